From an optimization exercise on the open Yosys and OpenROAD flow, aimed at small area, a short achievable clock period and few clock cycles per item; shortcuts taken in it are not production practice. At most, simulation tests tie the RTL to the original design; equivalence was not proved. Order is by start time. A run may have started before the one above it ended, and the first run may already hold edits. Not every run is shown, and edits may drop behaviour that the tests do not exercise. The RTL of runs 3 to 10, 17, 22, 23, 27, 28 and 31 to 33 was laid out without a check of its function.

==> design.v <==
module add2N #(
    parameter N = 32
)(
    input  wire [2*N-1:0] a,
    input  wire [2*N-1:0] b,
    output wire [2*N-1:0] y
);
    assign y = a + b;
endmodule
module down_counter #(
    parameter W = 6  
)(
    input  wire clk,
    input  wire rst,
    input  wire load,
    input  wire dec,
    input  wire [W-1:0] init_val,
    output wire is_zero,
    output reg  [W-1:0] value
);
    assign is_zero = (value == 0);
    always @(posedge clk) begin
        if (rst) begin
            value <= 0;
        end else if (load) begin
            value <= init_val;
        end else if (dec) begin
            value <= value - 1;
        end
    end
endmodule
module mul_control (
    input  wire clk,
    input  wire rst,
    input  wire start,
    input  wire cnt_zero,
    input  wire lsb_is_one,
    output reg  ld_operands,
    output reg  clr_product,
    output reg  add_enable,
    output reg  shift_enable,
    output reg  cnt_load,
    output reg  cnt_dec,
    output reg  sel_add_src,  
    output reg  busy,
    output reg  done
);
    localparam [1:0] 
        IDLE = 2'b00,
        LOAD = 2'b01,
        RUN  = 2'b10,
        DONE = 2'b11;
    reg [1:0] state, next_state;
    always @(posedge clk) begin
        if (rst) 
            state <= IDLE;
        else 
            state <= next_state;
    end
    always @* begin
        next_state = state;
        case (state)
            IDLE: begin
                if (start && !busy) next_state = LOAD;
                else        next_state = IDLE;
            end
            LOAD: begin
                next_state = RUN;
            end
            RUN: begin
                if (cnt_zero) next_state = DONE;
                else          next_state = RUN;
            end
            DONE: begin
                next_state = IDLE;
            end
            default: next_state = IDLE;
        endcase
    end
    always @* begin
        ld_operands  = 0;
        clr_product  = 0;
        add_enable   = 0;
        shift_enable = 0;
        cnt_load     = 0;
        cnt_dec      = 0;
        sel_add_src  = 0;  
        done         = 0;
        busy         = 1;  
        case (state)
            IDLE: begin
                busy = 0;  
            end
            LOAD: begin
                ld_operands = 1;
                clr_product = 1;
                cnt_load    = 1;
            end
            RUN: begin
                if (lsb_is_one) begin
                    add_enable = 1;
                end
                shift_enable = 1;
                cnt_dec      = 1;
            end
            DONE: begin
                done = 1;
                busy = 0;
            end
        endcase
    end
endmodule
module mul_datapath #(
    parameter N = 32
)(
    input  wire clk,
    input  wire rst,
    input  wire ld_operands,
    input  wire clr_product,
    input  wire add_enable,
    input  wire shift_enable,
    input  wire cnt_load,
    input  wire cnt_dec,
    input  wire sel_add_src,  
    output wire cnt_zero,
    output wire lsb_is_one,
    input  wire [N-1:0] multiplicand_in,
    input  wire [N-1:0] multiplier_in,
    output wire [2*N-1:0] product_out
);
    reg [2*N-1:0] mcand_reg;  
    reg [N-1:0]   mplier_reg;  
    reg [2*N-1:0] prod_reg;    
    wire [2*N-1:0] sum_result;
    wire [5:0]     cnt_value;  
    assign product_out = prod_reg;
    assign lsb_is_one  = mplier_reg[0];
    add2N #(.N(N)) adder_inst (
        .a(prod_reg),
        .b(mcand_reg),
        .y(sum_result)
    );
    down_counter #(.W(6)) counter_inst (
        .clk(clk),
        .rst(rst),
        .load(cnt_load),
        .dec(cnt_dec),
        .init_val(6'd32),  
        .is_zero(cnt_zero),
        .value(cnt_value)
    );
    always @(posedge clk) begin
        if (rst) begin
            mcand_reg  <= 0;
            mplier_reg <= 0;
            prod_reg   <= 0;
        end else begin
            if (ld_operands) begin
                mcand_reg  <= { {N{1'b0}}, multiplicand_in };  
                mplier_reg <= multiplier_in;
            end
            if (clr_product) begin
                prod_reg <= 0;
            end
            if (add_enable) begin
                prod_reg <= sum_result; 
            end
            if (shift_enable) begin
                mcand_reg  <= mcand_reg << 1;
                mplier_reg <= mplier_reg >> 1;
            end
        end
    end
endmodule
module seq_multiplier #(
    parameter N = 32
)(
    input  wire clk,
    input  wire rst,
    input  wire start,
    input  wire [N-1:0] multiplicand,
    input  wire [N-1:0] multiplier,
    output wire [2*N-1:0] product,
    output wire busy,
    output wire done
);
    wire ld_operands;
    wire clr_product;
    wire add_enable;
    wire shift_enable;
    wire cnt_load;
    wire cnt_dec;
    wire sel_add_src;  
    wire cnt_zero;
    wire lsb_is_one;
    mul_control ctrl_inst (
        .clk(clk),
        .rst(rst),
        .start(start),
        .cnt_zero(cnt_zero),
        .lsb_is_one(lsb_is_one),
        .ld_operands(ld_operands),
        .clr_product(clr_product),
        .add_enable(add_enable),
        .shift_enable(shift_enable),
        .cnt_load(cnt_load),
        .cnt_dec(cnt_dec),
        .sel_add_src(sel_add_src),
        .busy(busy),
        .done(done)
    );
    mul_datapath #(.N(N)) dp_inst (
        .clk(clk),
        .rst(rst),
        .ld_operands(ld_operands),
        .clr_product(clr_product),
        .add_enable(add_enable),
        .shift_enable(shift_enable),
        .cnt_load(cnt_load),
        .cnt_dec(cnt_dec),
        .sel_add_src(sel_add_src),
        .cnt_zero(cnt_zero),
        .lsb_is_one(lsb_is_one),
        .multiplicand_in(multiplicand),
        .multiplier_in(multiplier),
        .product_out(product)
    );
endmodule
==> run.sh <==
#!/bin/bash
# synth_recipe.tcl (not shown) runs the flow's synth.tcl, then flattens the netlist and writes it again
# the make line also repeats each setting of config.mk as NAME=value (left out here)
make -C /OpenROAD-flow-scripts/flow DESIGN_CONFIG=/design/flow/config.mk WORK_HOME=/design/flow/orfs CLKGATE_MAP_FILE= SYNTH_SCRIPT=/design/flow/synth_recipe.tcl finish
==> config.mk <==
export PLATFORM = sky130hd
export DESIGN_NAME = seq_multiplier
export DESIGN_NICKNAME = seq_multiplier
export VERILOG_FILES = /design/flow/design.v
export SDC_FILE = /design/flow/constraint.sdc
export NUM_CORES = 4
export LEC_CHECK = 0
export CAP_MARGIN = 20
export CORE_MARGIN = 2
export CORE_UTILIZATION = 40
export SLEW_MARGIN = 20
==> constraint.sdc <==
create_clock -name core_clock -period 4.5 [get_ports {clk}]
set_input_delay 0.9000 -clock core_clock [delete_from_list [all_inputs] [get_ports {clk}]]
set_output_delay 0.9000 -clock core_clock [all_outputs]
set_load 0.01 [all_outputs]
==> notes.md, run 1 <==
- The flow ran to the end and the layout has no timing, DRC or antenna violations.
- Buf+Inv Stages, Crit Path: 1
- The first routing iteration left 492 violations.
- CTS-repair resized insts: 0
- The worst path uses 79.40% of the clock period.
* Detail-routed via count per cell: 5.610
- Count of cell types in the netlist: 69
* Rel. slew slack: 47.99%
- Counting flops with a built-in enable in the synthesized netlist gives 0.
- Entering global routing, the biggest net connects a little over 70 pins.
- The synthesized netlist occupies a cell area of 9784 um2.
* Sum Neg Setup Slack: 0 ns
- The Yosys step of the flow raised 3 warnings.
- The routed layout has roughly 9000 vias.
* Clock Sinks: ~170
* Portion of the post-synthesis area used by sequential elements: 34.37%
- Kind of critical path: reg2reg
- Unrepaired setup endpoints after global routing: false
- FF+latch count, synth: 168
- At the worst endpoint, the required time is 4.83 ns.
* Standard cell with the maximum stage delay on the critical path: sky130_fd_sc_hd__a2111o_1
- Global route total overflow: 0
- Number of max-slew violations in the final report: 0
- Global-route wire length before repair: approximately 45000 um
- Based on the critical path, the design can be clocked at up to 279.9 MHz.
* Synth Area per Inst: about 8.3 um2
- Post-CTS setup buffer count: 0
- Row Count: 57
- Number of nets produced by synthesis: 1315
* # fillers: around 2400
- In this run the worst path has a maximum fanout of 4.
- Clock skew: 0.01502 ns
* Fraction of final layout cells with drive strength greater than 1: under 10%
- In this run the remaining antenna-violating nets after routing total 0.
- The floorplan step set the die height to 160.4 um.
* Transition time of the tightest slew-check pin: 0.7783 ns
- Drt pass-1 iters: 5
- Final-report hold violation count: 0
- Largest buffer count on any clock path: 2
* Multi-input gate area: roughly 6000 um2
* Worst path cell trace: ha_1 -> inv_1 -> fa_1 -> and2b_1 -> o2111ai_2 -> a211oi_1 -> o21bai_1 -> a2111o_1 -> a21oi_1 -> and2_1 -> a41oi_1 -> xnor2_1 -> a22o_1
- Async set or reset register ratio after synthesis: 0%
- Initial core utilization: 40.47%
* Area growth syn-to-layout: 21.39%
- The die is 160.4 um wide.
- Global routing consumed, over all layers together, 21.00% of the routing resources.
* Minimum period implied by the final worst setup slack: 3.573 ns
- The library cell used most frequently in the layout, excluding fill and tap cells, is sky130_fd_sc_hd__dfxtp_1.
- Antenna cells: 0
* Arrival time of the worst setup path: 3.90 ns
- In the layout the commonest cells are 168 x sky130_fd_sc_hd__dfxtp_1, 131 x sky130_fd_sc_hd__clkdlybuf4s50_1, 106 x sky130_fd_sc_hd__nand2_1, 102 x sky130_fd_sc_hd__nor2_1, 97 x sky130_fd_sc_hd__a21oi_1.
- Synth top area share: 34.37%
- Post-detail-place hpwl: 18940 um
- Clock H-tree levels: 4
- Placer Congestion: roughly 0.86
- For the worst-skew pair, the clock arrives at the later sink with an insertion delay of between 0.4 and 0.5 ns.
* Instance count of the mapped netlist: 1179
- Number of global-route vias before repair: between 8000 and 9000
- The worst setup path is launched from a flip-flop.
- Post-DR wirelength/cell: 16.76 um
* Crit-path max cell delay: 0.48 ns
* Total wirelength of the detailed-routed design: 26710 um
- Element type at the critical path end: flip-flop
* Biggest area contributors in the synthesized netlist: sky130_fd_sc_hd__dfxtp_1 34%, sky130_fd_sc_hd__ha_1 8.7%, sky130_fd_sc_hd__a21oi_1 5.0%
- Endpoints failing setup: 0
- Fin nets: 1392
* Main synth FF type: sky130_fd_sc_hd__dfxtp_1
* Clock slew seen by the registers of the worst setup and hold paths: 0.07 ns
* Number of primary I/O pins: approximately 130
* Standard cell core area: about 24000 um2
- Cell taking the most area after synthesis: sky130_fd_sc_hd__dfxtp_1
* Initial antenna violation count: 0
- Post-route DRC: 0
- Die Area: 25730 um2
- TritonCTS built the clock tree.
- Count of maximum capacitance violations: 0
- Input and output buffers added on the ports amount to 132.
* FF/Latch Area: 3363 um2
* Clock buffers created by TritonCTS: 17
* Hold buffer count at CTS: 0
- Among cell families on the critical path, the largest total delay comes from compound AO/OA/AOI/OAI gates.
* Clk root buf: sky130_fd_sc_hd__clkbuf_16
- Worst hold path type: reg2reg
## Yosys cell counts, types with 4 or more instances
| cell type | n |
|---|---|
| sky130_fd_sc_hd__ha_1 | 68 |
| sky130_fd_sc_hd__and3_1 | 6 |
| sky130_fd_sc_hd__o21ai_0 | 68 |
| sky130_fd_sc_hd__o21bai_1 | 13 |
| sky130_fd_sc_hd__buf_1 | 8 |
| sky130_fd_sc_hd__nand2_1 | 106 |
| sky130_fd_sc_hd__a22o_1 | 33 |
| sky130_fd_sc_hd__nand3_1 | 34 |
| sky130_fd_sc_hd__or3_1 | 5 |
| sky130_fd_sc_hd__a211oi_1 | 38 |
| sky130_fd_sc_hd__a21o_1 | 33 |
| sky130_fd_sc_hd__a22oi_1 | 63 |
| sky130_fd_sc_hd__o31ai_1 | 4 |
| sky130_fd_sc_hd__xnor2_1 | 37 |
| sky130_fd_sc_hd__a21oi_1 | 97 |
| sky130_fd_sc_hd__buf_2 | 5 |
| sky130_fd_sc_hd__xor2_1 | 23 |
| sky130_fd_sc_hd__o221ai_1 | 4 |
| sky130_fd_sc_hd__and2_1 | 5 |
| sky130_fd_sc_hd__clkbuf_1 | 71 |
| sky130_fd_sc_hd__nor4_1 | 5 |
| sky130_fd_sc_hd__nor2_1 | 105 |
| sky130_fd_sc_hd__o21a_1 | 10 |
| sky130_fd_sc_hd__nor2b_1 | 7 |
| sky130_fd_sc_hd__a31oi_1 | 11 |
| sky130_fd_sc_hd__mux2i_1 | 33 |
| sky130_fd_sc_hd__inv_1 | 32 |
| sky130_fd_sc_hd__nor3_1 | 6 |
| sky130_fd_sc_hd__nand4_1 | 23 |
| sky130_fd_sc_hd__dfxtp_1 | 168 |
## worst reg2reg max path, stage by stage (launching register included)
cell and delay (ns):
sky130_fd_sc_hd__dfxtp_1 0.36, sky130_fd_sc_hd__ha_1 0.18, sky130_fd_sc_hd__inv_1 0.05, sky130_fd_sc_hd__fa_1 0.37
sky130_fd_sc_hd__and2b_1 0.27, sky130_fd_sc_hd__o2111ai_2 0.15, sky130_fd_sc_hd__a211oi_1 0.47, sky130_fd_sc_hd__o21bai_1 0.17
sky130_fd_sc_hd__a2111o_1 0.48, sky130_fd_sc_hd__a21oi_1 0.22, sky130_fd_sc_hd__and2_1 0.26, sky130_fd_sc_hd__a41oi_1 0.16
sky130_fd_sc_hd__xnor2_1 0.15, sky130_fd_sc_hd__a22o_1 0.19
## per-layer routing
metal  vias to the layer above  share of wire [%]  wire length, um  global-route usage (%)
met5                         -                  0                0                       0
met4                         0                1.3              343                   4.382
met3                        24                5.0             1325                   4.623
met2                       216                 46            12380                   35.42
met1                      4207                 47            12660                   27.65
li1                       4489                  -                -                       -
## cell type report
type / count / area share [%]
sequential: 168 / 28.32
clock inverter: 15 / 1.390
clock buffer: 17 / 3.582
timing repair buffer: 142 / 11.74
inverter: 32 / 1.011
tap: 324 / 3.413
multi-input combinational: 895 / 50.55
## cells by family after synthesis
kind of cell    synth area share [%]
xor+xnor                       5.371
simple gates                   14.74
mux                            3.376
compound gates                 28.72
buf+inv                        4.514
flops                          34.37
fa+ha+maj                      8.900
## per-stage QoR
step                      utilization (%)  area, um2  hold slack [ns]  setup WS [ns]  instances
after CTS                           49.13      11880           0.4829         0.9540       1593
after detailed placement            46.69      11290           0.4729         0.9721       1561
final                               49.13      11880           0.4778         0.9270       1593
after global placement              46.68      11290           0.4606          1.081       1561
after floorplan                         -       9784           0.4494          1.341       1179
after global routing                49.13      11880           0.4997         0.6966       1593
## worst paths after layout
path	startpoint	endpoint	slack [ns]	cells after the start
hold reg to reg	dp_inst.counter_inst.value[5]$_SDFFE_PP0P_	dp_inst.counter_inst.value[5]$_SDFFE_PP0P_	0.48	2
setup / recovery	dp_inst.prod_reg[0]$_SDFFE_PP0P_	dp_inst.prod_reg[56]$_SDFFE_PP0P_	0.93	13
hold / removal	dp_inst.counter_inst.value[5]$_SDFFE_PP0P_	dp_inst.counter_inst.value[5]$_SDFFE_PP0P_	0.48	2
setup reg to reg	dp_inst.prod_reg[0]$_SDFFE_PP0P_	dp_inst.prod_reg[56]$_SDFFE_PP0P_	0.93	13
Testbench counts, summed over its fixed seeds: cycles 57,600, items 1,600.
Power of run 1 is not shown: the default activity estimate is doubtful for this run.
==> run 2, diff against run 1 <==
==> design.v (replaced) <==
module seq_multiplier #(
    parameter N = 32
)(
    input  wire clk,
    input  wire rst,
    input  wire start,
    input  wire [N-1:0] multiplicand,
    input  wire [N-1:0] multiplier,
    output wire [2*N-1:0] product,
    output wire busy,
    output wire done
);
  reg busy_r, done_r, cpa_r, first_r;
  reg [3:0] cnt;
  reg [31:0] mc;            
  reg [31:0] plo;           
  reg [34:0] s, c;          
  reg [3:0] px, py;         
  reg cf;                   
  reg na, oa, ta, nb, ob, tb;   
  assign busy = busy_r;
  assign done = done_r;
  assign product = {s[31:0], plo};
  always @(posedge clk) begin
    if (rst) begin
      busy_r <= 1'b0;
      done_r <= 1'b0;
      cpa_r  <= 1'b0;
    end else begin
      if (!busy_r) busy_r <= start;
      else if (cpa_r) busy_r <= 1'b0;
      done_r <= busy_r & cpa_r;
      cpa_r  <= busy_r & (cnt == 4'd8);
    end
    cnt <= busy_r ? cnt + 4'd1 : 4'd1;
    first_r <= ~busy_r;
  end
  wire m7 = (cnt == 4'd7);                   
  wire [2:0] tra = busy_r ? plo[6:4] : {multiplier[2:1], 1'b0};
  wire [2:0] trb = busy_r ? {plo[8] & ~m7, plo[7:6]} : multiplier[4:2];
  always @(posedge clk) begin
    na <= tra[2];
    oa <= tra[1] ^ tra[0];
    ta <= (tra[2] & ~tra[1] & ~tra[0]) | (~tra[2] & tra[1] & tra[0]);
    nb <= trb[2];
    ob <= trb[1] ^ trb[0];
    tb <= (trb[2] & ~trb[1] & ~trb[0]) | (~trb[2] & trb[1] & trb[0]);
  end
  wire [33:0] mcx = {1'b0, mc, 1'b0};
  wire [32:0] ppa, ppb;
  genvar k;
  generate
    for (k = 0; k < 33; k = k + 1) begin : g_pp
      assign ppa[k] = ((oa & mcx[k+1]) | (ta & mcx[k])) ^ na;
      assign ppb[k] = ((ob & mcx[k+1]) | (tb & mcx[k])) ^ nb;
    end
  endgenerate
  wire ta34 = first_r ? na : ~na;
  wire ta35 = first_r ? na : 1'b1;
  wire ta36 = first_r & ~na;
  wire [34:0] se = s & {35{~first_r | plo[0]}};
  wire fs1 = c[1] ^ na ^ se[1];
  wire fc2 = (c[1] & na) | (c[1] & se[1]) | (na & se[1]);
  wire fs3 = c[2] ^ se[2] ^ ppa[1];
  wire fc4 = (c[2] & se[2]) | (c[2] & ppa[1]) | (se[2] & ppa[1]);
  wire fs5 = c[3] ^ nb ^ se[3];
  wire fc6 = (c[3] & nb) | (c[3] & se[3]) | (nb & se[3]);
  wire fs7 = ppb[0] ^ ppa[2] ^ fs5;
  wire fc8 = (ppb[0] & ppa[2]) | (ppb[0] & fs5) | (ppa[2] & fs5);
  wire fs9 = c[4] ^ se[4] ^ ppb[1];
  wire fc10 = (c[4] & se[4]) | (c[4] & ppb[1]) | (se[4] & ppb[1]);
  wire fs11 = ppa[3] ^ fc6 ^ fc8;
  wire fc12 = (ppa[3] & fc6) | (ppa[3] & fc8) | (fc6 & fc8);
  wire fs13 = c[5] ^ se[5] ^ ppb[2];
  wire fc14 = (c[5] & se[5]) | (c[5] & ppb[2]) | (se[5] & ppb[2]);
  wire fs15 = ppa[4] ^ fc10 ^ fs13;
  wire fc16 = (ppa[4] & fc10) | (ppa[4] & fs13) | (fc10 & fs13);
  wire fs17 = c[6] ^ se[6] ^ ppb[3];
  wire fc18 = (c[6] & se[6]) | (c[6] & ppb[3]) | (se[6] & ppb[3]);
  wire fs19 = ppa[5] ^ fc14 ^ fs17;
  wire fc20 = (ppa[5] & fc14) | (ppa[5] & fs17) | (fc14 & fs17);
  wire fs21 = c[7] ^ se[7] ^ ppb[4];
  wire fc22 = (c[7] & se[7]) | (c[7] & ppb[4]) | (se[7] & ppb[4]);
  wire fs23 = ppa[6] ^ fc18 ^ fs21;
  wire fc24 = (ppa[6] & fc18) | (ppa[6] & fs21) | (fc18 & fs21);
  wire fs25 = c[8] ^ se[8] ^ ppb[5];
  wire fc26 = (c[8] & se[8]) | (c[8] & ppb[5]) | (se[8] & ppb[5]);
  wire fs27 = ppa[7] ^ fc22 ^ fs25;
  wire fc28 = (ppa[7] & fc22) | (ppa[7] & fs25) | (fc22 & fs25);
  wire fs29 = c[9] ^ se[9] ^ ppb[6];
  wire fc30 = (c[9] & se[9]) | (c[9] & ppb[6]) | (se[9] & ppb[6]);
  wire fs31 = ppa[8] ^ fc26 ^ fs29;
  wire fc32 = (ppa[8] & fc26) | (ppa[8] & fs29) | (fc26 & fs29);
  wire fs33 = c[10] ^ se[10] ^ ppb[7];
  wire fc34 = (c[10] & se[10]) | (c[10] & ppb[7]) | (se[10] & ppb[7]);
  wire fs35 = ppa[9] ^ fc30 ^ fs33;
  wire fc36 = (ppa[9] & fc30) | (ppa[9] & fs33) | (fc30 & fs33);
  wire fs37 = c[11] ^ se[11] ^ ppb[8];
  wire fc38 = (c[11] & se[11]) | (c[11] & ppb[8]) | (se[11] & ppb[8]);
  wire fs39 = ppa[10] ^ fc34 ^ fs37;
  wire fc40 = (ppa[10] & fc34) | (ppa[10] & fs37) | (fc34 & fs37);
  wire fs41 = c[12] ^ se[12] ^ ppb[9];
  wire fc42 = (c[12] & se[12]) | (c[12] & ppb[9]) | (se[12] & ppb[9]);
  wire fs43 = ppa[11] ^ fc38 ^ fs41;
  wire fc44 = (ppa[11] & fc38) | (ppa[11] & fs41) | (fc38 & fs41);
  wire fs45 = c[13] ^ se[13] ^ ppb[10];
  wire fc46 = (c[13] & se[13]) | (c[13] & ppb[10]) | (se[13] & ppb[10]);
  wire fs47 = ppa[12] ^ fc42 ^ fs45;
  wire fc48 = (ppa[12] & fc42) | (ppa[12] & fs45) | (fc42 & fs45);
  wire fs49 = c[14] ^ se[14] ^ ppb[11];
  wire fc50 = (c[14] & se[14]) | (c[14] & ppb[11]) | (se[14] & ppb[11]);
  wire fs51 = ppa[13] ^ fc46 ^ fs49;
  wire fc52 = (ppa[13] & fc46) | (ppa[13] & fs49) | (fc46 & fs49);
  wire fs53 = c[15] ^ se[15] ^ ppb[12];
  wire fc54 = (c[15] & se[15]) | (c[15] & ppb[12]) | (se[15] & ppb[12]);
  wire fs55 = ppa[14] ^ fc50 ^ fs53;
  wire fc56 = (ppa[14] & fc50) | (ppa[14] & fs53) | (fc50 & fs53);
  wire fs57 = c[16] ^ se[16] ^ ppb[13];
  wire fc58 = (c[16] & se[16]) | (c[16] & ppb[13]) | (se[16] & ppb[13]);
  wire fs59 = ppa[15] ^ fc54 ^ fs57;
  wire fc60 = (ppa[15] & fc54) | (ppa[15] & fs57) | (fc54 & fs57);
  wire fs61 = c[17] ^ se[17] ^ ppb[14];
  wire fc62 = (c[17] & se[17]) | (c[17] & ppb[14]) | (se[17] & ppb[14]);
  wire fs63 = ppa[16] ^ fc58 ^ fs61;
  wire fc64 = (ppa[16] & fc58) | (ppa[16] & fs61) | (fc58 & fs61);
  wire fs65 = c[18] ^ se[18] ^ ppb[15];
  wire fc66 = (c[18] & se[18]) | (c[18] & ppb[15]) | (se[18] & ppb[15]);
  wire fs67 = ppa[17] ^ fc62 ^ fs65;
  wire fc68 = (ppa[17] & fc62) | (ppa[17] & fs65) | (fc62 & fs65);
  wire fs69 = c[19] ^ se[19] ^ ppb[16];
  wire fc70 = (c[19] & se[19]) | (c[19] & ppb[16]) | (se[19] & ppb[16]);
  wire fs71 = ppa[18] ^ fc66 ^ fs69;
  wire fc72 = (ppa[18] & fc66) | (ppa[18] & fs69) | (fc66 & fs69);
  wire fs73 = c[20] ^ se[20] ^ ppb[17];
  wire fc74 = (c[20] & se[20]) | (c[20] & ppb[17]) | (se[20] & ppb[17]);
  wire fs75 = ppa[19] ^ fc70 ^ fs73;
  wire fc76 = (ppa[19] & fc70) | (ppa[19] & fs73) | (fc70 & fs73);
  wire fs77 = c[21] ^ se[21] ^ ppb[18];
  wire fc78 = (c[21] & se[21]) | (c[21] & ppb[18]) | (se[21] & ppb[18]);
  wire fs79 = ppa[20] ^ fc74 ^ fs77;
  wire fc80 = (ppa[20] & fc74) | (ppa[20] & fs77) | (fc74 & fs77);
  wire fs81 = c[22] ^ se[22] ^ ppb[19];
  wire fc82 = (c[22] & se[22]) | (c[22] & ppb[19]) | (se[22] & ppb[19]);
  wire fs83 = ppa[21] ^ fc78 ^ fs81;
  wire fc84 = (ppa[21] & fc78) | (ppa[21] & fs81) | (fc78 & fs81);
  wire fs85 = c[23] ^ se[23] ^ ppb[20];
  wire fc86 = (c[23] & se[23]) | (c[23] & ppb[20]) | (se[23] & ppb[20]);
  wire fs87 = ppa[22] ^ fc82 ^ fs85;
  wire fc88 = (ppa[22] & fc82) | (ppa[22] & fs85) | (fc82 & fs85);
  wire fs89 = c[24] ^ se[24] ^ ppb[21];
  wire fc90 = (c[24] & se[24]) | (c[24] & ppb[21]) | (se[24] & ppb[21]);
  wire fs91 = ppa[23] ^ fc86 ^ fs89;
  wire fc92 = (ppa[23] & fc86) | (ppa[23] & fs89) | (fc86 & fs89);
  wire fs93 = c[25] ^ se[25] ^ ppb[22];
  wire fc94 = (c[25] & se[25]) | (c[25] & ppb[22]) | (se[25] & ppb[22]);
  wire fs95 = ppa[24] ^ fc90 ^ fs93;
  wire fc96 = (ppa[24] & fc90) | (ppa[24] & fs93) | (fc90 & fs93);
  wire fs97 = c[26] ^ se[26] ^ ppb[23];
  wire fc98 = (c[26] & se[26]) | (c[26] & ppb[23]) | (se[26] & ppb[23]);
  wire fs99 = ppa[25] ^ fc94 ^ fs97;
  wire fc100 = (ppa[25] & fc94) | (ppa[25] & fs97) | (fc94 & fs97);
  wire fs101 = c[27] ^ se[27] ^ ppb[24];
  wire fc102 = (c[27] & se[27]) | (c[27] & ppb[24]) | (se[27] & ppb[24]);
  wire fs103 = ppa[26] ^ fc98 ^ fs101;
  wire fc104 = (ppa[26] & fc98) | (ppa[26] & fs101) | (fc98 & fs101);
  wire fs105 = c[28] ^ se[28] ^ ppb[25];
  wire fc106 = (c[28] & se[28]) | (c[28] & ppb[25]) | (se[28] & ppb[25]);
  wire fs107 = ppa[27] ^ fc102 ^ fs105;
  wire fc108 = (ppa[27] & fc102) | (ppa[27] & fs105) | (fc102 & fs105);
  wire fs109 = c[29] ^ se[29] ^ ppb[26];
  wire fc110 = (c[29] & se[29]) | (c[29] & ppb[26]) | (se[29] & ppb[26]);
  wire fs111 = ppa[28] ^ fc106 ^ fs109;
  wire fc112 = (ppa[28] & fc106) | (ppa[28] & fs109) | (fc106 & fs109);
  wire fs113 = c[30] ^ se[30] ^ ppb[27];
  wire fc114 = (c[30] & se[30]) | (c[30] & ppb[27]) | (se[30] & ppb[27]);
  wire fs115 = ppa[29] ^ fc110 ^ fs113;
  wire fc116 = (ppa[29] & fc110) | (ppa[29] & fs113) | (fc110 & fs113);
  wire fs117 = c[31] ^ se[31] ^ ppb[28];
  wire fc118 = (c[31] & se[31]) | (c[31] & ppb[28]) | (se[31] & ppb[28]);
  wire fs119 = ppa[30] ^ fc114 ^ fs117;
  wire fc120 = (ppa[30] & fc114) | (ppa[30] & fs117) | (fc114 & fs117);
  wire fs121 = c[32] ^ se[32] ^ ppb[29];
  wire fc122 = (c[32] & se[32]) | (c[32] & ppb[29]) | (se[32] & ppb[29]);
  wire fs123 = ppa[31] ^ fc118 ^ fs121;
  wire fc124 = (ppa[31] & fc118) | (ppa[31] & fs121) | (fc118 & fs121);
  wire fs125 = c[33] ^ se[33] ^ ppb[30];
  wire fc126 = (c[33] & se[33]) | (c[33] & ppb[30]) | (se[33] & ppb[30]);
  wire fs127 = ppa[32] ^ fc122 ^ fs125;
  wire fc128 = (ppa[32] & fc122) | (ppa[32] & fs125) | (fc122 & fs125);
  wire fs129 = c[34] ^ ta34 ^ se[34];
  wire fc130 = (c[34] & ta34) | (c[34] & se[34]) | (ta34 & se[34]);
  wire fs131 = ppb[31] ^ fs129 ^ fc126;
  wire fc132 = (ppb[31] & fs129) | (ppb[31] & fc126) | (fs129 & fc126);
  wire fs133 = ta35 ^ ppb[32] ^ fc130;
  wire fc134 = (ta35 & ppb[32]) | (ta35 & fc130) | (ppb[32] & fc130);
  wire fs135 = ta36 ^ ~nb ^ fc134;
  wire fc136 = (ta36 & ~nb) | (ta36 & fc134) | (~nb & fc134);
  wire [38:0] x = {1'b0, 1'b1, fs135, fs133, fc128, fc124, fc120, fc116, fc112, fc108, fc104, fc100, fc96, fc92, fc88, fc84, fc80, fc76, fc72, fc68, fc64, fc60, fc56, fc52, fc48, fc44, fc40, fc36, fc32, fc28, fc24, fc20, fc16, fc12, fs9, fc4, fc2, ppa[0], c[0]};
  wire [38:0] y = {1'b0, fc136, 1'b0, fc132, fs131, fs127, fs123, fs119, fs115, fs111, fs107, fs103, fs99, fs95, fs91, fs87, fs83, fs79, fs75, fs71, fs67, fs63, fs59, fs55, fs51, fs47, fs43, fs39, fs35, fs31, fs27, fs23, fs19, fs15, fs11, fs7, fs3, fs1, se[0]};
  wire [4:0] chunk = {1'b0, px} + {1'b0, py} + {4'd0, cf};
  wire [31:0] hi = s[31:0] + c[31:0] + {31'd0, chunk[4]};
  always @(posedge clk) begin
    mc <= multiplicand;
    if (!busy_r) begin
      plo <= multiplier;
      s   <= {3'b000, multiplicand};
      c   <= 35'd0;
      px  <= 4'd0;
      py  <= 4'd0;
      cf  <= 1'b0;
    end else begin
      plo <= {chunk[3:0], plo[31:4]};
      s   <= cpa_r ? {x[38:36], hi} : x[38:4];
      c   <= y[38:4];
      px  <= x[3:0];
      py  <= y[3:0];
      cf  <= chunk[4];
    end
  end
endmodule
==> run 2 against run 1 <==
Still clean. Synthesized cell count is 14% lower. Global-route usage is 0.94 points lower. Die area is 1.9% lower. Via count is 20% lower. First-iteration DRC count is 11% lower. Hold slack worse by 0.039 ns. Sequential cell count is 15 lower. Utilization hardly changed. Critical path type unchanged. Largest cell class unchanged.
==> notes.md, run 2 <==
* Multi-input gate area: approximately 5700 um2
- Die Y-Extent: between 150 and 200 um
- Of the cells placed in the final design, the portion with a size suffix greater than 1 is roughly 7.8%.
- The net count of the finished layout is 1261.
- Clock slew seen by the registers of the worst setup and hold paths: 0.08 ns
- Element type at the critical path end: flip-flop
- Global route total overflow: 0
- The critical path goes through inv_1 -> fa_1 -> inv_1 -> fa_1 -> a21o_1 -> a21o_1 -> fa_1 -> inv_1 -> fa_1 -> nor2b_1 -> o2111a_1 -> o21ai_1 -> a21oi_1 -> a21oi_1 -> o21ai_1 -> a221oi_2 -> xor2_1 -> o21ai_0.
- Post-Syn Area: 9598 um2
- For this run, design rule violations remaining after detail routing come to 0.
* Required time worst endpoint: 4.80 ns
- Most used standard cells in the synthesized netlist: 153 x sky130_fd_sc_hd__dfxtp_1, 107 x sky130_fd_sc_hd__inv_1, 86 x sky130_fd_sc_hd__xnor2_1
- After layout, the worst setup slack is 0.5921 ns.
- Row Count: 56
- Counting both buffers and inverters, the worst setup path holds a total of 3.
* Register with the most flip-flops: c
- Count of maximum capacitance violations: 0
* Outcome: finished clean
- Once the floorplan was initialized, standard cells occupied 40.77% of the core.
- The die covers 25250 um2.
* Startpoint of the worst hold path: cnt[0]$_SDFF_PN1_
- From left edge to right edge, the die measures around 160 um.
* Number of max-slew violations in the final report: 0
* Minimum period implied by the final worst setup slack: 3.908 ns
* FF+latch count, synth: 153
* Worst hold path type: reg2reg
- In this design, the stage delay of the slowest critical-path cell is 0.41 ns.
- Area growth syn-to-layout: 20.54%
* Flip-flop count of the largest register, all copies and words added: 33
* Cell count after placement: 1387
- Library cell with the highest instance count after synthesis: sky130_fd_sc_hd__dfxtp_1
- STA classifies the critical path startpoint as a flip-flop.
- Final-report hold violation count: 0
* Antenna cells: 0
- Highest attainable clock frequency: 255.9 MHz
* Clk root buf: sky130_fd_sc_hd__clkbuf_16
- Counting flops with an async set or reset pin after synthesis yields a share of 0%.
- Routability-driven placement finished with a final weighted congestion of about 0.84.
* Number of global-route vias before repair: between 7000 and 8000
* Synth top area share: 31.91%
- The biggest area contributor in the post-synthesis netlist is sky130_fd_sc_hd__dfxtp_1.
* Main synth FF type: sky130_fd_sc_hd__dfxtp_1
- Post-DR wirelength/cell: 17.62 um
- Clock tree from TritonCTS: built
- Total wirelength of the detailed-routed design: roughly 25000 um
* Post-detail-place hpwl: 18490 um
* Biggest area contributors in the synthesized netlist: sky130_fd_sc_hd__dfxtp_1 32%, sky130_fd_sc_hd__fa_1 14%, sky130_fd_sc_hd__xnor2_1 7.8%
- During placement, the flow inserted port buffers numbering 132.
- The worst register-to-register path ends at product[60]$_DFF_P_.
* Hold slack final: around 0.44 ns
- Hold path endpoint: cnt[0]$_SDFF_PN1_
- Largest buffer count on any clock path: 2
* Post-CTS setup buffer count: 0
- Transition time of the tightest slew-check pin: 1.074 ns
- Standard cell with the maximum stage delay on the critical path: sky130_fd_sc_hd__fa_1
- The detail route stage leaves a number of antenna-violating nets equal to 0.
- Leading cell type in the layout, fill and taps excluded: sky130_fd_sc_hd__dfxtp_1
- The layout has 2300 filler cells.
- CP top delay family: compound AO/OA/AOI/OAI gates
- Routed via count: between 7000 and 8000
- For the worst-skew pair, the clock arrives at the later sink with an insertion delay of 0.44 ns.
- FF/Latch Area: ~3000 um2
- Most Frequent Cell on Critical Path: sky130_fd_sc_hd__fa_1
- Highest-count cells in the layout ignoring fill and taps: 151 x sky130_fd_sc_hd__dfxtp_1, 132 x sky130_fd_sc_hd__clkdlybuf4s50_1, 107 x sky130_fd_sc_hd__inv_1, 86 x sky130_fd_sc_hd__xnor2_1, 69 x sky130_fd_sc_hd__fa_1
- In this run the mean area of a mapped cell was 9.512 um2.
- Yosys mapped a number of flops with a built-in enable equal to 0.
* Setup slack of the most critical reg-to-reg path: 0.59 ns
* Yosys warning total: 1
* Instance count of the mapped netlist: 1009
* Drt pass-1 iters: 7
- Number of nets produced by synthesis: around 1200
* Kind of critical path: reg2reg
- Startpoint of the lowest-slack register-to-register path: py[0]$_SDFF_PN0_
* Sum Neg Setup Slack: 0 ns
- Setup WS pre-CTS: 0.6345 ns
- The clock arrives with 0.01340 ns of skew.
* Portion of the post-synthesis area used by sequential elements: 31.91%
- The worst pin sits at a relative slew slack of 28.31%.
- Gates resized during post-CTS repair numbered 0.
* Initial antenna violation count: 0
- Pin count of the biggest net entering global routing: 90
* Crit Path Max Fanout: 3
- Global-route wire length before repair: between 40000 and 50000 um
* Hold buffer count at CTS: 0
- Post-layout instance count excluding filler cells: 1419
- The number of clock buffers added by TritonCTS is 17.
* Arrival time of the worst setup path: approximately 4.2 ns
- For this run, the total global-route usage over all layers was measured as about 20%.
- Setup violations remaining at the end of the flow were counted as 0.
- Along the worst hold path, the cell count comes to 1.
- The detailed router finished its first iteration with 438 violations.
* Number of primary I/O pins: 133
- Clock Sinks: 153
- Yosys mapped the design onto 62 distinct sky130hd cell types.
* Detail-routed via count per cell: 5.049
* Final Cycle Share: 86.84%
* Standard cell core area: roughly 24000 um2
- Unrepaired setup endpoints after global routing: false
- Clock H-tree levels: 4
- Cell depth of the worst flop-to-flop path: 18
run 2: cell type report:
cell class / count / share of cell area, %
clock buffer: 17 / 3.677
inverter: 107 / 3.471
timing repair buffer: 142 / 12.07
clock inverter: 15 / 1.709
tap: 319 / 3.450
sequential: 153 / 26.52
multi-input combinational: 666 / 49.11
run 2: kinds of logic (layout without fill, tap and decap cells):
family / Yosys count / after routing / synth area share (%)
xor gates and xnor gates: 101 / 101 / 9.217
buffers and inverters: 190 / 281 / 8.891
AOI/OAI and AO/OA: 211 / 211 / 15.27
DFF: 153 / 153 / 31.91
adders and majority gates: 107 / 107 / 19.35
muxes: 50 / 50 / 5.579
and+or+nand+nor: 197 / 197 / 9.790
run 2: how the worst max path moves through the flow:
stage,startpoint,to,slack [ns],cells after the start
finish,py[0]$_SDFF_PN0_,product[60]$_DFF_P_,0.59,18
global route,px[0]$_SDFF_PN0_,product[62]$_DFF_P_,0.37,18
CTS,py[0]$_SDFF_PN0_,product[60]$_DFF_P_,0.61,18
detailed placement,py[0]$_SDFF_PN0_,product[60]$_DFF_P_,0.63,18
global placement,px[0]$_SDFF_PN0_,product[60]$_DFF_P_,0.77,18
floorplan,px[0]$_SDFF_PN0_,product[60]$_DFF_P_,1.13,18
run 2: worst reg2reg max path, cell delays in order (launching register included):
cell                       delay [ns]
sky130_fd_sc_hd__dfxtp_1         0.30
sky130_fd_sc_hd__inv_1           0.07
sky130_fd_sc_hd__fa_1            0.17
sky130_fd_sc_hd__inv_1           0.06
sky130_fd_sc_hd__fa_1            0.40
sky130_fd_sc_hd__a21o_1          0.17
sky130_fd_sc_hd__a21o_1          0.19
sky130_fd_sc_hd__fa_1            0.41
sky130_fd_sc_hd__inv_1           0.10
sky130_fd_sc_hd__fa_1            0.21
sky130_fd_sc_hd__nor2b_1         0.07
sky130_fd_sc_hd__o2111a_1        0.28
sky130_fd_sc_hd__o21ai_1         0.20
sky130_fd_sc_hd__a21oi_1         0.10
sky130_fd_sc_hd__a21oi_1         0.31
sky130_fd_sc_hd__o21ai_1         0.19
sky130_fd_sc_hd__a221oi_2        0.31
sky130_fd_sc_hd__xor2_1          0.16
sky130_fd_sc_hd__o21ai_0         0.08
run 2: through the flow:
stage          util, %  area [um2]
6_report         49.14       11570
5_1_grt          49.14       11570
4_1_cts          49.14       11570
3_5_place_dp     46.50       10950
3_3_place_gp     46.50       10950
2_1_floorplan        -        9598
run 2: layer usage:
layer / vias to the layer above / track usage (%) / routed length (um)
met1: 3476 / 26.89 / 11520
met3: 22 / 4.467 / 1285
met2: 191 / 33.51 / 11990
met5: - / 0 / 0
met4: 0 / 3.967 / 209
li1: 3475 / - / -
Testbench counts for the RTL of run 2, summed over its fixed seeds: cycles 17,600, items 1,600.
Power of run 2 is not shown: the default activity estimate is doubtful for this run.
==> run 3, diff against run 2 <==
==> design.v (replaced) <==
module seq_multiplier #(
    parameter N = 32
)(
    input  wire clk,
    input  wire rst,
    input  wire start,
    input  wire [N-1:0] multiplicand,
    input  wire [N-1:0] multiplier,
    output wire [2*N-1:0] product,
    output wire busy,
    output wire done
);
  reg busy_q, idle_r, done_r, cpa_r, first_r;
  reg [3:0] cnt;
  reg [31:0] mc;            
  reg [31:0] plo;           
  reg [31:0] phi;           
  reg [34:0] s, c;          
  reg [3:0] px, py;         
  reg cf;                   
  reg na, oa, ta, nb, ob, tb;   
  assign busy = busy_q;
  assign done = done_r;
  assign product = {phi, plo};
  wire busy_n = ~rst & (idle_r ? start : ~cpa_r);
  always @(posedge clk) begin
    busy_q  <= busy_n;           
    idle_r  <= ~busy_n;          
    done_r  <= ~rst & ~idle_r & cpa_r;
    cpa_r   <= ~rst & ~idle_r & (cnt == 4'd8);
    cnt     <= idle_r ? 4'd1 : cnt + 4'd1;
    first_r <= idle_r;
  end
  wire m7 = (cnt == 4'd7);                   
  wire [2:0] tra = idle_r ? {multiplier[2:1], 1'b0} : plo[6:4];
  wire [2:0] trb = idle_r ? multiplier[4:2] : {plo[8] & ~m7, plo[7:6]};
  always @(posedge clk) begin
    na <= tra[2];
    oa <= tra[1] ^ tra[0];
    ta <= (tra[2] & ~tra[1] & ~tra[0]) | (~tra[2] & tra[1] & tra[0]);
    nb <= trb[2];
    ob <= trb[1] ^ trb[0];
    tb <= (trb[2] & ~trb[1] & ~trb[0]) | (~trb[2] & trb[1] & trb[0]);
  end
  wire [33:0] mcx = {1'b0, mc, 1'b0};
  wire [32:0] sa, sb;
  genvar k;
  generate
    for (k = 0; k < 33; k = k + 1) begin : g_pp
      assign sa[k] = (oa & mcx[k+1]) | (ta & mcx[k]);
      assign sb[k] = (ob & mcx[k+1]) | (tb & mcx[k]);
    end
  endgenerate
  wire ta34 = first_r ? na : ~na;
  wire ta35 = first_r ? na : 1'b1;
  wire ta36 = first_r & ~na;
  wire [34:0] se = first_r ? ({3'b000, mc} & {35{plo[0]}}) : s;
  wire [34:0] ce = c & {35{~first_r}};
  wire fs1 = ce[1] ^ na ^ se[1];
  wire fc2 = (ce[1] & na) | (ce[1] & se[1]) | (na & se[1]);
  wire pp3 = sa[0] ^ na;
  wire fx6 = ce[2] ^ se[2] ^ na;
  wire fg7 = na ? (ce[2] & se[2]) : (ce[2] | se[2]);
  wire fp8 = na ? (ce[2] | se[2]) : (ce[2] & se[2]);
  wire fs4 = fx6 ^ sa[1];
  wire fc5 = sa[1] ? fg7 : fp8;
  wire fs9 = ce[3] ^ nb ^ se[3];
  wire fc10 = (ce[3] & nb) | (ce[3] & se[3]) | (nb & se[3]);
  wire pp13 = sb[0] ^ nb;
  wire pp14 = sa[2] ^ na;
  wire fs11 = pp13 ^ pp14 ^ fs9;
  wire fc12 = (pp13 & pp14) | (pp13 & fs9) | (pp14 & fs9);
  wire fx17 = ce[4] ^ se[4] ^ nb;
  wire fg18 = nb ? (ce[4] & se[4]) : (ce[4] | se[4]);
  wire fp19 = nb ? (ce[4] | se[4]) : (ce[4] & se[4]);
  wire fs15 = fx17 ^ sb[1];
  wire fc16 = sb[1] ? fg18 : fp19;
  wire pp22 = sa[3] ^ na;
  wire fs20 = pp22 ^ fc10 ^ fs15;
  wire fc21 = (pp22 & fc10) | (pp22 & fs15) | (fc10 & fs15);
  wire fx25 = ce[5] ^ se[5] ^ nb;
  wire fg26 = nb ? (ce[5] & se[5]) : (ce[5] | se[5]);
  wire fp27 = nb ? (ce[5] | se[5]) : (ce[5] & se[5]);
  wire fs23 = fx25 ^ sb[2];
  wire fc24 = sb[2] ? fg26 : fp27;
  wire pp30 = sa[4] ^ na;
  wire fs28 = pp30 ^ fc16 ^ fs23;
  wire fc29 = (pp30 & fc16) | (pp30 & fs23) | (fc16 & fs23);
  wire fx33 = ce[6] ^ se[6] ^ nb;
  wire fg34 = nb ? (ce[6] & se[6]) : (ce[6] | se[6]);
  wire fp35 = nb ? (ce[6] | se[6]) : (ce[6] & se[6]);
  wire fs31 = fx33 ^ sb[3];
  wire fc32 = sb[3] ? fg34 : fp35;
  wire pp38 = sa[5] ^ na;
  wire fs36 = pp38 ^ fc24 ^ fs31;
  wire fc37 = (pp38 & fc24) | (pp38 & fs31) | (fc24 & fs31);
  wire fx41 = ce[7] ^ se[7] ^ nb;
  wire fg42 = nb ? (ce[7] & se[7]) : (ce[7] | se[7]);
  wire fp43 = nb ? (ce[7] | se[7]) : (ce[7] & se[7]);
  wire fs39 = fx41 ^ sb[4];
  wire fc40 = sb[4] ? fg42 : fp43;
  wire pp46 = sa[6] ^ na;
  wire fs44 = pp46 ^ fc32 ^ fs39;
  wire fc45 = (pp46 & fc32) | (pp46 & fs39) | (fc32 & fs39);
  wire fx49 = ce[8] ^ se[8] ^ nb;
  wire fg50 = nb ? (ce[8] & se[8]) : (ce[8] | se[8]);
  wire fp51 = nb ? (ce[8] | se[8]) : (ce[8] & se[8]);
  wire fs47 = fx49 ^ sb[5];
  wire fc48 = sb[5] ? fg50 : fp51;
  wire pp54 = sa[7] ^ na;
  wire fs52 = pp54 ^ fc40 ^ fs47;
  wire fc53 = (pp54 & fc40) | (pp54 & fs47) | (fc40 & fs47);
  wire fx57 = ce[9] ^ se[9] ^ nb;
  wire fg58 = nb ? (ce[9] & se[9]) : (ce[9] | se[9]);
  wire fp59 = nb ? (ce[9] | se[9]) : (ce[9] & se[9]);
  wire fs55 = fx57 ^ sb[6];
  wire fc56 = sb[6] ? fg58 : fp59;
  wire pp62 = sa[8] ^ na;
  wire fs60 = pp62 ^ fc48 ^ fs55;
  wire fc61 = (pp62 & fc48) | (pp62 & fs55) | (fc48 & fs55);
  wire fx65 = ce[10] ^ se[10] ^ nb;
  wire fg66 = nb ? (ce[10] & se[10]) : (ce[10] | se[10]);
  wire fp67 = nb ? (ce[10] | se[10]) : (ce[10] & se[10]);
  wire fs63 = fx65 ^ sb[7];
  wire fc64 = sb[7] ? fg66 : fp67;
  wire pp70 = sa[9] ^ na;
  wire fs68 = pp70 ^ fc56 ^ fs63;
  wire fc69 = (pp70 & fc56) | (pp70 & fs63) | (fc56 & fs63);
  wire fx73 = ce[11] ^ se[11] ^ nb;
  wire fg74 = nb ? (ce[11] & se[11]) : (ce[11] | se[11]);
  wire fp75 = nb ? (ce[11] | se[11]) : (ce[11] & se[11]);
  wire fs71 = fx73 ^ sb[8];
  wire fc72 = sb[8] ? fg74 : fp75;
  wire pp78 = sa[10] ^ na;
  wire fs76 = pp78 ^ fc64 ^ fs71;
  wire fc77 = (pp78 & fc64) | (pp78 & fs71) | (fc64 & fs71);
  wire fx81 = ce[12] ^ se[12] ^ nb;
  wire fg82 = nb ? (ce[12] & se[12]) : (ce[12] | se[12]);
  wire fp83 = nb ? (ce[12] | se[12]) : (ce[12] & se[12]);
  wire fs79 = fx81 ^ sb[9];
  wire fc80 = sb[9] ? fg82 : fp83;
  wire pp86 = sa[11] ^ na;
  wire fs84 = pp86 ^ fc72 ^ fs79;
  wire fc85 = (pp86 & fc72) | (pp86 & fs79) | (fc72 & fs79);
  wire fx89 = ce[13] ^ se[13] ^ nb;
  wire fg90 = nb ? (ce[13] & se[13]) : (ce[13] | se[13]);
  wire fp91 = nb ? (ce[13] | se[13]) : (ce[13] & se[13]);
  wire fs87 = fx89 ^ sb[10];
  wire fc88 = sb[10] ? fg90 : fp91;
  wire pp94 = sa[12] ^ na;
  wire fs92 = pp94 ^ fc80 ^ fs87;
  wire fc93 = (pp94 & fc80) | (pp94 & fs87) | (fc80 & fs87);
  wire fx97 = ce[14] ^ se[14] ^ nb;
  wire fg98 = nb ? (ce[14] & se[14]) : (ce[14] | se[14]);
  wire fp99 = nb ? (ce[14] | se[14]) : (ce[14] & se[14]);
  wire fs95 = fx97 ^ sb[11];
  wire fc96 = sb[11] ? fg98 : fp99;
  wire pp102 = sa[13] ^ na;
  wire fs100 = pp102 ^ fc88 ^ fs95;
  wire fc101 = (pp102 & fc88) | (pp102 & fs95) | (fc88 & fs95);
  wire fx105 = ce[15] ^ se[15] ^ nb;
  wire fg106 = nb ? (ce[15] & se[15]) : (ce[15] | se[15]);
  wire fp107 = nb ? (ce[15] | se[15]) : (ce[15] & se[15]);
  wire fs103 = fx105 ^ sb[12];
  wire fc104 = sb[12] ? fg106 : fp107;
  wire pp110 = sa[14] ^ na;
  wire fs108 = pp110 ^ fc96 ^ fs103;
  wire fc109 = (pp110 & fc96) | (pp110 & fs103) | (fc96 & fs103);
  wire fx113 = ce[16] ^ se[16] ^ nb;
  wire fg114 = nb ? (ce[16] & se[16]) : (ce[16] | se[16]);
  wire fp115 = nb ? (ce[16] | se[16]) : (ce[16] & se[16]);
  wire fs111 = fx113 ^ sb[13];
  wire fc112 = sb[13] ? fg114 : fp115;
  wire pp118 = sa[15] ^ na;
  wire fs116 = pp118 ^ fc104 ^ fs111;
  wire fc117 = (pp118 & fc104) | (pp118 & fs111) | (fc104 & fs111);
  wire fx121 = ce[17] ^ se[17] ^ nb;
  wire fg122 = nb ? (ce[17] & se[17]) : (ce[17] | se[17]);
  wire fp123 = nb ? (ce[17] | se[17]) : (ce[17] & se[17]);
  wire fs119 = fx121 ^ sb[14];
  wire fc120 = sb[14] ? fg122 : fp123;
  wire pp126 = sa[16] ^ na;
  wire fs124 = pp126 ^ fc112 ^ fs119;
  wire fc125 = (pp126 & fc112) | (pp126 & fs119) | (fc112 & fs119);
  wire fx129 = ce[18] ^ se[18] ^ nb;
  wire fg130 = nb ? (ce[18] & se[18]) : (ce[18] | se[18]);
  wire fp131 = nb ? (ce[18] | se[18]) : (ce[18] & se[18]);
  wire fs127 = fx129 ^ sb[15];
  wire fc128 = sb[15] ? fg130 : fp131;
  wire pp134 = sa[17] ^ na;
  wire fs132 = pp134 ^ fc120 ^ fs127;
  wire fc133 = (pp134 & fc120) | (pp134 & fs127) | (fc120 & fs127);
  wire fx137 = ce[19] ^ se[19] ^ nb;
  wire fg138 = nb ? (ce[19] & se[19]) : (ce[19] | se[19]);
  wire fp139 = nb ? (ce[19] | se[19]) : (ce[19] & se[19]);
  wire fs135 = fx137 ^ sb[16];
  wire fc136 = sb[16] ? fg138 : fp139;
  wire pp142 = sa[18] ^ na;
  wire fs140 = pp142 ^ fc128 ^ fs135;
  wire fc141 = (pp142 & fc128) | (pp142 & fs135) | (fc128 & fs135);
  wire fx145 = ce[20] ^ se[20] ^ nb;
  wire fg146 = nb ? (ce[20] & se[20]) : (ce[20] | se[20]);
  wire fp147 = nb ? (ce[20] | se[20]) : (ce[20] & se[20]);
  wire fs143 = fx145 ^ sb[17];
  wire fc144 = sb[17] ? fg146 : fp147;
  wire pp150 = sa[19] ^ na;
  wire fs148 = pp150 ^ fc136 ^ fs143;
  wire fc149 = (pp150 & fc136) | (pp150 & fs143) | (fc136 & fs143);
  wire fx153 = ce[21] ^ se[21] ^ nb;
  wire fg154 = nb ? (ce[21] & se[21]) : (ce[21] | se[21]);
  wire fp155 = nb ? (ce[21] | se[21]) : (ce[21] & se[21]);
  wire fs151 = fx153 ^ sb[18];
  wire fc152 = sb[18] ? fg154 : fp155;
  wire pp158 = sa[20] ^ na;
  wire fs156 = pp158 ^ fc144 ^ fs151;
  wire fc157 = (pp158 & fc144) | (pp158 & fs151) | (fc144 & fs151);
  wire fx161 = ce[22] ^ se[22] ^ nb;
  wire fg162 = nb ? (ce[22] & se[22]) : (ce[22] | se[22]);
  wire fp163 = nb ? (ce[22] | se[22]) : (ce[22] & se[22]);
  wire fs159 = fx161 ^ sb[19];
  wire fc160 = sb[19] ? fg162 : fp163;
  wire pp166 = sa[21] ^ na;
  wire fs164 = pp166 ^ fc152 ^ fs159;
  wire fc165 = (pp166 & fc152) | (pp166 & fs159) | (fc152 & fs159);
  wire fx169 = ce[23] ^ se[23] ^ nb;
  wire fg170 = nb ? (ce[23] & se[23]) : (ce[23] | se[23]);
  wire fp171 = nb ? (ce[23] | se[23]) : (ce[23] & se[23]);
  wire fs167 = fx169 ^ sb[20];
  wire fc168 = sb[20] ? fg170 : fp171;
  wire pp174 = sa[22] ^ na;
  wire fs172 = pp174 ^ fc160 ^ fs167;
  wire fc173 = (pp174 & fc160) | (pp174 & fs167) | (fc160 & fs167);
  wire fx177 = ce[24] ^ se[24] ^ nb;
  wire fg178 = nb ? (ce[24] & se[24]) : (ce[24] | se[24]);
  wire fp179 = nb ? (ce[24] | se[24]) : (ce[24] & se[24]);
  wire fs175 = fx177 ^ sb[21];
  wire fc176 = sb[21] ? fg178 : fp179;
  wire pp182 = sa[23] ^ na;
  wire fs180 = pp182 ^ fc168 ^ fs175;
  wire fc181 = (pp182 & fc168) | (pp182 & fs175) | (fc168 & fs175);
  wire fx185 = ce[25] ^ se[25] ^ nb;
  wire fg186 = nb ? (ce[25] & se[25]) : (ce[25] | se[25]);
  wire fp187 = nb ? (ce[25] | se[25]) : (ce[25] & se[25]);
  wire fs183 = fx185 ^ sb[22];
  wire fc184 = sb[22] ? fg186 : fp187;
  wire pp190 = sa[24] ^ na;
  wire fs188 = pp190 ^ fc176 ^ fs183;
  wire fc189 = (pp190 & fc176) | (pp190 & fs183) | (fc176 & fs183);
  wire fx193 = ce[26] ^ se[26] ^ nb;
  wire fg194 = nb ? (ce[26] & se[26]) : (ce[26] | se[26]);
  wire fp195 = nb ? (ce[26] | se[26]) : (ce[26] & se[26]);
  wire fs191 = fx193 ^ sb[23];
  wire fc192 = sb[23] ? fg194 : fp195;
  wire pp198 = sa[25] ^ na;
  wire fs196 = pp198 ^ fc184 ^ fs191;
  wire fc197 = (pp198 & fc184) | (pp198 & fs191) | (fc184 & fs191);
  wire fx201 = ce[27] ^ se[27] ^ nb;
  wire fg202 = nb ? (ce[27] & se[27]) : (ce[27] | se[27]);
  wire fp203 = nb ? (ce[27] | se[27]) : (ce[27] & se[27]);
  wire fs199 = fx201 ^ sb[24];
  wire fc200 = sb[24] ? fg202 : fp203;
  wire pp206 = sa[26] ^ na;
  wire fs204 = pp206 ^ fc192 ^ fs199;
  wire fc205 = (pp206 & fc192) | (pp206 & fs199) | (fc192 & fs199);
  wire fx209 = ce[28] ^ se[28] ^ nb;
  wire fg210 = nb ? (ce[28] & se[28]) : (ce[28] | se[28]);
  wire fp211 = nb ? (ce[28] | se[28]) : (ce[28] & se[28]);
  wire fs207 = fx209 ^ sb[25];
  wire fc208 = sb[25] ? fg210 : fp211;
  wire pp214 = sa[27] ^ na;
  wire fs212 = pp214 ^ fc200 ^ fs207;
  wire fc213 = (pp214 & fc200) | (pp214 & fs207) | (fc200 & fs207);
  wire fx217 = ce[29] ^ se[29] ^ nb;
  wire fg218 = nb ? (ce[29] & se[29]) : (ce[29] | se[29]);
  wire fp219 = nb ? (ce[29] | se[29]) : (ce[29] & se[29]);
  wire fs215 = fx217 ^ sb[26];
  wire fc216 = sb[26] ? fg218 : fp219;
  wire pp222 = sa[28] ^ na;
  wire fs220 = pp222 ^ fc208 ^ fs215;
  wire fc221 = (pp222 & fc208) | (pp222 & fs215) | (fc208 & fs215);
  wire fx225 = ce[30] ^ se[30] ^ nb;
  wire fg226 = nb ? (ce[30] & se[30]) : (ce[30] | se[30]);
  wire fp227 = nb ? (ce[30] | se[30]) : (ce[30] & se[30]);
  wire fs223 = fx225 ^ sb[27];
  wire fc224 = sb[27] ? fg226 : fp227;
  wire pp230 = sa[29] ^ na;
  wire fs228 = pp230 ^ fc216 ^ fs223;
  wire fc229 = (pp230 & fc216) | (pp230 & fs223) | (fc216 & fs223);
  wire fx233 = ce[31] ^ se[31] ^ nb;
  wire fg234 = nb ? (ce[31] & se[31]) : (ce[31] | se[31]);
  wire fp235 = nb ? (ce[31] | se[31]) : (ce[31] & se[31]);
  wire fs231 = fx233 ^ sb[28];
  wire fc232 = sb[28] ? fg234 : fp235;
  wire pp238 = sa[30] ^ na;
  wire fs236 = pp238 ^ fc224 ^ fs231;
  wire fc237 = (pp238 & fc224) | (pp238 & fs231) | (fc224 & fs231);
  wire fx241 = ce[32] ^ se[32] ^ nb;
  wire fg242 = nb ? (ce[32] & se[32]) : (ce[32] | se[32]);
  wire fp243 = nb ? (ce[32] | se[32]) : (ce[32] & se[32]);
  wire fs239 = fx241 ^ sb[29];
  wire fc240 = sb[29] ? fg242 : fp243;
  wire pp246 = sa[31] ^ na;
  wire fs244 = pp246 ^ fc232 ^ fs239;
  wire fc245 = (pp246 & fc232) | (pp246 & fs239) | (fc232 & fs239);
  wire fx249 = ce[33] ^ se[33] ^ nb;
  wire fg250 = nb ? (ce[33] & se[33]) : (ce[33] | se[33]);
  wire fp251 = nb ? (ce[33] | se[33]) : (ce[33] & se[33]);
  wire fs247 = fx249 ^ sb[30];
  wire fc248 = sb[30] ? fg250 : fp251;
  wire pp254 = sa[32] ^ na;
  wire fs252 = pp254 ^ fc240 ^ fs247;
  wire fc253 = (pp254 & fc240) | (pp254 & fs247) | (fc240 & fs247);
  wire fs255 = ce[34] ^ ta34 ^ se[34];
  wire fc256 = (ce[34] & ta34) | (ce[34] & se[34]) | (ta34 & se[34]);
  wire pp259 = sb[31] ^ nb;
  wire fs257 = pp259 ^ fs255 ^ fc248;
  wire fc258 = (pp259 & fs255) | (pp259 & fc248) | (fs255 & fc248);
  wire pp262 = sb[32] ^ nb;
  wire fs260 = ta35 ^ pp262 ^ fc256;
  wire fc261 = (ta35 & pp262) | (ta35 & fc256) | (pp262 & fc256);
  wire fs263 = ta36 ^ ~nb ^ fc261;
  wire fc264 = (ta36 & ~nb) | (ta36 & fc261) | (~nb & fc261);
  wire [38:0] x = {1'b0, 1'b1, fs263, fs260, fc253, fc245, fc237, fc229, fc221, fc213, fc205, fc197, fc189, fc181, fc173, fc165, fc157, fc149, fc141, fc133, fc125, fc117, fc109, fc101, fc93, fc85, fc77, fc69, fc61, fc53, fc45, fc37, fc29, fc21, fc12, fc5, fc2, pp3, ce[0]};
  wire [38:0] y = {1'b0, fc264, 1'b0, fc258, fs257, fs252, fs244, fs236, fs228, fs220, fs212, fs204, fs196, fs188, fs180, fs172, fs164, fs156, fs148, fs140, fs132, fs124, fs116, fs108, fs100, fs92, fs84, fs76, fs68, fs60, fs52, fs44, fs36, fs28, fs20, fs11, fs4, fs1, se[0]};
  wire [4:0] chunk = {1'b0, px} + {1'b0, py} + {4'd0, cf};
  wire [36:0] full = {s[31:0], px, 1'b1} + {c[31:0], py, cf};
  always @(posedge clk) begin
    mc  <= multiplicand;
    plo <= idle_r ? multiplier : {chunk[3:0], plo[31:4]};
    phi <= full[36:5];
    s   <= x[38:4];
    c   <= y[38:4];
    px  <= idle_r ? 4'd0 : x[3:0];
    py  <= idle_r ? 4'd0 : y[3:0];
    cf  <= ~idle_r & chunk[4];
  end
endmodule
==> run 3 against run 2 <==
Via count increased by 12%. Clock skew increased by 0.0020 ns. First-iteration DRC count decreased by 0.23%. Non-clock buffer count decreased by 2. Critical endpoint is now phi[31]$_DFF_P_. Clock-buffer cell count unchanged. Design area increased by 9.8%.
==> notes.md, run 3 <==
- Outcome: finished clean
- The final critical path takes up approximately 64% of the cycle.
- The total area inside the core boundary comes to 25840 um2.
- Synth Area per Inst: 9.428 um2
- Clock-pin slew was measured on the worst setup and hold paths at 0.08 ns.
* Detail-routed via count per cell: 5.129
* Main synth FF type: sky130_fd_sc_hd__dfxtp_1
- Standard cell with the maximum stage delay on the critical path: sky130_fd_sc_hd__a21oi_1
* Clock H-tree levels: 4
* Post-Syn Area: between 10000 and 15000 um2
- Cells fill 49.18% of the core in the end.
- The routed design has 26250 um of wire.
- In this run the deepest clock path goes through 2 buffers.
- For the final routed database, the setup TNS stands at 0 ns.
- sky130_fd_sc_hd__dfxtp_1 takes more of the synthesized area than any other cell.
* Number of nets produced by synthesis: 1311
- Of all flip-flops after synthesis, the portion carrying an async set or reset was 0%.
* Synth top area share: 35.45%
- The die covers 27430 um2.
- The final hold violation count was 0.
- Counting the buffers created by CTS gives 17.
- Pin count of the biggest net entering global routing: 70
- Counting both buffers and inverters, the worst setup path holds a total of 0.
- Number of cells traversed by the worst hold path: 1
- Cell depth of the worst flop-to-flop path: 9
- Global route total overflow: 0
- STA classifies the critical path startpoint as a flip-flop.
- In this run the horizontal extent of the chip is approximately 170 um.
- For this run, the register share of the synthesized area comes to 35.45%.
- Number of global-route vias before repair: 8168
* Initial detailed-routing violation count: between 400 and 500
- Instance count of the mapped netlist: 1108
* Transition time of the tightest slew-check pin: between 1 and 1.5 ns
- Initial antenna violation count: 0
- 0 antenna diodes ended up in the layout.
* Initial core utilization: 40.43%
- Hold slack final: 0.4401 ns
- Biggest area contributors in the synthesized netlist: sky130_fd_sc_hd__dfxtp_1 35%, sky130_fd_sc_hd__ha_1 12%, sky130_fd_sc_hd__fa_1 7.1%
- Post-CTS setup buffer count: 0
* Post-DR wirelength/cell: 16.78 um
- Data arrives at the worst endpoint at around 3.2 ns.
- Placer Congestion: between 0.8 and 0.9
- The clock net in this run drives a total of 185 sinks.
* Number of max-slew violations in the final report: 0
* Most Frequent Cell on Critical Path: sky130_fd_sc_hd__a21oi_1
- Required time worst endpoint: 4.83 ns
- Across every metal layer, demand over resource in global routing totals 19.23%.
* Yosys warning total: 1
* Worst hold path type: reg2reg
* Crit Path Max Fanout: 3
- Between clock sinks in the finished design, the worst skew comes to about 0.015 ns.
* Count of cell types in the netlist: between 50 and 60
- In this run the remaining antenna-violating nets after routing total 0.
- After clock tree synthesis, the repair step resized 0 gates.
- Number of enable flip-flop cells after synthesis: 0
- Of the cells placed in the final design, the portion with a size suffix greater than 1 is 6.265%.
* FF+latch count, synth: 185
- The setup check on the worst reg-to-reg path leaves a slack of 1.60 ns.
- Among all cell types in the netlist, the one instantiated most often is sky130_fd_sc_hd__dfxtp_1.
- Counting buffers and inverters, the worst setup path is 9 cells deep.
* Number of primary I/O pins: about 130
- Crit-path max cell delay: around 0.52 ns
* Clock Latency Late Sink: roughly 0.45 ns
- Leading cell type in the layout, fill and taps excluded: sky130_fd_sc_hd__dfxtp_1
* CP top delay family: compound AO/OA/AOI/OAI gates
* Kind of critical path: reg2reg
- Buffers inserted to repair hold after CTS numbered 0.
- For this run, the detailed router's first-pass iteration total came to 5.
- Routed via count: 8021
* Die Y-Extent: between 150 and 200 um
- Unrepaired setup endpoints after global routing: false
* Element type at the critical path end: flip-flop
- TritonCTS built the clock tree.
- In the routed design, unresolved DRC markers number 0.
- Fin nets: 1419
- Rel. slew slack: about a fifth
- Endpoints failing setup: 0
- The area growth from synthesis to layout is 21.64%.
- After floorplanning, the core was divided into 59 placement rows.
* Highest attainable clock frequency: roughly 350 MHz
- Worst path cell trace: fa_1 -> a211oi_1 -> o21ai_2 -> o2111ai_2 -> o311ai_1 -> a21oi_1 -> a21oi_2 -> a21oi_1 -> xnor2_1
- In the synthesized netlist, the cells that appear most often are 185 x sky130_fd_sc_hd__dfxtp_1, 112 x sky130_fd_sc_hd__inv_1, 99 x sky130_fd_sc_hd__ha_1.
* Clk root buf: sky130_fd_sc_hd__clkbuf_16
- Highest-count cells in the layout ignoring fill and taps: 181 x sky130_fd_sc_hd__dfxtp_1, 132 x sky130_fd_sc_hd__clkdlybuf4s50_1, 112 x sky130_fd_sc_hd__inv_1, 99 x sky130_fd_sc_hd__ha_1, 84 x sky130_fd_sc_hd__xnor2_1
* Count of maximum capacitance violations: 0
* Minimum period implied by the final worst setup slack: between 2 and 3 ns
* Post-detail-place hpwl: 19240 um
- Port buffering added around 130 buffers.
- Global-route wire length before repair: 42660 um
## run 3: path summary, 6_finish.rpt
kind,end,startpoint
setup / recovery,phi[31]$_DFF_P_,px[0]$_SDFF_PP0_
hold / removal,cnt[0]$_SDFF_PP1_,cnt[0]$_SDFF_PP1_
setup reg to reg,phi[31]$_DFF_P_,px[0]$_SDFF_PP0_
hold reg to reg,cnt[0]$_SDFF_PP1_,cnt[0]$_SDFF_PP1_
## run 3: area by class of cell
cell class,count,area [um2]
Multi-Input combinational cell,760,6122
Clock inverter,15,227.7
Inverter,112,420.4
Tap cell,335,419.2
Clock buffer,17,425.4
Fill cell,2443,13130
Timing Repair Buffer,140,1381
Sequential cell,185,3711
## run 3: per-layer routing
layer | GRT usage, % | routed length, um | vias up | part of all wire (%)
li1 | - | - | 3908 | -
met1 | 24.95 | 11570 | 3809 | 44
met2 | 31.90 | 12290 | 277 | 47
met3 | 4.994 | 1977 | 27 | 7.5
met4 | 4.991 | 416 | 0 | 1.6
met5 | 0 | 0 | - | 0
## run 3: stage by stage
stage               cells  area [um2]  setup WS, ns
finish               1564       12710         1.602
global route         1564       12710         1.351
detailed placement   1532       12050         1.681
floorplan            1108       10450         2.051
CTS                  1564       12700         1.645
global placement     1532       12050         1.701
## run 3: cells by family after synthesis
kind of cell    share of synthesized area (%)
compound gates                          15.85
simple gates                            9.474
flops                                   35.45
buf+inv                                 5.941
fa+ha+maj                               18.95
xor+xnor                                11.15
mux                                     3.186
## run 3: worst reg2reg max path: stages (launching register included)
cell and delay [ns]:
sky130_fd_sc_hd__dfxtp_1 0.34, sky130_fd_sc_hd__fa_1 0.47, sky130_fd_sc_hd__a211oi_1 0.31, sky130_fd_sc_hd__o21ai_2 0.14
sky130_fd_sc_hd__o2111ai_2 0.23, sky130_fd_sc_hd__o311ai_1 0.19, sky130_fd_sc_hd__a21oi_1 0.53, sky130_fd_sc_hd__a21oi_2 0.21
sky130_fd_sc_hd__a21oi_1 0.27, sky130_fd_sc_hd__xnor2_1 0.10
Power of run 3 is not shown: the default activity estimate is doubtful for this run.
==> run 4, diff against run 3 <==
--- a/config.mk
+++ b/config.mk
@@ -9,3 +9,4 @@
 export CORE_MARGIN = 2
 export CORE_UTILIZATION = 40
+export SETUP_SLACK_MARGIN = 2.6
 export SLEW_MARGIN = 20
==> run 4 against run 3 <==
Die area stayed put. Global-route usage is 1.2 points higher. Synthesized cell count stayed put. Largest cell class unchanged. Design area is 15% higher. Routed wire length is 11% higher. Utilization is 7.4 points higher. Hold slack better by 0.0042 ns. Final cell count is 3.7% higher. Critical path type unchanged. Still clean. Critical path depth stayed put.
==> notes.md, run 4 <==
* Outcome: finished clean
* Pin count of the biggest net entering global routing: 57
- Initial core utilization: between 40% and 50%
* Main synth FF type: sky130_fd_sc_hd__dfxtp_1
- Final Cycle Share: 53.21%
- From bottom edge to top edge, the die measures 165.6 um.
- Between clock sinks in the finished design, the worst skew comes to 0.01648 ns.
* Required time worst endpoint: 4.83 ns
- Biggest area contributors in the synthesized netlist: sky130_fd_sc_hd__dfxtp_1 35%, sky130_fd_sc_hd__ha_1 12%, sky130_fd_sc_hd__fa_1 7.1%
- Global routing used 20.40% of the available tracks.
- By count the netlist is led by 185 x sky130_fd_sc_hd__dfxtp_1, 112 x sky130_fd_sc_hd__inv_1, 99 x sky130_fd_sc_hd__ha_1.
- The number of placed instances, taps included, is 1532.
- In the synthesized netlist the async set-or-reset flop fraction comes to 0%.
- The worst setup path is captured at a flip-flop.
* Post-layout instance count excluding filler cells: 1622
- Cell taking the most area after synthesis: sky130_fd_sc_hd__dfxtp_1
- The setup path with the least slack is of type reg2reg.
- Highest-count cells in the layout ignoring fill and taps: 142 x sky130_fd_sc_hd__dfxtp_1, 107 x sky130_fd_sc_hd__inv_1, 80 x sky130_fd_sc_hd__xnor2_1, 66 x sky130_fd_sc_hd__clkdlybuf4s50_1, 62 x sky130_fd_sc_hd__a22oi_1
- The final hold violation count is 0.
* Count of maximum capacitance violations: 0
* Number of primary I/O pins: 133
- The via count of the first global-routing pass is 8536.
* Post-DR wirelength/cell: between 15 and 20 um
* Drt pass-1 iters: 5
- Using the TritonRoute via totals, the vias-per-cell ratio works out to 5.203.
- Post-detail-place hpwl: approximately 19000 um
* Sum Neg Setup Slack: 0 ns
- Standard cell core area: 25840 um2
- Number of max-slew violations in the final report: 0
- Synthesis produced a netlist whose cell count is 1108.
* Crit. Startpoint: px[0]$_SDFF_PP0_
* Minimum period implied by the final worst setup slack: around 2.4 ns
- Clock buffers created by TritonCTS: 17
- FF/Latch Area: 3775 um2
- The count of nets left with antenna violations once routing finished came out at 0.
- Area growth syn-to-layout: 39.87%
- Setup violations remaining at the end of the flow were counted as 0.
- Clock-pin slew was measured on the worst setup and hold paths at roughly 0.080 ns.
- Initial detailed-routing violation count: 563
* Clock Sinks: 185
- For this run, the number of Yosys warnings is 1.
* Transition time of the tightest slew-check pin: 0.6414 ns
- Measured along the x axis, the die boundary spans 165.6 um.
- For this run, design rule violations remaining after detail routing come to 0.
- The worst setup path is launched from a flip-flop.
* Clk root buf: sky130_fd_sc_hd__clkbuf_16
- After synthesis, flip-flops and latches occupy a little over a third of the total area.
- Row Count: 59
- In this run the number of H-tree levels came out at 4.
- Global route total overflow: 0
- In this run, distinct cell masters in the synthesized netlist total 53.
- Leading cell type in the layout, fill and taps excluded: sky130_fd_sc_hd__dfxtp_1
- Multi-input gate area: approximately 7600 um2
- # fillers: 2218
* Total wirelength of the detailed-routed design: approximately 29000 um
- Library cell with the highest instance count after synthesis: sky130_fd_sc_hd__dfxtp_1
- The number of antenna violations at the first check in global routing was 1.
- For this block, the via count after detailed routing is 8439.
* Arrival time of the worst setup path: around 2.7 ns
- The worst hold path begins at cnt[0]$_SDFF_PP1_.
- Synth top area share: 35.45%
* Post-Syn Area: 10450 um2
* Number of enable flip-flop cells after synthesis: 0
- The congestion estimate from routability-driven global placement came to 0.8563.
- The number of nets handed over by synthesis was about 1300.
- Of the cells placed in the final design, the portion with a size suffix greater than 1 is a little under two fifths.
* Crit Path Max Fanout: 3
- Worst hold path type: reg2reg
* Clock Latency Late Sink: 0.45 ns
* FF+latch count, synth: approximately 190
- The repair_antennas step left the layout with diodes totalling 0.
* Highest attainable clock frequency: 417.7 MHz
* Largest buffer count on any clock path: 2
- Fin nets: 1477
* Unrepaired setup endpoints after global routing: true
- In this run the critical register-to-register path is launched from px[0]$_SDFF_PP0_.
* Global-route wire length before repair: 45150 um
- Clock tree from TritonCTS: built
- Count of input and output buffers: 132
- Each instance of the synthesized netlist takes up on average between 9 and 10 um2.
- The worst pin sits at a relative slew slack of 57.24%.
* Die Area: 27430 um2
run 4: changes by cell type in the layout (fill, tap and decap cells not counted), moves of 33 or more:
| cell | delta |
|---|---|
| sky130_fd_sc_hd__dfxtp_2 | +33 |
| sky130_fd_sc_hd__ha_4 | +38 |
| sky130_fd_sc_hd__clkdlybuf4s50_1 | -66 |
| sky130_fd_sc_hd__dfxtp_1 | -39 |
| sky130_fd_sc_hd__a21oi_1 | -38 |
| sky130_fd_sc_hd__buf_2 | +49 |
| sky130_fd_sc_hd__ha_1 | -61 |
run 4: final timing paths:
kind                                     endpoint  slack, ns  cells past startpoint
worst max-delay path              phi[23]$_DFF_P_       2.11                      9
worst min-delay path            cnt[0]$_SDFF_PP1_       0.44                      1
worst max register to register    phi[23]$_DFF_P_       2.11                      9
worst min register to register  cnt[0]$_SDFF_PP1_       0.44                      1
run 4: kinds of logic (layout without fill, tap and decap cells):
logic type      Yosys count  in the layout  synth area share (%)
compound gates          252            252                 15.85
simple gates            209            209                 9.474
flops                   185            185                 35.45
buf+inv                 163            342                 5.941
fa+ha+maj               136            136                 18.95
xor+xnor                133            133                 11.15
mux                      30             30                 3.186
run 4: per-stage QoR:
step,hold slack [ns],util [%],area (um2),worst slack (ns)
2_1_floorplan,0.3289,-,10650,2.462
3_3_place_gp,0.4185,47.20,12200,1.868
3_5_place_dp,0.4271,47.21,12200,1.953
4_1_cts,0.4491,53.87,13920,2.128
5_1_grt,0.4726,56.55,14610,2.003
6_report,0.4443,56.55,14610,2.106
run 4: what timing repair did:
action,CTS,global route
pin swaps,54,62
buffers inserted,41,15
cloned,2,0
hold buffers,0,0
gates resized for setup,434,157
endpoints found under the setup margin,161,124
run 4: area by class of cell:
type	count	share of cell area, %
Inverter	112	2.903
Sequential cell	185	25.83
Tap cell	335	2.869
Timing Repair Buffer	198	11.71
Clock buffer	17	2.911
Multi-Input combinational cell	760	52.26
Clock inverter	15	1.507
run 4: layer usage:
metal	global-route usage (%)	part of all wire [%]	vias up
met5	0	0.045	-
met4	6.389	2.1	2
met3	4.707	6.8	34
met2	33.10	47	304
met1	27.02	44	4081
li1	-	-	4018
run 4: critical path: stages (launching register included):
cell and delay (ns):
sky130_fd_sc_hd__dfxtp_2 0.34, sky130_fd_sc_hd__fa_2 0.40, sky130_fd_sc_hd__a211oi_2 0.22, sky130_fd_sc_hd__o21ai_2 0.12
sky130_fd_sc_hd__o2111ai_4 0.31, sky130_fd_sc_hd__o311ai_4 0.15, sky130_fd_sc_hd__a21oi_4 0.33, sky130_fd_sc_hd__a21oi_4 0.13
sky130_fd_sc_hd__buf_4 0.15, sky130_fd_sc_hd__xor2_1 0.13
Power of run 4 is not shown: the default activity estimate is doubtful for this run.
==> run 5, diff against run 4 <==
--- a/design.v
+++ b/design.v
@@ -13,5 +13,4 @@
   reg busy_q, idle_r, done_r, cpa_r, first_r;
   reg [3:0] cnt;
-  reg [31:0] mc;            
   reg [31:0] plo;           
   reg [31:0] phi;           
@@ -43,5 +42,5 @@
     tb <= (trb[2] & ~trb[1] & ~trb[0]) | (~trb[2] & trb[1] & trb[0]);
   end
-  wire [33:0] mcx = {1'b0, mc, 1'b0};
+  wire [33:0] mcx = {1'b0, multiplicand, 1'b0};
   wire [32:0] sa, sb;
   genvar k;
@@ -55,5 +54,5 @@
   wire ta35 = first_r ? na : 1'b1;
   wire ta36 = first_r & ~na;
-  wire [34:0] se = first_r ? ({3'b000, mc} & {35{plo[0]}}) : s;
+  wire [34:0] se = first_r ? ({3'b000, multiplicand} & {35{plo[0]}}) : s;
   wire [34:0] ce = c & {35{~first_r}};
   wire fs1 = ce[1] ^ na ^ se[1];
@@ -326,5 +325,4 @@
   wire [36:0] full = {s[31:0], px, 1'b1} + {c[31:0], py, cf};
   always @(posedge clk) begin
-    mc  <= multiplicand;
     plo <= idle_r ? multiplier : {chunk[3:0], plo[31:4]};
     phi <= full[36:5];
==> flow/run.sh (new file) <==
#!/bin/bash
# Layout flow: the standard ORFS flow (standard.sh, unchanged synthesis), with the port
# buffers made of sky130_fd_sc_hd__buf_2 instead of the default delay-cell buffers.
# make's full output goes to make_finish.log in the work folder; ORFS keeps each step's log
# under orfs/logs/.
set -euo pipefail
bash standard.sh "BUFFER_PORTS_ARGS=-buffer_cell sky130_fd_sc_hd__buf_2" finish > make_finish.log 2>&1
test -f out/final.def
==> standard.sh (new file) <==
#!/bin/bash
# synth_recipe.tcl (not shown) runs the flow's synth.tcl, then flattens the netlist and writes it again
# the make line also repeats each setting of config.mk as NAME=value (left out here)
make -C /OpenROAD-flow-scripts/flow DESIGN_CONFIG=/design/flow/config.mk WORK_HOME=/design/flow/orfs CLKGATE_MAP_FILE= SYNTH_SCRIPT=/design/flow/synth_recipe.tcl "${@:-finish}"
--- a/config.mk
+++ b/config.mk
@@ -9,4 +9,6 @@
 export CORE_MARGIN = 2
 export CORE_UTILIZATION = 40
-export SETUP_SLACK_MARGIN = 2.6
+export CTS_BUF_LIST = sky130_fd_sc_hd__clkbuf_8
+export CTS_CLUSTER_SIZE = 40
+export SETUP_SLACK_MARGIN = 2.7
 export SLEW_MARGIN = 20
removed: run.sh
==> run 5 against run 4 <==
Synthesized cell count is 2.9% lower. Critical path depth is 2 higher. First-iteration DRC count is 23% lower. Critical path type unchanged. Design area is 2.9% lower. Register-to-register slack better by 0.09 ns. Area after synthesis is 6.0% lower. Hold slack better by 0.0026 ns. Setup slack better by 0.090 ns. Global-route usage is 1.0 points higher. Clock-buffer cell count stayed put. Still clean.
==> notes.md, run 5 <==
* # fillers: 1969
- Tracing the worst setup path back leads to its startpoint at px[2]$_SDFF_PP0_.
* Clock skew: between 0.02 and 0.025 ns
* Placer Congestion: between 0.8 and 0.9
* Startpoint of the lowest-slack register-to-register path: px[2]$_SDFF_PP0_
- Total wirelength of the detailed-routed design: 28810 um
- The synthesized design contains 153 register bits.
* Clk root buf: sky130_fd_sc_hd__clkbuf_8
* Area growth syn-to-layout: 44.56%
* Final-report hold violation count: 0
* Startpoint types: flip-flop
- Of the available clock period, the critical path in the final layout requires 51.20%.
* Sum Neg Setup Slack: 0 ns
- In this run the worst hold path is classified as reg2reg.
- The share of the Yosys chip area taken by registers is 31.21%.
* Cell taking the most area after synthesis: sky130_fd_sc_hd__dfxtp_1
* Clock slew seen by the registers of the worst setup and hold paths: 0.11 ns
- Count of cell types in the netlist: 53
* Synth Area per Inst: 9.121 um2
- Largest buffer count on any clock path: 2
* Pin count of the biggest net entering global routing: 57
* Post-Syn Area: just under 10000 um2
* Clock Latency Late Sink: 0.48 ns
* GRT Resource Usage Total: 21.44%
- The via count of the first global-routing pass was 8400.
- Clock buffers created by TritonCTS: 17
- Clock H-tree levels: 4
* Number of primary I/O pins: between 100 and 150
- Standard cell core area: 24180 um2
- Counting every instance in the synthesized netlist gives 1076.
- Die Y-Extent: 160.6 um
- The final-report max-slew violation count was 0.
- Floorplan die width: 160.6 um
- Detail-routed via count per cell: 5.246
- STA puts the critical path data required time at 4.90 ns.
- Counting flops with a built-in enable in the synthesized netlist gives 0.
- After floorplanning, the core was divided into 57 placement rows.
* Number of nets with antenna violations after routing: 0
- The worst setup path is of the reg2reg kind.
- In this run, post-CTS hold repair placed 0 buffers.
- STA classifies the critical path endpoint as a flip-flop.
- Initial core utilization: 40.59%
- Fraction of final layout cells with drive strength greater than 1: 48.37%
* Biggest area contributors in the synthesized netlist: sky130_fd_sc_hd__dfxtp_1 31%, sky130_fd_sc_hd__ha_1 13%, sky130_fd_sc_hd__fa_1 7.5%
- Main synth FF type: sky130_fd_sc_hd__dfxtp_1
* Minimum period implied by the final worst setup slack: 2.304 ns
* Global route total overflow: 0
- Count of maximum capacitance violations: 0
- Startpoint of the worst hold path: cnt[0]$_SDFF_PP1_
- Transition time of the tightest slew-check pin: between 0.6 and 0.7 ns
- Routed via count: 8305
* Fin nets: 1449
- The number of antenna violations at the first check in global routing was 0.
- In the synthesized netlist the async set-or-reset flop fraction comes to 0%.
* Yosys warning total: 1
- Measured against its own limit, the worst slew margin works out to 58.45%.
* Post-DR wirelength/cell: about 18 um
- Based on the critical path, the design can be clocked at up to 434.0 MHz.
- Detailed placement finished with a half-perimeter wire length of 18850 um.
- Die Area: 25810 um2
* Outcome: finished clean
* Drt pass-1 iters: 5
- Count of input and output buffers: between 100 and 150
- Global-route wire length before repair: 43630 um
- Initial detailed-routing violation count: 433
- Clock Sinks: 153
- Setup repair after global routing could not meet its margin everywhere.
* Post-route DRC: 0
- The number of antenna diodes in the final layout is 0.
* Most used standard cells in the synthesized netlist: 153 x sky130_fd_sc_hd__dfxtp_1, 112 x sky130_fd_sc_hd__inv_1, 99 x sky130_fd_sc_hd__ha_1
- TritonCTS built the clock tree.
- Leading cell type in the layout, fill and taps excluded: sky130_fd_sc_hd__inv_1
- Setup violations remaining at the end of the flow were counted as 0.
* Number of nets produced by synthesis: 1279
- At the worst endpoint, the arrival time is 2.71 ns.
- Among all cell types in the netlist, the one instantiated most often is sky130_fd_sc_hd__dfxtp_1.
- The top cell type by area accounts for 31.21% of the synthesized area.
- Of all nets on the critical path, the largest fanout is 4.
* Highest-count cells in the layout ignoring fill and taps: 102 x sky130_fd_sc_hd__inv_1, 92 x sky130_fd_sc_hd__buf_2, 91 x sky130_fd_sc_hd__dfxtp_1, 68 x sky130_fd_sc_hd__xnor2_1, 65 x sky130_fd_sc_hd__buf_6
## run 5: cell count changes after synthesis, sizes merged
cell | before | now
buf | 11 | 15
dfxtp | 185 | 153
clkbuf | 40 | 36
## run 5: cell families (layout without fill, tap and decap cells)
| logic type | Yosys count | in the layout | share of synthesized area [%] |
|---|---|---|---|
| and+or+nand+nor | 209 | 211 | 10.08 |
| adders and majority gates | 136 | 136 | 20.17 |
| AOI/OAI and AO/OA | 252 | 252 | 16.87 |
| muxes | 30 | 30 | 3.391 |
| DFF | 153 | 153 | 31.21 |
| buffers and inverters | 163 | 344 | 6.413 |
| xor gates and xnor gates | 133 | 133 | 11.87 |
## run 5: final cells by class
class                   count  area (um2)  area share, %
multi-input cells         762        8019          56.52
flip-flops and latches    153        3166          22.31
repair buffers            200        1725          12.16
inverters                 112       429.2          3.025
well taps                 324       405.4          2.857
clock buffers              17       234.0          1.649
clock inverters            15       209.0          1.473
## run 5: worst max-delay path: stages (launching register included)
cell	delay [ns]
sky130_fd_sc_hd__dfxtp_2	0.34
sky130_fd_sc_hd__ha_4	0.25
sky130_fd_sc_hd__buf_6	0.12
sky130_fd_sc_hd__a21oi_4	0.14
sky130_fd_sc_hd__nor2b_4	0.07
sky130_fd_sc_hd__o31ai_4	0.29
sky130_fd_sc_hd__a211oi_2	0.10
sky130_fd_sc_hd__buf_4	0.17
sky130_fd_sc_hd__a211oi_4	0.34
sky130_fd_sc_hd__o21bai_2	0.12
sky130_fd_sc_hd__a21oi_2	0.14
sky130_fd_sc_hd__xnor2_1	0.13
## run 5: stage by stage
stage / cells / instance area, um2 / worst slack [ns] / hold WS, ns / utilization [%]
2_1_floorplan: 1076 / 10350 / 2.365 / 0.3290 / -
3_3_place_gp: 1489 / 11210 / 1.847 / 0.4222 / 46.35
3_5_place_dp: 1489 / 11210 / 1.799 / 0.4216 / 46.35
4_1_cts: 1561 / 13020 / 2.209 / 0.4504 / 53.84
5_1_grt: 1583 / 14190 / 2.062 / 0.4742 / 58.68
6_report: 1583 / 14190 / 2.196 / 0.4469 / 58.68
## run 5: per-layer routing
| layer | global-route usage [%] | routed length, um | share of wire [%] | vias to the layer above |
|---|---|---|---|---|
| met1 | 27.80 | 12720 | 44 | 4098 |
| li1 | - | - | - | 3918 |
| met5 | 0 | 0 | 0 | - |
| met4 | 6.429 | 507 | 1.8 | 0 |
| met3 | 4.649 | 1641 | 5.7 | 37 |
| met2 | 35.87 | 13940 | 48 | 252 |
## run 5: final timing paths
kind / endpoint / slack [ns] / depth (start not counted)
setup / recovery: phi[24]$_DFF_P_ / 2.20 / 11
hold reg to reg: cnt[0]$_SDFF_PP1_ / 0.45 / 1
setup reg to reg: phi[24]$_DFF_P_ / 2.20 / 11
hold / removal: cnt[0]$_SDFF_PP1_ / 0.45 / 1
## run 5: timing repair
item / 4_1_cts / 5_1_grt
pin swaps: 42 / 77
cloned: 5 / 2
resized for setup: 226 / 171
buffers inserted: 35 / 20
endpoints found under the setup margin: 165 / 157
Power of run 5 is not shown: the default activity estimate is doubtful for this run.
==> run 6, diff against run 5 <==
--- a/config.mk
+++ b/config.mk
@@ -9,6 +9,4 @@
 export CORE_MARGIN = 2
 export CORE_UTILIZATION = 40
-export CTS_BUF_LIST = sky130_fd_sc_hd__clkbuf_8
-export CTS_CLUSTER_SIZE = 40
 export SETUP_SLACK_MARGIN = 2.7
 export SLEW_MARGIN = 20
==> run 6 against run 5 <==
Critical path type unchanged. First-iteration DRC count increased by 20%. Still clean on timing, DRC and antenna. Highest routed layer unchanged. Global-route usage is 0.15 points higher. Register-to-register slack about the same.
==> notes.md, run 6 <==
- The routed design has 29400 um of wire.
- For this run, design rule violations remaining after detail routing come to 0.
- In the synthesized netlist, the cells that appear most often are 153 x sky130_fd_sc_hd__dfxtp_1, 112 x sky130_fd_sc_hd__inv_1, 99 x sky130_fd_sc_hd__ha_1.
* Leading cell type in the layout, fill and taps excluded: sky130_fd_sc_hd__inv_1
- Endpoints failing setup: 0
- Startpoint of the lowest-slack register-to-register path: s[6]$_DFF_P_
- Post-layout instance count excluding filler cells: about 1600
- The final-report max-slew violation count came to 0.
- From synthesis to final layout, the design area changed by 49.11%.
- Post-DR wirelength/cell: roughly 18 um
- Count of maximum capacitance violations: 0
- Fin nets: 1460
* Number of primary I/O pins: approximately 130
- Standard cell core area: 24180 um2
- Counting tap cells, the placed design contains a total of 1489 instances.
- Met1 GRT Util: 28.20%
- Biggest area contributors in the synthesized netlist: sky130_fd_sc_hd__dfxtp_1 31%, sky130_fd_sc_hd__ha_1 13%, sky130_fd_sc_hd__fa_1 7.5%
- The floorplan step defined a die boundary enclosing 25810 um2.
- Main synth FF type: sky130_fd_sc_hd__dfxtp_1
- Initial antenna violation count: 0
- Number of enable flip-flop cells after synthesis: 0
* Number of nets with antenna violations after routing: 0
- FF+latch count, synth: 153
- The tree built by TritonCTS fans out to 153 sinks.
* Startpoint types: flip-flop
- The clock reaches the later pin of the worst-skew pair after 0.44 ns.
- Count of input and output buffers: 132
* Count of cell types in the netlist: 53
* Global-route wire length before repair: 44100 um
- The H-tree was split into 4 levels.
- Cells with a size suffix above 1 make up 50.47% of the layout.
- Clk root buf: sky130_fd_sc_hd__clkbuf_16
- Timing would allow up to 433.4 MHz.
- The via count of the first global-routing pass is 8429.
* Global routing's busiest layer: met2
* Async set or reset register ratio after synthesis: 0%
* Row Count: 57
- Clock-pin slew was measured on the worst setup and hold paths at 0.07 ns.
* Outcome: finished clean
* Pin count of the biggest net entering global routing: between 50 and 60
- Detailed routing inserted a total of approximately 8400 vias.
- Antenna cells: 0
* Highest-count cells in the layout ignoring fill and taps: 107 x sky130_fd_sc_hd__inv_1, 92 x sky130_fd_sc_hd__buf_2, 89 x sky130_fd_sc_hd__dfxtp_1, 67 x sky130_fd_sc_hd__xnor2_1, 62 x sky130_fd_sc_hd__buf_6
- Counting every instance in the synthesized netlist gives approximately 1100.
* Required time worst endpoint: 4.87 ns
- Once the floorplan was initialized, standard cells occupied 40.59% of the core.
- Adding up every negative setup slack in the final design gives 0 ns.
- Sequential cells were found to cover 31.21% of the synthesized design area.
* Synth Area per Inst: 9.121 um2
* Library cell with the highest instance count after synthesis: sky130_fd_sc_hd__dfxtp_1
- At the end of routability-driven placement, the weighted congestion stood at between 0.8 and 0.9.
* Capture point of the worst reg-to-reg path: phi[29]$_DFF_P_
- Detailed placement finished with a half-perimeter wire length of 18850 um.
- Die Y-Extent: approximately 160 um
- Cell depth of the worst flop-to-flop path: 8
* Transition time of the tightest slew-check pin: 0.6103 ns
- Global routing consumed, on the met3 layer, 3.977% of the routing resources.
- Yosys warning total: 1
- Element type at the critical path end: flip-flop
* Crit Path Max Fanout: 7
- Unrepaired setup endpoints after global routing: true
- Setup ws final: around 2.2 ns
- From left edge to right edge, the die measures between 150 and 200 um.
- The critical path ends at phi[29]$_DFF_P_.
- When the netlist entered floorplanning its net count stood at 1279.
- The detailed router finished its first iteration with 518 violations.
* Worst hold path type: reg2reg
- Minimum period implied by the final worst setup slack: about 2.3 ns
- By startpoint and endpoint, the worst setup path is classified as reg2reg.
- The final hold violation count is 0.
- Using the TritonRoute via totals, the vias-per-cell ratio works out to 5.246.
- Post-Syn Area: slightly below 10000 um2
- Cell taking the most area after synthesis: sky130_fd_sc_hd__dfxtp_1
- The first TritonRoute pass finished after 5 iterations.
* Global route total overflow: 0
- Synth top area share: 31.21%
- Global routing consumed, over all layers together, 21.59% of the routing resources.
- After filler insertion, the fill cell instance count of the layout stands at 1916.
- Setup WS pre-CTS: 1.799 ns
- Crit. Startpoint: s[6]$_DFF_P_
- Arrival time of the worst setup path: between 2 and 3 ns
- Clock skew: 0.01704 ns
- Setup slack of the most critical reg-to-reg path: between 2 and 2.5 ns
- TritonCTS built the clock tree.
* Clock buffers created by TritonCTS: 17
- Final Cycle Share: 51.28%
- Met2 GRT Util: between 30% and 40%
- The clock passes through at most 2 buffers.
- The worst pin sits at a relative slew slack of between 50% and 60%.
-- run 6: repair_timing --
action,in CTS,in global routing
hold buffers,0,0
setup buffers,45,20
pin swaps,66,95
gates resized for setup,238,169
endpoints found under the setup margin,129,138
gates cloned,5,3
-- run 6: how the worst min path moves through the flow --
stage                      start                end  cells after the start
2_1_floorplan     idle_r$_DFF_P_    first_r$_DFF_P_                      0
3_3_place_gp   cnt[0]$_SDFF_PP1_  cnt[0]$_SDFF_PP1_                      1
3_5_place_dp   cnt[0]$_SDFF_PP1_  cnt[0]$_SDFF_PP1_                      1
4_1_cts        cnt[0]$_SDFF_PP1_  cnt[0]$_SDFF_PP1_                      1
5_1_grt        cnt[0]$_SDFF_PP1_  cnt[0]$_SDFF_PP1_                      1
6_report       cnt[0]$_SDFF_PP1_  cnt[0]$_SDFF_PP1_                      1
-- run 6: layout make-up --
type                            instances  area (um2)  area share (%)
Clock buffer                           17       425.4           2.907
Clock inverter                         15       209.0           1.428
Inverter                              112       426.7           2.916
Multi-Input combinational cell        761        8135           55.59
Sequential cell                       153        3166           21.63
Tap cell                              324       405.4           2.770
Timing Repair Buffer                  212        1867           12.76
-- run 6: logic make-up (layout without fill, tap and decap cells) --
family / count (synthesis) / count (layout) / synth area share (%)
xor+xnor: 133 / 133 / 11.87
mux: 30 / 30 / 3.391
simple gates: 209 / 210 / 10.08
buf+inv: 163 / 356 / 6.413
compound gates: 252 / 252 / 16.87
flops: 153 / 153 / 31.21
fa+ha+maj: 136 / 136 / 20.17
-- run 6: per-stage QoR --
step                      hold slack [ns]  utilization (%)  area [um2]
after floorplan                    0.3290                -       10350
after global placement             0.4222            46.35       11210
after detailed placement           0.4216            46.35       11210
after CTS                          0.4425            55.32       13370
after global routing               0.4650            60.53       14630
final                              0.4389            60.53       14630
-- run 6: worst max-delay path: stages (launching register included) --
cell and delay (ns):
sky130_fd_sc_hd__dfxtp_1 0.35, sky130_fd_sc_hd__ha_2 0.46, sky130_fd_sc_hd__o21ai_0 0.15, sky130_fd_sc_hd__a21oi_1 0.23
sky130_fd_sc_hd__o21ai_1 0.14, sky130_fd_sc_hd__o2bb2ai_4 0.16, sky130_fd_sc_hd__o32a_4 0.36, sky130_fd_sc_hd__o41ai_4 0.24
sky130_fd_sc_hd__xor2_1 0.16
-- run 6: per-layer routing --
metal	routed length [um]	share of wire, %
met5	0	0
met4	604	2.1
met3	1719	5.8
met2	14210	48
met1	12860	44
Power of run 6 is not shown: the default activity estimate is doubtful for this run.
==> run 7, diff against run 6 <==
--- a/design.v
+++ b/design.v
@@ -322,14 +322,302 @@
   wire [38:0] x = {1'b0, 1'b1, fs263, fs260, fc253, fc245, fc237, fc229, fc221, fc213, fc205, fc197, fc189, fc181, fc173, fc165, fc157, fc149, fc141, fc133, fc125, fc117, fc109, fc101, fc93, fc85, fc77, fc69, fc61, fc53, fc45, fc37, fc29, fc21, fc12, fc5, fc2, pp3, ce[0]};
   wire [38:0] y = {1'b0, fc264, 1'b0, fc258, fs257, fs252, fs244, fs236, fs228, fs220, fs212, fs204, fs196, fs188, fs180, fs172, fs164, fs156, fs148, fs140, fs132, fs124, fs116, fs108, fs100, fs92, fs84, fs76, fs68, fs60, fs52, fs44, fs36, fs28, fs20, fs11, fs4, fs1, se[0]};
-  wire [4:0] chunk = {1'b0, px} + {1'b0, py} + {4'd0, cf};
-  wire [36:0] full = {s[31:0], px, 1'b1} + {c[31:0], py, cf};
+  wire [35:0] ap, ag;
+  assign ap[0] = px[0] ^ py[0];
+  assign ag[0] = px[0] & py[0];
+  assign ap[1] = px[1] ^ py[1];
+  assign ag[1] = px[1] & py[1];
+  assign ap[2] = px[2] ^ py[2];
+  assign ag[2] = px[2] & py[2];
+  assign ap[3] = px[3] ^ py[3];
+  assign ag[3] = px[3] & py[3];
+  assign ap[4] = s[0] ^ c[0];
+  assign ag[4] = s[0] & c[0];
+  assign ap[5] = s[1] ^ c[1];
+  assign ag[5] = s[1] & c[1];
+  assign ap[6] = s[2] ^ c[2];
+  assign ag[6] = s[2] & c[2];
+  assign ap[7] = s[3] ^ c[3];
+  assign ag[7] = s[3] & c[3];
+  assign ap[8] = s[4] ^ c[4];
+  assign ag[8] = s[4] & c[4];
+  assign ap[9] = s[5] ^ c[5];
+  assign ag[9] = s[5] & c[5];
+  assign ap[10] = s[6] ^ c[6];
+  assign ag[10] = s[6] & c[6];
+  assign ap[11] = s[7] ^ c[7];
+  assign ag[11] = s[7] & c[7];
+  assign ap[12] = s[8] ^ c[8];
+  assign ag[12] = s[8] & c[8];
+  assign ap[13] = s[9] ^ c[9];
+  assign ag[13] = s[9] & c[9];
+  assign ap[14] = s[10] ^ c[10];
+  assign ag[14] = s[10] & c[10];
+  assign ap[15] = s[11] ^ c[11];
+  assign ag[15] = s[11] & c[11];
+  assign ap[16] = s[12] ^ c[12];
+  assign ag[16] = s[12] & c[12];
+  assign ap[17] = s[13] ^ c[13];
+  assign ag[17] = s[13] & c[13];
+  assign ap[18] = s[14] ^ c[14];
+  assign ag[18] = s[14] & c[14];
+  assign ap[19] = s[15] ^ c[15];
+  assign ag[19] = s[15] & c[15];
+  assign ap[20] = s[16] ^ c[16];
+  assign ag[20] = s[16] & c[16];
+  assign ap[21] = s[17] ^ c[17];
+  assign ag[21] = s[17] & c[17];
+  assign ap[22] = s[18] ^ c[18];
+  assign ag[22] = s[18] & c[18];
+  assign ap[23] = s[19] ^ c[19];
+  assign ag[23] = s[19] & c[19];
+  assign ap[24] = s[20] ^ c[20];
+  assign ag[24] = s[20] & c[20];
+  assign ap[25] = s[21] ^ c[21];
+  assign ag[25] = s[21] & c[21];
+  assign ap[26] = s[22] ^ c[22];
+  assign ag[26] = s[22] & c[22];
+  assign ap[27] = s[23] ^ c[23];
+  assign ag[27] = s[23] & c[23];
+  assign ap[28] = s[24] ^ c[24];
+  assign ag[28] = s[24] & c[24];
+  assign ap[29] = s[25] ^ c[25];
+  assign ag[29] = s[25] & c[25];
+  assign ap[30] = s[26] ^ c[26];
+  assign ag[30] = s[26] & c[26];
+  assign ap[31] = s[27] ^ c[27];
+  assign ag[31] = s[27] & c[27];
+  assign ap[32] = s[28] ^ c[28];
+  assign ag[32] = s[28] & c[28];
+  assign ap[33] = s[29] ^ c[29];
+  assign ag[33] = s[29] & c[29];
+  assign ap[34] = s[30] ^ c[30];
+  assign ag[34] = s[30] & c[30];
+  assign ap[35] = s[31] ^ c[31];
+  assign ag[35] = s[31] & c[31];
+  wire kg0_1 = ag[0] | (ap[0] & cf);
+  wire kg0_3 = ag[2] | (ap[2] & ag[1]);
+  wire kp0_3 = ap[2] & ap[1];
+  wire kg0_5 = ag[4] | (ap[4] & ag[3]);
+  wire kp0_5 = ap[4] & ap[3];
+  wire kg0_7 = ag[6] | (ap[6] & ag[5]);
+  wire kp0_7 = ap[6] & ap[5];
+  wire kg0_9 = ag[8] | (ap[8] & ag[7]);
+  wire kp0_9 = ap[8] & ap[7];
+  wire kg0_11 = ag[10] | (ap[10] & ag[9]);
+  wire kp0_11 = ap[10] & ap[9];
+  wire kg0_13 = ag[12] | (ap[12] & ag[11]);
+  wire kp0_13 = ap[12] & ap[11];
+  wire kg0_15 = ag[14] | (ap[14] & ag[13]);
+  wire kp0_15 = ap[14] & ap[13];
+  wire kg0_17 = ag[16] | (ap[16] & ag[15]);
+  wire kp0_17 = ap[16] & ap[15];
+  wire kg0_19 = ag[18] | (ap[18] & ag[17]);
+  wire kp0_19 = ap[18] & ap[17];
+  wire kg0_21 = ag[20] | (ap[20] & ag[19]);
+  wire kp0_21 = ap[20] & ap[19];
+  wire kg0_23 = ag[22] | (ap[22] & ag[21]);
+  wire kp0_23 = ap[22] & ap[21];
+  wire kg0_25 = ag[24] | (ap[24] & ag[23]);
+  wire kp0_25 = ap[24] & ap[23];
+  wire kg0_27 = ag[26] | (ap[26] & ag[25]);
+  wire kp0_27 = ap[26] & ap[25];
+  wire kg0_29 = ag[28] | (ap[28] & ag[27]);
+  wire kp0_29 = ap[28] & ap[27];
+  wire kg0_31 = ag[30] | (ap[30] & ag[29]);
+  wire kp0_31 = ap[30] & ap[29];
+  wire kg0_33 = ag[32] | (ap[32] & ag[31]);
+  wire kp0_33 = ap[32] & ap[31];
+  wire kg0_35 = ag[34] | (ap[34] & ag[33]);
+  wire kp0_35 = ap[34] & ap[33];
+  wire kg1_2 = ag[1] | (ap[1] & kg0_1);
+  wire kp1_2 = ap[1] & 1'b0;
+  wire kg1_3 = kg0_3 | (kp0_3 & kg0_1);
+  wire kp1_3 = kp0_3 & 1'b0;
+  wire kg1_6 = ag[5] | (ap[5] & kg0_5);
+  wire kp1_6 = ap[5] & kp0_5;
+  wire kg1_7 = kg0_7 | (kp0_7 & kg0_5);
+  wire kp1_7 = kp0_7 & kp0_5;
+  wire kg1_10 = ag[9] | (ap[9] & kg0_9);
+  wire kp1_10 = ap[9] & kp0_9;
+  wire kg1_11 = kg0_11 | (kp0_11 & kg0_9);
+  wire kp1_11 = kp0_11 & kp0_9;
+  wire kg1_14 = ag[13] | (ap[13] & kg0_13);
+  wire kp1_14 = ap[13] & kp0_13;
+  wire kg1_15 = kg0_15 | (kp0_15 & kg0_13);
+  wire kp1_15 = kp0_15 & kp0_13;
+  wire kg1_18 = ag[17] | (ap[17] & kg0_17);
+  wire kp1_18 = ap[17] & kp0_17;
+  wire kg1_19 = kg0_19 | (kp0_19 & kg0_17);
+  wire kp1_19 = kp0_19 & kp0_17;
+  wire kg1_22 = ag[21] | (ap[21] & kg0_21);
+  wire kp1_22 = ap[21] & kp0_21;
+  wire kg1_23 = kg0_23 | (kp0_23 & kg0_21);
+  wire kp1_23 = kp0_23 & kp0_21;
+  wire kg1_26 = ag[25] | (ap[25] & kg0_25);
+  wire kp1_26 = ap[25] & kp0_25;
+  wire kg1_27 = kg0_27 | (kp0_27 & kg0_25);
+  wire kp1_27 = kp0_27 & kp0_25;
+  wire kg1_30 = ag[29] | (ap[29] & kg0_29);
+  wire kp1_30 = ap[29] & kp0_29;
+  wire kg1_31 = kg0_31 | (kp0_31 & kg0_29);
+  wire kp1_31 = kp0_31 & kp0_29;
+  wire kg1_34 = ag[33] | (ap[33] & kg0_33);
+  wire kp1_34 = ap[33] & kp0_33;
+  wire kg1_35 = kg0_35 | (kp0_35 & kg0_33);
+  wire kp1_35 = kp0_35 & kp0_33;
+  wire kg2_4 = ag[3] | (ap[3] & kg1_3);
+  wire kp2_4 = ap[3] & kp1_3;
+  wire kg2_5 = kg0_5 | (kp0_5 & kg1_3);
+  wire kp2_5 = kp0_5 & kp1_3;
+  wire kg2_6 = kg1_6 | (kp1_6 & kg1_3);
+  wire kp2_6 = kp1_6 & kp1_3;
+  wire kg2_7 = kg1_7 | (kp1_7 & kg1_3);
+  wire kp2_7 = kp1_7 & kp1_3;
+  wire kg2_12 = ag[11] | (ap[11] & kg1_11);
+  wire kp2_12 = ap[11] & kp1_11;
+  wire kg2_13 = kg0_13 | (kp0_13 & kg1_11);
+  wire kp2_13 = kp0_13 & kp1_11;
+  wire kg2_14 = kg1_14 | (kp1_14 & kg1_11);
+  wire kp2_14 = kp1_14 & kp1_11;
+  wire kg2_15 = kg1_15 | (kp1_15 & kg1_11);
+  wire kp2_15 = kp1_15 & kp1_11;
+  wire kg2_20 = ag[19] | (ap[19] & kg1_19);
+  wire kp2_20 = ap[19] & kp1_19;
+  wire kg2_21 = kg0_21 | (kp0_21 & kg1_19);
+  wire kp2_21 = kp0_21 & kp1_19;
+  wire kg2_22 = kg1_22 | (kp1_22 & kg1_19);
+  wire kp2_22 = kp1_22 & kp1_19;
+  wire kg2_23 = kg1_23 | (kp1_23 & kg1_19);
+  wire kp2_23 = kp1_23 & kp1_19;
+  wire kg2_28 = ag[27] | (ap[27] & kg1_27);
+  wire kp2_28 = ap[27] & kp1_27;
+  wire kg2_29 = kg0_29 | (kp0_29 & kg1_27);
+  wire kp2_29 = kp0_29 & kp1_27;
+  wire kg2_30 = kg1_30 | (kp1_30 & kg1_27);
+  wire kp2_30 = kp1_30 & kp1_27;
+  wire kg2_31 = kg1_31 | (kp1_31 & kg1_27);
+  wire kp2_31 = kp1_31 & kp1_27;
+  wire kg2_36 = ag[35] | (ap[35] & kg1_35);
+  wire kp2_36 = ap[35] & kp1_35;
+  wire kg3_8 = ag[7] | (ap[7] & kg2_7);
+  wire kp3_8 = ap[7] & kp2_7;
+  wire kg3_9 = kg0_9 | (kp0_9 & kg2_7);
+  wire kp3_9 = kp0_9 & kp2_7;
+  wire kg3_10 = kg1_10 | (kp1_10 & kg2_7);
+  wire kp3_10 = kp1_10 & kp2_7;
+  wire kg3_11 = kg1_11 | (kp1_11 & kg2_7);
+  wire kp3_11 = kp1_11 & kp2_7;
+  wire kg3_12 = kg2_12 | (kp2_12 & kg2_7);
+  wire kp3_12 = kp2_12 & kp2_7;
+  wire kg3_13 = kg2_13 | (kp2_13 & kg2_7);
+  wire kp3_13 = kp2_13 & kp2_7;
+  wire kg3_14 = kg2_14 | (kp2_14 & kg2_7);
+  wire kp3_14 = kp2_14 & kp2_7;
+  wire kg3_15 = kg2_15 | (kp2_15 & kg2_7);
+  wire kp3_15 = kp2_15 & kp2_7;
+  wire kg3_24 = ag[23] | (ap[23] & kg2_23);
+  wire kp3_24 = ap[23] & kp2_23;
+  wire kg3_25 = kg0_25 | (kp0_25 & kg2_23);
+  wire kp3_25 = kp0_25 & kp2_23;
+  wire kg3_26 = kg1_26 | (kp1_26 & kg2_23);
+  wire kp3_26 = kp1_26 & kp2_23;
+  wire kg3_27 = kg1_27 | (kp1_27 & kg2_23);
+  wire kp3_27 = kp1_27 & kp2_23;
+  wire kg3_28 = kg2_28 | (kp2_28 & kg2_23);
+  wire kp3_28 = kp2_28 & kp2_23;
+  wire kg3_29 = kg2_29 | (kp2_29 & kg2_23);
+  wire kp3_29 = kp2_29 & kp2_23;
+  wire kg3_30 = kg2_30 | (kp2_30 & kg2_23);
+  wire kp3_30 = kp2_30 & kp2_23;
+  wire kg3_31 = kg2_31 | (kp2_31 & kg2_23);
+  wire kp3_31 = kp2_31 & kp2_23;
+  wire kg4_16 = ag[15] | (ap[15] & kg3_15);
+  wire kp4_16 = ap[15] & kp3_15;
+  wire kg4_17 = kg0_17 | (kp0_17 & kg3_15);
+  wire kp4_17 = kp0_17 & kp3_15;
+  wire kg4_18 = kg1_18 | (kp1_18 & kg3_15);
+  wire kp4_18 = kp1_18 & kp3_15;
+  wire kg4_19 = kg1_19 | (kp1_19 & kg3_15);
+  wire kp4_19 = kp1_19 & kp3_15;
+  wire kg4_20 = kg2_20 | (kp2_20 & kg3_15);
+  wire kp4_20 = kp2_20 & kp3_15;
+  wire kg4_21 = kg2_21 | (kp2_21 & kg3_15);
+  wire kp4_21 = kp2_21 & kp3_15;
+  wire kg4_22 = kg2_22 | (kp2_22 & kg3_15);
+  wire kp4_22 = kp2_22 & kp3_15;
+  wire kg4_23 = kg2_23 | (kp2_23 & kg3_15);
+  wire kp4_23 = kp2_23 & kp3_15;
+  wire kg4_24 = kg3_24 | (kp3_24 & kg3_15);
+  wire kp4_24 = kp3_24 & kp3_15;
+  wire kg4_25 = kg3_25 | (kp3_25 & kg3_15);
+  wire kp4_25 = kp3_25 & kp3_15;
+  wire kg4_26 = kg3_26 | (kp3_26 & kg3_15);
+  wire kp4_26 = kp3_26 & kp3_15;
+  wire kg4_27 = kg3_27 | (kp3_27 & kg3_15);
+  wire kp4_27 = kp3_27 & kp3_15;
+  wire kg4_28 = kg3_28 | (kp3_28 & kg3_15);
+  wire kp4_28 = kp3_28 & kp3_15;
+  wire kg4_29 = kg3_29 | (kp3_29 & kg3_15);
+  wire kp4_29 = kp3_29 & kp3_15;
+  wire kg4_30 = kg3_30 | (kp3_30 & kg3_15);
+  wire kp4_30 = kp3_30 & kp3_15;
+  wire kg4_31 = kg3_31 | (kp3_31 & kg3_15);
+  wire kp4_31 = kp3_31 & kp3_15;
+  wire kg5_32 = ag[31] | (ap[31] & kg4_31);
+  wire kp5_32 = ap[31] & kp4_31;
+  wire kg5_33 = kg0_33 | (kp0_33 & kg4_31);
+  wire kp5_33 = kp0_33 & kp4_31;
+  wire kg5_34 = kg1_34 | (kp1_34 & kg4_31);
+  wire kp5_34 = kp1_34 & kp4_31;
+  wire kg5_35 = kg1_35 | (kp1_35 & kg4_31);
+  wire kp5_35 = kp1_35 & kp4_31;
+  wire kg5_36 = kg2_36 | (kp2_36 & kg4_31);
+  wire kp5_36 = kp2_36 & kp4_31;
+  wire [35:0] sum;
+  assign sum[0] = ap[0] ^ cf;
+  assign sum[1] = ap[1] ^ kg0_1;
+  assign sum[2] = ap[2] ^ kg1_2;
+  assign sum[3] = ap[3] ^ kg1_3;
+  assign sum[4] = ap[4] ^ kg2_4;
+  assign sum[5] = ap[5] ^ kg2_5;
+  assign sum[6] = ap[6] ^ kg2_6;
+  assign sum[7] = ap[7] ^ kg2_7;
+  assign sum[8] = ap[8] ^ kg3_8;
+  assign sum[9] = ap[9] ^ kg3_9;
+  assign sum[10] = ap[10] ^ kg3_10;
+  assign sum[11] = ap[11] ^ kg3_11;
+  assign sum[12] = ap[12] ^ kg3_12;
+  assign sum[13] = ap[13] ^ kg3_13;
+  assign sum[14] = ap[14] ^ kg3_14;
+  assign sum[15] = ap[15] ^ kg3_15;
+  assign sum[16] = ap[16] ^ kg4_16;
+  assign sum[17] = ap[17] ^ kg4_17;
+  assign sum[18] = ap[18] ^ kg4_18;
+  assign sum[19] = ap[19] ^ kg4_19;
+  assign sum[20] = ap[20] ^ kg4_20;
+  assign sum[21] = ap[21] ^ kg4_21;
+  assign sum[22] = ap[22] ^ kg4_22;
+  assign sum[23] = ap[23] ^ kg4_23;
+  assign sum[24] = ap[24] ^ kg4_24;
+  assign sum[25] = ap[25] ^ kg4_25;
+  assign sum[26] = ap[26] ^ kg4_26;
+  assign sum[27] = ap[27] ^ kg4_27;
+  assign sum[28] = ap[28] ^ kg4_28;
+  assign sum[29] = ap[29] ^ kg4_29;
+  assign sum[30] = ap[30] ^ kg4_30;
+  assign sum[31] = ap[31] ^ kg4_31;
+  assign sum[32] = ap[32] ^ kg5_32;
+  assign sum[33] = ap[33] ^ kg5_33;
+  assign sum[34] = ap[34] ^ kg5_34;
+  assign sum[35] = ap[35] ^ kg5_35;
+  wire cy4 = kg2_4;
   always @(posedge clk) begin
-    plo <= idle_r ? multiplier : {chunk[3:0], plo[31:4]};
-    phi <= full[36:5];
+    plo <= idle_r ? multiplier : {sum[3:0], plo[31:4]};
+    phi <= sum[35:4];
     s   <= x[38:4];
     c   <= y[38:4];
     px  <= idle_r ? 4'd0 : x[3:0];
     py  <= idle_r ? 4'd0 : y[3:0];
-    cf  <= ~idle_r & chunk[4];
+    cf  <= ~idle_r & cy4;
   end
 endmodule
--- a/config.mk
+++ b/config.mk
@@ -9,4 +9,3 @@
 export CORE_MARGIN = 2
 export CORE_UTILIZATION = 40
-export SETUP_SLACK_MARGIN = 2.7
 export SLEW_MARGIN = 20
==> run 7 against run 6 <==
Setup slack lost 0.35 ns. Via count shrank 17%. Sequential cell count is the same. First-iteration DRC count shrank 47%. Critical path depth grew 1. Clock skew shrank 0.0090 ns. Non-clock buffer count shrank 74. Sequential share of layout area grew 6.5 points. Largest cell class unchanged. Critical endpoint is now phi[25]$_DFF_P_. Critical path type unchanged. Synthesized cell count shrank 8.6%. Routed wire length shrank 28%.
==> notes.md, run 7 <==
* Most Frequent Cell on Critical Path: sky130_fd_sc_hd__o21ai_2
- Highest-count cells in the layout ignoring fill and taps: 147 x sky130_fd_sc_hd__dfxtp_1, 132 x sky130_fd_sc_hd__buf_2, 123 x sky130_fd_sc_hd__inv_1, 98 x sky130_fd_sc_hd__ha_1, 87 x sky130_fd_sc_hd__xnor2_1
- Fraction of final layout cells with drive strength greater than 1: 19.19%
- Counting the fill cells in the layout gives 2199.
- Clock-pin slew was measured on the worst setup and hold paths at roughly 0.08 ns.
- Post-CTS setup buffer count: 0
- Leading cell type in the layout, fill and taps excluded: sky130_fd_sc_hd__dfxtp_1
- Clock Latency Late Sink: 0.43 ns
* Final-report hold violation count: 0
* Count of maximum capacitance violations: 0
* Rel. slew slack: roughly 51%
- Startpoint of the worst hold path: cnt[0]$_SDFF_PP1_
- Pin count of the biggest net entering global routing: between 70 and 80
- Placer Congestion: roughly 0.8
- FF+latch count, synth: 153
* Placed cell areas: 10280 um2
- Number of nets produced by synthesis: 1189
- By count the netlist is led by 153 x sky130_fd_sc_hd__dfxtp_1, 123 x sky130_fd_sc_hd__inv_1, 98 x sky130_fd_sc_hd__ha_1.
- Number of enable flip-flop cells after synthesis: 0
- Sequential cells were found to cover about a third of the synthesized design area.
- Dividing the synthesized area by the synthesized cell count gives 9.488 um2.
* Yosys warning total: 1
* Count of cell types in the netlist: 49
- Instance count of the mapped netlist: 983
* Detail-routed via count per cell: 4.851
* Total wirelength of the detailed-routed design: 21190 um
- Global routing finished with a remaining overflow of 0.
- After synthesis, the largest area contributor takes up 32.84% of total cell area.
- Static timing analysis puts the maximum clock frequency at 376.9 MHz.
* End-of-flow core utilization: between 40 and 50%
- Global routing used 17.91% of the available tracks.
- Transition time of the tightest slew-check pin: 0.7280 ns
- Number of max-slew violations in the final report: 0
- Biggest area contributors in the synthesized netlist: sky130_fd_sc_hd__dfxtp_1 33%, sky130_fd_sc_hd__ha_1 13%, sky130_fd_sc_hd__fa_1 8.8%
- Clock H-tree levels: 4
* Standard cell with the maximum stage delay on the critical path: sky130_fd_sc_hd__fa_1
* Post-Syn Area: 9326 um2
- Hold buffer count at CTS: 0
- Main synth FF type: sky130_fd_sc_hd__dfxtp_1
- Post-detail-place hpwl: about 16000 um
- For this run, design rule violations remaining after detail routing come to 0.
- Summing all non-filler instances in the final layout gives an area of between 10000 and 15000 um2.
- Kind of critical path: reg2reg
- Adding up every negative setup slack in the final design gives 0 ns.
* Global-route wire length before repair: 34240 um
- After the first detailed-routing iteration, the DRC count stood at 276.
- CP top delay family: compound AO/OA/AOI/OAI gates
* Clock Sinks: 153
* Floorplan die width: between 150 and 200 um
- Count of input and output buffers: about 130
- The flow ran to the end and the layout has no timing, DRC or antenna violations.
- Crit Path Max Fanout: 5
- Number of nets with antenna violations after routing: 0
- TritonCTS built the clock tree.
- Dividing the final minimum period by the clock period gives between 50% and 60%.
- Startpoint of the lowest-slack register-to-register path: px[0]$_SDFF_PP0_
- Fin nets: approximately 1300
- Die Y-Extent: between 150 and 200 um
* Initial antenna violation count: 3
- Crit. Startpoint: px[0]$_SDFF_PP0_
- Drt pass-1 iters: 5
- Yosys instantiated no cell more often than sky130_fd_sc_hd__dfxtp_1.
- Number of global-route vias before repair: 6743
- Clk root buf: sky130_fd_sc_hd__clkbuf_16
- Worst hold path type: reg2reg
- The biggest area contributor in the post-synthesis netlist is sky130_fd_sc_hd__dfxtp_1.
* Die Area: 24550 um2
* Initial core utilization: between 40 and 50%
* Clock buffers created by TritonCTS: 17
- Worst path cell trace: fa_1 -> a211oi_1 -> nor3_1 -> o21ai_2 -> nand2_1 -> a31oi_4 -> o21ai_2 -> a31oi_1 -> xnor2_1
* Number of primary I/O pins: 133
- STA puts the critical path data arrival time at 3.02 ns.
- Endpoints failing setup: 0
- Async set or reset register ratio after synthesis: 0%
- Post-DR wirelength/cell: 14.81 um
* Routed via count: 6942
- CTS-repair resized insts: 0
- Minimum period implied by the final worst setup slack: 2.653 ns
- Row Count: 55
- STA classifies the critical path startpoint as a flip-flop.
- Element type at the critical path end: flip-flop
- Clock skew on the completed layout was measured at 0.008079 ns.
* Standard cell core area: about 23000 um2
- Setup repair after global routing left no endpoint under its margin.
- Relative to the synthesized area, the layout overhead comes to 17.23%.
- Buf+Inv Stages, Crit Path: 0
- For this run, the slowest stage of the critical path takes approximately 0.47 ns.
- For the worst setup path, the data required time is 4.86 ns.
- Largest buffer count on any clock path: 2
## run 7: cell types whose count changed after synthesis, moves of 5 or more
cell,before,now
sky130_fd_sc_hd__a21o_1,13,4
sky130_fd_sc_hd__a21oi_1,80,51
sky130_fd_sc_hd__inv_1,112,123
sky130_fd_sc_hd__nand2_1,71,56
sky130_fd_sc_hd__nand4_1,9,4
sky130_fd_sc_hd__o21ai_0,30,15
sky130_fd_sc_hd__xor2_1,49,39
## run 7: layout make-up
| type | count | area (um2) | share of cell area (%) |
|---|---|---|---|
| diodes | 3 | 7.507 | 0.06867 |
| clock buffers | 17 | 425.4 | 3.891 |
| clock inverters | 15 | 214.0 | 1.957 |
| inverters | 123 | 461.7 | 4.223 |
| multi-input cells | 669 | 5657 | 51.74 |
| flip-flops and latches | 153 | 3070 | 28.08 |
| well taps | 313 | 391.6 | 3.582 |
| repair buffers | 138 | 705.7 | 6.455 |
## run 7: worst paths after layout
check	to	slack, ns	depth (start not counted)
setup / recovery	phi[25]$_DFF_P_	1.85	9
setup reg to reg	phi[25]$_DFF_P_	1.85	9
hold / removal	cnt[0]$_SDFF_PP1_	0.44	1
hold reg to reg	cnt[0]$_SDFF_PP1_	0.44	1
## run 7: cells by family after synthesis
| group | share of synthesized area, % |
|---|---|
| AOI/OAI and AO/OA | 13.91 |
| xor gates and xnor gates | 11.83 |
| adders and majority gates | 21.95 |
| buffers and inverters | 6.520 |
| DFF | 32.84 |
| muxes | 3.582 |
| and+or+nand+nor | 9.364 |
## run 7: routing by layer
metal | routed length [um] | part of all wire [%] | vias up | GRT usage, %
met3 | 938 | 4.4 | 16 | 3.766
met5 | 0 | 0 | - | 0
met1 | 9681 | 46 | 3316 | 23.11
met2 | 10340 | 49 | 143 | 30.50
li1 | - | - | 3467 | -
met4 | 229 | 1.1 | 0 | 4.587
## run 7: stage by stage
| step | hold slack, ns | worst slack [ns] | instances |
|---|---|---|---|
| final | 0.4361 | 1.847 | 1431 |
| after global routing | 0.4736 | 1.577 | 1429 |
| after CTS | 0.4399 | 1.799 | 1428 |
| after detailed placement | 0.4223 | 1.827 | 1396 |
| after global placement | 0.4206 | 1.625 | 1396 |
| after floorplan | 0.3412 | 2.051 | 983 |
Power of run 7 is not shown: the default activity estimate is doubtful for this run.
==> run 8, diff against run 7 <==
--- a/config.mk
+++ b/config.mk
@@ -9,3 +9,5 @@
 export CORE_MARGIN = 2
 export CORE_UTILIZATION = 40
+export SETUP_SLACK_MARGIN = 2.6
 export SLEW_MARGIN = 20
+export TNS_END_PERCENT = 10
==> run 8 against run 7 <==
Synthesized cell count unchanged. Non-clock buffer count grew 21. Clock-buffer cell count unchanged. Sequential cell count stayed put. Sequential share of layout area decreased by 1.4 points. Largest cell class unchanged. Critical path type unchanged. Clock skew rose by 0.0064 ns. Still clean on timing, DRC and antenna.
==> notes.md, run 8 <==
- The clock period could shrink to ~2.4 ns.
* Placer Congestion: 0.7970
- At the worst endpoint, the required time is slightly below 5 ns.
* Post-Syn Area: ~9300 um2
* Most used standard cells in the synthesized netlist: 153 x sky130_fd_sc_hd__dfxtp_1, 123 x sky130_fd_sc_hd__inv_1, 98 x sky130_fd_sc_hd__ha_1
- The flow ran to the end and the layout has no timing, DRC or antenna violations.
- Hold buffer count at CTS: 0
* Initial core utilization: 40.94%
* Fin nets: 1329
- For the worst setup path, the data arrival time is about 2.8 ns.
- Setup repair after global routing could not meet its margin everywhere.
- Dividing the detail-routed via count by the number of cells gives 4.862.
- Synthesis handed over a netlist of 983 instances.
- Number of max-slew violations in the final report: 0
- End-of-flow core utilization: roughly half
* Portion of the post-synthesis area used by sequential elements: 32.84%
- Routed via count: 7059
- Post-detail-place hpwl: 15740 um
* Area growth syn-to-layout: 23.97%
- Async set or reset register ratio after synthesis: 0%
* Clock Sinks: around 150
- Sorting the synthesized cells by area gives the leading types as sky130_fd_sc_hd__dfxtp_1 33%, sky130_fd_sc_hd__ha_1 13%, sky130_fd_sc_hd__fa_1 8.8%.
- Main synth FF type: sky130_fd_sc_hd__dfxtp_1
* Drt pass-1 iters: 5
- Entering global routing, the biggest net connects 71 pins.
- Of all nets on the critical path, the largest fanout is 3.
- Kind of critical path: reg2reg
* Element type at the critical path end: flip-flop
- Clock Latency Late Sink: 0.44 ns
* Highest attainable clock frequency: 413.4 MHz
* Row Count: 55
* Die Y-Extent: 156.7 um
- Clock tree from TritonCTS: built
* Clock buffers created by TritonCTS: 17
* Number of nets with antenna violations after routing: 0
- The highest metal layer carrying signal wires in the routed design is met4.
- Post-DR wirelength/cell: between 15 and 20 um
* FF+latch count, synth: 153
* Initial detailed-routing violation count: approximately 320
* Met2 Wirelength: 10880 um
- Final-report hold violation count: 0
- The largest total area in the synthesized netlist belongs to sky130_fd_sc_hd__dfxtp_1.
- Synthesis produced a netlist with a net count of 1189.
- The via count of the first global-routing pass is a little over 7000.
- Library cell with the highest instance count after synthesis: sky130_fd_sc_hd__dfxtp_1
- For the pin with the worst max-slew slack, the measured transition is 0.6342 ns.
- Clock slew seen by the registers of the worst setup and hold paths: 0.08 ns
- Yosys warning total: 1
- Met3 routed wirelength: 927 um
- Count of cell types in the netlist: 49
- The library cells used most frequently in the layout, excluding fill and tap cells, are 138 x sky130_fd_sc_hd__dfxtp_1, 132 x sky130_fd_sc_hd__buf_2, 122 x sky130_fd_sc_hd__inv_1, 85 x sky130_fd_sc_hd__xnor2_1, 85 x sky130_fd_sc_hd__ha_1.
- Counting flops with a built-in enable in the synthesized netlist gives 0.
- On the final layout, the worst clock skew is 0.01447 ns.
- Global route total overflow: 0
- The die covers 24550 um2.
- Endpoints failing setup: 0
- Standard cell core area: 22780 um2
- The tightest hold path in the finished design has a slack of 0.4394 ns.
- The first global-routing pass estimated 35780 um of wire.
- Rel. slew slack: 57.72%
- For this block, wires on met1 add up to 10030 um.
- The library cell used most frequently in the layout, excluding fill and tap cells, is sky130_fd_sc_hd__dfxtp_1.
- Across the run, the number of max-cap violations was 0.
* Worst hold path type: reg2reg
- In this run the mean area of a mapped cell was 9.488 um2.
- In the final layout, the share of cells above drive strength 1 is about a quarter.
- GRT Resource Usage Total: between 10% and 20%
- Clock H-tree levels: 4
* Number of primary I/O pins: 133
* Total wirelength of the detailed-routed design: 22190 um
* Final Cycle Share: about 54%
- Startpoint types: flip-flop
* Largest buffer count on any clock path: 2
- Post-route DRC: 0
- In the final timing run, aggregate negative setup slack is 0 ns.
- Synth top area share: 32.84%
- Port buffering added between 100 and 150 buffers.
- CTS placed an instance of sky130_fd_sc_hd__clkbuf_16 at the clock tree root.
- Initial antenna violation count: 2
- The die is 156.7 um wide.
## run 8: cells by family after synthesis
group | synth area share [%]
AOI/OAI and AO/OA | 13.91
and+or+nand+nor | 9.364
buffers and inverters | 6.520
DFF | 32.84
adders and majority gates | 21.95
xor gates and xnor gates | 11.83
muxes | 3.582
## run 8: timing repair
| item | in CTS | in global routing |
|---|---|---|
| pin swaps | 23 | 19 |
| gates resized for setup | 52 | 26 |
| gates cloned | 3 | 0 |
| endpoints found under the setup margin | 97 | 104 |
| buffers inserted | 6 | 10 |
## run 8: cell type report
cell class                      count  area [um2]
Antenna cell                        3       7.507
Fill cell                        2132       11220
Timing Repair Buffer              159       980.9
Clock buffer                       17       425.4
Sequential cell                   153        3089
Inverter                          123       461.7
Tap cell                          313       391.6
Clock inverter                     15       206.4
Multi-Input combinational cell    669        6000
## run 8: final timing paths
kind                       end  slack [ns]  cells after the start              start
max            phi[27]$_DFF_P_        2.08                      8       s[1]$_DFF_P_
min          cnt[0]$_SDFF_PP1_        0.44                      1  cnt[0]$_SDFF_PP1_
max reg2reg    phi[27]$_DFF_P_        2.08                      8       s[1]$_DFF_P_
min reg2reg  cnt[0]$_SDFF_PP1_        0.44                      1  cnt[0]$_SDFF_PP1_
## run 8: layer usage
metal | global-route usage, % | vias to the layer above
met3 | 3.572 | 24
met5 | 0 | -
li1 | - | 3517
met2 | 31.72 | 149
met4 | 6.073 | 0
met1 | 23.91 | 3369
## run 8: critical path: stages (launching register included)
cell                        delay [ns]
sky130_fd_sc_hd__dfxtp_2          0.36
sky130_fd_sc_hd__ha_4             0.28
sky130_fd_sc_hd__nand4_1          0.18
sky130_fd_sc_hd__nor3_4           0.29
sky130_fd_sc_hd__o21ai_4          0.13
sky130_fd_sc_hd__a2111oi_4        0.43
sky130_fd_sc_hd__nor2_2           0.10
sky130_fd_sc_hd__fa_2             0.54
sky130_fd_sc_hd__inv_2            0.03
## run 8: through the flow
step | instances | instance area, um2 | setup WS [ns]
after floorplan | 983 | 9398 | 2.351
after global placement | 1398 | 10350 | 1.966
after detailed placement | 1398 | 10350 | 1.950
after CTS | 1439 | 11350 | 2.077
after global routing | 1450 | 11560 | 1.998
final | 1452 | 11560 | 2.081
Power of run 8 is not shown: the default activity estimate is doubtful for this run.
==> run 9, diff against run 8 <==
--- a/design.v
+++ b/design.v
@@ -18,5 +18,6 @@
   reg [3:0] px, py;         
   reg cf;                   
-  reg na, oa, ta, nb, ob, tb;   
+  reg nan, oa, ta, nb, ob, tb;   
+  wire na = ~nan;              
   assign busy = busy_q;
   assign done = done_r;
@@ -35,5 +36,5 @@
   wire [2:0] trb = idle_r ? multiplier[4:2] : {plo[8] & ~m7, plo[7:6]};
   always @(posedge clk) begin
-    na <= tra[2];
+    nan <= ~tra[2];
     oa <= tra[1] ^ tra[0];
     ta <= (tra[2] & ~tra[1] & ~tra[0]) | (~tra[2] & tra[1] & tra[0]);
==> flow/run.sh (replaced) <==
#!/bin/bash
# Layout flow: the standard ORFS flow (standard.sh, unchanged synthesis), with
#  - port buffers made of sky130_fd_sc_hd__buf_2 instead of the default delay-cell buffers;
#  - clock tree synthesis without dummy load cells, with larger sink clusters.
# make's full output goes to make_finish.log in the work folder; ORFS keeps each step's log
# under orfs/logs/.
set -euo pipefail
CTS="-sink_clustering_enable -repair_clock_nets -dont_use_dummy_load -sink_clustering_size 30 -buf_list sky130_fd_sc_hd__clkbuf_16"
bash standard.sh "BUFFER_PORTS_ARGS=-buffer_cell sky130_fd_sc_hd__buf_2" "CTS_ARGS=$CTS" finish > make_finish.log 2>&1
test -f out/final.def
==> run 9 against run 8 <==
Synthesized cell count decreased by 0.41%. Register-to-register slack got worse by 0.07 ns. Non-clock buffer count increased by 7. Hold slack got worse by 0.0082 ns. Die area increased by 0.65%. Routed wire length increased by 1.8%. Clock-buffer cell count unchanged. Via count increased by 0.25%. Design area unchanged. Fmax decreased by 2.8%. Sequential share of layout area increased by 0.32 points. Critical path type unchanged. Highest routed layer unchanged.
==> notes.md, run 9 <==
- On the critical path, the stage with the largest delay is an instance of sky130_fd_sc_hd__or4b_4.
* Total wirelength of the detailed-routed design: 22580 um
- Highest attainable clock frequency: 401.6 MHz
- Cell depth of the worst flop-to-flop path: 9
- The critical path starts at s[12]$_DFF_P_.
* Startpoint types: flip-flop
- In the synthesized netlist the async set-or-reset flop fraction comes to 0%.
* Initial detailed-routing violation count: 363
- Arrival time of the worst setup path: 2.80 ns
- Entering global routing, the biggest net connects 70 pins.
- Post-DR wirelength/cell: 15.61 um
- Startpoint of the lowest-slack register-to-register path: s[12]$_DFF_P_
* Cell taking the most area after synthesis: sky130_fd_sc_hd__dfxtp_1
* Number of global-route vias before repair: slightly above 7000
- Yosys warning total: 1
- Fin nets: 1334
* Clock Sinks: 154
* Leading cell type in the layout, fill and taps excluded: sky130_fd_sc_hd__buf_2
* Clock skew: 0.03632 ns
- Minimum period implied by the final worst setup slack: about 2.5 ns
- After technology mapping, the gate count stands at 979.
* Main synth FF type: sky130_fd_sc_hd__dfxtp_1
- Placer Congestion: 0.7773
- Post-route DRC: 0
- Final-report hold violation count: 0
- The top cell type by area accounts for 32.84% of the synthesized area.
- After synthesis the cells add up to 9389 um2.
* # fillers: 2190
* Element type at the critical path end: flip-flop
- Portion of the post-synthesis area used by sequential elements: around a third
* Capture point of the worst reg-to-reg path: phi[28]$_DFF_P_
* Detail-routed via count per cell: 4.891
- Number of enable flip-flop cells after synthesis: 0
- Setup slack of the most critical reg-to-reg path: 2.01 ns
- In the finished design, the share of the clock period the worst path needs comes to 55.33%.
* Clock Latency Late Sink: 0.44 ns
- The floorplan step set the die width to approximately 160 um.
- The top cell types in the final layout, fill and taps aside, are 132 x sky130_fd_sc_hd__buf_2, 125 x sky130_fd_sc_hd__dfxtp_1, 118 x sky130_fd_sc_hd__inv_1, 84 x sky130_fd_sc_hd__xnor2_1, 78 x sky130_fd_sc_hd__ha_1.
* Worst path cell trace: ha_4 -> nand4_1 -> nor2_2 -> or4b_4 -> a21oi_4 -> or2_4 -> nor2_2 -> fa_1 -> xnor2_1
- Transition time of the tightest slew-check pin: 0.5947 ns
- Number of nets with antenna violations after routing: 0
- The first global-routing pass estimated 36290 um of wire.
- Number of stages on the worst setup path: 9
* Fraction of final layout cells with drive strength greater than 1: 27.00%
* Kind of critical path: reg2reg
- GRT Resource Usage Total: between 10% and 20%
* Clk root buf: sky130_fd_sc_hd__clkbuf_16
* Synth Area per Inst: 9.590 um2
- Number of primary I/O pins: 133
* Routed via count: a little over 7000
* Standard cell core area: ~23000 um2
- The die is 157.2 um tall.
- The number of antenna violations at the first check in global routing was 2.
* Clock H-tree levels: 4
* Biggest area contributors in the synthesized netlist: sky130_fd_sc_hd__dfxtp_1 33%, sky130_fd_sc_hd__ha_1 13%, sky130_fd_sc_hd__fa_1 8.7%
* Crit Path Max Fanout: 6
- Required time worst endpoint: 4.81 ns
- Clock-pin slew was measured on the worst setup and hold paths at 0.06 ns.
- Most used standard cells in the synthesized netlist: 154 x sky130_fd_sc_hd__dfxtp_1, 119 x sky130_fd_sc_hd__inv_1, 98 x sky130_fd_sc_hd__ha_1
- Crit-path max cell delay: 0.55 ns
* Most Frequent Cell on Critical Path: sky130_fd_sc_hd__nor2_2
- Initial core utilization: 40.36%
- The floorplan step defined a die boundary enclosing between 20000 and 25000 um2.
* Number of max-slew violations in the final report: 0
- Unrepaired setup endpoints after global routing: true
- Yosys instantiated no cell more often than sky130_fd_sc_hd__dfxtp_1.
- Rel. slew slack: 60.35%
- The synthesized netlist contains 53 unique library cells.
- Area growth syn-to-layout: 23.15%
- Row generation in the floorplan step produced 56 rows.
- After routing, the total negative slack on setup checks comes to 0 ns.
- FF+latch count, synth: between 150 and 200
* Endpoints failing setup: 0
- Largest buffer count on any clock path: 2
- Across the run, the number of max-cap violations was 0.
- Post-detail-place hpwl: 16050 um
- Global route total overflow: 0
- Startpoint of the worst hold path: cnt[0]$_SDFF_PP1_
- Following the worst setup path forward leads to its endpoint at phi[28]$_DFF_P_.
* Clock buffers created by TritonCTS: 17
- The pre-antenna-repair detailed-routing pass consisted of 4 iterations.
- CP top delay family: simple AND/OR/NAND/NOR gates
- The run finished with no timing, DRC or antenna violations.
* Count of input and output buffers: around 130
* Number of nets produced by synthesis: 1185
- TritonCTS built the clock tree.
- The critical path contains buffers and inverters numbering 0 combined.
* Worst hold path type: reg2reg
## run 9: cell count changes after synthesis, moves of 3 or more
cell,before,now
sky130_fd_sc_hd__a221o_1,0,3
sky130_fd_sc_hd__o21a_1,33,30
sky130_fd_sc_hd__a21oi_1,51,44
sky130_fd_sc_hd__o21ai_1,0,3
sky130_fd_sc_hd__inv_1,123,119
sky130_fd_sc_hd__nor2b_1,5,11
sky130_fd_sc_hd__nand2_1,56,47
sky130_fd_sc_hd__clkbuf_1,33,30
## run 9: how the worst min path moves through the flow
| stage | slack (ns) | cells past startpoint | end |
|---|---|---|---|
| global placement | 0.42 | 1 | cnt[0]$_SDFF_PP1_ |
| CTS | 0.44 | 1 | cnt[0]$_SDFF_PP1_ |
| finish | 0.43 | 1 | cnt[0]$_SDFF_PP1_ |
| detailed placement | 0.42 | 1 | cnt[0]$_SDFF_PP1_ |
| global route | 0.46 | 1 | cnt[0]$_SDFF_PP1_ |
| floorplan | 0.34 | 0 | first_r$_DFF_P_ |
## run 9: layout make-up
class / instances / area (um2) / area share, %
Timing Repair Buffer: 166 / 1016 / 8.787
Clock buffer: 17 / 425.4 / 3.679
Multi-Input combinational cell: 669 / 6137 / 53.08
Inverter: 120 / 452.9 / 3.917
Sequential cell: 154 / 3127 / 27.04
Antenna cell: 2 / 5.005 / 0.04329
Tap cell: 319 / 399.1 / 3.452
## run 9: cell families after synthesis
family | synth area share (%)
AND/OR/NAND/NOR | 9.915
multiplexers | 3.425
AO/OA/AOI/OAI | 13.94
XOR/XNOR | 11.85
adder cells (fa/ha/maj) | 21.80
buffers and inverters | 6.237
flip-flops | 32.84
## run 9: repair_timing
item                                    in CTS  in global routing
hold buffers                                 0                  0
resized for setup                           53                 23
cloned                                       1                  0
setup buffers                               17                  8
pin swaps                                   30                  9
endpoints found under the setup margin      98                 90
## run 9: through the flow
stage / instances / worst slack, ns / instance area, um2 / hold WS [ns] / util (%)
floorplan: 979 / 2.141 / 9612 / 0.3412 / -
global placement: 1402 / 1.834 / 10590 / 0.4218 / 45.50
detailed placement: 1402 / 1.815 / 10590 / 0.4214 / 45.50
CTS: 1437 / 1.999 / 11390 / 0.4368 / 48.98
global route: 1445 / 1.929 / 11560 / 0.4610 / 49.68
finish: 1447 / 2.010 / 11560 / 0.4313 / 49.70
## run 9: per-layer routing
layer  global-route usage (%)  vias up  wire, um
met5                        0        -         0
met3                    5.149       30      1336
met4                    5.974        0       491
met2                    30.21      178     10310
met1                    24.53     3353     10450
li1                         -     3516         -
Power of run 9 is not shown: the default activity estimate is doubtful for this run.
## Run 10: large edit since run 9, in outline
design.v: 624 -> 355 lines; modules unchanged: 0
  seq_multiplier: edited, 624 -> 355 lines, shown in part
==> module seq_multiplier, changes in run 10, first 44 of 364 lines <==
@@ -11,5 +11,6 @@
     output wire done
 );
-  reg busy_q, idle_r, done_r, cpa_r, first_r;
+  reg busy_q, idle_r, done_r, cpa2_r, first_r;
+  reg gm, gs, gcn;          
   reg [3:0] cnt;
   reg [31:0] plo;           
@@ -18,4 +19,6 @@
   reg [3:0] px, py;         
   reg cf;                   
+  reg [3:0] lo;             
+  reg [2:0] bg, bp;         
   reg nan, oa, ta, nb, ob, tb;   
   wire na = ~nan;              
@@ -23,12 +26,15 @@
   assign done = done_r;
   assign product = {phi, plo};
-  wire busy_n = ~rst & (idle_r ? start : ~cpa_r);
+  wire busy_n = ~rst & (idle_r ? start : ~cpa2_r);
   always @(posedge clk) begin
     busy_q  <= busy_n;           
     idle_r  <= ~busy_n;          
-    done_r  <= ~rst & ~idle_r & cpa_r;
-    cpa_r   <= ~rst & ~idle_r & (cnt == 4'd8);
+    done_r  <= ~rst & ~idle_r & cpa2_r;
+    cpa2_r  <= ~rst & ~idle_r & (cnt == 4'd9);
     cnt     <= idle_r ? 4'd1 : cnt + 4'd1;
     first_r <= idle_r;
+    gm      <= idle_r & multiplier[0];   
+    gs      <= ~idle_r;                  
+    gcn     <= idle_r;                   
   end
   wire m7 = (cnt == 4'd7);                   
@@ -55,6 +61,6 @@
   wire ta35 = first_r ? na : 1'b1;
   wire ta36 = first_r & ~na;
-  wire [34:0] se = first_r ? ({3'b000, multiplicand} & {35{plo[0]}}) : s;
-  wire [34:0] ce = c & {35{~first_r}};
+  wire [34:0] se = ({3'b000, multiplicand} & {35{gm}}) | (s & {35{gs}});
+  wire [34:0] ce = c & ~{35{gcn}};
   wire fs1 = ce[1] ^ na ^ se[1];
   wire fc2 = (ce[1] & na) | (ce[1] & se[1]) | (na & se[1]);
@@ -323,302 +329,27 @@
==> run 10 against run 9 <==
Still clean. Die area grew 8.2%. Setup slack improved by 0.52 ns. Clock skew down 0.015 ns. Final cell count rose by 4.0%. Synthesized cell count increased by 5.8%. Largest cell class unchanged.
==> notes.md, run 10 <==
- Outcome: finished clean
- In this run the tool buffered the top-level ports with between 100 and 150 buffer cells.
- The detail route stage leaves a number of antenna-violating nets equal to 0.
* Cell count after placement: 1468
- In this run, synthesis inferred 0 flip-flops with an integrated enable.
- Setup total negative slack on the finished layout was measured at 0 ns.
- The clock net in this run drives a total of 166 sinks.
- The root buffer cell chosen for the clock tree is sky130_fd_sc_hd__clkbuf_16.
* Yosys warning total: 1
- Between clock sinks in the finished design, the worst skew comes to 0.02096 ns.
- Initial core utilization: 40.55%
- Yosys instantiated no cell more often than sky130_fd_sc_hd__dfxtp_1.
* Element type at the critical path end: flip-flop
- Transition time of the tightest slew-check pin: 0.6141 ns
- After layout, the minimum clock period comes to 1.970 ns.
- FF+latch count, synth: around 170
- Summing every instance area after synthesis gives 10180 um2.
- The total area inside the core boundary comes to 25110 um2.
- Crit Path Max Fanout: 5
* Pin count of the biggest net entering global routing: 44
* Die Y-Extent: 163.6 um
* Clock Latency Late Sink: 0.42 ns
- Total wirelength of the detailed-routed design: 24040 um
- The first detailed-routing pass took 5 iterations.
- Routed via count: 7542
* Fin nets: 1392
- The worst hold path belongs to the class reg2reg.
* Final-report hold violation count: 0
* Unrepaired setup endpoints after global routing: true
- Post-route DRC: 0
- After synthesis, the most frequently instantiated cells are 166 x sky130_fd_sc_hd__dfxtp_1, 111 x sky130_fd_sc_hd__inv_1, 108 x sky130_fd_sc_hd__ha_1.
* Detail-routed via count per cell: 5.011
- Die Area: 26750 um2
- Synthesis instantiated 43 different standard cells from the library.
- Synth top area share: between 30% and 40%
- The via count of the first global-routing pass came to 7705.
- For the worst setup path, the data required time is 4.77 ns.
- Hold slack final: about 0.42 ns
* Post-detail-place hpwl: 17570 um
- Number of primary I/O pins: 133
- The critical path is of the in2reg type.
* Final Cycle Share: 43.79%
- The clock passes through at most 2 buffers.
- In the final layout, the share of cells above drive strength 1 is 24.79%.
- The worst setup path is launched from an input port.
* Floorplan die width: 163.6 um
- Highest attainable clock frequency: 507.5 MHz
- Leading cell type in the layout, fill and taps excluded: sky130_fd_sc_hd__dfxtp_1
- In this run the core area contains just under 60 standard-cell rows.
* Arrival time of the worst setup path: 2.25 ns
- Number of nets produced by synthesis: 1252
* Global-route wire length before repair: 39040 um
- Dividing the synthesized area by the synthesized cell count gives ~9.8 um2.
* Main synth FF type: sky130_fd_sc_hd__dfxtp_1
- TritonCTS built the clock tree.
- Across the run, the number of max-cap violations was 0.
* Clock H-tree levels: 4
* Highest-count cells in the layout ignoring fill and taps: 151 x sky130_fd_sc_hd__dfxtp_1, 127 x sky130_fd_sc_hd__buf_2, 108 x sky130_fd_sc_hd__inv_1, 100 x sky130_fd_sc_hd__ha_1, 78 x sky130_fd_sc_hd__xnor2_1
- Instance count of the mapped netlist: 1036
- The final-report max-slew violation count came to 0.
* Area growth syn-to-layout: 20.07%
- Post-DR wirelength/cell: between 15 and 20 um
* GRT Resource Usage Total: ~18%
* Endpoints failing setup: 0
* Rel. slew slack: 59.06%
* Global route total overflow: 0
- Leaving out filler cells and counting taps, the final layout contains 1505.
- TritonCTS created 17 clock buffers.
- Hold buffer count at CTS: 0
- Biggest area contributors in the synthesized netlist: sky130_fd_sc_hd__dfxtp_1 33%, sky130_fd_sc_hd__ha_1 13%, sky130_fd_sc_hd__fa_1 8.1%
* Portion of the post-synthesis area used by sequential elements: between 30% and 40%
* Async set or reset register ratio after synthesis: 0%
- The number of antenna violations at the first check in global routing came to 1.
- Initial detailed-routing violation count: roughly 440
- Routability-driven placement finished with a final weighted congestion of 0.7983.
- Clock-pin slew was measured on the worst setup and hold paths at around 0.060 ns.
- Cell taking the most area after synthesis: sky130_fd_sc_hd__dfxtp_1
==> run 10: cell count changes in the layout (fill, tap and decap cells not counted), sizes merged, moves of 8 or more <==
| cell | before | now |
|---|---|---|
| o21ai | 16 | 38 |
| ha | 98 | 108 |
| mux2 | 25 | 36 |
| mux2i | 4 | 21 |
| o21a | 30 | 2 |
| nand3 | 9 | 22 |
| inv | 120 | 112 |
| xor2 | 41 | 53 |
| nor2 | 61 | 34 |
| dfxtp | 154 | 166 |
| and3 | 0 | 8 |
| a22o | 0 | 26 |
| a21oi | 47 | 29 |
==> run 10: cell families after synthesis <==
kind of cell,after synthesis,synth area share (%)
buffers and inverters,152,5.788
AOI/OAI and AO/OA,189,12.72
muxes,57,6.046
DFF,166,32.64
and+or+nand+nor,178,9.007
adders and majority gates,149,21.33
xor gates and xnor gates,145,12.47
==> run 10: timing repair <==
item                                    CTS  global route
endpoints found under the setup margin   81            70
gates resized for setup                  60            46
setup buffers                            12             7
pin swaps                                22            24
==> run 10: final timing paths <==
kind | start | endpoint | slack [ns] | cells past startpoint
worst max register to register | nb$_DFF_P_ | c[18]$_DFF_P_ | 2.59 | 4
worst max-delay path | multiplicand[27] | c[23]$_DFF_P_ | 2.53 | 6
worst min register to register | cnt[0]$_SDFF_PP1_ | cnt[0]$_SDFF_PP1_ | 0.42 | 1
worst min-delay path | cnt[0]$_SDFF_PP1_ | cnt[0]$_SDFF_PP1_ | 0.42 | 1
==> run 10: layer usage <==
metal	track usage, %	share of wire [%]	vias to the layer above	wire length [um]
li1	-	-	3746	-
met1	24.65	47	3636	11380
met2	30.90	48	140	11490
met3	3.580	3.8	18	925
met4	4.226	0.94	2	227
met5	0	0.046	-	11
==> run 10: cell type report <==
type	count	area (um2)
clock buffers	17	425.4
multi-input cells	718	6611
flip-flops and latches	166	3357
diodes	1	2.502
repair buffers	161	993.5
fillers	2453	12880
well taps	330	412.9
inverters	112	422.9
==> run 10: worst max-delay path, stage by stage <==
cell	delay [ns]
sky130_fd_sc_hd__buf_2	0.14
sky130_fd_sc_hd__a22o_1	0.26
sky130_fd_sc_hd__inv_1	0.10
sky130_fd_sc_hd__ha_4	0.21
sky130_fd_sc_hd__xor2_2	0.17
sky130_fd_sc_hd__fa_1	0.45
==> run 10: stage by stage <==
| stage | utilization, % | worst slack [ns] | instance area (um2) |
|---|---|---|---|
| global route | 48.68 | 2.449 | 12220 |
| finish | 48.69 | 2.530 | 12230 |
| global placement | 44.49 | 2.073 | 11170 |
| detailed placement | 44.49 | 2.012 | 11170 |
| CTS | 47.55 | 2.539 | 11940 |
| floorplan | - | 2.308 | 10190 |
Power of run 10 is not shown: the default activity estimate is doubtful for this run.
==> run 11, diff against run 10 <==
--- a/design.v
+++ b/design.v
@@ -12,5 +12,4 @@
 );
   reg busy_q, idle_r, done_r, cpa2_r, first_r;
-  reg gm, gs, gcn;          
   reg [3:0] cnt;
   reg [31:0] plo;           
@@ -34,7 +33,4 @@
     cnt     <= idle_r ? 4'd1 : cnt + 4'd1;
     first_r <= idle_r;
-    gm      <= idle_r & multiplier[0];   
-    gs      <= ~idle_r;                  
-    gcn     <= idle_r;                   
   end
   wire m7 = (cnt == 4'd7);                   
@@ -61,6 +57,6 @@
   wire ta35 = first_r ? na : 1'b1;
   wire ta36 = first_r & ~na;
-  wire [34:0] se = ({3'b000, multiplicand} & {35{gm}}) | (s & {35{gs}});
-  wire [34:0] ce = c & ~{35{gcn}};
+  wire [34:0] se = first_r ? ({3'b000, multiplicand} & {35{plo[0]}}) : s;
+  wire [34:0] ce = c & {35{~first_r}};
   wire fs1 = ce[1] ^ na ^ se[1];
   wire fc2 = (ce[1] & na) | (ce[1] & se[1]) | (na & se[1]);
==> run 11 against run 10 <==
Sequential cell count down 2. Sequential share of layout area about the same. Clock skew up 0.0024 ns. Utilization down 1.0 points. Critical path type is now reg2reg. Synthesized cell count up 4.6%. Setup slack worse by 0.078 ns. Die area up 1.3%. Critical path depth up 1. Area after synthesis up 1.3%.
==> notes.md, run 11 <==
* Startpoint types: flip-flop
- The path with the worst hold slack has its endpoint at cnt[0]$_SDFF_PP1_.
- In the final timing run, aggregate negative setup slack is 0 ns.
- At the pin with the least slew margin, the transition time is 0.6136 ns.
* Number of nets produced by synthesis: ~1300
- FF+latch count, synth: 164
- Highest-count cells in the layout ignoring fill and taps: 151 x sky130_fd_sc_hd__dfxtp_1, 136 x sky130_fd_sc_hd__inv_1, 132 x sky130_fd_sc_hd__buf_2, 103 x sky130_fd_sc_hd__ha_1, 89 x sky130_fd_sc_hd__xnor2_1
- The core region is 25250 um2.
- Counting every sink on the clock net gives 164.
- The flow ran to the end and the layout has no timing, DRC or antenna violations.
* Largest buffer count on any clock path: 2
- Post-route DRC: 0
* Standard cell with the maximum stage delay on the critical path: sky130_fd_sc_hd__fa_1
- The worst hold path begins at cnt[0]$_SDFF_PP1_.
- The synthesized netlist devotes ~10% of its cell area to simple gates.
- Instance count of the mapped netlist: 1084
* Count of input and output buffers: approximately 130
* Pin count of the biggest net entering global routing: 56
* Biggest area contributors in the synthesized netlist: sky130_fd_sc_hd__dfxtp_1 32%, sky130_fd_sc_hd__ha_1 13%, sky130_fd_sc_hd__fa_1 8.0%
- The startpoint identified for the worst register-to-register timing path is first_r$_DFF_P_.
- Count of maximum capacitance violations: 0
- In this run the mean area of a mapped cell was 9.514 um2.
* Clock buffers created by TritonCTS: 17
- The first global-routing pass estimated between 30000 and 40000 um of wire.
- Unrepaired setup endpoints after global routing: true
* Number of primary I/O pins: 133
- Clock tree from TritonCTS: built
- Clock latency on the worst-skew pair, taken at its later pin, is around 0.43 ns.
* Cell depth of the worst flop-to-flop path: 7
- At the end of routability-driven placement, the weighted congestion stood at ~0.80.
* Placed cell areas: 11280 um2
- Antenna cells: 0
* Post-Syn Area: 10310 um2
- Total wirelength of the detailed-routed design: 23190 um
- In the final layout, the share of cells above drive strength 1 is a little over 20%.
- For this block, the initial DRC count from the detailed router was 370.
- Routed via count: 7548
- Final-report hold violation count: 0
- After filler insertion, the fill cell instance count of the layout stands at about 2500.
* CP top delay family: adder cells
* Number of global-route vias before repair: roughly 7400
* Hold buffer count at CTS: 0
* Yosys warning total: 1
- Clock H-tree levels: 4
- The critical path in this run is classified as reg2reg.
* Clk root buf: sky130_fd_sc_hd__clkbuf_16
- Final Cycle Share: a little under half
- Based on the critical path, the design can be clocked at up to 488.2 MHz.
* Element type at the critical path end: flip-flop
* Area growth syn-to-layout: 16.69%
* Synth top area share: 31.83%
* Most used standard cells in the synthesized netlist: 164 x sky130_fd_sc_hd__dfxtp_1, 136 x sky130_fd_sc_hd__inv_1, 106 x sky130_fd_sc_hd__ha_1
- Main synth FF type: sky130_fd_sc_hd__dfxtp_1
- Counting flops with a built-in enable in the synthesized netlist gives 0.
- GRT Resource Usage Total: 17.55%
- Setup ws final: 2.451 ns
- Worst hold path type: reg2reg
- Library cell with the highest instance count after synthesis: sky130_fd_sc_hd__dfxtp_1
* Setup WS pre-CTS: about 1.8 ns
* Cell count after placement: roughly 1500
- After routing the design area is 12040 um2.
* Row Count: between 50 and 60
* Buf+Inv Stages, Crit Path: 1
- The worst register-to-register path ends at c[25]$_DFF_P_.
- Die Area: 27080 um2
* Leading cell type in the layout, fill and taps excluded: sky130_fd_sc_hd__dfxtp_1
- Die Y-Extent: 164.6 um
* Rel. slew slack: 59.09%
- In this run the horizontal extent of the chip is roughly 160 um.
- Fin nets: 1424
- After detailed routing, the average wire length per cell comes to between 15 and 20 um.
- Counting flops with an async set or reset pin after synthesis yields a share of 0%.
- Xor and xnor area share after synthesis: between 10% and 20%
- Count of cell types in the netlist: 41
* Crit-path max cell delay: 0.47 ns
- Clock slew seen by the registers of the worst setup and hold paths: approximately 0.06 ns
* Setup slack of the most critical reg-to-reg path: 2.45 ns
- In this run the remaining antenna-violating nets after routing total 0.
- Initial core utilization: 40.84%
* Clock skew: between 0.02 and 0.025 ns
* Arrival time of the worst setup path: 2.34 ns
- Post-layout instance count excluding filler cells: around 1500
- Combinational family with the most area after synthesis: adder cells
- Initial antenna violation count: 0
- Endpoints failing setup: 0
- Fraction of synthesized area in multiplexers: ~6.3%
- Along the worst hold path, the cell count comes to 1.
- The largest total area in the synthesized netlist belongs to sky130_fd_sc_hd__dfxtp_1.
* Portion of the post-synthesis area used by sequential elements: 31.83%
* Worst path cell trace: and2_4 -> buf_12 -> nand2_1 -> o21a_1 -> ha_1 -> xor2_2 -> fa_1
- In the routed layout, each cell is associated on average with a via count of between 4 and 5.
- STA puts the critical path data required time at ~4.8 ns.
- Subtracting the final worst setup slack from the clock period gives 2.049 ns.
* Global route total overflow: 0
- Drt pass-1 iters: 5
- Area share of fa/ha/maj cells after synthesis: 20.82%
- Post-detail-place hpwl: 17020 um
- The synthesized netlist devotes 12.05% of its cell area to compound gates.
- Of all nets on the critical path, the largest fanout is 10.
* Number of max-slew violations in the final report: 0
==> run 11: worst max-delay path by stage <==
stage | slack (ns) | cells past startpoint | from | to
final | 2.45 | 7 | first_r$_DFF_P_ | c[25]$_DFF_P_
after global routing | 2.38 | 5 | ob$_DFF_P_ | c[26]$_DFF_P_
after CTS | 2.46 | 7 | first_r$_DFF_P_ | c[25]$_DFF_P_
after detailed placement | 1.76 | 4 | tb$_DFF_P_ | c[25]$_DFF_P_
after global placement | 1.89 | 4 | tb$_DFF_P_ | c[25]$_DFF_P_
after floorplan | 2.37 | 5 | multiplicand[3] | py[3]$_SDFF_PP0_
==> run 11: layout make-up <==
class	count	area, um2	share of cell area, %
clock buffer	17	425.4	3.535
inverter	137	516.7	4.294
multi-input combinational	741	6466	53.73
sequential	164	3309	27.50
tap	330	412.9	3.431
timing repair buffer	149	904.6	7.516
==> run 11: routing by layer <==
metal	track usage [%]	part of all wire, %	vias to the layer above
met4	4.348	1.2	0
met1	22.67	47	3599
met3	2.687	3.5	19
met2	30.73	48	124
met5	0	0	-
li1	-	-	3806
==> run 11: stage by stage <==
step | utilization (%) | hold slack (ns)
after global placement | 44.67 | 0.4225
after detailed placement | 44.67 | 0.4275
after floorplan | - | 0.3258
after CTS | 47.12 | 0.4437
final | 47.66 | 0.4426
after global routing | 47.66 | 0.4611
==> run 11: cells by family (layout without fill, tap and decap cells) <==
kind of cell,count (synthesis),in the layout
compound gates,185,185
simple gates,204,204
buf+inv,179,303
mux,60,60
fa+ha+maj,147,147
flops,164,164
xor+xnor,145,145
==> run 11: what timing repair did <==
item,CTS,global route
cloned,2,1
pin swaps,4,12
buffers inserted,4,2
hold endpoints to repair,0,0
gates resized for setup,28,21
setup endpoints to repair,82,94
Testbench counts for the RTL of run 11, summed over its fixed seeds: cycles 19,200, items 1,600.
Power of run 11 is not shown: the default activity estimate is doubtful for this run.
==> run 12, diff against run 11 <==
==> design.v (replaced) <==
module seq_multiplier #(
    parameter N = 32
)(
    input  wire clk,
    input  wire rst,
    input  wire start,
    input  wire [N-1:0] multiplicand,
    input  wire [N-1:0] multiplier,
    output wire [2*N-1:0] product,
    output wire busy,
    output wire done
);
  reg busy_q, idle_r, done_r, cpa2_r, first_r;
  reg gm, gs, gcn;          
  reg [3:0] cnt;
  reg [31:0] plo;           
  reg [31:0] phi;           
  reg [34:0] s, c;          
  reg [3:0] px, py;         
  reg cf;                   
  reg [3:0] lo;             
  reg [2:0] bg, bp;         
  reg nan, oa, ta, nb, ob, tb;   
  wire na = ~nan;              
  assign busy = busy_q;
  assign done = done_r;
  assign product = {phi, plo};
  wire busy_n = ~rst & (idle_r ? start : ~cpa2_r);
  always @(posedge clk) begin
    busy_q  <= busy_n;           
    idle_r  <= ~busy_n;          
    done_r  <= ~rst & ~idle_r & cpa2_r;
    cpa2_r  <= ~rst & ~idle_r & (cnt == 4'd9);
    cnt     <= idle_r ? 4'd1 : cnt + 4'd1;
    first_r <= idle_r;
    gm      <= idle_r & multiplier[0];   
    gs      <= ~idle_r;                  
    gcn     <= idle_r;                   
  end
  wire m7 = (cnt == 4'd7);                   
  wire [2:0] tra = idle_r ? {multiplier[2:1], 1'b0} : plo[6:4];
  wire [2:0] trb = idle_r ? multiplier[4:2] : {plo[8] & ~m7, plo[7:6]};
  always @(posedge clk) begin
    nan <= ~tra[2];
    oa <= tra[1] ^ tra[0];
    ta <= (tra[2] & ~tra[1] & ~tra[0]) | (~tra[2] & tra[1] & tra[0]);
    nb <= trb[2];
    ob <= trb[1] ^ trb[0];
    tb <= (trb[2] & ~trb[1] & ~trb[0]) | (~trb[2] & trb[1] & trb[0]);
  end
  wire [33:0] mcx = {1'b0, multiplicand, 1'b0};
  wire [32:0] sa, sb;
  genvar k;
  generate
    for (k = 0; k < 33; k = k + 1) begin : g_pp
      assign sa[k] = (oa & mcx[k+1]) | (ta & mcx[k]);
      assign sb[k] = (ob & mcx[k+1]) | (tb & mcx[k]);
    end
  endgenerate
  wire ta34 = first_r ? na : ~na;
  wire ta35 = first_r ? na : 1'b1;
  wire ta36 = first_r & ~na;
  wire [34:0] se = ({3'b000, multiplicand} & {35{gm}}) | (s & {35{gs}});
  wire [34:0] ce = c & ~{35{gcn}};
  wire fs1 = ce[1] ^ na ^ se[1];
  wire fc2 = (ce[1] & na) | (ce[1] & se[1]) | (na & se[1]);
  wire pp3 = sa[0] ^ na;
  wire pp6 = sa[1] ^ na;
  wire fs4 = ce[2] ^ se[2] ^ pp6;
  wire fc5 = (ce[2] & se[2]) | (ce[2] & pp6) | (se[2] & pp6);
  wire fs7 = ce[3] ^ nb ^ se[3];
  wire fc8 = (ce[3] & nb) | (ce[3] & se[3]) | (nb & se[3]);
  wire pp11 = sb[0] ^ nb;
  wire pp12 = sa[2] ^ na;
  wire fs9 = pp11 ^ pp12 ^ fs7;
  wire fc10 = (pp11 & pp12) | (pp11 & fs7) | (pp12 & fs7);
  wire pp15 = sb[1] ^ nb;
  wire fs13 = ce[4] ^ se[4] ^ pp15;
  wire fc14 = (ce[4] & se[4]) | (ce[4] & pp15) | (se[4] & pp15);
  wire pp18 = sa[3] ^ na;
  wire fs16 = pp18 ^ fc8 ^ fs13;
  wire fc17 = (pp18 & fc8) | (pp18 & fs13) | (fc8 & fs13);
  wire pp21 = sb[2] ^ nb;
  wire fs19 = ce[5] ^ se[5] ^ pp21;
  wire fc20 = (ce[5] & se[5]) | (ce[5] & pp21) | (se[5] & pp21);
  wire pp24 = sa[4] ^ na;
  wire fs22 = pp24 ^ fc14 ^ fs19;
  wire fc23 = (pp24 & fc14) | (pp24 & fs19) | (fc14 & fs19);
  wire pp27 = sb[3] ^ nb;
  wire fs25 = ce[6] ^ se[6] ^ pp27;
  wire fc26 = (ce[6] & se[6]) | (ce[6] & pp27) | (se[6] & pp27);
  wire pp30 = sa[5] ^ na;
  wire fs28 = pp30 ^ fc20 ^ fs25;
  wire fc29 = (pp30 & fc20) | (pp30 & fs25) | (fc20 & fs25);
  wire pp33 = sb[4] ^ nb;
  wire fs31 = ce[7] ^ se[7] ^ pp33;
  wire fc32 = (ce[7] & se[7]) | (ce[7] & pp33) | (se[7] & pp33);
  wire pp36 = sa[6] ^ na;
  wire fs34 = pp36 ^ fc26 ^ fs31;
  wire fc35 = (pp36 & fc26) | (pp36 & fs31) | (fc26 & fs31);
  wire pp39 = sb[5] ^ nb;
  wire fs37 = ce[8] ^ se[8] ^ pp39;
  wire fc38 = (ce[8] & se[8]) | (ce[8] & pp39) | (se[8] & pp39);
  wire pp42 = sa[7] ^ na;
  wire fs40 = pp42 ^ fc32 ^ fs37;
  wire fc41 = (pp42 & fc32) | (pp42 & fs37) | (fc32 & fs37);
  wire pp45 = sb[6] ^ nb;
  wire fs43 = ce[9] ^ se[9] ^ pp45;
  wire fc44 = (ce[9] & se[9]) | (ce[9] & pp45) | (se[9] & pp45);
  wire pp48 = sa[8] ^ na;
  wire fs46 = pp48 ^ fc38 ^ fs43;
  wire fc47 = (pp48 & fc38) | (pp48 & fs43) | (fc38 & fs43);
  wire pp51 = sb[7] ^ nb;
  wire fs49 = ce[10] ^ se[10] ^ pp51;
  wire fc50 = (ce[10] & se[10]) | (ce[10] & pp51) | (se[10] & pp51);
  wire pp54 = sa[9] ^ na;
  wire fs52 = pp54 ^ fc44 ^ fs49;
  wire fc53 = (pp54 & fc44) | (pp54 & fs49) | (fc44 & fs49);
  wire pp57 = sb[8] ^ nb;
  wire fs55 = ce[11] ^ se[11] ^ pp57;
  wire fc56 = (ce[11] & se[11]) | (ce[11] & pp57) | (se[11] & pp57);
  wire pp60 = sa[10] ^ na;
  wire fs58 = pp60 ^ fc50 ^ fs55;
  wire fc59 = (pp60 & fc50) | (pp60 & fs55) | (fc50 & fs55);
  wire pp63 = sb[9] ^ nb;
  wire fs61 = ce[12] ^ se[12] ^ pp63;
  wire fc62 = (ce[12] & se[12]) | (ce[12] & pp63) | (se[12] & pp63);
  wire pp66 = sa[11] ^ na;
  wire fs64 = pp66 ^ fc56 ^ fs61;
  wire fc65 = (pp66 & fc56) | (pp66 & fs61) | (fc56 & fs61);
  wire pp69 = sb[10] ^ nb;
  wire fs67 = ce[13] ^ se[13] ^ pp69;
  wire fc68 = (ce[13] & se[13]) | (ce[13] & pp69) | (se[13] & pp69);
  wire pp72 = sa[12] ^ na;
  wire fs70 = pp72 ^ fc62 ^ fs67;
  wire fc71 = (pp72 & fc62) | (pp72 & fs67) | (fc62 & fs67);
  wire pp75 = sb[11] ^ nb;
  wire fs73 = ce[14] ^ se[14] ^ pp75;
  wire fc74 = (ce[14] & se[14]) | (ce[14] & pp75) | (se[14] & pp75);
  wire pp78 = sa[13] ^ na;
  wire fs76 = pp78 ^ fc68 ^ fs73;
  wire fc77 = (pp78 & fc68) | (pp78 & fs73) | (fc68 & fs73);
  wire pp81 = sb[12] ^ nb;
  wire fs79 = ce[15] ^ se[15] ^ pp81;
  wire fc80 = (ce[15] & se[15]) | (ce[15] & pp81) | (se[15] & pp81);
  wire pp84 = sa[14] ^ na;
  wire fs82 = pp84 ^ fc74 ^ fs79;
  wire fc83 = (pp84 & fc74) | (pp84 & fs79) | (fc74 & fs79);
  wire pp87 = sb[13] ^ nb;
  wire fs85 = ce[16] ^ se[16] ^ pp87;
  wire fc86 = (ce[16] & se[16]) | (ce[16] & pp87) | (se[16] & pp87);
  wire pp90 = sa[15] ^ na;
  wire fs88 = pp90 ^ fc80 ^ fs85;
  wire fc89 = (pp90 & fc80) | (pp90 & fs85) | (fc80 & fs85);
  wire pp93 = sb[14] ^ nb;
  wire fs91 = ce[17] ^ se[17] ^ pp93;
  wire fc92 = (ce[17] & se[17]) | (ce[17] & pp93) | (se[17] & pp93);
  wire pp96 = sa[16] ^ na;
  wire fs94 = pp96 ^ fc86 ^ fs91;
  wire fc95 = (pp96 & fc86) | (pp96 & fs91) | (fc86 & fs91);
  wire pp99 = sb[15] ^ nb;
  wire fs97 = ce[18] ^ se[18] ^ pp99;
  wire fc98 = (ce[18] & se[18]) | (ce[18] & pp99) | (se[18] & pp99);
  wire pp102 = sa[17] ^ na;
  wire fs100 = pp102 ^ fc92 ^ fs97;
  wire fc101 = (pp102 & fc92) | (pp102 & fs97) | (fc92 & fs97);
  wire pp105 = sb[16] ^ nb;
  wire fs103 = ce[19] ^ se[19] ^ pp105;
  wire fc104 = (ce[19] & se[19]) | (ce[19] & pp105) | (se[19] & pp105);
  wire pp108 = sa[18] ^ na;
  wire fs106 = pp108 ^ fc98 ^ fs103;
  wire fc107 = (pp108 & fc98) | (pp108 & fs103) | (fc98 & fs103);
  wire pp111 = sb[17] ^ nb;
  wire fs109 = ce[20] ^ se[20] ^ pp111;
  wire fc110 = (ce[20] & se[20]) | (ce[20] & pp111) | (se[20] & pp111);
  wire pp114 = sa[19] ^ na;
  wire fs112 = pp114 ^ fc104 ^ fs109;
  wire fc113 = (pp114 & fc104) | (pp114 & fs109) | (fc104 & fs109);
  wire pp117 = sb[18] ^ nb;
  wire fs115 = ce[21] ^ se[21] ^ pp117;
  wire fc116 = (ce[21] & se[21]) | (ce[21] & pp117) | (se[21] & pp117);
  wire pp120 = sa[20] ^ na;
  wire fs118 = pp120 ^ fc110 ^ fs115;
  wire fc119 = (pp120 & fc110) | (pp120 & fs115) | (fc110 & fs115);
  wire pp123 = sb[19] ^ nb;
  wire fs121 = ce[22] ^ se[22] ^ pp123;
  wire fc122 = (ce[22] & se[22]) | (ce[22] & pp123) | (se[22] & pp123);
  wire pp126 = sa[21] ^ na;
  wire fs124 = pp126 ^ fc116 ^ fs121;
  wire fc125 = (pp126 & fc116) | (pp126 & fs121) | (fc116 & fs121);
  wire pp129 = sb[20] ^ nb;
  wire fs127 = ce[23] ^ se[23] ^ pp129;
  wire fc128 = (ce[23] & se[23]) | (ce[23] & pp129) | (se[23] & pp129);
  wire pp132 = sa[22] ^ na;
  wire fs130 = pp132 ^ fc122 ^ fs127;
  wire fc131 = (pp132 & fc122) | (pp132 & fs127) | (fc122 & fs127);
  wire pp135 = sb[21] ^ nb;
  wire fs133 = ce[24] ^ se[24] ^ pp135;
  wire fc134 = (ce[24] & se[24]) | (ce[24] & pp135) | (se[24] & pp135);
  wire pp138 = sa[23] ^ na;
  wire fs136 = pp138 ^ fc128 ^ fs133;
  wire fc137 = (pp138 & fc128) | (pp138 & fs133) | (fc128 & fs133);
  wire pp141 = sb[22] ^ nb;
  wire fs139 = ce[25] ^ se[25] ^ pp141;
  wire fc140 = (ce[25] & se[25]) | (ce[25] & pp141) | (se[25] & pp141);
  wire pp144 = sa[24] ^ na;
  wire fs142 = pp144 ^ fc134 ^ fs139;
  wire fc143 = (pp144 & fc134) | (pp144 & fs139) | (fc134 & fs139);
  wire pp147 = sb[23] ^ nb;
  wire fs145 = ce[26] ^ se[26] ^ pp147;
  wire fc146 = (ce[26] & se[26]) | (ce[26] & pp147) | (se[26] & pp147);
  wire pp150 = sa[25] ^ na;
  wire fs148 = pp150 ^ fc140 ^ fs145;
  wire fc149 = (pp150 & fc140) | (pp150 & fs145) | (fc140 & fs145);
  wire pp153 = sb[24] ^ nb;
  wire fs151 = ce[27] ^ se[27] ^ pp153;
  wire fc152 = (ce[27] & se[27]) | (ce[27] & pp153) | (se[27] & pp153);
  wire pp156 = sa[26] ^ na;
  wire fs154 = pp156 ^ fc146 ^ fs151;
  wire fc155 = (pp156 & fc146) | (pp156 & fs151) | (fc146 & fs151);
  wire pp159 = sb[25] ^ nb;
  wire fs157 = ce[28] ^ se[28] ^ pp159;
  wire fc158 = (ce[28] & se[28]) | (ce[28] & pp159) | (se[28] & pp159);
  wire pp162 = sa[27] ^ na;
  wire fs160 = pp162 ^ fc152 ^ fs157;
  wire fc161 = (pp162 & fc152) | (pp162 & fs157) | (fc152 & fs157);
  wire pp165 = sb[26] ^ nb;
  wire fs163 = ce[29] ^ se[29] ^ pp165;
  wire fc164 = (ce[29] & se[29]) | (ce[29] & pp165) | (se[29] & pp165);
  wire pp168 = sa[28] ^ na;
  wire fs166 = pp168 ^ fc158 ^ fs163;
  wire fc167 = (pp168 & fc158) | (pp168 & fs163) | (fc158 & fs163);
  wire pp171 = sb[27] ^ nb;
  wire fs169 = ce[30] ^ se[30] ^ pp171;
  wire fc170 = (ce[30] & se[30]) | (ce[30] & pp171) | (se[30] & pp171);
  wire pp174 = sa[29] ^ na;
  wire fs172 = pp174 ^ fc164 ^ fs169;
  wire fc173 = (pp174 & fc164) | (pp174 & fs169) | (fc164 & fs169);
  wire pp177 = sb[28] ^ nb;
  wire fs175 = ce[31] ^ se[31] ^ pp177;
  wire fc176 = (ce[31] & se[31]) | (ce[31] & pp177) | (se[31] & pp177);
  wire pp180 = sa[30] ^ na;
  wire fs178 = pp180 ^ fc170 ^ fs175;
  wire fc179 = (pp180 & fc170) | (pp180 & fs175) | (fc170 & fs175);
  wire pp183 = sb[29] ^ nb;
  wire fs181 = ce[32] ^ se[32] ^ pp183;
  wire fc182 = (ce[32] & se[32]) | (ce[32] & pp183) | (se[32] & pp183);
  wire pp186 = sa[31] ^ na;
  wire fs184 = pp186 ^ fc176 ^ fs181;
  wire fc185 = (pp186 & fc176) | (pp186 & fs181) | (fc176 & fs181);
  wire pp189 = sb[30] ^ nb;
  wire fs187 = ce[33] ^ se[33] ^ pp189;
  wire fc188 = (ce[33] & se[33]) | (ce[33] & pp189) | (se[33] & pp189);
  wire pp192 = sa[32] ^ na;
  wire fs190 = pp192 ^ fc182 ^ fs187;
  wire fc191 = (pp192 & fc182) | (pp192 & fs187) | (fc182 & fs187);
  wire fs193 = ce[34] ^ ta34 ^ se[34];
  wire fc194 = (ce[34] & ta34) | (ce[34] & se[34]) | (ta34 & se[34]);
  wire pp197 = sb[31] ^ nb;
  wire fs195 = pp197 ^ fs193 ^ fc188;
  wire fc196 = (pp197 & fs193) | (pp197 & fc188) | (fs193 & fc188);
  wire pp200 = sb[32] ^ nb;
  wire fs198 = ta35 ^ pp200 ^ fc194;
  wire fc199 = (ta35 & pp200) | (ta35 & fc194) | (pp200 & fc194);
  wire fs201 = ta36 ^ ~nb ^ fc199;
  wire fc202 = (ta36 & ~nb) | (ta36 & fc199) | (~nb & fc199);
  wire [38:0] x = {1'b0, 1'b1, fs201, fs198, fc191, fc185, fc179, fc173, fc167, fc161, fc155, fc149, fc143, fc137, fc131, fc125, fc119, fc113, fc107, fc101, fc95, fc89, fc83, fc77, fc71, fc65, fc59, fc53, fc47, fc41, fc35, fc29, fc23, fc17, fc10, fc5, fc2, pp3, ce[0]};
  wire [38:0] y = {1'b0, fc202, 1'b0, fc196, fs195, fs190, fs184, fs178, fs172, fs166, fs160, fs154, fs148, fs142, fs136, fs130, fs124, fs118, fs112, fs106, fs100, fs94, fs88, fs82, fs76, fs70, fs64, fs58, fs52, fs46, fs40, fs34, fs28, fs22, fs16, fs9, fs4, fs1, se[0]};
  wire [4:0] lo5 = {1'b0, px} + {1'b0, py} + {4'd0, cf};
  wire [8:0] a0 = {1'b0, s[7:0]}   + {1'b0, c[7:0]};
  wire [8:0] a1 = {1'b0, s[15:8]}  + {1'b0, c[15:8]};
  wire [8:0] a2 = {1'b0, s[23:16]} + {1'b0, c[23:16]};
  wire [7:0] a3 = s[31:24] + c[31:24];
  wire k1 = bg[0] | (bp[0] & cf);
  wire k2 = bg[1] | (bp[1] & bg[0]) | (bp[1] & bp[0] & cf);
  wire k3 = bg[2] | (bp[2] & bg[1]) | (bp[2] & bp[1] & bg[0]) | (bp[2] & bp[1] & bp[0] & cf);
  wire [7:0] i0 = phi[7:0]   + {7'd0, cf};
  wire [7:0] i1 = phi[15:8]  + {7'd0, k1};
  wire [7:0] i2 = phi[23:16] + {7'd0, k2};
  wire [7:0] i3 = phi[31:24] + {7'd0, k3};
  always @(posedge clk) begin
    plo <= idle_r ? multiplier : {lo, plo[31:4]};
    lo  <= lo5[3:0];
    phi <= cpa2_r ? {i3, i2, i1, i0} : {a3, a2[7:0], a1[7:0], a0[7:0]};
    bg  <= {a2[8], a1[8], a0[8]};
    bp  <= {&a2[7:0], &a1[7:0], &a0[7:0]};
    s   <= x[38:4];
    c   <= y[38:4];
    px  <= idle_r ? 4'd0 : x[3:0];
    py  <= idle_r ? 4'd0 : y[3:0];
    cf  <= ~idle_r & lo5[4];
  end
endmodule
==> run 12 against run 11 <==
Still clean. Utilization rose by 1.8 points. Critical path depth fell by 2. Via count fell by 11%. Non-clock buffer count rose by 15. Final cell count fell by 16%. Area after synthesis fell by 10%. Synthesized cell count fell by 20%. Register-to-register slack barely moved.
==> notes.md, run 12 <==
- Main synth FF type: sky130_fd_sc_hd__dfxtp_1
- Final Cycle Share: 46.43%
* Instance count of the mapped netlist: 868
- The tool flagged a number of max-cap violations equal to 0.
- In this run, synthesis inferred 0 flip-flops with an integrated enable.
* Crit Path Max Fanout: 5
- Headroom to the max-slew limit came out at 60.15%.
- Summing the areas of all and, or, nand and nor instances in the mapped netlist gives a little under a tenth of the synthesized area.
- Fraction of synthesized area in multiplexers: 4.545%
- In this run, distinct cell masters in the synthesized netlist total 49.
* Count of input and output buffers: 132
- Entering global routing, the biggest net connects 58 pins.
* Async set or reset register ratio after synthesis: 0%
- Transition time of the tightest slew-check pin: about 0.60 ns
* Highest attainable clock frequency: 478.6 MHz
* Area growth syn-to-layout: 21.11%
- STA classifies the critical path endpoint as a flip-flop.
- Setup violations remaining at the end of the flow were counted as 0.
- After the first detailed-routing iteration, the DRC count stood at 405.
- In the final routed layout, each cell accounts on average for 17.30 um.
* Unrepaired setup endpoints after global routing: true
- CP top delay family: adder cells
- The flow ran to the end and the layout has no timing, DRC or antenna violations.
* Global-route wire length before repair: 35870 um
- Required time worst endpoint: 4.77 ns
- Leading cell type in the layout, fill and taps excluded: sky130_fd_sc_hd__dfxtp_1
* Post-route DRC: 0
- Standard cell with the maximum stage delay on the critical path: sky130_fd_sc_hd__fa_1
* Startpoint types: input port
* Clk root buf: sky130_fd_sc_hd__clkbuf_16
- For the worst-skew pair, the clock arrives at the later sink with an insertion delay of between 0.4 and 0.5 ns.
- Summed over all layers, the global routing overflow is 0.
- No sink is reached through more buffers than the 2 on the longest clock path.
- For this run, the register share of the synthesized area comes to 35.93%.
- The worst path needs ~2.1 ns of the cycle, external delays included.
- Number of global-route vias before repair: 6664
- Initial core utilization: about 40%
* Synth Area per Inst: roughly 11 um2
- For this run, the slowest stage of the critical path takes 0.47 ns.
- In this run the biggest area consumer among cell types represents 35.93% of the synthesized area.
- By instance count, the leading cell after synthesis is sky130_fd_sc_hd__dfxtp_1.
- Before antenna repair, the detailed router went through 5 iterations.
- Summing the areas of all fa, ha and maj instances in the mapped netlist gives roughly 22% of the synthesized area.
- By area the synthesized netlist is led by sky130_fd_sc_hd__dfxtp_1 36%, sky130_fd_sc_hd__fa_1 15%, sky130_fd_sc_hd__xnor2_1 8.6%.
* Fraction of final layout cells with drive strength greater than 1: 26.26%
- Clock H-tree levels: 4
* Cell taking the most area after synthesis: sky130_fd_sc_hd__dfxtp_1
- Clock skew: about 0.033 ns
- Yosys warning total: 1
- The tightest min-delay check is of the reg2reg type.
- Buf+Inv Stages, Crit Path: 1
- Counting flops and latches in the post-synthesis netlist gives 166.
- Xor and xnor area share after synthesis: 10.89%
* Floorplan die width: 156.1 um
- Die Y-Extent: 156.1 um
- Summing the areas of all compound-gate instances in the mapped netlist gives 14.35% of the synthesized area.
- Worst path cell trace: buf_2 -> a22oi_2 -> xnor2_2 -> fa_1 -> fa_1
- Total wirelength of the detailed-routed design: 22400 um
- Sum Neg Setup Slack: 0 ns
- The number of nets in the synthesized netlist is 1053.
- The final-report max-slew violation count was 0.
- Fin nets: 1196
* Clock buffers created by TritonCTS: 17
* Final-report hold violation count: 0
* Die Area: 24360 um2
* Clock slew seen by the registers of the worst setup and hold paths: 0.06 ns
* Clock tree from TritonCTS: built
- Most Frequent Cell on Critical Path: sky130_fd_sc_hd__fa_1
* Placer Congestion: roughly 0.83
- By startpoint and endpoint, the worst setup path is classified as in2reg.
- At the worst endpoint, the arrival time is 2.36 ns.
- In this run the count of I/O pins placed on the die edge is 133.
- The floorplan has 55 rows.
* Number of nets with antenna violations after routing: 0
* GRT Resource Usage Total: 18.86%
- In the layout the commonest cells are 154 x sky130_fd_sc_hd__dfxtp_1, 124 x sky130_fd_sc_hd__buf_2, 89 x sky130_fd_sc_hd__xnor2_1, 68 x sky130_fd_sc_hd__fa_1, 55 x sky130_fd_sc_hd__a22oi_1.
* Combinational family with the most area after synthesis: adder cells
* Post-detail-place hpwl: 16120 um
- Most used standard cells in the synthesized netlist: 166 x sky130_fd_sc_hd__dfxtp_1, 91 x sky130_fd_sc_hd__xnor2_1, 71 x sky130_fd_sc_hd__fa_1
* Detail-routed via count per cell: 5.215
* Initial antenna violation count: 2
* Post-Syn Area: 9250 um2
- For this design, the sink count on the clock tree is 166.
- Routed via count: 6753
- The region available for standard cell placement spans between 20000 and 25000 um2.
run 12: cell count changes after synthesis, sizes merged, moves of 8 or more:
cell,change
nand2,-25
nor2b,+27
clkbuf,+11
nor2,-14
buf,-13
inv,-92
mux2i,-17
ha,-59
xor2,-29
a22o,+25
o21a,-26
nand2b,-30
a21oi,-8
fa,+30
run 12: final timing paths:
path                                        start                 to  slack (ns)  cells past startpoint
worst max register to register       s[8]$_DFF_P_      bp[1]$_DFF_P_        2.44                      8
worst max-delay path              multiplicand[5]       c[4]$_DFF_P_        2.41                      5
worst min-delay path            cnt[0]$_SDFF_PP1_  cnt[0]$_SDFF_PP1_        0.44                      1
worst min register to register  cnt[0]$_SDFF_PP1_  cnt[0]$_SDFF_PP1_        0.44                      1
run 12: per-stage QoR:
step / std cells / setup slack (ns) / area, um2 / hold WS [ns] / util (%)
after global placement: 1253 / 1.697 / 10190 / 0.4195 / 45.01
after CTS: 1289 / 2.429 / 11010 / 0.4375 / 48.62
after floorplan: 868 / 2.269 / 9260 / 0.3290 / -
after global routing: 1294 / 2.381 / 11200 / 0.4509 / 49.47
final: 1295 / 2.411 / 11200 / 0.4360 / 49.48
after detailed placement: 1253 / 1.976 / 10190 / 0.4231 / 45.02
run 12: cell type report:
cell class	instances	area (um2)
Antenna cell	1	2.502
Clock buffer	17	425.4
Fill cell	2103	11440
Inverter	45	171.4
Multi-Input combinational cell	617	5821
Sequential cell	166	3356
Tap cell	285	356.6
Timing Repair Buffer	164	1071
run 12: kinds of logic after synthesis:
family	Yosys count
flip-flops	166
AO/OA/AOI/OAI	190
AND/OR/NAND/NOR	156
buffers and inverters	85
XOR/XNOR	115
multiplexers	38
adder cells (fa/ha/maj)	118
run 12: repair_timing:
action | CTS | global route
buffers inserted | 19 | 5
setup endpoints to repair | 83 | 95
pin swaps | 25 | 14
cloned | 0 | 0
gates resized for setup | 48 | 40
hold buffers | 0 | 0
run 12: layer usage:
metal	wire (um)	track usage (%)
met5	11	0
met4	290	4.980
met3	1307	4.111
met2	9770	28.32
met1	11020	27.47
Testbench counts for the RTL of run 12, summed over its fixed seeds: cycles 19,200, items 1,600.
Power of run 12 is not shown: the default activity estimate is doubtful for this run.
==> run 13, diff against run 12 <==
--- a/config.mk
+++ b/config.mk
@@ -8,5 +8,6 @@
 export CAP_MARGIN = 20
 export CORE_MARGIN = 2
-export CORE_UTILIZATION = 40
+export CORE_UTILIZATION = 60
+export PLACE_DENSITY = 0.7
 export SETUP_SLACK_MARGIN = 2.6
 export SLEW_MARGIN = 20
==> run 13 against run 12 <==
Design area increased by 0.36%. First-iteration DRC count increased by 6.9%. Sequential share of layout area is 0.062 points lower. Non-clock buffer count is 4 higher. Utilization grew 25 points. Hold slack improved by 0.0056 ns. Register-to-register slack got worse by 0.04 ns. Sequential cell count unchanged. Clock skew down 0.015 ns. Global-route usage rose by 10 points. Final cell count decreased by 7.3%. Critical path type is now reg2reg.
==> notes.md, run 13 <==
- Global route total overflow: 0
- Fin nets: 1200
- Die Y-Extent: about 130 um
* Rel. slew slack: 57.52%
- Measured along the x axis, the die boundary spans 128.2 um.
- The first global-routing pass estimated 36670 um of wire.
* Met2 Wirelength: 10990 um
- Clock tree synthesis selected as its root buffer the cell sky130_fd_sc_hd__clkbuf_16.
- Buf+Inv Stages, Crit Path: 0
* Transition time of the tightest slew-check pin: between 0.6 and 0.7 ns
* Instance count of the mapped netlist: roughly 870
- The worst setup path is captured at a flip-flop.
- Standard cell core area: 15150 um2
* Count of maximum capacitance violations: 0
- Yosys mapped the design onto 49 distinct sky130hd cell types.
* # fillers: 1071
- Along the worst path, the maximum fanout reaches 2.
- Leaving out fill and tap cells, the most frequent cell in the layout is sky130_fd_sc_hd__dfxtp_1.
- Total wirelength of the detailed-routed design: 22770 um
- Setup violations remaining at the end of the flow were counted as 0.
- Portion of the post-synthesis area used by sequential elements: 35.93%
- CTS built an H-tree with a depth of 4.
* Clock Latency Late Sink: 0.42 ns
- Main synth FF type: sky130_fd_sc_hd__dfxtp_1
* Fraction of final layout cells with drive strength greater than 1: 27.44%
- Highest attainable clock frequency: 476.3 MHz
* Async set or reset register ratio after synthesis: 0%
- For this block, wires on met1 add up to 9530 um.
* Placer Congestion: 0.8691
* Arrival time of the worst setup path: 2.41 ns
- The routed layout has 7029 vias.
- Row Count: 45
* Number of global-route vias before repair: 7378
- Pin count of the biggest net entering global routing: 53
* Final-report hold violation count: 0
* Worst hold path type: reg2reg
- Clock skew: between 0.015 and 0.02 ns
* Initial detailed-routing violation count: 433
- By area the synthesized netlist is led by sky130_fd_sc_hd__dfxtp_1 36%, sky130_fd_sc_hd__fa_1 15%, sky130_fd_sc_hd__xnor2_1 8.6%.
- Clock buffers created by TritonCTS: 17
* Initial antenna violation count: 0
- Summing all multi-input logic gate instances after layout gives 5858 um2.
* Clock Sinks: around 170
* GRT Resource Usage Total: 28.86%
* Kind of critical path: reg2reg
* FF/Latch Area: 3361 um2
- Number of enable flip-flop cells after synthesis: 0
- 0 antenna diodes ended up in the layout.
* Crit-path max cell delay: 0.36 ns
- In this run the remaining antenna-violating nets after routing total 0.
- Setup repair after global routing could not meet its margin everywhere.
* Most used standard cells in the synthesized netlist: 166 x sky130_fd_sc_hd__dfxtp_1, 91 x sky130_fd_sc_hd__xnor2_1, 71 x sky130_fd_sc_hd__fa_1
* Highest-count cells in the layout ignoring fill and taps: 152 x sky130_fd_sc_hd__dfxtp_1, 121 x sky130_fd_sc_hd__buf_2, 88 x sky130_fd_sc_hd__xnor2_1, 68 x sky130_fd_sc_hd__fa_1, 52 x sky130_fd_sc_hd__a22oi_1
- In the final timing run, aggregate negative setup slack is 0 ns.
- Using the TritonRoute via totals, the vias-per-cell ratio works out to 5.853.
* Number of primary I/O pins: 133
- Hold buffer count at CTS: 0
* Uppermost routed layer: met4
- Dividing the final minimum period by the clock period gives approximately 47%.
* Post-detail-place hpwl: between 15000 and 20000 um
- Clock-pin slew was measured on the worst setup and hold paths at about 0.07 ns.
- Met3 routed wirelength: around 1600 um
- Drt pass-1 iters: 5
- Synth top area share: 35.93%
* Die Area: ~16000 um2
- Largest buffer count on any clock path: 2
* Cell taking the most area after synthesis: sky130_fd_sc_hd__dfxtp_1
* Standard cell with the maximum stage delay on the critical path: sky130_fd_sc_hd__dfxtp_4
- The final-report max-slew violation count came to 0.
- The initial utilization of the core area, before any placement, comes to 61.07%.
- TritonCTS built the clock tree.
* Outcome: finished clean
* Post-DR wirelength/cell: 18.96 um
- Worst path cell trace: a21o_4 -> a21o_4 -> a21o_1 -> ha_4 -> ha_4 -> nand3_4 -> nor2_2 -> xor2_1 -> a221oi_2 -> nand3_1
* Required time worst endpoint: between 4 and 5 ns
- Synth Area per Inst: 10.66 um2
- Post-route DRC: 0
- The smallest clock period supported by the final layout is computed as 2.100 ns.
- Yosys instantiated no cell more often than sky130_fd_sc_hd__dfxtp_1.
* Yosys warning total: 1
* CP top delay family: compound AO/OA/AOI/OAI gates
- Number of nets produced by synthesis: roughly 1100
* Count of input and output buffers: 132
* FF+latch count, synth: 166
- Startpoint types: flip-flop
* Post-Syn Area: a little over 9000 um2
- Area growth syn-to-layout: 21.55%
run 13: cell counts after synthesis:
Identical to the previous run, type by type.
run 13: metrics by stage:
| step | setup WS, ns | area [um2] | cells | hold slack [ns] | utilization, % |
|---|---|---|---|---|---|
| floorplan | 2.269 | 9260 | 868 | 0.3290 | - |
| detailed placement | 1.986 | 10070 | 1156 | 0.4301 | 66.49 |
| global placement | 1.826 | 10070 | 1156 | 0.4095 | 66.48 |
| global route | 2.339 | 11240 | 1201 | 0.4726 | 74.23 |
| finish | 2.400 | 11240 | 1201 | 0.4416 | 74.23 |
| CTS | 2.348 | 11030 | 1197 | 0.4444 | 72.85 |
run 13: worst paths after layout:
| path | startpoint | endpoint | slack (ns) | depth (start not counted) |
|---|---|---|---|---|
| worst max register to register | cf$_DFF_P_ | phi[30]$_DFF_P_ | 2.40 | 10 |
| worst min register to register | cnt[0]$_SDFF_PP1_ | cnt[0]$_SDFF_PP1_ | 0.44 | 1 |
| worst min-delay path | cnt[0]$_SDFF_PP1_ | cnt[0]$_SDFF_PP1_ | 0.44 | 1 |
| worst max-delay path | cf$_DFF_P_ | phi[30]$_DFF_P_ | 2.40 | 10 |
run 13: timing repair:
action / 4_1_cts / 5_1_grt
resized for setup: 63 / 45
endpoints found under the setup margin: 84 / 90
hold endpoints to repair: 0 / 0
cloned: 3 / 0
pin swaps: 30 / 21
buffers inserted: 21 / 4
run 13: worst reg2reg max path, delay by kind of cell, from the launching register on:
kind	cells	cell delay, ns
AND/OR/NAND/NOR	3	0.23
XOR/XNOR	1	0.15
AO/OA/AOI/OAI	4	0.90
flip-flops	1	0.36
adder cells (fa/ha/maj)	2	0.35
run 13: layout make-up:
cell class                 instances  share of cell area (%)
clock buffer                      17                   3.784
tap                              188                   2.092
multi-input combinational        617                   52.10
inverter                          45                   1.525
timing repair buffer             168                   10.61
sequential                       166                   29.89
run 13: metal layers:
| layer | vias up | track usage, % |
|---|---|---|
| met5 | - | 0 |
| met4 | 0 | 12.67 |
| met3 | 61 | 6.219 |
| met2 | 324 | 47.28 |
| met1 | 3359 | 37.00 |
| li1 | 3285 | - |
run 13: logic make-up (layout without fill, tap and decap cells):
| group | count (synthesis) | in the layout | synth area share (%) |
|---|---|---|---|
| AOI/OAI and AO/OA | 190 | 190 | 14.35 |
| xor gates and xnor gates | 115 | 115 | 10.89 |
| muxes | 38 | 38 | 4.545 |
| DFF | 166 | 166 | 35.93 |
| and+or+nand+nor | 156 | 156 | 9.103 |
| buffers and inverters | 85 | 230 | 3.463 |
| adders and majority gates | 118 | 118 | 21.72 |
Power of run 13 is not shown: the default activity estimate is doubtful for this run.
==> run 14, diff against run 13 <==
--- a/config.mk
+++ b/config.mk
@@ -8,7 +8,4 @@
 export CAP_MARGIN = 20
 export CORE_MARGIN = 2
-export CORE_UTILIZATION = 60
-export PLACE_DENSITY = 0.7
-export SETUP_SLACK_MARGIN = 2.6
+export CORE_UTILIZATION = 40
 export SLEW_MARGIN = 20
-export TNS_END_PERCENT = 10
==> run 14 against run 13 <==
Critical path type unchanged. Largest cell class unchanged. Sequential cell count unchanged. Die area up 48%. Via count down 6.5%. Area after synthesis unchanged. Synthesized cell count unchanged. Register-to-register slack worse by 0.52 ns. Non-clock buffer count down 28. Global-route usage down 9.9 points. Setup slack worse by 0.52 ns. Sequential share of layout area up 1.5 points.
==> notes.md, run 14 <==
- In this run the critical register-to-register path is launched from gm$_DFF_P_.
- Met1 GRT Util: 27.63%
* Crit Path Max Fanout: 19
- Global routing met3 resource utilization: 4.111%
- Clock-pin slew was measured on the worst setup and hold paths at ~0.060 ns.
* Clock Sinks: roughly 170
* Post-Syn Area: 9250 um2
- Pin count of the biggest net entering global routing: 58
- Count of cell types in the netlist: 49
* Arrival time of the worst setup path: roughly 2.9 ns
* Clock Latency Late Sink: 0.44 ns
* Startpoint of the worst hold path: cnt[0]$_SDFF_PP1_
- The number of antenna violations at the first check in global routing was 2.
* Number of max-slew violations in the final report: 0
- Main synth FF type: sky130_fd_sc_hd__dfxtp_1
- Unrepaired setup endpoints after global routing: false
- Highest-count cells in the layout ignoring fill and taps: 161 x sky130_fd_sc_hd__dfxtp_1, 132 x sky130_fd_sc_hd__buf_2, 91 x sky130_fd_sc_hd__xnor2_1, 71 x sky130_fd_sc_hd__fa_1, 65 x sky130_fd_sc_hd__a22oi_1
- The H-tree was split into 4 levels.
* GRT Resource Usage Total: 18.98%
- Adding up every negative setup slack in the final design gives 0 ns.
- Max-cap violations in this run came to 0.
* Synth top area share: 35.93%
* Most used standard cells in the synthesized netlist: 166 x sky130_fd_sc_hd__dfxtp_1, 91 x sky130_fd_sc_hd__xnor2_1, 71 x sky130_fd_sc_hd__fa_1
* Drt pass-1 iters: 5
* Number of nets with antenna violations after routing: 0
* Crit. Startpoint: gm$_DFF_P_
- Number of nets produced by synthesis: 1053
* Startpoint types: flip-flop
* Total wirelength of the detailed-routed design: 22020 um
- Instance count of the mapped netlist: 868
- Required time worst endpoint: 4.78 ns
* Routed via count: 6572
- After layout, the worst path uses about three fifths of the clock period.
- Yosys attributes the largest share of cell area to sky130_fd_sc_hd__dfxtp_1 36%, sky130_fd_sc_hd__fa_1 15%, sky130_fd_sc_hd__xnor2_1 8.6%.
* Fraction of final layout cells with drive strength greater than 1: 20.30%
- Summed over all nets, the half-perimeter wirelength after detailed placement is 16450 um.
* Rel. slew slack: 34.16%
- Post-DR wirelength/cell: 17.31 um
* Floorplan die width: 156.1 um
- The run finished with no timing, DRC or antenna violations.
- For this run, the register share of the synthesized area comes to between 30% and 40%.
* Global route total overflow: 0
- Hold buffer count at CTS: 0
* Count of input and output buffers: 132
- Number of enable flip-flop cells after synthesis: 0
* CTS-repair resized insts: 0
- Standard cell core area: 22640 um2
- Element type at the critical path end: flip-flop
* Cell taking the most area after synthesis: sky130_fd_sc_hd__dfxtp_1
- Row Count: 55
* Post-CTS setup buffer count: 0
- The root buffer cell chosen for the clock tree is sky130_fd_sc_hd__clkbuf_16.
- The floorplan step set the die height to 156.1 um.
- After the first detailed-routing iteration, the DRC count stood at 421.
- Library cell with the highest instance count after synthesis: sky130_fd_sc_hd__dfxtp_1
- Highest attainable clock frequency: 382.4 MHz
* Clock skew: 0.03021 ns
- Area growth syn-to-layout: 14.73%
* Clock buffers created by TritonCTS: 17
- Synth Area per Inst: 10.66 um2
- Dividing the detail-routed via count by the number of cells gives ~5.2.
* Initial core utilization: 40.86%
- Number of global-route vias before repair: 6842
- Post-route DRC: 0
* Final-report hold violation count: 0
* Endpoints failing setup: 0
* Worst hold path type: reg2reg
* Kind of critical path: reg2reg
- Synthesis inferred 166 register bits.
* Leading cell type in the layout, fill and taps excluded: sky130_fd_sc_hd__dfxtp_1
- At the end of routability-driven placement, the weighted congestion stood at around 0.83.
- Transition time of the tightest slew-check pin: 0.9862 ns
* Fin nets: around 1200
- Clock tree from TritonCTS: built
- After global routing, the most crowded layer is met2.
- The first global-routing pass estimated between 30000 and 40000 um of wire.
- For this design the top-level I/O count stands at 133.
* Yosys warning total: 1
- The smallest clock period supported by the final layout is computed as 2.615 ns.
- Largest buffer count on any clock path: 2
* Die Area: between 20000 and 25000 um2
* Met2 GRT Util: 28.45%
- Async set or reset register ratio after synthesis: 0%
-- run 14: cell counts after synthesis --
No cell type changed its count.
-- run 14: path summary, 6_finish.rpt --
| path | to | slack (ns) | cells past startpoint |
|---|---|---|---|
| setup / recovery | py[3]$_SDFF_PP0_ | 1.88 | 6 |
| hold / removal | cnt[0]$_SDFF_PP1_ | 0.44 | 1 |
| setup reg to reg | py[3]$_SDFF_PP0_ | 1.88 | 6 |
| hold reg to reg | cnt[0]$_SDFF_PP1_ | 0.44 | 1 |
-- run 14: layer usage --
layer	share of wire (%)	wire length, um
met1	49	10900
met2	44	9670
met3	5.3	1172
met4	1.3	278
met5	0	0
-- run 14: layout make-up --
| class | instances | area, um2 |
|---|---|---|
| multi-input cells | 617 | 5607 |
| fillers | 2120 | 12030 |
| inverters | 45 | 168.9 |
| flip-flops and latches | 166 | 3329 |
| repair buffers | 140 | 720.7 |
| clock buffers | 17 | 425.4 |
| diodes | 2 | 5.005 |
| well taps | 285 | 356.6 |
-- run 14: cells by family (layout without fill, tap and decap cells) --
logic type	after synthesis	after routing	synth area share, %
other cells	0	2	0
mux	38	38	4.545
compound gates	190	190	14.35
flops	166	166	35.93
xor+xnor	115	115	10.89
fa+ha+maj	118	118	21.72
buf+inv	85	202	3.463
simple gates	156	156	9.103
-- run 14: critical path: stages, from the launching register on --
cell and delay [ns]:
sky130_fd_sc_hd__dfxtp_1 0.86, sky130_fd_sc_hd__buf_4 0.35, sky130_fd_sc_hd__a22oi_1 0.14, sky130_fd_sc_hd__fa_1 0.49, sky130_fd_sc_hd__inv_1 0.05, sky130_fd_sc_hd__fa_1 0.44
sky130_fd_sc_hd__nor2b_1 0.14
-- run 14: through the flow --
stage / area (um2) / hold WS [ns] / utilization [%] / worst slack (ns) / instances
floorplan: 9250 / 0.3290 / - / 2.251 / 868
global placement: 10180 / 0.4205 / 44.96 / 1.769 / 1253
detailed placement: 10180 / 0.4230 / 44.97 / 1.862 / 1253
CTS: 10610 / 0.4398 / 46.85 / 1.854 / 1270
global route: 10610 / 0.4723 / 46.86 / 1.774 / 1271
finish: 10610 / 0.4428 / 46.87 / 1.885 / 1272
Power of run 14 is not shown: the default activity estimate is doubtful for this run.
==> run 15, diff against run 14 <==
--- a/config.mk
+++ b/config.mk
@@ -9,3 +9,5 @@
 export CORE_MARGIN = 2
 export CORE_UTILIZATION = 40
+export SETUP_SLACK_MARGIN = 2.8
 export SLEW_MARGIN = 20
+export TNS_END_PERCENT = 20
==> run 15 against run 14 <==
Clock-buffer cell count unchanged. Utilization increased by 4.7 points. Hold slack improved by 0.0034 ns. Critical path depth unchanged. Non-clock buffer count increased by 34. Sequential share of layout area decreased by 2.6 points. Final cell count increased by 2.7%.
==> notes.md, run 15 <==
- After detailed routing, the number of vias per cell comes to 5.202.
- In this run, CTS created clock tree buffers numbering 17.
- Detailed placement ended at an HPWL of ~16000 um.
- Global route total overflow: 0
- Ranked by total cell area, the synthesized netlist is headed by sky130_fd_sc_hd__dfxtp_1 36%, sky130_fd_sc_hd__fa_1 15%, sky130_fd_sc_hd__xnor2_1 8.6%.
* Transition time of the tightest slew-check pin: 0.6032 ns
- Clock skew: ~0.028 ns
- The number of antenna violations at the first check in global routing was 3.
* Unrepaired setup endpoints after global routing: true
- Async set or reset register ratio after synthesis: 0%
- Endpoints failing setup: 0
- Most used standard cells in the synthesized netlist: 166 x sky130_fd_sc_hd__dfxtp_1, 91 x sky130_fd_sc_hd__xnor2_1, 71 x sky130_fd_sc_hd__fa_1
* Rel. slew slack: 59.78%
- Count of cell types in the netlist: 49
* Initial core utilization: ~41%
- Minimum period implied by the final worst setup slack: 2.038 ns
- Sum Neg Setup Slack: 0 ns
- The via count of the first global-routing pass was between 6000 and 7000.
* Startpoint types: flip-flop
- Global-route wire length before repair: 37050 um
- Pin count of the biggest net entering global routing: between 50 and 60
- In this run the number of H-tree levels came out at 4.
- The flow ran to the end and the layout has no timing, DRC or antenna violations.
- Clk root buf: sky130_fd_sc_hd__clkbuf_16
- FF+latch count, synth: 166
- Number of max-slew violations in the final report: 0
* Capture point of the worst reg-to-reg path: bp[1]$_DFF_P_
- GRT Resource Usage Total: 19.70%
- Post-Syn Area: 9250 um2
* Instance count of the mapped netlist: 868
- At the end of the flow the core is filled with cells to between 50 and 60%.
* Kind of critical path: reg2reg
* Clock tree from TritonCTS: built
- The startpoint identified for the worst hold timing path is cnt[0]$_SDFF_PP1_.
* Placer Congestion: 0.8278
* Placed cell areas: 10200 um2
- Fraction of final layout cells with drive strength greater than 1: about 34%
- The floorplan step defined a die boundary enclosing 24360 um2.
* Cell depth of the worst flop-to-flop path: 6
* Clock slew seen by the registers of the worst setup and hold paths: 0.07 ns
* Highest attainable clock frequency: 490.7 MHz
* Die Y-Extent: around 160 um
- Standard cell core area: 22640 um2
- Dividing the detail-routed wire length by the instance count gives 18.12 um.
- At the end of the flow, the number of nets in the layout was between 1000 and 1500.
- Clock tree synthesis found a total of 166 sinks.
- Total wirelength of the detailed-routed design: 23660 um
- Before antenna repair, the detailed router went through 5 iterations.
* Cell taking the most area after synthesis: sky130_fd_sc_hd__dfxtp_1
* Portion of the post-synthesis area used by sequential elements: 35.93%
* Arrival time of the worst setup path: 2.39 ns
- The startpoint identified for the worst register-to-register timing path is c[10]$_DFF_P_.
- Area growth syn-to-layout: 26.19%
* Number of enable flip-flop cells after synthesis: 0
- Row Count: between 50 and 60
- Port buffering added 132 buffers.
- The most used flip-flop cell after synthesis is sky130_fd_sc_hd__dfxtp_1.
- Library cell with the highest instance count after synthesis: sky130_fd_sc_hd__dfxtp_1
- Highest-count cells in the layout ignoring fill and taps: 148 x sky130_fd_sc_hd__dfxtp_1, 112 x sky130_fd_sc_hd__buf_2, 75 x sky130_fd_sc_hd__xnor2_1, 52 x sky130_fd_sc_hd__fa_1
- The top cell type by area accounts for 35.93% of the synthesized area.
* Worst hold path type: reg2reg
- Initial detailed-routing violation count: 364
- After detailed routing, the number of remaining DRC violations is 0.
- The worst setup path is captured at a flip-flop.
- For this run, the number of Yosys warnings is 1.
- The number of nets handed over by synthesis was 1053.
- The path with the worst hold slack has its endpoint at cnt[0]$_SDFF_PP1_.
* Setup slack of the most critical reg-to-reg path: 2.46 ns
- Number of primary I/O pins: 133
* Largest buffer count on any clock path: 2
* Floorplan die width: 156.1 um
* Final-report hold violation count: 0
* Routed via count: 6794
* Synth Area per Inst: 10.66 um2
- Counting instances, the worst hold path has a depth of 1.
- Clock Latency Late Sink: 0.44 ns
- Final Cycle Share: between 40% and 50%
* Count of maximum capacitance violations: 0
* Leading cell type in the layout, fill and taps excluded: sky130_fd_sc_hd__dfxtp_1
- Crit Path Max Fanout: 4
* Number of nets with antenna violations after routing: 0
- For the worst setup path, the data required time is 4.85 ns.
* Post-route design area: 11670 um2
==> run 15: cell counts after synthesis <==
No cell type changed its count.
==> run 15: cell type report <==
type | count | area [um2]
fillers | 2011 | 10970
multi-input cells | 617 | 6121
flip-flops and latches | 166 | 3363
repair buffers | 174 | 1230
clock buffers | 17 | 425.4
well taps | 285 | 356.6
inverters | 45 | 171.4
diodes | 2 | 5.005
==> run 15: repair_timing <==
action,4_1_cts,5_1_grt
resized for setup,94,87
pin swaps,66,70
gates cloned,1,2
buffers inserted,20,10
setup endpoints to repair,161,165
hold buffers,0,0
==> run 15: worst max path at each step <==
stage          slack [ns]              end             start  depth (start not counted)
2_1_floorplan        2.27    c[13]$_DFF_P_  multiplicand[13]                          4
3_3_place_gp         1.81     c[4]$_DFF_P_        tb$_DFF_P_                          4
3_5_place_dp         1.86    c[26]$_DFF_P_        ob$_DFF_P_                          5
4_1_cts              2.45    bp[1]$_DFF_P_      s[8]$_DFF_P_                          8
5_1_grt              2.38  phi[30]$_DFF_P_        cf$_DFF_P_                         10
6_report             2.46    bp[1]$_DFF_P_     c[10]$_DFF_P_                          6
==> run 15: cells by family after synthesis <==
| logic type | after synthesis | share of synthesized area (%) |
|---|---|---|
| compound gates | 190 | 14.35 |
| xor+xnor | 115 | 10.89 |
| fa+ha+maj | 118 | 21.72 |
| buf+inv | 85 | 3.463 |
| flops | 166 | 35.93 |
| mux | 38 | 4.545 |
| simple gates | 156 | 9.103 |
==> run 15: metal layers <==
layer | wire length (um) | part of all wire, % | global-route usage (%)
met2 | 10430 | 44 | 28.78
met3 | 1449 | 6.1 | 4.722
met1 | 11380 | 48 | 28.72
met5 | 13 | 0.055 | 0
met4 | 397 | 1.7 | 6.116
==> run 15: worst max-delay path, stage by stage (launching register included) <==
cell,delay [ns]
sky130_fd_sc_hd__dfxtp_1,0.37
sky130_fd_sc_hd__ha_2,0.33
sky130_fd_sc_hd__nor2b_4,0.15
sky130_fd_sc_hd__o21a_1,0.21
sky130_fd_sc_hd__o21a_1,0.23
sky130_fd_sc_hd__or4b_4,0.54
sky130_fd_sc_hd__nor4_2,0.14
==> run 15: metrics by stage <==
step | setup slack (ns) | cells | hold WS (ns)
final | 2.462 | 1306 | 0.4462
after CTS | 2.453 | 1292 | 0.4517
after global placement | 1.807 | 1254 | 0.4180
after floorplan | 2.269 | 868 | 0.3290
after detailed placement | 1.859 | 1254 | 0.4362
after global routing | 2.383 | 1305 | 0.4857
Power of run 15 is not shown: the default activity estimate is doubtful for this run.
==> run 16, diff against run 15 <==
==> flow/run.sh (replaced) <==
#!/bin/bash
# Layout flow: the standard ORFS flow (standard.sh, unchanged synthesis), with
#  - port buffers made of sky130_fd_sc_hd__buf_2 instead of the default delay-cell buffers;
#  - clock tree synthesis without dummy load cells, with a clkbuf_16 root and clkbuf_8 leaves.
# make's full output goes to make_finish.log in the work folder; ORFS keeps each step's log
# under orfs/logs/.
set -euo pipefail
CTS="-sink_clustering_enable -repair_clock_nets -dont_use_dummy_load -root_buf sky130_fd_sc_hd__clkbuf_16 -buf_list sky130_fd_sc_hd__clkbuf_8"
bash standard.sh "BUFFER_PORTS_ARGS=-buffer_cell sky130_fd_sc_hd__buf_2" "CTS_ARGS=$CTS" finish > make_finish.log 2>&1
test -f out/final.def
--- a/config.mk
+++ b/config.mk
@@ -9,5 +9,5 @@
 export CORE_MARGIN = 2
 export CORE_UTILIZATION = 40
-export SETUP_SLACK_MARGIN = 2.8
+export SETUP_SLACK_MARGIN = 2.6
 export SLEW_MARGIN = 20
-export TNS_END_PERCENT = 20
+export TNS_END_PERCENT = 10
==> run 16 against run 15 <==
Critical path depth is 1 lower. First-iteration DRC count is 1.4% lower. Hold slack worse by 0.0077 ns. Global-route usage is 0.96 points lower. Sequential cell count stayed put. Clock skew is 0.017 ns higher. Synthesized cell count stayed put. Design area is 5.2% lower. Utilization is 2.7 points lower. Register-to-register slack worse by 0.03 ns. Area after synthesis stayed put. Via count is 1.4% lower. Critical path type is now in2reg.
==> notes.md, run 16 <==
- The run finished with no timing, DRC or antenna violations.
- Count of input and output buffers: 132
- Leading cell type in the layout, fill and taps excluded: sky130_fd_sc_hd__dfxtp_1
* Final Cycle Share: 46.82%
- Dividing the detail-routed via count by the number of cells gives slightly above 5.
* Sum Neg Setup Slack: 0 ns
- The count of nets left with antenna violations once routing finished came out at 0.
* Die Area: 24360 um2
* Cell depth of the worst flop-to-flop path: 8
- The floorplan has 55 rows.
- Final-report hold violation count: 0
- Library cell with the highest instance count after synthesis: sky130_fd_sc_hd__dfxtp_1
- At the worst endpoint, the required time is 4.74 ns.
- Setup slack of the most critical reg-to-reg path: 2.43 ns
- After synthesis, flip-flops and latches occupy 35.93% of the total area.
- Crit. Startpoint: multiplicand[25]
- Most used standard cells in the synthesized netlist: 166 x sky130_fd_sc_hd__dfxtp_1, 91 x sky130_fd_sc_hd__xnor2_1, 71 x sky130_fd_sc_hd__fa_1
- The endpoint identified for the worst register-to-register timing path is bp[1]$_DFF_P_.
- Cell taking the most area after synthesis: sky130_fd_sc_hd__dfxtp_1
- On the final layout, the worst clock skew is ~0.045 ns.
* Fin nets: 1197
- Clock tree from TritonCTS: built
- Floorplan die width: 156.1 um
* Number of global-route vias before repair: between 6000 and 7000
- Clock buffers created by TritonCTS: 17
- Clock latency on the worst-skew pair, taken at its later pin, is about 0.39 ns.
- After global routing the overflow that remains totals 0.
* Initial antenna violation count: 1
- Startpoint types: input port
- Synth top area share: 35.93%
- Highest attainable clock frequency: 474.7 MHz
- Global-route wire length before repair: 35570 um
- Hold buffer count at CTS: 0
- The synthesized design contains 0 enable-type register cells.
- Clk root buf: sky130_fd_sc_hd__clkbuf_16
* Pin count of the biggest net entering global routing: 58
* Clock H-tree levels: 4
* Post-Syn Area: just over 9000 um2
- Counting along the longest clock path gives a buffer depth of 2.
- The routed design has ~22000 um of wire.
- Setup violations remaining at the end of the flow were counted as 0.
* Biggest area contributors in the synthesized netlist: sky130_fd_sc_hd__dfxtp_1 36%, sky130_fd_sc_hd__fa_1 15%, sky130_fd_sc_hd__xnor2_1 8.6%
- Count of cell types in the netlist: 49
- Dividing the detail-routed wire length by the instance count gives 17.26 um.
* Minimum period implied by the final worst setup slack: between 2 and 2.5 ns
- Initial detailed-routing violation count: roughly 360
- GRT Resource Usage Total: between 10% and 20%
- Post-detail-place hpwl: 16120 um
- Main synth FF type: sky130_fd_sc_hd__dfxtp_1
* Clock slew seen by the registers of the worst setup and hold paths: 0.07 ns
- Standard cell core area: 22640 um2
- Relative to the synthesized area, the layout overhead comes to 19.61%.
* Number of nets produced by synthesis: 1053
- The initial utilization of the core area, before any placement, comes to 40.86%.
* Fraction of final layout cells with drive strength greater than 1: 26.83%
- Following the worst setup path forward leads to its endpoint at c[25]$_DFF_P_.
* Placer Congestion: between 0.8 and 0.9
- Number of primary I/O pins: 133
* Instance count of the mapped netlist: 868
* Async set or reset register ratio after synthesis: 0%
* Yosys warning total: 1
* Transition time of the tightest slew-check pin: roughly 0.6 ns
* Unrepaired setup endpoints after global routing: true
- Routed via count: around 6700
- The worst setup path is of the in2reg kind.
* Synth Area per Inst: 10.66 um2
* Drt pass-1 iters: 4
- The worst setup path is captured at a flip-flop.
* Startpoint of the lowest-slack register-to-register path: s[8]$_DFF_P_
- Synthesis inferred approximately 170 register bits.
- Highest-count cells in the layout ignoring fill and taps: 155 x sky130_fd_sc_hd__dfxtp_1, 120 x sky130_fd_sc_hd__buf_2, 85 x sky130_fd_sc_hd__xnor2_1, 68 x sky130_fd_sc_hd__fa_1, 55 x sky130_fd_sc_hd__a22oi_1
- Arrival time of the worst setup path: 2.34 ns
- In this run the worst path has a maximum fanout of 5.
* Number of max-slew violations in the final report: 0
- Post-route DRC: 0
* Die Y-Extent: 156.1 um
* Clock Sinks: around 170
- Count of maximum capacitance violations: 0
- Rel. slew slack: 59.96%
* Worst hold path type: reg2reg
## run 16: per-stage QoR
| step | area, um2 | utilization [%] | instances | hold slack [ns] | setup slack (ns) |
|---|---|---|---|---|---|
| floorplan | 9260 | - | 868 | 0.3290 | 2.269 |
| finish | 11060 | 48.87 | 1296 | 0.4386 | 2.393 |
| detailed placement | 10190 | 45.02 | 1253 | 0.4231 | 1.976 |
| CTS | 10730 | 47.39 | 1285 | 0.4422 | 2.406 |
| global placement | 10190 | 45.01 | 1253 | 0.4195 | 1.697 |
| global route | 11060 | 48.86 | 1295 | 0.4569 | 2.348 |
## run 16: cells by family (layout without fill, tap and decap cells)
| group | Yosys count | count (layout) | share of synthesized area (%) |
|---|---|---|---|
| AOI/OAI and AO/OA | 190 | 190 | 14.35 |
| xor gates and xnor gates | 115 | 115 | 10.89 |
| adders and majority gates | 118 | 118 | 21.72 |
| buffers and inverters | 85 | 227 | 3.463 |
| DFF | 166 | 166 | 35.93 |
| muxes | 38 | 38 | 4.545 |
| other | 0 | 1 | 0 |
| and+or+nand+nor | 156 | 156 | 9.103 |
## run 16: area by class of cell
type                    instances  area [um2]
fillers                      2126       11580
multi-input cells             617        5849
flip-flops and latches        166        3354
repair buffers                165        1085
well taps                     285       356.6
clock buffers                  17       245.2
inverters                      45       171.4
diodes                          1       2.502
## run 16: worst min path at each step
stage                        end         startpoint  cells after the start  slack, ns
2_1_floorplan    first_r$_DFF_P_     idle_r$_DFF_P_                      0       0.33
3_3_place_gp   cnt[0]$_SDFF_PP1_  cnt[0]$_SDFF_PP1_                      1       0.42
3_5_place_dp   cnt[0]$_SDFF_PP1_  cnt[0]$_SDFF_PP1_                      1       0.42
4_1_cts        cnt[0]$_SDFF_PP1_  cnt[0]$_SDFF_PP1_                      1       0.44
5_1_grt        cnt[0]$_SDFF_PP1_  cnt[0]$_SDFF_PP1_                      1       0.46
6_report       cnt[0]$_SDFF_PP1_  cnt[0]$_SDFF_PP1_                      1       0.44
## run 16: layer usage
layer | track usage [%] | wire (um) | vias up
met3 | 4.361 | 1381 | 18
met1 | 27.59 | 11010 | 3205
met4 | 4.980 | 240 | 0
li1 | - | - | 3278
met5 | 0 | 0 | -
met2 | 27.58 | 9738 | 197
## run 16: worst max-delay path, stage by stage
cell	delay (ns)
sky130_fd_sc_hd__buf_2	0.14
sky130_fd_sc_hd__a22oi_1	0.22
sky130_fd_sc_hd__xnor2_1	0.18
sky130_fd_sc_hd__fa_1	0.46
sky130_fd_sc_hd__fa_1	0.44
## run 16: repair_timing
action / CTS / global route
pin swaps: 21 / 27
endpoints found under the setup margin: 80 / 91
cloned: 0 / 1
buffers inserted: 15 / 9
gates resized for setup: 40 / 54
Power of run 16 is not shown: the default activity estimate is doubtful for this run.
==> run 17, diff against run 16 <==
--- a/design.v
+++ b/design.v
@@ -21,5 +21,7 @@
   reg [3:0] lo;             
   reg [2:0] bg, bp;         
-  reg nan, oa, ta, nb, ob, tb;   
+  reg nan, na1, nb, nb1;
+  reg [1:0] oa, ob;
+  reg [2:0] ta, tb;
   wire na = ~nan;              
   assign busy = busy_q;
@@ -42,10 +44,18 @@
   wire [2:0] trb = idle_r ? multiplier[4:2] : {plo[8] & ~m7, plo[7:6]};
   always @(posedge clk) begin
-    nan <= ~tra[2];
-    oa <= tra[1] ^ tra[0];
-    ta <= (tra[2] & ~tra[1] & ~tra[0]) | (~tra[2] & tra[1] & tra[0]);
-    nb <= trb[2];
-    ob <= trb[1] ^ trb[0];
-    tb <= (trb[2] & ~trb[1] & ~trb[0]) | (~trb[2] & trb[1] & trb[0]);
+    nan   <= ~tra[2];
+    na1   <= (tra[2] & tra[1]) | (tra[2] & ~tra[1]);
+    oa[0] <= tra[1] ^ tra[0];
+    oa[1] <= ~((tra[2] & ~tra[1] & ~tra[0]) | (~tra[2] & tra[1] & tra[0])) & ~((tra[2] & tra[1] & tra[0]) | ~(tra[2] | tra[1] | tra[0]));
+    ta[0] <= (tra[2] & ~tra[1] & ~tra[0]) | (~tra[2] & tra[1] & tra[0]);
+    ta[1] <= tra[2] ? ~(tra[1] | tra[0]) : (tra[1] & tra[0]);
+    ta[2] <= (tra[2] ^ tra[1]) & ~(tra[1] ^ tra[0]);
+    nb    <= trb[2];
+    nb1   <= (trb[2] & trb[1]) | (trb[2] & ~trb[1]);
+    ob[0] <= trb[1] ^ trb[0];
+    ob[1] <= ~((trb[2] & ~trb[1] & ~trb[0]) | (~trb[2] & trb[1] & trb[0])) & ~((trb[2] & trb[1] & trb[0]) | ~(trb[2] | trb[1] | trb[0]));
+    tb[0] <= (trb[2] & ~trb[1] & ~trb[0]) | (~trb[2] & trb[1] & trb[0]);
+    tb[1] <= trb[2] ? ~(trb[1] | trb[0]) : (trb[1] & trb[0]);
+    tb[2] <= (trb[2] ^ trb[1]) & ~(trb[1] ^ trb[0]);
   end
   wire [33:0] mcx = {1'b0, multiplicand, 1'b0};
@@ -54,6 +64,6 @@
   generate
     for (k = 0; k < 33; k = k + 1) begin : g_pp
-      assign sa[k] = (oa & mcx[k+1]) | (ta & mcx[k]);
-      assign sb[k] = (ob & mcx[k+1]) | (tb & mcx[k]);
+      assign sa[k] = (oa[k/17] & mcx[k+1]) | (ta[k/11] & mcx[k]);
+      assign sb[k] = (ob[k/17] & mcx[k+1]) | (tb[k/11] & mcx[k]);
     end
   endgenerate
@@ -162,5 +172,5 @@
   wire fs97 = ce[18] ^ se[18] ^ pp99;
   wire fc98 = (ce[18] & se[18]) | (ce[18] & pp99) | (se[18] & pp99);
-  wire pp102 = sa[17] ^ na;
+  wire pp102 = sa[17] ^ na1;
   wire fs100 = pp102 ^ fc92 ^ fs97;
   wire fc101 = (pp102 & fc92) | (pp102 & fs97) | (fc92 & fs97);
@@ -168,97 +178,97 @@
   wire fs103 = ce[19] ^ se[19] ^ pp105;
   wire fc104 = (ce[19] & se[19]) | (ce[19] & pp105) | (se[19] & pp105);
-  wire pp108 = sa[18] ^ na;
+  wire pp108 = sa[18] ^ na1;
   wire fs106 = pp108 ^ fc98 ^ fs103;
   wire fc107 = (pp108 & fc98) | (pp108 & fs103) | (fc98 & fs103);
-  wire pp111 = sb[17] ^ nb;
+  wire pp111 = sb[17] ^ nb1;
   wire fs109 = ce[20] ^ se[20] ^ pp111;
   wire fc110 = (ce[20] & se[20]) | (ce[20] & pp111) | (se[20] & pp111);
-  wire pp114 = sa[19] ^ na;
+  wire pp114 = sa[19] ^ na1;
   wire fs112 = pp114 ^ fc104 ^ fs109;
   wire fc113 = (pp114 & fc104) | (pp114 & fs109) | (fc104 & fs109);
-  wire pp117 = sb[18] ^ nb;
+  wire pp117 = sb[18] ^ nb1;
   wire fs115 = ce[21] ^ se[21] ^ pp117;
   wire fc116 = (ce[21] & se[21]) | (ce[21] & pp117) | (se[21] & pp117);
-  wire pp120 = sa[20] ^ na;
+  wire pp120 = sa[20] ^ na1;
   wire fs118 = pp120 ^ fc110 ^ fs115;
   wire fc119 = (pp120 & fc110) | (pp120 & fs115) | (fc110 & fs115);
-  wire pp123 = sb[19] ^ nb;
+  wire pp123 = sb[19] ^ nb1;
   wire fs121 = ce[22] ^ se[22] ^ pp123;
   wire fc122 = (ce[22] & se[22]) | (ce[22] & pp123) | (se[22] & pp123);
-  wire pp126 = sa[21] ^ na;
+  wire pp126 = sa[21] ^ na1;
   wire fs124 = pp126 ^ fc116 ^ fs121;
   wire fc125 = (pp126 & fc116) | (pp126 & fs121) | (fc116 & fs121);
-  wire pp129 = sb[20] ^ nb;
+  wire pp129 = sb[20] ^ nb1;
   wire fs127 = ce[23] ^ se[23] ^ pp129;
   wire fc128 = (ce[23] & se[23]) | (ce[23] & pp129) | (se[23] & pp129);
-  wire pp132 = sa[22] ^ na;
+  wire pp132 = sa[22] ^ na1;
   wire fs130 = pp132 ^ fc122 ^ fs127;
   wire fc131 = (pp132 & fc122) | (pp132 & fs127) | (fc122 & fs127);
-  wire pp135 = sb[21] ^ nb;
+  wire pp135 = sb[21] ^ nb1;
   wire fs133 = ce[24] ^ se[24] ^ pp135;
   wire fc134 = (ce[24] & se[24]) | (ce[24] & pp135) | (se[24] & pp135);
-  wire pp138 = sa[23] ^ na;
+  wire pp138 = sa[23] ^ na1;
   wire fs136 = pp138 ^ fc128 ^ fs133;
   wire fc137 = (pp138 & fc128) | (pp138 & fs133) | (fc128 & fs133);
-  wire pp141 = sb[22] ^ nb;
+  wire pp141 = sb[22] ^ nb1;
   wire fs139 = ce[25] ^ se[25] ^ pp141;
   wire fc140 = (ce[25] & se[25]) | (ce[25] & pp141) | (se[25] & pp141);
-  wire pp144 = sa[24] ^ na;
+  wire pp144 = sa[24] ^ na1;
   wire fs142 = pp144 ^ fc134 ^ fs139;
   wire fc143 = (pp144 & fc134) | (pp144 & fs139) | (fc134 & fs139);
-  wire pp147 = sb[23] ^ nb;
+  wire pp147 = sb[23] ^ nb1;
   wire fs145 = ce[26] ^ se[26] ^ pp147;
   wire fc146 = (ce[26] & se[26]) | (ce[26] & pp147) | (se[26] & pp147);
-  wire pp150 = sa[25] ^ na;
+  wire pp150 = sa[25] ^ na1;
   wire fs148 = pp150 ^ fc140 ^ fs145;
   wire fc149 = (pp150 & fc140) | (pp150 & fs145) | (fc140 & fs145);
-  wire pp153 = sb[24] ^ nb;
+  wire pp153 = sb[24] ^ nb1;
   wire fs151 = ce[27] ^ se[27] ^ pp153;
   wire fc152 = (ce[27] & se[27]) | (ce[27] & pp153) | (se[27] & pp153);
-  wire pp156 = sa[26] ^ na;
+  wire pp156 = sa[26] ^ na1;
   wire fs154 = pp156 ^ fc146 ^ fs151;
   wire fc155 = (pp156 & fc146) | (pp156 & fs151) | (fc146 & fs151);
-  wire pp159 = sb[25] ^ nb;
+  wire pp159 = sb[25] ^ nb1;
   wire fs157 = ce[28] ^ se[28] ^ pp159;
   wire fc158 = (ce[28] & se[28]) | (ce[28] & pp159) | (se[28] & pp159);
-  wire pp162 = sa[27] ^ na;
+  wire pp162 = sa[27] ^ na1;
   wire fs160 = pp162 ^ fc152 ^ fs157;
   wire fc161 = (pp162 & fc152) | (pp162 & fs157) | (fc152 & fs157);
-  wire pp165 = sb[26] ^ nb;
+  wire pp165 = sb[26] ^ nb1;
   wire fs163 = ce[29] ^ se[29] ^ pp165;
   wire fc164 = (ce[29] & se[29]) | (ce[29] & pp165) | (se[29] & pp165);
-  wire pp168 = sa[28] ^ na;
+  wire pp168 = sa[28] ^ na1;
   wire fs166 = pp168 ^ fc158 ^ fs163;
   wire fc167 = (pp168 & fc158) | (pp168 & fs163) | (fc158 & fs163);
-  wire pp171 = sb[27] ^ nb;
+  wire pp171 = sb[27] ^ nb1;
   wire fs169 = ce[30] ^ se[30] ^ pp171;
   wire fc170 = (ce[30] & se[30]) | (ce[30] & pp171) | (se[30] & pp171);
-  wire pp174 = sa[29] ^ na;
+  wire pp174 = sa[29] ^ na1;
   wire fs172 = pp174 ^ fc164 ^ fs169;
   wire fc173 = (pp174 & fc164) | (pp174 & fs169) | (fc164 & fs169);
-  wire pp177 = sb[28] ^ nb;
+  wire pp177 = sb[28] ^ nb1;
   wire fs175 = ce[31] ^ se[31] ^ pp177;
   wire fc176 = (ce[31] & se[31]) | (ce[31] & pp177) | (se[31] & pp177);
-  wire pp180 = sa[30] ^ na;
+  wire pp180 = sa[30] ^ na1;
   wire fs178 = pp180 ^ fc170 ^ fs175;
   wire fc179 = (pp180 & fc170) | (pp180 & fs175) | (fc170 & fs175);
-  wire pp183 = sb[29] ^ nb;
+  wire pp183 = sb[29] ^ nb1;
   wire fs181 = ce[32] ^ se[32] ^ pp183;
   wire fc182 = (ce[32] & se[32]) | (ce[32] & pp183) | (se[32] & pp183);
-  wire pp186 = sa[31] ^ na;
+  wire pp186 = sa[31] ^ na1;
   wire fs184 = pp186 ^ fc176 ^ fs181;
   wire fc185 = (pp186 & fc176) | (pp186 & fs181) | (fc176 & fs181);
-  wire pp189 = sb[30] ^ nb;
+  wire pp189 = sb[30] ^ nb1;
   wire fs187 = ce[33] ^ se[33] ^ pp189;
   wire fc188 = (ce[33] & se[33]) | (ce[33] & pp189) | (se[33] & pp189);
-  wire pp192 = sa[32] ^ na;
+  wire pp192 = sa[32] ^ na1;
   wire fs190 = pp192 ^ fc182 ^ fs187;
   wire fc191 = (pp192 & fc182) | (pp192 & fs187) | (fc182 & fs187);
   wire fs193 = ce[34] ^ ta34 ^ se[34];
   wire fc194 = (ce[34] & ta34) | (ce[34] & se[34]) | (ta34 & se[34]);
-  wire pp197 = sb[31] ^ nb;
+  wire pp197 = sb[31] ^ nb1;
   wire fs195 = pp197 ^ fs193 ^ fc188;
   wire fc196 = (pp197 & fs193) | (pp197 & fc188) | (fs193 & fc188);
-  wire pp200 = sb[32] ^ nb;
+  wire pp200 = sb[32] ^ nb1;
   wire fs198 = ta35 ^ pp200 ^ fc194;
   wire fc199 = (ta35 & pp200) | (ta35 & fc194) | (pp200 & fc194);
==> run 17 against run 16 <==
Utilization is 1.3 points lower. Clock skew is 0.020 ns lower. First-iteration DRC count is 3.3% lower. Fmax is 0.44% higher. Area after synthesis is 3.2% higher. Sequential share of layout area is 0.91 points higher. Register-to-register slack worse by 0.02 ns. Via count is 1.8% higher.
==> notes.md, run 17 <==
- Total wirelength of the detailed-routed design: 22280 um
- Crit-path max cell delay: between 0.4 and 0.5 ns
* Yosys warning total: 1
* Clock skew: 0.02469 ns
* Met2 Wirelength: 10240 um
* Post-DR wirelength/cell: 16.68 um
- For the worst-skew pair, the clock arrives at the later sink with an insertion delay of 0.37 ns.
- Unrepaired setup endpoints after global routing: true
- On the critical path, the stage with the largest delay is an instance of sky130_fd_sc_hd__fa_1.
* Initial detailed-routing violation count: 347
- The floorplan has 56 rows.
* Die Y-Extent: ~160 um
- Hold buffer count at CTS: 0
- STA classifies the critical path startpoint as an input port.
- Cell taking the most area after synthesis: sky130_fd_sc_hd__dfxtp_1
* Required time worst endpoint: about 4.7 ns
- Kind of critical path: in2reg
* Number of max-slew violations in the final report: 0
- In the routed layout, each cell is associated on average with a via count of 5.103.
* Cell count after placement: 1304
- The worst hold path belongs to the class reg2reg.
- The number of different library cells used by synthesis comes to 47.
- Setup total negative slack on the finished layout was measured at 0 ns.
* Drt pass-1 iters: 5
- Number of global-route vias before repair: 6902
* Post-Syn Area: 9550 um2
- Clock H-tree levels: 4
- In the routed design, unresolved DRC markers number 0.
- 0 antenna diodes ended up in the layout.
- After synthesis, the largest area contributor takes up 36.05% of total cell area.
- GRT Resource Usage Total: 18.37%
- Clk root buf: sky130_fd_sc_hd__clkbuf_16
* End-of-flow core utilization: 47.54%
- After the last flow step, the layout net total stands at 1215.
- After synthesis, the mean cell area works out to 10.75 um2.
- FF+latch count, synth: 172
* Wire length the detailed router placed on met1: around 10000 um
* Transition time of the tightest slew-check pin: roughly 0.6 ns
* Element type at the critical path end: flip-flop
- Highest-count cells in the layout ignoring fill and taps: 157 x sky130_fd_sc_hd__dfxtp_1, 126 x sky130_fd_sc_hd__buf_2, 86 x sky130_fd_sc_hd__xnor2_1, 69 x sky130_fd_sc_hd__fa_1, 56 x sky130_fd_sc_hd__a22oi_1
- Floorplan die width: 158.5 um
- In this run the remaining antenna-violating nets after routing total 0.
- In the post-synthesis netlist, the cell with the most instances is sky130_fd_sc_hd__dfxtp_1.
- Met3 routed wirelength: ~1300 um
- The initial utilization of the core area, before any placement, comes to about two fifths.
* Async set or reset register ratio after synthesis: 0%
- For the worst flop-to-flop path, the logic depth is 5.
- Final Cycle Share: 46.61%
- The portion of synthesized area spent on multiplexers is 5.070%.
- The die covers ~25000 um2.
- For the finished layout, the period the worst path requires is 2.097 ns.
* Portion of the post-synthesis area used by sequential elements: a little over a third
- Among all flip-flop cells after synthesis, the most frequent one is sky130_fd_sc_hd__dfxtp_1.
- Setup slack of the most critical reg-to-reg path: 2.41 ns
* Count of input and output buffers: 132
* Most Frequent Cell on Critical Path: sky130_fd_sc_hd__fa_1
- Startpoint of the lowest-slack register-to-register path: ob[1]$_DFF_P_
- Of all nets on the critical path, the largest fanout is 5.
- Count of maximum capacitance violations: 0
- Arrival time of the worst setup path: 2.33 ns
- Number of primary I/O pins: 133
* Complex-gate fraction of the synthesized area: 13.44%
* Setup WS pre-CTS: 1.861 ns
- The flow ran to the end and the layout has no timing, DRC or antenna violations.
- After synthesis, the cell types taking the most area are sky130_fd_sc_hd__dfxtp_1 36%, sky130_fd_sc_hd__fa_1 15%, sky130_fd_sc_hd__xnor2_1 8.2%.
- In this run the most critical hold path is launched from cnt[0]$_SDFF_PP1_.
* Number of enable flip-flop cells after synthesis: 0
* Buf+Inv Stages, Crit Path: 2
* Setup ws final: 2.403 ns
* Area share of fa/ha/maj cells after synthesis: 22.48%
- Most used standard cells in the synthesized netlist: 172 x sky130_fd_sc_hd__dfxtp_1, 89 x sky130_fd_sc_hd__xnor2_1, 71 x sky130_fd_sc_hd__fa_1
* Post-layout instance count excluding filler cells: 1336
* Combinational family with the most area after synthesis: adder cells
- Number of cells traversed by the worst hold path: 1
- The post-route netlist has between 20% and 30% of its cells at a drive strength greater than 1.
- Detailed routing inserted a total of 6817 vias.
- Headroom to the max-slew limit came out at 58.83%.
- Instance count of the mapped netlist: 888
- In this design, the largest share of critical-path delay is due to adder cells.
- Area growth syn-to-layout: 16.83%
* Clock tree from TritonCTS: built
* Initial antenna violation count: 0
* Worst path cell trace: buf_2 -> a22oi_2 -> xor2_1 -> fa_1 -> inv_1 -> fa_1
- Xor and xnor area share after synthesis: 10.27%
- Highest attainable clock frequency: approximately 480 MHz
* Hold path endpoint: cnt[0]$_SDFF_PP1_
* Global-route wire length before repair: 35900 um
* Clock Sinks: 172
- Standard cell core area: 23470 um2
* Global route total overflow: 0
- Placer Congestion: between 0.8 and 0.9
* Final-report hold violation count: 0
- In this run the critical register-to-register path is captured at c[2]$_DFF_P_.
* Post-detail-place hpwl: 16510 um
* Clock slew seen by the registers of the worst setup and hold paths: about 0.070 ns
- Endpoints failing setup: 0
- Synth Area in Simple Gates: a little under a tenth
- Largest buffer count on any clock path: 2
* Clock buffers created by TritonCTS: 17
- Uppermost routed layer: met4
- Pin count of the biggest net entering global routing: 36
- Number of nets produced by synthesis: around 1100
- Leaving out fill and tap cells, the most frequent cell in the layout is sky130_fd_sc_hd__dfxtp_1.
## run 17: what timing repair did
item,in CTS,in global routing
endpoints found under the setup margin,82,90
gates resized for setup,29,53
buffers inserted,5,10
pin swaps,9,14
## run 17: worst max path at each step
stage	from	end	slack, ns	cells after the start
after global placement	ob[1]$_DFF_P_	c[1]$_DFF_P_	1.81	5
after CTS	cf$_DFF_P_	phi[30]$_DFF_P_	2.35	10
after global routing	s[8]$_DFF_P_	bp[1]$_DFF_P_	2.27	8
after floorplan	multiplicand[29]	c[29]$_DFF_P_	2.24	5
after detailed placement	nb$_DFF_P_	py[3]$_SDFF_PP0_	1.86	5
final	multiplicand[29]	c[29]$_DFF_P_	2.40	6
## run 17: cell families after synthesis
logic type / after synthesis
XOR/XNOR: 112
multiplexers: 44
adder cells (fa/ha/maj): 129
AO/OA/AOI/OAI: 183
AND/OR/NAND/NOR: 160
buffers and inverters: 88
flip-flops: 172
## run 17: layer usage
metal / up-vias / track usage, %
li1: 3319 / -
met1: 3270 / 24.83
met2: 208 / 29.25
met3: 20 / 4.545
met4: 0 / 5.277
met5: - / 0
## run 17: per-stage QoR
step                      cell area (um2)  hold slack, ns
after CTS                           10880          0.4402
after global routing                11160          0.4665
after detailed placement            10500          0.4225
after global placement              10500          0.4156
final                               11160          0.4367
after floorplan                      9560          0.3909
## run 17: layout make-up
type,count,area [um2]
Clock buffer,17,245.2
Fill cell,2221,12310
Tap cell,319,399.1
Multi-Input combinational cell,628,5949
Inverter,48,180.2
Sequential cell,172,3485
Timing Repair Buffer,152,899.6
Power of run 17 is not shown: the default activity estimate is doubtful for this run.
==> run 18, diff against run 17 <==
==> design.v: back to that of run 12 <==
--- a/config.mk
+++ b/config.mk
@@ -9,5 +9,5 @@
 export CORE_MARGIN = 2
 export CORE_UTILIZATION = 40
-export SETUP_SLACK_MARGIN = 2.6
+export SETUP_SLACK_MARGIN = 2.5
 export SLEW_MARGIN = 20
-export TNS_END_PERCENT = 10
+export TNS_END_PERCENT = 100
==> run 18 against run 17 <==
Still clean on timing, DRC and antenna. Fmax fell by 0.93%. Clock skew rose by 0.011 ns. Design area rose by 1.7%. Non-clock buffer count rose by 12. Clock-buffer cell count did not move. Register-to-register slack barely moved. First-iteration DRC count rose by 6.3%. Critical endpoint unchanged. Highest routed layer unchanged.
==> notes.md, run 18 <==
* Initial antenna violation count: 1
- STA classifies the critical path endpoint as a flip-flop.
- Count of input and output buffers: 132
- Data on the critical path is required at its endpoint by 4.81 ns.
- Placer Congestion: 0.8569
* Die Area: 24360 um2
- Number of enable flip-flop cells after synthesis: 0
- Counting the buffers created by CTS gives 17.
- Total wirelength of the detailed-routed design: 23470 um
- After synthesis the netlist holds a flip-flop and latch count of 166.
- Max-cap violations in this run came to 0.
* Biggest area contributors in the synthesized netlist: sky130_fd_sc_hd__dfxtp_1 36%, sky130_fd_sc_hd__fa_1 15%, sky130_fd_sc_hd__xnor2_1 8.6%
- The final-report max-slew violation count was 0.
- Highest-count cells in the layout ignoring fill and taps: 153 x sky130_fd_sc_hd__dfxtp_1, 114 x sky130_fd_sc_hd__buf_2, 76 x sky130_fd_sc_hd__xnor2_1, 58 x sky130_fd_sc_hd__fa_1
* Library cell with the highest instance count after synthesis: sky130_fd_sc_hd__dfxtp_1
* Clock skew: 0.03553 ns
- Initial core utilization: ~41%
- The root buffer cell chosen for the clock tree is sky130_fd_sc_hd__clkbuf_16.
* Synth top area share: 35.93%
* Floorplan die width: 156.1 um
- The synthesized netlist occupies a cell area of 9250 um2.
- The worst path needs 2.117 ns of the cycle, external delays included.
- Kind of critical path: in2reg
* # fillers: 2068
- Of the total synthesized cell area, the portion taken by AND, OR, NAND and NOR gates is 9.103%.
- Each instance of the synthesized netlist takes up on average ~11 um2.
- Largest buffer count on any clock path: 2
* Final Cycle Share: 47.05%
* Xor and xnor area share after synthesis: 10.89%
* Detail-routed via count per cell: 5.249
* Complex-gate fraction of the synthesized area: 14.35%
- For this run, the number of Yosys warnings is 1.
- The library cell used most frequently in the layout, excluding fill and tap cells, is sky130_fd_sc_hd__dfxtp_1.
* Clock slew seen by the registers of the worst setup and hold paths: approximately 0.080 ns
- The path class of the tightest hold or removal check is reg2reg.
- The die is 156.1 um tall.
- After synthesis, the share of cell area in mux cells is 4.545%.
- Transition time of the tightest slew-check pin: approximately 0.63 ns
- Instance count of the mapped netlist: 868
- Setup total negative slack on the finished layout was measured at 0 ns.
- Endpoints failing setup: 0
* Standard cell core area: 22640 um2
- From synthesis to final layout, the design area changed by 22.67%.
- Fin nets: 1196
* Number of nets produced by synthesis: approximately 1100
* Rel. slew slack: 58.15%
- Global routing finished with a remaining overflow of 0.
* Async set or reset register ratio after synthesis: 0%
- Entering global routing, the biggest net connects between 40 and 50 pins.
- By count the netlist is led by 166 x sky130_fd_sc_hd__dfxtp_1, 91 x sky130_fd_sc_hd__xnor2_1, 71 x sky130_fd_sc_hd__fa_1.
- Outcome: finished clean
* Unrepaired setup endpoints after global routing: true
* Main synth FF type: sky130_fd_sc_hd__dfxtp_1
- Summing the areas of all fa, ha and maj instances in the mapped netlist gives 21.72% of the synthesized area.
- Initial detailed-routing violation count: 369
* Routed via count: 6798
- The detail route stage leaves a number of antenna-violating nets equal to 0.
- Fraction of final layout cells with drive strength greater than 1: 31.22%
* Setup slack of the most critical reg-to-reg path: 2.41 ns
- The via count of the first global-routing pass is about 7000.
- Arrival time of the worst setup path: around 2.4 ns
- Summing all flip-flop and latch instances after layout gives 3349 um2.
* Post-route DRC: 0
- End-of-flow core utilization: 50.12%
- In this run the worst path has a maximum fanout of 4.
- Number of primary I/O pins: 133
- Count of cell types in the netlist: 49
* Startpoint types: input port
* Portion of the post-synthesis area used by sequential elements: a little over a third
- Clock Latency Late Sink: 0.40 ns
- Clock Sinks: 166
- In the final routed layout, each cell accounts on average for 18.13 um.
- Final-report hold violation count: 0
- The first global-routing pass estimated 37160 um of wire.
- Clock H-tree levels: 4
- Placed cell areas: just over 10000 um2
- Row Count: 55
- Highest attainable clock frequency: ~470 MHz
- GRT Resource Usage Total: about 20%
- Post-detail-place hpwl: 16650 um
- For this run, the detailed router's first-pass iteration total came to 5.
- Combinational family with the most area after synthesis: adder cells
- Summing all multi-input logic gate instances after layout gives 6046 um2.
* Post-route design area: approximately 11000 um2
* Cell taking the most area after synthesis: sky130_fd_sc_hd__dfxtp_1
* Clock tree from TritonCTS: built
==> run 18: layout make-up <==
| type | instances | area share, % |
|---|---|---|
| sequential | 166 | 29.52 |
| tap | 285 | 3.143 |
| timing repair buffer | 164 | 10.37 |
| clock buffer | 17 | 2.161 |
| antenna | 1 | 0.02205 |
| multi-input combinational | 617 | 53.28 |
| inverter | 45 | 1.511 |
==> run 18: metal layers <==
| layer | global-route usage, % | up-vias | routed length [um] |
|---|---|---|---|
| li1 | - | 3276 | - |
| met1 | 26.31 | 3295 | 10960 |
| met2 | 31.77 | 201 | 10900 |
| met3 | 4.417 | 26 | 1293 |
| met4 | 5.679 | 0 | 315 |
| met5 | 0 | - | 0 |
==> run 18: path summary, 6_finish.rpt <==
check,startpoint,to,cells after the start
max reg2reg,cf$_DFF_P_,phi[30]$_DFF_P_,10
max,multiplicand[29],c[29]$_DFF_P_,6
min reg2reg,cnt[0]$_SDFF_PP1_,cnt[0]$_SDFF_PP1_,1
min,cnt[0]$_SDFF_PP1_,cnt[0]$_SDFF_PP1_,1
==> run 18: stage by stage <==
| step | setup WS (ns) | hold slack, ns | instances |
|---|---|---|---|
| after floorplan | 2.269 | 0.3290 | 868 |
| after global placement | 2.006 | 0.4212 | 1255 |
| after detailed placement | 2.003 | 0.4295 | 1255 |
| after global routing | 2.299 | 0.4711 | 1295 |
| final | 2.383 | 0.4452 | 1295 |
| after CTS | 2.414 | 0.4496 | 1285 |
==> run 18: cells by family (layout without fill, tap and decap cells) <==
logic type | Yosys count | after routing
compound gates | 190 | 190
xor+xnor | 115 | 115
fa+ha+maj | 118 | 118
buf+inv | 85 | 226
flops | 166 | 166
mux | 38 | 38
other cells | 0 | 1
simple gates | 156 | 156
==> run 18: worst max-delay path: stages <==
cell and delay, ns:
sky130_fd_sc_hd__buf_8 0.10, sky130_fd_sc_hd__a22oi_2 0.24, sky130_fd_sc_hd__xnor2_2 0.10, sky130_fd_sc_hd__fa_2 0.53, sky130_fd_sc_hd__inv_1 0.05, sky130_fd_sc_hd__fa_2 0.50
==> run 18: timing repair <==
action / CTS / global route
setup buffers: 12 / 7
cloned: 1 / 2
endpoints found under the hold margin: 0 / 0
pin swaps: 65 / 69
gates resized for setup: 95 / 59
endpoints found under the setup margin: 70 / 56
hold buffers: 0 / 0
Testbench counts for the RTL of run 18, summed over its fixed seeds: cycles 19,200, items 1,600.
Power of run 18 is not shown: the default activity estimate is doubtful for this run.
==> run 19, diff against run 18 <==
--- a/config.mk
+++ b/config.mk
@@ -9,5 +9,5 @@
 export CORE_MARGIN = 2
 export CORE_UTILIZATION = 40
-export SETUP_SLACK_MARGIN = 2.5
+export SETUP_SLACK_MARGIN = 2.6
 export SLEW_MARGIN = 20
-export TNS_END_PERCENT = 100
+export TNS_END_PERCENT = 50
==> run 19 against run 18 <==
Routed wire length about the same. Final cell count increased by 0.31%. Sequential cell count unchanged. Register-to-register slack got worse by 0.07 ns. Clock skew increased by 0.0055 ns. Design area increased by 2.0%. Clock-buffer cell count unchanged. Die area unchanged. Synthesized cell count unchanged. Critical path depth increased by 4. Hold slack got worse by 0.0088 ns. Highest routed layer unchanged.
==> notes.md, run 19 <==
- Between clock sinks in the finished design, the worst skew comes to between 0.04 and 0.05 ns.
- Of the cells placed in the final design, the portion with a size suffix greater than 1 is 32.84%.
- Element type at the critical path end: flip-flop
- Leaving out fill and tap cells, the most frequent cell in the layout is sky130_fd_sc_hd__dfxtp_1.
* Post-Syn Area: 9250 um2
- For this run, the number of Yosys warnings is 1.
- For this run, the leading register cell type out of synthesis is sky130_fd_sc_hd__dfxtp_1.
- Crit Path Max Fanout: 2
- Synth top area share: 35.93%
- Counting I/O delays and the setup requirement, the final critical path takes between 2 and 2.5 ns.
* Crit. Startpoint: cf$_DFF_P_
- Startpoint of the worst hold path: cnt[0]$_SDFF_PP1_
* Async set or reset register ratio after synthesis: 0%
* Clock Sinks: between 150 and 200
* Total wirelength of the detailed-routed design: about 23000 um
* Clk root buf: sky130_fd_sc_hd__clkbuf_16
* Number of primary I/O pins: approximately 130
- Row Count: 55
- The tightest min-delay check is of the reg2reg type.
* Portion of the post-synthesis area used by sequential elements: 35.93%
* Required time worst endpoint: 4.74 ns
* Initial antenna violation count: 0
* Fin nets: 1201
- Timing would allow up to 462.7 MHz.
* Largest buffer count on any clock path: 2
* Die Area: 24360 um2
- Library cell with the highest instance count after synthesis: sky130_fd_sc_hd__dfxtp_1
* Startpoint of the lowest-slack register-to-register path: cf$_DFF_P_
- Final Cycle Share: 48.03%
- Detail-routed via count per cell: around 5.3
- Dividing the synthesized area by the synthesized cell count gives 10.66 um2.
- Headroom to the max-slew limit came out at 33.90%.
- The number of nets in the synthesized netlist is roughly 1100.
- In the post-route analysis, the smallest setup slack over all paths is roughly 2.3 ns.
- Arrival time of the worst setup path: 2.40 ns
* Global route total overflow: 0
- Clock buffers created by TritonCTS: 17
- Area growth syn-to-layout: 25.09%
- Drt pass-1 iters: 4
* Standard cell core area: 22640 um2
- Clock-pin slew was measured on the worst setup and hold paths at 0.09 ns.
- Entering global routing, the biggest net connects between 50 and 60 pins.
- Count of maximum capacitance violations: 0
- Measured on the finished design, the core utilization comes to 51.11%.
* Routed via count: 6834
* Die Y-Extent: 156.1 um
- Synthesis inferred 166 register bits.
- The worst setup path is of the reg2reg kind.
- Count of cell types in the netlist: between 40 and 50
- At the pin with the least slew margin, the transition time is approximately 0.99 ns.
- Synthesis handed over a netlist of slightly below 900 instances.
* Number of enable flip-flop cells after synthesis: 0
- sky130_fd_sc_hd__dfxtp_1 takes more of the synthesized area than any other cell.
* Highest-count cells in the layout ignoring fill and taps: 151 x sky130_fd_sc_hd__dfxtp_1, 107 x sky130_fd_sc_hd__buf_2, 72 x sky130_fd_sc_hd__xnor2_1, 52 x sky130_fd_sc_hd__fa_1, 42 x sky130_fd_sc_hd__inv_1
* Setup WS pre-CTS: around 2 ns
* Clock H-tree levels: 4
- The final hold violation count came to 0.
- GRT Resource Usage Total: 19.41%
- The number of antenna diodes in the final layout is 0.
- Clock tree from TritonCTS: built
* Endpoints failing setup: 0
- Placed cell areas: ~10000 um2
- Placer Congestion: 0.7888
- Post-DR wirelength/cell: approximately 18 um
- Detailed placement ended at an HPWL of ~16000 um.
- Global-route wire length before repair: about 37000 um
- Post-route DRC: 0
* Count of input and output buffers: 132
- Startpoint types: flip-flop
* Most used standard cells in the synthesized netlist: 166 x sky130_fd_sc_hd__dfxtp_1, 91 x sky130_fd_sc_hd__xnor2_1, 71 x sky130_fd_sc_hd__fa_1
- Outcome: finished clean
* Number of global-route vias before repair: 7139
- Clock Latency Late Sink: 0.40 ns
* Unrepaired setup endpoints after global routing: true
* Post-route design area: 11570 um2
- Floorplan die width: 156.1 um
- The final-report max-slew violation count was 0.
* Biggest area contributors in the synthesized netlist: sky130_fd_sc_hd__dfxtp_1 36%, sky130_fd_sc_hd__fa_1 15%, sky130_fd_sc_hd__xnor2_1 8.6%
- Once the floorplan was initialized, standard cells occupied between 40% and 50% of the core.
- The count of nets left with antenna violations once routing finished came out at 0.
* Initial detailed-routing violation count: 438
- Setup total negative slack on the finished layout was measured at 0 ns.
==> run 19: changes by cell type in the layout (fill, tap and decap cells not counted), moves of 4 or more <==
cell                      change
sky130_fd_sc_hd__buf_2        -7
sky130_fd_sc_hd__dfxtp_4      +4
sky130_fd_sc_hd__buf_6        +9
sky130_fd_sc_hd__fa_2         +6
sky130_fd_sc_hd__xnor2_2      +4
sky130_fd_sc_hd__xnor2_1      -4
sky130_fd_sc_hd__fa_1         -6
==> run 19: critical path: stages, from the launching register on <==
cell and delay [ns]:
sky130_fd_sc_hd__dfxtp_4 0.37, sky130_fd_sc_hd__a21o_1 0.22, sky130_fd_sc_hd__a21o_1 0.20, sky130_fd_sc_hd__a21o_1 0.19
sky130_fd_sc_hd__ha_4 0.17, sky130_fd_sc_hd__ha_4 0.17, sky130_fd_sc_hd__nand3_4 0.08, sky130_fd_sc_hd__nor2_2 0.04
sky130_fd_sc_hd__xor2_1 0.18, sky130_fd_sc_hd__a221oi_2 0.25, sky130_fd_sc_hd__nand3_1 0.14
==> run 19: area by class of cell <==
class	count	area (um2)
timing repair buffer	169	1320
clock buffer	17	245.2
inverter	45	175.2
fill	2026	11070
sequential	166	3362
multi-input combinational	617	6112
tap	285	356.6
==> run 19: kinds of logic (layout without fill, tap and decap cells) <==
family,Yosys count,after routing,share of synthesized area (%)
mux,38,38,4.545
xor+xnor,115,115,10.89
compound gates,190,190,14.35
buf+inv,85,231,3.463
fa+ha+maj,118,118,21.72
flops,166,166,35.93
simple gates,156,156,9.103
==> run 19: repair_timing <==
action                     CTS  global route
gates cloned                 3             4
setup endpoints to repair   80            86
resized for setup          112            79
hold buffers                 0             0
setup buffers               12             8
pin swaps                   76            78
==> run 19: per-layer routing <==
metal  wire (um)  vias to the layer above  global-route usage, %
li1            -                     3290                      -
met1       10840                     3295                  26.26
met2       10800                      223                  30.99
met3        1539                       26                  4.778
met4         316                        0                  5.461
met5           0                        -                      0
==> run 19: path summary, 6_finish.rpt <==
kind	endpoint	slack [ns]	depth (start not counted)
max	phi[30]$_DFF_P_	2.34	10
min	cnt[0]$_SDFF_PP1_	0.44	1
max reg2reg	phi[30]$_DFF_P_	2.34	10
min reg2reg	cnt[0]$_SDFF_PP1_	0.44	1
==> run 19: through the flow <==
step                instances  hold WS, ns
finish                   1299       0.4364
global route             1299       0.4672
CTS                      1287       0.4401
detailed placement       1255       0.4232
global placement         1255       0.4170
floorplan                 868       0.3290
Power of run 19 is not shown: the default activity estimate is doubtful for this run.
==> run 20, diff against run 19 <==
--- a/config.mk
+++ b/config.mk
@@ -9,5 +9,5 @@
 export CORE_MARGIN = 2
 export CORE_UTILIZATION = 40
-export SETUP_SLACK_MARGIN = 2.6
+export SETUP_SLACK_MARGIN = 2.7
 export SLEW_MARGIN = 20
-export TNS_END_PERCENT = 50
+export TNS_END_PERCENT = 5
==> run 20 against run 19 <==
Via count is 1.2% lower. Die area stayed put. Synthesized cell count is the same. First-iteration DRC count down 11%. Clock-buffer cell count did not move. Still clean on timing, DRC and antenna. Sequential share of layout area increased by 1.8 points.
==> notes.md, run 20 <==
- Outcome: finished clean
* Post-DR wirelength/cell: 17.58 um
* Required time worst endpoint: 4.75 ns
- Worst setup path endpoint: c[1]$_DFF_P_
* Cell taking the most area after synthesis: sky130_fd_sc_hd__dfxtp_1
- Initial antenna violation count: 2
- In this design, the stage delay of the slowest critical-path cell is 0.46 ns.
* Biggest area contributors in the synthesized netlist: sky130_fd_sc_hd__dfxtp_1 36%, sky130_fd_sc_hd__fa_1 15%, sky130_fd_sc_hd__xnor2_1 8.6%
* Fraction of final layout cells with drive strength greater than 1: 26.05%
- The startpoint identified for the worst register-to-register timing path is cf$_DFF_P_.
- Setup slack of the most critical reg-to-reg path: 2.47 ns
* Fin nets: 1189
* Async set or reset register ratio after synthesis: 0%
- The clock passes through at most 2 buffers.
- Yosys warning total: 1
- Final-report hold violation count: 0
- Crit Path Max Fanout: 5
- The largest individual stage delay along the critical path comes from the cell sky130_fd_sc_hd__fa_1.
- Hold slack final: 0.4413 ns
- Drt pass-1 iters: 5
- Of the total synthesized cell area, the portion taken by full adders, half adders and majority gates is about 22%.
- Based on the critical path, the design can be clocked at up to 478.7 MHz.
- At the pin with the least slew margin, the transition time is 0.5868 ns.
- During placement, the flow inserted port buffers numbering between 100 and 150.
- The synthesized netlist devotes 14.35% of its cell area to compound gates.
- The top cell type by area accounts for 35.93% of the synthesized area.
- STA classifies the critical path startpoint as an input port.
- From left edge to right edge, the die measures ~160 um.
* Die Y-Extent: 156.1 um
- Clock tree from TritonCTS: built
- Capture point of the worst reg-to-reg path: phi[30]$_DFF_P_
- Number of nets with antenna violations after routing: 0
- The routed layout has 6755 vias.
* Leading cell type in the layout, fill and taps excluded: sky130_fd_sc_hd__dfxtp_1
- Clock-pin slew was measured on the worst setup and hold paths at 0.08 ns.
* Die Area: 24360 um2
- Rel. slew slack: 60.88%
- Setup WS pre-CTS: 1.850 ns
* Worst hold path type: reg2reg
* GRT Resource Usage Total: between 10% and 20%
- The tool flagged a number of max-cap violations equal to 0.
* Initial detailed-routing violation count: 390
* Post-route DRC: 0
- Post-detail-place hpwl: 16310 um
* Main synth FF type: sky130_fd_sc_hd__dfxtp_1
- In this run the number of H-tree levels came out at 4.
* Hold buffer count at CTS: 0
* Number of nets produced by synthesis: 1053
- Arrival time of the worst setup path: 2.34 ns
* Detail-routed via count per cell: 5.245
- Clock Sinks: between 150 and 200
- Clock Latency Late Sink: roughly 0.4 ns
- Synth Area per Inst: 10.66 um2
- Endpoints failing setup: 0
- The layout has 2116 filler cells.
- Standard cell core area: 22640 um2
- Number of max-slew violations in the final report: 0
- By area, the combinational part of the netlist is dominated by adder cells.
* Initial core utilization: 40.86%
- Most used standard cells in the synthesized netlist: 166 x sky130_fd_sc_hd__dfxtp_1, 91 x sky130_fd_sc_hd__xnor2_1, 71 x sky130_fd_sc_hd__fa_1
- The share of the Yosys chip area taken by registers is 35.93%.
* Kind of critical path: in2reg
* Number of cells traversed by the worst hold path: 1
- Number of enable flip-flop cells after synthesis: 0
- The number of placed instances, taps included, is between 1000 and 1500.
- Setup ws final: 2.411 ns
* Placer Congestion: ~0.85
- The first global-routing pass estimated 36510 um of wire.
* Highest-count cells in the layout ignoring fill and taps: 152 x sky130_fd_sc_hd__dfxtp_1, 129 x sky130_fd_sc_hd__buf_2, 87 x sky130_fd_sc_hd__xnor2_1, 69 x sky130_fd_sc_hd__fa_1, 53 x sky130_fd_sc_hd__a22oi_1
- Number of global-route vias before repair: 6757
* Most Frequent Cell on Critical Path: sky130_fd_sc_hd__fa_1
- sky130_fd_sc_hd__dfxtp_1 is the most common cell in the netlist.
- The number of cells on the worst reg-to-reg path is 10.
* Synth Area in Simple Gates: 9.103%
* Xor and xnor area share after synthesis: 10.89%
- Counting the buffers created by CTS gives 17.
- Pin count of the biggest net entering global routing: 57
* Global route total overflow: 0
- Clock skew: 0.04884 ns
- The finished layout holds 1288 standard cells, fillers aside.
- Sum Neg Setup Slack: 0 ns
- Total wirelength of the detailed-routed design: 22640 um
* Unrepaired setup endpoints after global routing: true
- Instance count of the mapped netlist: 868
* Area growth syn-to-layout: 17.42%
* Final Cycle Share: 46.42%
* Worst path cell trace: buf_2 -> a22oi_1 -> xnor2_1 -> fa_1 -> fa_1
* Minimum period implied by the final worst setup slack: 2.089 ns
- The mapped netlist covers roughly 9300 um2.
- Count of cell types in the netlist: 49
- In this run, synthesis produced a sequential element count of ~170.
* Element type at the critical path end: flip-flop
- The initialized floorplan defines 55 standard-cell rows.
- The critical path starts at multiplicand[2].
- Fraction of synthesized area in multiplexers: 4.545%
- Number of primary I/O pins: 133
- Clock tree synthesis selected as its root buffer the cell sky130_fd_sc_hd__clkbuf_16.
run 20: changes by cell type in the layout (fill, tap and decap cells not counted), sizes merged:
cell / previous run / this run
buf: 165 / 157
clkbuf: 21 / 17
clkinvlp: 1 / 0
diode: 0 / 1
inv: 44 / 45
run 20: routing by layer:
metal	vias up	global-route usage (%)	part of all wire, %
met5	-	0	0.053
met4	2	4.806	1.2
met3	24	3.861	5.7
met2	177	28.66	44
met1	3295	28.47	49
li1	3257	-	-
run 20: worst min-delay path by stage:
stage,to,slack (ns),start
final,cnt[0]$_SDFF_PP1_,0.44,cnt[0]$_SDFF_PP1_
after global routing,cnt[0]$_SDFF_PP1_,0.46,cnt[0]$_SDFF_PP1_
after CTS,cnt[0]$_SDFF_PP1_,0.44,cnt[0]$_SDFF_PP1_
after detailed placement,cnt[0]$_SDFF_PP1_,0.42,cnt[0]$_SDFF_PP1_
after global placement,cnt[0]$_SDFF_PP1_,0.42,cnt[0]$_SDFF_PP1_
after floorplan,first_r$_DFF_P_,0.33,idle_r$_DFF_P_
run 20: logic make-up (layout without fill, tap and decap cells):
family / Yosys count / in the layout
simple gates: 156 / 156
compound gates: 190 / 190
fa+ha+maj: 118 / 118
xor+xnor: 115 / 115
buf+inv: 85 / 219
other cells: 0 / 1
mux: 38 / 38
flops: 166 / 166
run 20: worst max-delay path: cells and delay by family:
kind / cells / cell delay [ns]
AOI/OAI and AO/OA: 1 / 0.22
xor gates and xnor gates: 1 / 0.16
adders and majority gates: 2 / 0.92
buffers and inverters: 1 / 0.14
run 20: area by class of cell:
type                    count  area (um2)  share of cell area, %
well taps                 285       356.6                  3.283
diodes                      1       2.502                0.02304
inverters                  45       171.4                  1.578
repair buffers            157       927.1                  8.536
multi-input cells         617        5806                  53.45
flip-flops and latches    166        3353                  30.87
clock buffers              17       245.2                  2.258
run 20: repair_timing:
item / CTS / global route
buffers inserted: 13 / 3
setup endpoints to repair: 117 / 137
pin swaps: 18 / 15
hold endpoints to repair: 0 / 0
gates resized for setup: 37 / 25
run 20: stage by stage:
stage | utilization [%] | area, um2
floorplan | - | 9260
CTS | 47.41 | 10730
global placement | 45.04 | 10200
finish | 47.97 | 10860
global route | 47.96 | 10860
detailed placement | 45.05 | 10200
Power of run 20 is not shown: the default activity estimate is doubtful for this run.
==> run 21, diff against run 20 <==
==> flow/run.sh (replaced) <==
#!/bin/bash
# Layout flow: the standard ORFS flow (standard.sh, unchanged synthesis), with
#  - port buffers made of sky130_fd_sc_hd__buf_2 instead of the default delay-cell buffers;
#  - clock tree synthesis without dummy load cells, with a clkbuf_16 root and clkbuf_8 leaves;
#  - power recovery (downsizing of cells off the critical paths) after global routing.
# make's full output goes to make_finish.log in the work folder; ORFS keeps each step's log
# under orfs/logs/.
set -euo pipefail
CTS="-sink_clustering_enable -repair_clock_nets -dont_use_dummy_load -root_buf sky130_fd_sc_hd__clkbuf_16 -buf_list sky130_fd_sc_hd__clkbuf_8"
bash standard.sh "BUFFER_PORTS_ARGS=-buffer_cell sky130_fd_sc_hd__buf_2" "CTS_ARGS=$CTS" RECOVER_POWER=100 finish > make_finish.log 2>&1
test -f out/final.def
--- a/config.mk
+++ b/config.mk
@@ -9,5 +9,5 @@
 export CORE_MARGIN = 2
 export CORE_UTILIZATION = 40
-export SETUP_SLACK_MARGIN = 2.7
+export SETUP_SLACK_MARGIN = 2.6
 export SLEW_MARGIN = 20
-export TNS_END_PERCENT = 5
+export TNS_END_PERCENT = 10
==> run 21 against run 20 <==
Now fails the layout checks on capacitance limit, slew limit. Clock-buffer cell count unchanged. Register-to-register slack got worse by 1.1 ns. Design area increased by 0.69%. Final cell count increased by 0.62%. Clock skew decreased by 0.0032 ns. Utilization increased by 0.33 points. Sequential share of layout area decreased by 0.28 points. Area after synthesis unchanged. Largest cell class unchanged.
==> notes.md, run 21 <==
- Area growth syn-to-layout: 18.23%
- The cell that appears most often on the critical path is sky130_fd_sc_hd__fa_1.
- CTS placed an instance of sky130_fd_sc_hd__clkbuf_16 at the clock tree root.
* Post-route DRC: 0
- In the synthesized netlist the async set-or-reset flop fraction comes to 0%.
- The average instance in the mapped netlist occupies 10.66 um2.
- Initial detailed-routing violation count: 386
- Routability-driven placement finished with a final weighted congestion of slightly above 0.8.
- Crit-path max cell delay: between 1 and 1.5 ns
- Counting buffers and inverters, the worst setup path is 4 cells deep.
- After Yosys synthesis, full adders, half adders and majority gates account for between 20% and 30% of the synthesized area.
- CP top delay family: buffers and inverters
- Post-Syn Area: 9250 um2
- Number of nets with antenna violations after routing: 0
- The min-delay analysis places its worst path in the category reg2reg.
- The synthesized netlist devotes 10.89% of its cell area to XOR and XNOR gates.
- Rel. slew slack: -56.78%
* Synth top area share: between 30% and 40%
- Startpoint of the lowest-slack register-to-register path: first_r$_DFF_P_
- Cell taking the most area after synthesis: sky130_fd_sc_hd__dfxtp_1
* Detail-routed via count per cell: 5.172
- In this run the cell area measured after placement is 10190 um2.
- Instance count of the mapped netlist: 868
* Setup slack of the most critical reg-to-reg path: 1.36 ns
- STA puts the critical path data required time at 4.72 ns.
- Layout Check Failures: capacitance limit, slew limit
* Final-report hold violation count: 0
- Worst setup path endpoint: c[21]$_DFF_P_
* Highest attainable clock frequency: 318.2 MHz
* Highest-count cells in the layout ignoring fill and taps: 158 x sky130_fd_sc_hd__dfxtp_1, 85 x sky130_fd_sc_hd__xnor2_1, 70 x sky130_fd_sc_hd__clkbuf_1, 69 x sky130_fd_sc_hd__fa_1, 55 x sky130_fd_sc_hd__a22oi_1
- After synthesis, the largest family of logic cells by area is adder cells.
- In the synthesized netlist the dominant register cell turns out to be sky130_fd_sc_hd__dfxtp_1.
- The worst setup path is captured at a flip-flop.
* Total wirelength of the detailed-routed design: 22450 um
* Clock tree from TritonCTS: built
- The count of buffers added on input and output ports is 132.
* Largest buffer count on any clock path: 2
- Standard cell with the maximum stage delay on the critical path: sky130_fd_sc_hd__clkbuf_1
* Routed via count: 6703
* Fin nets: 1197
* Library cell with the highest instance count after synthesis: sky130_fd_sc_hd__dfxtp_1
- Standard cell core area: 22640 um2
- STA classifies the critical path startpoint as a flip-flop.
- Arrival time of the worst setup path: 3.37 ns
- Pin count of the biggest net entering global routing: 58
- Once layout is done, the placed cells without fillers occupy 10940 um2.
- In this run the number of H-tree levels came out at 4.
* Capture point of the worst reg-to-reg path: c[21]$_DFF_P_
* Clock buffers created by TritonCTS: 17
- For the pin with the worst max-slew slack, the measured transition is ~2.4 ns.
- The library cell used most frequently in the layout, excluding fill and tap cells, is sky130_fd_sc_hd__dfxtp_1.
* Number of nets produced by synthesis: 1053
- Most used standard cells in the synthesized netlist: 166 x sky130_fd_sc_hd__dfxtp_1, 91 x sky130_fd_sc_hd__xnor2_1, 71 x sky130_fd_sc_hd__fa_1
- between 100 and 150 I/O pins were placed.
* Endpoints failing setup: 0
* Initial core utilization: 40.86%
* Row Count: 55
- Count of cell types in the netlist: 49
- The smallest clock period supported by the final layout is computed as 3.142 ns.
- Clock Sinks: 166
- After routing, the total negative slack on setup checks comes to 0 ns.
- Die Area: 24360 um2
* GRT Resource Usage Total: a little under a fifth
- Kind of critical path: reg2reg
- Fill cells in the final layout number between 2000 and 2500.
- Buf+Inv Stages, Crit Path: 1
* Number of max-slew violations in the final report: between 90 and 100
- FF+latch count, synth: ~170
- The flow ran to the end, but the layout failed its checks.
- Crit Path Max Fanout: 34
- The HPWL after detailed placement is about 16000 um.
- Global route total overflow: 0
* Fraction of synthesized area in multiplexers: 4.545%
* Initial antenna violation count: 1
- Of the total synthesized cell area, the portion taken by AND, OR, NAND and NOR gates is 9.103%.
- Portion of the post-synthesis area used by sequential elements: 35.93%
- Global-route wire length before repair: 35570 um
- Number of global-route vias before repair: 6591
- Fraction of final layout cells with drive strength greater than 1: a little under a fifth
- Biggest area contributors in the synthesized netlist: sky130_fd_sc_hd__dfxtp_1 36%, sky130_fd_sc_hd__fa_1 15%, sky130_fd_sc_hd__xnor2_1 8.6%
* Crit. Startpoint: first_r$_DFF_P_
* Hold buffer count at CTS: 0
- The die is 156.1 um tall.
- Count of maximum capacitance violations: 2
- Final Cycle Share: 69.83%
* Complex-gate fraction of the synthesized area: 14.35%
- Drt pass-1 iters: 5
- For this run, the number of Yosys warnings is 1.
* Number of enable flip-flop cells after synthesis: 0
- Measured in cells, the most critical reg-to-reg path has a length of 4.
- Measured along the x axis, the die boundary spans 156.1 um.
* Clock skew: 0.04568 ns
* Clock slew seen by the registers of the worst setup and hold paths: 0.08 ns
* Clock Latency Late Sink: about 0.4 ns
- Post-DR wirelength/cell: ~17 um
- The critical path goes through clkbuf_1 -> nor2_1 -> fa_1 -> fa_1.
* Unrepaired setup endpoints after global routing: true
==> run 21: changes by cell type in the layout (fill, tap and decap cells not counted), sizes merged <==
cell    delta
buf       -63
clkbuf    +71
==> run 21: layout make-up <==
class                      count  area [um2]  share of cell area, %
multi-input combinational    617        5829                  53.30
timing repair buffer         165       985.9                  9.015
antenna                        1       2.502                0.02288
inverter                      45       171.4                  1.567
sequential                   166        3346                  30.59
tap                          285       356.6                  3.261
clock buffer                  17       245.2                  2.242
==> run 21: kinds of logic (layout without fill, tap and decap cells) <==
logic type | Yosys count | count (layout)
AOI/OAI and AO/OA | 190 | 190
DFF | 166 | 166
muxes | 38 | 38
xor gates and xnor gates | 115 | 115
other | 0 | 1
adders and majority gates | 118 | 118
buffers and inverters | 85 | 227
and+or+nand+nor | 156 | 156
==> run 21: how the worst min path moves through the flow <==
stage | startpoint | end | slack (ns) | depth (start not counted)
6_report | cnt[0]$_SDFF_PP1_ | cnt[0]$_SDFF_PP1_ | 0.44 | 1
5_1_grt | cnt[0]$_SDFF_PP1_ | cnt[0]$_SDFF_PP1_ | 0.46 | 1
4_1_cts | cnt[0]$_SDFF_PP1_ | cnt[0]$_SDFF_PP1_ | 0.44 | 1
3_5_place_dp | cnt[0]$_SDFF_PP1_ | cnt[0]$_SDFF_PP1_ | 0.42 | 1
3_3_place_gp | cnt[0]$_SDFF_PP1_ | cnt[0]$_SDFF_PP1_ | 0.42 | 1
2_1_floorplan | idle_r$_DFF_P_ | first_r$_DFF_P_ | 0.33 | 0
==> run 21: layer usage <==
metal,vias up,global-route usage [%],share of wire [%]
met3,20,4.361,6.4
li1,3272,-,-
met5,-,0,0
met2,209,27.58,44
met4,0,4.980,1.1
met1,3202,27.59,49
==> run 21: what timing repair did <==
item                                    in CTS  in global routing
resized for setup                           40                 54
buffers inserted                            15                  9
gates cloned                                 0                  1
endpoints found under the setup margin      80                 91
pin swaps                                   21                 27
hold endpoints to repair                     0                  0
==> run 21: worst reg2reg max path, cell delays in order, from the launching register on <==
cell and delay (ns):
sky130_fd_sc_hd__dfxtp_1 0.31, sky130_fd_sc_hd__clkbuf_1 1.32, sky130_fd_sc_hd__nor2_1 0.31, sky130_fd_sc_hd__fa_1 0.64, sky130_fd_sc_hd__fa_1 0.40
==> run 21: per-stage QoR <==
step / hold WS (ns) / utilization, % / cells / setup WS [ns]
final: 0.4387 / 48.31 / 1296 / 1.358
after global routing: 0.4569 / 48.30 / 1295 / 1.204
after CTS: 0.4422 / 47.39 / 1285 / 2.406
after detailed placement: 0.4231 / 45.02 / 1253 / 1.976
after global placement: 0.4195 / 45.01 / 1253 / 1.697
after floorplan: 0.3290 / - / 868 / 2.269
Power of run 21 is not shown: the default activity estimate is doubtful for this run.
==> run 22, diff against run 21 <==
--- a/design.v
+++ b/design.v
@@ -287,7 +287,7 @@
     s   <= x[38:4];
     c   <= y[38:4];
-    px  <= idle_r ? 4'd0 : x[3:0];
-    py  <= idle_r ? 4'd0 : y[3:0];
-    cf  <= ~idle_r & lo5[4];
+    px  <= x[3:0];
+    py  <= y[3:0];
+    cf  <= ~first_r & lo5[4];    
   end
 endmodule
==> flow/run.sh (replaced) <==
#!/bin/bash
# Layout flow: the standard ORFS flow (standard.sh, unchanged synthesis), with
#  - port buffers made of sky130_fd_sc_hd__buf_2 instead of the default delay-cell buffers;
#  - clock tree synthesis without dummy load cells, with a clkbuf_16 root and clkbuf_8 leaves.
# make's full output goes to make_finish.log in the work folder; ORFS keeps each step's log
# under orfs/logs/.
set -euo pipefail
CTS="-sink_clustering_enable -repair_clock_nets -dont_use_dummy_load -root_buf sky130_fd_sc_hd__clkbuf_16 -buf_list sky130_fd_sc_hd__clkbuf_8"
bash standard.sh "BUFFER_PORTS_ARGS=-buffer_cell sky130_fd_sc_hd__buf_2" "CTS_ARGS=$CTS" finish > make_finish.log 2>&1
test -f out/final.def
--- a/config.mk
+++ b/config.mk
@@ -9,5 +9,5 @@
 export CORE_MARGIN = 2
 export CORE_UTILIZATION = 40
-export SETUP_SLACK_MARGIN = 2.6
+export SETUP_SLACK_MARGIN = 2.8
 export SLEW_MARGIN = 20
-export TNS_END_PERCENT = 10
+export TNS_END_PERCENT = 3
==> run 22 against run 21 <==
The run now finishes clean. Hold slack better by 0.0054 ns. Clock skew down 0.0011 ns. Synthesized cell count down 0.81%. Non-clock buffer count down 4. Utilization down 0.22 points. Critical path depth up 1.
==> notes.md, run 22 <==
* Antenna cells: 0
- The via count of the first global-routing pass came to 6765.
* Met2 GRT Util: a little under a third
* Most used standard cells in the synthesized netlist: 166 x sky130_fd_sc_hd__dfxtp_1, 92 x sky130_fd_sc_hd__xnor2_1, 71 x sky130_fd_sc_hd__fa_1
- Traced cell by cell, the critical path runs through buf_2 -> a22oi_1 -> xnor2_1 -> fa_1 -> fa_1.
- Crit Path Max Fanout: 5
- Buffers placed on the I/O ports in this run total 132.
- Number of primary I/O pins: 133
- Count of cell types in the netlist: 43
- In this run the number of H-tree levels came out at 4.
* Hold buffer count at CTS: 0
- Counting buffers and inverters, the worst setup path is 5 cells deep.
* Setup slack of the most critical reg-to-reg path: 2.45 ns
- Standard cell with the maximum stage delay on the critical path: sky130_fd_sc_hd__fa_1
- Number of enable flip-flop cells after synthesis: 0
* Startpoint of the lowest-slack register-to-register path: gs$_DFF_P_
* Fin nets: between 1000 and 1500
- Clock-pin slew was measured on the worst setup and hold paths at roughly 0.080 ns.
- Capture point of the worst reg-to-reg path: c[5]$_DFF_P_
- The worst setup path is launched from an input port.
- Met1 GRT Util: 25.57%
* Library cell with the highest instance count after synthesis: sky130_fd_sc_hd__dfxtp_1
- The critical path ends at c[15]$_DFF_P_.
- For this configuration, the core starts out at a cell density of approximately 41%.
- After detailed routing, the number of remaining DRC violations is 0.
- For the worst setup path, the data required time is 4.75 ns.
* Cell taking the most area after synthesis: sky130_fd_sc_hd__dfxtp_1
- The clock arrives with 0.04454 ns of skew.
- Crit-path max cell delay: 0.48 ns
- In the final layout, the share of cells above drive strength 1 is 25.30%.
* Endpoints failing setup: 0
- After synthesis, the cell types taking the most area are sky130_fd_sc_hd__dfxtp_1 36%, sky130_fd_sc_hd__fa_1 16%, sky130_fd_sc_hd__xnor2_1 8.8%.
* Leading cell type in the layout, fill and taps excluded: sky130_fd_sc_hd__dfxtp_1
* Clock buffers created by TritonCTS: 17
- The most used flip-flop cell after synthesis is sky130_fd_sc_hd__dfxtp_1.
- Tracing the worst setup path back leads to its startpoint at multiplicand[15].
- The count of nets left with antenna violations once routing finished came out at 0.
- FF+latch count, synth: 166
* Synth Area per Inst: between 10 and 15 um2
* Floorplan die width: around 160 um
* Global-route wire length before repair: 35590 um
- Sequential cells were found to cover 36.28% of the synthesized design area.
* Number of nets produced by synthesis: 1046
* Unrepaired setup endpoints after global routing: true
- Post-detail-place hpwl: 15920 um
- In this design, the critical path's most frequently occurring cell is sky130_fd_sc_hd__fa_1.
- Standard cell core area: between 20000 and 25000 um2
- Number of cells traversed by the worst hold path: 1
- The final hold violation count is 0.
- The detailed router finished its first iteration with 468 violations.
- Pin count of the biggest net entering global routing: 45
* Instance count of the mapped netlist: between 800 and 900
* Global routing met3 resource utilization: 3.621%
- Yosys warning total: 1
- The area growth from synthesis to layout is 18.51%.
- Leaving out fill and tap cells, the most frequent cells in the layout are 156 x sky130_fd_sc_hd__dfxtp_1, 123 x sky130_fd_sc_hd__buf_2, 86 x sky130_fd_sc_hd__xnor2_1, 70 x sky130_fd_sc_hd__fa_1, 56 x sky130_fd_sc_hd__a22oi_1.
* Clk root buf: sky130_fd_sc_hd__clkbuf_16
- Across all layers, the routed design uses 6705 vias.
- Largest buffer count on any clock path: 2
- Global routing's busiest layer: met2
* Count of maximum capacitance violations: 0
* Placer Congestion: 0.7890
- Initial antenna violation count: 0
* Detail-routed via count per cell: roughly 5.2
- Minimum period implied by the final worst setup slack: 2.115 ns
- The worst path uses ~47% of the clock period.
* Clock Latency Late Sink: around 0.40 ns
* Total wirelength of the detailed-routed design: 22510 um
* Number of max-slew violations in the final report: 0
- In this run the core area contains 55 standard-cell rows.
- In this run the worst hold path is classified as reg2reg.
- Based on the critical path, the design can be clocked at up to ~470 MHz.
- In the final timing run, aggregate negative setup slack is 0 ns.
* Clock tree from TritonCTS: built
* Drt pass-1 iters: 5
- Arrival time of the worst setup path: 2.36 ns
- The worst setup path is of the in2reg kind.
* Element type at the critical path end: flip-flop
- Die Area: 24120 um2
- Buf+Inv Stages, Crit Path: 1
* Post-Syn Area: about 9000 um2
* Clock Sinks: 166
- Synth top area share: between 30% and 40%
- The die is approximately 160 um tall.
* CP top delay family: adder cells
- Async set or reset register ratio after synthesis: 0%
- Cell depth of the worst flop-to-flop path: 4
* Post-DR wirelength/cell: 17.52 um
- Outcome: finished clean
- Global routing finished with a remaining overflow of 0.
* Transition time of the tightest slew-check pin: 1.033 ns
- GRT Resource Usage Total: between 10% and 20%
- Measured against its own limit, the worst slew margin works out to 31.04%.
## run 22: cell families after synthesis
logic type,Yosys count,share of synthesized area [%]
compound gates,198,14.86
flops,166,36.28
simple gates,152,8.484
fa+ha+maj,118,21.94
xor+xnor,114,10.90
buf+inv,79,3.347
mux,34,4.180
## run 22: worst min path at each step
stage                        end  slack (ns)               from
2_1_floorplan    first_r$_DFF_P_        0.33     idle_r$_DFF_P_
3_3_place_gp   cnt[0]$_SDFF_PP1_        0.42  cnt[0]$_SDFF_PP1_
3_5_place_dp   cnt[0]$_SDFF_PP1_        0.43  cnt[0]$_SDFF_PP1_
4_1_cts        cnt[0]$_SDFF_PP1_        0.45  cnt[0]$_SDFF_PP1_
5_1_grt          plo[31]$_DFF_P_        0.46      lo[3]$_DFF_P_
6_report       cnt[0]$_SDFF_PP1_        0.44  cnt[0]$_SDFF_PP1_
## run 22: repair_timing
| item | 4_1_cts | 5_1_grt |
|---|---|---|
| gates resized for setup | 32 | 41 |
| buffers inserted | 6 | 17 |
| endpoints found under the setup margin | 168 | 167 |
| pin swaps | 14 | 22 |
## run 22: cell type report
type | instances | area, um2
timing repair buffer | 161 | 1042
clock buffer | 17 | 245.2
sequential | 166 | 3358
multi-input combinational | 616 | 5702
fill | 2137 | 11720
tap | 285 | 356.6
inverter | 40 | 150.1
## run 22: layer usage
metal | vias up | wire, um
met4 | 0 | 175
met2 | 191 | 10810
met3 | 15 | 1186
met1 | 3251 | 10340
li1 | 3248 | -
met5 | - | 0
## run 22: stage by stage
step | area [um2] | utilization (%) | hold WS (ns) | std cells | worst slack [ns]
finish | 10850 | 48.09 | 0.4441 | 1285 | 2.385
floorplan | 9169 | - | 0.3258 | 861 | 2.271
detailed placement | 10080 | 44.65 | 0.4257 | 1245 | 1.788
CTS | 10500 | 46.53 | 0.4471 | 1268 | 2.406
global placement | 10080 | 44.65 | 0.4200 | 1245 | 1.777
global route | 10850 | 48.09 | 0.4636 | 1285 | 2.331
Power of run 22 is not shown: the default activity estimate is doubtful for this run.
==> run 23, diff against run 22 <==
--- a/config.mk
+++ b/config.mk
@@ -9,5 +9,5 @@
 export CORE_MARGIN = 2
 export CORE_UTILIZATION = 40
-export SETUP_SLACK_MARGIN = 2.8
+export SETUP_SLACK_MARGIN = 2.7
 export SLEW_MARGIN = 20
-export TNS_END_PERCENT = 3
+export TNS_END_PERCENT = 5
==> run 23 against run 22 <==
Die area did not move. Global-route usage rose by 0.33 points. Final cell count fell by 0.16%. Non-clock buffer count fell by 6. Fmax barely moved. Clock skew fell by 0.0060 ns. Hold slack got worse by 0.00051 ns.
==> notes.md, run 23 <==
* Fin nets: roughly 1200
* Most used standard cells in the synthesized netlist: 166 x sky130_fd_sc_hd__dfxtp_1, 92 x sky130_fd_sc_hd__xnor2_1, 71 x sky130_fd_sc_hd__fa_1
- The initial utilization of the core area, before any placement, comes to just over 40%.
- Number of max-slew violations in the final report: 0
- Transition time of the tightest slew-check pin: 0.8499 ns
* Die Y-Extent: 155.3 um
- Post-route design area: between 10000 and 15000 um2
* Hold buffer count at CTS: 0
- Clock buffers created by TritonCTS: 17
- Standard cell core area: 22570 um2
- Derived from the worst setup path, the maximum achievable clock frequency is 472.6 MHz.
- The most used flip-flop cell after synthesis is sky130_fd_sc_hd__dfxtp_1.
* Cell depth of the worst flop-to-flop path: 6
* Area growth syn-to-layout: 18.44%
- Setup violations remaining at the end of the flow were counted as 0.
- Post-DR wirelength/cell: roughly 17 um
- Total wirelength of the detailed-routed design: 22390 um
- For this run the aggregate overflow at the end of global routing stands at 0.
- The later pin in the worst-skew pair is clocked with a latency of 0.40 ns.
- The critical path is of the in2reg type.
- Synthesis produced a netlist with a net count of between 1000 and 1500.
- Number of cells traversed by the worst hold path: 1
- Biggest area contributors in the synthesized netlist: sky130_fd_sc_hd__dfxtp_1 36%, sky130_fd_sc_hd__fa_1 16%, sky130_fd_sc_hd__xnor2_1 8.8%
* Clock Sinks: 166
- The first global-routing pass estimated 36250 um of wire.
- Row Count: 55
* Number of global-route vias before repair: 6959
- Final-report hold violation count: 0
- 133 I/O pins were placed.
- Sum Neg Setup Slack: 0 ns
* Crit Path Max Fanout: 4
- The placed instances occupy a cell area of 10080 um2.
- Leaving out fill and tap cells, the most frequent cell in the layout is sky130_fd_sc_hd__dfxtp_1.
* Minimum period implied by the final worst setup slack: 2.116 ns
* Unrepaired setup endpoints after global routing: true
* Number of enable flip-flop cells after synthesis: 0
- Worst hold path type: reg2reg
- Counting distinct cell types in the post-synthesis netlist gives 43.
- For this run, the number of Yosys warnings is 1.
- Instance count of the mapped netlist: 861
* Met1 GRT Util: roughly a quarter
- The routed layout has 6628 vias.
* Initial antenna violation count: 3
* Final Cycle Share: between 40% and 50%
* Count of input and output buffers: 132
- For this run, design rule violations remaining after detail routing come to 0.
* Drt pass-1 iters: 5
- At the worst endpoint, the required time is 4.81 ns.
* FF+latch count, synth: approximately 170
* Count of maximum capacitance violations: 0
- Post-Syn Area: 9159 um2
- The clock tree synthesis step divided the H-tree into 4 levels.
- The top cell types in the final layout, fill and taps aside, are 157 x sky130_fd_sc_hd__dfxtp_1, 122 x sky130_fd_sc_hd__buf_2, 85 x sky130_fd_sc_hd__xnor2_1, 68 x sky130_fd_sc_hd__fa_1, 48 x sky130_fd_sc_hd__a22oi_1.
- Floorplan die width: 155.3 um
- Detail-routed via count per cell: 5.166
- TritonCTS built the clock tree.
* Global routing's busiest layer: met2
- Synth Area per Inst: around 11 um2
- Once layout is complete, the utilization of the core stands at 48.06%.
- Outcome: finished clean
- Arrival time of the worst setup path: 2.42 ns
- Post-detail-place hpwl: 15800 um
- Once detail routing completed, the nets flagged for antenna violations numbered 0.
- Synth top area share: 36.28%
* Clk root buf: sky130_fd_sc_hd__clkbuf_16
* Initial detailed-routing violation count: 432
- Portion of the post-synthesis area used by sequential elements: 36.28%
- Placer Congestion: 0.7874
- By instance count, the leading cell after synthesis is sky130_fd_sc_hd__dfxtp_1.
- Clock-pin slew was measured on the worst setup and hold paths at 0.07 ns.
* GRT Resource Usage Total: 19.09%
- Rel. slew slack: 43.28%
- Largest buffer count on any clock path: 2
* Fraction of final layout cells with drive strength greater than 1: 25.86%
- Clock skew: slightly below 0.04 ns
- Cell taking the most area after synthesis: sky130_fd_sc_hd__dfxtp_1
* Element type at the critical path end: flip-flop
* Global routing met3 resource utilization: 4.039%
- Startpoint types: input port
- Met2 GRT Util: 31.22%
- Pin count of the biggest net entering global routing: 45
- The die covers about 24000 um2.
- Async set or reset register ratio after synthesis: 0%
[run 23: final timing paths]
| path | start | end | slack [ns] |
|---|---|---|---|
| max | multiplicand[6] | c[6]$_DFF_P_ | 2.38 |
| min | cnt[0]$_SDFF_PP1_ | cnt[0]$_SDFF_PP1_ | 0.44 |
| max reg2reg | tb$_DFF_P_ | c[29]$_DFF_P_ | 2.48 |
| min reg2reg | cnt[0]$_SDFF_PP1_ | cnt[0]$_SDFF_PP1_ | 0.44 |
[run 23: cell type report]
cell class,instances,area (um2)
sequential,166,3354
antenna,4,10.01
fill,2140,11720
clock buffer,17,245.2
multi-input combinational,616,5758
timing repair buffer,155,970.9
tap,285,356.6
inverter,40,152.6
[run 23: worst max-delay path, stage by stage]
cell and delay (ns):
sky130_fd_sc_hd__buf_8 0.10, sky130_fd_sc_hd__a22oi_2 0.21, sky130_fd_sc_hd__xnor2_2 0.17, sky130_fd_sc_hd__fa_1 0.49, sky130_fd_sc_hd__fa_2 0.55
[run 23: kinds of logic after synthesis]
group	after synthesis	share of synthesized area [%]
AO/OA/AOI/OAI	198	14.86
XOR/XNOR	114	10.90
adder cells (fa/ha/maj)	118	21.94
buffers and inverters	79	3.347
flip-flops	166	36.28
multiplexers	34	4.180
AND/OR/NAND/NOR	152	8.484
[run 23: timing repair]
action,4_1_cts,5_1_grt
cloned,0,0
setup buffers,5,12
setup endpoints to repair,124,145
resized for setup,29,61
pin swaps,14,29
hold endpoints to repair,0,0
[run 23: metrics by stage]
stage               hold WS, ns  setup WS [ns]  instances
finish                   0.4435          2.384       1283
CTS                      0.4473          2.391       1267
global route             0.4744          2.375       1281
floorplan                0.3258          2.271        861
global placement         0.4193          1.744       1245
detailed placement       0.4257          1.759       1245
[run 23: per-layer routing]
metal,vias up,wire length [um]
met4,0,179
met1,3213,10630
met3,10,1118
met5,-,0
met2,162,10470
li1,3243,-
Power of run 23 is not shown: the default activity estimate is doubtful for this run.
==> run 24, diff against run 23 <==
--- a/design.v
+++ b/design.v
@@ -284,5 +284,5 @@
     phi <= cpa2_r ? {i3, i2, i1, i0} : {a3, a2[7:0], a1[7:0], a0[7:0]};
     bg  <= {a2[8], a1[8], a0[8]};
-    bp  <= {&a2[7:0], &a1[7:0], &a0[7:0]};
+    bp  <= {&(s[23:16] ^ c[23:16]), &(s[15:8] ^ c[15:8]), &(s[7:0] ^ c[7:0])};
     s   <= x[38:4];
     c   <= y[38:4];
==> run 24 against run 23 <==
Still clean on timing, DRC and antenna. Routed wire length is 2.8% lower. Fmax is 0.32% higher. Register-to-register slack better by 0.02 ns. Synthesized cell count is 2.0% lower. Sequential share of layout area hardly changed. Non-clock buffer count is 3 higher. Clock skew is 0.0033 ns higher. Design area hardly changed. Critical path depth stayed put. Critical endpoint unchanged.
==> notes.md, run 24 <==
- After synthesis the cells add up to 9119 um2.
* Die Y-Extent: 155.0 um
- Number of max-slew violations in the final report: 0
- Synth Area per Inst: around 11 um2
* Transition time of the tightest slew-check pin: 1.008 ns
- Once detailed placement completed, the half-perimeter wirelength came to 15500 um.
- The count of nets left with antenna violations once routing finished came out at 0.
- Yosys warning total: 1
* Die Area: 24020 um2
- For this run, the register share of the synthesized area comes to 36.44%.
* Detail-routed via count per cell: approximately 5.2
* Placer Congestion: 0.7924
- Most used standard cells in the synthesized netlist: 166 x sky130_fd_sc_hd__dfxtp_1, 95 x sky130_fd_sc_hd__xnor2_1, 71 x sky130_fd_sc_hd__fa_1
- Async set or reset register ratio after synthesis: 0%
* Pin count of the biggest net entering global routing: 44
- Sum Neg Setup Slack: 0 ns
* Setup ws final: 2.391 ns
* Number of global-route vias before repair: 6704
* Clock Sinks: 166
- The final critical path takes up a little under half of the cycle.
- The detailed router finished its first iteration with approximately 410 violations.
- Worst hold path type: reg2reg
- At the worst endpoint, the arrival time is 2.36 ns.
* Post-layout instance count excluding filler cells: 1265
- sky130_fd_sc_hd__dfxtp_1 is the most common cell in the netlist.
- Leading cell type in the layout, fill and taps excluded: sky130_fd_sc_hd__dfxtp_1
- Hold slack final: 0.4412 ns
* Clock H-tree levels: 4
- Data on the critical path is required at its endpoint by 4.75 ns.
- Floorplan die width: 155.0 um
- STA classifies the critical path endpoint as a flip-flop.
- Global-route wire length before repair: between 30000 and 40000 um
* Drt pass-1 iters: 5
- The worst pin sits at a relative slew slack of 32.70%.
- The root buffer cell chosen for the clock tree is sky130_fd_sc_hd__clkbuf_16.
* Count of maximum capacitance violations: 0
- In this run, synthesis produced a sequential element count of around 170.
* Routed via count: 6620
- sky130_fd_sc_hd__dfxtp_1 takes more of the synthesized area than any other cell.
- Cell count after placement: about 1200
* # fillers: 2041
- In the routed design, unresolved DRC markers number 0.
- In this run the standard cell core region covers ~23000 um2.
* Clock skew: 0.04182 ns
* Clock Latency Late Sink: 0.40 ns
- Pin placement for this block handled 133 I/O pins.
- Final-report hold violation count: 0
* Unrepaired setup endpoints after global routing: true
- Count of input and output buffers: 132
- In the final routed layout, each cell accounts on average for between 15 and 20 um.
* Highest attainable clock frequency: approximately 470 MHz
- Clock slew seen by the registers of the worst setup and hold paths: approximately 0.09 ns
- TritonCTS built the clock tree.
* Startpoint types: input port
- The number of antenna violations at the first check in global routing was 0.
* Initial core utilization: 40.52%
* Kind of critical path: in2reg
- Total wirelength of the detailed-routed design: 21770 um
- Synth top area share: a little over a third
- Highest-count cells in the layout ignoring fill and taps: 155 x sky130_fd_sc_hd__dfxtp_1, 123 x sky130_fd_sc_hd__buf_2, 87 x sky130_fd_sc_hd__xnor2_1, 69 x sky130_fd_sc_hd__fa_1, 49 x sky130_fd_sc_hd__a22oi_1
- After the last flow step, the layout net total stands at 1166.
* Clock buffers created by TritonCTS: 17
- Multi-input gate area: 5768 um2
* Fraction of final layout cells with drive strength greater than 1: 27.27%
- Area growth syn-to-layout: 18.94%
- Number of enable flip-flop cells after synthesis: 0
- FF/Latch Area: 3352 um2
- Endpoints failing setup: 0
* Crit Path Max Fanout: 5
- Count of cell types in the netlist: 43
* Outcome: finished clean
* Row Count: 55
* Largest buffer count on any clock path: 2
* GRT Resource Usage Total: between 10% and 20%
- Global route total overflow: 0
- Setup WS pre-CTS: 1.819 ns
* Hold buffer count at CTS: 0
- The worst path needs 2.109 ns of the cycle, external delays included.
- Among all flip-flop cells after synthesis, the most frequent one is sky130_fd_sc_hd__dfxtp_1.
* Biggest area contributors in the synthesized netlist: sky130_fd_sc_hd__dfxtp_1 36%, sky130_fd_sc_hd__fa_1 16%, sky130_fd_sc_hd__xnor2_1 9.1%
- The number of nets handed over by synthesis was 1029.
- Synthesis handed over a netlist of 844 instances.
-- run 24: cell types whose count changed after synthesis, moves of 5 or more --
cell / before / now
sky130_fd_sc_hd__xor2_1: 22 / 17
sky130_fd_sc_hd__nor2_1: 25 / 14
sky130_fd_sc_hd__nand4_1: 0 / 7
sky130_fd_sc_hd__o21ai_0: 42 / 29
sky130_fd_sc_hd__o21a_1: 5 / 10
sky130_fd_sc_hd__inv_1: 39 / 31
sky130_fd_sc_hd__nor3_1: 4 / 9
-- run 24: layout make-up --
cell class              count  area share (%)
multi-input cells         606           53.18
flip-flops and latches    166           30.91
repair buffers            158           9.195
well taps                 285           3.288
clock buffers              17           2.261
inverters                  32           1.142
diodes                      1         0.02307
-- run 24: cells by family after synthesis --
logic type,count (synthesis),share of synthesized area [%]
flops,166,36.44
fa+ha+maj,118,22.04
xor+xnor,112,10.76
buf+inv,72,3.101
compound gates,197,15.26
simple gates,142,7.862
mux,37,4.542
-- run 24: metal layers --
layer / GRT usage [%] / vias to the layer above / part of all wire (%)
li1: - / 3211 / -
met1: 24.63 / 3213 / 47
met2: 29.42 / 173 / 47
met3: 4.095 / 23 / 5.1
met4: 4.453 / 0 / 1.2
met5: 0 / - / 0
-- run 24: what timing repair did --
item / 4_1_cts / 5_1_grt
cloned: 0 / 1
setup buffers: 6 / 11
gates resized for setup: 45 / 41
endpoints found under the setup margin: 121 / 140
pin swaps: 20 / 28
-- run 24: worst max-delay path, cell delays in order --
cell	delay (ns)
sky130_fd_sc_hd__buf_2	0.14
sky130_fd_sc_hd__a22oi_1	0.23
sky130_fd_sc_hd__xnor2_1	0.18
sky130_fd_sc_hd__fa_1	0.47
sky130_fd_sc_hd__fa_1	0.43
-- run 24: per-stage QoR --
| stage | util [%] | instance area (um2) |
|---|---|---|
| after floorplan | - | 9134 |
| after global placement | 44.67 | 10050 |
| after detailed placement | 44.67 | 10050 |
| after CTS | 46.74 | 10520 |
| after global routing | 48.18 | 10840 |
| final | 48.20 | 10850 |
-- run 24: worst paths after layout --
kind / from / to / slack (ns) / cells after the start
setup / recovery: multiplicand[6] / c[6]$_DFF_P_ / 2.39 / 5
hold / removal: cnt[0]$_SDFF_PP1_ / cnt[0]$_SDFF_PP1_ / 0.44 / 1
setup reg to reg: gs$_DFF_P_ / c[2]$_DFF_P_ / 2.50 / 5
hold reg to reg: cnt[0]$_SDFF_PP1_ / cnt[0]$_SDFF_PP1_ / 0.44 / 1
Testbench counts for the RTL of run 24, summed over its fixed seeds: cycles 19,200, items 1,600.
Power of run 24 is not shown: the default activity estimate is doubtful for this run.
==> run 25, diff against run 24 <==
--- a/config.mk
+++ b/config.mk
@@ -8,5 +8,5 @@
 export CAP_MARGIN = 20
 export CORE_MARGIN = 2
-export CORE_UTILIZATION = 40
+export CORE_UTILIZATION = 50
 export SETUP_SLACK_MARGIN = 2.7
 export SLEW_MARGIN = 20
==> run 25 against run 24 <==
Still clean on timing, DRC and antenna. Clock skew decreased by 0.013 ns. Die area decreased by 20%. Routed wire length is 1.3% higher. Critical endpoint is now c[1]$_DFF_P_. Global-route usage up 4.9 points. Highest routed layer unchanged. Critical path type unchanged. Setup slack got worse by 0.0065 ns.
==> notes.md, run 25 <==
* Number of global-route vias before repair: between 7000 and 8000
- On the critical path, the stage with the largest delay is an instance of sky130_fd_sc_hd__fa_1.
- STA puts the critical path data required time at between 4 and 5 ns.
- Clk root buf: sky130_fd_sc_hd__clkbuf_16
- Counting cells, the worst reg-to-reg path comes to 7.
- Portion of the post-synthesis area used by sequential elements: roughly 36%
- Drt pass-1 iters: 6
- Initial antenna violation count: 0
- The first global-routing pass estimated 35770 um of wire.
- Number of max-slew violations in the final report: 0
- The later pin in the worst-skew pair is clocked with a latency of 0.39 ns.
* Clock buffers created by TritonCTS: 17
* Synth top area share: 36.44%
- For this run, the number of Yosys warnings is 1.
* Biggest area contributors in the synthesized netlist: sky130_fd_sc_hd__dfxtp_1 36%, sky130_fd_sc_hd__fa_1 16%, sky130_fd_sc_hd__xnor2_1 9.1%
- Synthesis instantiated between 40 and 50 different standard cells from the library.
- The worst hold path belongs to the class reg2reg.
- The first routing iteration left 403 violations.
- Most Frequent Cell on Critical Path: sky130_fd_sc_hd__fa_1
- Startpoint of the worst hold path: cnt[0]$_SDFF_PP1_
- Clock slew seen by the registers of the worst setup and hold paths: 0.09 ns
- Sum Neg Setup Slack: 0 ns
* Standard cell core area: 17900 um2
* Floorplan die width: about 140 um
* Fin nets: 1167
- Endpoints failing setup: 0
- Antenna cells: 0
- Routability-driven placement finished with a final weighted congestion of approximately 0.80.
- Post-route DRC: 0
* Initial core utilization: 50.94%
- After synthesis, the share of flip-flops with an asynchronous set or reset is 0%.
* Clock H-tree levels: 4
- Synth Area per Inst: 10.80 um2
* Main synth FF type: sky130_fd_sc_hd__dfxtp_1
- Global route total overflow: 0
* Post-Syn Area: 9119 um2
- Cell taking the most area after synthesis: sky130_fd_sc_hd__dfxtp_1
* Highest-count cells in the layout ignoring fill and taps: 158 x sky130_fd_sc_hd__dfxtp_1, 117 x sky130_fd_sc_hd__buf_2, 87 x sky130_fd_sc_hd__xnor2_1, 71 x sky130_fd_sc_hd__fa_1, 49 x sky130_fd_sc_hd__a22oi_1
- Startpoint of the lowest-slack register-to-register path: c[16]$_DFF_P_
* Element type at the critical path end: flip-flop
- Die Area: 19330 um2
- Global routing met3 resource utilization: about 5%
- GRT Resource Usage Total: around 23%
- Using the TritonRoute via totals, the vias-per-cell ratio works out to 5.588.
- Setup slack of the most critical reg-to-reg path: 2.47 ns
* Number of cells traversed by the worst hold path: 1
- Clock tree synthesis found a total of 166 sinks.
- The count of buffers added on input and output ports is about 130.
- In this run, synthesis produced a sequential element count of approximately 170.
- Number of enable flip-flop cells after synthesis: 0
* Global routing's busiest layer: met2
- Row Count: 49
- Outcome: finished clean
- Most used standard cells in the synthesized netlist: 166 x sky130_fd_sc_hd__dfxtp_1, 95 x sky130_fd_sc_hd__xnor2_1, 71 x sky130_fd_sc_hd__fa_1
- Post-route design area: 10750 um2
- For the pin with the worst max-slew slack, the measured transition is 0.7509 ns.
* Placed cell areas: 9961 um2
* Clock tree from TritonCTS: built
* Highest attainable clock frequency: 472.7 MHz
- Total wirelength of the detailed-routed design: 22050 um
* Die Y-Extent: 139.0 um
* Instance count of the mapped netlist: 844
* Fraction of final layout cells with drive strength greater than 1: 25.71%
- Startpoint types: input port
* Number of nets with antenna violations after routing: 0
* # fillers: around 1600
- The area growth from synthesis to layout is 17.91%.
- Detailed placement ended at an HPWL of 15630 um.
* Buf+Inv Stages, Crit Path: 1
- Worst path cell trace: buf_8 -> a22oi_2 -> xnor2_2 -> fa_1 -> fa_1
- Pin count of the biggest net entering global routing: 58
- Capture point of the worst reg-to-reg path: phi[22]$_DFF_P_
* Largest buffer count on any clock path: 2
* Met2 GRT Util: 38.53%
* Arrival time of the worst setup path: 2.35 ns
* Minimum period implied by the final worst setup slack: 2.116 ns
- Clock skew: 0.02870 ns
* Crit. Startpoint: multiplicand[2]
- Crit Path Max Fanout: 3
- Max-cap violations in this run came to 0.
- During I/O placement, the number of pins put on the boundary was 133.
- Met1 GRT Util: 30.08%
- The most common cell in the synthesized netlist is sky130_fd_sc_hd__dfxtp_1.
- Summing over every cut layer, the via total after detailed routing is 6756.
- The number of nets handed over by synthesis was 1029.
- Unrepaired setup endpoints after global routing: true
- CP top delay family: adder cells
- Leading cell type in the layout, fill and taps excluded: sky130_fd_sc_hd__dfxtp_1
* Hold path endpoint: cnt[0]$_SDFF_PP1_
* Final Cycle Share: 47.02%
* Final-report hold violation count: 0
- By startpoint and endpoint, the worst setup path is classified as in2reg.
- Measured against its own limit, the worst slew margin works out to 49.94%.
- In the final routed layout, each cell accounts on average for 18.24 um.
- In this design, the stage delay of the slowest critical-path cell is 0.50 ns.
[run 25: cell counts after synthesis]
No cell type changed its count.
[run 25: routing by layer]
layer  routed length [um]  share of wire (%)  up-vias
met4                  303                1.4        0
met1                 9790                 44     3323
met2                10700                 49      209
met5                    0                  0        -
li1                     -                  -     3203
met3                 1258                5.7       21
[run 25: worst reg2reg max path: cells and delay by family, from the launching register on]
family                   cells  cell delay, ns
AO/OA/AOI/OAI                4            0.86
flip-flops                   1            0.32
adder cells (fa/ha/maj)      2            0.67
AND/OR/NAND/NOR              1            0.11
[run 25: logic make-up after synthesis]
| logic type | after synthesis | synth area share (%) |
|---|---|---|
| muxes | 37 | 4.542 |
| AOI/OAI and AO/OA | 197 | 15.26 |
| DFF | 166 | 36.44 |
| xor gates and xnor gates | 112 | 10.76 |
| adders and majority gates | 118 | 22.04 |
| buffers and inverters | 72 | 3.101 |
| and+or+nand+nor | 142 | 7.862 |
[run 25: what timing repair did]
item	4_1_cts	5_1_grt
gates resized for setup	46	39
pin swaps	25	21
gates cloned	0	0
endpoints found under the setup margin	111	141
buffers inserted	14	8
hold buffers	0	0
[run 25: stage by stage]
| step | hold slack [ns] | util [%] | setup slack [ns] | cells |
|---|---|---|---|---|
| 3_3_place_gp | 0.4157 | 55.63 | 1.844 | 1170 |
| 4_1_cts | 0.4459 | 58.74 | 2.413 | 1201 |
| 3_5_place_dp | 0.4240 | 55.64 | 1.778 | 1170 |
| 2_1_floorplan | 0.3258 | - | 2.203 | 844 |
| 5_1_grt | 0.4721 | 60.06 | 2.363 | 1209 |
| 6_report | 0.4418 | 60.06 | 2.384 | 1209 |
[run 25: how the worst max path moves through the flow]
| stage | cells past startpoint | slack [ns] | end |
|---|---|---|---|
| CTS | 5 | 2.41 | c[1]$_DFF_P_ |
| detailed placement | 5 | 1.78 | c[29]$_DFF_P_ |
| floorplan | 5 | 2.20 | c[29]$_DFF_P_ |
| finish | 5 | 2.38 | c[1]$_DFF_P_ |
| global placement | 5 | 1.84 | c[29]$_DFF_P_ |
| global route | 5 | 2.36 | c[1]$_DFF_P_ |
[run 25: layout make-up]
| class | count | area, um2 | share of cell area, % |
|---|---|---|---|
| clock buffer | 17 | 245.2 | 2.281 |
| inverter | 32 | 122.6 | 1.140 |
| multi-input combinational | 606 | 5688 | 52.90 |
| sequential | 166 | 3346 | 31.12 |
| tap | 229 | 286.5 | 2.665 |
| timing repair buffer | 159 | 1064 | 9.892 |
Power of run 25 is not shown: the default activity estimate is doubtful for this run.
==> run 26, diff against run 25 <==
--- a/config.mk
+++ b/config.mk
@@ -9,4 +9,5 @@
 export CORE_MARGIN = 2
 export CORE_UTILIZATION = 50
+export GPL_ROUTABILITY_DRIVEN = 0
 export SETUP_SLACK_MARGIN = 2.7
 export SLEW_MARGIN = 20
==> run 26 against run 25 <==
Still clean on timing, DRC and antenna. Via count is the same. Hold slack unchanged. Area after synthesis stayed put. Critical path type unchanged. Largest cell class unchanged.
==> notes.md, run 26 <==
- The run finished with no timing, DRC or antenna violations.
* Antenna cells: 0
* Detail-routed via count per cell: 5.588
* Standard cell with the maximum stage delay on the critical path: sky130_fd_sc_hd__fa_1
* Startpoint types: input port
- Total wirelength of the detailed-routed design: 22050 um
- Clock H-tree levels: 4
* Kind of critical path: in2reg
* Async set or reset register ratio after synthesis: 0%
- In the finished design, the share of the clock period the worst path needs comes to 47.02%.
- Clk root buf: sky130_fd_sc_hd__clkbuf_16
* Post-layout instance count excluding filler cells: about 1200
* Final-report hold violation count: 0
* Post-DR wirelength/cell: 18.24 um
- Clock tree from TritonCTS: built
* Area growth syn-to-layout: 17.91%
- Clock skew: 0.02870 ns
- Setup violations remaining at the end of the flow were counted as 0.
- Most used standard cells in the synthesized netlist: 166 x sky130_fd_sc_hd__dfxtp_1, 95 x sky130_fd_sc_hd__xnor2_1, 71 x sky130_fd_sc_hd__fa_1
- Traced cell by cell, the critical path runs through buf_8 -> a22oi_2 -> xnor2_2 -> fa_1 -> fa_1.
- Cell count after placement: around 1200
- After routing, the total negative slack on setup checks comes to 0 ns.
- Cell taking the most area after synthesis: sky130_fd_sc_hd__dfxtp_1
- Number of nets produced by synthesis: 1029
- At the worst endpoint, the arrival time is 2.35 ns.
- Number of max-slew violations in the final report: 0
* Required time worst endpoint: 4.74 ns
* Count of cell types in the netlist: 43
- Post-detail-place hpwl: roughly 16000 um
- For the worst-skew pair, the clock arrives at the later sink with an insertion delay of 0.39 ns.
- Global route total overflow: 0
- Fraction of final layout cells with drive strength greater than 1: 25.71%
* Initial core utilization: 50.94%
- Worst hold path type: reg2reg
- Post-route DRC: 0
* Main synth FF type: sky130_fd_sc_hd__dfxtp_1
- Die Area: 19330 um2
* Unrepaired setup endpoints after global routing: true
- The mapped netlist covers 9119 um2.
* Standard cell core area: 17900 um2
- Number of global-route vias before repair: 7080
* Floorplan die width: 139.0 um
- In this design, the critical path's most frequently occurring cell is sky130_fd_sc_hd__fa_1.
- In this run, synthesis inferred 0 flip-flops with an integrated enable.
* Routed via count: 6756
- # fillers: 1554
- Minimum period implied by the final worst setup slack: 2.116 ns
- Row Count: 49
- Instance count of the mapped netlist: around 840
- Count of maximum capacitance violations: 0
- The clock passes through at most 2 buffers.
- Yosys warning total: 1
* Number of nets with antenna violations after routing: 0
- STA classifies the critical path endpoint as a flip-flop.
* Transition time of the tightest slew-check pin: 0.7509 ns
* Drt pass-1 iters: 6
- Clock tree synthesis found a total of 166 sinks.
- GRT Resource Usage Total: 22.99%
- By area the synthesized netlist is led by sky130_fd_sc_hd__dfxtp_1 36%, sky130_fd_sc_hd__fa_1 16%, sky130_fd_sc_hd__xnor2_1 9.1%.
- Die Y-Extent: 139.0 um
* Synth Area per Inst: 10.80 um2
- Initial detailed-routing violation count: just over 400
* Crit-path max cell delay: roughly 0.50 ns
- Clock buffers created by TritonCTS: 17
* Fin nets: between 1000 and 1500
- Library cell with the highest instance count after synthesis: sky130_fd_sc_hd__dfxtp_1
- In the layout the commonest cells are 158 x sky130_fd_sc_hd__dfxtp_1, 117 x sky130_fd_sc_hd__buf_2, 87 x sky130_fd_sc_hd__xnor2_1, 71 x sky130_fd_sc_hd__fa_1, 49 x sky130_fd_sc_hd__a22oi_1.
- The number of antenna violations at the first check in global routing was 0.
* Rel. slew slack: 49.94%
- Clock slew seen by the registers of the worst setup and hold paths: 0.09 ns
- Counting flops and latches in the post-synthesis netlist gives 166.
- Leaving out fill and tap cells, the most frequent cell in the layout is sky130_fd_sc_hd__dfxtp_1.
* Synth top area share: 36.44%
- Crit Path Max Fanout: 3
* Pin count of the biggest net entering global routing: 58
* Highest attainable clock frequency: 472.7 MHz
- In this run the count of I/O pins placed on the die edge is 133.
- The first global-routing pass estimated 35770 um of wire.
- Port buffering added 132 buffers.
* Portion of the post-synthesis area used by sequential elements: between 30% and 40%
run 26: cell counts after synthesis:
Identical to the previous run, type by type.
run 26: metal layers:
metal,GRT usage (%),share of wire (%),vias to the layer above
li1,-,-,3203
met1,30.08,44,3323
met2,38.53,49,209
met3,5.110,5.7,21
met4,6.592,1.4,0
met5,0,0,-
run 26: worst paths after layout:
check | slack, ns | cells past startpoint | to | startpoint
setup / recovery | 2.38 | 5 | c[1]$_DFF_P_ | multiplicand[2]
hold / removal | 0.44 | 1 | cnt[0]$_SDFF_PP1_ | cnt[0]$_SDFF_PP1_
setup reg to reg | 2.47 | 7 | phi[22]$_DFF_P_ | c[16]$_DFF_P_
hold reg to reg | 0.44 | 1 | cnt[0]$_SDFF_PP1_ | cnt[0]$_SDFF_PP1_
run 26: kinds of logic (layout without fill, tap and decap cells):
kind of cell | count (synthesis) | after routing | synth area share [%]
AO/OA/AOI/OAI | 197 | 197 | 15.26
XOR/XNOR | 112 | 112 | 10.76
adder cells (fa/ha/maj) | 118 | 118 | 22.04
buffers and inverters | 72 | 208 | 3.101
flip-flops | 166 | 166 | 36.44
multiplexers | 37 | 37 | 4.542
AND/OR/NAND/NOR | 142 | 142 | 7.862
run 26: cell type report:
cell class / count / area, um2 / share of cell area, %
sequential: 166 / 3346 / 31.12
tap: 229 / 286.5 / 2.665
timing repair buffer: 159 / 1064 / 9.892
clock buffer: 17 / 245.2 / 2.281
inverter: 32 / 122.6 / 1.140
multi-input combinational: 606 / 5688 / 52.90
run 26: metrics by stage:
step	instance area [um2]	setup WS (ns)	util, %	hold WS [ns]
floorplan	9134	2.203	-	0.3258
global placement	9958	1.844	55.63	0.4157
detailed placement	9961	1.778	55.64	0.4240
CTS	10520	2.413	58.74	0.4459
global route	10750	2.363	60.06	0.4721
finish	10750	2.384	60.06	0.4418
run 26: what timing repair did:
item / in CTS / in global routing
setup endpoints to repair: 111 / 141
resized for setup: 46 / 39
hold buffers: 0 / 0
cloned: 0 / 0
pin swaps: 25 / 21
setup buffers: 14 / 8
run 26: worst max-delay path: cells and delay by family:
kind                       cells  cell delay [ns]
AOI/OAI and AO/OA              1             0.22
xor gates and xnor gates       1             0.14
adders and majority gates      2             0.98
buffers and inverters          1             0.10
Power of run 26 is not shown: the default activity estimate is doubtful for this run.
==> run 27, diff against run 26 <==
==> design.v (replaced) <==
module seq_multiplier #(
    parameter N = 32
)(
    input  wire clk,
    input  wire rst,
    input  wire start,
    input  wire [N-1:0] multiplicand,
    input  wire [N-1:0] multiplier,
    output wire [2*N-1:0] product,
    output wire busy,
    output wire done
);
  reg busy_q, idle_r, done_r, cpa2_r, first_r;
  reg [3:0] cnt;
  reg [31:0] plo;           
  reg [31:0] phi;           
  reg [34:0] s, c;          
  reg [3:0] px, py;         
  reg cf;                   
  reg [3:0] lo;             
  reg [2:0] bg, bp;         
  reg nan, oa, ta;          
  wire na = ~nan;              
  reg [32:0] pbr;           
  reg nbr;                  
  assign busy = busy_q;
  assign done = done_r;
  assign product = {phi, plo};
  wire busy_n = ~rst & (idle_r ? start : ~cpa2_r);
  always @(posedge clk) begin
    busy_q  <= busy_n;           
    idle_r  <= ~busy_n;          
    done_r  <= ~rst & ~idle_r & cpa2_r;
    cpa2_r  <= ~rst & ~idle_r & (cnt == 4'd9);
    cnt     <= idle_r ? 4'd1 : cnt + 4'd1;
    first_r <= idle_r;
  end
  wire m7 = (cnt == 4'd7);                   
  wire [2:0] tra = idle_r ? {multiplier[2:1], 1'b0} : plo[6:4];
  wire [2:0] trb = idle_r ? multiplier[4:2] : {plo[8] & ~m7, plo[7:6]};
  always @(posedge clk) begin
    nan <= ~tra[2];
    oa <= tra[1] ^ tra[0];
    ta <= (tra[2] & ~tra[1] & ~tra[0]) | (~tra[2] & tra[1] & tra[0]);
  end
  wire nbn = trb[2];
  wire obn = trb[1] ^ trb[0];
  wire tbn = (trb[2] & ~trb[1] & ~trb[0]) | (~trb[2] & trb[1] & trb[0]);
  wire [33:0] mcx = {1'b0, multiplicand, 1'b0};
  wire [32:0] sa, pbn;
  genvar k;
  generate
    for (k = 0; k < 33; k = k + 1) begin : g_pp
      assign sa[k] = (oa & mcx[k+1]) | (ta & mcx[k]);
      assign pbn[k] = (obn & mcx[k+1]) | (tbn & mcx[k]);
    end
  endgenerate
  wire ta34 = first_r ? na : ~na;
  wire ta35 = first_r ? na : 1'b1;
  wire ta36 = first_r & ~na;
  wire [34:0] se = s;
  wire [34:0] ce = c;
  wire fs1 = se[1] ^ ce[1] ^ na;
  wire fc2 = (se[1] & ce[1]) | (se[1] & na) | (ce[1] & na);
  wire pp3 = sa[0] ^ na;
  wire fs4 = se[2] ^ ce[2] ^ fc2;
  wire fc5 = (se[2] & ce[2]) | (se[2] & fc2) | (ce[2] & fc2);
  wire pp6 = sa[1] ^ na;
  wire fs7 = se[3] ^ ce[3] ^ nbr;
  wire fc8 = (se[3] & ce[3]) | (se[3] & nbr) | (ce[3] & nbr);
  wire pp11 = pbr[0] ^ nbr;
  wire pp12 = sa[2] ^ na;
  wire fs9 = pp11 ^ fs7 ^ pp12;
  wire fc10 = (pp11 & fs7) | (pp11 & pp12) | (fs7 & pp12);
  wire pp15 = pbr[1] ^ nbr;
  wire fs13 = se[4] ^ ce[4] ^ pp15;
  wire fc14 = (se[4] & ce[4]) | (se[4] & pp15) | (ce[4] & pp15);
  wire pp18 = sa[3] ^ na;
  wire fs16 = fc8 ^ pp18 ^ fs13;
  wire fc17 = (fc8 & pp18) | (fc8 & fs13) | (pp18 & fs13);
  wire pp21 = pbr[2] ^ nbr;
  wire fs19 = se[5] ^ ce[5] ^ pp21;
  wire fc20 = (se[5] & ce[5]) | (se[5] & pp21) | (ce[5] & pp21);
  wire pp24 = sa[4] ^ na;
  wire fs22 = pp24 ^ fc14 ^ fs19;
  wire fc23 = (pp24 & fc14) | (pp24 & fs19) | (fc14 & fs19);
  wire pp27 = pbr[3] ^ nbr;
  wire fs25 = se[6] ^ ce[6] ^ pp27;
  wire fc26 = (se[6] & ce[6]) | (se[6] & pp27) | (ce[6] & pp27);
  wire pp30 = sa[5] ^ na;
  wire fs28 = pp30 ^ fc20 ^ fs25;
  wire fc29 = (pp30 & fc20) | (pp30 & fs25) | (fc20 & fs25);
  wire pp33 = pbr[4] ^ nbr;
  wire fs31 = se[7] ^ ce[7] ^ pp33;
  wire fc32 = (se[7] & ce[7]) | (se[7] & pp33) | (ce[7] & pp33);
  wire pp36 = sa[6] ^ na;
  wire fs34 = pp36 ^ fc26 ^ fs31;
  wire fc35 = (pp36 & fc26) | (pp36 & fs31) | (fc26 & fs31);
  wire pp39 = pbr[5] ^ nbr;
  wire fs37 = se[8] ^ ce[8] ^ pp39;
  wire fc38 = (se[8] & ce[8]) | (se[8] & pp39) | (ce[8] & pp39);
  wire pp42 = sa[7] ^ na;
  wire fs40 = pp42 ^ fc32 ^ fs37;
  wire fc41 = (pp42 & fc32) | (pp42 & fs37) | (fc32 & fs37);
  wire pp45 = pbr[6] ^ nbr;
  wire fs43 = se[9] ^ ce[9] ^ pp45;
  wire fc44 = (se[9] & ce[9]) | (se[9] & pp45) | (ce[9] & pp45);
  wire pp48 = sa[8] ^ na;
  wire fs46 = pp48 ^ fc38 ^ fs43;
  wire fc47 = (pp48 & fc38) | (pp48 & fs43) | (fc38 & fs43);
  wire pp51 = pbr[7] ^ nbr;
  wire fs49 = se[10] ^ ce[10] ^ pp51;
  wire fc50 = (se[10] & ce[10]) | (se[10] & pp51) | (ce[10] & pp51);
  wire pp54 = sa[9] ^ na;
  wire fs52 = pp54 ^ fc44 ^ fs49;
  wire fc53 = (pp54 & fc44) | (pp54 & fs49) | (fc44 & fs49);
  wire pp57 = pbr[8] ^ nbr;
  wire fs55 = se[11] ^ ce[11] ^ pp57;
  wire fc56 = (se[11] & ce[11]) | (se[11] & pp57) | (ce[11] & pp57);
  wire pp60 = sa[10] ^ na;
  wire fs58 = pp60 ^ fc50 ^ fs55;
  wire fc59 = (pp60 & fc50) | (pp60 & fs55) | (fc50 & fs55);
  wire pp63 = pbr[9] ^ nbr;
  wire fs61 = se[12] ^ ce[12] ^ pp63;
  wire fc62 = (se[12] & ce[12]) | (se[12] & pp63) | (ce[12] & pp63);
  wire pp66 = sa[11] ^ na;
  wire fs64 = pp66 ^ fc56 ^ fs61;
  wire fc65 = (pp66 & fc56) | (pp66 & fs61) | (fc56 & fs61);
  wire pp69 = pbr[10] ^ nbr;
  wire fs67 = se[13] ^ ce[13] ^ pp69;
  wire fc68 = (se[13] & ce[13]) | (se[13] & pp69) | (ce[13] & pp69);
  wire pp72 = sa[12] ^ na;
  wire fs70 = pp72 ^ fc62 ^ fs67;
  wire fc71 = (pp72 & fc62) | (pp72 & fs67) | (fc62 & fs67);
  wire pp75 = pbr[11] ^ nbr;
  wire fs73 = se[14] ^ ce[14] ^ pp75;
  wire fc74 = (se[14] & ce[14]) | (se[14] & pp75) | (ce[14] & pp75);
  wire pp78 = sa[13] ^ na;
  wire fs76 = pp78 ^ fc68 ^ fs73;
  wire fc77 = (pp78 & fc68) | (pp78 & fs73) | (fc68 & fs73);
  wire pp81 = pbr[12] ^ nbr;
  wire fs79 = se[15] ^ ce[15] ^ pp81;
  wire fc80 = (se[15] & ce[15]) | (se[15] & pp81) | (ce[15] & pp81);
  wire pp84 = sa[14] ^ na;
  wire fs82 = pp84 ^ fc74 ^ fs79;
  wire fc83 = (pp84 & fc74) | (pp84 & fs79) | (fc74 & fs79);
  wire pp87 = pbr[13] ^ nbr;
  wire fs85 = se[16] ^ ce[16] ^ pp87;
  wire fc86 = (se[16] & ce[16]) | (se[16] & pp87) | (ce[16] & pp87);
  wire pp90 = sa[15] ^ na;
  wire fs88 = pp90 ^ fc80 ^ fs85;
  wire fc89 = (pp90 & fc80) | (pp90 & fs85) | (fc80 & fs85);
  wire pp93 = pbr[14] ^ nbr;
  wire fs91 = se[17] ^ ce[17] ^ pp93;
  wire fc92 = (se[17] & ce[17]) | (se[17] & pp93) | (ce[17] & pp93);
  wire pp96 = sa[16] ^ na;
  wire fs94 = pp96 ^ fc86 ^ fs91;
  wire fc95 = (pp96 & fc86) | (pp96 & fs91) | (fc86 & fs91);
  wire pp99 = pbr[15] ^ nbr;
  wire fs97 = se[18] ^ ce[18] ^ pp99;
  wire fc98 = (se[18] & ce[18]) | (se[18] & pp99) | (ce[18] & pp99);
  wire pp102 = sa[17] ^ na;
  wire fs100 = pp102 ^ fc92 ^ fs97;
  wire fc101 = (pp102 & fc92) | (pp102 & fs97) | (fc92 & fs97);
  wire pp105 = pbr[16] ^ nbr;
  wire fs103 = se[19] ^ ce[19] ^ pp105;
  wire fc104 = (se[19] & ce[19]) | (se[19] & pp105) | (ce[19] & pp105);
  wire pp108 = sa[18] ^ na;
  wire fs106 = pp108 ^ fc98 ^ fs103;
  wire fc107 = (pp108 & fc98) | (pp108 & fs103) | (fc98 & fs103);
  wire pp111 = pbr[17] ^ nbr;
  wire fs109 = se[20] ^ ce[20] ^ pp111;
  wire fc110 = (se[20] & ce[20]) | (se[20] & pp111) | (ce[20] & pp111);
  wire pp114 = sa[19] ^ na;
  wire fs112 = pp114 ^ fc104 ^ fs109;
  wire fc113 = (pp114 & fc104) | (pp114 & fs109) | (fc104 & fs109);
  wire pp117 = pbr[18] ^ nbr;
  wire fs115 = se[21] ^ ce[21] ^ pp117;
  wire fc116 = (se[21] & ce[21]) | (se[21] & pp117) | (ce[21] & pp117);
  wire pp120 = sa[20] ^ na;
  wire fs118 = pp120 ^ fc110 ^ fs115;
  wire fc119 = (pp120 & fc110) | (pp120 & fs115) | (fc110 & fs115);
  wire pp123 = pbr[19] ^ nbr;
  wire fs121 = se[22] ^ ce[22] ^ pp123;
  wire fc122 = (se[22] & ce[22]) | (se[22] & pp123) | (ce[22] & pp123);
  wire pp126 = sa[21] ^ na;
  wire fs124 = pp126 ^ fc116 ^ fs121;
  wire fc125 = (pp126 & fc116) | (pp126 & fs121) | (fc116 & fs121);
  wire pp129 = pbr[20] ^ nbr;
  wire fs127 = se[23] ^ ce[23] ^ pp129;
  wire fc128 = (se[23] & ce[23]) | (se[23] & pp129) | (ce[23] & pp129);
  wire pp132 = sa[22] ^ na;
  wire fs130 = pp132 ^ fc122 ^ fs127;
  wire fc131 = (pp132 & fc122) | (pp132 & fs127) | (fc122 & fs127);
  wire pp135 = pbr[21] ^ nbr;
  wire fs133 = se[24] ^ ce[24] ^ pp135;
  wire fc134 = (se[24] & ce[24]) | (se[24] & pp135) | (ce[24] & pp135);
  wire pp138 = sa[23] ^ na;
  wire fs136 = pp138 ^ fc128 ^ fs133;
  wire fc137 = (pp138 & fc128) | (pp138 & fs133) | (fc128 & fs133);
  wire pp141 = pbr[22] ^ nbr;
  wire fs139 = se[25] ^ ce[25] ^ pp141;
  wire fc140 = (se[25] & ce[25]) | (se[25] & pp141) | (ce[25] & pp141);
  wire pp144 = sa[24] ^ na;
  wire fs142 = pp144 ^ fc134 ^ fs139;
  wire fc143 = (pp144 & fc134) | (pp144 & fs139) | (fc134 & fs139);
  wire pp147 = pbr[23] ^ nbr;
  wire fs145 = se[26] ^ ce[26] ^ pp147;
  wire fc146 = (se[26] & ce[26]) | (se[26] & pp147) | (ce[26] & pp147);
  wire pp150 = sa[25] ^ na;
  wire fs148 = pp150 ^ fc140 ^ fs145;
  wire fc149 = (pp150 & fc140) | (pp150 & fs145) | (fc140 & fs145);
  wire pp153 = pbr[24] ^ nbr;
  wire fs151 = se[27] ^ ce[27] ^ pp153;
  wire fc152 = (se[27] & ce[27]) | (se[27] & pp153) | (ce[27] & pp153);
  wire pp156 = sa[26] ^ na;
  wire fs154 = pp156 ^ fc146 ^ fs151;
  wire fc155 = (pp156 & fc146) | (pp156 & fs151) | (fc146 & fs151);
  wire pp159 = pbr[25] ^ nbr;
  wire fs157 = se[28] ^ ce[28] ^ pp159;
  wire fc158 = (se[28] & ce[28]) | (se[28] & pp159) | (ce[28] & pp159);
  wire pp162 = sa[27] ^ na;
  wire fs160 = pp162 ^ fc152 ^ fs157;
  wire fc161 = (pp162 & fc152) | (pp162 & fs157) | (fc152 & fs157);
  wire pp165 = pbr[26] ^ nbr;
  wire fs163 = se[29] ^ ce[29] ^ pp165;
  wire fc164 = (se[29] & ce[29]) | (se[29] & pp165) | (ce[29] & pp165);
  wire pp168 = sa[28] ^ na;
  wire fs166 = pp168 ^ fc158 ^ fs163;
  wire fc167 = (pp168 & fc158) | (pp168 & fs163) | (fc158 & fs163);
  wire pp171 = pbr[27] ^ nbr;
  wire fs169 = se[30] ^ ce[30] ^ pp171;
  wire fc170 = (se[30] & ce[30]) | (se[30] & pp171) | (ce[30] & pp171);
  wire pp174 = sa[29] ^ na;
  wire fs172 = pp174 ^ fc164 ^ fs169;
  wire fc173 = (pp174 & fc164) | (pp174 & fs169) | (fc164 & fs169);
  wire pp177 = pbr[28] ^ nbr;
  wire fs175 = se[31] ^ ce[31] ^ pp177;
  wire fc176 = (se[31] & ce[31]) | (se[31] & pp177) | (ce[31] & pp177);
  wire pp180 = sa[30] ^ na;
  wire fs178 = pp180 ^ fc170 ^ fs175;
  wire fc179 = (pp180 & fc170) | (pp180 & fs175) | (fc170 & fs175);
  wire pp183 = pbr[29] ^ nbr;
  wire fs181 = se[32] ^ ce[32] ^ pp183;
  wire fc182 = (se[32] & ce[32]) | (se[32] & pp183) | (ce[32] & pp183);
  wire pp186 = sa[31] ^ na;
  wire fs184 = pp186 ^ fc176 ^ fs181;
  wire fc185 = (pp186 & fc176) | (pp186 & fs181) | (fc176 & fs181);
  wire pp189 = pbr[30] ^ nbr;
  wire fs187 = se[33] ^ ce[33] ^ pp189;
  wire fc188 = (se[33] & ce[33]) | (se[33] & pp189) | (ce[33] & pp189);
  wire pp192 = sa[32] ^ na;
  wire fs190 = pp192 ^ fc182 ^ fs187;
  wire fc191 = (pp192 & fc182) | (pp192 & fs187) | (fc182 & fs187);
  wire fs193 = se[34] ^ ce[34] ^ ta34;
  wire fc194 = (se[34] & ce[34]) | (se[34] & ta34) | (ce[34] & ta34);
  wire pp197 = pbr[31] ^ nbr;
  wire fs195 = pp197 ^ fs193 ^ fc188;
  wire fc196 = (pp197 & fs193) | (pp197 & fc188) | (fs193 & fc188);
  wire pp200 = pbr[32] ^ nbr;
  wire fs198 = ta35 ^ pp200 ^ fc194;
  wire fc199 = (ta35 & pp200) | (ta35 & fc194) | (pp200 & fc194);
  wire fs201 = ~nbr ^ ta36 ^ fc199;
  wire fc202 = (~nbr & ta36) | (~nbr & fc199) | (ta36 & fc199);
  wire [38:0] x = {1'b0, 1'b1, fs201, fs198, fc191, fc185, fc179, fc173, fc167, fc161, fc155, fc149, fc143, fc137, fc131, fc125, fc119, fc113, fc107, fc101, fc95, fc89, fc83, fc77, fc71, fc65, fc59, fc53, fc47, fc41, fc35, fc29, fc23, fc17, fc10, fc5, pp6, pp3, se[0]};
  wire [38:0] y = {1'b0, fc202, 1'b0, fc196, fs195, fs190, fs184, fs178, fs172, fs166, fs160, fs154, fs148, fs142, fs136, fs130, fs124, fs118, fs112, fs106, fs100, fs94, fs88, fs82, fs76, fs70, fs64, fs58, fs52, fs46, fs40, fs34, fs28, fs22, fs16, fs9, fs4, fs1, ce[0]};
  wire [4:0] lo5 = {1'b0, px} + {1'b0, py} + {4'd0, cf};
  wire [8:0] a0 = {1'b0, s[7:0]}   + {1'b0, c[7:0]};
  wire [8:0] a1 = {1'b0, s[15:8]}  + {1'b0, c[15:8]};
  wire [8:0] a2 = {1'b0, s[23:16]} + {1'b0, c[23:16]};
  wire [7:0] a3 = s[31:24] + c[31:24];
  wire k1 = bg[0] | (bp[0] & cf);
  wire k2 = bg[1] | (bp[1] & bg[0]) | (bp[1] & bp[0] & cf);
  wire k3 = bg[2] | (bp[2] & bg[1]) | (bp[2] & bp[1] & bg[0]) | (bp[2] & bp[1] & bp[0] & cf);
  wire [7:0] i0 = phi[7:0]   + {7'd0, cf};
  wire [7:0] i1 = phi[15:8]  + {7'd0, k1};
  wire [7:0] i2 = phi[23:16] + {7'd0, k2};
  wire [7:0] i3 = phi[31:24] + {7'd0, k3};
  always @(posedge clk) begin
    plo <= idle_r ? multiplier : {lo, plo[31:4]};
    lo  <= lo5[3:0];
    phi <= cpa2_r ? {i3, i2, i1, i0} : {a3, a2[7:0], a1[7:0], a0[7:0]};
    bg  <= {a2[8], a1[8], a0[8]};
    bp  <= {&(s[23:16] ^ c[23:16]), &(s[15:8] ^ c[15:8]), &(s[7:0] ^ c[7:0])};
    pbr <= pbn;
    nbr <= nbn;
    s   <= idle_r ? ({3'b000, multiplicand} & {35{multiplier[0]}}) : x[38:4];
    c   <= idle_r ? 35'd0 : y[38:4];
    px  <= x[3:0];
    py  <= y[3:0];
    cf  <= ~first_r & lo5[4];    
  end
endmodule
==> flow/run.sh (replaced) <==
#!/bin/bash
# Layout flow: the standard ORFS flow (standard.sh, unchanged synthesis), with
#  - port buffers made of sky130_fd_sc_hd__buf_2 instead of the default delay-cell buffers;
#  - clock tree synthesis without dummy load cells, with larger sink clusters.
# make's full output goes to make_finish.log in the work folder; ORFS keeps each step's log
# under orfs/logs/.
set -euo pipefail
CTS="-sink_clustering_enable -repair_clock_nets -dont_use_dummy_load -sink_clustering_size 30 -buf_list sky130_fd_sc_hd__clkbuf_16"
bash standard.sh "BUFFER_PORTS_ARGS=-buffer_cell sky130_fd_sc_hd__buf_2" "CTS_ARGS=$CTS" finish > make_finish.log 2>&1
test -f out/final.def
--- a/config.mk
+++ b/config.mk
@@ -8,6 +8,5 @@
 export CAP_MARGIN = 20
 export CORE_MARGIN = 2
-export CORE_UTILIZATION = 50
-export GPL_ROUTABILITY_DRIVEN = 0
+export CORE_UTILIZATION = 40
 export SETUP_SLACK_MARGIN = 2.7
 export SLEW_MARGIN = 20
==> run 27 against run 26 <==
Critical path depth grew 2. Clock-buffer cell count is the same. Routed wire length grew 21%. Non-clock buffer count grew 1. Via count grew 15%. Utilization shrank 11 points. Design area grew 18%. Synthesized cell count grew 21%. Register-to-register slack is essentially flat. Final cell count grew 23%. Largest cell class unchanged. Sequential share of layout area grew 0.092 points.
==> notes.md, run 27 <==
- By count the netlist is led by 196 x sky130_fd_sc_hd__dfxtp_1, 149 x sky130_fd_sc_hd__inv_1, 71 x sky130_fd_sc_hd__fa_1.
* # fillers: 2462
- Clock buffers created by TritonCTS: 17
- The worst setup path is captured at a flip-flop.
- After synthesis the cells add up to 10570 um2.
- TritonCTS built the clock tree.
- The HPWL after detailed placement is about 18000 um.
- Main synth FF type: sky130_fd_sc_hd__dfxtp_1
- Number of primary I/O pins: 133
* Synth top area share: 37.11%
* Final-report hold violation count: 0
- The first routing iteration left 498 violations.
* Pin count of the biggest net entering global routing: 56
- For this run, the number of Yosys warnings is 1.
* Antenna cells: 0
- Transition time of the tightest slew-check pin: 0.6428 ns
- Post-route DRC: 0
* Largest buffer count on any clock path: 2
* Complex-gate fraction of the synthesized area: 16.13%
- Number of max-slew violations in the final report: 0
* Combinational family with the most area after synthesis: adder cells
* Fraction of synthesized area in multiplexers: 4.355%
- Buffers placed on the I/O ports in this run total 132.
- Hold repair after CTS inserted 0 buffers.
- Arrival time of the worst setup path: 2.32 ns
- Row Count: 59
- Clock Sinks: approximately 200
- Initial core utilization: 40.69%
* Xor and xnor area share after synthesis: 7.112%
* Portion of the post-synthesis area used by sequential elements: 37.11%
* Clk root buf: sky130_fd_sc_hd__clkbuf_16
- Data on the critical path is required at its endpoint by roughly 4.8 ns.
- Die Area: 27750 um2
- Post-DR wirelength/cell: around 18 um
- Drt pass-1 iters: 4
- Count of cell types in the netlist: 57
- Area share of fa/ha/maj cells after synthesis: around a fifth
* Number of enable flip-flop cells after synthesis: 0
* Standard cell with the maximum stage delay on the critical path: sky130_fd_sc_hd__dfxtp_4
- Synthesis produced a netlist whose cell count is around 1000.
- Global routing used between 10% and 20% of the available tracks across all layers.
- Fin nets: approximately 1300
- Global-route wire length before repair: ~43000 um
* Clock H-tree levels: 4
* Highest attainable clock frequency: 496.0 MHz
- The critical path is of the reg2reg type.
- Area growth syn-to-layout: 19.62%
- Startpoint types: flip-flop
* Endpoints failing setup: 0
* Rel. slew slack: a little under three fifths
- Counting flops per register, the top entry is s.
* Floorplan die width: 166.6 um
- Number of nets with antenna violations after routing: 0
* Outcome: finished clean
- The path class of the tightest hold or removal check is reg2reg.
- Global route total overflow: 0
* Async set or reset register ratio after synthesis: 0%
- Clock-pin slew was measured on the worst setup and hold paths at 0.06 ns.
* Detail-routed via count per cell: 5.217
- Highest-count cells in the layout ignoring fill and taps: 187 x sky130_fd_sc_hd__dfxtp_1, 147 x sky130_fd_sc_hd__inv_1, 132 x sky130_fd_sc_hd__buf_2, 64 x sky130_fd_sc_hd__fa_1
- Flip-flop count of the largest register, all copies and words added: 34
* Biggest area contributors in the synthesized netlist: sky130_fd_sc_hd__dfxtp_1 37%, sky130_fd_sc_hd__fa_1 13%, sky130_fd_sc_hd__xnor2_1 5.8%
- On the final layout, the worst clock skew is 0.03943 ns.
* Crit Path Max Fanout: 4
- Setup repair after global routing could not meet its margin everywhere.
- Sum Neg Setup Slack: 0 ns
- The congestion estimate from routability-driven global placement came to slightly below 0.8.
* Die Y-Extent: 166.6 um
- The number of antenna violations at the first check in global routing is 0.
* Number of global-route vias before repair: 7906
* Library cell with the highest instance count after synthesis: sky130_fd_sc_hd__dfxtp_1
* Standard cell core area: 25980 um2
- The number of cells on the worst reg-to-reg path is 7.
- The later pin in the worst-skew pair is clocked with a latency of 0.45 ns.
- Counting every net in the synthesized netlist gives 1211.
* Count of maximum capacitance violations: 0
* Number of cells traversed by the worst hold path: 0
- Summing over every cut layer, the via total after detailed routing is 7784.
* Synth Area in Simple Gates: 8.484%
- Counting flops and latches in the post-synthesis netlist gives 196.
- Synth Area per Inst: a little over 10 um2
- Leaving out fill and tap cells, the most frequent cell in the layout is sky130_fd_sc_hd__dfxtp_1.
* Final Cycle Share: 44.80%
* Cell taking the most area after synthesis: sky130_fd_sc_hd__dfxtp_1
* Fraction of final layout cells with drive strength greater than 1: approximately a quarter
- The largest single stage delay on the critical path is 0.36 ns.
- Wires add up to 26640 um.
- Most Frequent Cell on Critical Path: sky130_fd_sc_hd__a21o_1
- Minimum period implied by the final worst setup slack: 2.016 ns
* Worst path cell trace: a21o_1 -> a21o_1 -> a21o_1 -> ha_4 -> and4_1 -> a211o_1 -> and4b_1
run 27: worst max-delay path, delay by kind of cell, from the launching register on:
| family | cells | cell delay (ns) |
|---|---|---|
| adder cells (fa/ha/maj) | 1 | 0.18 |
| flip-flops | 1 | 0.36 |
| AND/OR/NAND/NOR | 2 | 0.42 |
| AO/OA/AOI/OAI | 4 | 0.93 |
run 27: layout make-up:
class | instances | area, um2 | share of cell area, %
clock buffers | 17 | 425.4 | 3.363
well taps | 335 | 419.2 | 3.314
inverters | 152 | 575.6 | 4.550
multi-input cells | 632 | 6262 | 49.51
repair buffers | 160 | 1018 | 8.052
flip-flops and latches | 196 | 3948 | 31.21
run 27: cells by family (layout without fill, tap and decap cells):
logic type,after synthesis,after routing
adders and majority gates,119,119
and+or+nand+nor,158,158
buffers and inverters,198,329
muxes,39,40
DFF,196,196
xor gates and xnor gates,85,85
AOI/OAI and AO/OA,230,230
run 27: final timing paths:
kind,start,to,slack [ns]
worst max-delay path,cf$_DFF_P_,phi[29]$_DFF_P_,2.48
worst min-delay path,c[0]$_SDFF_PP0_,py[0]$_DFF_P_,0.40
worst max register to register,cf$_DFF_P_,phi[29]$_DFF_P_,2.48
worst min register to register,c[0]$_SDFF_PP0_,py[0]$_DFF_P_,0.40
run 27: repair_timing:
item                                    in CTS  in global routing
buffers inserted                            12                  8
cloned                                       2                  1
pin swaps                                   14                 10
endpoints found under the setup margin     190                184
resized for setup                           31                 30
run 27: metrics by stage:
step | instance area, um2 | setup WS (ns) | std cells | hold WS (ns) | util, %
floorplan | 10760 | 2.574 | 1025 | 0.3345 | -
global placement | 11610 | 1.857 | 1452 | 0.3587 | 44.69
detailed placement | 11610 | 1.847 | 1452 | 0.3580 | 44.69
CTS | 12390 | 2.446 | 1483 | 0.3624 | 47.70
global route | 12650 | 2.395 | 1492 | 0.4010 | 48.68
finish | 12650 | 2.484 | 1492 | 0.4024 | 48.68
run 27: layer usage:
| metal | wire [um] | vias to the layer above | track usage [%] |
|---|---|---|---|
| li1 | - | 3783 | - |
| met1 | 12920 | 3831 | 26.65 |
| met2 | 12490 | 138 | 31.19 |
| met3 | 804 | 32 | 3.303 |
| met4 | 426 | 0 | 5.435 |
| met5 | 0 | - | 0 |
Power of run 27 is not shown: the default activity estimate is doubtful for this run.
==> run 28, diff against run 27 <==
--- a/design.v
+++ b/design.v
@@ -12,4 +12,5 @@
 );
   reg busy_q, idle_r, done_r, cpa2_r, first_r;
+  reg gcn;                  
   reg [3:0] cnt;
   reg [31:0] plo;           
@@ -35,4 +36,5 @@
     cnt     <= idle_r ? 4'd1 : cnt + 4'd1;
     first_r <= idle_r;
+    gcn     <= idle_r;                   
   end
   wire m7 = (cnt == 4'd7);                   
@@ -60,5 +62,5 @@
   wire ta36 = first_r & ~na;
   wire [34:0] se = s;
-  wire [34:0] ce = c;
+  wire [34:0] ce = c & ~{35{gcn}};
   wire fs1 = se[1] ^ ce[1] ^ na;
   wire fc2 = (se[1] & ce[1]) | (se[1] & na) | (ce[1] & na);
@@ -67,10 +69,10 @@
   wire fc5 = (se[2] & ce[2]) | (se[2] & fc2) | (ce[2] & fc2);
   wire pp6 = sa[1] ^ na;
-  wire fs7 = se[3] ^ ce[3] ^ nbr;
-  wire fc8 = (se[3] & ce[3]) | (se[3] & nbr) | (ce[3] & nbr);
+  wire fs7 = se[3] ^ nbr ^ ce[3];
+  wire fc8 = (se[3] & nbr) | (se[3] & ce[3]) | (nbr & ce[3]);
   wire pp11 = pbr[0] ^ nbr;
   wire pp12 = sa[2] ^ na;
-  wire fs9 = pp11 ^ fs7 ^ pp12;
-  wire fc10 = (pp11 & fs7) | (pp11 & pp12) | (fs7 & pp12);
+  wire fs9 = pp11 ^ pp12 ^ fs7;
+  wire fc10 = (pp11 & pp12) | (pp11 & fs7) | (pp12 & fs7);
   wire pp15 = pbr[1] ^ nbr;
   wire fs13 = se[4] ^ ce[4] ^ pp15;
@@ -286,5 +288,5 @@
     nbr <= nbn;
     s   <= idle_r ? ({3'b000, multiplicand} & {35{multiplier[0]}}) : x[38:4];
-    c   <= idle_r ? 35'd0 : y[38:4];
+    c   <= y[38:4];
     px  <= x[3:0];
     py  <= y[3:0];
==> run 28 against run 27 <==
Still clean on timing, DRC and antenna. Routed wire length down 14%. Register-to-register slack about the same. Hold slack got worse by 0.013 ns. Non-clock buffer count grew 4. Critical path depth fell by 1.
==> notes.md, run 28 <==
- Transition time of the tightest slew-check pin: between 0.4 and 0.5 ns
- The worst setup path is captured at a flip-flop.
- In this run the clock root is driven by a sky130_fd_sc_hd__clkbuf_16.
* Async set or reset register ratio after synthesis: 0%
- Minimum period implied by the final worst setup slack: between 2 and 2.5 ns
* Main synth FF type: sky130_fd_sc_hd__dfxtp_1
* Post-route DRC: 0
- Die Area: 25920 um2
- TritonCTS built the clock tree.
- The initial utilization of the core area, before any placement, comes to 40.67%.
- Port buffering added 132 buffers.
- Register with the most flip-flops: s
- # fillers: 2224
- For this design, the CTS-stage hold fixing added 0 buffers.
* Final-report hold violation count: 0
- Number of enable flip-flop cells after synthesis: 0
* Initial antenna violation count: 2
* Synth Area per Inst: ~11 um2
- Leaving out fill and tap cells, the most frequent cell in the layout is sky130_fd_sc_hd__dfxtp_1.
* Detail-routed via count per cell: ~5.0
* Rel. slew slack: 72.19%
* Portion of the post-synthesis area used by sequential elements: between 30% and 40%
- Of all cell types, the one taking the most synthesized area is sky130_fd_sc_hd__dfxtp_1.
- Number of max-slew violations in the final report: 0
* Endpoints failing setup: 0
* Count of cell types in the netlist: 48
* FF+latch count, synth: 196
- In the final routed layout, each cell accounts on average for 17.01 um.
* Sum Neg Setup Slack: 0 ns
- In the layout the commonest cells are 186 x sky130_fd_sc_hd__dfxtp_1, 132 x sky130_fd_sc_hd__buf_2, 75 x sky130_fd_sc_hd__xor2_1, 60 x sky130_fd_sc_hd__a22o_1, 56 x sky130_fd_sc_hd__fa_1.
* Synth top area share: 39.79%
- Of the cells placed in the final design, the portion with a size suffix greater than 1 is 28.31%.
- Entering global routing, the biggest net connects 38 pins.
* Global route total overflow: 0
- Arrival time of the worst setup path: 2.34 ns
- Drt pass-1 iters: 5
- Flip-flop count of the largest register, all copies and words added: 34
* Area growth syn-to-layout: 20.54%
- Between clock sinks in the finished design, the worst skew comes to 0.02270 ns.
* Row Count: 57
- Counting the buffers created by CTS gives 17.
* Count of maximum capacitance violations: 0
- In this run the number of H-tree levels came out at 4.
* Clock Sinks: 196
- Biggest area contributors in the synthesized netlist: sky130_fd_sc_hd__dfxtp_1 40%, sky130_fd_sc_hd__fa_1 14%, sky130_fd_sc_hd__xor2_1 7.9%
* Post-detail-place hpwl: 16110 um
- Kind of critical path: reg2reg
* Instance count of the mapped netlist: 880
- Post-layout instance count excluding filler cells: between 1000 and 1500
* Number of global-route vias before repair: ~7000
- Sorting the synthesized cells by how often they occur yields 196 x sky130_fd_sc_hd__dfxtp_1, 89 x sky130_fd_sc_hd__xor2_1, 71 x sky130_fd_sc_hd__fa_1.
- Routed via count: slightly below 7000
- Largest buffer count on any clock path: 2
- Crit Path Max Fanout: 7
* Cell count after placement: 1303
* Initial detailed-routing violation count: 291
* GRT Resource Usage Total: 18.28%
- Yosys warning total: 1
* Floorplan die width: 161.0 um
- STA puts the critical path data required time at 4.82 ns.
- Library cell with the highest instance count after synthesis: sky130_fd_sc_hd__dfxtp_1
- The flow ran to the end and the layout has no timing, DRC or antenna violations.
- For the worst-skew pair, the clock arrives at the later sink with an insertion delay of between 0.4 and 0.5 ns.
- Summed over all layers, the routed wires come to 22910 um.
* Highest attainable clock frequency: 494.1 MHz
- Clock slew seen by the registers of the worst setup and hold paths: roughly 0.07 ns
- The tightest min-delay check is of the reg2reg type.
* Fin nets: approximately 1200
* Startpoint types: flip-flop
* Number of primary I/O pins: 133
- Die Y-Extent: 161.0 um
* Number of nets produced by synthesis: between 1000 and 1500
* Post-Syn Area: 9861 um2
- Placer Congestion: 0.8026
- Setup repair after global routing could not meet its margin everywhere.
* Final Cycle Share: 44.98%
- Standard cell core area: 24250 um2
* Number of nets with antenna violations after routing: 0
- The first global-routing pass estimated about 37000 um of wire.
==> run 28: cell type report <==
type | count | area [um2] | share of cell area [%]
Antenna cell | 2 | 5.005 | 0.04211
Clock buffer | 17 | 425.4 | 3.579
Inverter | 39 | 153.9 | 1.295
Multi-Input combinational cell | 605 | 5904 | 49.67
Sequential cell | 196 | 3951 | 33.24
Tap cell | 324 | 405.4 | 3.411
Timing Repair Buffer | 164 | 1041 | 8.758
==> run 28: cells by family (layout without fill, tap and decap cells) <==
| group | count (synthesis) | in the layout | share of synthesized area, % |
|---|---|---|---|
| AND/OR/NAND/NOR | 138 | 138 | 7.258 |
| adder cells (fa/ha/maj) | 118 | 118 | 20.38 |
| multiplexers | 43 | 44 | 4.974 |
| flip-flops | 196 | 196 | 39.79 |
| buffers and inverters | 80 | 220 | 3.477 |
| AO/OA/AOI/OAI | 187 | 187 | 13.56 |
| other | 0 | 2 | 0 |
| XOR/XNOR | 118 | 118 | 10.56 |
==> run 28: timing repair <==
action,in CTS,in global routing
gates cloned,2,1
resized for setup,38,45
pin swaps,10,21
setup endpoints to repair,178,181
setup buffers,15,7
==> run 28: layer usage <==
metal / part of all wire, % / global-route usage, % / vias up
met5: 0 / 0 / -
met4: 1.5 / 5.114 / 0
met3: 5.6 / 4.905 / 27
met2: 47 / 30.06 / 187
met1: 46 / 23.84 / 3293
li1: - / - / 3287
==> run 28: worst max-delay path: stages (launching register included) <==
cell,delay (ns)
sky130_fd_sc_hd__dfxtp_4,0.36
sky130_fd_sc_hd__buf_12,0.14
sky130_fd_sc_hd__buf_12,0.14
sky130_fd_sc_hd__xor2_1,0.21
sky130_fd_sc_hd__fa_1,0.46
sky130_fd_sc_hd__fa_1,0.38
sky130_fd_sc_hd__a22o_1,0.23
==> run 28: path summary, 6_finish.rpt <==
check | slack, ns | cells past startpoint | start | endpoint
max | 2.48 | 6 | nbr$_DFF_P_ | s[22]$_DFF_P_
min | 0.39 | 0 | s[0]$_DFF_P_ | px[0]$_DFF_P_
max reg2reg | 2.48 | 6 | nbr$_DFF_P_ | s[22]$_DFF_P_
min reg2reg | 0.39 | 0 | s[0]$_DFF_P_ | px[0]$_DFF_P_
==> run 28: metrics by stage <==
step | setup WS (ns) | hold WS (ns) | instance area, um2 | util, %
2_1_floorplan | 2.544 | 0.3345 | 9922 | -
3_3_place_gp | 1.915 | 0.3796 | 10820 | 44.61
3_5_place_dp | 1.964 | 0.3766 | 10820 | 44.61
4_1_cts | 2.520 | 0.3951 | 11590 | 47.79
5_1_grt | 2.442 | 0.4056 | 11890 | 49.02
6_report | 2.476 | 0.3892 | 11890 | 49.02
Power of run 28 is not shown: the default activity estimate is doubtful for this run.
==> run 29, diff against run 28 <==
==> design.v: back to that of run 24 <==
==> flow/run.sh (replaced) <==
#!/bin/bash
# Layout flow: the standard ORFS flow (standard.sh, unchanged synthesis), with
#  - port buffers made of sky130_fd_sc_hd__buf_2 instead of the default delay-cell buffers;
#  - clock tree synthesis without dummy load cells, with a clkbuf_16 root and clkbuf_8 leaves.
# make's full output goes to make_finish.log in the work folder; ORFS keeps each step's log
# under orfs/logs/.
set -euo pipefail
CTS="-sink_clustering_enable -repair_clock_nets -dont_use_dummy_load -root_buf sky130_fd_sc_hd__clkbuf_16 -buf_list sky130_fd_sc_hd__clkbuf_8"
bash standard.sh "BUFFER_PORTS_ARGS=-buffer_cell sky130_fd_sc_hd__buf_2" "CTS_ARGS=$CTS" finish > make_finish.log 2>&1
test -f out/final.def
--- a/config.mk
+++ b/config.mk
@@ -8,5 +8,6 @@
 export CAP_MARGIN = 20
 export CORE_MARGIN = 2
-export CORE_UTILIZATION = 40
+export CORE_UTILIZATION = 60
+export PLACE_DENSITY = 0.85
 export SETUP_SLACK_MARGIN = 2.7
 export SLEW_MARGIN = 20
==> run 29 against run 28 <==
Critical path depth down 1. Setup slack got worse by 0.12 ns. Utilization rose by 22 points. Clock skew is 0.0074 ns higher. First-iteration DRC count grew 75%. Die area fell by 38%. Design area is 11% lower. Routed wire length is 5.9% lower. Still clean. Synthesized cell count down 4.1%.
==> notes.md, run 29 <==
* Clock Latency Late Sink: 0.39 ns
- The first detailed-routing pass took 5 iterations.
- The initial utilization of the core area, before any placement, comes to 60.66%.
- Summed over its instances, the top area cell type makes up 36.44% of the synthesized netlist area.
- In the post-synthesis netlist, the cell with the most instances is sky130_fd_sc_hd__dfxtp_1.
* Largest buffer count on any clock path: 2
- In the synthesized netlist the dominant register cell turns out to be sky130_fd_sc_hd__dfxtp_1.
- The detailed router placed 6899 vias in this run.
* Initial detailed-routing violation count: between 500 and 600
* Clock slew seen by the registers of the worst setup and hold paths: 0.08 ns
- Area growth syn-to-layout: 16.44%
* Sum Neg Setup Slack: 0 ns
* Endpoints failing setup: 0
* Hold slack final: 0.4503 ns
- Outcome: finished clean
* CP top delay family: adder cells
- By instance count, the cell type seen most on the critical path is sky130_fd_sc_hd__fa_1.
- For this run, the number of Yosys warnings is 1.
- The floorplan step set the die width to 127.3 um.
- For the pin with the worst max-slew slack, the measured transition is slightly below 1 ns.
- Number of enable flip-flop cells after synthesis: 0
* Highest attainable clock frequency: between 400 and 500 MHz
- The share of the Yosys chip area taken by registers is 36.44%.
- The largest individual stage delay along the critical path comes from the cell sky130_fd_sc_hd__fa_1.
- In this run the standard cell core region covers 15030 um2.
* GRT Resource Usage Total: 26.83%
- The tightest min-delay check is of the reg2reg type.
- Multi-input gate area: 5693 um2
* FF/Latch Area: 3357 um2
* Buf+Inv Stages, Crit Path: 1
- Hold repair after CTS inserted 0 buffers.
* Placer Congestion: 0.8587
- Initial antenna violation count: 0
- Rel. slew slack: 33.58%
- Clk root buf: sky130_fd_sc_hd__clkbuf_16
- The cell count after synthesis came out at 844.
- Pin count of the biggest net entering global routing: 45
* Cell count after placement: 1128
- Global route total overflow: 0
- Detail-routed via count per cell: 5.937
* Row Count: 45
- In this run the cell area of the synthesized design comes to 9119 um2.
- Counting every net in the synthesized netlist gives 1029.
- The routed design has 21560 um of wire.
* Fraction of final layout cells with drive strength greater than 1: roughly 26%
- Count of input and output buffers: 132
- Leaving out fill and tap cells, the most frequent cell in the layout is sky130_fd_sc_hd__dfxtp_1.
- Required time worst endpoint: 4.76 ns
- Kind of critical path: in2reg
* Async set or reset register ratio after synthesis: 0%
* Post-route DRC: 0
- Yosys mapped the design onto 43 distinct sky130hd cell types.
- 133 I/O pins were placed.
- The number of antenna diodes in the final layout is 0.
- The clock arrives with 0.03009 ns of skew.
- Setup slack of the most critical reg-to-reg path: between 2 and 2.5 ns
- The final-report max-slew violation count was 0.
- In the final design database the tool counted ~1200 nets.
- Clock tree from TritonCTS: built
- Post-layout instance count excluding filler cells: 1162
- The die is ~130 um tall.
* Post-DR wirelength/cell: about 19 um
* Cell taking the most area after synthesis: sky130_fd_sc_hd__dfxtp_1
- Once detailed placement completed, the half-perimeter wirelength came to 14860 um.
* Highest-count cells in the layout ignoring fill and taps: 153 x sky130_fd_sc_hd__dfxtp_1, 123 x sky130_fd_sc_hd__buf_2, 88 x sky130_fd_sc_hd__xnor2_1, 70 x sky130_fd_sc_hd__fa_1, 49 x sky130_fd_sc_hd__a22oi_1
* Synth Area per Inst: 10.80 um2
- Unrepaired setup endpoints after global routing: true
- Worst path cell trace: buf_2 -> a22oi_1 -> xnor2_1 -> fa_1 -> fa_1
- The final hold violation count came to 0.
- Crit Path Max Fanout: 5
- Final Cycle Share: 47.67%
- Measured on the finished design, the core utilization comes to 70.63%.
* Count of maximum capacitance violations: 0
- In this design, the stage delay of the slowest critical-path cell is between 0.4 and 0.5 ns.
* Element type at the critical path end: flip-flop
* Clock Sinks: 166
- The worst setup path is launched from an input port.
- Buffers inserted during clock tree synthesis total 17.
* Die Area: 16200 um2
- Clock H-tree levels: 4
* FF+latch count, synth: 166
* Arrival time of the worst setup path: between 2 and 2.5 ns
- The first global-routing pass estimated 34180 um of wire.
* Minimum period implied by the final worst setup slack: 2.145 ns
- In this run the remaining antenna-violating nets after routing total 0.
- # fillers: 1005
- Most used standard cells in the synthesized netlist: 166 x sky130_fd_sc_hd__dfxtp_1, 95 x sky130_fd_sc_hd__xnor2_1, 71 x sky130_fd_sc_hd__fa_1
- Ranked by total cell area, the synthesized netlist is headed by sky130_fd_sc_hd__dfxtp_1 36%, sky130_fd_sc_hd__fa_1 16%, sky130_fd_sc_hd__xnor2_1 9.1%.
- Number of global-route vias before repair: 7037
==> run 29: changes by cell type after synthesis, sizes merged, moves of 10 or more <==
cell and delta:
a21oi -12, a22o -31, a22oi +33, buf -10, dfxtp -30, o21a +10
xnor2 +66, xor2 -72
==> run 29: path summary, 6_finish.rpt <==
kind                                   startpoint           endpoint  cells past startpoint
worst max-delay path              multiplicand[6]       c[6]$_DFF_P_                      5
worst min-delay path            cnt[0]$_SDFF_PP1_  cnt[0]$_SDFF_PP1_                      1
worst max register to register         tb$_DFF_P_       c[6]$_DFF_P_                      5
worst min register to register  cnt[0]$_SDFF_PP1_  cnt[0]$_SDFF_PP1_                      1
==> run 29: repair_timing <==
item	in CTS	in global routing
setup endpoints to repair	105	133
buffers inserted	12	5
gates resized for setup	50	22
pin swaps	26	18
==> run 29: cell families after synthesis <==
family | share of synthesized area [%]
muxes | 4.542
xor gates and xnor gates | 10.76
and+or+nand+nor | 7.862
AOI/OAI and AO/OA | 15.26
buffers and inverters | 3.101
DFF | 36.44
adders and majority gates | 22.04
==> run 29: through the flow <==
| stage | setup WS [ns] | area, um2 |
|---|---|---|
| floorplan | 2.203 | 9134 |
| detailed placement | 1.859 | 9903 |
| global placement | 1.896 | 9901 |
| finish | 2.355 | 10620 |
| global route | 2.325 | 10620 |
| CTS | 2.429 | 10490 |
==> run 29: area by class of cell <==
| cell class | instances | share of cell area, % |
|---|---|---|
| multi-input combinational | 606 | 53.62 |
| sequential | 166 | 31.62 |
| timing repair buffer | 153 | 9.109 |
| clock buffer | 17 | 2.310 |
| tap | 188 | 2.215 |
| inverter | 32 | 1.131 |
==> run 29: routing by layer <==
layer / global-route usage (%) / up-vias / share of wire [%]
met4: 10.15 / 0 / 2.6
met5: 0 / - / 0
met2: 44.29 / 303 / 49
met3: 6.910 / 53 / 7.2
met1: 34.13 / 3333 / 41
li1: - / 3210 / -
Testbench counts for the RTL of run 29, summed over its fixed seeds: cycles 19,200, items 1,600.
Power of run 29 is not shown: the default activity estimate is doubtful for this run.
==> run 30, diff against run 29 <==
--- a/config.mk
+++ b/config.mk
@@ -8,7 +8,7 @@
 export CAP_MARGIN = 20
 export CORE_MARGIN = 2
-export CORE_UTILIZATION = 60
-export PLACE_DENSITY = 0.85
-export SETUP_SLACK_MARGIN = 2.7
+export CORE_UTILIZATION = 50
+export PLACE_DENSITY = 0.75
+export SETUP_SLACK_MARGIN = 2.6
 export SLEW_MARGIN = 20
-export TNS_END_PERCENT = 5
+export TNS_END_PERCENT = 10
==> run 30 against run 29 <==
Die area rose by 19%. Via count fell by 2.2%. Sequential share of layout area fell by 0.37 points. Clock skew barely moved. Largest cell class unchanged.
==> notes.md, run 30 <==
- After the last flow step, the layout net total stands at 1164.
* Unrepaired setup endpoints after global routing: true
- The initialized floorplan defines 49 standard-cell rows.
* Portion of the post-synthesis area used by sequential elements: 36.44%
- Cell taking the most area after synthesis: sky130_fd_sc_hd__dfxtp_1
- The clock reaches the later pin of the worst-skew pair after 0.39 ns.
- Clock H-tree levels: 4
- Yosys instantiated no cell more often than sky130_fd_sc_hd__dfxtp_1.
* Count of maximum capacitance violations: 0
- Arrival time of the worst setup path: 2.37 ns
- Clock slew seen by the registers of the worst setup and hold paths: ~0.090 ns
- Once the floorplan was initialized, standard cells occupied between 50% and 60% of the core.
- For this run, the leading register cell type out of synthesis is sky130_fd_sc_hd__dfxtp_1.
- Instance count of the mapped netlist: between 800 and 900
- The netlist uses 43 different library cells.
- For this run, design rule violations remaining after detail routing come to 0.
* Global-route wire length before repair: about 35000 um
* Total wirelength of the detailed-routed design: 21280 um
- Detailed routing inserted a total of 6749 vias.
- In this run the worst path has a maximum fanout of 5.
- Global route total overflow: 0
- The clock passes through at most 2 buffers.
- STA puts the critical path data required time at 4.74 ns.
- Startpoint types: input port
- The final hold violation count is 0.
- Global routing used 22.17% of the available tracks across all layers.
* Area growth syn-to-layout: 17.91%
- Placer Congestion: ~0.82
- The number of antenna violations at the first check in global routing was 1.
- The number of clock buffers added by TritonCTS is 17.
- Standard cell core area: 17900 um2
* Post-Syn Area: 9119 um2
- Entering global routing, the biggest net connects between 40 and 50 pins.
- Highest attainable clock frequency: about 470 MHz
- Pin placement for this block handled 133 I/O pins.
* Post-DR wirelength/cell: 17.65 um
- The root buffer cell chosen for the clock tree is sky130_fd_sc_hd__clkbuf_16.
* Die Area: slightly below 20000 um2
- Counting flops and latches in the post-synthesis netlist gives 166.
* Detail-routed via count per cell: around 5.6
- The clock arrives with 0.03028 ns of skew.
* Drt pass-1 iters: 5
- Setup slack on the worst reg-to-reg path comes out at about 2.5 ns.
- The via count of the first global-routing pass was 6838.
* Final Cycle Share: between 40% and 50%
- Yosys warning total: 1
- Antenna cells: 0
- The run finished with no timing, DRC or antenna violations.
- Kind of critical path: in2reg
* Floorplan die width: 139.0 um
- Sum Neg Setup Slack: 0 ns
- Synth top area share: 36.44%
* Clock tree from TritonCTS: built
* Highest-count cells in the layout ignoring fill and taps: 153 x sky130_fd_sc_hd__dfxtp_1, 121 x sky130_fd_sc_hd__buf_2, 87 x sky130_fd_sc_hd__xnor2_1, 70 x sky130_fd_sc_hd__fa_1, 51 x sky130_fd_sc_hd__a22oi_1
- In this run, post-CTS hold repair placed 0 buffers.
- Transition time of the tightest slew-check pin: between 0.9 and 1 ns
- Sorting the synthesized cells by how often they occur yields 166 x sky130_fd_sc_hd__dfxtp_1, 95 x sky130_fd_sc_hd__xnor2_1, 71 x sky130_fd_sc_hd__fa_1.
* Minimum period implied by the final worst setup slack: 2.131 ns
* Biggest area contributors in the synthesized netlist: sky130_fd_sc_hd__dfxtp_1 36%, sky130_fd_sc_hd__fa_1 16%, sky130_fd_sc_hd__xnor2_1 9.1%
- The floorplan step set the die height to 139.0 um.
* Clock Sinks: 166
- The min-delay analysis places its worst path in the category reg2reg.
* Count of input and output buffers: around 130
- Cells fill 60.06% of the core in the end.
- Counting flops with a built-in enable in the synthesized netlist gives 0.
- Once detail routing completed, the nets flagged for antenna violations numbered 0.
- Number of nets produced by synthesis: 1029
* Synth Area per Inst: between 10 and 15 um2
- Element type at the critical path end: flip-flop
- Rel. slew slack: between 30% and 40%
* Fraction of final layout cells with drive strength greater than 1: 26.41%
* Initial detailed-routing violation count: 451
* Number of max-slew violations in the final report: 0
* Post-detail-place hpwl: 15270 um
- Setup violations remaining at the end of the flow were counted as 0.
* Async set or reset register ratio after synthesis: 0%
- Leading cell type in the layout, fill and taps excluded: sky130_fd_sc_hd__dfxtp_1
[run 30: timing repair]
item | CTS | global route
setup endpoints to repair | 78 | 79
gates resized for setup | 40 | 45
pin swaps | 21 | 23
setup buffers | 10 | 10
[run 30: cells by family (layout without fill, tap and decap cells)]
family / after synthesis / count (layout) / share of synthesized area, %
xor gates and xnor gates: 112 / 112 / 10.76
and+or+nand+nor: 142 / 142 / 7.862
adders and majority gates: 118 / 118 / 22.04
AOI/OAI and AO/OA: 197 / 197 / 15.26
buffers and inverters: 72 / 205 / 3.101
muxes: 37 / 37 / 4.542
DFF: 166 / 166 / 36.44
[run 30: worst max-delay path, stage by stage]
cell and delay, ns:
sky130_fd_sc_hd__buf_8 0.11, sky130_fd_sc_hd__a22oi_2 0.23, sky130_fd_sc_hd__xnor2_2 0.16, sky130_fd_sc_hd__fa_1 0.49, sky130_fd_sc_hd__fa_1 0.48
[run 30: layout make-up]
| type | instances | area [um2] |
|---|---|---|
| multi-input cells | 606 | 5723 |
| flip-flops and latches | 166 | 3359 |
| well taps | 229 | 286.5 |
| repair buffers | 156 | 1017 |
| fillers | 1480 | 7151 |
| inverters | 32 | 120.1 |
| clock buffers | 17 | 245.2 |
[run 30: per-layer routing]
metal / global-route usage (%) / vias up / part of all wire [%]
met3: 6.215 / 28 / 6.3
met5: 0 / - / 0.056
met4: 6.645 / 2 / 1.7
met1: 28.92 / 3295 / 43
met2: 36.14 / 225 / 49
li1: - / 3199 / -
[run 30: worst paths after layout]
check,from,end,cells after the start
max,multiplicand[3],c[3]$_DFF_P_,5
min,cnt[0]$_SDFF_PP1_,cnt[0]$_SDFF_PP1_,1
min reg2reg,cnt[0]$_SDFF_PP1_,cnt[0]$_SDFF_PP1_,1
max reg2reg,ob$_DFF_P_,c[3]$_DFF_P_,5
[run 30: metrics by stage]
step / instances / setup slack (ns) / hold WS [ns] / instance area, um2
finish: 1206 / 2.369 / 0.4458 / 10750
global route: 1206 / 2.333 / 0.4721 / 10750
CTS: 1196 / 2.390 / 0.4509 / 10480
detailed placement: 1169 / 1.786 / 0.4191 / 9965
global placement: 1169 / 1.830 / 0.4147 / 9962
floorplan: 844 / 2.203 / 0.3258 / 9144
Power of run 30 is not shown: the default activity estimate is doubtful for this run.
--- run 31: outline of the changes from run 30 ---
design.v: 293 -> 566 lines; modules unchanged: 0
  seq_multiplier: edited, 293 -> 566 lines, shown in part
==> module seq_multiplier, changes in run 31, first 32 of 349 lines <==
@@ -11,5 +11,5 @@
     output wire done
 );
-  reg busy_q, idle_r, done_r, cpa2_r, first_r;
+  reg busy_q, idle_r, done_r, cpa_r, first_r;
   reg gm, gs, gcn;          
   reg [3:0] cnt;
@@ -19,6 +19,4 @@
   reg [3:0] px, py;         
   reg cf;                   
-  reg [3:0] lo;             
-  reg [2:0] bg, bp;         
   reg nan, oa, ta, nb, ob, tb;   
   wire na = ~nan;              
@@ -26,10 +24,10 @@
   assign done = done_r;
   assign product = {phi, plo};
-  wire busy_n = ~rst & (idle_r ? start : ~cpa2_r);
+  wire busy_n = ~rst & (idle_r ? start : ~cpa_r);
   always @(posedge clk) begin
     busy_q  <= busy_n;           
     idle_r  <= ~busy_n;          
-    done_r  <= ~rst & ~idle_r & cpa2_r;
-    cpa2_r  <= ~rst & ~idle_r & (cnt == 4'd9);
+    done_r  <= ~rst & ~idle_r & cpa_r;
+    cpa_r   <= ~rst & ~idle_r & (cnt == 4'd8);
     cnt     <= idle_r ? 4'd1 : cnt + 4'd1;
     first_r <= idle_r;
@@ -267,27 +265,302 @@
   wire [38:0] x = {1'b0, 1'b1, fs201, fs198, fc191, fc185, fc179, fc173, fc167, fc161, fc155, fc149, fc143, fc137, fc131, fc125, fc119, fc113, fc107, fc101, fc95, fc89, fc83, fc77, fc71, fc65, fc59, fc53, fc47, fc41, fc35, fc29, fc23, fc17, fc10, fc5, fc2, pp3, ce[0]};
   wire [38:0] y = {1'b0, fc202, 1'b0, fc196, fs195, fs190, fs184, fs178, fs172, fs166, fs160, fs154, fs148, fs142, fs136, fs130, fs124, fs118, fs112, fs106, fs100, fs94, fs88, fs82, fs76, fs70, fs64, fs58, fs52, fs46, fs40, fs34, fs28, fs22, fs16, fs9, fs4, fs1, se[0]};
-  wire [4:0] lo5 = {1'b0, px} + {1'b0, py} + {4'd0, cf};
--- a/config.mk
+++ b/config.mk
@@ -10,5 +10,5 @@
 export CORE_UTILIZATION = 50
 export PLACE_DENSITY = 0.75
-export SETUP_SLACK_MARGIN = 2.6
+export SETUP_SLACK_MARGIN = 2.7
 export SLEW_MARGIN = 20
-export TNS_END_PERCENT = 10
+export TNS_END_PERCENT = 5
==> run 31 against run 30 <==
Global-route usage rose by 0.42 points. Critical path type is now reg2reg. Design area fell by 6.7%. Final cell count shrank 9.1%. Die area is 8.9% lower. Critical path depth increased by 3. Non-clock buffer count up 2. Clock-buffer cell count unchanged. Utilization increased by 1.1 points. Critical endpoint is now phi[31]$_DFF_P_. First-iteration DRC count shrank 33%. Sequential cell count shrank 10.
==> notes.md, run 31 <==
- The portion of synthesized area spent on multiplexers is 3.627%.
- For this run, global-route usage on met1 was measured as 29.14%.
- Row Count: 47
- Clock H-tree levels: 4
- TritonCTS built the clock tree.
- 0 antenna diodes ended up in the layout.
- Worst setup path endpoint: phi[31]$_DFF_P_
* Rel. slew slack: about a third
- The first global-routing pass estimated 31470 um of wire.
* Global route total overflow: 0
- The die covers 17600 um2.
- Global routing's busiest layer: met2
* Clock Latency Late Sink: 0.39 ns
- Of the available clock period, the critical path in the final layout requires a little under three fifths.
* Clock slew seen by the registers of the worst setup and hold paths: 0.09 ns
- Number of primary I/O pins: roughly 130
- Die Y-Extent: roughly 130 um
- The commonest cells after synthesis are 156 x sky130_fd_sc_hd__dfxtp_1, 87 x sky130_fd_sc_hd__xnor2_1, 71 x sky130_fd_sc_hd__fa_1.
- Number of max-slew violations in the final report: 0
* Routed via count: just under 6000
- Number of nets produced by synthesis: 911
- Setup WS pre-CTS: 1.798 ns
- The via count of the first global-routing pass is 6312.
* GRT Resource Usage Total: 22.59%
- Of all cell types, the one taking the most synthesized area is sky130_fd_sc_hd__dfxtp_1.
- For this run, global-route usage on met3 was measured as between 6 and 7%.
* Area growth syn-to-layout: 21.19%
* Worst hold path type: reg2reg
- In the routed layout, each cell is associated on average with a via count of 5.359.
- In the post-synthesis netlist, the biggest area contributors are sky130_fd_sc_hd__dfxtp_1 38%, sky130_fd_sc_hd__fa_1 17%, sky130_fd_sc_hd__xnor2_1 9.2%.
* Highest-count cells in the layout ignoring fill and taps: 141 x sky130_fd_sc_hd__dfxtp_1, 126 x sky130_fd_sc_hd__buf_2, 84 x sky130_fd_sc_hd__xnor2_1, 69 x sky130_fd_sc_hd__fa_1, 40 x sky130_fd_sc_hd__a22oi_1
- Unrepaired setup endpoints after global routing: true
* Number of nets with antenna violations after routing: 0
- The endpoint identified for the worst register-to-register timing path is phi[31]$_DFF_P_.
- Portion of the post-synthesis area used by sequential elements: ~38%
* Synth Area in Simple Gates: 6.937%
- Main synth FF type: sky130_fd_sc_hd__dfxtp_1
* Initial antenna violation count: 0
- Startpoint types: flip-flop
* Cell depth of the worst flop-to-flop path: 8
* Area share of fa/ha/maj cells after synthesis: 23.06%
- In this run the register-to-register setup slack is 1.91 ns.
* Worst path cell trace: ha_1 -> and2_1 -> a22o_1 -> o41ai_2 -> o21ai_1 -> a22o_1 -> or2_4 -> a311oi_2
- Required time worst endpoint: 4.77 ns
* Kind of critical path: reg2reg
* Minimum period implied by the final worst setup slack: 2.585 ns
* Largest buffer count on any clock path: 2
* Most Frequent Cell on Critical Path: sky130_fd_sc_hd__a22o_1
- Complex-gate fraction of the synthesized area: 15.22%
- Counting flops and latches in the post-synthesis netlist gives between 150 and 200.
- The run finished with no timing, DRC or antenna violations.
* Yosys warning total: 1
* Standard cell with the maximum stage delay on the critical path: sky130_fd_sc_hd__o41ai_2
* Arrival time of the worst setup path: 2.85 ns
- Total wirelength of the detailed-routed design: 19090 um
- The final hold violation count came to 0.
- Post-DR wirelength/cell: 17.42 um
* Leading cell type in the layout, fill and taps excluded: sky130_fd_sc_hd__dfxtp_1
- At the end of routability-driven placement, the weighted congestion stood at slightly above 0.8.
* Initial core utilization: 50.46%
- The number of clock buffers added by TritonCTS is 17.
* Instance count of the mapped netlist: 734
- Yosys mapped a number of flops with a built-in enable equal to 0.
- The critical path crosses 8 cells after its start point.
- Post-Syn Area: 8279 um2
- Cells with a size suffix above 1 make up 31.74% of the layout.
- Of the total synthesized cell area, the portion taken by XOR and XNOR cells is 10.26%.
- Setup violations remaining at the end of the flow were counted as 0.
- The pre-antenna-repair detailed-routing pass consisted of 4 iterations.
- After layout, the worst setup slack is 1.915 ns.
- Static timing analysis puts the maximum clock frequency at roughly 390 MHz.
- The tool flagged a number of max-cap violations equal to 0.
- Crit Path Max Fanout: 4
- Clk root buf: sky130_fd_sc_hd__clkbuf_16
* Crit-path max cell delay: between 0.5 and 0.6 ns
- Library cell with the highest instance count after synthesis: sky130_fd_sc_hd__dfxtp_1
- Crit. Startpoint: c[21]$_DFF_P_
- Clock Sinks: ~160
- Count of input and output buffers: around 130
* Element type at the critical path end: flip-flop
- Between clock sinks in the finished design, the worst skew comes to 0.03336 ns.
- CP top delay family: compound AO/OA/AOI/OAI gates
- Synth Area per Inst: 11.28 um2
* Buf+Inv Stages, Crit Path: 0
- After synthesis, the largest area contributor takes up 37.72% of total cell area.
* Combinational family with the most area after synthesis: adder cells
* Placed cell areas: 9383 um2
- Sum Neg Setup Slack: 0 ns
* Met2 GRT Util: about 36%
* Transition time of the tightest slew-check pin: 0.9725 ns
* Initial detailed-routing violation count: 300
* Post-route design area: 10030 um2
* # fillers: 1342
* Fin nets: 1055
- Entering global routing, the biggest net connects 35 pins.
* Standard cell core area: around 16000 um2
- The worst register-to-register path begins at c[21]$_DFF_P_.
- In the routed design, unresolved DRC markers number 0.
- Measured along the x axis, the die boundary spans between 100 and 150 um.
- Post-detail-place hpwl: 13980 um
- Count of cell types in the netlist: 54
- Of all flip-flops after synthesis, the portion carrying an async set or reset was 0%.
run 31: changes by cell type in the layout (fill, tap and decap cells not counted), sizes merged, moves of 9 or more:
cell and change:
nand3 -15, o21ai -9, nand2 -19, dfxtp -10
mux2 -11
run 31: timing repair:
| item | CTS | global route |
|---|---|---|
| hold buffers | 0 | 0 |
| pin swaps | 21 | 4 |
| buffers inserted | 12 | 4 |
| resized for setup | 43 | 17 |
| endpoints found under the hold margin | 0 | 0 |
| setup endpoints to repair | 107 | 114 |
run 31: metrics by stage:
stage / util (%) / instances / hold slack [ns]
2_1_floorplan: - / 734 / 0.3290
3_3_place_gp: 57.19 / 1063 / 0.4168
3_5_place_dp: 57.19 / 1063 / 0.4191
4_1_cts: 60.21 / 1092 / 0.4404
5_1_grt: 61.15 / 1096 / 0.4586
6_report: 61.15 / 1096 / 0.4453
run 31: layout make-up:
| type | count | area [um2] | share of cell area (%) |
|---|---|---|---|
| Timing Repair Buffer | 158 | 933.4 | 9.303 |
| Sequential cell | 156 | 3154 | 31.44 |
| Clock buffer | 17 | 245.2 | 2.444 |
| Tap cell | 220 | 275.3 | 2.743 |
| Multi-Input combinational cell | 508 | 5286 | 52.69 |
| Inverter | 37 | 138.9 | 1.384 |
run 31: logic make-up (layout without fill, tap and decap cells):
kind of cell,count (synthesis),after routing
and+or+nand+nor,107,107
muxes,27,27
DFF,156,156
AOI/OAI and AO/OA,167,167
xor gates and xnor gates,97,97
adders and majority gates,110,110
buffers and inverters,70,212
run 31: how the worst min path moves through the flow:
stage               slack [ns]                end  cells past startpoint               from
floorplan                 0.33    first_r$_DFF_P_                      0     idle_r$_DFF_P_
global placement          0.42  cnt[0]$_SDFF_PP1_                      1  cnt[0]$_SDFF_PP1_
detailed placement        0.42  cnt[0]$_SDFF_PP1_                      1  cnt[0]$_SDFF_PP1_
CTS                       0.44  cnt[0]$_SDFF_PP1_                      1  cnt[0]$_SDFF_PP1_
global route              0.46  cnt[0]$_SDFF_PP1_                      1  cnt[0]$_SDFF_PP1_
finish                    0.45  cnt[0]$_SDFF_PP1_                      1  cnt[0]$_SDFF_PP1_
run 31: layer usage:
metal / part of all wire [%] / vias up
met5: 0 / -
met4: 1.9 / 0
met3: 6.3 / 28
met2: 47 / 179
met1: 44 / 2845
li1: - / 2822
Power of run 31 is not shown: the default activity estimate is doubtful for this run.
==> run 32, diff against run 31 <==
--- a/config.mk
+++ b/config.mk
@@ -8,6 +8,5 @@
 export CAP_MARGIN = 20
 export CORE_MARGIN = 2
-export CORE_UTILIZATION = 50
-export PLACE_DENSITY = 0.75
+export CORE_UTILIZATION = 40
 export SETUP_SLACK_MARGIN = 2.7
 export SLEW_MARGIN = 20
==> run 32 against run 31 <==
Register-to-register slack improved by 0.096 ns. Hold slack got worse by 0.0087 ns. Synthesized cell count unchanged. Setup slack improved by 0.096 ns. Critical endpoint is now phi[27]$_DFF_P_.
==> notes.md, run 32 <==
- Setup violations remaining at the end of the flow were counted as 0.
- No sink is reached through more buffers than the 2 on the longest clock path.
* Standard cell core area: 20300 um2
- In this run, synthesis inferred 0 flip-flops with an integrated enable.
- STA classifies the critical path endpoint as a flip-flop.
- From synthesis to final layout, the design area changed by 21.46%.
* Clk root buf: sky130_fd_sc_hd__clkbuf_16
* FF+latch count, synth: 156
- Startpoint types: flip-flop
- Post-route DRC: 0
- Required time worst endpoint: 4.77 ns
- The placed instances occupy a cell area of 9432 um2.
- Outcome: finished clean
- Multi-input gate area: 5259 um2
- By count the netlist is led by 156 x sky130_fd_sc_hd__dfxtp_1, 87 x sky130_fd_sc_hd__xnor2_1, 71 x sky130_fd_sc_hd__fa_1.
* Hold buffer count at CTS: 0
- Total wirelength of the detailed-routed design: approximately 20000 um
- The congestion estimate from routability-driven global placement came to 0.7889.
* Number of max-slew violations in the final report: 0
- Sum Neg Setup Slack: 0 ns
* Rel. slew slack: 32.24%
* Minimum period implied by the final worst setup slack: 2.490 ns
* Clock buffers created by TritonCTS: 17
* Highest-count cells in the layout ignoring fill and taps: 138 x sky130_fd_sc_hd__dfxtp_1, 128 x sky130_fd_sc_hd__buf_2, 85 x sky130_fd_sc_hd__xnor2_1, 70 x sky130_fd_sc_hd__fa_1, 41 x sky130_fd_sc_hd__a22oi_1
- The number of antenna violations at the first check in global routing came to 1.
- Arrival time of the worst setup path: 2.76 ns
* Post-detail-place hpwl: 14400 um
- Initial detailed-routing violation count: 370
- Main synth FF type: sky130_fd_sc_hd__dfxtp_1
- Drt pass-1 iters: 5
- Biggest area contributors in the synthesized netlist: sky130_fd_sc_hd__dfxtp_1 38%, sky130_fd_sc_hd__fa_1 17%, sky130_fd_sc_hd__xnor2_1 9.2%
- The floorplan step set the die width to ~150 um.
- sky130_fd_sc_hd__dfxtp_1 is the most common cell in the netlist.
- The tool flagged a number of max-cap violations equal to 0.
* Startpoint of the lowest-slack register-to-register path: s[2]$_DFF_P_
* Leading cell type in the layout, fill and taps excluded: sky130_fd_sc_hd__dfxtp_1
* Number of cells traversed by the worst hold path: 1
- With fillers left out, the area of the finished cells amounts to 10060 um2.
- Highest attainable clock frequency: 401.7 MHz
- Instance count of the mapped netlist: 734
- Counting every net in the synthesized netlist gives roughly 900.
* Async set or reset register ratio after synthesis: 0%
* Number of primary I/O pins: 133
- Dividing the detail-routed via count by the number of cells gives 5.131.
- For this run, the number of Yosys warnings is 1.
- The setup check on the worst reg-to-reg path leaves a slack of 2.01 ns.
- The worst register-to-register path has a depth of 10.
- Across every metal layer, demand over resource in global routing totals 18.59%.
* Final Cycle Share: 55.32%
* FF/Latch Area: 3158 um2
- Count of input and output buffers: 132
* Pin count of the biggest net entering global routing: 36
- Clock skew: 0.03435 ns
* Hold path endpoint: cnt[0]$_SDFF_PP1_
* Routed via count: 5870
* Unrepaired setup endpoints after global routing: true
- Kind of critical path: reg2reg
- Antenna cells: 0
- The clock net in this run drives a total of 156 sinks.
* Die Y-Extent: around 150 um
- Global route total overflow: 0
- Fin nets: 1053
- Fraction of final layout cells with drive strength greater than 1: between 30 and 40%
* Die Area: around 22000 um2
- Startpoint of the worst hold path: cnt[0]$_SDFF_PP1_
* Global-route wire length before repair: 32000 um
- The min-delay analysis places its worst path in the category reg2reg.
- Post-DR wirelength/cell: around 17 um
* Row Count: 52
- Clock H-tree levels: 4
- For this configuration, the core starts out at a cell density of between 40% and 50%.
- Number of nets with antenna violations after routing: 0
- At the pin with the least slew margin, the transition time is 1.015 ns.
- The share of synthesized area in the top cell type comes to 37.72%.
- Clock tree from TritonCTS: built
* Cell taking the most area after synthesis: sky130_fd_sc_hd__dfxtp_1
- Along the worst path, the maximum fanout reaches 3.
- Clock latency on the worst-skew pair, taken at its later pin, is approximately 0.38 ns.
- The final hold violation count came to 0.
* Count of cell types in the netlist: 54
* Post-Syn Area: roughly 8300 um2
- Number of global-route vias before repair: just over 6000
- Capture point of the worst reg-to-reg path: phi[27]$_DFF_P_
* Portion of the post-synthesis area used by sequential elements: between 30% and 40%
- In this run the mean area of a mapped cell was 11.28 um2.
* # fillers: 1920
- After clock tree synthesis, the clock-pin slew on the worst setup and hold paths is about 0.09 ns.
==> run 32: metal layers <==
layer,track usage [%],up-vias,wire (um)
met1,25.67,2857,9381
met3,5.185,20,1244
met5,0,-,0
met4,5.333,0,218
li1,-,2814,-
met2,28.67,179,8935
==> run 32: per-stage QoR <==
| step | instances | utilization [%] | worst slack, ns | hold slack (ns) |
|---|---|---|---|---|
| floorplan | 734 | - | 2.200 | 0.3290 |
| global placement | 1111 | 46.46 | 1.837 | 0.4183 |
| detailed placement | 1111 | 46.46 | 1.844 | 0.4197 |
| CTS | 1140 | 49.08 | 1.976 | 0.4379 |
| global route | 1144 | 49.54 | 1.927 | 0.4567 |
| finish | 1144 | 49.54 | 2.010 | 0.4366 |
==> run 32: worst max-delay path by stage <==
stage | slack, ns | to | cells past startpoint | start
5_1_grt | 1.93 | phi[27]$_DFF_P_ | 9 | s[10]$_DFF_P_
4_1_cts | 1.98 | phi[27]$_DFF_P_ | 10 | px[0]$_DFF_P_
6_report | 2.01 | phi[27]$_DFF_P_ | 10 | s[2]$_DFF_P_
3_5_place_dp | 1.84 | c[5]$_DFF_P_ | 5 | multiplicand[6]
2_1_floorplan | 2.20 | c[16]$_DFF_P_ | 4 | multiplicand[16]
3_3_place_gp | 1.84 | c[5]$_DFF_P_ | 5 | multiplicand[6]
==> run 32: worst max-delay path, stage by stage, from the launching register on <==
cell                        delay (ns)
sky130_fd_sc_hd__dfxtp_2          0.34
sky130_fd_sc_hd__ha_4             0.27
sky130_fd_sc_hd__o21ai_2          0.06
sky130_fd_sc_hd__a211o_1          0.36
sky130_fd_sc_hd__nor4_4           0.15
sky130_fd_sc_hd__buf_4            0.18
sky130_fd_sc_hd__o2111ai_4        0.21
sky130_fd_sc_hd__a21oi_2          0.20
sky130_fd_sc_hd__nor2_1           0.07
sky130_fd_sc_hd__fa_1             0.48
sky130_fd_sc_hd__inv_1            0.04
==> run 32: what timing repair did <==
action / CTS / global route
pin swaps: 20 / 11
endpoints found under the hold margin: 0 / 0
setup buffers: 12 / 4
resized for setup: 40 / 14
endpoints found under the setup margin: 122 / 139
==> run 32: final cells by class <==
| type | instances | area share [%] |
|---|---|---|
| sequential | 156 | 31.40 |
| timing repair buffer | 156 | 9.120 |
| multi-input combinational | 508 | 52.30 |
| clock buffer | 17 | 2.439 |
| inverter | 37 | 1.381 |
| tap | 270 | 3.359 |
==> run 32: cell families (layout without fill, tap and decap cells) <==
kind of cell	after synthesis	in the layout	share of synthesized area, %
DFF	156	156	37.72
xor gates and xnor gates	97	97	10.26
muxes	27	27	3.627
and+or+nand+nor	107	107	6.937
adders and majority gates	110	110	23.06
buffers and inverters	70	210	3.174
AOI/OAI and AO/OA	167	167	15.22
Power of run 32 is not shown: the default activity estimate is doubtful for this run.
==> run 33, diff against run 32 <==
==> flow/run.sh (replaced) <==
#!/bin/bash
# Layout flow: the standard ORFS flow (standard.sh, the standard flow's synthesis script), with
#  - no adder-cell mapping (ADDER_MAP_FILE empty): full/half adders are left to abc as plain
#    gates instead of the slower sky130 fa/ha cells; registers are unchanged;
#  - port buffers made of sky130_fd_sc_hd__buf_2 instead of the default delay-cell buffers;
#  - clock tree synthesis without dummy load cells, with a clkbuf_16 root and clkbuf_8 leaves.
# make's full output goes to make_finish.log in the work folder; ORFS keeps each step's log
# under orfs/logs/.
set -euo pipefail
CTS="-sink_clustering_enable -repair_clock_nets -dont_use_dummy_load -root_buf sky130_fd_sc_hd__clkbuf_16 -buf_list sky130_fd_sc_hd__clkbuf_8"
bash standard.sh "ADDER_MAP_FILE=" "BUFFER_PORTS_ARGS=-buffer_cell sky130_fd_sc_hd__buf_2" "CTS_ARGS=$CTS" finish > make_finish.log 2>&1
test -f out/final.def
==> run 33 against run 32 <==
Hold slack improved by 0.019 ns. Global-route usage rose by 0.32 points. Clock skew rose by 0.014 ns. Sequential share of layout area fell by 0.86 points. Setup slack got worse by 0.17 ns. Highest routed layer unchanged. Final cell count rose by 16%. Sequential cell count did not move. Utilization fell by 2.6 points. Area after synthesis rose by 7.8%. Via count rose by 19%. Non-clock buffer count fell by 1.
==> notes.md, run 33 <==
- For this run, the top clock speed supported by timing is roughly 380 MHz.
* Met1 GRT Util: 24.36%
* Number of enable flip-flop cells after synthesis: 0
- The tool flagged a number of max-cap violations equal to 0.
- In this run the register-to-register setup slack is 1.84 ns.
- Synthesis produced a netlist whose cell count is 908.
* Required time worst endpoint: 4.75 ns
* Outcome: finished clean
- Global routing's busiest layer: met2
* Detail-routed via count per cell: between 5 and 6
- Endpoints failing setup: 0
* Clock H-tree levels: 4
- Initial antenna violation count: 0
- By area, the combinational part of the netlist is dominated by XOR/XNOR gates.
- Post-detail-place hpwl: 15430 um
- The synthesized design contains 156 register bits.
- Highest-count cells in the layout ignoring fill and taps: 172 x sky130_fd_sc_hd__xnor2_1, 144 x sky130_fd_sc_hd__dfxtp_1, 132 x sky130_fd_sc_hd__buf_2, 70 x sky130_fd_sc_hd__xor2_1, 65 x sky130_fd_sc_hd__a22oi_1
- Summed over its instances, the top area cell type makes up 34.99% of the synthesized netlist area.
- Buffers placed on the I/O ports in this run total 132.
- Fraction of final layout cells with drive strength greater than 1: about 22%
* Main synth FF type: sky130_fd_sc_hd__dfxtp_1
- Pin count of the biggest net entering global routing: 46
- Summing the areas of all compound-gate instances in the mapped netlist gives 15.51% of the synthesized area.
* Sum Neg Setup Slack: 0 ns
- Placed cell areas: 9869 um2
- Routability-driven placement finished with a final weighted congestion of 0.8380.
- Clock Latency Late Sink: ~0.4 ns
- Standard cell core area: 21890 um2
* Largest buffer count on any clock path: 2
* Element type at the critical path end: flip-flop
- Transition time of the tightest slew-check pin: 0.8766 ns
- The final hold violation count was 0.
- Counting buffers and inverters, the worst setup path is 10 cells deep.
- Crit. Startpoint: cf$_DFF_P_
* Met2 GRT Util: 31.70%
* Global routing met3 resource utilization: 4.168%
- Traced cell by cell, the critical path runs through maj3_2 -> o211a_1 -> o211ai_1 -> buf_4 -> nand2_4 -> a41oi_4 -> a21oi_2 -> o41a_1 -> maj3_2 -> xnor2_1.
* Final Cycle Share: 59.11%
- Counting distinct cell types in the post-synthesis netlist gives 55.
- The number of antenna diodes in the final layout is 0.
- Global routing finished with a remaining overflow of 0.
* Crit Path Max Fanout: 3
- Global-route wire length before repair: 35840 um
- Initial detailed-routing violation count: 344
- For the worst flop-to-flop path, the logic depth is 10.
* Number of max-slew violations in the final report: 0
* Fraction of synthesized area in multiplexers: just over 3%
- Worst hold path type: reg2reg
* Die Area: 23520 um2
- Biggest area contributors in the synthesized netlist: sky130_fd_sc_hd__dfxtp_1 35%, sky130_fd_sc_hd__xnor2_1 17%, sky130_fd_sc_hd__maj3_1 7.1%
* Unrepaired setup endpoints after global routing: true
* Capture point of the worst reg-to-reg path: phi[30]$_DFF_P_
- The critical path is of the reg2reg type.
- In this run, CTS created clock tree buffers numbering 17.
* GRT Resource Usage Total: 18.91%
- Measured along the x axis, the die boundary spans 153.4 um.
- Post-route design area: a little over 10000 um2
- Once the floorplan was initialized, standard cells occupied between 40% and 50% of the core.
- Library cell with the highest instance count after synthesis: sky130_fd_sc_hd__xnor2_1
* Area growth syn-to-layout: 15.10%
- Most Frequent Cell on Critical Path: sky130_fd_sc_hd__maj3_2
- Drt pass-1 iters: 5
* Cell taking the most area after synthesis: sky130_fd_sc_hd__dfxtp_1
- On the worst path, the slowest cell contributes a delay of 0.40 ns.
- Post-route DRC: 0
- After clock tree synthesis, the clock-pin slew on the worst setup and hold paths is 0.12 ns.
* Leading cell type in the layout, fill and taps excluded: sky130_fd_sc_hd__xnor2_1
- Post-DR wirelength/cell: 16.59 um
- Yosys warning total: 1
- Minimum period implied by the final worst setup slack: ~2.7 ns
- Sorting the synthesized cells by how often they occur yields 172 x sky130_fd_sc_hd__xnor2_1, 156 x sky130_fd_sc_hd__dfxtp_1, 70 x sky130_fd_sc_hd__xor2_1.
- Async set or reset register ratio after synthesis: 0%
- The tree built by TritonCTS fans out to 156 sinks.
- At the end of the flow, the number of nets in the layout was 1112.
* Number of primary I/O pins: 133
* Number of global-route vias before repair: 6985
* Setup ws final: 1.840 ns
- Setup WS pre-CTS: approximately 1.6 ns
- Clk root buf: sky130_fd_sc_hd__clkbuf_16
- The number of buffers and inverters on the critical path is 1.
* Clock skew: 0.04850 ns
- Routed via count: approximately 7000
- Portion of the post-synthesis area used by sequential elements: about a third
- The synthesized netlist occupies a cell area of 8925 um2.
- Startpoint types: flip-flop
- Summing the areas of all and, or, nand and nor instances in the mapped netlist gives 8.804% of the synthesized area.
- Xor and xnor area share after synthesis: 27.74%
- On the critical path, the stage with the largest delay is an instance of sky130_fd_sc_hd__o41a_1.
- Row Count: 54
- Rel. slew slack: 41.48%
- In this run the vertical extent of the chip is 153.4 um.
* Startpoint of the lowest-slack register-to-register path: cf$_DFF_P_
* CP top delay family: compound AO/OA/AOI/OAI gates
- Total wirelength of the detailed-routed design: 21950 um
- Counting every net in the synthesized netlist gives a little under 1000.
- Arrival time of the worst setup path: 2.91 ns
* Worst setup path endpoint: phi[30]$_DFF_P_
- Area share of fa/ha/maj cells after synthesis: 7.697%
* Hold buffer count at CTS: 0
- TritonCTS built the clock tree.
- Synth Area per Inst: 9.829 um2
* Number of nets with antenna violations after routing: 0
==> run 33: worst min-delay path, cell delays in order, from the launching register on <==
cell and delay, ns:
sky130_fd_sc_hd__dfxtp_1 0.32, sky130_fd_sc_hd__nand2_1 0.08, sky130_fd_sc_hd__nand2_1 0.05
==> run 33: cells by family after synthesis <==
| group | count (synthesis) |
|---|---|
| compound gates | 188 |
| xor+xnor | 257 |
| fa+ha+maj | 68 |
| buf+inv | 53 |
| flops | 156 |
| mux | 24 |
| simple gates | 162 |
==> run 33: area by class of cell <==
type,instances,area (um2)
fill,2171,11620
multi-input combinational,699,5645
sequential,156,3138
timing repair buffer,155,833.3
tap,280,350.3
clock buffer,17,245.2
inverter,16,60.06
==> run 33: what timing repair did <==
item	CTS	global route
endpoints found under the setup margin	119	128
resized for setup	15	4
setup buffers	13	2
pin swaps	15	2
==> run 33: how the worst min path moves through the flow <==
stage | startpoint | end | slack, ns | cells past startpoint
6_report | plo[8]$_DFF_P_ | plo[4]$_DFF_P_ | 0.46 | 2
5_1_grt | plo[23]$_DFF_P_ | plo[19]$_DFF_P_ | 0.48 | 1
4_1_cts | plo[8]$_DFF_P_ | plo[4]$_DFF_P_ | 0.45 | 2
3_5_place_dp | cnt[0]$_SDFF_PP1_ | cnt[0]$_SDFF_PP1_ | 0.46 | 1
3_3_place_gp | cnt[0]$_SDFF_PP1_ | cnt[0]$_SDFF_PP1_ | 0.43 | 1
2_1_floorplan | idle_r$_DFF_P_ | first_r$_DFF_P_ | 0.33 | 0
==> run 33: per-layer routing <==
metal / part of all wire, % / vias up
met5: 0 / -
met4: 1.2 / 0
met3: 4.6 / 15
met2: 48 / 148
met1: 46 / 3364
li1: - / 3447
==> run 33: metrics by stage <==
| step | instances | utilization (%) | hold slack [ns] |
|---|---|---|---|
| 2_1_floorplan | 908 | - | 0.3290 |
| 3_3_place_gp | 1291 | 45.08 | 0.4338 |
| 6_report | 1323 | 46.93 | 0.4559 |
| 5_1_grt | 1323 | 46.93 | 0.4847 |
| 3_5_place_dp | 1291 | 45.08 | 0.4565 |
| 4_1_cts | 1321 | 46.83 | 0.4466 |
Power of run 33 is not shown: the default activity estimate is doubtful for this run.
==> run 34, diff against run 33 <==
==> design.v: back to that of run 24 <==
--- a/config.mk
+++ b/config.mk
@@ -8,5 +8,6 @@
 export CAP_MARGIN = 20
 export CORE_MARGIN = 2
-export CORE_UTILIZATION = 40
+export CORE_UTILIZATION = 50
+export PLACE_DENSITY = 0.75
 export SETUP_SLACK_MARGIN = 2.7
 export SLEW_MARGIN = 20
==> run 34 against run 33 <==
Die area down 14%. First-iteration DRC count rose by 46%. Via count increased by 8.2%. Setup slack gained 0.54 ns. Clock skew fell by 0.013 ns. Clock-buffer cell count did not move. Hold slack lost 0.011 ns. Sequential cell count up 10. Global-route usage rose by 3.8 points. Final cell count increased by 2.1%. Register-to-register slack better by 0.54 ns. Critical endpoint is now phi[23]$_DFF_P_.
==> notes.md, run 34 <==
- Minimum period implied by the final worst setup slack: around 2.1 ns
- The final hold violation count came to 0.
- After synthesis, the cell types taking the most area are sky130_fd_sc_hd__dfxtp_1 35%, sky130_fd_sc_hd__xnor2_1 14%, sky130_fd_sc_hd__xor2_1 8.6%.
- For this run, the number of Yosys warnings is 1.
- Highest-count cells in the layout ignoring fill and taps: 152 x sky130_fd_sc_hd__xnor2_1, 147 x sky130_fd_sc_hd__dfxtp_1, 132 x sky130_fd_sc_hd__buf_2, 93 x sky130_fd_sc_hd__xor2_1, 77 x sky130_fd_sc_hd__nand2_1
- Clock H-tree levels: 4
- Sorting the synthesized cells by how often they occur yields 166 x sky130_fd_sc_hd__dfxtp_1, 156 x sky130_fd_sc_hd__xnor2_1, 93 x sky130_fd_sc_hd__xor2_1.
- Crit Path Max Fanout: 4
- Clock latency on the worst-skew pair, taken at its later pin, is about 0.4 ns.
* Post-DR wirelength/cell: 16.71 um
* Routed via count: 7549
- The number of antenna violations at the first check in global routing is 1.
- Global routing used 5.384% of the available met3 tracks.
* Global route total overflow: 0
- Detail-routed via count per cell: 5.588
* Largest buffer count on any clock path: 2
- The tool flagged a number of max-cap violations equal to 0.
- Counting flops and latches in the post-synthesis netlist gives 166.
- Met1 GRT Util: 27.76%
- The finished cells cover 11000 um2.
* Clock skew: 0.03551 ns
- Number of nets produced by synthesis: between 1000 and 1500
- Floorplan die width: 142.0 um
- Fraction of synthesized area in multiplexers: 3.734%
- Transition time of the tightest slew-check pin: 1.033 ns
* Post-detail-place hpwl: 15970 um
* Worst hold path type: reg2reg
- Clock slew seen by the registers of the worst setup and hold paths: 0.08 ns
- Clk root buf: sky130_fd_sc_hd__clkbuf_16
- Kind of critical path: reg2reg
- Post-Syn Area: 9517 um2
- Drt pass-1 iters: 5
- Tracing the worst setup path back leads to its startpoint at c[16]$_DFF_P_.
* Clock Sinks: 166
- Antenna cells: 0
- Synth Area per Inst: approximately 9.6 um2
- By area, the combinational part of the netlist is dominated by XOR/XNOR gates.
- Highest attainable clock frequency: 472.8 MHz
* Async set or reset register ratio after synthesis: 0%
- STA classifies the critical path endpoint as a flip-flop.
* Number of enable flip-flop cells after synthesis: 0
* Hold buffer count at CTS: 0
- Final Cycle Share: 47.00%
- Startpoint types: flip-flop
- Clock tree from TritonCTS: built
- In this run the vertical extent of the chip is 142.0 um.
- Of the total synthesized cell area, the portion taken by AND, OR, NAND and NOR gates is 10.39%.
- In this run the remaining antenna-violating nets after routing total 0.
* Instance count of the mapped netlist: 994
- Fin nets: 1186
- Headroom to the max-slew limit came out at 31.03%.
- Standard cell core area: 18710 um2
- The final layout contains routed wiring with a total length of 22580 um.
- Counting the buffers created by CTS gives 17.
* Cell taking the most area after synthesis: sky130_fd_sc_hd__dfxtp_1
* Leading cell type in the layout, fill and taps excluded: sky130_fd_sc_hd__xnor2_1
- Area share of fa/ha/maj cells after synthesis: under 10%
- Complex-gate fraction of the synthesized area: 14.76%
- Count of input and output buffers: roughly 130
- Required time worst endpoint: about 4.8 ns
- Number of max-slew violations in the final report: 0
- Startpoint of the worst hold path: cnt[0]$_SDFF_PP1_
* Count of cell types in the netlist: 52
* Global routing's busiest layer: met2
* Row Count: 50
- Main synth FF type: sky130_fd_sc_hd__dfxtp_1
* Synth top area share: 34.92%
- Placer Congestion: a little under 0.8
- The floorplan step defined a die boundary enclosing 20150 um2.
- Cells fill 58.79% of the core in the end.
- Cell depth of the worst flop-to-flop path: 7
* Global-route wire length before repair: 36360 um
- Arrival time of the worst setup path: 2.41 ns
- Once placement finished, the instance area stood at 10470 um2.
- GRT Resource Usage Total: 22.68%
- Cells with a size suffix above 1 make up between 20% and 30% of the layout.
* Startpoint of the lowest-slack register-to-register path: c[16]$_DFF_P_
- Portion of the post-synthesis area used by sequential elements: 34.92%
- Endpoints failing setup: 0
* Library cell with the highest instance count after synthesis: sky130_fd_sc_hd__dfxtp_1
* Met2 GRT Util: between 30 and 40%
* Sum Neg Setup Slack: 0 ns
* Outcome: finished clean
- Summing the areas of all xor and xnor instances in the mapped netlist gives 27.91% of the synthesized area.
- Post-route DRC: 0
* Unrepaired setup endpoints after global routing: true
- The first routing iteration left 502 violations.
* Number of primary I/O pins: 133
- From synthesis to final layout, the design area changed by 15.55%.
* Number of cells traversed by the worst hold path: 1
- Initial core utilization: 50.88%
- Pin count of the biggest net entering global routing: 45
- The via count of the first global-routing pass came to ~7500.
==> run 34: layout make-up <==
| cell class | count | area (um2) |
|---|---|---|
| fillers | 1627 | 7709 |
| multi-input cells | 773 | 6187 |
| flip-flops and latches | 166 | 3372 |
| repair buffers | 154 | 873.3 |
| well taps | 234 | 292.8 |
| clock buffers | 17 | 245.2 |
| inverters | 7 | 26.28 |
==> run 34: logic make-up after synthesis <==
group                    after synthesis
adder cells (fa/ha/maj)               57
XOR/XNOR                             269
flip-flops                           166
buffers and inverters                 55
multiplexers                          32
AND/OR/NAND/NOR                      211
AO/OA/AOI/OAI                        204
==> run 34: final timing paths <==
kind	to	slack [ns]
max	phi[23]$_DFF_P_	2.38
min	cnt[0]$_SDFF_PP1_	0.45
max reg2reg	phi[23]$_DFF_P_	2.38
min reg2reg	cnt[0]$_SDFF_PP1_	0.45
==> run 34: through the flow <==
step                hold slack [ns]  instances  setup slack (ns)
floorplan                    0.3290        994             2.466
global placement             0.4259       1321             2.063
detailed placement           0.4364       1322             2.040
CTS                          0.4517       1347             2.384
global route                 0.4805       1351             2.314
finish                       0.4454       1351             2.385
==> run 34: what timing repair did <==
action | in CTS | in global routing
setup endpoints to repair | 112 | 119
resized for setup | 31 | 21
pin swaps | 17 | 7
setup buffers | 8 | 4
cloned | 0 | 0
==> run 34: layer usage <==
layer	up-vias	share of wire, %
li1	3703	-
met1	3575	43
met2	245	49
met3	24	6.2
met4	2	1.4
met5	-	0.058
==> run 34: worst max-delay path, stage by stage (launching register included) <==
cell                       delay, ns
sky130_fd_sc_hd__dfxtp_4        0.36
sky130_fd_sc_hd__a31oi_4        0.19
sky130_fd_sc_hd__o31ai_2        0.09
sky130_fd_sc_hd__maj3_2         0.33
sky130_fd_sc_hd__maj3_2         0.33
sky130_fd_sc_hd__maj3_2         0.34
sky130_fd_sc_hd__o41a_1         0.32
sky130_fd_sc_hd__o211ai_1       0.09
Testbench counts for the RTL of run 34, summed over its fixed seeds: cycles 19,200, items 1,600.
Power of run 34 is not shown: the default activity estimate is doubtful for this run.
==> run 35, diff against run 34 <==
==> flow/run.sh (replaced) <==
#!/bin/bash
# Layout flow: the standard ORFS flow (standard.sh, unchanged synthesis), with
#  - port buffers made of sky130_fd_sc_hd__buf_2 instead of the default delay-cell buffers;
#  - clock tree synthesis without dummy load cells, with a clkbuf_16 root and clkbuf_8 leaves.
# make's full output goes to make_finish.log in the work folder; ORFS keeps each step's log
# under orfs/logs/.
set -euo pipefail
CTS="-sink_clustering_enable -repair_clock_nets -dont_use_dummy_load -root_buf sky130_fd_sc_hd__clkbuf_16 -buf_list sky130_fd_sc_hd__clkbuf_8"
bash standard.sh "BUFFER_PORTS_ARGS=-buffer_cell sky130_fd_sc_hd__buf_2" "CTS_ARGS=$CTS" finish > make_finish.log 2>&1
test -f out/final.def
==> run 35 against run 34 <==
Critical path type is now in2reg. Hold slack worse by 0.0075 ns. Die area fell by 4.1%. Fmax about the same. Design area is 3.5% lower. Global-route usage shrank 1.1 points. Final cell count down 11%. Largest cell class unchanged. Via count down 11%.
==> notes.md, run 35 <==
- Cell taking the most area after synthesis: sky130_fd_sc_hd__dfxtp_1
* Clock slew seen by the registers of the worst setup and hold paths: 0.09 ns
- Outcome: finished clean
- For this design the top-level I/O count stands at ~130.
* # fillers: about 1500
* Startpoint types: input port
- Measured along the y axis, the die boundary spans 139.0 um.
- Buffers placed on the I/O ports in this run total 132.
- Required time worst endpoint: 4.76 ns
* Element type at the critical path end: flip-flop
- The placed instances occupy a cell area of 9961 um2.
- Across all hold checks on the routed design, the worst slack comes to 0.4379 ns.
- In the finished design, the share of the clock period the worst path needs comes to 46.97%.
* Unrepaired setup endpoints after global routing: true
* Number of enable flip-flop cells after synthesis: 0
- Entering global routing, the biggest net connects 45 pins.
- Number of max-slew violations in the final report: 0
- Summed over all layers, the routed wires come to approximately 21000 um.
- Setup slack on the worst reg-to-reg path comes out at approximately 2.4 ns.
- In this run the remaining antenna-violating nets after routing total 0.
* Leading cell type in the layout, fill and taps excluded: sky130_fd_sc_hd__dfxtp_1
* Library cell with the highest instance count after synthesis: sky130_fd_sc_hd__dfxtp_1
- Main synth FF type: sky130_fd_sc_hd__dfxtp_1
- OpenSTA, run right after detailed placement, puts the worst setup slack at approximately 1.8 ns.
* Highest attainable clock frequency: 473.1 MHz
* Initial core utilization: 50.94%
- Among cell families on the critical path, the largest total delay comes from adder cells.
- On the worst path, the slowest cell contributes a delay of 0.48 ns.
* Capture point of the worst reg-to-reg path: c[3]$_DFF_P_
* Fraction of final layout cells with drive strength greater than 1: 25.15%
- Startpoint of the worst hold path: cnt[0]$_SDFF_PP1_
* Post-route DRC: 0
- The commonest cells after synthesis are 166 x sky130_fd_sc_hd__dfxtp_1, 95 x sky130_fd_sc_hd__xnor2_1, 71 x sky130_fd_sc_hd__fa_1.
- Standard cell core area: about 18000 um2
* GRT Resource Usage Total: 21.61%
- Portion of the post-synthesis area used by sequential elements: 36.44%
* Standard cell with the maximum stage delay on the critical path: sky130_fd_sc_hd__fa_1
* Initial detailed-routing violation count: 453
- For the pin with the worst max-slew slack, the measured transition is 0.7220 ns.
- For this run, the number of Yosys warnings is 1.
- The first TritonRoute pass finished after 5 iterations.
- Worst hold path type: reg2reg
- In the post-route analysis, the smallest setup slack over all paths is 2.386 ns.
- Max-cap violations in this run came to 0.
- From left edge to right edge, the die measures 139.0 um.
- Each instance of the synthesized netlist takes up on average about 11 um2.
* Initial antenna violation count: 1
- Counting buffers and inverters, the worst setup path is 5 cells deep.
- After synthesis the netlist holds a flip-flop and latch count of between 150 and 200.
- Buffers inserted to repair hold after CTS numbered 0.
- In the routed layout, each cell is associated on average with a via count of 5.594.
- Clock Latency Late Sink: 0.39 ns
- Largest buffer count on any clock path: 2
- Counting every net in the synthesized netlist gives 1029.
* Clock Sinks: 166
- Arrival time of the worst setup path: approximately 2.4 ns
- Startpoint of the lowest-slack register-to-register path: ob$_DFF_P_
* Synth top area share: 36.44%
* Instance count of the mapped netlist: ~840
- Row Count: 49
- The clock arrives with 0.03194 ns of skew.
- Counting I/O delays and the setup requirement, the final critical path takes 2.114 ns.
- Worst path cell trace: buf_2 -> a22oi_1 -> xnor2_1 -> fa_1 -> fa_1
* Sum Neg Setup Slack: 0 ns
* Post-DR wirelength/cell: 17.32 um
* Hold path endpoint: cnt[0]$_SDFF_PP1_
* Final-report hold violation count: 0
* Global route total overflow: 0
* Async set or reset register ratio after synthesis: 0%
- Clk root buf: sky130_fd_sc_hd__clkbuf_16
- After legalization and detailed placement, the total HPWL measured 14810 um.
* Clock H-tree levels: 4
* Kind of critical path: in2reg
* Global-route wire length before repair: 33640 um
- The mapped netlist covers 9119 um2.
- Fin nets: ~1200
* Number of cells traversed by the worst hold path: 1
- The floorplan step defined a die boundary enclosing slightly below 20000 um2.
- Post-route design area: 10610 um2
* Most Frequent Cell on Critical Path: sky130_fd_sc_hd__fa_1
* Number of global-route vias before repair: 6793
- Routed via count: 6735
* Rel. slew slack: 51.87%
- The number of buffers and inverters on the critical path is 1.
- Area growth syn-to-layout: 16.40%
- Count of cell types in the netlist: between 40 and 50
- Crit Path Max Fanout: 5
- TritonCTS built the clock tree.
- Biggest area contributors in the synthesized netlist: sky130_fd_sc_hd__dfxtp_1 36%, sky130_fd_sc_hd__fa_1 16%, sky130_fd_sc_hd__xnor2_1 9.1%
- The worst register-to-register path has a depth of 5.
- Highest-count cells in the layout ignoring fill and taps: 156 x sky130_fd_sc_hd__dfxtp_1, 124 x sky130_fd_sc_hd__buf_2, 91 x sky130_fd_sc_hd__xnor2_1, 70 x sky130_fd_sc_hd__fa_1, 55 x sky130_fd_sc_hd__a22oi_1
* Clock buffers created by TritonCTS: 17
- Routability-driven placement finished with a final weighted congestion of 0.8266.
* Endpoints failing setup: 0
[run 35: cell count changes in the layout (fill, tap and decap cells not counted), moves of 23 or more]
cell	previous run	this run
sky130_fd_sc_hd__o21ai_1	24	1
sky130_fd_sc_hd__xor2_1	93	16
sky130_fd_sc_hd__inv_1	7	31
sky130_fd_sc_hd__nand2_1	77	45
sky130_fd_sc_hd__nor2_1	55	13
sky130_fd_sc_hd__maj3_1	41	0
sky130_fd_sc_hd__ha_1	0	44
sky130_fd_sc_hd__fa_1	0	70
sky130_fd_sc_hd__xnor2_1	152	91
[run 35: per-stage QoR]
step           utilization, %  cells
2_1_floorplan               -    844
4_1_cts                 58.11   1195
3_5_place_dp            55.64   1170
6_report                59.29   1204
3_3_place_gp            55.63   1170
5_1_grt                 59.29   1204
[run 35: worst reg2reg max path: stages, from the launching register on]
cell and delay (ns):
sky130_fd_sc_hd__dfxtp_4 0.51, sky130_fd_sc_hd__buf_6 0.24, sky130_fd_sc_hd__a22oi_1 0.11, sky130_fd_sc_hd__xnor2_1 0.19, sky130_fd_sc_hd__fa_1 0.47, sky130_fd_sc_hd__fa_1 0.44
[run 35: worst max-delay path by stage]
stage | startpoint | end | slack, ns
2_1_floorplan | multiplicand[29] | c[29]$_DFF_P_ | 2.20
3_3_place_gp | tb$_DFF_P_ | c[15]$_DFF_P_ | 1.91
3_5_place_dp | nb$_DFF_P_ | c[29]$_DFF_P_ | 1.84
4_1_cts | multiplicand[12] | c[12]$_DFF_P_ | 2.40
5_1_grt | multiplicand[29] | c[29]$_DFF_P_ | 2.34
6_report | multiplicand[9] | c[8]$_DFF_P_ | 2.39
[run 35: logic make-up (layout without fill, tap and decap cells)]
logic type,after synthesis,after routing,share of synthesized area [%]
AOI/OAI and AO/OA,197,197,15.26
and+or+nand+nor,142,142,7.862
muxes,37,37,4.542
buffers and inverters,72,202,3.101
other,0,1,0
xor gates and xnor gates,112,112,10.76
DFF,166,166,36.44
adders and majority gates,118,118,22.04
[run 35: timing repair]
| item | CTS | global route |
|---|---|---|
| buffers inserted | 8 | 8 |
| setup endpoints to repair | 107 | 141 |
| resized for setup | 35 | 32 |
| pin swaps | 16 | 16 |
[run 35: per-layer routing]
layer	global-route usage (%)	vias to the layer above	part of all wire, %
met5	0	-	0
met3	5.180	30	6.0
li1	-	3202	-
met4	5.795	0	1.6
met2	35.42	201	48
met1	28.87	3302	44
[run 35: final cells by class]
class | count | area (um2) | share of cell area [%]
diodes | 1 | 2.502 | 0.02358
inverters | 32 | 122.6 | 1.155
flip-flops and latches | 166 | 3351 | 31.57
repair buffers | 153 | 918.4 | 8.653
multi-input cells | 606 | 5688 | 53.59
well taps | 229 | 286.5 | 2.700
clock buffers | 17 | 245.2 | 2.311
Power of run 35 is not shown: the default activity estimate is doubtful for this run.
==> run 36, diff against run 35 <==
--- a/design.v
+++ b/design.v
@@ -268,21 +268,240 @@
   wire [38:0] y = {1'b0, fc202, 1'b0, fc196, fs195, fs190, fs184, fs178, fs172, fs166, fs160, fs154, fs148, fs142, fs136, fs130, fs124, fs118, fs112, fs106, fs100, fs94, fs88, fs82, fs76, fs70, fs64, fs58, fs52, fs46, fs40, fs34, fs28, fs22, fs16, fs9, fs4, fs1, se[0]};
   wire [4:0] lo5 = {1'b0, px} + {1'b0, py} + {4'd0, cf};
-  wire [8:0] a0 = {1'b0, s[7:0]}   + {1'b0, c[7:0]};
-  wire [8:0] a1 = {1'b0, s[15:8]}  + {1'b0, c[15:8]};
-  wire [8:0] a2 = {1'b0, s[23:16]} + {1'b0, c[23:16]};
-  wire [7:0] a3 = s[31:24] + c[31:24];
+  wire [31:0] hp = s[31:0] ^ c[31:0];
+  wire [31:0] hg = s[31:0] & c[31:0];
+  wire bg0_0_1 = hg[1] | (hp[1] & hg[0]);
+  wire bpp0_0_1 = hp[1] & hp[0];
+  wire bg0_0_3 = hg[3] | (hp[3] & hg[2]);
+  wire bpp0_0_3 = hp[3] & hp[2];
+  wire bg0_0_5 = hg[5] | (hp[5] & hg[4]);
+  wire bpp0_0_5 = hp[5] & hp[4];
+  wire bg0_0_7 = hg[7] | (hp[7] & hg[6]);
+  wire bpp0_0_7 = hp[7] & hp[6];
+  wire bg0_1_2 = hg[2] | (hp[2] & bg0_0_1);
+  wire bpp0_1_2 = hp[2] & bpp0_0_1;
+  wire bg0_1_3 = bg0_0_3 | (bpp0_0_3 & bg0_0_1);
+  wire bpp0_1_3 = bpp0_0_3 & bpp0_0_1;
+  wire bg0_1_6 = hg[6] | (hp[6] & bg0_0_5);
+  wire bpp0_1_6 = hp[6] & bpp0_0_5;
+  wire bg0_1_7 = bg0_0_7 | (bpp0_0_7 & bg0_0_5);
+  wire bpp0_1_7 = bpp0_0_7 & bpp0_0_5;
+  wire bg0_2_4 = hg[4] | (hp[4] & bg0_1_3);
+  wire bpp0_2_4 = hp[4] & bpp0_1_3;
+  wire bg0_2_5 = bg0_0_5 | (bpp0_0_5 & bg0_1_3);
+  wire bpp0_2_5 = bpp0_0_5 & bpp0_1_3;
+  wire bg0_2_6 = bg0_1_6 | (bpp0_1_6 & bg0_1_3);
+  wire bpp0_2_6 = bpp0_1_6 & bpp0_1_3;
+  wire bg0_2_7 = bg0_1_7 | (bpp0_1_7 & bg0_1_3);
+  wire bpp0_2_7 = bpp0_1_7 & bpp0_1_3;
+  wire [7:0] a0;
+  assign a0[0] = hp[0] ^ 1'b0;
+  assign a0[1] = hp[1] ^ hg[0];
+  assign a0[2] = hp[2] ^ bg0_0_1;
+  assign a0[3] = hp[3] ^ bg0_1_2;
+  assign a0[4] = hp[4] ^ bg0_1_3;
+  assign a0[5] = hp[5] ^ bg0_2_4;
+  assign a0[6] = hp[6] ^ bg0_2_5;
+  assign a0[7] = hp[7] ^ bg0_2_6;
+  wire a0g = bg0_2_7;
+  wire a0p = bpp0_2_7;
+  wire bg1_0_1 = hg[9] | (hp[9] & hg[8]);
+  wire bpp1_0_1 = hp[9] & hp[8];
+  wire bg1_0_3 = hg[11] | (hp[11] & hg[10]);
+  wire bpp1_0_3 = hp[11] & hp[10];
+  wire bg1_0_5 = hg[13] | (hp[13] & hg[12]);
+  wire bpp1_0_5 = hp[13] & hp[12];
+  wire bg1_0_7 = hg[15] | (hp[15] & hg[14]);
+  wire bpp1_0_7 = hp[15] & hp[14];
+  wire bg1_1_2 = hg[10] | (hp[10] & bg1_0_1);
+  wire bpp1_1_2 = hp[10] & bpp1_0_1;
+  wire bg1_1_3 = bg1_0_3 | (bpp1_0_3 & bg1_0_1);
+  wire bpp1_1_3 = bpp1_0_3 & bpp1_0_1;
+  wire bg1_1_6 = hg[14] | (hp[14] & bg1_0_5);
+  wire bpp1_1_6 = hp[14] & bpp1_0_5;
+  wire bg1_1_7 = bg1_0_7 | (bpp1_0_7 & bg1_0_5);
+  wire bpp1_1_7 = bpp1_0_7 & bpp1_0_5;
+  wire bg1_2_4 = hg[12] | (hp[12] & bg1_1_3);
+  wire bpp1_2_4 = hp[12] & bpp1_1_3;
+  wire bg1_2_5 = bg1_0_5 | (bpp1_0_5 & bg1_1_3);
+  wire bpp1_2_5 = bpp1_0_5 & bpp1_1_3;
+  wire bg1_2_6 = bg1_1_6 | (bpp1_1_6 & bg1_1_3);
+  wire bpp1_2_6 = bpp1_1_6 & bpp1_1_3;
+  wire bg1_2_7 = bg1_1_7 | (bpp1_1_7 & bg1_1_3);
+  wire bpp1_2_7 = bpp1_1_7 & bpp1_1_3;
+  wire [7:0] a1;
+  assign a1[0] = hp[8] ^ 1'b0;
+  assign a1[1] = hp[9] ^ hg[8];
+  assign a1[2] = hp[10] ^ bg1_0_1;
+  assign a1[3] = hp[11] ^ bg1_1_2;
+  assign a1[4] = hp[12] ^ bg1_1_3;
+  assign a1[5] = hp[13] ^ bg1_2_4;
+  assign a1[6] = hp[14] ^ bg1_2_5;
+  assign a1[7] = hp[15] ^ bg1_2_6;
+  wire a1g = bg1_2_7;
+  wire a1p = bpp1_2_7;
+  wire bg2_0_1 = hg[17] | (hp[17] & hg[16]);
+  wire bpp2_0_1 = hp[17] & hp[16];
+  wire bg2_0_3 = hg[19] | (hp[19] & hg[18]);
+  wire bpp2_0_3 = hp[19] & hp[18];
+  wire bg2_0_5 = hg[21] | (hp[21] & hg[20]);
+  wire bpp2_0_5 = hp[21] & hp[20];
+  wire bg2_0_7 = hg[23] | (hp[23] & hg[22]);
+  wire bpp2_0_7 = hp[23] & hp[22];
+  wire bg2_1_2 = hg[18] | (hp[18] & bg2_0_1);
+  wire bpp2_1_2 = hp[18] & bpp2_0_1;
+  wire bg2_1_3 = bg2_0_3 | (bpp2_0_3 & bg2_0_1);
+  wire bpp2_1_3 = bpp2_0_3 & bpp2_0_1;
+  wire bg2_1_6 = hg[22] | (hp[22] & bg2_0_5);
+  wire bpp2_1_6 = hp[22] & bpp2_0_5;
+  wire bg2_1_7 = bg2_0_7 | (bpp2_0_7 & bg2_0_5);
+  wire bpp2_1_7 = bpp2_0_7 & bpp2_0_5;
+  wire bg2_2_4 = hg[20] | (hp[20] & bg2_1_3);
+  wire bpp2_2_4 = hp[20] & bpp2_1_3;
+  wire bg2_2_5 = bg2_0_5 | (bpp2_0_5 & bg2_1_3);
+  wire bpp2_2_5 = bpp2_0_5 & bpp2_1_3;
+  wire bg2_2_6 = bg2_1_6 | (bpp2_1_6 & bg2_1_3);
+  wire bpp2_2_6 = bpp2_1_6 & bpp2_1_3;
+  wire bg2_2_7 = bg2_1_7 | (bpp2_1_7 & bg2_1_3);
+  wire bpp2_2_7 = bpp2_1_7 & bpp2_1_3;
+  wire [7:0] a2;
+  assign a2[0] = hp[16] ^ 1'b0;
+  assign a2[1] = hp[17] ^ hg[16];
+  assign a2[2] = hp[18] ^ bg2_0_1;
+  assign a2[3] = hp[19] ^ bg2_1_2;
+  assign a2[4] = hp[20] ^ bg2_1_3;
+  assign a2[5] = hp[21] ^ bg2_2_4;
+  assign a2[6] = hp[22] ^ bg2_2_5;
+  assign a2[7] = hp[23] ^ bg2_2_6;
+  wire a2g = bg2_2_7;
+  wire a2p = bpp2_2_7;
+  wire bg3_0_1 = hg[25] | (hp[25] & hg[24]);
+  wire bpp3_0_1 = hp[25] & hp[24];
+  wire bg3_0_3 = hg[27] | (hp[27] & hg[26]);
+  wire bpp3_0_3 = hp[27] & hp[26];
+  wire bg3_0_5 = hg[29] | (hp[29] & hg[28]);
+  wire bpp3_0_5 = hp[29] & hp[28];
+  wire bg3_0_7 = hg[31] | (hp[31] & hg[30]);
+  wire bpp3_0_7 = hp[31] & hp[30];
+  wire bg3_1_2 = hg[26] | (hp[26] & bg3_0_1);
+  wire bpp3_1_2 = hp[26] & bpp3_0_1;
+  wire bg3_1_3 = bg3_0_3 | (bpp3_0_3 & bg3_0_1);
+  wire bpp3_1_3 = bpp3_0_3 & bpp3_0_1;
+  wire bg3_1_6 = hg[30] | (hp[30] & bg3_0_5);
+  wire bpp3_1_6 = hp[30] & bpp3_0_5;
+  wire bg3_1_7 = bg3_0_7 | (bpp3_0_7 & bg3_0_5);
+  wire bpp3_1_7 = bpp3_0_7 & bpp3_0_5;
+  wire bg3_2_4 = hg[28] | (hp[28] & bg3_1_3);
+  wire bpp3_2_4 = hp[28] & bpp3_1_3;
+  wire bg3_2_5 = bg3_0_5 | (bpp3_0_5 & bg3_1_3);
+  wire bpp3_2_5 = bpp3_0_5 & bpp3_1_3;
+  wire bg3_2_6 = bg3_1_6 | (bpp3_1_6 & bg3_1_3);
+  wire bpp3_2_6 = bpp3_1_6 & bpp3_1_3;
+  wire bg3_2_7 = bg3_1_7 | (bpp3_1_7 & bg3_1_3);
+  wire bpp3_2_7 = bpp3_1_7 & bpp3_1_3;
+  wire [7:0] a3;
+  assign a3[0] = hp[24] ^ 1'b0;
+  assign a3[1] = hp[25] ^ hg[24];
+  assign a3[2] = hp[26] ^ bg3_0_1;
+  assign a3[3] = hp[27] ^ bg3_1_2;
+  assign a3[4] = hp[28] ^ bg3_1_3;
+  assign a3[5] = hp[29] ^ bg3_2_4;
+  assign a3[6] = hp[30] ^ bg3_2_5;
+  assign a3[7] = hp[31] ^ bg3_2_6;
+  wire a3g = bg3_2_7;
+  wire a3p = bpp3_2_7;
+  wire k0 = cf;
   wire k1 = bg[0] | (bp[0] & cf);
   wire k2 = bg[1] | (bp[1] & bg[0]) | (bp[1] & bp[0] & cf);
   wire k3 = bg[2] | (bp[2] & bg[1]) | (bp[2] & bp[1] & bg[0]) | (bp[2] & bp[1] & bp[0] & cf);
-  wire [7:0] i0 = phi[7:0]   + {7'd0, cf};
-  wire [7:0] i1 = phi[15:8]  + {7'd0, k1};
-  wire [7:0] i2 = phi[23:16] + {7'd0, k2};
-  wire [7:0] i3 = phi[31:24] + {7'd0, k3};
+  wire ia0_0_1 = phi[1] & phi[0];
+  wire ia0_0_3 = phi[3] & phi[2];
+  wire ia0_0_5 = phi[5] & phi[4];
+  wire ia0_0_7 = phi[7] & phi[6];
+  wire ia0_1_2 = phi[2] & ia0_0_1;
+  wire ia0_1_3 = ia0_0_3 & ia0_0_1;
+  wire ia0_1_6 = phi[6] & ia0_0_5;
+  wire ia0_1_7 = ia0_0_7 & ia0_0_5;
+  wire ia0_2_4 = phi[4] & ia0_1_3;
+  wire ia0_2_5 = ia0_0_5 & ia0_1_3;
+  wire ia0_2_6 = ia0_1_6 & ia0_1_3;
+  wire ia0_2_7 = ia0_1_7 & ia0_1_3;
+  wire [7:0] i0;
+  assign i0[0] = phi[0] ^ k0;
+  assign i0[1] = phi[1] ^ (k0 & phi[0]);
+  assign i0[2] = phi[2] ^ (k0 & ia0_0_1);
+  assign i0[3] = phi[3] ^ (k0 & ia0_1_2);
+  assign i0[4] = phi[4] ^ (k0 & ia0_1_3);
+  assign i0[5] = phi[5] ^ (k0 & ia0_2_4);
+  assign i0[6] = phi[6] ^ (k0 & ia0_2_5);
+  assign i0[7] = phi[7] ^ (k0 & ia0_2_6);
+  wire ia1_0_1 = phi[9] & phi[8];
+  wire ia1_0_3 = phi[11] & phi[10];
+  wire ia1_0_5 = phi[13] & phi[12];
+  wire ia1_0_7 = phi[15] & phi[14];
+  wire ia1_1_2 = phi[10] & ia1_0_1;
+  wire ia1_1_3 = ia1_0_3 & ia1_0_1;
+  wire ia1_1_6 = phi[14] & ia1_0_5;
+  wire ia1_1_7 = ia1_0_7 & ia1_0_5;
+  wire ia1_2_4 = phi[12] & ia1_1_3;
+  wire ia1_2_5 = ia1_0_5 & ia1_1_3;
+  wire ia1_2_6 = ia1_1_6 & ia1_1_3;
+  wire ia1_2_7 = ia1_1_7 & ia1_1_3;
+  wire [7:0] i1;
+  assign i1[0] = phi[8] ^ k1;
+  assign i1[1] = phi[9] ^ (k1 & phi[8]);
+  assign i1[2] = phi[10] ^ (k1 & ia1_0_1);
+  assign i1[3] = phi[11] ^ (k1 & ia1_1_2);
+  assign i1[4] = phi[12] ^ (k1 & ia1_1_3);
+  assign i1[5] = phi[13] ^ (k1 & ia1_2_4);
+  assign i1[6] = phi[14] ^ (k1 & ia1_2_5);
+  assign i1[7] = phi[15] ^ (k1 & ia1_2_6);
+  wire ia2_0_1 = phi[17] & phi[16];
+  wire ia2_0_3 = phi[19] & phi[18];
+  wire ia2_0_5 = phi[21] & phi[20];
+  wire ia2_0_7 = phi[23] & phi[22];
+  wire ia2_1_2 = phi[18] & ia2_0_1;
+  wire ia2_1_3 = ia2_0_3 & ia2_0_1;
+  wire ia2_1_6 = phi[22] & ia2_0_5;
+  wire ia2_1_7 = ia2_0_7 & ia2_0_5;
+  wire ia2_2_4 = phi[20] & ia2_1_3;
+  wire ia2_2_5 = ia2_0_5 & ia2_1_3;
+  wire ia2_2_6 = ia2_1_6 & ia2_1_3;
+  wire ia2_2_7 = ia2_1_7 & ia2_1_3;
+  wire [7:0] i2;
+  assign i2[0] = phi[16] ^ k2;
+  assign i2[1] = phi[17] ^ (k2 & phi[16]);
+  assign i2[2] = phi[18] ^ (k2 & ia2_0_1);
+  assign i2[3] = phi[19] ^ (k2 & ia2_1_2);
+  assign i2[4] = phi[20] ^ (k2 & ia2_1_3);
+  assign i2[5] = phi[21] ^ (k2 & ia2_2_4);
+  assign i2[6] = phi[22] ^ (k2 & ia2_2_5);
+  assign i2[7] = phi[23] ^ (k2 & ia2_2_6);
+  wire ia3_0_1 = phi[25] & phi[24];
+  wire ia3_0_3 = phi[27] & phi[26];
+  wire ia3_0_5 = phi[29] & phi[28];
+  wire ia3_0_7 = phi[31] & phi[30];
+  wire ia3_1_2 = phi[26] & ia3_0_1;
+  wire ia3_1_3 = ia3_0_3 & ia3_0_1;
+  wire ia3_1_6 = phi[30] & ia3_0_5;
+  wire ia3_1_7 = ia3_0_7 & ia3_0_5;
+  wire ia3_2_4 = phi[28] & ia3_1_3;
+  wire ia3_2_5 = ia3_0_5 & ia3_1_3;
+  wire ia3_2_6 = ia3_1_6 & ia3_1_3;
+  wire ia3_2_7 = ia3_1_7 & ia3_1_3;
+  wire [7:0] i3;
+  assign i3[0] = phi[24] ^ k3;
+  assign i3[1] = phi[25] ^ (k3 & phi[24]);
+  assign i3[2] = phi[26] ^ (k3 & ia3_0_1);
+  assign i3[3] = phi[27] ^ (k3 & ia3_1_2);
+  assign i3[4] = phi[28] ^ (k3 & ia3_1_3);
+  assign i3[5] = phi[29] ^ (k3 & ia3_2_4);
+  assign i3[6] = phi[30] ^ (k3 & ia3_2_5);
+  assign i3[7] = phi[31] ^ (k3 & ia3_2_6);
   always @(posedge clk) begin
     plo <= idle_r ? multiplier : {lo, plo[31:4]};
     lo  <= lo5[3:0];
-    phi <= cpa2_r ? {i3, i2, i1, i0} : {a3, a2[7:0], a1[7:0], a0[7:0]};
-    bg  <= {a2[8], a1[8], a0[8]};
-    bp  <= {&(s[23:16] ^ c[23:16]), &(s[15:8] ^ c[15:8]), &(s[7:0] ^ c[7:0])};
+    phi <= cpa2_r ? {i3, i2, i1, i0} : {a3, a2, a1, a0};
+    bg  <= {a2g, a1g, a0g};
+    bp  <= {a2p, a1p, a0p};
     s   <= x[38:4];
     c   <= y[38:4];
==> flow/run.sh (replaced) <==
#!/bin/bash
# Layout flow: the standard ORFS flow (standard.sh, the standard flow's synthesis script), with
#  - no adder-cell mapping (ADDER_MAP_FILE empty): full/half adders are left to abc as plain
#    gates instead of the slower sky130 fa/ha cells; registers are unchanged;
#  - port buffers made of sky130_fd_sc_hd__buf_2 instead of the default delay-cell buffers;
#  - clock tree synthesis without dummy load cells, with a clkbuf_16 root and clkbuf_8 leaves.
# make's full output goes to make_finish.log in the work folder; ORFS keeps each step's log
# under orfs/logs/.
set -euo pipefail
CTS="-sink_clustering_enable -repair_clock_nets -dont_use_dummy_load -root_buf sky130_fd_sc_hd__clkbuf_16 -buf_list sky130_fd_sc_hd__clkbuf_8"
bash standard.sh "ADDER_MAP_FILE=" "BUFFER_PORTS_ARGS=-buffer_cell sky130_fd_sc_hd__buf_2" "CTS_ARGS=$CTS" finish > make_finish.log 2>&1
test -f out/final.def
==> run 36 against run 35 <==
Critical path type unchanged. Highest routed layer unchanged. Area after synthesis rose by 10%. Fmax up 10%. Largest cell class unchanged. Design area grew 9.3%. Sequential share of layout area is 2.5 points lower. Hold slack better by 0.026 ns.
==> notes.md, run 36 <==
* Minimum period implied by the final worst setup slack: 1.922 ns
* Post-route DRC: 0
- Counting distinct cell types in the post-synthesis netlist gives about 60.
- Crit-path max cell delay: 0.37 ns
* Fin nets: 1220
- Of the available clock period, the critical path in the final layout requires 42.71%.
- Outcome: finished clean
* Number of enable flip-flop cells after synthesis: 0
* Arrival time of the worst setup path: roughly 2.2 ns
- Highest attainable clock frequency: 520.3 MHz
* Crit Path Max Fanout: 5
* Clk root buf: sky130_fd_sc_hd__clkbuf_16
- Floorplan die width: roughly 150 um
* Complex-gate fraction of the synthesized area: ~17%
- Most used standard cells in the synthesized netlist: 166 x sky130_fd_sc_hd__dfxtp_1, 129 x sky130_fd_sc_hd__xnor2_1, 99 x sky130_fd_sc_hd__xor2_1
- Hold buffer count at CTS: 0
* Largest buffer count on any clock path: 2
* Synth top area share: about a third
* Row Count: just over 50
* Highest-count cells in the layout ignoring fill and taps: 148 x sky130_fd_sc_hd__dfxtp_1, 131 x sky130_fd_sc_hd__buf_2, 119 x sky130_fd_sc_hd__xnor2_1, 99 x sky130_fd_sc_hd__xor2_1, 95 x sky130_fd_sc_hd__nand2_1
- Fraction of synthesized area in multiplexers: under 10%
* Post-DR wirelength/cell: ~17 um
- The synthesized netlist occupies a cell area of roughly 10000 um2.
* Clock skew: 0.03996 ns
* Clock slew seen by the registers of the worst setup and hold paths: 0.10 ns
- The clock net in this run drives a total of roughly 170 sinks.
* Element type at the critical path end: flip-flop
- Post-detail-place hpwl: 17120 um
- Sum Neg Setup Slack: 0 ns
- Headroom to the max-slew limit came out at between 60% and 70%.
- Library cell with the highest instance count after synthesis: sky130_fd_sc_hd__dfxtp_1
- Main synth FF type: sky130_fd_sc_hd__dfxtp_1
- The number of antenna violations at the first check in global routing is 0.
- Global route total overflow: 0
* Synth Area in Simple Gates: 10.23%
* Clock Latency Late Sink: 0.39 ns
- Die Y-Extent: 146.0 um
* Yosys warning total: 1
- Async set or reset register ratio after synthesis: 0%
* Clock tree from TritonCTS: built
- Worst path cell trace: buf_2 -> a22oi_2 -> xnor2_2 -> nor2_1 -> o21ai_1 -> xor3_1
* Clock H-tree levels: 4
- Area growth syn-to-layout: 15.11%
- Across the whole layout, storage elements account for 3368 um2.
- Counting buffers and inverters, the worst setup path is 6 cells deep.
* Endpoints failing setup: 0
- Together, buffers and inverters on the worst path number 1.
* Instance count of the mapped netlist: about 1000
* Cell depth of the worst flop-to-flop path: 6
- Global-route wire length before repair: a little under 40000 um
- Startpoint types: input port
- Biggest area contributors in the synthesized netlist: sky130_fd_sc_hd__dfxtp_1 33%, sky130_fd_sc_hd__xnor2_1 11%, sky130_fd_sc_hd__xor2_1 8.6%
- Clock tree synthesis inserted a total of 17 buffers.
- Unrepaired setup endpoints after global routing: true
- CP top delay family: compound AO/OA/AOI/OAI gates
- Portion of the post-synthesis area used by sequential elements: roughly 33%
- Synthesis inferred 166 register bits.
* GRT Resource Usage Total: 23.19%
- Buffers placed on the I/O ports in this run total 132.
* Area share of fa/ha/maj cells after synthesis: under 10%
- Leading cell type in the layout, fill and taps excluded: sky130_fd_sc_hd__dfxtp_1
- After floorplanning, the core was sized to cover 19590 um2.
- Synth Area per Inst: 9.821 um2
- The final-report max-slew violation count is 0.
- At the pin with the least slew margin, the transition time is approximately 0.60 ns.
- In this run the worst hold path is classified as reg2reg.
* Number of cells traversed by the worst hold path: 1
- Placer Congestion: 0.8604
- Number of nets produced by synthesis: 1093
- The multi-input combinational cells in the finished layout cover a total of between 6000 and 7000 um2.
- Die Area: 21300 um2
* Initial core utilization: 51.43%
* Initial detailed-routing violation count: 585
- Xor and xnor area share after synthesis: around 28%
- Kind of critical path: in2reg
- Required time worst endpoint: 4.74 ns
* Routed via count: 7867
* Combinational family with the most area after synthesis: XOR/XNOR gates
- Antenna cells: 0
- In the routed layout, each cell is associated on average with a via count of 5.556.
- In this run the remaining antenna-violating nets after routing total 0.
- The via count of the first global-routing pass was around 7600.
- The final hold violation count came to 0.
- Total wirelength of the detailed-routed design: 24750 um
- # fillers: 1693
* Count of maximum capacitance violations: 0
* Fraction of final layout cells with drive strength greater than 1: between 20 and 30%
- Among all stages on the critical path, the largest delay is contributed by sky130_fd_sc_hd__xor3_1.
- Pin count of the biggest net entering global routing: 47
- Cell taking the most area after synthesis: sky130_fd_sc_hd__dfxtp_1
* Drt pass-1 iters: 7
* Number of primary I/O pins: 133
==> run 36: changes by cell type in the layout (fill, tap and decap cells not counted), sizes merged, moves of 22 or more <==
cell / delta
ha: -47
xor2: +82
maj3: +47
xor3: +22
inv: -24
fa: -71
xnor2: +51
nand2: +50
nor2: +44
==> run 36: worst paths after layout <==
kind                                        start           endpoint  slack, ns
worst max register to register      c[18]$_DFF_P_    phi[23]$_DFF_P_       2.59
worst min register to register  cnt[0]$_SDFF_PP1_  cnt[0]$_SDFF_PP1_       0.46
worst min-delay path            cnt[0]$_SDFF_PP1_  cnt[0]$_SDFF_PP1_       0.46
worst max-delay path             multiplicand[15]      c[16]$_DFF_P_       2.58
==> run 36: per-stage QoR <==
stage          hold slack (ns)  util [%]  setup slack, ns  cell area [um2]  instances
3_5_place_dp            0.4404     55.80            2.024            10930       1376
4_1_cts                 0.4650     58.20            2.458            11400       1407
2_1_floorplan           0.3290         -            2.541            10180       1026
5_1_grt                 0.4876     59.21            2.502            11600       1416
6_report                0.4635     59.21            2.578            11600       1416
3_3_place_gp            0.4364     55.80            2.029            10930       1376
==> run 36: metal layers <==
| layer | GRT usage, % | part of all wire (%) | vias to the layer above |
|---|---|---|---|
| met2 | 36.58 | 45 | 281 |
| met1 | 30.48 | 45 | 3708 |
| met4 | 8.627 | 2.3 | 0 |
| met5 | 0 | 0 | - |
| met3 | 6.238 | 7.5 | 36 |
| li1 | - | - | 3842 |
==> run 36: cells by family (layout without fill, tap and decap cells) <==
group,count (synthesis),count (layout)
AOI/OAI and AO/OA,228,228
xor gates and xnor gates,267,267
adders and majority gates,47,47
buffers and inverters,63,188
DFF,166,166
muxes,32,32
and+or+nand+nor,223,223
==> run 36: final cells by class <==
type	instances	area share [%]
flip-flops and latches	166	29.04
clock buffers	17	2.114
multi-input cells	797	57.09
repair buffers	159	8.382
well taps	265	2.859
inverters	10	0.3884
repair inverters	2	0.1295
==> run 36: timing repair <==
action / 4_1_cts / 5_1_grt
cloned: 2 / 0
buffers inserted: 12 / 9
endpoints found under the setup margin: 115 / 129
pin swaps: 0 / 7
resized for setup: 22 / 32
Testbench counts for the RTL of run 36, summed over its fixed seeds: cycles 19,200, items 1,600.
Power of run 36 is not shown: the default activity estimate is doubtful for this run.
==> run 37, diff against run 36 <==
--- a/config.mk
+++ b/config.mk
@@ -10,5 +10,5 @@
 export CORE_UTILIZATION = 50
 export PLACE_DENSITY = 0.75
-export SETUP_SLACK_MARGIN = 2.7
+export SETUP_SLACK_MARGIN = 2.5
 export SLEW_MARGIN = 20
 export TNS_END_PERCENT = 5
==> run 37 against run 36 <==
Critical path type is now reg2reg. Register-to-register slack got worse by 0.18 ns. Clock skew decreased by 0.0011 ns. First-iteration DRC count increased by 2.1%. Global-route usage decreased by 1.2 points. Final cell count decreased by 0.71%. Die area unchanged. Still clean.
==> notes.md, run 37 <==
* Outcome: finished clean
- The clock arrives with approximately 0.039 ns of skew.
- Routed via count: just under 8000
* Synth Area per Inst: 9.821 um2
* Required time worst endpoint: 4.80 ns
- The die covers 21300 um2.
* Count of input and output buffers: 132
- Yosys warning total: 1
* Complex-gate fraction of the synthesized area: between 10% and 20%
- In the routed design, unresolved DRC markers number 0.
- Summed over all nets, wire length on met2 after detailed routing comes to 10600 um.
- Async set or reset register ratio after synthesis: 0%
- Clock Sinks: 166
* Fraction of final layout cells with drive strength greater than 1: 23.51%
- Startpoint types: flip-flop
- Setup repair after global routing could not meet its margin everywhere.
* Detail-routed via count per cell: between 5 and 6
* Initial antenna violation count: 1
- Area share of fa/ha/maj cells after synthesis: around 4.8%
- Highest-count cells in the layout ignoring fill and taps: 160 x sky130_fd_sc_hd__dfxtp_1, 132 x sky130_fd_sc_hd__buf_2, 128 x sky130_fd_sc_hd__xnor2_1, 99 x sky130_fd_sc_hd__xor2_1, 95 x sky130_fd_sc_hd__nand2_1
- At the end of the flow, the number of nets in the layout was 1209.
- After the first detailed-routing iteration, the DRC count stood at 597.
* Highest attainable clock frequency: 477.9 MHz
- Instance count of the mapped netlist: about 1000
* Largest buffer count on any clock path: 2
- Initial core utilization: around half
* Standard cell core area: roughly 20000 um2
* Worst hold path type: reg2reg
- The finished layout holds 1406 standard cells, fillers aside.
- After synthesis, the largest family of logic cells by area is XOR/XNOR gates.
* Number of max-slew violations in the final report: 0
* Library cell with the highest instance count after synthesis: sky130_fd_sc_hd__dfxtp_1
- Most used standard cells in the synthesized netlist: 166 x sky130_fd_sc_hd__dfxtp_1, 129 x sky130_fd_sc_hd__xnor2_1, 99 x sky130_fd_sc_hd__xor2_1
- Clock slew seen by the registers of the worst setup and hold paths: 0.09 ns
- Post-Syn Area: ~10000 um2
- Met3 routed wirelength: 1510 um
* Arrival time of the worst setup path: around 2.4 ns
- The synthesized design spends more area on one cell type than any other, namely sky130_fd_sc_hd__dfxtp_1.
* Placer Congestion: 0.8472
- Counting distinct cell types in the post-synthesis netlist gives 61.
- TritonCTS built the clock tree.
- Kind of critical path: reg2reg
* Drt pass-1 iters: 5
* Final-report hold violation count: 0
- Clk root buf: sky130_fd_sc_hd__clkbuf_16
- Global route total overflow: 0
- Yosys mapped a number of flops with a built-in enable equal to 0.
* Hold buffer count at CTS: 0
- In this run the vertical extent of the chip is 146.0 um.
- Number of cells traversed by the worst hold path: 1
* Cell depth of the worst flop-to-flop path: 6
* Element type at the critical path end: flip-flop
- Global-route wire length before repair: 37750 um
* Wire length the detailed router placed on met1: 11000 um
* Synth top area share: about a third
- At the placement stage, the worst setup path has a slack of around 2.0 ns.
- Main synth FF type: sky130_fd_sc_hd__dfxtp_1
* Hold slack final: 0.4585 ns
* Minimum period implied by the final worst setup slack: 2.092 ns
- Relative to the synthesized area, the layout overhead comes to 11.40%.
* Biggest area contributors in the synthesized netlist: sky130_fd_sc_hd__dfxtp_1 33%, sky130_fd_sc_hd__xnor2_1 11%, sky130_fd_sc_hd__xor2_1 8.6%
* Number of primary I/O pins: 133
- Cell count after placement: 1379
- The via count of the first global-routing pass came to 7389.
- Clock H-tree levels: 4
* Floorplan die width: 146.0 um
- Portion of the post-synthesis area used by sequential elements: around a third
- Post-DR wirelength/cell: 16.71 um
- Setup violations remaining at the end of the flow were counted as 0.
* Synth Area in Simple Gates: 10.23%
- Final Cycle Share: 46.50%
* Clock buffers created by TritonCTS: 17
* FF+latch count, synth: 166
* Total wirelength of the detailed-routed design: 23490 um
- Rel. slew slack: 52.71%
- Setup total negative slack on the finished layout was measured at 0 ns.
- Setup slack of the most critical reg-to-reg path: 2.41 ns
- Across the run, the number of max-cap violations was 0.
- Leading cell type in the layout, fill and taps excluded: sky130_fd_sc_hd__dfxtp_1
- Fraction of synthesized area in multiplexers: 3.527%
* GRT Resource Usage Total: 21.97%
* Setup ws final: 2.408 ns
- Transition time of the tightest slew-check pin: 0.7084 ns
- Post-detail-place hpwl: 16960 um
* Uppermost routed layer: met4
* Clock Latency Late Sink: slightly below 0.4 ns
- Summing the areas of all xor and xnor instances in the mapped netlist gives 27.75% of the synthesized area.
- Synthesis produced a netlist with a net count of 1093.
- The detail route stage leaves a number of antenna-violating nets equal to 0.
* Crit Path Max Fanout: 6
- In this run the core area contains 51 standard-cell rows.
* Pin count of the biggest net entering global routing: 47
-- run 37: cell counts after synthesis --
No cell type changed its count.
-- run 37: worst paths after layout --
kind	to	startpoint
worst max-delay path	phi[15]$_DFF_P_	cf$_DFF_P_
worst min-delay path	cnt[0]$_SDFF_PP1_	cnt[0]$_SDFF_PP1_
worst max register to register	phi[15]$_DFF_P_	cf$_DFF_P_
worst min register to register	cnt[0]$_SDFF_PP1_	cnt[0]$_SDFF_PP1_
-- run 37: cell type report --
cell class                      instances  area (um2)
Multi-Input combinational cell        797        6432
Clock buffer                           17       245.2
Timing Repair Buffer                  148       812.0
Inverter                               10       45.04
Tap cell                              265       331.6
Fill cell                            1718        8366
Sequential cell                       166        3343
Antenna cell                            1       2.502
Timing Repair inverter                  2       12.51
-- run 37: cell families after synthesis --
| kind of cell | count (synthesis) |
|---|---|
| adders and majority gates | 47 |
| xor gates and xnor gates | 267 |
| buffers and inverters | 63 |
| and+or+nand+nor | 223 |
| AOI/OAI and AO/OA | 228 |
| DFF | 166 |
| muxes | 32 |
-- run 37: critical path, cell delays in order, from the launching register on --
cell                       delay (ns)
sky130_fd_sc_hd__dfxtp_1         0.46
sky130_fd_sc_hd__a21o_1          0.29
sky130_fd_sc_hd__and2_4          0.21
sky130_fd_sc_hd__and4_1          0.30
sky130_fd_sc_hd__nand4_1         0.29
sky130_fd_sc_hd__xor2_1          0.24
sky130_fd_sc_hd__a211oi_2        0.21
-- run 37: routing by layer --
| metal | vias to the layer above | global-route usage, % |
|---|---|---|
| li1 | 3814 | - |
| met1 | 3624 | 30.13 |
| met2 | 253 | 35.00 |
| met3 | 31 | 4.483 |
| met4 | 0 | 6.569 |
| met5 | - | 0 |
-- run 37: stage by stage --
step	utilization, %	instance area, um2
2_1_floorplan	-	10080
3_3_place_gp	55.36	10850
3_5_place_dp	55.36	10850
4_1_cts	56.81	11130
5_1_grt	57.28	11220
6_report	57.30	11220
-- run 37: timing repair --
action | 4_1_cts | 5_1_grt
cloned | 2 | 0
setup buffers | 0 | 7
gates resized for setup | 10 | 7
setup endpoints to repair | 79 | 49
Power of run 37 is not shown: the default activity estimate is doubtful for this run.
==> run 38, diff against run 37 <==
--- a/config.mk
+++ b/config.mk
@@ -10,5 +10,5 @@
 export CORE_UTILIZATION = 50
 export PLACE_DENSITY = 0.75
-export SETUP_SLACK_MARGIN = 2.5
+export SETUP_SLACK_MARGIN = 2.6
 export SLEW_MARGIN = 20
 export TNS_END_PERCENT = 5
==> run 38 against run 37 <==
Still clean. Via count up 1.8%. Clock skew up 0.0027 ns. Die area unchanged. Critical path type is now in2reg. Highest routed layer unchanged.
==> notes.md, run 38 <==
* Highest attainable clock frequency: 518.9 MHz
- Worst setup path endpoint: c[17]$_DFF_P_
- In this run the remaining antenna-violating nets after routing total 0.
- Measured in cells, the most critical reg-to-reg path has a length of 5.
* Detail-routed via count per cell: 5.563
- Data arrives at the worst endpoint at approximately 2.2 ns.
- Counting flops with an async set or reset pin after synthesis yields a share of 0%.
* Portion of the post-synthesis area used by sequential elements: 32.98%
* Highest-count cells in the layout ignoring fill and taps: 151 x sky130_fd_sc_hd__dfxtp_1, 132 x sky130_fd_sc_hd__buf_2, 123 x sky130_fd_sc_hd__xnor2_1, 99 x sky130_fd_sc_hd__xor2_1, 95 x sky130_fd_sc_hd__nand2_1
- TritonCTS built the clock tree.
- Area growth syn-to-layout: 13.96%
* Leading cell type in the layout, fill and taps excluded: sky130_fd_sc_hd__dfxtp_1
* Biggest area contributors in the synthesized netlist: sky130_fd_sc_hd__dfxtp_1 33%, sky130_fd_sc_hd__xnor2_1 11%, sky130_fd_sc_hd__xor2_1 8.6%
- The endpoint identified for the worst register-to-register timing path is c[23]$_DFF_P_.
- Number of stages on the worst setup path: 6
- Floorplan die width: approximately 150 um
- By instance count, the leading cell after synthesis is sky130_fd_sc_hd__dfxtp_1.
* Placer Congestion: between 0.8 and 0.9
* Clock Latency Late Sink: about 0.4 ns
* Clock skew: 0.04153 ns
* Count of maximum capacitance violations: 0
- For this design, the sink count on the clock tree is 166.
* Crit Path Max Fanout: 5
- Fraction of final layout cells with drive strength greater than 1: roughly a quarter
- Port buffering added roughly 130 buffers.
* Endpoints failing setup: 0
- The final-report max-slew violation count is 0.
- Post-DR wirelength/cell: 17.42 um
- GRT Resource Usage Total: 22.45%
- The synthesized netlist contains 61 unique library cells.
- Element type at the critical path end: flip-flop
* Global-route wire length before repair: ~38000 um
- Initial core utilization: 51.43%
- For this design the top-level I/O count stands at roughly 130.
* Cell taking the most area after synthesis: sky130_fd_sc_hd__dfxtp_1
* Crit-path max cell delay: 0.39 ns
- Required time worst endpoint: 4.74 ns
- The tree is rooted in a sky130_fd_sc_hd__clkbuf_16.
- In this run, synthesis inferred 0 flip-flops with an integrated enable.
* Initial antenna violation count: 1
- The critical path goes through buf_2 -> a22oi_2 -> xnor2_2 -> nor2_1 -> o21ai_1 -> xor3_1.
* Crit. Startpoint: multiplicand[16]
- Instance count of the mapped netlist: 1026
- For this run, the number of Yosys warnings is 1.
* FF+latch count, synth: 166
- The final hold violation count was 0.
* Number of global-route vias before repair: 7560
- Die Area: about 21000 um2
* Buf+Inv Stages, Crit Path: 1
- At the end of the flow, the number of nets in the layout was 1216.
- Clock-pin slew was measured on the worst setup and hold paths at approximately 0.090 ns.
- Initial detailed-routing violation count: 494
- Most used standard cells in the synthesized netlist: 166 x sky130_fd_sc_hd__dfxtp_1, 129 x sky130_fd_sc_hd__xnor2_1, 99 x sky130_fd_sc_hd__xor2_1
- The worst setup path is launched from an input port.
- Setup repair after global routing could not meet its margin everywhere.
* Die Y-Extent: 146.0 um
* Pin count of the biggest net entering global routing: 45
- Counting the buffers created by CTS gives 17.
- The region available for standard cell placement spans 19590 um2.
- # fillers: 1678
- Rel. slew slack: 44.01%
- In this run the biggest area consumer among cell types represents 32.98% of the synthesized area.
- Routed via count: between 7000 and 8000
* Main synth FF type: sky130_fd_sc_hd__dfxtp_1
- The H-tree was split into 4 levels.
- Before antenna repair, the detailed router went through 5 iterations.
- At the pin with the least slew margin, the transition time is 0.8390 ns.
* Worst hold path type: reg2reg
* Startpoint of the lowest-slack register-to-register path: gs$_DFF_P_
* CP top delay family: XOR/XNOR gates
- Largest buffer count on any clock path: 2
- Row Count: around 50
* Minimum period implied by the final worst setup slack: a little under 2 ns
- Adding up every negative setup slack in the final design gives 0 ns.
- Final Cycle Share: 42.83%
- Summed over all nets, the half-perimeter wirelength after detailed placement is 17160 um.
* Outcome: finished clean
* Synth Area per Inst: 9.821 um2
- Standard cell with the maximum stage delay on the critical path: sky130_fd_sc_hd__xor3_1
- Number of nets produced by synthesis: roughly 1100
* Post-route DRC: 0
- Setup slack of the most critical reg-to-reg path: 2.58 ns
* Global route total overflow: 0
- The routed design has 24610 um of wire.
* Post-Syn Area: 10080 um2
- Kind of critical path: in2reg
run 38: cell counts after synthesis:
Identical to the previous run, type by type.
run 38: cell type report:
class | count | area [um2] | share of cell area [%]
antenna | 1 | 2.502 | 0.02179
timing repair buffer | 156 | 949.7 | 8.271
tap | 265 | 331.6 | 2.888
timing repair inverter | 1 | 7.507 | 0.06538
clock buffer | 17 | 245.2 | 2.136
sequential | 166 | 3359 | 29.26
multi-input combinational | 797 | 6545 | 57.00
inverter | 10 | 41.29 | 0.3596
run 38: per-stage QoR:
| stage | cells | worst slack, ns | hold WS (ns) | utilization, % | area [um2] |
|---|---|---|---|---|---|
| 2_1_floorplan | 1026 | 2.541 | 0.3290 | - | 10180 |
| 3_3_place_gp | 1378 | 2.105 | 0.4384 | 55.87 | 10950 |
| 3_5_place_dp | 1378 | 2.076 | 0.4497 | 55.87 | 10950 |
| 4_1_cts | 1400 | 2.475 | 0.4717 | 57.65 | 11290 |
| 5_1_grt | 1413 | 2.495 | 0.4871 | 58.61 | 11480 |
| 6_report | 1413 | 2.573 | 0.4723 | 58.61 | 11480 |
run 38: logic make-up after synthesis:
| group | Yosys count | share of synthesized area [%] |
|---|---|---|
| fa+ha+maj | 47 | 4.831 |
| buf+inv | 63 | 3.303 |
| xor+xnor | 267 | 27.75 |
| simple gates | 223 | 10.23 |
| compound gates | 228 | 17.37 |
| flops | 166 | 32.98 |
| mux | 32 | 3.527 |
run 38: how the worst min path moves through the flow:
stage	from	endpoint	slack, ns	depth (start not counted)
2_1_floorplan	idle_r$_DFF_P_	first_r$_DFF_P_	0.33	0
3_3_place_gp	cnt[0]$_SDFF_PP1_	cnt[0]$_SDFF_PP1_	0.44	1
3_5_place_dp	plo[8]$_DFF_P_	plo[4]$_DFF_P_	0.45	2
4_1_cts	plo[8]$_DFF_P_	plo[4]$_DFF_P_	0.47	2
5_1_grt	plo[8]$_DFF_P_	plo[4]$_DFF_P_	0.49	2
6_report	plo[8]$_DFF_P_	plo[4]$_DFF_P_	0.47	2
run 38: repair_timing:
item,in CTS,in global routing
hold buffers,0,0
buffers inserted,4,12
resized for setup,12,13
setup endpoints to repair,72,71
gates cloned,1,0
pin swaps,0,1
run 38: tightest hold or removal path, delay by kind of cell, from the launching register on:
| kind | cells | cell delay, ns |
|---|---|---|
| flip-flops | 1 | 0.32 |
| AND/OR/NAND/NOR | 2 | 0.11 |
run 38: metal layers:
layer / global-route usage (%) / vias to the layer above / wire, um
met3: 5.893 / 31 / 1637
met1: 29.77 / 3725 / 11310
met2: 36.01 / 269 / 11350
li1: - / 3835 / -
met5: 0 / - / 0
met4: 6.716 / 0 / 316
Power of run 38 is not shown: the default activity estimate is doubtful for this run.
==> run 39, diff against run 38 <==
==> flow/run.sh (replaced) <==
#!/bin/bash
# Layout flow: the standard ORFS flow (standard.sh, the standard flow's synthesis script), with
#  - no adder-cell mapping (ADDER_MAP_FILE empty): full/half adders are left to abc as plain
#    gates instead of the slower sky130 fa/ha cells; registers are unchanged;
#  - port buffers made of sky130_fd_sc_hd__buf_2 instead of the default delay-cell buffers;
#  - clock tree synthesis without dummy load cells, with clkbuf_16 buffers and sink clusters of up to 40.
# make's full output goes to make_finish.log in the work folder; ORFS keeps each step's log
# under orfs/logs/.
set -euo pipefail
CTS="-sink_clustering_enable -repair_clock_nets -dont_use_dummy_load -sink_clustering_size 40 -sink_clustering_max_diameter 100 -root_buf sky130_fd_sc_hd__clkbuf_16 -buf_list sky130_fd_sc_hd__clkbuf_16"
bash standard.sh "ADDER_MAP_FILE=" "BUFFER_PORTS_ARGS=-buffer_cell sky130_fd_sc_hd__buf_2" "CTS_ARGS=$CTS" finish > make_finish.log 2>&1
test -f out/final.def
==> run 39 against run 38 <==
Sequential cell count is the same. Clock-buffer cell count unchanged. Non-clock buffer count fell by 6. Critical path depth unchanged. Register-to-register slack about the same. Setup slack better by 0.0083 ns. Die area did not move. Hold slack got worse by 0.0042 ns. Critical endpoint is now c[15]$_DFF_P_. Largest cell class unchanged.
==> notes.md, run 39 <==
- Count of maximum capacitance violations: 0
* Final-report hold violation count: 0
* Initial detailed-routing violation count: 531
- The net count of the finished layout is 1210.
- Post-detail-place hpwl: 17160 um
* Main synth FF type: sky130_fd_sc_hd__dfxtp_1
- Clock buffers created by TritonCTS: 17
- Number of cells traversed by the worst hold path: 2
- The initial utilization of the core area, before any placement, comes to between 50% and 60%.
* Detail-routed via count per cell: 5.574
* Final Cycle Share: 42.64%
- The die is around 150 um tall.
- Area growth syn-to-layout: 15.34%
* Unrepaired setup endpoints after global routing: true
- Biggest area contributors in the synthesized netlist: sky130_fd_sc_hd__dfxtp_1 33%, sky130_fd_sc_hd__xnor2_1 11%, sky130_fd_sc_hd__xor2_1 8.6%
- Portion of the post-synthesis area used by sequential elements: 32.98%
* Highest attainable clock frequency: ~520 MHz
* Post-Syn Area: 10080 um2
* Yosys warning total: 1
* Count of input and output buffers: 132
* Global route total overflow: 0
* Met1 GRT Util: 29.63%
* Outcome: finished clean
- Startpoint types: flip-flop
- Total wirelength of the detailed-routed design: around 25000 um
- The count of nets left with antenna violations once routing finished came out at 0.
- Setup slack of the most critical reg-to-reg path: roughly 2.6 ns
- Highest-count cells in the layout ignoring fill and taps: 146 x sky130_fd_sc_hd__dfxtp_1, 132 x sky130_fd_sc_hd__buf_2, 123 x sky130_fd_sc_hd__xnor2_1, 99 x sky130_fd_sc_hd__xor2_1, 95 x sky130_fd_sc_hd__nand2_1
* Placer Congestion: 0.8885
- Global routing used 22.38% of the available tracks across all layers.
* Capture point of the worst reg-to-reg path: c[15]$_DFF_P_
- Headroom to the max-slew limit came out at 42.75%.
- The first global-routing pass estimated ~38000 um of wire.
* Clock skew: 0.02701 ns
* Number of enable flip-flop cells after synthesis: 0
- Worst path cell trace: buf_16 -> a22oi_2 -> xnor2_2 -> nor2_1 -> o21ai_1 -> xor3_1
- Required time worst endpoint: about 4.8 ns
- Standard cell core area: between 15000 and 20000 um2
* Pin count of the biggest net entering global routing: 45
- Floorplan die width: 146.0 um
* Crit Path Max Fanout: 18
* Count of cell types in the netlist: 61
- Sum Neg Setup Slack: 0 ns
* Initial antenna violation count: 1
- The synthesized design contains 166 register bits.
* Global routing's busiest layer: met2
- Transition time of the tightest slew-check pin: 0.8578 ns
- STA classifies the critical path endpoint as a flip-flop.
- Clock Sinks: 166
- The via count of the first global-routing pass is about 7600.
- Row Count: 51
- Setup violations remaining at the end of the flow were counted as 0.
* Arrival time of the worst setup path: around 2.2 ns
- Leaving out fill and tap cells, the most frequent cell in the layout is sky130_fd_sc_hd__dfxtp_1.
- For this run, asynchronously set or reset flops after synthesis account for 0%.
* Largest buffer count on any clock path: 2
* Crit-path max cell delay: 0.57 ns
* Clock H-tree levels: 4
* Global routing met3 resource utilization: 5.486%
* Instance count of the mapped netlist: 1026
- Number of nets produced by synthesis: 1093
* Routed via count: 7842
- Startpoint of the worst hold path: plo[8]$_DFF_P_
- Among all stages on the critical path, the largest delay is contributed by sky130_fd_sc_hd__dfxtp_4.
* Synth top area share: 32.98%
- Dividing the detail-routed wire length by the instance count gives 17.54 um.
* Synth Area per Inst: 9.821 um2
- Hold buffer count at CTS: 0
- Cell taking the most area after synthesis: sky130_fd_sc_hd__dfxtp_1
* Most used standard cells in the synthesized netlist: 166 x sky130_fd_sc_hd__dfxtp_1, 129 x sky130_fd_sc_hd__xnor2_1, 99 x sky130_fd_sc_hd__xor2_1
* Clock Latency Late Sink: 0.43 ns
* Clock tree from TritonCTS: built
* Kind of critical path: reg2reg
- The number of cells on the worst reg-to-reg path is 6.
* Fraction of final layout cells with drive strength greater than 1: between 20% and 30%
- Drt pass-1 iters: 5
- In the global route stage, met2 resource usage came out at a little over a third.
* Number of primary I/O pins: ~130
- Library cell with the highest instance count after synthesis: sky130_fd_sc_hd__dfxtp_1
- Number of max-slew violations in the final report: 0
- Hold path endpoint: plo[4]$_DFF_P_
* Die Area: 21300 um2
- For the finished layout, the period the worst path requires is 1.919 ns.
- Clock slew seen by the registers of the worst setup and hold paths: 0.07 ns
* Clk root buf: sky130_fd_sc_hd__clkbuf_16
- For this run, design rule violations remaining after detail routing come to 0.
- Startpoint of the lowest-slack register-to-register path: tb$_DFF_P_
- Worst hold path type: reg2reg
[run 39: changes by cell type in the layout (fill, tap and decap cells not counted)]
cell,change
sky130_fd_sc_hd__a221oi_1,-1
sky130_fd_sc_hd__a221oi_2,+1
sky130_fd_sc_hd__buf_12,-1
sky130_fd_sc_hd__buf_4,-6
sky130_fd_sc_hd__buf_6,+1
sky130_fd_sc_hd__clkbuf_16,+16
sky130_fd_sc_hd__clkbuf_8,-16
sky130_fd_sc_hd__dfxtp_1,-5
sky130_fd_sc_hd__dfxtp_2,+5
[run 39: how the worst max path moves through the flow]
stage,cells past startpoint,endpoint,start,slack (ns)
3_3_place_gp,4,s[25]$_DFF_P_,nb$_DFF_P_,2.10
5_1_grt,6,phi[23]$_DFF_P_,c[16]$_DFF_P_,2.52
2_1_floorplan,4,c[5]$_DFF_P_,multiplicand[9],2.54
3_5_place_dp,4,s[25]$_DFF_P_,nb$_DFF_P_,2.08
4_1_cts,6,phi[31]$_DFF_P_,cf$_DFF_P_,2.48
6_report,6,c[15]$_DFF_P_,tb$_DFF_P_,2.58
[run 39: logic make-up (layout without fill, tap and decap cells)]
group | count (synthesis) | count (layout) | share of synthesized area, %
mux | 32 | 32 | 3.527
other cells | 0 | 1 | 0
flops | 166 | 166 | 32.98
simple gates | 223 | 223 | 10.23
buf+inv | 63 | 178 | 3.303
compound gates | 228 | 228 | 17.37
fa+ha+maj | 47 | 47 | 4.831
xor+xnor | 267 | 267 | 27.75
[run 39: timing repair]
| action | CTS | global route |
|---|---|---|
| setup buffers | 3 | 7 |
| endpoints found under the setup margin | 75 | 75 |
| pin swaps | 0 | 1 |
| gates resized for setup | 12 | 20 |
| gates cloned | 1 | 0 |
[run 39: metal layers]
metal	up-vias	share of wire, %
li1	3832	-
met1	3702	45
met2	266	46
met3	42	6.8
met4	0	1.7
met5	-	0
[run 39: metrics by stage]
| step | cells | setup slack, ns | utilization, % | area (um2) | hold slack (ns) |
|---|---|---|---|---|---|
| 6_report | 1407 | 2.581 | 59.32 | 11620 | 0.4681 |
| 5_1_grt | 1407 | 2.522 | 59.32 | 11620 | 0.4825 |
| 4_1_cts | 1399 | 2.481 | 58.43 | 11450 | 0.4673 |
| 3_5_place_dp | 1378 | 2.076 | 55.87 | 10950 | 0.4497 |
| 3_3_place_gp | 1378 | 2.105 | 55.87 | 10950 | 0.4384 |
| 2_1_floorplan | 1026 | 2.541 | - | 10180 | 0.3290 |
[run 39: worst max-delay path, delay by kind of cell (launching register included)]
kind,cells,cell delay [ns]
xor+xnor,2,0.58
compound gates,2,0.33
buf+inv,1,0.23
simple gates,1,0.08
flops,1,0.57
[run 39: area by class of cell]
cell class	instances	area, um2
Antenna cell	1	2.502
Multi-Input combinational cell	797	6551
Tap cell	265	331.6
Inverter	10	41.29
Fill cell	1661	7969
Sequential cell	166	3366
Timing Repair inverter	1	7.507
Timing Repair Buffer	150	895.9
Clock buffer	17	425.4
Power of run 39 is not shown: the default activity estimate is doubtful for this run.
==> run 40, diff against run 39 <==
==> flow/run.sh (replaced) <==
#!/bin/bash
# Layout flow: the standard ORFS flow (standard.sh, the standard flow's synthesis script), with
#  - no adder-cell mapping (ADDER_MAP_FILE empty): full/half adders are left to abc as plain
#    gates instead of the slower sky130 fa/ha cells; registers are unchanged;
#  - port buffers made of sky130_fd_sc_hd__buf_2 instead of the default delay-cell buffers;
#  - clock tree synthesis without dummy load cells, with a clkbuf_16 root and clkbuf_8 leaves;
#  - power recovery (downsizing cells on 30% of the paths with positive slack) after global routing.
# make's full output goes to make_finish.log in the work folder; ORFS keeps each step's log
# under orfs/logs/.
set -euo pipefail
CTS="-sink_clustering_enable -repair_clock_nets -dont_use_dummy_load -root_buf sky130_fd_sc_hd__clkbuf_16 -buf_list sky130_fd_sc_hd__clkbuf_8"
bash standard.sh "ADDER_MAP_FILE=" "BUFFER_PORTS_ARGS=-buffer_cell sky130_fd_sc_hd__buf_2" "CTS_ARGS=$CTS" RECOVER_POWER=30 finish > make_finish.log 2>&1
test -f out/final.def
==> run 40 against run 39 <==
First-iteration DRC count fell by 11%. Now fails the layout checks on capacitance limit, slew limit. Via count up 0.73%. Routed wire length decreased by 0.14%. Register-to-register slack worse by 0.94 ns. Sequential cell count unchanged. Non-clock buffer count grew 6. Sequential share of layout area increased by 0.30 points. Area after synthesis is the same. Clock-buffer cell count is the same. Hold slack improved by 0.0040 ns. Die area did not move.
==> notes.md, run 40 <==
- The flow ran to the end, but the layout failed its checks.
* Layout Check Failures: capacitance limit, slew limit
* Synth top area share: 32.98%
- Post-Syn Area: roughly 10000 um2
- The worst register-to-register path has a depth of 4.
- STA classifies the critical path startpoint as a flip-flop.
- Highest attainable clock frequency: 349.9 MHz
* Cell taking the most area after synthesis: sky130_fd_sc_hd__dfxtp_1
- STA classifies the critical path endpoint as a flip-flop.
- The library cell used most frequently in the layout, excluding fill and tap cells, is sky130_fd_sc_hd__dfxtp_1.
- Clock H-tree levels: 4
* Post-DR wirelength/cell: 17.44 um
* FF+latch count, synth: 166
* Library cell with the highest instance count after synthesis: sky130_fd_sc_hd__dfxtp_1
- Fin nets: roughly 1200
- Entering global routing, the biggest net connects 45 pins.
- Main synth FF type: sky130_fd_sc_hd__dfxtp_1
* Clock Latency Late Sink: 0.40 ns
* Standard cell core area: approximately 20000 um2
- Total wirelength of the detailed-routed design: 24640 um
* Hold slack final: 0.4721 ns
- Die Area: 21300 um2
- Biggest area contributors in the synthesized netlist: sky130_fd_sc_hd__dfxtp_1 33%, sky130_fd_sc_hd__xnor2_1 11%, sky130_fd_sc_hd__xor2_1 8.6%
- The worst hold path passes through 2 cells.
* Crit. Startpoint: oa$_DFF_P_
* Count of input and output buffers: 132
- For this run the aggregate overflow at the end of global routing stands at 0.
- Final-report hold violation count: 0
* Clock Sinks: 166
- Post-detail-place hpwl: 17160 um
- The share of the Yosys chip area taken by registers is 32.98%.
- Clock-pin slew was measured on the worst setup and hold paths at 0.11 ns.
* Post-route DRC: 0
- The startpoint identified for the worst hold timing path is plo[8]$_DFF_P_.
- Kind of critical path: reg2reg
- Synth Area per Inst: 9.821 um2
- Yosys mapped a number of flops with a built-in enable equal to 0.
* Area growth syn-to-layout: 13.72%
- Startpoint of the lowest-slack register-to-register path: oa$_DFF_P_
- Clock buffers created by TritonCTS: 17
- The die is 146.0 um wide.
- The routed layout has 7899 vias.
- Number of max-slew violations in the final report: 123
* Endpoints failing setup: 0
- Unrepaired setup endpoints after global routing: true
* Minimum period implied by the final worst setup slack: 2.858 ns
- Between clock sinks in the finished design, the worst skew comes to 0.04292 ns.
- Worst hold path type: reg2reg
- Row Count: 51
* Number of global-route vias before repair: 7560
- Initial core utilization: about half
- Count of cell types in the netlist: 61
* Number of nets with antenna violations after routing: 0
* Largest buffer count on any clock path: 2
- Fraction of final layout cells with drive strength greater than 1: 25.54%
- Initial antenna violation count: 1
- GRT Resource Usage Total: about 22%
* Detail-routed via count per cell: ~5.6
* Global-route wire length before repair: between 30000 and 40000 um
* Required time worst endpoint: 4.73 ns
- Synthesis produced between 1000 and 1500 cells.
- Arrival time of the worst setup path: 3.09 ns
- Max-cap violations in this run came to 3.
- For this run, the number of Yosys warnings is 1.
- Rel. slew slack: -44.97%
* Drt pass-1 iters: 5
- Placer Congestion: about 0.9
- Leaving out fill and tap cells, the most frequent cells in the layout are 154 x sky130_fd_sc_hd__dfxtp_1, 131 x sky130_fd_sc_hd__buf_2, 123 x sky130_fd_sc_hd__xnor2_1, 99 x sky130_fd_sc_hd__xor2_1, 95 x sky130_fd_sc_hd__nand2_1.
* Sum Neg Setup Slack: 0 ns
- Async set or reset register ratio after synthesis: 0%
* Clk root buf: sky130_fd_sc_hd__clkbuf_16
* Transition time of the tightest slew-check pin: about 2.2 ns
- # fillers: 1688
- Most used standard cells in the synthesized netlist: 166 x sky130_fd_sc_hd__dfxtp_1, 129 x sky130_fd_sc_hd__xnor2_1, 99 x sky130_fd_sc_hd__xor2_1
* Final Cycle Share: 63.50%
* Crit Path Max Fanout: 32
* Clock tree from TritonCTS: built
- Die Y-Extent: 146.0 um
* Number of nets produced by synthesis: 1093
- After the first detailed-routing iteration, the DRC count stood at approximately 480.
* Number of primary I/O pins: 133
-- run 40: layout make-up --
class	instances	area [um2]	area share, %
diodes	1	2.502	0.02184
flip-flops and latches	166	3353	29.26
clock buffers	17	245.2	2.140
well taps	265	331.6	2.894
inverters	10	41.29	0.3603
multi-input cells	797	6544	57.11
repair inverters	1	7.507	0.06552
repair buffers	156	933.4	8.146
-- run 40: path summary, 6_finish.rpt --
kind | end | slack, ns
worst max register to register | c[10]$_DFF_P_ | 1.64
worst min register to register | plo[4]$_DFF_P_ | 0.47
worst min-delay path | plo[4]$_DFF_P_ | 0.47
worst max-delay path | c[10]$_DFF_P_ | 1.64
-- run 40: per-layer routing --
layer	vias up	GRT usage, %	wire length [um]
li1	3839	-	-
met1	3786	29.77	11270
met2	241	36.01	11380
met3	33	5.893	1655
met4	0	6.716	327
met5	-	0	0
-- run 40: critical path, stage by stage, from the launching register on --
cell	delay (ns)
sky130_fd_sc_hd__dfxtp_1	0.33
sky130_fd_sc_hd__clkbuf_1	1.30
sky130_fd_sc_hd__a22oi_1	0.28
sky130_fd_sc_hd__xor2_1	0.31
sky130_fd_sc_hd__xor3_1	0.45
-- run 40: kinds of logic (layout without fill, tap and decap cells) --
family,Yosys count,in the layout,synth area share (%)
flops,166,166,32.98
xor+xnor,267,267,27.75
simple gates,223,223,10.23
fa+ha+maj,47,47,4.831
other cells,0,1,0
compound gates,228,228,17.37
buf+inv,63,184,3.303
mux,32,32,3.527
-- run 40: metrics by stage --
step                      std cells  instance area (um2)  setup slack (ns)  util [%]
after floorplan                1026                10180             2.541         -
after global placement         1378                10950             2.105     55.87
after detailed placement       1378                10950             2.076     55.87
after CTS                      1400                11290             2.475     57.65
after global routing           1413                11460             1.406     58.49
final                          1413                11460             1.642     58.49
-- run 40: what timing repair did --
action,in CTS,in global routing
hold buffers,0,0
buffers inserted,4,12
resized for setup,12,13
pin swaps,0,1
endpoints found under the hold margin,0,0
cloned,1,0
setup endpoints to repair,72,71
Power of run 40 is not shown: the default activity estimate is doubtful for this run.
==> run 41, diff against run 40 <==
==> flow/run.sh (replaced) <==
#!/bin/bash
# Layout flow: the standard ORFS flow (standard.sh, the standard flow's synthesis script), with
#  - no adder-cell mapping (ADDER_MAP_FILE empty): full/half adders are left to abc as plain
#    gates instead of the slower sky130 fa/ha cells; registers are unchanged;
#  - port buffers made of sky130_fd_sc_hd__buf_2 instead of the default delay-cell buffers;
#  - clock tree synthesis without dummy load cells, with a clkbuf_16 root and clkbuf_8 leaves;
#  - power recovery (downsizing cells on 60% of the paths with positive slack) after global routing.
# make's full output goes to make_finish.log in the work folder; ORFS keeps each step's log
# under orfs/logs/.
set -euo pipefail
CTS="-sink_clustering_enable -repair_clock_nets -dont_use_dummy_load -root_buf sky130_fd_sc_hd__clkbuf_16 -buf_list sky130_fd_sc_hd__clkbuf_8"
bash standard.sh "ADDER_MAP_FILE=" "BUFFER_PORTS_ARGS=-buffer_cell sky130_fd_sc_hd__buf_2" "CTS_ARGS=$CTS" RECOVER_POWER=60 finish > make_finish.log 2>&1
test -f out/final.def
==> run 41 against run 40 <==
The layout still fails its checks (capacitance limit, slew limit). Sequential share of layout area grew 0.13 points. Register-to-register slack is essentially flat. Hold slack about the same. Setup slack improved by 0.0097 ns. Fmax is 0.34% higher. Via count rose by 0.20%. Routed wire length barely moved. Clock skew down 0.0012 ns. Clock-buffer cell count is the same. Critical endpoint unchanged. Critical path type unchanged. First-iteration DRC count up 2.9%.
==> notes.md, run 41 <==
* Count of maximum capacitance violations: 3
* Initial antenna violation count: 1
- Based on the critical path, the design can be clocked at up to 351.1 MHz.
- Die Area: 21300 um2
- The final-report max-slew violation count is 123.
* Main synth FF type: sky130_fd_sc_hd__dfxtp_1
* Count of input and output buffers: 132
* Rel. slew slack: -45.06%
* Clock Latency Late Sink: 0.40 ns
* Number of nets with antenna violations after routing: 0
- The worst register-to-register path ends at c[10]$_DFF_P_.
- The tightest min-delay check is of the reg2reg type.
- Portion of the post-synthesis area used by sequential elements: 32.98%
- Area growth syn-to-layout: 13.22%
- Layout Check Failures: capacitance limit, slew limit
* Cell taking the most area after synthesis: sky130_fd_sc_hd__dfxtp_1
- Counting cells, the worst reg-to-reg path comes to 4.
* Endpoints failing setup: 0
* Worst path cell trace: clkbuf_1 -> a22oi_1 -> xor2_1 -> xor3_1
* Final-report hold violation count: 0
* Yosys warning total: 1
- Setup slack of the most critical reg-to-reg path: 1.65 ns
- In this run, distinct cell masters in the synthesized netlist total 61.
* Kind of critical path: reg2reg
- The core region is approximately 20000 um2.
* Hold path endpoint: plo[4]$_DFF_P_
- FF+latch count, synth: around 170
- Async set or reset register ratio after synthesis: 0%
- Startpoint types: flip-flop
- Library cell with the highest instance count after synthesis: sky130_fd_sc_hd__dfxtp_1
* Crit Path Max Fanout: 32
- Summed over all layers, the global routing overflow is 0.
- Total wirelength of the detailed-routed design: approximately 25000 um
- Post-DR wirelength/cell: roughly 17 um
- The number of clock buffers added by TritonCTS is 17.
* Final Cycle Share: 63.29%
- Number of global-route vias before repair: around 7600
- The worst setup path is captured at a flip-flop.
- At the pin with the least slew margin, the transition time is 2.176 ns.
- Required time worst endpoint: 4.73 ns
- For this block, wires on met1 add up to around 11000 um.
- In the final layout, the share of cells above drive strength 1 is 22.49%.
- Post-route DRC: 0
- Counting instances, the worst hold path has a depth of 2.
- Synth Area per Inst: 9.821 um2
* GRT Resource Usage Total: between 20 and 25%
- Counting both buffers and inverters, the worst setup path holds a total of 1.
* Clk root buf: sky130_fd_sc_hd__clkbuf_16
- Floorplan die width: 146.0 um
- Clock skew: 0.04169 ns
* Post-detail-place hpwl: ~17000 um
* Standard cell with the maximum stage delay on the critical path: sky130_fd_sc_hd__clkbuf_1
* Initial detailed-routing violation count: just under 500
- TritonCTS built the clock tree.
* Clock Sinks: ~170
- For the final routed database, the setup TNS stands at 0 ns.
* Minimum period implied by the final worst setup slack: around 2.8 ns
- The run finished, with violations left.
* Met2 Wirelength: around 11000 um
- Leaving out fill and tap cells, the most frequent cell in the layout is sky130_fd_sc_hd__dfxtp_1.
- Counting flops with a built-in enable in the synthesized netlist gives 0.
* Number of primary I/O pins: between 100 and 150
- The number of hold buffers added after CTS was 0.
* Fin nets: 1216
- Routed via count: 7915
- The startpoint identified for the worst register-to-register timing path is oa$_DFF_P_.
- Leaving out fill and tap cells, the most frequent cells in the layout are 154 x sky130_fd_sc_hd__dfxtp_1, 123 x sky130_fd_sc_hd__xnor2_1, 102 x sky130_fd_sc_hd__buf_2, 99 x sky130_fd_sc_hd__xor2_1, 95 x sky130_fd_sc_hd__nand2_1.
- Met3 routed wirelength: 1800 um
- After clock tree synthesis, the clock-pin slew on the worst setup and hold paths is 0.11 ns.
* Global-route wire length before repair: 38320 um
- Largest buffer count on any clock path: 2
* Drt pass-1 iters: 5
* Most used standard cells in the synthesized netlist: 166 x sky130_fd_sc_hd__dfxtp_1, 129 x sky130_fd_sc_hd__xnor2_1, 99 x sky130_fd_sc_hd__xor2_1
* Unrepaired setup endpoints after global routing: true
- The number of nets in the synthesized netlist is 1093.
- Uppermost routed layer: met4
- Using the TritonRoute via totals, the vias-per-cell ratio works out to about 5.6.
* Startpoint of the worst hold path: plo[8]$_DFF_P_
- Hold is met by 0.4721 ns.
- Synth top area share: between 30 and 40%
- CTS built an H-tree with a depth of 4.
- By area the synthesized netlist is led by sky130_fd_sc_hd__dfxtp_1 33%, sky130_fd_sc_hd__xnor2_1 11%, sky130_fd_sc_hd__xor2_1 8.6%.
* Post-Syn Area: 10080 um2
- On the worst path, the slowest cell contributes a delay of 1.29 ns.
- Placer Congestion: 0.8885
* Arrival time of the worst setup path: 3.08 ns
- CP top delay family: buffers and inverters
- Row Count: 51
- Die Y-Extent: 146.0 um
- Instance count of the mapped netlist: 1026
- Initial core utilization: 51.43%
- Entering global routing, the biggest net connects 45 pins.
[run 41: cell counts after synthesis]
No cell type changed its count.
[run 41: logic make-up after synthesis]
group,synth area share (%)
xor gates and xnor gates,27.75
AOI/OAI and AO/OA,17.37
and+or+nand+nor,10.23
DFF,32.98
buffers and inverters,3.303
adders and majority gates,4.831
muxes,3.527
[run 41: area by class of cell]
| cell class | count | area (um2) |
|---|---|---|
| timing repair inverter | 1 | 7.507 |
| fill | 1707 | 8182 |
| clock buffer | 17 | 245.2 |
| sequential | 166 | 3353 |
| multi-input combinational | 797 | 6534 |
| timing repair buffer | 156 | 893.4 |
| tap | 265 | 331.6 |
| inverter | 10 | 41.29 |
| antenna | 1 | 2.502 |
[run 41: stage by stage]
stage,setup WS [ns],std cells,utilization [%],cell area (um2)
after floorplan,2.541,1026,-,10180
after global placement,2.105,1378,55.87,10950
after detailed placement,2.076,1378,55.87,10950
after CTS,2.475,1400,57.65,11290
after global routing,1.406,1413,58.24,11410
final,1.652,1413,58.24,11410
[run 41: per-layer routing]
layer	vias to the layer above	GRT usage [%]
li1	3843	-
met1	3774	29.77
met2	261	36.01
met3	37	5.893
met4	0	6.716
met5	-	0
[run 41: what timing repair did]
item / in CTS / in global routing
endpoints found under the setup margin: 72 / 71
buffers inserted: 4 / 12
endpoints found under the hold margin: 0 / 0
pin swaps: 0 / 1
cloned: 1 / 0
resized for setup: 12 / 13
[run 41: worst max path at each step]
stage / startpoint / to / slack, ns / cells past startpoint
CTS: cf$_DFF_P_ / phi[31]$_DFF_P_ / 2.47 / 6
global route: idle_r$_DFF_P_ / tb$_DFF_P_ / 1.41 / 5
global placement: nb$_DFF_P_ / s[25]$_DFF_P_ / 2.10 / 4
detailed placement: nb$_DFF_P_ / s[25]$_DFF_P_ / 2.08 / 4
finish: oa$_DFF_P_ / c[10]$_DFF_P_ / 1.65 / 4
floorplan: multiplicand[9] / c[5]$_DFF_P_ / 2.54 / 4
[run 41: worst register-to-register path, stage by stage, from the launching register on]
cell and delay, ns:
sky130_fd_sc_hd__dfxtp_1 0.33, sky130_fd_sc_hd__clkbuf_1 1.29, sky130_fd_sc_hd__a22oi_1 0.31, sky130_fd_sc_hd__xor2_1 0.32, sky130_fd_sc_hd__xor3_1 0.45
Power of run 41 is not shown: the default activity estimate is doubtful for this run.
==> run 42, diff against run 41 <==
==> flow/run.sh (replaced) <==
#!/bin/bash
# Layout flow: the standard ORFS flow (standard.sh, the standard flow's synthesis script), with
#  - no adder-cell mapping (ADDER_MAP_FILE empty): full/half adders are left to abc as plain
#    gates instead of the slower sky130 fa/ha cells; registers are unchanged;
#  - port buffers made of sky130_fd_sc_hd__buf_2 instead of the default delay-cell buffers;
#  - clock tree synthesis without dummy load cells, with a clkbuf_16 root and clkbuf_8 leaves.
# make's full output goes to make_finish.log in the work folder; ORFS keeps each step's log
# under orfs/logs/.
set -euo pipefail
CTS="-sink_clustering_enable -repair_clock_nets -dont_use_dummy_load -root_buf sky130_fd_sc_hd__clkbuf_16 -buf_list sky130_fd_sc_hd__clkbuf_8"
bash standard.sh "ADDER_MAP_FILE=" "BUFFER_PORTS_ARGS=-buffer_cell sky130_fd_sc_hd__buf_2" "CTS_ARGS=$CTS" finish > make_finish.log 2>&1
test -f out/final.def
--- a/config.mk
+++ b/config.mk
@@ -12,3 +12,3 @@
 export SETUP_SLACK_MARGIN = 2.6
 export SLEW_MARGIN = 20
-export TNS_END_PERCENT = 5
+export TNS_END_PERCENT = 10
==> run 42 against run 41 <==
Now clean on timing, DRC and antenna. Non-clock buffer count down 2. First-iteration DRC count rose by 28%. Setup slack gained 0.90 ns. Critical path depth unchanged. Final cell count down 0.14%. Via count down 1.6%. Largest cell class unchanged. Fmax rose by 47%. Global-route usage grew 0.57 points. Area after synthesis unchanged. Sequential cell count is the same. Clock-buffer cell count unchanged. Utilization is 0.23 points higher.
==> notes.md, run 42 <==
- The flow ran to the end and the layout has no timing, DRC or antenna violations.
* Pin count of the biggest net entering global routing: 47
- Highest-count cells in the layout ignoring fill and taps: 153 x sky130_fd_sc_hd__dfxtp_1, 132 x sky130_fd_sc_hd__buf_2, 123 x sky130_fd_sc_hd__xnor2_1, 99 x sky130_fd_sc_hd__xor2_1, 95 x sky130_fd_sc_hd__nand2_1
- Row generation in the floorplan step produced 51 rows.
- Count of input and output buffers: 132
* GRT Resource Usage Total: ~23%
- Initial detailed-routing violation count: 624
- The first detailed-routing pass ran for 6 iterations.
- # fillers: about 1700
- The routed layout has 7792 vias.
- Clock skew: 0.04203 ns
- The via count of the first global-routing pass was 7557.
* Global route total overflow: 0
- The floorplan step set the die width to 146.0 um.
* Yosys warning total: 1
- Clock-pin slew was measured on the worst setup and hold paths at 0.10 ns.
- The first global-routing pass estimated a little under 40000 um of wire.
- Once the floorplan was initialized, standard cells occupied roughly half of the core.
- Async set or reset register ratio after synthesis: 0%
* Highest attainable clock frequency: 514.5 MHz
* Antenna cells: 0
* Number of max-slew violations in the final report: 0
- Setup repair after global routing could not meet its margin everywhere.
* Number of enable flip-flop cells after synthesis: 0
- Summed over all failing endpoints, the final setup total negative slack is 0 ns.
- The number of antenna violations at the first check in global routing came to 0.
* Area growth syn-to-layout: 13.67%
- The final hold violation count is 0.
- Counting instances in the post-synthesis netlist gives the leading cell types as 166 x sky130_fd_sc_hd__dfxtp_1, 129 x sky130_fd_sc_hd__xnor2_1, 99 x sky130_fd_sc_hd__xor2_1.
- Summing all multi-input logic gate instances after layout gives 6545 um2.
* Cell taking the most area after synthesis: sky130_fd_sc_hd__dfxtp_1
* Fraction of final layout cells with drive strength greater than 1: 26.27%
- The clock drives 166 sinks.
- Die Y-Extent: 146.0 um
- Die Area: 21300 um2
* Post-DR wirelength/cell: between 15 and 20 um
* Portion of the post-synthesis area used by sequential elements: 32.98%
* Arrival time of the worst setup path: 2.18 ns
- Count of maximum capacitance violations: 0
* Clock Latency Late Sink: between 0.3 and 0.4 ns
* Clock H-tree levels: 4
* Clock tree from TritonCTS: built
- Total wirelength of the detailed-routed design: 24300 um
* Leading cell type in the layout, fill and taps excluded: sky130_fd_sc_hd__dfxtp_1
- FF+latch count, synth: 166
- Post-route design area: around 11000 um2
* End-of-flow core utilization: between 50 and 60%
- In the post-synthesis netlist, the biggest area contributors are sky130_fd_sc_hd__dfxtp_1 33%, sky130_fd_sc_hd__xnor2_1 11%, sky130_fd_sc_hd__xor2_1 8.6%.
- The core region is 19590 um2.
- The worst setup path is launched from a flip-flop.
- At the pin with the least slew margin, the transition time is 0.5984 ns.
- Clk root buf: sky130_fd_sc_hd__clkbuf_16
- Main synth FF type: sky130_fd_sc_hd__dfxtp_1
- Walking the worst path, the cells encountered are buf_4 -> a22oi_1 -> xor2_1 -> xor3_1.
- Worst hold path type: reg2reg
- Detailed placement finished with a half-perimeter wire length of about 17000 um.
- The largest single stage delay on the critical path is 0.51 ns.
- In the final layout, flip-flops and latches occupy 3354 um2.
* Minimum period implied by the final worst setup slack: 1.944 ns
* Number of primary I/O pins: 133
- Number of nets produced by synthesis: 1093
- Counting distinct cell types in the post-synthesis netlist gives 61.
* Post-Syn Area: 10080 um2
* Synth top area share: between 30% and 40%
* Detail-routed via count per cell: 5.522
- Required time worst endpoint: 4.74 ns
- In this run the cell area measured after placement is 10930 um2.
* Synth Area per Inst: a little under 10 um2
- Number of nets with antenna violations after routing: 0
* Post-route DRC: 0
* Kind of critical path: reg2reg
* Crit Path Max Fanout: 25
- Endpoints failing setup: 0
* Rel. slew slack: 60.11%
* Placer Congestion: about 0.86
- Standard cell with the maximum stage delay on the critical path: sky130_fd_sc_hd__dfxtp_1
- Fin nets: ~1200
- Instance count of the mapped netlist: about 1000
* Clock buffers created by TritonCTS: 17
- Final Cycle Share: 43.19%
- The clock passes through at most 2 buffers.
- In this run, post-CTS hold repair placed 0 buffers.
- sky130_fd_sc_hd__dfxtp_1 is the most common cell in the netlist.
* Element type at the critical path end: flip-flop
run 42: cell counts after synthesis:
No cell type changed its count.
run 42: critical path, delay by kind of cell, from the launching register on:
family / cells / cell delay (ns)
buffers and inverters: 1 / 0.39
AOI/OAI and AO/OA: 1 / 0.16
DFF: 1 / 0.51
xor gates and xnor gates: 2 / 0.75
run 42: final cells by class:
type	instances	share of cell area [%]
clock buffers	17	2.141
repair inverters	2	0.1311
inverters	10	0.3933
well taps	265	2.895
repair buffers	154	8.007
flip-flops and latches	166	29.29
multi-input cells	797	57.14
run 42: repair_timing:
item                                    in CTS  in global routing
cloned                                       2                  0
endpoints found under the hold margin        0                  0
buffers inserted                             8                  8
endpoints found under the setup margin      82                 68
resized for setup                           16                 10
run 42: worst paths after layout:
path	startpoint	end	slack (ns)	cells past startpoint
max	ta$_DFF_P_	c[25]$_DFF_P_	2.56	4
min	cnt[0]$_SDFF_PP1_	cnt[0]$_SDFF_PP1_	0.46	1
max reg2reg	ta$_DFF_P_	c[25]$_DFF_P_	2.56	4
min reg2reg	cnt[0]$_SDFF_PP1_	cnt[0]$_SDFF_PP1_	0.46	1
run 42: through the flow:
step	setup slack, ns	instances	hold WS (ns)
3_5_place_dp	2.024	1376	0.4404
4_1_cts	2.458	1403	0.4650
5_1_grt	2.491	1411	0.4876
2_1_floorplan	2.541	1026	0.3290
3_3_place_gp	2.029	1376	0.4364
6_report	2.556	1411	0.4638
run 42: logic make-up (layout without fill, tap and decap cells):
kind of cell	count (synthesis)	count (layout)	synth area share [%]
xor gates and xnor gates	267	267	27.75
AOI/OAI and AO/OA	228	228	17.37
and+or+nand+nor	223	223	10.23
DFF	166	166	32.98
buffers and inverters	63	183	3.303
adders and majority gates	47	47	4.831
muxes	32	32	3.527
run 42: metal layers:
metal	part of all wire, %	up-vias	global-route usage, %	wire length [um]
li1	-	3836	-	-
met1	46	3668	30.60	11180
met2	45	259	36.42	10970
met3	6.9	29	5.987	1668
met4	2.0	0	7.843	480
met5	0	-	0	0
Power of run 42 is not shown: the default activity estimate is doubtful for this run.

[separate check: timing with driven ports]
In the flow no input, the clock included, has a driving cell. The finished layouts below were timed again as built, in two steps.
Step 1: set_driving_cell puts a clkbuf_16 on clk and a buf_2 on each other input, an assumption about the parent block.
Step 2 times the ports against the registers' clock, not the clock port: input delays grow and output delays shrink by t, the midpoint of the rising clock arrivals with the driver on.
Three values: ideal ports, drivers, drivers and shift; two values: the first two.
run | t (ns) | slack for setup (ns) | worst register clock-pin slew, ns
run 1 | 0.479 | 0.927 / 0.927 / 0.927 | 0.08 / 0.08
run 2 | 0.477 | 0.592 / 0.592 / 0.592 | 0.08 / 0.08
run 3 | 0.485 | 1.602 / 1.602 / 1.602 | 0.09 / 0.09
run 4 | 0.491 | 2.106 / 2.106 / 2.106 | 0.09 / 0.09
run 5 | 0.518 | 2.196 / 2.196 / 1.922 | 0.12 / 0.12
run 6 | 0.485 | 2.193 / 2.193 / 1.987 | 0.09 / 0.09
run 7 | 0.478 | 1.847 / 1.847 / 1.847 | 0.08 / 0.08
run 8 | 0.480 | 2.081 / 2.062 / 2.043 | 0.08 / 0.08
run 9 | 0.471 | 2.010 / 2.010 / 1.992 | 0.08 / 0.08
run 10 | 0.468 | 2.530 / 2.525 / 2.080 | 0.08 / 0.08
run 11 | 0.466 | 2.451 / 2.451 / 2.056 | 0.08 / 0.08
run 12 | 0.458 | 2.411 / 2.434 / 1.976 | 0.08 / 0.08
run 13 | 0.459 | 2.400 / 2.400 / 2.005 | 0.07 / 0.07
run 14 | 0.468 | 1.885 / 1.885 / 1.885 | 0.08 / 0.08
run 15 | 0.475 | 2.462 / 2.462 / 1.997 | 0.08 / 0.08
run 16 | 0.415 | 2.393 / 2.402 / 1.986 | 0.11 / 0.11
run 17 | 0.409 | 2.403 / 2.412 / 2.013 | 0.09 / 0.09
run 18 | 0.422 | 2.383 / 2.391 / 1.969 | 0.11 / 0.11
run 19 | 0.421 | 2.339 / 2.339 / 1.977 | 0.11 / 0.11
run 20 | 0.424 | 2.411 / 2.423 / 1.999 | 0.12 / 0.12
run 21 | 0.416 | 1.358 / 1.358 / 1.358 | 0.11 / 0.11
run 22 | 0.422 | 2.385 / 2.396 / 1.974 | 0.11 / 0.11
run 23 | 0.422 | 2.384 / 2.365 / 1.942 | 0.12 / 0.12
run 24 | 0.420 | 2.391 / 2.402 / 1.981 | 0.12 / 0.12
run 25 | 0.421 | 2.384 / 2.393 / 1.972 | 0.10 / 0.10
run 26 | 0.421 | 2.384 / 2.393 / 1.972 | 0.10 / 0.10
run 27 | 0.473 | 2.484 / 2.484 / 2.167 | 0.09 / 0.09
run 28 | 0.470 | 2.476 / 2.476 / 2.279 | 0.08 / 0.08
run 29 | 0.419 | 2.355 / 2.347 / 1.927 | 0.09 / 0.09
run 30 | 0.424 | 2.369 / 2.356 / 1.932 | 0.10 / 0.10
run 31 | 0.412 | 1.915 / 1.915 / 1.900 | 0.09 / 0.09
run 32 | 0.411 | 2.010 / 2.010 / 1.842 | 0.10 / 0.10
run 33 | 0.427 | 1.840 / 1.840 / 1.840 | 0.12 / 0.12
run 34 | 0.413 | 2.385 / 2.385 / 2.168 | 0.10 / 0.10
run 35 | 0.423 | 2.386 / 2.374 / 1.951 | 0.10 / 0.10
run 36 | 0.413 | 2.578 / 2.550 / 2.187 | 0.10 / 0.10
run 37 | 0.417 | 2.408 / 2.408 / 2.117 | 0.10 / 0.10
run 38 | 0.424 | 2.573 / 2.531 / 2.177 | 0.11 / 0.11
run 39 | 0.469 | 2.581 / 2.546 / 2.187 | 0.08 / 0.08
run 40 | 0.425 | 1.642 / 1.642 / 1.642 | 0.11 / 0.11
run 41 | 0.425 | 1.652 / 1.652 / 1.652 | 0.11 / 0.11
run 42 | 0.413 | 2.556 / 2.542 / 2.200 | 0.10 / 0.10
For run 15, which loses most, drivers alone change the setup slack by 0.000 ns; drivers and shift together by -0.465 ns.
